Context: an optimization exercise on an open-source flow, tuned for small area and a short achievable clock period. The choices shown serve that exercise and are no tape-out recipe.
At most, simulation tests tie the RTL to the original design; equivalence was not proved.
Runs are listed by start time; runs that overlapped did not see each other's results, and the first one shown may already differ from the original design.
Some runs may be left out. An edit can pass the tests and still lose a function that they never use.
For runs 5 to 10, 15, 18, 24 to 26, 34, 36, 38, 54 and 55, only the layout was checked, not whether the RTL still works.
Power and IR drop assume default switching activity.

==> flow/design.v <==
module alu(
	input 	wire[3:0]	op,
	input	wire[15:0]	A,
	input	wire[15:0]	B,
	output	reg[15:0]	out,
	output wire     		CF_out, 	 
  	output wire			ZF_out,		 
  	output wire			SF_out,		 
	output wire			OF_out		 
	);
	reg 	SF; 	 
	reg 	OF; 	 
	reg 	ZF; 	 
	reg 	CF; 	 
	assign SF_out = SF;
	assign OF_out = OF;
	assign ZF_out = ZF;
	assign CF_out = CF;
	always @(*) begin
		case(op)
			4'b0001: begin
				{CF, out} = {1'b0, A} + {1'b0, B};  
				OF = ($signed(A) > 0 && $signed(B) > 0 && $signed(out) < 0)||($signed(A) < 0 && $signed(B) < 0 && $signed(out) >= 0);
			end
			4'b0010: begin
				{CF, out} = {1'b1, A} - {1'b0, B};
				CF = ~ CF;  
				OF = ($signed(out) < 0 && $signed(A) > 0 && $signed(B) < 0)||($signed(out) > 0 && $signed(A) < 0 && $signed(B) > 0);
			end
			4'b0011: begin
				out = A & B;
				CF = 0;
				OF = 0;
			end
			4'b0100: begin
				out = A | B;
				CF = 0;
				OF = 0;
			end
			4'b0101: begin
				out = A ^ B;
				CF = 0;
				OF = 0;
			end
			4'b0110: begin
				out = ~ A;
				CF = 0;
				OF = 0;
			end
			4'b0111: begin
				out = A << B;
				CF = 0;
				OF = 0;
			end
			4'b1000: begin
				out = A >> B;
				CF = 0;
				OF = 0;
			end
			4'b1001: begin
				out = $signed(A) >>> B;
				CF = 0;
				OF = 0;
			end
			4'b1010: begin
				out = (A << B) | (A >> (16 - B));
				CF = 0;
				OF = 0;
			end
			default: begin
				out = 0;
				CF = 0;
				OF = 0;
			end
		endcase
		SF = out[15];
		ZF = ($signed(out) == 0);
	end
endmodule
module statem(
	input 	wire    	clk,
	input 	wire    	rst,
	input 	wire[15:0] 	sw,
	output 	wire[15:0] 	Fout
    );
	reg[3:0]	op0;
	reg[15:0]	A0;
	reg[15:0]	B0;
	integer 	i;
  	wire			SF;		 
	wire			OF;		 
  	wire			ZF;		 
	wire     		CF; 	 
	always @(posedge clk or negedge rst) begin
		if (rst == 0) begin
			i <= 0;
			op0 <= 0;
		end else if (i == 0) begin
			A0 <= sw[15:0];
			i <= i + 1;
		end else if (i == 1) begin
			B0 <= sw[15:0];
			i <= i + 1;
		end else if (i == 2) begin
			op0 <= sw[3:0];
			i <= i + 1;
		end else if (i == 3) begin
			op0 <= 4'b0001;
			i <= 0;
			A0 <= {SF, OF, ZF, CF};
			B0 <= 0;
		end
	end
	alu a(.op(op0), .A(A0), .B(B0), .out(Fout), .CF_out(CF), .OF_out(OF), .SF_out(SF), .ZF_out(ZF));
endmodule
==> flow/run.sh <==
#!/bin/bash
# synth_recipe.tcl (not shown) runs the flow's synth.tcl, then flattens the netlist and writes it again
# the make line also repeats each setting of config.mk as NAME=value (left out here)
make -C /OpenROAD-flow-scripts/flow DESIGN_CONFIG=/design/flow/config.mk WORK_HOME=/design/flow/orfs CLKGATE_MAP_FILE= SYNTH_SCRIPT=/design/flow/synth_recipe.tcl finish
==> flow/config.mk <==
export PLATFORM = sky130hd
export DESIGN_NAME = statem
export DESIGN_NICKNAME = statem
export VERILOG_FILES = /design/flow/design.v
export SDC_FILE = /design/flow/constraint.sdc
export NUM_CORES = 4
export LEC_CHECK = 0
export CAP_MARGIN = 20
export CORE_MARGIN = 2
export CORE_UTILIZATION = 40
export SLEW_MARGIN = 20
==> flow/constraint.sdc <==
create_clock -name core_clock -period 6.0 [get_ports {clk}]
set_input_delay 1.2000 -clock core_clock [delete_from_list [all_inputs] [get_ports {clk}]]
set_output_delay 1.2000 -clock core_clock [all_outputs]
set_load 0.01 [all_outputs]
==> results of run 1 <==
cell families (layout without fill, tap and decap cells):
kind of cell               count (synthesis)  after routing  share of synthesized area (%)
and+or+nand+nor                          367            367                           23.2
AOI/OAI and AO/OA                        277            277                           22.5
buffers and inverters                    172            151                           8.43
muxes                                     88             88                           14.5
DFF                                       68             68                           21.3
adders and majority gates                 55             55                           8.05
xor gates and xnor gates                  20             20                           2.01
final cells by class:
type / instances / area (um^2)
fill: 2165 / 12000
multi-input combinational: 807 / 6150
sequential: 68 / 1860
timing repair buffer: 78 / 663
tap: 280 / 350
clock buffer: 11 / 264
inverter: 57 / 214
clock inverter: 5 / 65.1
cell usage after synthesis, drive strengths merged, types with 7 or more instances:
| cell | instances | area (um^2) |
|---|---|---|
| ha | 53 | 663 |
| dfrtp | 36 | 901 |
| a22oi | 10 | 75.1 |
| nand3 | 27 | 148 |
| mux2 | 17 | 195 |
| a31oi | 16 | 100 |
| buf | 32 | 210 |
| nor3 | 39 | 211 |
| or3 | 8 | 50.1 |
| nand2b | 10 | 62.6 |
| a311oi | 8 | 70.1 |
| xnor2 | 13 | 114 |
| and3 | 37 | 231 |
| nand2 | 84 | 315 |
| nor4 | 24 | 186 |
| inv | 54 | 203 |
| xor2 | 7 | 61.3 |
| or4 | 11 | 91.3 |
| a21oi | 55 | 287 |
| clkbuf | 83 | 312 |
| mux4 | 29 | 653 |
| a211oi | 12 | 90.1 |
| o21ai | 50 | 250 |
| o211ai | 13 | 97.6 |
| nor2b | 12 | 75.1 |
| o22ai | 11 | 68.8 |
| edfxtp | 32 | 961 |
| nand4 | 16 | 100 |
| a221oi | 8 | 76.3 |
| nor2 | 61 | 229 |
| o21bai | 8 | 60.1 |
| mux2i | 42 | 420 |
routing by layer:
metal | GRT usage [%] | vias to the layer above | part of all wire (%)
met4 | 17.0 | 2 | 5.8
met2 | 43.4 | 614 | 42
met1 | 42.1 | 4206 | 41
li1 | - | 3902 | -
met5 | 0 | - | 0.043
met3 | 6.05 | 129 | 11
power breakdown:
| group | switching [mW] | internal [mW] |
|---|---|---|
| combinational | 0.201 | 0.143 |
| sequential | 0.0174 | 0.497 |
| clock | 0.207 | 0.362 |
| total | 0.425 | 1.00 |
final timing paths:
path                                startpoint                 to  slack, ns  cells past startpoint
hold / removal               i[28]$_DFFE_PN0P_  i[28]$_DFFE_PN0P_       0.38                      0
setup reg to reg           B0[1]$_SDFFCE_PN0P_    A0[1]$_DFFE_PP_       1.35                     12
hold reg to reg              i[28]$_DFFE_PN0P_  i[28]$_DFFE_PN0P_       0.38                      0
max in group asynchronous                  rst  i[23]$_DFFE_PN0P_       4.55                      1
min in group asynchronous                  rst   i[1]$_DFFE_PN0P_       0.95                      1
setup / recovery           B0[0]$_SDFFCE_PN0P_           Fout[14]       0.65                     12
flip-flops by register name, summed over array words and instances, names as in the netlist:
name / cells
B0: 16
i: 32
A0: 16
op0: 4
per-stage QoR:
stage | hold slack [ns] | setup WS, ns | cell area (um^2) | util (%)
2_1_floorplan | 0.429 | 1.35 | 8730 | -
3_3_place_gp | 0.366 | 1.10 | 9240 | 42.7
3_5_place_dp | 0.367 | 1.11 | 9240 | 42.7
4_1_cts | 0.381 | 0.746 | 9570 | 44.3
5_1_grt | 0.384 | 0.514 | 9570 | 44.3
6_report | 0.376 | 0.652 | 9570 | 44.3
placed cells by master (no fill, tap or decap), drive strengths merged, types with 7 or more instances in the layout:
master	instances
a311oi	8
edfxtp	32
nor3	39
a31oi	16
xnor2	13
nand2	84
mux4	29
mux2	17
and3	37
clkdlybuf4s50	32
a21oi	55
nand2b	10
a221oi	8
ha	53
dfrtp	36
nor2	61
buf	46
mux2i	42
nand4	16
nor2b	12
or4	11
o211ai	13
o21bai	8
inv	55
nand3	27
clkbuf	11
o21ai	50
nor4	24
xor2	7
a211oi	12
o22ai	11
a22oi	10
or3	8
==> results.json, run 1 <==
{
  "crit_required_ns": 4.80,
  "initial_core_util_pct": 40.4,
  "fmax_ghz": 0.187,
  "dp_hpwl_um": 26100,
  "async_flop_share_pct": 52.9,
  "crit_family": "compound AO/OA/AOI/OAI gates",
  "hold_viol_final": 0,
  "min_path_type": "reg -> reg",
  "die_w_um": 152,
  "rows": 54,
  "cts_setup_buffers": 0,
  "p_leak_nw": 3.88,
  "crit_path_max_incr_delay_ns": 0.62,
  "start_kind": "flop",
  "grt_setup_unrepaired": "false",
  "synth_area_mm2": 0.00873,
  "fin_tns_setup_ns": 0,
  "cts.reportedPaths.clkPinSlew_ns": 0.06,
  "drtPass1Iterations": 8,
  "track_usage_pct": 30.2,
  "syn_area_per_cell_um2": 8.34,
  "yosysWarnings": 2,
  "worstPathCellList": "buf_4 > ha_1 > fa_1 > nand3_1 > a21oi_1 > nor2_1 > o21ai_0 > a31oi_1 > nor2_1 > a211oi_1 > o21ai_0 > clkdlybuf4s50_1",
  "maxCapViolCount": 0,
  "drive_gt1_share_pct": 13.8,
  "finalSetupViolCount": 0,
  "cpMaxStageDelayCell": "clkdlybuf4s50_1",
  "port_buffers": 33,
  "slew_violations": 0,
  "layoutNonFillerInstCount": 1306,
  "viasPerCell": 6.78,
  "status": "timing/DRC/antenna clean",
  "htree_levels": 3,
  "clock_sinks": 68,
  "syn_to_final_growth_pct": 9.63,
  "max_slew_margin_pct": 39.5,
  "vias": 8853,
  "diodes": 0,
  "cp_max_fo": 21,
  "synthFlopType": "dfrtp_1",
  "gp_congestion": 1.04,
  "die_h_um": 152,
  "arrival_ns": 4.15,
  "grt_pass1_vias": 8277,
  "core_mm2": 0.0216,
  "period_share_pct": 89.1,
  "ys_seq_area_share_pct": 21.3,
  "antenna_left": 0,
  "cellPowerDensity_mw_per_mm2": 149,
  "wirelength_um": 34600,
  "grt_max_degree": 55,
  "cts_buffers": 9,
  "cts_resized": 0,
  "ioPinCount": 34,
  "drt_iter0_drc": 1216,
  "postCtsHoldBufs": 0,
  "critical_path_class": "reg -> out",
  "synth-edff-count": 32,
  "die_area_mm2": 0.0230,
  "insertion_delay_ns": 0.33,
  "grt_pass1_wl_um": 51800,
  "synthCells": 1047,
  "path_buf_inv": 2,
  "cts_root_buf": "clkbuf_16",
  "synth.net_count": 1120,
  "antenna_found_initial": 1,
  "layout_min_cycle_time_ns": 5.35,
  "place_inst": 1290,
  "cts.path.max_buffers": 2,
  "total_power_mw": 1.43,
  "fin_worst_skew_ns": 0.00833,
  "synth_seq_cells": 68,
  "finalNetCount": 1094,
  "tritoncts": "built",
  "grt.overflow.total": 0,
  "worstMarginPinSlew_ns": 0.908,
  "max-vdd-ir-drop_uv": 160,
  "drc": 0,
  "cp-end-kind": "primary output",
  "ys_types": 95,
  "post_drt_wl_per_cell_um": 26.5
}
==> run 2, diff against run 1 <==
==> flow/design.v (replaced) <==
module alu(
	input	wire		en,
	input	wire[3:0]	op,
	input	wire[15:0]	A,
	input	wire[15:0]	B,
	input	wire[15:0]	p,
	input	wire[15:0]	g,
	output	wire[15:0]	res
	);
	wire	o_and = en & (op == 4'b0011);
	wire	o_or  = en & (op == 4'b0100);
	wire	o_xor = en & (op == 4'b0101);
	wire	o_not = en & (op == 4'b0110);
	wire	o_sll = en & (op == 4'b0111);
	wire	o_srl = en & (op == 4'b1000);
	wire	o_sra = en & (op == 4'b1001);
	wire	o_rol = en & (op == 4'b1010);
	wire	right = (op[3:1] == 3'b100);
	wire	sg = o_and | o_or;
	wire	sp = o_or | o_xor;
	wire[15:0]	lo = ({16{sg}} & g) | ({16{sp}} & p) | ({16{o_not}} & ~A);
	wire[3:0]	b = B[3:0];
	wire[3:0]	amt;
	assign amt[0] = b[0];
	assign amt[1] = b[1] ^ (right & b[0]);
	assign amt[2] = b[2] ^ (right & (b[0] | b[1]));
	assign amt[3] = b[3] ^ (right & (b[0] | b[1] | b[2]));
	wire[15:0]	r0 = amt[0] ? {A[14:0], A[15]} : A;
	wire[15:0]	r1 = amt[1] ? {r0[13:0], r0[15:14]} : r0;
	wire[15:0]	r2 = amt[2] ? {r1[11:0], r1[15:12]} : r1;
	wire[15:0]	r3 = amt[3] ? {r2[7:0], r2[15:8]} : r2;
	wire		big = |B[15:4];
	wire		b16 = (B == 16'd16);
	wire[15:0]	tlv = 16'hffff << b;	 
	wire		rolm = o_rol & (~big | b16);
	wire		sllm = o_sll & ~big;
	wire		srm = (o_srl | o_sra) & ~big;
	genvar k;
	generate
		for (k = 0; k < 16; k = k + 1) begin : shm
			wire tr = tlv[15-k];
			wire m = (sllm & tlv[k]) | (srm & tr) | rolm;
			assign res[k] = (r3[k] & m) | (o_sra & A[15] & ~(tr & ~big)) | lo[k];
		end
	endgenerate
endmodule
module statem(
	input	wire		clk,
	input	wire		rst,
	input	wire[15:0]	sw,
	output	wire[15:0]	Fout
	);
	reg[1:0]	i;
	reg		show;		 
	reg[15:0]	A0;
	reg[15:0]	B0;
	reg		cin;
	wire[15:0]	p = A0 ^ B0;
	wire[15:0]	g = A0 & B0;
	wire[79:0]	gl;
	wire[79:0]	pl;
	assign gl[15:0] = {g[15:1], g[0] | (p[0] & cin)};
	assign pl[15:0] = p;
	genvar k, l;
	generate
		for (l = 0; l < 4; l = l + 1) begin : lvl
			for (k = 0; k < 16; k = k + 1) begin : bt
				if ((k >> l) & 1) begin : op
					localparam integer j = ((k >> l) << l) - 1;
					assign gl[16*l+16+k] = gl[16*l+k] | (pl[16*l+k] & gl[16*l+j]);
					assign pl[16*l+16+k] = pl[16*l+k] & pl[16*l+j];
				end else begin : pass
					assign gl[16*l+16+k] = gl[16*l+k];
					assign pl[16*l+16+k] = pl[16*l+k];
				end
			end
		end
	endgenerate
	wire[16:0]	c = {gl[79:64], cin};
	wire[15:0]	s = p ^ c[15:0];
	assign Fout = {16{show}} & s;
	wire	SF = s[15];
	wire	ZF = ~(|s);
	wire	CF = c[16] ^ cin;
	wire	OF = (c[15] ^ c[16]) & ~(cin & ~(|A0));
	wire	i0 = (i == 2'd0);
	wire	i1 = (i == 2'd1);
	wire	i2 = (i == 2'd2);
	wire	i3 = (i == 2'd3);
	wire	o_add = (sw[3:0] == 4'b0001);
	wire	o_sub = (sw[3:0] == 4'b0010);
	wire[15:0]	res;
	alu a(.en(i2), .op(sw[3:0]), .A(A0), .B(B0), .p(p), .g(g), .res(res));
	always @(posedge clk or negedge rst) begin
		if (rst == 0) begin
			i <= 2'd0;
			show <= 1'b0;
		end else begin
			i <= i + 2'd1;
			if (i2)
				show <= 1'b1;
		end
	end
	always @(posedge clk) begin
		cin <= i2 & o_sub;
		if (i0 | i3 | (i2 & ~o_add & ~o_sub))
			A0 <= ({16{i0}} & sw) | res | {12'b0, {4{i3}} & {SF, OF, ZF, CF}};
		if (i1 | i3 | (i2 & ~o_add))
			B0 <= ({16{i1}} & sw) | ({16{i2 & o_sub}} & ~B0);
	end
endmodule
==> results.json, run 2 <==
{
  "max_slew_margin_pct": 39.3,
  "yosys.area.top_type_share_pct": 22.3,
  "slew_violations": 0,
  "internal_power_mw": 0.448,
  "multi_input_cells": 411,
  "start_kind": "flop",
  "synth_top_family_by_area": "compound AO/OA/AOI/OAI gates",
  "finalSetupViolCount": 0,
  "ioPinCount": 34,
  "maxCapViolCount": 0,
  "insertion_delay_ns": 0.32,
  "nonClkBufAreaFrac_pct": 8.56,
  "antenna_left": 0,
  "p_leak_nw": 1.74,
  "top_regs": "A0: 16 flops, B0: 16 flops, i: 2 flops",
  "place_inst": 642,
  "core_mm2": 0.0104,
  "tritoncts": "built",
  "synth_seq_cells": 36,
  "vias": 4321,
  "r2r_slack_ns": 2.00,
  "finalNetCount": 556,
  "largest_cell_class": "multi-input combinational cells",
  "syn_area_per_cell_um2": 8.68,
  "ys_types": 66,
  "p_clk_share_pct": 29.8,
  "async_flop_share_pct": 8.33,
  "drt_iter0_drc": 431,
  "gp_congestion": 1.01,
  "drtPass1Iterations": 5,
  "regToRegStartpoint": "A0[0]$_DFFE_PP_",
  "grt.overflow.total": 0,
  "placed_cell_area_mm2": 0.00473,
  "antenna_found_initial": 0,
  "die_h_um": 108,
  "cts.reportedPaths.clkPinSlew_ns": 0.09,
  "cts_buffers": 5,
  "post_drt_wl_per_cell_um": 23.8,
  "combPwrFrac_pct": 26.2,
  "rows": 37,
  "critical_path_class": "reg -> out",
  "synth_area_mm2": 0.00431,
  "synth-simple-area-share_pct": 18.3,
  "synth-xor-area-share_pct": 3.02,
  "htree_levels": 2,
  "grt_pass1_wl_um": 24100,
  "nWellTaps": 136,
  "inv_count": 15,
  "arrival_ns": 3.75,
  "regToRegEndpoint": "A0[1]$_DFFE_PP_",
  "fin_tns_setup_ns": 0,
  "fillers": 1039,
  "drive_gt1_share_pct": 8.95,
  "layout_commonest_cell": "o21ai_0",
  "seq_area_share_pct": 21.9,
  "design_area_mm2": 0.00482,
  "area_share_clock_buf_inv_pct": 1.92,
  "layoutNonFillerInstCount": 650,
  "status": "timing/DRC/antenna clean",
  "fin_worst_skew_ns": 0.0232,
  "min_path_type": "reg -> reg",
  "synthCells": 497,
  "cts_resized": 0,
  "synth.mux.area_fraction_pct": 15.5,
  "hold_viol_final": 0,
  "worst_hold_path.endpoint": "i[0]$_DFF_PN0_",
  "synthAdderAreaFrac_pct": 8.12,
  "p_seq_share_pct": 44.0,
  "period_share_pct": 82.4,
  "postCtsHoldBufs": 0,
  "ys_seq_area_share_pct": 24.5,
  "switchingPower_mw": 0.220,
  "synth_compound_area_share_pct": 25.3,
  "yosys-top-cells-area": "edfxtp_1, o21ai_0, mux2i_1",
  "multi_input_area_mm2": 0.00304,
  "cts.path.max_buffers": 2,
  "r2r_cells": 15,
  "yosysMostFrequentCell": "o21ai_0",
  "port_buffers": 33,
  "synthFlopType": "edfxtp_1",
  "cellPowerDensity_mw_per_mm2": 139,
  "nClkBuffers": 5,
  "grt_setup_unrepaired": "false",
  "dp_hpwl_um": 11500,
  "clock_sinks": 36,
  "crit_required_ns": 4.80,
  "wirelength_um": 15500,
  "seq_cells": 36,
  "synth.net_count": 540,
  "die_w_um": 108,
  "yosysWarnings": 1,
  "initial_core_util_pct": 41.4,
  "sw_frac_of_total_pct": 33.0,
  "synth_common_cells": "o21ai_0, nor2_1, nand2_1, edfxtp_1, mux2i_1",
  "holdPathStages": 1,
  "cp-end-kind": "primary output",
  "cts_setup_buffers": 0,
  "netlist.top_cell.by_area": "edfxtp_1",
  "worstMarginPinSlew_ns": 0.911,
  "regArea_mm2": 0.00106,
  "grt_pass1_vias": 4083,
  "fmax_ghz": 0.202,
  "syn_to_final_growth_pct": 11.9,
  "cts_root_buf": "clkbuf_8",
  "synth-edff-count": 32,
  "buffers_excl_clock": 44,
  "die_area_mm2": 0.0116,
  "grt_max_degree": 32,
  "cp_max_fo": 9,
  "layout_common_cells": "o21ai_0, nand2_1, nor2_1",
  "layout_min_cycle_time_ns": 4.95,
  "multi_input_area_share_pct": 62.9,
  "drc": 0,
  "diodes": 0,
  "hp-start": "i[0]$_DFF_PN0_",
  "viasPerCell": 6.65,
  "max-vdd-ir-drop_uv": 90.2,
  "track_usage_pct": 27.6,
  "total_power_mw": 0.668
}
==> run 2: cells by family after synthesis <==
group / after synthesis
AOI/OAI and AO/OA: 167
and+or+nand+nor: 154
muxes: 51
buffers and inverters: 50
DFF: 36
adders and majority gates: 25
xor gates and xnor gates: 14
==> run 2: worst max path at each step <==
stage | from | end | slack (ns) | cells after the start
5_1_grt | A0[0]$_DFFE_PP_ | Fout[9] | 0.85 | 13
4_1_cts | A0[0]$_DFFE_PP_ | Fout[9] | 1.07 | 13
6_report | A0[0]$_DFFE_PP_ | Fout[9] | 1.05 | 13
2_1_floorplan | B0[1]$_DFFE_PP_ | Fout[8] | 1.92 | 13
3_3_place_gp | A0[0]$_DFFE_PP_ | Fout[9] | 1.44 | 13
3_5_place_dp | A0[0]$_DFFE_PP_ | Fout[9] | 1.42 | 13
==> run 2: routing by layer <==
metal | up-vias | part of all wire, % | global-route usage (%)
li1 | 1945 | - | -
met1 | 2081 | 43 | 40.5
met2 | 250 | 43 | 39.9
met3 | 45 | 10 | 4.18
met4 | 0 | 4.2 | 11.7
met5 | - | 0 | 0
==> run 2: power groups by stage <==
stage                     combinational, mW  clock [mW]  sequential, mW
after floorplan                       0.111           0           0.289
after global placement                0.171           0           0.299
after detailed placement              0.172           0           0.299
after CTS                             0.173       0.197           0.294
after global routing                  0.189       0.207           0.295
final                                 0.175       0.199           0.294
==> run 2: critical path, stage by stage, from the launching register on <==
cell and delay, ns:
edfxtp_1 0.54, fa_1 0.47, inv_1 0.08, fa_1 0.20, nor2b_1 0.08, o31ai_1 0.20, nand2_1 0.12, and2_1 0.21
o21ai_0 0.20, nand2b_1 0.10, fa_1 0.38, xor2_1 0.19, and2_1 0.14, clkdlybuf4s50_1 0.52
==> run 2: stage by stage <==
| stage | setup WS (ns) | hold slack (ns) | util, % |
|---|---|---|---|
| 6_report | 1.05 | 0.518 | 46.3 |
| 2_1_floorplan | 1.92 | 0.465 | - |
| 4_1_cts | 1.07 | 0.516 | 46.3 |
| 5_1_grt | 0.855 | 0.552 | 46.3 |
| 3_5_place_dp | 1.42 | 0.504 | 45.4 |
| 3_3_place_gp | 1.44 | 0.477 | 45.4 |
==> run 3, diff against run 2 <==
--- a/flow/config.mk
+++ b/flow/config.mk
@@ -9,3 +9,4 @@
 export CORE_MARGIN = 2
 export CORE_UTILIZATION = 40
+export SETUP_SLACK_MARGIN = 3.0
 export SLEW_MARGIN = 20
==> results.json, run 3 <==
{
  "initial_core_util_pct": 41.4,
  "slew_violations": 0,
  "regToRegStartpoint": "A0[0]$_DFFE_PP_",
  "wirelength_um": 17600,
  "regToRegEndpoint": "A0[1]$_DFFE_PP_",
  "placed_cell_area_mm2": 0.00482,
  "place_inst": 639,
  "yosys.area.top_type_share_pct": 22.3,
  "syn_to_final_growth_pct": 38.2,
  "p_comb_mw": 0.271,
  "arrival_ns": 2.97,
  "drive_gt1_share_pct": 35.9,
  "start_kind": "flop",
  "finalSetupViolCount": 0,
  "core_mm2": 0.0104,
  "synth_seq_cells": 36,
  "antenna_found_initial": 0,
  "tritoncts": "built",
  "fin_worst_skew_ns": 0.0164,
  "track_usage_pct": 29.6,
  "layout_min_cycle_time_ns": 4.17,
  "insertion_delay_ns": 0.31,
  "dp_hpwl_um": 11400,
  "min_path_type": "reg -> reg",
  "fmax_ghz": 0.240,
  "worstMarginPinSlew_ns": 0.778,
  "gp_congestion": 0.991,
  "r2r_cells": 17,
  "status": "timing/DRC/antenna clean",
  "cts_root_buf": "clkbuf_8",
  "grt_max_degree": 32,
  "worst_hold_path.endpoint": "i[0]$_DFF_PN0_",
  "max-vdd-ir-drop_uv": 106,
  "diodes": 0,
  "max_slew_margin_pct": 48.2,
  "holdPathStages": 1,
  "port_buffers": 33,
  "cts.reportedPaths.clkPinSlew_ns": 0.09,
  "switchingPower_mw": 0.250,
  "critical_path_class": "reg -> out",
  "ioPinCount": 34,
  "ys_types": 66,
  "hold_ws_ns": 0.519,
  "sw_frac_of_total_pct": 32.7,
  "synth.net_count": 540,
  "dp_slack_ns": 1.49,
  "yosys-top-cells-area": "edfxtp_1, o21ai_0, mux2i_1",
  "crit_required_ns": 4.80,
  "synthFlopType": "edfxtp_1",
  "p_clk_mw": 0.201,
  "synth_common_cells": "o21ai_0, nor2_1, nand2_1, edfxtp_1, mux2i_1",
  "netlist.top_cell.by_area": "edfxtp_1",
  "layoutNonFillerInstCount": 715,
  "die_area_mm2": 0.0116,
  "clock_sinks": 36,
  "drc": 0,
  "cts.path.max_buffers": 2,
  "viasPerCell": 6.65,
  "design_area_mm2": 0.00596,
  "period_share_pct": 69.6,
  "maxCapViolCount": 0,
  "fin_tns_setup_ns": 0,
  "grt_pass1_vias": 4512,
  "antenna_left": 0,
  "ys_seq_area_share_pct": 24.5,
  "top_regs": "A0: 16 flops, B0: 16 flops, i: 2 flops",
  "p_clk_share_pct": 26.3,
  "grt_setup_unrepaired": "true",
  "hold_viol_final": 0,
  "total_power_mw": 0.762,
  "cts_buffers": 5,
  "grt.overflow.total": 0,
  "drt_iter0_drc": 597,
  "yosysMostFrequentCell": "o21ai_0",
  "combPwrFrac_pct": 35.6,
  "synth-edff-count": 32,
  "hp-start": "i[0]$_DFF_PN0_",
  "finalNetCount": 621,
  "p_leak_nw": 2.22,
  "pg_seq_mw": 0.291,
  "htree_levels": 2,
  "async_flop_share_pct": 8.33,
  "finalWorstSetupSlack_ns": 1.83,
  "layout_commonest_cell": "buf_4",
  "grt_pass1_wl_um": 26000,
  "fillers": 911,
  "power_leader": "sequential cells",
  "finish.utilization_pct": 57.2,
  "cellPowerDensity_mw_per_mm2": 128,
  "die_w_um": 108,
  "drtPass1Iterations": 5,
  "p_seq_share_pct": 38.1,
  "cp_max_fo": 3,
  "synth_area_mm2": 0.00431,
  "r2r_slack_ns": 2.36,
  "rows": 37,
  "die_h_um": 108,
  "syn_area_per_cell_um2": 8.68,
  "vias": 4755,
  "post_drt_wl_per_cell_um": 24.7,
  "synthCells": 497,
  "yosysWarnings": 1,
  "layout_common_cells": "buf_4, o21ai_0, nand2_1",
  "internal_power_mw": 0.513,
  "cp-end-kind": "primary output"
}
## run 3: cell counts after synthesis
Identical to the previous run, type by type.
## run 3: logic make-up after synthesis
group	after synthesis	share of synthesized area, %
AO/OA/AOI/OAI	167	25.3
XOR/XNOR	14	3.02
adder cells (fa/ha/maj)	25	8.12
buffers and inverters	50	5.25
flip-flops	36	24.5
multiplexers	51	15.5
AND/OR/NAND/NOR	154	18.3
## run 3: worst max-delay path: stages, from the launching register on
cell      delay [ns]
edfxtp_1        0.47
fa_2            0.38
inv_2           0.06
fa_2            0.20
nor2b_2         0.06
o31ai_2         0.20
nand2_1         0.10
and2_4          0.17
o21ai_2         0.11
nand2b_1        0.10
fa_2            0.37
xor2_2          0.16
and2_4          0.16
buf_2           0.13
## run 3: per-layer routing
layer  routed length, um  vias to the layer above  global-route usage (%)
met5                   0                        -                       0
met4                 682                        0                    11.5
met3                1920                       62                    5.81
met2                7990                      316                    45.6
met1                7040                     2311                    40.9
li1                    -                     2066                       -
## run 3: area by class of cell
cell class | count | area [um^2] | area share (%)
Clock buffer | 7 | 86.3 | 1.45
Clock inverter | 1 | 7.51 | 0.126
Inverter | 15 | 58.8 | 0.986
Multi-Input combinational cell | 411 | 3590 | 60.2
Sequential cell | 36 | 1060 | 17.7
Tap cell | 136 | 170 | 2.85
Timing Repair Buffer | 109 | 992 | 16.6
## run 3: worst max path at each step
| stage | startpoint | end | slack [ns] | depth (start not counted) |
|---|---|---|---|---|
| CTS | A0[0]$_DFFE_PP_ | Fout[9] | 1.74 | 13 |
| finish | A0[0]$_DFFE_PP_ | Fout[9] | 1.83 | 13 |
| global placement | A0[0]$_DFFE_PP_ | Fout[9] | 1.61 | 13 |
| global route | B0[0]$_DFFE_PP_ | Fout[9] | 1.75 | 13 |
| detailed placement | A0[0]$_DFFE_PP_ | Fout[9] | 1.49 | 13 |
| floorplan | A0[0]$_DFFE_PP_ | Fout[8] | 2.34 | 11 |
## run 3: repair_timing
action,in CTS,in global routing
setup buffers,45,21
pin swaps,32,30
endpoints found under the setup margin,35,31
gates cloned,1,1
gates resized for setup,128,52
hold buffers,0,0
==> run 4, diff against run 3 <==
--- a/flow/config.mk
+++ b/flow/config.mk
@@ -9,4 +9,4 @@
 export CORE_MARGIN = 2
 export CORE_UTILIZATION = 40
-export SETUP_SLACK_MARGIN = 3.0
+export SETUP_SLACK_MARGIN = 2.0
 export SLEW_MARGIN = 20
==> results.json, run 4 <==
{
  "status": "timing/DRC/antenna clean",
  "yosysWarnings": 1,
  "fmax_ghz": 0.233,
  "start_kind": "flop",
  "cts.reportedPaths.clkPinSlew_ns": 0.09,
  "port_buffers": 33,
  "maxCapViolCount": 0,
  "grt_setup_unrepaired": "true",
  "gp_congestion": 0.931,
  "rows": 37,
  "synthFlopType": "edfxtp_1",
  "max-vdd-ir-drop_uv": 106,
  "crit_family": "adder cells",
  "regToRegStartpoint": "B0[0]$_DFFE_PP_",
  "top_regs": "A0: 16 flops, B0: 16 flops, i: 2 flops",
  "track_usage_pct": 28.6,
  "layout_common_cells": "o21ai_0, nor2_1, nand2_1",
  "max_slew_margin_pct": 37.6,
  "finalNetCount": 580,
  "yosys.area.top_type_share_pct": 22.3,
  "fin_worst_skew_ns": 0.00854,
  "cpMaxStageDelayCell": "edfxtp_1",
  "core_mm2": 0.0104,
  "drive_gt1_share_pct": 18.0,
  "wirelength_um": 16500,
  "critical_path_class": "reg -> out",
  "post_drt_wl_per_cell_um": 24.4,
  "grt.overflow.total": 0,
  "holdPathStages": 1,
  "syn_to_final_growth_pct": 18.1,
  "hold_viol_final": 0,
  "ioPinCount": 34,
  "finalSetupViolCount": 0,
  "cellPowerDensity_mw_per_mm2": 134,
  "antenna_found_initial": 0,
  "diodes": 0,
  "synth-edff-count": 32,
  "cts_buffers": 5,
  "hold_ws_ns": 0.504,
  "crit_required_ns": 4.80,
  "die_area_mm2": 0.0116,
  "placed_cell_area_mm2": 0.00474,
  "synth_seq_cells": 36,
  "netlist.top_cell.by_area": "edfxtp_1",
  "total_power_mw": 0.685,
  "drtPass1Iterations": 7,
  "initial_core_util_pct": 41.4,
  "ys_types": 66,
  "grt_pass1_vias": 4246,
  "hp-start": "i[0]$_DFF_PN0_",
  "synth.net_count": 540,
  "syn_area_per_cell_um2": 8.68,
  "regToRegEndpoint": "A0[1]$_DFFE_PP_",
  "worst_hold_path.endpoint": "i[0]$_DFF_PN0_",
  "die_h_um": 108,
  "dp_slack_ns": 1.34,
  "antenna_left": 0,
  "htree_levels": 2,
  "cp_max_fo": 3,
  "cts_root_buf": "clkbuf_8",
  "yosysMostFrequentCell": "o21ai_0",
  "synthCells": 497,
  "yosys-top-cells-area": "edfxtp_1, o21ai_0, mux2i_1",
  "synth_area_mm2": 0.00431,
  "cp-end-kind": "primary output",
  "layout_commonest_cell": "o21ai_0",
  "dp_hpwl_um": 11900,
  "clock_sinks": 36,
  "p_leak_nw": 1.92,
  "path_buf_inv": 2,
  "layoutNonFillerInstCount": 674,
  "min_path_type": "reg -> reg",
  "crit_path_frequent_cell": "fa_2",
  "insertion_delay_ns": 0.31,
  "cts.path.max_buffers": 2,
  "slew_violations": 0,
  "viasPerCell": 6.65,
  "layout_min_cycle_time_ns": 4.29,
  "place_inst": 644,
  "worstMarginPinSlew_ns": 0.936,
  "crit_path_max_incr_delay_ns": 0.48,
  "vias": 4482,
  "ys_seq_area_share_pct": 24.5,
  "finalWorstSetupSlack_ns": 1.71,
  "design_area_mm2": 0.00509,
  "period_share_pct": 71.4,
  "drt_iter0_drc": 488,
  "drc": 0,
  "r2r_cells": 16,
  "r2r_slack_ns": 2.21,
  "tritoncts": "built",
  "finish.utilization_pct": 48.9,
  "arrival_ns": 3.09,
  "fin_tns_setup_ns": 0,
  "grt_max_degree": 32,
  "die_w_um": 108,
  "worstPathCellList": "fa_2 > inv_2 > fa_2 > nor2b_2 > o31ai_2 > nand2_1 > and2_4 > o21ai_2 > nand2b_1 > fa_2 > xor2_2 > and2_1 > buf_2",
  "async_flop_share_pct": 8.33,
  "synth_common_cells": "o21ai_0, nor2_1, nand2_1, edfxtp_1, mux2i_1",
  "grt_pass1_wl_um": 24900
}
-- run 4: cell count changes in the layout (fill, tap and decap cells not counted), moves of 9 or more --
cell | before | now
buf_4 | 64 | 34
mux2i_1 | 14 | 28
mux2i_4 | 10 | 0
nor2_1 | 29 | 38
o21ai_0 | 49 | 58
o21ai_1 | 11 | 2
-- run 4: cell families after synthesis --
group	count (synthesis)	synth area share, %
xor+xnor	14	3.02
simple gates	154	18.3
fa+ha+maj	25	8.12
mux	51	15.5
buf+inv	50	5.25
flops	36	24.5
compound gates	167	25.3
-- run 4: how the worst max path moves through the flow --
stage	startpoint	cells past startpoint	endpoint	slack, ns
2_1_floorplan	B0[1]$_DFFE_PP_	13	Fout[8]	2.00
3_3_place_gp	sw[1]	8	A0[1]$_DFFE_PP_	1.43
3_5_place_dp	sw[1]	8	A0[1]$_DFFE_PP_	1.34
4_1_cts	B0[0]$_DFFE_PP_	13	Fout[9]	1.79
5_1_grt	A0[0]$_DFFE_PP_	13	Fout[9]	1.62
6_report	B0[0]$_DFFE_PP_	13	Fout[9]	1.71
-- run 4: timing repair --
| item | 4_1_cts | 5_1_grt |
|---|---|---|
| gates cloned | 0 | 0 |
| hold buffers | 0 | 0 |
| buffers inserted | 20 | 2 |
| endpoints found under the setup margin | 29 | 14 |
| gates resized for setup | 59 | 6 |
| pin swaps | 17 | 7 |
-- run 4: metal layers --
layer	track usage, %	wire length [um]
met4	10.4	624
met1	40.7	6820
met3	5.02	1730
met2	43.4	7300
met5	0	0
-- run 4: power breakdown --
group / total (mW) / leakage (nW) / internal, mW / switching [mW]
Combinational: 0.197 / 1.57 / 0.0976 / 0.0992
Clock: 0.195 / 0.0404 / 0.0825 / 0.112
Sequential: 0.293 / 0.309 / 0.277 / 0.0167
Total: 0.685 / 1.92 / 0.457 / 0.228
-- run 4: area by class of cell --
type                       instances  area, um^2
sequential                        36        1060
inverter                          15        56.3
timing repair buffer              68         571
multi-input combinational        411        3150
fill                            1022        5320
clock inverter                     3        23.8
tap                              136         170
clock buffer                       5        68.8
==> run 5, diff against run 4 <==
--- a/flow/design.v
+++ b/flow/design.v
@@ -45,20 +45,13 @@
 	endgenerate
 endmodule
-module statem(
-	input	wire		clk,
-	input	wire		rst,
-	input	wire[15:0]	sw,
-	output	wire[15:0]	Fout
+module cla16(
+	input	wire[15:0]	g,
+	input	wire[15:0]	p,
+	input	wire		ci,
+	output	wire[16:0]	c
 	);
-	reg[1:0]	i;
-	reg		show;		 
-	reg[15:0]	A0;
-	reg[15:0]	B0;
-	reg		cin;
-	wire[15:0]	p = A0 ^ B0;
-	wire[15:0]	g = A0 & B0;
 	wire[79:0]	gl;
 	wire[79:0]	pl;
-	assign gl[15:0] = {g[15:1], g[0] | (p[0] & cin)};
+	assign gl[15:0] = {g[15:1], g[0] | (p[0] & ci)};
 	assign pl[15:0] = p;
 	genvar k, l;
@@ -77,5 +70,45 @@
 		end
 	endgenerate
-	wire[16:0]	c = {gl[79:64], cin};
+	assign c = {gl[79:64], ci};
+endmodule
+module statem(
+	input	wire		clk,
+	input	wire		rst,
+	input	wire[15:0]	sw,
+	output	wire[15:0]	Fout
+	);
+	reg[1:0]	i;
+	reg		show;		 
+	reg[15:0]	A0;
+	reg[15:0]	B0;
+	reg		cin;
+	reg		c4, c8, c12;
+	wire	i0 = (i == 2'd0);
+	wire	i1 = (i == 2'd1);
+	wire	i2 = (i == 2'd2);
+	wire	i3 = (i == 2'd3);
+	wire	o_add = (sw[3:0] == 4'b0001);
+	wire	o_sub = (sw[3:0] == 4'b0010);
+	wire[15:0]	bn = ({16{i1}} & sw) | ({16{i2 & o_add}} & B0) | ({16{i2 & o_sub}} & ~B0);
+	wire		cn = i2 & o_sub;
+	wire[15:0]	pn = A0 ^ bn;
+	wire[15:0]	gn = A0 & bn;
+	wire[16:0]	cc;
+	cla16 nc(.g(gn), .p(pn), .ci(cn), .c(cc));
+	wire[15:0]	p = A0 ^ B0;
+	wire[15:0]	g = A0 & B0;
+	genvar k;
+	wire[16:0]	c;
+	assign c[0] = cin;
+	assign c[4] = c4;
+	assign c[8] = c8;
+	assign c[12] = c12;
+	generate
+		for (k = 0; k < 16; k = k + 1) begin : fc
+			if (k % 4 != 3)
+				assign c[k+1] = g[k] | (p[k] & c[k]);
+		end
+	endgenerate
+	assign c[16] = g[15] | (p[15] & c[15]);
 	wire[15:0]	s = p ^ c[15:0];
 	assign Fout = {16{show}} & s;
@@ -84,10 +117,4 @@
 	wire	CF = c[16] ^ cin;
 	wire	OF = (c[15] ^ c[16]) & ~(cin & ~(|A0));
-	wire	i0 = (i == 2'd0);
-	wire	i1 = (i == 2'd1);
-	wire	i2 = (i == 2'd2);
-	wire	i3 = (i == 2'd3);
-	wire	o_add = (sw[3:0] == 4'b0001);
-	wire	o_sub = (sw[3:0] == 4'b0010);
 	wire[15:0]	res;
 	alu a(.en(i2), .op(sw[3:0]), .A(A0), .B(B0), .p(p), .g(g), .res(res));
@@ -103,9 +130,11 @@
 	end
 	always @(posedge clk) begin
-		cin <= i2 & o_sub;
+		B0 <= bn;
+		cin <= cn;
+		c4 <= cc[4];
+		c8 <= cc[8];
+		c12 <= cc[12];
 		if (i0 | i3 | (i2 & ~o_add & ~o_sub))
 			A0 <= ({16{i0}} & sw) | res | {12'b0, {4{i3}} & {SF, OF, ZF, CF}};
-		if (i1 | i3 | (i2 & ~o_add))
-			B0 <= ({16{i1}} & sw) | ({16{i2 & o_sub}} & ~B0);
 	end
 endmodule
--- a/flow/config.mk
+++ b/flow/config.mk
@@ -9,4 +9,4 @@
 export CORE_MARGIN = 2
 export CORE_UTILIZATION = 40
-export SETUP_SLACK_MARGIN = 2.0
+export SETUP_SLACK_MARGIN = 2.5
 export SLEW_MARGIN = 20
==> results.json, run 5 <==
{
  "status": "timing/DRC/antenna clean",
  "async_flop_share_pct": 7.69,
  "finalSetupViolCount": 0,
  "p_clk_share_pct": 37.1,
  "ys_seq_area_share_pct": 21.7,
  "combPwrFrac_pct": 18.7,
  "p_leak_nw": 2.23,
  "yosysMostFrequentCell": "nor2_1",
  "synth-edff-count": 16,
  "slew_violations": 0,
  "yosys.area.top_type_share_pct": 10.9,
  "synth-xor-area-share_pct": 2.56,
  "synth-simple-area-share_pct": 16.3,
  "fillers": 1056,
  "ys_types": 63,
  "netlist.top_cell.by_area": "edfxtp_1",
  "drive_gt1_share_pct": 18.9,
  "synthFlopType": "dfxtp_1",
  "internal_power_mw": 0.473,
  "period_share_pct": 63.3,
  "rows": 38,
  "p_comb_mw": 0.125,
  "syn_to_final_growth_pct": 21.1,
  "top_layer": "met4",
  "pg_seq_mw": 0.293,
  "grt_util_met2_pct": 43.3,
  "hold_viol_final": 0,
  "switchingPower_mw": 0.191,
  "synth_seq_cells": 39,
  "cts_root_buf": "clkbuf_8",
  "synth.net_count": 573,
  "syn_area_per_cell_um2": 8.63,
  "gp_congestion": 0.984,
  "met1_usage_pct": 36.1,
  "dp_hpwl_um": 10800,
  "viasPerCell": 6.45,
  "cp_max_fo": 2,
  "fmax_ghz": 0.263,
  "htree_levels": 2,
  "drt_iter0_drc": 451,
  "drtPass1Iterations": 5,
  "grt.overflow.total": 0,
  "wl_met1_um": 6480,
  "arrival_ns": 2.60,
  "cellPowerDensity_mw_per_mm2": 125,
  "cts.reportedPaths.clkPinSlew_ns": 0.09,
  "p_seq_share_pct": 44.2,
  "maxCapViolCount": 0,
  "grt_setup_unrepaired": "true",
  "diodes": 0,
  "cts_buffers": 5,
  "port_buffers": 33,
  "postCtsHoldBufs": 0,
  "critical_path_class": "reg -> out",
  "synth.mux.area_fraction_pct": 11.3,
  "total_power_mw": 0.664,
  "vias": 4452,
  "tritoncts": "built",
  "synth_common_cells": "nor2_1, a21oi_1, ha_1, mux2i_1, inv_1",
  "layout_min_cycle_time_ns": 3.80,
  "route.met3.wl_um": 1320,
  "top_regs": "A0: 16 flops, B0: 16 flops, i: 2 flops",
  "drc": 0,
  "wirelength_um": 15900,
  "core_mm2": 0.0108,
  "crit_required_ns": 4.80,
  "start_kind": "flop",
  "yosysWarnings": 1,
  "met2_length_um": 7080,
  "synth_top_family_by_area": "compound AO/OA/AOI/OAI gates",
  "grt_max_degree": 27,
  "die_area_mm2": 0.0119,
  "sw_frac_of_total_pct": 28.8,
  "die_w_um": 109,
  "ioPinCount": 34,
  "synth_compound_area_share_pct": 27.3,
  "p_clk_mw": 0.246,
  "synthCells": 510,
  "finalNetCount": 612,
  "min_path_type": "reg -> reg",
  "yosys-top-cells-area": "edfxtp_1, dfxtp_1, ha_1",
  "fin_worst_skew_ns": 0.0109,
  "cts.path.max_buffers": 2,
  "busiest_layer": "met2",
  "cp-end-kind": "primary output",
  "synthAdderAreaFrac_pct": 15.0,
  "post_drt_wl_per_cell_um": 23.1,
  "die_h_um": 109,
  "antenna_found_initial": 0,
  "grt_pass1_vias": 4371,
  "use_met3_pct": 5.02,
  "track_usage_pct": 27.9,
  "power_leader": "sequential cells",
  "max-vdd-ir-drop_uv": 89.8,
  "fin_tns_setup_ns": 0,
  "layout_common_cells": "nor2_1, a21oi_1, ha_1",
  "initial_core_util_pct": 40.8,
  "layout_commonest_cell": "nor2_1",
  "insertion_delay_ns": 0.31,
  "max_slew_margin_pct": 39.3,
  "worstMarginPinSlew_ns": 0.911,
  "synth_area_mm2": 0.00440,
  "clock_sinks": 39,
  "grt_pass1_wl_um": 24700,
  "antenna_left": 0
}
==> run 5: worst paths after layout <==
path / startpoint / end / slack [ns] / depth (start not counted)
setup / recovery: A0[12]$_DFFE_PP_ / Fout[15] / 2.20 / 9
hold / removal: i[0]$_DFF_PN0_ / i[0]$_DFF_PN0_ / 0.52 / 1
setup reg to reg: A0[12]$_DFFE_PP_ / A0[3]$_DFFE_PP_ / 2.70 / 14
hold reg to reg: i[0]$_DFF_PN0_ / i[0]$_DFF_PN0_ / 0.52 / 1
max in group asynchronous: rst / show$_DFFE_PN0N_ / 4.79 / 1
min in group asynchronous: rst / i[0]$_DFF_PN0_ / 1.06 / 1
==> run 5: stage by stage <==
step                setup slack, ns  utilization (%)  hold WS, ns  std cells  instance area [um^2]
CTS                            2.22             49.2        0.523        688                  5310
detailed placement             1.51             44.6        0.514        655                  4810
global placement               1.63             44.6        0.490        655                  4810
global route                   2.16             49.4        0.549        690                  5330
finish                         2.20             49.4        0.518        690                  5330
floorplan                      2.55                -        0.465        510                  4410
==> run 5: repair_timing <==
action / 4_1_cts / 5_1_grt
pin swaps: 13 / 6
resized for setup: 71 / 15
gates cloned: 4 / 0
endpoints found under the setup margin: 31 / 19
setup buffers: 21 / 2
==> run 5: cell type report <==
class	instances	area [um^2]	share of cell area [%]
Timing Repair Buffer	66	666	12.5
Tap cell	140	175	3.29
Multi-Input combinational cell	408	3290	61.7
Inverter	29	109	2.04
Clock buffer	8	123	2.30
Sequential cell	39	970	18.2
==> run 5: cell families (layout without fill, tap and decap cells) <==
family | count (synthesis) | after routing
AO/OA/AOI/OAI | 171 | 171
XOR/XNOR | 9 | 9
adder cells (fa/ha/maj) | 45 | 45
buffers and inverters | 63 | 103
flip-flops | 39 | 39
multiplexers | 45 | 45
AND/OR/NAND/NOR | 138 | 138
==> run 5: worst max-delay path, stage by stage (launching register included) <==
cell and delay, ns:
edfxtp_1 0.49, fa_2 0.40, inv_2 0.06, fa_2 0.17, inv_1 0.05, fa_2 0.35
inv_2 0.07, fa_2 0.45, nor2b_1 0.12, buf_2 0.14
==> run 6, diff against run 5 <==
--- a/flow/config.mk
+++ b/flow/config.mk
@@ -9,4 +9,4 @@
 export CORE_MARGIN = 2
 export CORE_UTILIZATION = 40
-export SETUP_SLACK_MARGIN = 2.5
+export SETUP_SLACK_MARGIN = 3.0
 export SLEW_MARGIN = 20
==> results.json, run 6 <==
{
  "finalSetupViolCount": 0,
  "route.met3.wl_um": 1530,
  "arrival_ns": 2.59,
  "cts_buffers": 5,
  "cp_max_fo": 2,
  "cts.reportedPaths.clkPinSlew_ns": 0.08,
  "layout_commonest_cell": "buf_4",
  "finalNetCount": 637,
  "ioPinCount": 34,
  "multi_input_cells": 408,
  "top_layer": "met4",
  "placed_cell_area_mm2": 0.00490,
  "maxCapViolCount": 0,
  "yosys.area.top_type_share_pct": 10.9,
  "hp-start": "i[0]$_DFF_PN0_",
  "synth.net_count": 573,
  "grt_max_degree": 27,
  "grt_pass1_vias": 4339,
  "fillers": 999,
  "nonClkBufAreaFrac_pct": 15.4,
  "layout_min_cycle_time_ns": 3.79,
  "sw_frac_of_total_pct": 30.6,
  "hold_viol_final": 0,
  "cp-end-kind": "primary output",
  "drc": 0,
  "p_leak_nw": 2.43,
  "die_h_um": 109,
  "start_kind": "flop",
  "design_area_mm2": 0.00565,
  "synth-edff-count": 16,
  "grt_pass1_wl_um": 24900,
  "tritoncts": "built",
  "buffers_excl_clock": 91,
  "syn_to_final_growth_pct": 28.3,
  "wl_met1_um": 6630,
  "wirelength_um": 16400,
  "rows": 38,
  "hold_ws_ns": 0.521,
  "yosys-top-cells-area": "edfxtp_1, dfxtp_1, ha_1",
  "met2_length_um": 7260,
  "min_path_type": "reg -> reg",
  "track_usage_pct": 28.1,
  "clock_sinks": 39,
  "place_inst": 653,
  "internal_power_mw": 0.438,
  "antenna_left": 0,
  "p_clk_share_pct": 30.9,
  "seq_area_share_pct": 17.2,
  "area_share_clock_buf_inv_pct": 1.51,
  "worstMarginPinSlew_ns": 0.921,
  "dp_hpwl_um": 10900,
  "drtPass1Iterations": 6,
  "synthCells": 510,
  "gp_congestion": 0.972,
  "largest_cell_class": "multi-input combinational cells",
  "multi_input_area_mm2": 0.00344,
  "cts_root_buf": "clkbuf_8",
  "drt_iter0_drc": 579,
  "drive_gt1_share_pct": 29.2,
  "synthFlopType": "dfxtp_1",
  "nClkBuffers": 7,
  "grt_setup_unrepaired": "true",
  "inv_count": 29,
  "postCtsHoldBufs": 0,
  "top_regs": "A0: 16 flops, B0: 16 flops, i: 2 flops",
  "core_mm2": 0.0108,
  "viasPerCell": 6.42,
  "switchingPower_mw": 0.193,
  "slew_violations": 0,
  "port_buffers": 33,
  "vias": 4593,
  "combPwrFrac_pct": 22.5,
  "multi_input_area_share_pct": 60.9,
  "p_seq_share_pct": 46.6,
  "netlist.top_cell.by_area": "edfxtp_1",
  "r2r_slack_ns": 2.82,
  "seq_cells": 39,
  "diodes": 0,
  "layout_common_cells": "buf_4, nor2_1, mux2i_1",
  "critical_path_class": "reg -> out",
  "regToRegStartpoint": "A0[12]$_DFFE_PP_",
  "max_slew_margin_pct": 38.6,
  "fmax_ghz": 0.264,
  "yosysMostFrequentCell": "nor2_1",
  "synth_common_cells": "nor2_1, a21oi_1, ha_1, mux2i_1, inv_1",
  "grt.overflow.total": 0,
  "initial_core_util_pct": 40.8,
  "max-vdd-ir-drop_uv": 72.4,
  "synth_area_mm2": 0.00440,
  "regArea_um2": 971,
  "crit_required_ns": 4.80,
  "period_share_pct": 63.2,
  "die_w_um": 109,
  "layoutNonFillerInstCount": 715,
  "yosysWarnings": 1,
  "status": "timing/DRC/antenna clean",
  "ys_types": 63,
  "async_flop_share_pct": 7.69,
  "antenna_found_initial": 0,
  "nWellTaps": 140,
  "crit_start": "A0[12]$_DFFE_PP_",
  "ys_seq_area_share_pct": 21.7,
  "die_area_mm2": 0.0119,
  "fin_tns_setup_ns": 0,
  "fin_worst_skew_ns": 0.0104,
  "htree_levels": 2,
  "insertion_delay_ns": 0.31,
  "syn_area_per_cell_um2": 8.63,
  "cellPowerDensity_mw_per_mm2": 112,
  "cts.path.max_buffers": 2,
  "post_drt_wl_per_cell_um": 22.9,
  "synth_seq_cells": 39
}
==> run 6: per-layer routing <==
metal / global-route usage (%) / vias to the layer above
met5: 0 / -
met4: 15.2 / 0
met3: 6.04 / 64
met2: 42.3 / 255
met1: 37.6 / 2220
li1: - / 2054
==> run 6: cell families after synthesis <==
logic type               after synthesis  synth area share, %
AND/OR/NAND/NOR                      138                 16.3
AO/OA/AOI/OAI                        171                 27.3
multiplexers                          45                 11.3
flip-flops                            39                 21.7
buffers and inverters                 63                 5.88
adder cells (fa/ha/maj)               45                 15.0
XOR/XNOR                               9                 2.56
==> run 6: worst paths after layout <==
check	endpoint	cells after the start
max	Fout[15]	9
min reg2reg	i[0]$_DFF_PN0_	1
min	i[0]$_DFF_PN0_	1
max in group asynchronous	i[1]$_DFF_PN0_	1
max reg2reg	A0[3]$_DFFE_PP_	14
min in group asynchronous	i[0]$_DFF_PN0_	1
==> run 6: per-stage QoR <==
step	total power, mW	setup slack (ns)	util (%)
after floorplan	0.368	2.71	-
after global placement	0.417	1.67	45.4
after detailed placement	0.419	1.57	45.4
after CTS	0.619	2.15	50.6
after global routing	0.648	2.15	52.3
final	0.631	2.21	52.3
==> run 6: what timing repair did <==
| action | CTS | global route |
|---|---|---|
| pin swaps | 31 | 26 |
| buffers inserted | 40 | 11 |
| gates resized for setup | 118 | 24 |
| cloned | 2 | 1 |
| endpoints found under the setup margin | 51 | 33 |
==> run 6: critical path, cell delays in order, from the launching register on <==
cell,delay [ns]
edfxtp_1,0.50
fa_2,0.38
inv_2,0.06
fa_1,0.17
inv_2,0.04
fa_2,0.35
inv_2,0.07
fa_2,0.46
nor2b_2,0.12
buf_2,0.13
==> run 6: power groups by stage <==
stage          registers [mW]  logic, mW  clock network (mW)
6_report                0.294      0.142               0.195
5_1_grt                 0.294      0.152               0.203
4_1_cts                 0.294      0.132               0.193
3_5_place_dp            0.306      0.113                   0
3_3_place_gp            0.306      0.111                   0
2_1_floorplan           0.295     0.0721                   0
==> run 7, diff against run 6 <==
==> flow/flow/run.sh (new file) <==
#!/bin/bash
# Own flow: the standard layout, except that synthesis leaves adders to ABC
# (no full/half-adder cells) and maps with the ABC script in flow/abc.script.
set -euo pipefail
W=$(pwd)
# scripts folder = ORFS's scripts, with abc_area.script replaced by ours
mkdir -p "$W/scripts_own"
for f in "$FLOW_HOME"/scripts/*; do ln -sf "$f" "$W/scripts_own/"; done
rm -f "$W/scripts_own/abc_area.script"
cp "$W/flow/abc.script" "$W/scripts_own/abc_area.script"
make -C "$FLOW_HOME" DESIGN_CONFIG="$W/config.mk" WORK_HOME="$W/orfs" CLKGATE_MAP_FILE= \
	SYNTH_SCRIPT="$W/synth_recipe.tcl" SCRIPTS_DIR="$W/scripts_own" \
	ADDER_MAP_FILE= ABC_AREA=1 synth > "$W/synth.log" 2>&1
# the rest of the standard flow (synthesis is up to date, so make skips it)
bash "$W/standard.sh" > "$W/layout.log" 2>&1
==> flow/flow/abc.script (new file) <==
strash
dch -f
map -a
topo
==> flow/standard.sh (new file) <==
#!/bin/bash
# synth_recipe.tcl (not shown) runs the flow's synth.tcl, then flattens the netlist and writes it again
# the make line also repeats each setting of config.mk as NAME=value (left out here)
make -C /OpenROAD-flow-scripts/flow DESIGN_CONFIG=/design/flow/config.mk WORK_HOME=/design/flow/orfs CLKGATE_MAP_FILE= SYNTH_SCRIPT=/design/flow/synth_recipe.tcl "${@:-finish}"
--- a/flow/config.mk
+++ b/flow/config.mk
@@ -9,4 +9,4 @@
 export CORE_MARGIN = 2
 export CORE_UTILIZATION = 40
-export SETUP_SLACK_MARGIN = 3.0
+export SETUP_SLACK_MARGIN = 2.5
 export SLEW_MARGIN = 20
removed: flow/run.sh
==> results.json, run 7 <==
{
  "synth_area_mm2": 0.00379,
  "hold_viol_final": 0,
  "grt_setup_unrepaired": "true",
  "synth-edff-count": 16,
  "synth_seq_cells": 39,
  "crit_family": "buffers and inverters",
  "diodes": 0,
  "wirelength_um": 16200,
  "max-vdd-ir-drop_uv": 85.7,
  "finalSetupViolCount": 0,
  "cts_root_buf": "clkbuf_8",
  "maxCapViolCount": 0,
  "start_kind": "flop",
  "initial_core_util_pct": 41.1,
  "vias": 4815,
  "synth.net_count": 625,
  "htree_levels": 2,
  "async_flop_share_pct": 7.69,
  "rows": 35,
  "yosys-top-cells-area": "edfxtp_1, nor2_1, dfxtp_1",
  "crit_path_frequent_cell": "nor2_1",
  "cp_max_fo": 5,
  "die_h_um": 101,
  "crit_path_max_incr_delay_ns": 0.56,
  "synth_common_cells": "nor2_1, clkinv_1, nand2_1, o21ai_0, a21oi_1",
  "ys_seq_area_share_pct": 25.2,
  "worstMarginPinSlew_ns": 0.900,
  "dp_hpwl_um": 12000,
  "insertion_delay_ns": 0.31,
  "viasPerCell": 5.91,
  "grt_pass1_wl_um": 24700,
  "p_leak_nw": 1.79,
  "synthCells": 607,
  "antenna_found_initial": 0,
  "top_regs": "A0: 16 flops, B0: 16 flops, i: 2 flops",
  "period_share_pct": 58.0,
  "drive_gt1_share_pct": 13.6,
  "cp-end-kind": "primary output",
  "track_usage_pct": 31.6,
  "arrival_ns": 2.28,
  "gp_congestion": 0.984,
  "drc": 0,
  "status": "timing/DRC/antenna clean",
  "finalNetCount": 703,
  "cts_buffers": 5,
  "layout_common_cells": "nor2_1, clkinv_1, nand2_1",
  "yosysWarnings": 1,
  "grt_max_degree": 34,
  "syn_area_per_cell_um2": 6.25,
  "yosys.area.top_type_share_pct": 12.7,
  "die_w_um": 101,
  "drt_iter0_drc": 660,
  "netlist.top_cell.by_area": "edfxtp_1",
  "antenna_left": 0,
  "cpMaxStageDelayCell": "clkdlybuf4s50_1",
  "drtPass1Iterations": 7,
  "cts.reportedPaths.clkPinSlew_ns": 0.10,
  "cts.path.max_buffers": 2,
  "fmax_ghz": 0.287,
  "synthFlopType": "dfxtp_1",
  "port_buffers": 33,
  "yosysMostFrequentCell": "nor2_1",
  "fin_worst_skew_ns": 0.00992,
  "fin_tns_setup_ns": 0,
  "max_slew_margin_pct": 38.4,
  "layout_commonest_cell": "nor2_1",
  "ioPinCount": 34,
  "crit_required_ns": 4.80,
  "layout_min_cycle_time_ns": 3.48,
  "die_area_mm2": 0.0103,
  "total_power_mw": 0.660,
  "grt.overflow.total": 0,
  "syn_to_final_growth_pct": 28.9,
  "min_path_type": "reg -> reg",
  "path_buf_inv": 2,
  "grt_pass1_vias": 4560,
  "tritoncts": "built",
  "ys_types": 31,
  "post_drt_wl_per_cell_um": 19.8,
  "slew_violations": 0,
  "worstPathCellList": "clkinv_2 > nor2_1 > o21bai_1 > a21oi_2 > o21ai_1 > xnor2_1 > nor2_1 > clkdlybuf4s50_1",
  "clock_sinks": 39,
  "core_mm2": 0.00924,
  "critical_path_class": "reg -> out",
  "cellPowerDensity_mw_per_mm2": 135
}
[run 7: kinds of logic after synthesis]
family          synth area share [%]
xor+xnor                        5.08
simple gates                    26.1
fa+ha+maj                      0.264
flops                           25.2
buf+inv                         9.89
mux                             1.09
compound gates                  32.3
[run 7: routing by layer]
layer,wire length [um],vias up,GRT usage [%],share of wire [%]
met5,0,-,0,0
met4,730,0,14.8,4.5
met3,1660,60,6.14,10
met2,7310,298,52.1,45
met1,6460,2162,40.0,40
li1,-,2295,-,-
[run 7: per-stage QoR]
stage	hold slack [ns]	cells	instance area, um^2	utilization (%)	worst slack (ns)
global route	0.549	815	4890	53.0	2.34
floorplan	0.469	607	3860	-	2.45
finish	0.523	815	4890	53.0	2.52
detailed placement	0.490	775	4390	47.6	1.03
CTS	0.517	814	4850	52.4	2.49
global placement	0.485	775	4390	47.6	1.22
[run 7: power by group]
group          switching (mW)  internal [mW]
clock                   0.118          0.108
combinational          0.0853         0.0589
sequential            0.00954          0.281
total                   0.213          0.448
[run 7: what timing repair did]
action / CTS / global route
endpoints found under the setup margin: 27 / 20
setup buffers: 28 / 1
pin swaps: 9 / 4
gates cloned: 3 / 0
hold buffers: 0 / 0
resized for setup: 46 / 24
[run 7: worst paths after layout]
kind                                       from               end  slack, ns  depth (start not counted)
worst max register to register   B0[13]$_DFF_P_   A0[0]$_DFFE_PP_       2.79                         11
min in group asynchronous                   rst  show$_DFFE_PN0N_       1.06                          1
worst min register to register   i[0]$_DFF_PN0_    i[0]$_DFF_PN0_       0.52                          1
worst max-delay path            A0[8]$_DFFE_PP_          Fout[11]       2.52                          8
max in group asynchronous                   rst    i[1]$_DFF_PN0_       4.80                          1
worst min-delay path             i[0]$_DFF_PN0_    i[0]$_DFF_PN0_       0.52                          1
[run 7: layout make-up]
type                            count  area [um^2]
Sequential cell                    39          963
Inverter                          100          405
Clock buffer                        6         93.8
Tap cell                          129          161
Fill cell                         944         4350
Clock inverter                      2         12.5
Timing Repair Buffer               68          622
Multi-Input combinational cell    471         2640
==> run 8, diff against run 7 <==
==> flow/flow/abc.script (replaced) <==
strash
&get -n
&st
&dch -f
&nf -a
&put
topo
==> results.json, run 8 <==
{
  "insertion_delay_ns": 0.30,
  "crit_required_ns": 4.80,
  "synth_common_cells": "nor2_1, o21ai_0, mux2i_1, nand2_1, a21oi_1",
  "antenna_left": 0,
  "slew_violations": 0,
  "die_h_um": 101,
  "status": "timing/DRC/antenna clean",
  "layoutNonFillerInstCount": 664,
  "drc": 0,
  "fin_tns_setup_ns": 0,
  "layout_commonest_cell": "nor2_1",
  "synth.net_count": 483,
  "postCtsHoldBufs": 0,
  "track_usage_pct": 28.2,
  "max_slew_margin_pct": 24.7,
  "place_inst": 636,
  "fin_worst_skew_ns": 0.00627,
  "grt_pass1_wl_um": 22000,
  "initial_core_util_pct": 41.1,
  "finalWorstSetupSlack_ns": 2.46,
  "cp-end-kind": "primary output",
  "gp_congestion": 0.903,
  "maxCapViolCount": 0,
  "core_mm2": 0.00924,
  "cts_resized": 50,
  "cts.path.max_buffers": 2,
  "finalNetCount": 552,
  "syn_to_final_growth_pct": 25.8,
  "grt_setup_unrepaired": "true",
  "vias": 4207,
  "drtPass1Iterations": 5,
  "die_w_um": 101,
  "drive_gt1_share_pct": 12.7,
  "ys_types": 51,
  "cts.reportedPaths.clkPinSlew_ns": 0.08,
  "cts_root_buf": "clkbuf_8",
  "finalSetupViolCount": 0,
  "ys_seq_area_share_pct": 25.2,
  "synth_seq_cells": 39,
  "clock_sinks": 39,
  "max-vdd-ir-drop_uv": 84.0,
  "synth-edff-count": 16,
  "antenna_found_initial": 0,
  "post_drt_wl_per_cell_um": 21.5,
  "critical_path_class": "reg -> out",
  "yosysWarnings": 1,
  "arrival_ns": 2.34,
  "min_path_type": "reg -> reg",
  "design_area_mm2": 0.00478,
  "synth_area_mm2": 0.00380,
  "cts_setup_buffers": 11,
  "p_leak_nw": 1.79,
  "yosysMostFrequentCell": "nor2_1",
  "multi_input_area_mm2": 0.00297,
  "start_kind": "flop",
  "grt.overflow.total": 0,
  "placed_cell_area_mm2": 0.00438,
  "netlist.top_cell.by_area": "edfxtp_1",
  "diodes": 0,
  "cts_buffers": 5,
  "layout_common_cells": "nor2_1, mux2i_1, nand2_1",
  "dp_hpwl_um": 10200,
  "grt_pass1_vias": 3968,
  "total_power_mw": 0.641,
  "dp_slack_ns": 1.65,
  "finish.utilization_pct": 51.7,
  "fillers": 877,
  "period_share_pct": 59.0,
  "hold_viol_final": 0,
  "async_flop_share_pct": 7.69,
  "port_buffers": 33,
  "fmax_ghz": 0.283,
  "hold_ws_ns": 0.555,
  "layout_min_cycle_time_ns": 3.54,
  "cp_max_fo": 2,
  "synthFlopType": "dfxtp_1",
  "yosys-top-cells-area": "edfxtp_1, dfxtp_1, mux2i_1",
  "regArea_um2": 957,
  "top_regs": "A0: 16 flops, B0: 16 flops, i: 2 flops",
  "yosys.area.top_type_share_pct": 12.7,
  "synthCells": 465,
  "rows": 35,
  "wirelength_um": 14300,
  "syn_area_per_cell_um2": 8.17,
  "ioPinCount": 34,
  "cellPowerDensity_mw_per_mm2": 134,
  "htree_levels": 2,
  "tritoncts": "built",
  "drt_iter0_drc": 390,
  "worstMarginPinSlew_ns": 1.12,
  "viasPerCell": 6.34,
  "die_area_mm2": 0.0103,
  "grt_max_degree": 28
}
## run 8: cell types whose count changed after synthesis, sizes merged, moves of 13 or more
| cell | change |
|---|---|
| and2 | +18 |
| clkinv | -94 |
| maj3 | +13 |
| mux2i | +35 |
| nand2 | -47 |
| nor2 | -80 |
| o21ai | -32 |
| xnor2 | +16 |
## run 8: layout make-up
class | instances | share of cell area (%)
Tap cell | 129 | 3.38
Timing Repair Buffer | 61 | 11.2
Clock inverter | 1 | 0.131
Clock buffer | 7 | 2.49
Sequential cell | 39 | 20.0
Multi-Input combinational cell | 421 | 62.3
Inverter | 6 | 0.472
## run 8: worst max-delay path, cell delays in order (launching register included)
cell and delay [ns]:
edfxtp_1 0.44, maj3_2 0.36, maj3_2 0.34, maj3_2 0.33
xor2_2 0.16, and2_0 0.17, clkdlybuf4s15_1 0.23
## run 8: cells by family after synthesis
group	share of synthesized area, %
simple gates	23.5
buf+inv	0.593
flops	25.2
xor+xnor	8.99
fa+ha+maj	3.69
mux	12.1
compound gates	26.0
## run 8: where the power goes
group / total, mW / internal, mW / switching, mW
logic: 0.107 / 0.0517 / 0.0552
registers: 0.297 / 0.281 / 0.0159
clock network: 0.238 / 0.133 / 0.105
total: 0.641 / 0.465 / 0.176
## run 8: metal layers
layer  vias up  GRT usage (%)  share of wire, %  routed length [um]
met5         -              0                 0                   0
met4         0           10.2               2.9                 414
met1      1981           38.9                43                6150
met3        36           4.49               8.7                1250
li1       1976              -                 -                   -
met2       214           44.8                45                6470
## run 8: worst paths after layout
check / start / to / slack (ns) / cells past startpoint
min in group asynchronous: rst / i[0]$_DFF_PN0_ / 1.07 / 1
worst min-delay path: i[0]$_DFF_PN0_ / i[0]$_DFF_PN0_ / 0.55 / 1
worst max-delay path: A0[8]$_DFFE_PP_ / Fout[11] / 2.46 / 6
max in group asynchronous: rst / show$_DFFE_PN0N_ / 4.80 / 1
worst max register to register: A0[12]$_DFFE_PP_ / A0[3]$_DFFE_PP_ / 3.01 / 8
worst min register to register: i[0]$_DFF_PN0_ / i[0]$_DFF_PN0_ / 0.55 / 1
==> run 9, diff against run 8 <==
--- a/flow/config.mk
+++ b/flow/config.mk
@@ -9,4 +9,4 @@
 export CORE_MARGIN = 2
 export CORE_UTILIZATION = 40
-export SETUP_SLACK_MARGIN = 2.5
+export SETUP_SLACK_MARGIN = 3.0
 export SLEW_MARGIN = 20
==> results.json, run 9 <==
{
  "status": "timing/DRC/antenna clean",
  "top_regs": "A0: 16 flops, B0: 16 flops, i: 2 flops",
  "period_share_pct": 57.6,
  "ioPinCount": 34,
  "max-vdd-ir-drop_uv": 68.7,
  "maxCapViolCount": 0,
  "yosys-top-cells-area": "edfxtp_1, dfxtp_1, mux2i_1",
  "antenna_found_initial": 0,
  "vias": 4549,
  "yosys.area.top_type_share_pct": 12.7,
  "cp-end-kind": "primary output",
  "layout_commonest_cell": "buf_4",
  "arrival_ns": 2.26,
  "worstMarginPinSlew_ns": 1.24,
  "clock_sinks": 39,
  "grt_max_degree": 21,
  "synth.net_count": 483,
  "p_leak_nw": 2.03,
  "rows": 35,
  "initial_core_util_pct": 41.1,
  "hold_viol_final": 0,
  "worstPathCellList": "maj3_2 > maj3_2 > maj3_2 > xor2_2 > and2_4 > buf_6",
  "regToRegEndpoint": "A0[5]$_DFFE_PP_",
  "core_mm2": 0.00924,
  "cts_buffers": 5,
  "layout_common_cells": "buf_4, nor2_1, nand2_1",
  "regToRegStartpoint": "i[0]$_DFF_PN0_",
  "crit_family": "adder cells",
  "die_w_um": 101,
  "diodes": 0,
  "drtPass1Iterations": 5,
  "tritoncts": "built",
  "cts.path.max_buffers": 2,
  "syn_to_final_growth_pct": 44.0,
  "layout_min_cycle_time_ns": 3.46,
  "yosysMostFrequentCell": "nor2_1",
  "crit_path_max_incr_delay_ns": 0.48,
  "track_usage_pct": 29.9,
  "cpMaxStageDelayCell": "edfxtp_1",
  "hold_ws_ns": 0.567,
  "synth_area_mm2": 0.00380,
  "start_kind": "flop",
  "synthFlopType": "dfxtp_1",
  "yosysWarnings": 1,
  "htree_levels": 2,
  "synth-edff-count": 16,
  "fin_tns_setup_ns": 0,
  "r2r_slack_ns": 3.12,
  "worst_hold_path.endpoint": "i[0]$_DFF_PN0_",
  "die_area_mm2": 0.0103,
  "post_drt_wl_per_cell_um": 22.6,
  "cellPowerDensity_mw_per_mm2": 113,
  "gp_congestion": 0.966,
  "die_h_um": 101,
  "grt_pass1_wl_um": 23500,
  "wirelength_um": 15600,
  "min_path_type": "reg -> reg",
  "synth_common_cells": "nor2_1, o21ai_0, mux2i_1, nand2_1, a21oi_1",
  "placed_cell_area_mm2": 0.00448,
  "fin_worst_skew_ns": 0.0148,
  "antenna_left": 0,
  "holdPathStages": 1,
  "drive_gt1_share_pct": 28.5,
  "hp-start": "i[0]$_DFF_PN0_",
  "insertion_delay_ns": 0.31,
  "grt_pass1_vias": 4283,
  "cts_root_buf": "clkbuf_8",
  "finalNetCount": 581,
  "r2r_cells": 6,
  "dp_hpwl_um": 10400,
  "grt.overflow.total": 0,
  "critical_path_class": "reg -> out",
  "cts.reportedPaths.clkPinSlew_ns": 0.09,
  "grt_setup_unrepaired": "true",
  "max_slew_margin_pct": 16.7,
  "drc": 0,
  "port_buffers": 33,
  "syn_area_per_cell_um2": 8.17,
  "netlist.top_cell.by_area": "edfxtp_1",
  "design_area_mm2": 0.00547,
  "ys_types": 51,
  "crit_path_frequent_cell": "maj3_2",
  "synthCells": 465,
  "viasPerCell": 6.56,
  "crit_required_ns": 4.80,
  "drt_iter0_drc": 434,
  "ys_seq_area_share_pct": 25.2,
  "slew_violations": 0,
  "fmax_ghz": 0.289,
  "finalSetupViolCount": 0,
  "cp_max_fo": 2,
  "path_buf_inv": 1,
  "synth_seq_cells": 39,
  "fillers": 809,
  "async_flop_share_pct": 7.69
}
## run 9: where the power goes
group	internal, mW	total (mW)	leakage, nW	switching, mW
clock	0.0821	0.192	0.0422	0.110
sequential	0.279	0.293	0.357	0.0139
combinational	0.0682	0.135	1.63	0.0669
## run 9: timing repair
item | CTS | global route
resized for setup | 108 | 62
setup buffers | 31 | 20
endpoints found under the setup margin | 55 | 28
pin swaps | 26 | 29
hold buffers | 0 | 0
cloned | 2 | 0
## run 9: routing by layer
| metal | share of wire [%] | global-route usage [%] |
|---|---|---|
| met5 | 0 | 0 |
| met4 | 3.6 | 12.3 |
| met3 | 10 | 6.63 |
| met2 | 47 | 49.2 |
| met1 | 39 | 38.0 |
## run 9: worst max-delay path by stage
stage	from	end	slack, ns	cells past startpoint
floorplan	sw[1]	A0[9]$_DFFE_PP_	2.94	7
global placement	sw[3]	A0[0]$_DFFE_PP_	2.01	8
detailed placement	sw[2]	c12$_DFF_P_	1.94	8
CTS	A0[4]$_DFFE_PP_	Fout[7]	2.55	6
global route	A0[4]$_DFFE_PP_	Fout[7]	2.50	6
finish	A0[4]$_DFFE_PP_	Fout[7]	2.54	6
## run 9: final cells by class
cell class	instances	area (um^2)	area share, %
clock buffers	7	76.3	1.40
clock inverters	1	5.00	0.0915
inverters	6	22.5	0.412
multi-input cells	422	3410	62.4
flip-flops and latches	39	973	17.8
well taps	129	161	2.95
repair buffers	89	818	15.0
## run 9: through the flow
step           total power [mW]  worst slack, ns  instances  util, %
5_1_grt                   0.638             2.50        693     59.2
2_1_floorplan             0.356             2.94        465        -
4_1_cts                   0.600             2.55        673     54.9
3_3_place_gp              0.403             2.01        632     48.5
3_5_place_dp              0.405             1.94        632     48.5
6_report                  0.620             2.54        693     59.2
## run 9: cells by family after synthesis
| kind of cell | count (synthesis) | synth area share, % |
|---|---|---|
| multiplexers | 45 | 12.1 |
| XOR/XNOR | 39 | 8.99 |
| AND/OR/NAND/NOR | 178 | 23.5 |
| adder cells (fa/ha/maj) | 14 | 3.69 |
| AO/OA/AOI/OAI | 144 | 26.0 |
| flip-flops | 39 | 25.2 |
| buffers and inverters | 6 | 0.593 |
==> run 10, diff against run 9 <==
--- a/flow/config.mk
+++ b/flow/config.mk
@@ -9,4 +9,4 @@
 export CORE_MARGIN = 2
 export CORE_UTILIZATION = 40
-export SETUP_SLACK_MARGIN = 3.0
+export SETUP_SLACK_MARGIN = 3.4
 export SLEW_MARGIN = 20
==> results.json, run 10 <==
{
  "regToRegEndpoint": "A0[11]$_DFFE_PP_",
  "combPwrFrac_pct": 25.9,
  "core_mm2": 0.00924,
  "fillers": 743,
  "track_usage_pct": 33.5,
  "fmax_ghz": 0.286,
  "pg_seq_mw": 0.294,
  "async_flop_share_pct": 7.69,
  "slew_violations": 0,
  "power_leader": "sequential cells",
  "yosys.area.top_type_share_pct": 12.7,
  "clock_sinks": 39,
  "die_area_mm2": 0.0103,
  "tritoncts": "built",
  "syn_to_final_growth_pct": 65.2,
  "wl_met1_um": 6640,
  "rows": 35,
  "worst_hold_path.endpoint": "i[0]$_DFF_PN0_",
  "layoutNonFillerInstCount": 736,
  "diodes": 0,
  "grt_pass1_vias": 4615,
  "synth_seq_cells": 39,
  "design_area_mm2": 0.00627,
  "dp_hpwl_um": 10500,
  "finalNetCount": 624,
  "multi_input_area_mm2": 0.00382,
  "die_h_um": 101,
  "port_buffers": 33,
  "p_clk_share_pct": 28.8,
  "vias": 4945,
  "cpMaxStageDelayCell": "edfxtp_1",
  "r2r_slack_ns": 3.11,
  "grt_pass1_wl_um": 26000,
  "place_inst": 630,
  "yosys-top-cells-area": "edfxtp_1, dfxtp_1, mux2i_1",
  "cts.path.max_buffers": 2,
  "layout_common_cells": "buf_4, nor2_1, nand2_1",
  "synthCells": 465,
  "ioPinCount": 34,
  "crit_start": "A0[4]$_DFFE_PP_",
  "yosysMostFrequentCell": "nor2_1",
  "path_buf_inv": 1,
  "max-vdd-ir-drop_uv": 96.8,
  "wirelength_um": 17700,
  "finish.utilization_pct": 67.9,
  "gp_congestion": 0.959,
  "placed_cell_area_mm2": 0.00453,
  "viasPerCell": 6.72,
  "synthFlopType": "dfxtp_1",
  "p_seq_share_pct": 45.4,
  "total_power_mw": 0.649,
  "p_leak_nw": 2.26,
  "arrival_ns": 2.30,
  "worstMarginPinSlew_ns": 0.729,
  "holdPathStages": 1,
  "post_drt_wl_per_cell_um": 24.0,
  "finalSetupViolCount": 0,
  "insertion_delay_ns": 0.31,
  "initial_core_util_pct": 41.1,
  "synth_common_cells": "nor2_1, o21ai_0, mux2i_1, nand2_1, a21oi_1",
  "r2r_cells": 6,
  "regArea_um2": 971,
  "htree_levels": 2,
  "critical_path_class": "reg -> out",
  "antenna_left": 0,
  "drt_iter0_drc": 654,
  "synth-edff-count": 16,
  "met2_length_um": 8370,
  "dp_slack_ns": 1.94,
  "ys_types": 51,
  "yosysWarnings": 1,
  "drtPass1Iterations": 8,
  "finalWorstSetupSlack_ns": 2.50,
  "sw_frac_of_total_pct": 30.8,
  "hold_viol_final": 0,
  "max_slew_margin_pct": 51.3,
  "top_layer": "met4",
  "synth.net_count": 483,
  "start_kind": "flop",
  "grt_max_degree": 21,
  "period_share_pct": 58.3,
  "grt.overflow.total": 0,
  "maxCapViolCount": 0,
  "cts.reportedPaths.clkPinSlew_ns": 0.09,
  "drc": 0,
  "cts_buffers": 5,
  "crit_path_max_incr_delay_ns": 0.48,
  "netlist.top_cell.by_area": "edfxtp_1",
  "route.met3.wl_um": 1670,
  "cellPowerDensity_mw_per_mm2": 103,
  "fin_worst_skew_ns": 0.00954,
  "p_clk_mw": 0.187,
  "antenna_found_initial": 0,
  "regToRegStartpoint": "B0[13]$_DFF_P_",
  "cts_root_buf": "clkbuf_8",
  "grt_setup_unrepaired": "true",
  "p_comb_mw": 0.168,
  "crit_path_frequent_cell": "maj3_2",
  "status": "timing/DRC/antenna clean",
  "cp_max_fo": 2,
  "hold_ws_ns": 0.573,
  "ys_seq_area_share_pct": 25.2,
  "min_path_type": "reg -> reg",
  "crit_family": "adder cells",
  "top_regs": "A0: 16 flops, B0: 16 flops, i: 2 flops",
  "drive_gt1_share_pct": 42.0,
  "die_w_um": 101,
  "syn_area_per_cell_um2": 8.17,
  "switchingPower_mw": 0.200,
  "hp-start": "i[0]$_DFF_PN0_",
  "synth_area_mm2": 0.00380,
  "internal_power_mw": 0.449,
  "layout_commonest_cell": "buf_4",
  "fin_tns_setup_ns": 0,
  "worstPathCellList": "maj3_2 > maj3_2 > maj3_2 > xor2_2 > and2_4 > buf_6",
  "crit_required_ns": 4.80,
  "cp-end-kind": "primary output",
  "layout_min_cycle_time_ns": 3.50
}
-- run 10: changes by cell type in the layout (fill, tap and decap cells not counted), moves of 5 or more --
| cell | before | now |
|---|---|---|
| buf_6 | 13 | 33 |
| buf_4 | 42 | 61 |
| mux2i_1 | 35 | 21 |
| o21ai_0 | 31 | 17 |
| mux2i_2 | 3 | 11 |
| o21ai_1 | 4 | 12 |
| xnor2_4 | 8 | 16 |
| o21ai_2 | 1 | 8 |
| mux2_1 | 7 | 1 |
| mux2_4 | 0 | 6 |
| mux2i_4 | 0 | 6 |
| a21oi_1 | 20 | 15 |
-- run 10: how the worst max path moves through the flow --
stage / slack, ns / depth (start not counted) / end
after floorplan: 2.94 / 7 / A0[9]$_DFFE_PP_
final: 2.50 / 6 / Fout[7]
after detailed placement: 1.94 / 8 / c12$_DFF_P_
after CTS: 2.59 / 6 / Fout[7]
after global placement: 1.98 / 8 / c12$_DFF_P_
after global routing: 2.48 / 6 / Fout[7]
-- run 10: layer usage --
layer / track usage [%] / vias to the layer above
li1: - / 2117
met1: 41.7 / 2374
met2: 55.3 / 351
met3: 6.63 / 103
met4: 17.0 / 0
met5: 0 / -
-- run 10: layout make-up --
cell class | count | share of cell area, %
multi-input combinational | 426 | 60.9
clock inverter | 1 | 0.0798
inverter | 6 | 0.359
clock buffer | 7 | 1.22
timing repair buffer | 128 | 19.4
sequential | 39 | 15.5
tap | 129 | 2.57
-- run 10: cells by family (layout without fill, tap and decap cells) --
logic type | count (synthesis) | after routing | synth area share (%)
AOI/OAI and AO/OA | 144 | 144 | 26.0
xor gates and xnor gates | 39 | 44 | 8.99
adders and majority gates | 14 | 14 | 3.69
buffers and inverters | 6 | 142 | 0.593
DFF | 39 | 39 | 25.2
muxes | 45 | 45 | 12.1
and+or+nand+nor | 178 | 179 | 23.5
-- run 10: timing repair --
item,CTS,global route
resized for setup,206,68
hold buffers,0,0
buffers inserted,68,24
setup endpoints to repair,68,35
pin swaps,53,50
cloned,6,0
==> run 11, diff against run 10 <==
--- a/flow/design.v
+++ b/flow/design.v
@@ -82,6 +82,5 @@
 	reg[15:0]	A0;
 	reg[15:0]	B0;
-	reg		cin;
-	reg		c4, c8, c12;
+	reg[7:0]	cr;		 
 	wire	i0 = (i == 2'd0);
 	wire	i1 = (i == 2'd1);
@@ -91,21 +90,17 @@
 	wire	o_sub = (sw[3:0] == 4'b0010);
 	wire[15:0]	bn = ({16{i1}} & sw) | ({16{i2 & o_add}} & B0) | ({16{i2 & o_sub}} & ~B0);
-	wire		cn = i2 & o_sub;
-	wire[15:0]	pn = A0 ^ bn;
-	wire[15:0]	gn = A0 & bn;
-	wire[16:0]	cc;
-	cla16 nc(.g(gn), .p(pn), .ci(cn), .c(cc));
+	wire[15:0]	y = i1 ? sw : ~B0;
+	wire[16:0]	cy;
+	cla16 nc(.g(A0 & y), .p(A0 ^ y), .ci(~i1), .c(cy));
+	wire[7:0]	cyv = {cy[14], cy[12], cy[10], cy[8], cy[6], cy[4], cy[2], cy[0]};
+	wire[7:0]	crn = ({8{i1 | (i2 & o_sub)}} & cyv) | ({8{i2 & o_add}} & cr);
 	wire[15:0]	p = A0 ^ B0;
 	wire[15:0]	g = A0 & B0;
+	wire[16:0]	c;
 	genvar k;
-	wire[16:0]	c;
-	assign c[0] = cin;
-	assign c[4] = c4;
-	assign c[8] = c8;
-	assign c[12] = c12;
 	generate
-		for (k = 0; k < 16; k = k + 1) begin : fc
-			if (k % 4 != 3)
-				assign c[k+1] = g[k] | (p[k] & c[k]);
+		for (k = 0; k < 8; k = k + 1) begin : fc
+			assign c[2*k] = cr[k];
+			assign c[2*k+1] = g[2*k] | (p[2*k] & cr[k]);
 		end
 	endgenerate
@@ -115,6 +110,6 @@
 	wire	SF = s[15];
 	wire	ZF = ~(|s);
-	wire	CF = c[16] ^ cin;
-	wire	OF = (c[15] ^ c[16]) & ~(cin & ~(|A0));
+	wire	CF = c[16] ^ cr[0];
+	wire	OF = (c[15] ^ c[16]) & ~(cr[0] & ~(|A0));
 	wire[15:0]	res;
 	alu a(.en(i2), .op(sw[3:0]), .A(A0), .B(B0), .p(p), .g(g), .res(res));
@@ -131,8 +126,5 @@
 	always @(posedge clk) begin
 		B0 <= bn;
-		cin <= cn;
-		c4 <= cc[4];
-		c8 <= cc[8];
-		c12 <= cc[12];
+		cr <= crn;
 		if (i0 | i3 | (i2 & ~o_add & ~o_sub))
 			A0 <= ({16{i0}} & sw) | res | {12'b0, {4{i3}} & {SF, OF, ZF, CF}};
--- a/flow/config.mk
+++ b/flow/config.mk
@@ -9,4 +9,4 @@
 export CORE_MARGIN = 2
 export CORE_UTILIZATION = 40
-export SETUP_SLACK_MARGIN = 3.4
+export SETUP_SLACK_MARGIN = 3.1
 export SLEW_MARGIN = 20
==> results.json, run 11 <==
{
  "status": "timing/DRC/antenna clean",
  "largest_cell_class": "multi-input combinational cells",
  "cts.reportedPaths.clkPinSlew_ns": 0.10,
  "layoutNonFillerInstCount": 816,
  "grt.overflow.total": 0,
  "arrival_ns": 1.80,
  "worstPathCellList": "buf_6 > buf_6 > maj3_2 > xnor2_2 > and2_0 > buf_2",
  "drt_iter0_drc": 742,
  "die_h_um": 106,
  "fin_tns_setup_ns": 0,
  "seq_area_share_pct": 17.0,
  "top_regs": "A0: 16 flops, B0: 16 flops, cr: 8 flops",
  "diodes": 0,
  "seq_cells": 43,
  "multi_input_area_share_pct": 61.1,
  "port_buffers": 33,
  "crit_family": "flip-flops",
  "async_flop_share_pct": 6.98,
  "crit_required_ns": 4.80,
  "antenna_left": 0,
  "fmax_ghz": 0.333,
  "nonClkBufAreaFrac_pct": 17.2,
  "yosys-top-cells-area": "dfxtp_1, edfxtp_1, mux2i_1",
  "crit_path_max_incr_delay_ns": 0.44,
  "postCtsHoldBufs": 0,
  "die_w_um": 106,
  "p_leak_nw": 2.25,
  "layout_commonest_cell": "buf_4",
  "nClkBuffers": 6,
  "grt_setup_unrepaired": "true",
  "finalNetCount": 697,
  "drive_gt1_share_pct": 33.2,
  "post_drt_wl_per_cell_um": 22.8,
  "clock_sinks": 43,
  "htree_levels": 2,
  "rows": 37,
  "initial_core_util_pct": 40.7,
  "fin_worst_skew_ns": 0.00808,
  "grt_pass1_wl_um": 28100,
  "critical_path_class": "reg -> out",
  "total_power_mw": 0.705,
  "track_usage_pct": 32.7,
  "slew_violations": 0,
  "hold_viol_final": 0,
  "place_inst": 714,
  "netlist.top_cell.by_area": "dfxtp_1",
  "die_area_mm2": 0.0112,
  "cts.path.max_buffers": 2,
  "synth_area_mm2": 0.00415,
  "cpMaxStageDelayCell": "edfxtp_1",
  "cp_max_fo": 2,
  "start_kind": "flop",
  "vias": 5304,
  "cp-end-kind": "primary output",
  "drtPass1Iterations": 6,
  "max-vdd-ir-drop_uv": 79.8,
  "drc": 0,
  "nWellTaps": 136,
  "syn_area_per_cell_um2": 7.66,
  "synth-edff-count": 16,
  "maxCapViolCount": 0,
  "synth_common_cells": "nand2_1, nor2_1, o21ai_0, a21oi_1, mux2i_1",
  "max_slew_margin_pct": 25.4,
  "layout_min_cycle_time_ns": 3.00,
  "wirelength_um": 18600,
  "core_mm2": 0.0102,
  "antenna_found_initial": 0,
  "finalSetupViolCount": 0,
  "dp_hpwl_um": 11500,
  "min_path_type": "reg -> reg",
  "grt_pass1_vias": 4899,
  "yosysWarnings": 1,
  "cellPowerDensity_mw_per_mm2": 113,
  "area_share_clock_buf_inv_pct": 1.37,
  "synth.net_count": 559,
  "buffers_excl_clock": 127,
  "tritoncts": "built",
  "ys_types": 56,
  "cts_buffers": 5,
  "ys_seq_area_share_pct": 25.0,
  "period_share_pct": 50.1,
  "inv_count": 10,
  "insertion_delay_ns": 0.32,
  "layout_common_cells": "buf_4, nand2_1, nor2_1",
  "synthFlopType": "dfxtp_1",
  "crit_path_frequent_cell": "buf_6",
  "grt_max_degree": 26,
  "path_buf_inv": 3,
  "multi_input_area_mm2": 0.00380,
  "gp_congestion": 0.941,
  "regArea_mm2": 0.00106,
  "syn_to_final_growth_pct": 49.9,
  "yosysMostFrequentCell": "nand2_1",
  "fillers": 895,
  "synth_seq_cells": 43,
  "yosys.area.top_type_share_pct": 11.6,
  "worstMarginPinSlew_ns": 1.11,
  "viasPerCell": 6.50,
  "multi_input_cells": 492,
  "cts_root_buf": "clkbuf_8",
  "ioPinCount": 34,
  "synthCells": 541
}
[run 11: what timing repair did]
action / CTS / global route
hold endpoints to repair: 0 / 0
buffers inserted: 72 / 18
gates cloned: 4 / 0
endpoints found under the setup margin: 71 / 34
pin swaps: 29 / 28
resized for setup: 147 / 72
[run 11: power by group]
group / switching (mW) / internal (mW)
combinational: 0.0947 / 0.0925
clock: 0.122 / 0.0818
sequential: 0.00821 / 0.306
total: 0.225 / 0.480
[run 11: layer usage]
layer / up-vias / track usage [%] / wire length (um)
met5: - / 0 / 0
met4: 0 / 12.2 / 932
met3: 92 / 7.61 / 2110
met2: 394 / 51.3 / 8210
met1: 2483 / 43.7 / 7380
li1: 2335 / - / -
[run 11: final timing paths]
| path | start | end | slack (ns) | cells past startpoint |
|---|---|---|---|---|
| max | A0[12]$_DFFE_PP_ | Fout[13] | 3.00 | 6 |
| min | cr[4]$_DFF_P_ | cr[4]$_DFF_P_ | 0.52 | 2 |
| max reg2reg | A0[12]$_DFFE_PP_ | A0[2]$_DFFE_PP_ | 3.19 | 9 |
| min reg2reg | cr[4]$_DFF_P_ | cr[4]$_DFF_P_ | 0.52 | 2 |
| max in group asynchronous | rst | i[1]$_DFF_PN0_ | 4.80 | 1 |
| min in group asynchronous | rst | i[0]$_DFF_PN0_ | 1.05 | 1 |
[run 11: cell families after synthesis]
family                     after synthesis  share of synthesized area [%]
adders and majority gates               10                           2.41
muxes                                   39                           9.54
AOI/OAI and AO/OA                      174                           27.0
and+or+nand+nor                        224                           26.5
xor gates and xnor gates                41                           8.66
DFF                                     43                           25.0
buffers and inverters                   10                          0.906
[run 11: stage by stage]
stage / setup WS [ns] / instance area [um^2] / utilization (%) / hold slack [ns]
finish: 3.00 / 6210 / 61.0 / 0.521
floorplan: 2.98 / 4220 / - / 0.452
detailed placement: 1.86 / 4760 / 46.7 / 0.485
global route: 2.96 / 6210 / 61.0 / 0.543
global placement: 1.98 / 4760 / 46.7 / 0.481
CTS: 2.92 / 5860 / 57.5 / 0.500
==> run 12, diff against run 11 <==
--- a/flow/config.mk
+++ b/flow/config.mk
@@ -9,4 +9,4 @@
 export CORE_MARGIN = 2
 export CORE_UTILIZATION = 40
-export SETUP_SLACK_MARGIN = 3.1
+export SETUP_SLACK_MARGIN = 2.5
 export SLEW_MARGIN = 20
==> results.json, run 12 <==
{
  "status": "timing/DRC/antenna clean",
  "finalNetCount": 622,
  "vias": 4739,
  "arrival_ns": 3.50,
  "finalSetupViolCount": 0,
  "use_met3_pct": 4.14,
  "route.met3.wl_um": 1450,
  "period_share_pct": 57.9,
  "postCtsHoldBufs": 0,
  "layout_min_cycle_time_ns": 3.48,
  "synth_area_mm2": 0.00415,
  "grt_util_met2_pct": 43.7,
  "combPwrFrac_pct": 18.9,
  "drc": 0,
  "layout_commonest_cell": "nand2_1",
  "wirelength_um": 15900,
  "dp_slack_ns": 1.49,
  "grt_setup_unrepaired": "true",
  "yosysMostFrequentCell": "nand2_1",
  "cts.path.max_buffers": 2,
  "cpMaxStageDelayCell": "clkdlybuf4s50_1",
  "diodes": 0,
  "synth_top_family_by_area": "compound AO/OA/AOI/OAI gates",
  "tritoncts": "built",
  "post_drt_wl_per_cell_um": 21.5,
  "met2_length_um": 6980,
  "synth-simple-area-share_pct": 26.5,
  "layoutNonFillerInstCount": 741,
  "track_usage_pct": 27.9,
  "cp-end-kind": "flop",
  "top_regs": "A0: 16 flops, B0: 16 flops, cr: 8 flops",
  "min_path_type": "reg -> reg",
  "grt.overflow.total": 0,
  "core_mm2": 0.0102,
  "ioPinCount": 34,
  "hp-start": "cr[4]$_DFF_P_",
  "p_clk_share_pct": 31.2,
  "top_layer": "met4",
  "die_h_um": 106,
  "antenna_left": 0,
  "syn_to_final_growth_pct": 22.9,
  "synth-edff-count": 16,
  "synthFlopType": "dfxtp_1",
  "viasPerCell": 6.40,
  "regToRegStartpoint": "i[1]$_DFF_PN0_",
  "port_buffers": 33,
  "drtPass1Iterations": 5,
  "critical_path_class": "in -> reg",
  "layout_common_cells": "nand2_1, nor2_1, o21ai_0",
  "max_slew_margin_pct": 27.1,
  "synthCells": 541,
  "synthAdderAreaFrac_pct": 2.41,
  "place_inst": 717,
  "met1_usage_pct": 38.1,
  "grt_pass1_wl_um": 24200,
  "synth_seq_cells": 43,
  "grt_max_degree": 26,
  "path_buf_inv": 2,
  "yosys.area.top_type_share_pct": 11.6,
  "sw_frac_of_total_pct": 30.5,
  "fin_tns_setup_ns": 0,
  "synth_common_cells": "nand2_1, nor2_1, o21ai_0, a21oi_1, mux2i_1",
  "rows": 37,
  "crit_path_max_incr_delay_ns": 0.63,
  "clock_sinks": 43,
  "crit_required_ns": 6.02,
  "cts.reportedPaths.clkPinSlew_ns": 0.09,
  "grt_pass1_vias": 4247,
  "cellPowerDensity_mw_per_mm2": 126,
  "wl_met1_um": 6670,
  "gp_congestion": 0.993,
  "die_area_mm2": 0.0112,
  "yosysWarnings": 1,
  "antenna_found_initial": 0,
  "cts_buffers": 5,
  "async_flop_share_pct": 6.98,
  "synth.net_count": 559,
  "switchingPower_mw": 0.196,
  "crit_family": "compound AO/OA/AOI/OAI gates",
  "cp_max_fo": 16,
  "initial_core_util_pct": 40.7,
  "internal_power_mw": 0.447,
  "start_kind": "input pin",
  "drt_iter0_drc": 535,
  "fmax_ghz": 0.288,
  "max-vdd-ir-drop_uv": 68.3,
  "synth.mux.area_fraction_pct": 9.54,
  "crit_start": "sw[0]",
  "dp_hpwl_um": 11500,
  "hold_viol_final": 0,
  "drive_gt1_share_pct": 8.60,
  "htree_levels": 2,
  "p_seq_share_pct": 49.9,
  "synth-xor-area-share_pct": 8.66,
  "p_leak_nw": 1.75,
  "finalWorstSetupSlack_ns": 2.52,
  "ys_seq_area_share_pct": 25.0,
  "slew_violations": 0,
  "total_power_mw": 0.643,
  "syn_area_per_cell_um2": 7.66,
  "fin_worst_skew_ns": 0.00337,
  "insertion_delay_ns": 0.31,
  "yosys-top-cells-area": "dfxtp_1, edfxtp_1, mux2i_1",
  "synth_compound_area_share_pct": 27.0,
  "die_w_um": 106,
  "maxCapViolCount": 0,
  "worstPathCellList": "clkdlybuf4s50_1 > nand2_1 > nor3_1 > o21ai_1 > buf_4 > o221ai_1 > a2111oi_0 > o21ai_0",
  "cts_root_buf": "clkbuf_8",
  "busiest_layer": "met2",
  "ys_types": 56,
  "netlist.top_cell.by_area": "dfxtp_1",
  "worstMarginPinSlew_ns": 1.08
}
## run 12: cell count changes in the layout (fill, tap and decap cells not counted), sizes merged
cell and delta:
clkdlybuf4s50 +17, xnor2 -2, clkbuf -9, o21ai -1
buf -81, dlymetal6s2s +3, dlygate4sd2 -2
## run 12: stage by stage
step | cell area [um^2] | hold slack (ns) | util [%]
2_1_floorplan | 4160 | 0.452 | -
3_3_place_gp | 4720 | 0.486 | 46.3
4_1_cts | 4910 | 0.499 | 48.3
5_1_grt | 5090 | 0.539 | 50.0
3_5_place_dp | 4730 | 0.486 | 46.4
6_report | 5090 | 0.499 | 50.0
## run 12: timing repair
item                                   4_1_cts  5_1_grt
gates cloned                                 0        1
pin swaps                                    1        4
gates resized for setup                     14       18
endpoints found under the hold margin        0        0
setup endpoints to repair                   22       23
setup buffers                                4       11
## run 12: layout make-up
cell class | count | area (um^2)
clock inverters | 2 | 12.5
flip-flops and latches | 43 | 1050
repair buffers | 55 | 529
clock buffers | 6 | 72.6
multi-input cells | 489 | 3220
well taps | 136 | 170
inverters | 10 | 37.5
fillers | 996 | 5090
## run 12: cells by family (layout without fill, tap and decap cells)
family | after synthesis | after routing
compound gates | 174 | 174
xor+xnor | 41 | 42
fa+ha+maj | 10 | 10
buf+inv | 10 | 73
flops | 43 | 43
mux | 39 | 39
simple gates | 224 | 224
## run 12: power groups by stage
stage,Combinational [mW],Clock (mW),Sequential (mW)
finish,0.122,0.201,0.321
global route,0.133,0.213,0.321
CTS,0.111,0.203,0.323
detailed placement,0.108,0,0.331
global placement,0.106,0,0.330
floorplan,0.0651,0,0.324
## run 12: path summary, 6_finish.rpt
check	cells past startpoint	slack [ns]	to
min	2	0.50	cr[4]$_DFF_P_
min reg2reg	2	0.50	cr[4]$_DFF_P_
max in group asynchronous	1	4.81	i[1]$_DFF_PN0_
max reg2reg	6	2.86	cr[5]$_DFF_P_
min in group asynchronous	1	1.05	i[0]$_DFF_PN0_
max	8	2.52	A0[14]$_DFFE_PP_
## run 12: worst min-delay path, cell delays in order, from the launching register on
cell	delay [ns]
dfxtp_1	0.35
nand2_1	0.07
nand2_1	0.04
==> run 13, diff against run 12 <==
--- a/flow/config.mk
+++ b/flow/config.mk
@@ -9,4 +9,4 @@
 export CORE_MARGIN = 2
 export CORE_UTILIZATION = 40
-export SETUP_SLACK_MARGIN = 2.5
+export SETUP_SLACK_MARGIN = 2.8
 export SLEW_MARGIN = 20
==> results.json, run 13 <==
{
  "top_regs": "A0: 16 flops, B0: 16 flops, cr: 8 flops",
  "ioPinCount": 34,
  "port_buffers": 33,
  "yosys.area.top_type_share_pct": 11.6,
  "max-vdd-ir-drop_uv": 105,
  "r2r_slack_ns": 2.97,
  "internal_power_mw": 0.457,
  "cts.path.max_buffers": 2,
  "tritoncts": "built",
  "drtPass1Iterations": 6,
  "cp-end-kind": "primary output",
  "layout_common_cells": "nand2_1, nor2_1, o21ai_0",
  "sw_frac_of_total_pct": 31.3,
  "max_slew_margin_pct": 27.9,
  "clock_sinks": 43,
  "min_path_type": "reg -> reg",
  "synthFlopType": "dfxtp_1",
  "post_drt_wl_per_cell_um": 22.4,
  "netlist.top_cell.by_area": "dfxtp_1",
  "yosys-top-cells-area": "dfxtp_1, edfxtp_1, mux2i_1",
  "vias": 4855,
  "worstMarginPinSlew_ns": 1.08,
  "drt_iter0_drc": 570,
  "grt_max_degree": 26,
  "diodes": 0,
  "synth.net_count": 559,
  "cts_root_buf": "clkbuf_8",
  "crit_required_ns": 4.80,
  "combPwrFrac_pct": 21.8,
  "cpMaxStageDelayCell": "clkdlybuf4s50_1",
  "hold_ws_ns": 0.523,
  "start_kind": "flop",
  "postCtsHoldBufs": 0,
  "synth_area_mm2": 0.00415,
  "core_mm2": 0.0102,
  "grt.overflow.total": 0,
  "multi_input_area_mm2": 0.00339,
  "die_h_um": 106,
  "fin_tns_setup_ns": 0,
  "wirelength_um": 17200,
  "period_share_pct": 53.3,
  "die_w_um": 106,
  "cellPowerDensity_mw_per_mm2": 122,
  "drive_gt1_share_pct": 17.1,
  "yosysMostFrequentCell": "nand2_1",
  "htree_levels": 2,
  "die_area_mm2": 0.0112,
  "rows": 37,
  "maxCapViolCount": 0,
  "grt_setup_unrepaired": "true",
  "synthCells": 541,
  "synth_common_cells": "nand2_1, nor2_1, o21ai_0, a21oi_1, mux2i_1",
  "design_area_mm2": 0.00547,
  "insertion_delay_ns": 0.33,
  "initial_core_util_pct": 40.7,
  "cp_max_fo": 3,
  "yosysWarnings": 1,
  "crit_path_max_incr_delay_ns": 0.54,
  "worstPathCellList": "maj3_2 > xor2_2 > and2_0 > clkdlybuf4s50_1",
  "finalWorstSetupSlack_ns": 2.80,
  "synth_seq_cells": 43,
  "antenna_left": 0,
  "fin_worst_skew_ns": 0.00478,
  "drc": 0,
  "regArea_mm2": 0.00105,
  "p_leak_nw": 1.98,
  "arrival_ns": 2.00,
  "layout_min_cycle_time_ns": 3.20,
  "dp_slack_ns": 1.72,
  "fillers": 978,
  "finalSetupViolCount": 0,
  "cts.reportedPaths.clkPinSlew_ns": 0.09,
  "dp_hpwl_um": 11300,
  "p_clk_share_pct": 30.4,
  "grt_pass1_wl_um": 26000,
  "syn_to_final_growth_pct": 31.9,
  "critical_path_class": "reg -> out",
  "switchingPower_mw": 0.208,
  "ys_seq_area_share_pct": 25.0,
  "p_comb_mw": 0.145,
  "cts_buffers": 5,
  "synth-edff-count": 16,
  "placed_cell_area_mm2": 0.00476,
  "hold_viol_final": 0,
  "finalNetCount": 650,
  "gp_congestion": 0.928,
  "track_usage_pct": 30.7,
  "syn_area_per_cell_um2": 7.66,
  "fmax_ghz": 0.313,
  "ys_types": 56,
  "async_flop_share_pct": 6.98,
  "antenna_found_initial": 0,
  "power_leader": "sequential cells",
  "status": "timing/DRC/antenna clean",
  "p_clk_mw": 0.202,
  "p_seq_share_pct": 47.8,
  "layout_commonest_cell": "nand2_1",
  "total_power_mw": 0.665,
  "viasPerCell": 6.31,
  "pg_seq_mw": 0.318,
  "slew_violations": 0,
  "grt_pass1_vias": 4430
}
==> run 13: cell count changes in the layout (fill, tap and decap cells not counted), sizes merged <==
cell	change
buf	+27
bufbuf	+1
clkbuf	+2
clkdlybuf4s15	+1
clkdlybuf4s50	-13
dlygate4sd2	+10
==> run 13: final timing paths <==
check                                   end            start  cells past startpoint
min                           cr[4]$_DFF_P_    cr[4]$_DFF_P_                      2
max                                 Fout[9]  A0[8]$_DFFE_PP_                      4
min in group asynchronous    i[0]$_DFF_PN0_              rst                      1
max reg2reg                A0[13]$_DFFE_PP_   i[1]$_DFF_PN0_                      6
max in group asynchronous    i[1]$_DFF_PN0_              rst                      1
min reg2reg                   cr[4]$_DFF_P_    cr[4]$_DFF_P_                      2
==> run 13: what timing repair did <==
action | 4_1_cts | 5_1_grt
setup endpoints to repair | 34 | 25
buffers inserted | 33 | 7
pin swaps | 12 | 7
gates cloned | 2 | 0
resized for setup | 63 | 22
==> run 13: cells by family (layout without fill, tap and decap cells) <==
group | after synthesis | in the layout | synth area share, %
compound gates | 174 | 174 | 27.0
flops | 43 | 43 | 25.0
xor+xnor | 41 | 42 | 8.66
mux | 39 | 39 | 9.54
buf+inv | 10 | 101 | 0.906
fa+ha+maj | 10 | 10 | 2.41
simple gates | 224 | 224 | 26.5
==> run 13: worst max-delay path: cells and delay by family, from the launching register on <==
kind / cells / cell delay (ns)
xor+xnor: 1 / 0.14
fa+ha+maj: 1 / 0.36
buf+inv: 1 / 0.54
flops: 1 / 0.48
simple gates: 1 / 0.15
==> run 13: cell type report <==
class                      count  share of cell area, %
multi-input combinational    489                   62.0
sequential                    43                   19.2
timing repair buffer          83                   13.5
tap                          136                   3.11
clock buffer                   6                   1.33
inverter                      10                  0.686
clock inverter                 2                  0.229
==> run 13: metal layers <==
metal  wire, um  global-route usage (%)
met5          0                       0
met4        389                    10.6
met3       1870                    5.57
met2       7830                    48.3
met1       7130                    42.4
==> run 13: stage by stage <==
| step | std cells | util, % |
|---|---|---|
| floorplan | 541 | - |
| global placement | 719 | 46.7 |
| detailed placement | 719 | 46.7 |
| CTS | 762 | 52.6 |
| global route | 769 | 53.7 |
| finish | 769 | 53.7 |
==> run 14, diff against run 13 <==
--- a/flow/flow/run.sh
+++ b/flow/flow/run.sh
@@ -12,4 +12,6 @@
 	SYNTH_SCRIPT="$W/synth_recipe.tcl" SCRIPTS_DIR="$W/scripts_own" \
 	ADDER_MAP_FILE= ABC_AREA=1 synth > "$W/synth.log" 2>&1
-# the rest of the standard flow (synthesis is up to date, so make skips it)
+# the rest of the standard flow (synthesis is up to date, so make skips it),
+# with plain buffers on the ports
+export BUFFER_PORTS_ARGS="-buffer_cell sky130_fd_sc_hd__buf_2"
 bash "$W/standard.sh" > "$W/layout.log" 2>&1
--- a/flow/config.mk
+++ b/flow/config.mk
@@ -9,4 +9,4 @@
 export CORE_MARGIN = 2
 export CORE_UTILIZATION = 40
-export SETUP_SLACK_MARGIN = 2.8
+export SETUP_SLACK_MARGIN = 2.5
 export SLEW_MARGIN = 20
==> results.json, run 14 <==
{
  "status": "timing/DRC/antenna clean",
  "rows": 37,
  "die_w_um": 106,
  "dp_hpwl_um": 11400,
  "synth_seq_cells": 43,
  "finish.utilization_pct": 45.9,
  "yosysWarnings": 1,
  "p_leak_nw": 1.60,
  "core_mm2": 0.0102,
  "drt_iter0_drc": 448,
  "dp_slack_ns": 2.04,
  "top_regs": "A0: 16 flops, B0: 16 flops, cr: 8 flops",
  "design_area_mm2": 0.00468,
  "grt_pass1_vias": 4288,
  "synthFlopType": "dfxtp_1",
  "cts.path.max_buffers": 2,
  "place_inst": 716,
  "layout_commonest_cell": "nand2_1",
  "synth.net_count": 559,
  "drtPass1Iterations": 5,
  "syn_to_final_growth_pct": 12.9,
  "maxCapViolCount": 0,
  "synth_common_cells": "nand2_1, nor2_1, o21ai_0, a21oi_1, mux2i_1",
  "crit_required_ns": 6.05,
  "worstPathCellList": "buf_2 > nand2b_1 > nand2b_1 > o221ai_1 > a2111oi_0 > o21ai_0",
  "track_usage_pct": 28.0,
  "async_flop_share_pct": 6.98,
  "yosys-top-cells-area": "dfxtp_1, edfxtp_1, mux2i_1",
  "cts_setup_buffers": 0,
  "ys_types": 56,
  "layoutNonFillerInstCount": 724,
  "diodes": 0,
  "cts_root_buf": "clkbuf_8",
  "min_path_type": "reg -> reg",
  "cellPowerDensity_mw_per_mm2": 135,
  "worstMarginPinSlew_ns": 1.11,
  "fillers": 1049,
  "regToRegStartpoint": "i[1]$_DFF_PN0_",
  "tritoncts": "built",
  "grt.overflow.total": 0,
  "insertion_delay_ns": 0.34,
  "htree_levels": 2,
  "finalWorstSetupSlack_ns": 2.63,
  "finalNetCount": 605,
  "period_share_pct": 56.1,
  "hp-start": "cr[4]$_DFF_P_",
  "hold_viol_final": 0,
  "initial_core_util_pct": 40.7,
  "wirelength_um": 15600,
  "cpMaxStageDelayCell": "a2111oi_0",
  "antenna_left": 0,
  "grt_max_degree": 32,
  "max_slew_margin_pct": 25.5,
  "vias": 4628,
  "layout_common_cells": "nand2_1, nor2_1, o21ai_0",
  "viasPerCell": 6.39,
  "critical_path_class": "in -> reg",
  "fmax_ghz": 0.297,
  "start_kind": "input pin",
  "placed_cell_area_mm2": 0.00455,
  "cts_buffers": 5,
  "regArea_mm2": 0.00104,
  "port_buffers": 33,
  "netlist.top_cell.by_area": "dfxtp_1",
  "synth_area_mm2": 0.00415,
  "cts.reportedPaths.clkPinSlew_ns": 0.10,
  "arrival_ns": 3.42,
  "regToRegEndpoint": "A0[14]$_DFFE_PP_",
  "clock_sinks": 43,
  "max-vdd-ir-drop_uv": 81.2,
  "ioPinCount": 34,
  "syn_area_per_cell_um2": 7.66,
  "gp_congestion": 0.926,
  "ys_seq_area_share_pct": 25.0,
  "cp_max_fo": 16,
  "drc": 0,
  "r2r_cells": 6,
  "layout_min_cycle_time_ns": 3.37,
  "yosys.area.top_type_share_pct": 11.6,
  "cp-end-kind": "flop",
  "die_h_um": 106,
  "path_buf_inv": 1,
  "synth-edff-count": 16,
  "yosysMostFrequentCell": "nand2_1",
  "r2r_slack_ns": 2.65,
  "crit_family": "compound AO/OA/AOI/OAI gates",
  "post_drt_wl_per_cell_um": 21.6,
  "drive_gt1_share_pct": 9.01,
  "antenna_found_initial": 0,
  "fin_worst_skew_ns": 0.0138,
  "synthCells": 541,
  "multi_input_area_mm2": 0.00314,
  "worst_hold_path.endpoint": "cr[4]$_DFF_P_",
  "slew_violations": 0,
  "fin_tns_setup_ns": 0,
  "grt_pass1_wl_um": 24000,
  "crit_path_frequent_cell": "nand2b_1",
  "grt_setup_unrepaired": "false",
  "die_area_mm2": 0.0112,
  "finalSetupViolCount": 0,
  "total_power_mw": 0.630,
  "crit_path_max_incr_delay_ns": 0.72,
  "holdPathStages": 2,
  "hold_ws_ns": 0.496
}
==> run 14: cell counts after synthesis <==
No cell type changed its count.
==> run 14: per-layer routing <==
metal | vias up | track usage [%] | wire [um]
met4 | 0 | 8.83 | 361
li1 | 2159 | - | -
met1 | 2231 | 36.1 | 6620
met2 | 211 | 46.1 | 7260
met5 | - | 0 | 0
met3 | 27 | 6.62 | 1370
==> run 14: final cells by class <==
class	instances	area share, %
Clock inverter	3	0.321
Tap cell	136	3.64
Sequential cell	43	22.2
Timing Repair Buffer	39	4.49
Clock buffer	5	1.47
Inverter	10	0.802
Multi-Input combinational cell	488	67.1
==> run 14: repair_timing <==
| action | CTS | global route |
|---|---|---|
| endpoints found under the setup margin | 5 | 13 |
| gates cloned | 0 | 0 |
| endpoints found under the hold margin | 0 | 0 |
| hold buffers | 0 | 0 |
| resized for setup | 1 | 3 |
==> run 14: worst min-delay path: cells and delay by family, from the launching register on <==
family,cells,cell delay [ns]
flops,1,0.35
simple gates,2,0.10
==> run 14: where the power goes <==
group	total [mW]	internal [mW]	switching [mW]
clock	0.206	0.0795	0.127
combinational	0.0991	0.0419	0.0572
sequential	0.325	0.308	0.0172
total	0.630	0.429	0.201
==> run 14: worst max-delay path by stage <==
stage,cells after the start,from,endpoint
floorplan,6,sw[1],A0[9]$_DFFE_PP_
global placement,7,sw[1],A0[9]$_DFFE_PP_
detailed placement,7,sw[1],A0[9]$_DFFE_PP_
CTS,7,sw[1],A0[9]$_DFFE_PP_
global route,7,sw[1],A0[1]$_DFFE_PP_
finish,6,sw[3],A0[14]$_DFFE_PP_
==> run 14: logic make-up after synthesis <==
kind of cell    after synthesis  synth area share (%)
simple gates                224                  26.5
compound gates              174                  27.0
flops                        43                  25.0
xor+xnor                     41                  8.66
mux                          39                  9.54
buf+inv                      10                 0.906
fa+ha+maj                    10                  2.41
==> run 15, diff against run 14 <==
--- a/flow/design.v
+++ b/flow/design.v
@@ -82,5 +82,6 @@
 	reg[15:0]	A0;
 	reg[15:0]	B0;
-	reg[7:0]	cr;		 
+	reg		cin;
+	reg		c4, c8, c12;
 	wire	i0 = (i == 2'd0);
 	wire	i1 = (i == 2'd1);
@@ -90,17 +91,21 @@
 	wire	o_sub = (sw[3:0] == 4'b0010);
 	wire[15:0]	bn = ({16{i1}} & sw) | ({16{i2 & o_add}} & B0) | ({16{i2 & o_sub}} & ~B0);
-	wire[15:0]	y = i1 ? sw : ~B0;
-	wire[16:0]	cy;
-	cla16 nc(.g(A0 & y), .p(A0 ^ y), .ci(~i1), .c(cy));
-	wire[7:0]	cyv = {cy[14], cy[12], cy[10], cy[8], cy[6], cy[4], cy[2], cy[0]};
-	wire[7:0]	crn = ({8{i1 | (i2 & o_sub)}} & cyv) | ({8{i2 & o_add}} & cr);
+	wire		cn = i2 & o_sub;
+	wire[15:0]	pn = A0 ^ bn;
+	wire[15:0]	gn = A0 & bn;
+	wire[16:0]	cc;
+	cla16 nc(.g(gn), .p(pn), .ci(cn), .c(cc));
 	wire[15:0]	p = A0 ^ B0;
 	wire[15:0]	g = A0 & B0;
+	genvar k;
 	wire[16:0]	c;
-	genvar k;
+	assign c[0] = cin;
+	assign c[4] = c4;
+	assign c[8] = c8;
+	assign c[12] = c12;
 	generate
-		for (k = 0; k < 8; k = k + 1) begin : fc
-			assign c[2*k] = cr[k];
-			assign c[2*k+1] = g[2*k] | (p[2*k] & cr[k]);
+		for (k = 0; k < 16; k = k + 1) begin : fc
+			if (k % 4 != 3)
+				assign c[k+1] = g[k] | (p[k] & c[k]);
 		end
 	endgenerate
@@ -110,6 +115,6 @@
 	wire	SF = s[15];
 	wire	ZF = ~(|s);
-	wire	CF = c[16] ^ cr[0];
-	wire	OF = (c[15] ^ c[16]) & ~(cr[0] & ~(|A0));
+	wire	CF = c[16] ^ cin;
+	wire	OF = (c[15] ^ c[16]) & ~(cin & ~(|A0));
 	wire[15:0]	res;
 	alu a(.en(i2), .op(sw[3:0]), .A(A0), .B(B0), .p(p), .g(g), .res(res));
@@ -126,5 +131,8 @@
 	always @(posedge clk) begin
 		B0 <= bn;
-		cr <= crn;
+		cin <= cn;
+		c4 <= cc[4];
+		c8 <= cc[8];
+		c12 <= cc[12];
 		if (i0 | i3 | (i2 & ~o_add & ~o_sub))
 			A0 <= ({16{i0}} & sw) | res | {12'b0, {4{i3}} & {SF, OF, ZF, CF}};
==> results.json, run 15 <==
{
  "grt.overflow.total": 0,
  "viasPerCell": 6.41,
  "drt_iter0_drc": 436,
  "finalSetupViolCount": 0,
  "cellPowerDensity_mw_per_mm2": 138,
  "yosysWarnings": 1,
  "async_flop_share_pct": 7.69,
  "p_seq_share_pct": 48.3,
  "start_kind": "flop",
  "dp_hpwl_um": 10200,
  "crit_family": "adder cells",
  "ys_seq_area_share_pct": 25.2,
  "die_h_um": 101,
  "fillers": 917,
  "die_area_mm2": 0.0103,
  "synth-edff-count": 16,
  "crit_required_ns": 4.80,
  "insertion_delay_ns": 0.30,
  "cp-end-kind": "primary output",
  "die_w_um": 101,
  "crit_path_frequent_cell": "maj3_2",
  "synth.net_count": 483,
  "fin_tns_setup_ns": 0,
  "layout_common_cells": "nor2_1, mux2i_1, nand2_1",
  "track_usage_pct": 27.2,
  "grt_pass1_vias": 3940,
  "cts.path.max_buffers": 2,
  "hold_viol_final": 0,
  "syn_to_final_growth_pct": 17.8,
  "yosys-top-cells-area": "edfxtp_1, dfxtp_1, mux2i_1",
  "layout_min_cycle_time_ns": 3.45,
  "dp_slack_ns": 2.07,
  "p_clk_share_pct": 36.3,
  "wirelength_um": 14000,
  "rows": 35,
  "antenna_found_initial": 0,
  "finalWorstSetupSlack_ns": 2.55,
  "cts_root_buf": "clkbuf_8",
  "syn_area_per_cell_um2": 8.17,
  "synth_seq_cells": 39,
  "p_comb_mw": 0.0952,
  "internal_power_mw": 0.441,
  "switchingPower_mw": 0.174,
  "cp_max_fo": 2,
  "power_leader": "sequential cells",
  "diodes": 0,
  "hp-start": "i[0]$_DFF_PN0_",
  "htree_levels": 2,
  "path_buf_inv": 1,
  "synth_area_mm2": 0.00380,
  "min_path_type": "reg -> reg",
  "finalNetCount": 544,
  "worstMarginPinSlew_ns": 1.16,
  "port_buffers": 33,
  "post_drt_wl_per_cell_um": 21.3,
  "synthCells": 465,
  "cts_buffers": 5,
  "crit_path_max_incr_delay_ns": 0.44,
  "synthFlopType": "dfxtp_1",
  "critical_path_class": "reg -> out",
  "ioPinCount": 34,
  "top_regs": "A0: 16 flops, B0: 16 flops, i: 2 flops",
  "slew_violations": 0,
  "fin_worst_skew_ns": 0.00759,
  "status": "timing/DRC/antenna clean",
  "placed_cell_area_mm2": 0.00422,
  "combPwrFrac_pct": 15.5,
  "ys_types": 51,
  "pg_seq_mw": 0.297,
  "sw_frac_of_total_pct": 28.3,
  "grt_setup_unrepaired": "false",
  "cpMaxStageDelayCell": "edfxtp_1",
  "fmax_ghz": 0.290,
  "layout_commonest_cell": "nor2_1",
  "tritoncts": "built",
  "yosysMostFrequentCell": "nor2_1",
  "drtPass1Iterations": 6,
  "drc": 0,
  "drive_gt1_share_pct": 15.2,
  "vias": 4206,
  "regToRegStartpoint": "B0[1]$_DFF_P_",
  "maxCapViolCount": 0,
  "core_mm2": 0.00924,
  "max-vdd-ir-drop_uv": 70.5,
  "design_area_mm2": 0.00447,
  "period_share_pct": 57.5,
  "synth_common_cells": "nor2_1, o21ai_0, mux2i_1, nand2_1, a21oi_1",
  "netlist.top_cell.by_area": "edfxtp_1",
  "yosys.area.top_type_share_pct": 12.7,
  "arrival_ns": 2.25,
  "max_slew_margin_pct": 22.2,
  "gp_congestion": 0.904,
  "clock_sinks": 39,
  "grt_max_degree": 28,
  "worstPathCellList": "maj3_2 > maj3_2 > maj3_2 > xor2_2 > and2_0 > buf_2",
  "p_clk_mw": 0.223,
  "postCtsHoldBufs": 0,
  "p_leak_nw": 1.69,
  "antenna_left": 0,
  "cts.reportedPaths.clkPinSlew_ns": 0.09,
  "hold_ws_ns": 0.550,
  "initial_core_util_pct": 41.1,
  "grt_pass1_wl_um": 21500,
  "crit_start": "A0[8]$_DFFE_PP_"
}
==> run 15: cell types whose count changed in the layout (fill, tap and decap cells not counted), sizes merged, moves of 7 or more <==
cell	before	now
buf	39	54
nand2	62	38
a21oi	36	23
o211ai	10	3
nand3b	8	0
nor2	59	45
a32oi	0	9
o21ai	57	42
==> run 15: worst paths after layout <==
kind | end | slack (ns) | cells after the start
max | Fout[11] | 2.55 | 6
min | i[0]$_DFF_PN0_ | 0.55 | 1
max reg2reg | A0[9]$_DFFE_PP_ | 3.08 | 6
min reg2reg | i[0]$_DFF_PN0_ | 0.55 | 1
max in group asynchronous | show$_DFFE_PN0N_ | 5.21 | 1
min in group asynchronous | i[0]$_DFF_PN0_ | 0.69 | 1
==> run 15: stage by stage <==
step                      utilization (%)  power [mW]  std cells
final                                48.4       0.615        656
after global routing                 48.4       0.640        656
after CTS                            47.6       0.614        650
after detailed placement             45.6       0.390        636
after global placement               45.6       0.388        636
after floorplan                         -       0.353        465
==> run 15: logic make-up (layout without fill, tap and decap cells) <==
family                     count (synthesis)  after routing  share of synthesized area, %
muxes                                     45             45                          12.1
xor gates and xnor gates                  39             39                          8.99
buffers and inverters                      6             68                         0.593
DFF                                       39             39                          25.2
adders and majority gates                 14             14                          3.69
and+or+nand+nor                          178            178                          23.5
AOI/OAI and AO/OA                        144            144                          26.0
==> run 15: what timing repair did <==
item                                    4_1_cts  5_1_grt
cloned                                        0        0
endpoints found under the setup margin        6       14
resized for setup                            15        7
buffers inserted                              6        6
pin swaps                                     2        2
endpoints found under the hold margin         0        0
==> run 15: area by class of cell <==
class	count	area, um^2	area share, %
clock buffer	7	108	2.41
sequential	39	956	21.4
inverter	6	22.5	0.503
multi-input combinational	420	2890	64.7
clock inverter	1	5.00	0.112
timing repair buffer	54	327	7.30
tap	129	161	3.61
==> run 15: routing by layer <==
| layer | wire length (um) | track usage, % | part of all wire, % |
|---|---|---|---|
| met5 | 0 | 0 | 0 |
| met4 | 339 | 9.04 | 2.4 |
| met3 | 1220 | 4.97 | 8.7 |
| met2 | 6360 | 43.6 | 45 |
| met1 | 6070 | 37.0 | 43 |
==> run 16, diff against run 15 <==
--- a/flow/design.v
+++ b/flow/design.v
@@ -82,6 +82,5 @@
 	reg[15:0]	A0;
 	reg[15:0]	B0;
-	reg		cin;
-	reg		c4, c8, c12;
+	reg[7:0]	cr;		 
 	wire	i0 = (i == 2'd0);
 	wire	i1 = (i == 2'd1);
@@ -91,21 +90,17 @@
 	wire	o_sub = (sw[3:0] == 4'b0010);
 	wire[15:0]	bn = ({16{i1}} & sw) | ({16{i2 & o_add}} & B0) | ({16{i2 & o_sub}} & ~B0);
-	wire		cn = i2 & o_sub;
-	wire[15:0]	pn = A0 ^ bn;
-	wire[15:0]	gn = A0 & bn;
-	wire[16:0]	cc;
-	cla16 nc(.g(gn), .p(pn), .ci(cn), .c(cc));
+	wire[15:0]	y = i1 ? sw : ~B0;
+	wire[16:0]	cy;
+	cla16 nc(.g(A0 & y), .p(A0 ^ y), .ci(~i1), .c(cy));
+	wire[7:0]	cyv = {cy[14], cy[12], cy[10], cy[8], cy[6], cy[4], cy[2], cy[0]};
+	wire[7:0]	crn = ({8{i1 | (i2 & o_sub)}} & cyv) | ({8{i2 & o_add}} & cr);
 	wire[15:0]	p = A0 ^ B0;
 	wire[15:0]	g = A0 & B0;
+	wire[16:0]	c;
 	genvar k;
-	wire[16:0]	c;
-	assign c[0] = cin;
-	assign c[4] = c4;
-	assign c[8] = c8;
-	assign c[12] = c12;
 	generate
-		for (k = 0; k < 16; k = k + 1) begin : fc
-			if (k % 4 != 3)
-				assign c[k+1] = g[k] | (p[k] & c[k]);
+		for (k = 0; k < 8; k = k + 1) begin : fc
+			assign c[2*k] = cr[k];
+			assign c[2*k+1] = g[2*k] | (p[2*k] & cr[k]);
 		end
 	endgenerate
@@ -115,6 +110,6 @@
 	wire	SF = s[15];
 	wire	ZF = ~(|s);
-	wire	CF = c[16] ^ cin;
-	wire	OF = (c[15] ^ c[16]) & ~(cin & ~(|A0));
+	wire	CF = c[16] ^ cr[0];
+	wire	OF = (c[15] ^ c[16]) & ~(cr[0] & ~(|A0));
 	wire[15:0]	res;
 	alu a(.en(i2), .op(sw[3:0]), .A(A0), .B(B0), .p(p), .g(g), .res(res));
@@ -131,8 +126,5 @@
 	always @(posedge clk) begin
 		B0 <= bn;
-		cin <= cn;
-		c4 <= cc[4];
-		c8 <= cc[8];
-		c12 <= cc[12];
+		cr <= crn;
 		if (i0 | i3 | (i2 & ~o_add & ~o_sub))
 			A0 <= ({16{i0}} & sw) | res | {12'b0, {4{i3}} & {SF, OF, ZF, CF}};
--- a/flow/config.mk
+++ b/flow/config.mk
@@ -9,4 +9,4 @@
 export CORE_MARGIN = 2
 export CORE_UTILIZATION = 40
-export SETUP_SLACK_MARGIN = 2.5
+export SETUP_SLACK_MARGIN = 2.8
 export SLEW_MARGIN = 20
==> results.json, run 16 <==
{
  "cp-end-kind": "flop",
  "crit_required_ns": 6.16,
  "finalSetupViolCount": 0,
  "post_drt_wl_per_cell_um": 21.6,
  "synth_area_mm2": 0.00415,
  "critical_path_class": "in -> reg",
  "design_area_mm2": 0.00478,
  "cts.path.max_buffers": 2,
  "synth-simple-area-share_pct": 26.5,
  "antenna_left": 0,
  "synth_top_family_by_area": "compound AO/OA/AOI/OAI gates",
  "ys_types": 56,
  "finalNetCount": 610,
  "cellPowerDensity_mw_per_mm2": 136,
  "ioPinCount": 34,
  "yosysWarnings": 1,
  "crit_family": "simple AND/OR/NAND/NOR gates",
  "hold_viol_final": 0,
  "fin_tns_setup_ns": 0,
  "synth-edff-count": 16,
  "worstMarginPinSlew_ns": 1.11,
  "synthAdderAreaFrac_pct": 2.41,
  "synth-xor-area-share_pct": 8.66,
  "fin_worst_skew_ns": 0.00941,
  "drtPass1Iterations": 6,
  "multi_input_area_mm2": 0.00315,
  "finish.utilization_pct": 46.9,
  "cpMaxStageDelayCell": "nand3_1",
  "gp_congestion": 0.932,
  "ys_seq_area_share_pct": 25.0,
  "p_clk_share_pct": 34.5,
  "netlist.top_cell.by_area": "dfxtp_1",
  "cts_root_buf": "clkbuf_8",
  "die_h_um": 106,
  "syn_area_per_cell_um2": 7.66,
  "clock_sinks": 43,
  "dp_slack_ns": 2.31,
  "path_buf_inv": 1,
  "yosys.area.top_type_share_pct": 11.6,
  "min_path_type": "reg -> reg",
  "grt_max_degree": 32,
  "arrival_ns": 3.30,
  "crit_path_frequent_cell": "nor2_1",
  "p_seq_share_pct": 50.3,
  "p_leak_nw": 1.66,
  "internal_power_mw": 0.456,
  "max-vdd-ir-drop_uv": 83.8,
  "diodes": 0,
  "insertion_delay_ns": 0.32,
  "port_buffers": 33,
  "layout_commonest_cell": "nand2_1",
  "rows": 37,
  "syn_to_final_growth_pct": 15.3,
  "antenna_found_initial": 0,
  "fillers": 1074,
  "dp_hpwl_um": 11500,
  "layout_min_cycle_time_ns": 3.14,
  "grt_pass1_wl_um": 24500,
  "status": "timing/DRC/antenna clean",
  "viasPerCell": 6.42,
  "slew_violations": 0,
  "synth_common_cells": "nand2_1, nor2_1, o21ai_0, a21oi_1, mux2i_1",
  "drive_gt1_share_pct": 11.1,
  "max_slew_margin_pct": 25.6,
  "core_mm2": 0.0102,
  "synth.mux.area_fraction_pct": 9.54,
  "grt.overflow.total": 0,
  "fmax_ghz": 0.318,
  "drt_iter0_drc": 412,
  "cts.reportedPaths.clkPinSlew_ns": 0.10,
  "sw_frac_of_total_pct": 29.7,
  "postCtsHoldBufs": 0,
  "track_usage_pct": 28.5,
  "initial_core_util_pct": 40.7,
  "grt_setup_unrepaired": "true",
  "crit_path_max_incr_delay_ns": 0.48,
  "synthFlopType": "dfxtp_1",
  "start_kind": "input pin",
  "top_regs": "A0: 16 flops, B0: 16 flops, cr: 8 flops",
  "wirelength_um": 15800,
  "worstPathCellList": "buf_2 > or3b_1 > nor2_1 > nand3_1 > nor2_1 > a2111oi_1 > o21ai_0",
  "cp_max_fo": 12,
  "maxCapViolCount": 0,
  "period_share_pct": 52.4,
  "placed_cell_area_mm2": 0.00460,
  "die_w_um": 106,
  "drc": 0,
  "finalWorstSetupSlack_ns": 2.86,
  "htree_levels": 2,
  "yosys-top-cells-area": "dfxtp_1, edfxtp_1, mux2i_1",
  "synthCells": 541,
  "yosysMostFrequentCell": "nand2_1",
  "hold_ws_ns": 0.494,
  "synth_seq_cells": 43,
  "switchingPower_mw": 0.193,
  "layout_common_cells": "nand2_1, nor2_1, o21ai_0",
  "synth.net_count": 559,
  "cts_buffers": 5,
  "die_area_mm2": 0.0112,
  "combPwrFrac_pct": 15.2,
  "regArea_mm2": 0.00104,
  "grt_pass1_vias": 4324,
  "async_flop_share_pct": 6.98,
  "tritoncts": "built",
  "vias": 4683,
  "synth_compound_area_share_pct": 27.0
}
==> run 16: cell families (layout without fill, tap and decap cells) <==
logic type | after synthesis | after routing
and+or+nand+nor | 224 | 224
AOI/OAI and AO/OA | 174 | 174
DFF | 43 | 43
xor gates and xnor gates | 41 | 41
muxes | 39 | 39
adders and majority gates | 10 | 10
buffers and inverters | 10 | 62
==> run 16: path summary, 6_finish.rpt <==
check	from	to	slack, ns	depth (start not counted)
max	sw[1]	A0[14]$_DFFE_PP_	2.86	7
min	cr[4]$_DFF_P_	cr[4]$_DFF_P_	0.49	2
max reg2reg	B0[8]$_DFF_P_	A0[10]$_DFFE_PP_	2.96	6
min reg2reg	cr[4]$_DFF_P_	cr[4]$_DFF_P_	0.49	2
max in group asynchronous	rst	i[1]$_DFF_PN0_	5.22	1
min in group asynchronous	rst	i[0]$_DFF_PN0_	0.66	1
==> run 16: final cells by class <==
type	instances	share of cell area, %
Clock buffer	7	2.02
Clock inverter	1	0.131
Inverter	10	0.785
Multi-Input combinational cell	488	65.9
Sequential cell	43	21.8
Tap cell	136	3.56
Timing Repair Buffer	44	5.86
==> run 16: stage by stage <==
stage	cells	total power [mW]
after floorplan	541	0.389
after global placement	718	0.426
after detailed placement	718	0.428
after CTS	729	0.648
after global routing	729	0.676
final	729	0.648
==> run 16: repair_timing <==
action,in CTS,in global routing
cloned,0,0
setup endpoints to repair,10,14
resized for setup,4,7
setup buffers,3,0
==> run 16: metal layers <==
| metal | track usage [%] | share of wire, % |
|---|---|---|
| met5 | 0 | 0 |
| met4 | 11.7 | 3.3 |
| met3 | 4.95 | 8.1 |
| met2 | 45.9 | 45 |
| met1 | 37.6 | 44 |
==> run 16: power groups by stage <==
| stage | logic [mW] | registers (mW) | clock network [mW] |
|---|---|---|---|
| 6_report | 0.0987 | 0.326 | 0.224 |
| 5_1_grt | 0.110 | 0.327 | 0.239 |
| 4_1_cts | 0.0974 | 0.325 | 0.226 |
| 3_5_place_dp | 0.0965 | 0.332 | 0 |
| 3_3_place_gp | 0.0945 | 0.332 | 0 |
| 2_1_floorplan | 0.0652 | 0.324 | 0 |
==> run 17, diff against run 16 <==
--- a/flow/config.mk
+++ b/flow/config.mk
@@ -9,4 +9,4 @@
 export CORE_MARGIN = 2
 export CORE_UTILIZATION = 40
-export SETUP_SLACK_MARGIN = 2.8
+export SETUP_SLACK_MARGIN = 3.0
 export SLEW_MARGIN = 20
==> results.json, run 17 <==
{
  "yosysWarnings": 1,
  "fin_worst_skew_ns": 0.0137,
  "yosysMostFrequentCell": "nand2_1",
  "slew_violations": 0,
  "cts.reportedPaths.clkPinSlew_ns": 0.10,
  "synthCells": 541,
  "cp-end-kind": "primary output",
  "drc": 0,
  "synth-edff-count": 16,
  "post_drt_wl_per_cell_um": 21.4,
  "cts_root_buf": "clkbuf_8",
  "hp-start": "cr[4]$_DFF_P_",
  "synth.net_count": 559,
  "synth.mux.area_fraction_pct": 9.54,
  "synth_top_family_by_area": "compound AO/OA/AOI/OAI gates",
  "layoutNonFillerInstCount": 753,
  "placed_cell_area_mm2": 0.00460,
  "regToRegStartpoint": "i[1]$_DFF_PN0_",
  "syn_to_final_growth_pct": 25.1,
  "track_usage_pct": 28.7,
  "yosys.area.top_type_share_pct": 11.6,
  "synth_common_cells": "nand2_1, nor2_1, o21ai_0, a21oi_1, mux2i_1",
  "critical_path_class": "reg -> out",
  "layout_common_cells": "nand2_1, nor2_1, o21ai_0",
  "synth-xor-area-share_pct": 8.66,
  "gp_congestion": 0.970,
  "cellPowerDensity_mw_per_mm2": 128,
  "die_h_um": 106,
  "max_slew_margin_pct": 47.1,
  "grt_pass1_vias": 4453,
  "cts_buffers": 5,
  "synthAdderAreaFrac_pct": 2.41,
  "layout_min_cycle_time_ns": 2.96,
  "finalNetCount": 634,
  "crit_start": "B0[2]$_DFF_P_",
  "r2r_slack_ns": 3.11,
  "start_kind": "flop",
  "synth-simple-area-share_pct": 26.5,
  "cts.path.max_buffers": 2,
  "core_mm2": 0.0102,
  "grt_util_met2_pct": 45.6,
  "r2r_cells": 6,
  "grt_setup_unrepaired": "true",
  "drtPass1Iterations": 5,
  "worst_hold_path.endpoint": "cr[4]$_DFF_P_",
  "postCtsHoldBufs": 0,
  "grt_max_degree": 32,
  "p_leak_nw": 1.81,
  "busiest_layer": "met2",
  "synthFlopType": "dfxtp_1",
  "async_flop_share_pct": 6.98,
  "finalWorstSetupSlack_ns": 3.04,
  "die_area_mm2": 0.0112,
  "max-vdd-ir-drop_uv": 83.6,
  "ys_types": 56,
  "layout_commonest_cell": "nand2_1",
  "finalSetupViolCount": 0,
  "crit_required_ns": 4.80,
  "period_share_pct": 49.4,
  "port_buffers": 33,
  "grt.overflow.total": 0,
  "top_regs": "A0: 16 flops, B0: 16 flops, cr: 8 flops",
  "met1_usage_pct": 38.2,
  "drt_iter0_drc": 571,
  "cpMaxStageDelayCell": "dfxtp_4",
  "use_met3_pct": 6.00,
  "htree_levels": 2,
  "status": "timing/DRC/antenna clean",
  "netlist.top_cell.by_area": "dfxtp_1",
  "diodes": 0,
  "vias": 4743,
  "antenna_left": 0,
  "synth_compound_area_share_pct": 27.0,
  "crit_path_max_incr_delay_ns": 0.60,
  "design_area_mm2": 0.00519,
  "worstMarginPinSlew_ns": 0.793,
  "place_inst": 716,
  "antenna_found_initial": 0,
  "clock_sinks": 43,
  "synth_seq_cells": 43,
  "grt_pass1_wl_um": 24800,
  "dp_slack_ns": 2.39,
  "initial_core_util_pct": 40.7,
  "min_path_type": "reg -> reg",
  "syn_area_per_cell_um2": 7.66,
  "fillers": 988,
  "ys_seq_area_share_pct": 25.0,
  "dp_hpwl_um": 11200,
  "insertion_delay_ns": 0.32,
  "viasPerCell": 6.30,
  "wirelength_um": 16100,
  "fin_tns_setup_ns": 0,
  "yosys-top-cells-area": "dfxtp_1, edfxtp_1, mux2i_1",
  "fmax_ghz": 0.338,
  "rows": 37,
  "regToRegEndpoint": "A0[13]$_DFFE_PP_",
  "die_w_um": 106,
  "cp_max_fo": 23,
  "holdPathStages": 2,
  "maxCapViolCount": 0,
  "arrival_ns": 1.76,
  "hold_viol_final": 0,
  "synth_area_mm2": 0.00415,
  "tritoncts": "built",
  "ioPinCount": 34,
  "worstPathCellList": "xnor2_2 > o21ai_0 > xnor2_1 > and2_0 > buf_2",
  "drive_gt1_share_pct": 18.6
}
-- run 17: timing repair --
action | in CTS | in global routing
pin swaps | 2 | 8
buffers inserted | 13 | 14
gates cloned | 1 | 1
setup endpoints to repair | 24 | 23
resized for setup | 16 | 31
-- run 17: worst max-delay path by stage --
stage                            end  slack (ns)  cells after the start
finish                       Fout[3]        3.04                      5
global route         A0[0]$_DFFE_PP_        2.97                      8
CTS                          Fout[3]        2.90                      5
detailed placement  A0[15]$_DFFE_PP_        2.39                      7
global placement     A0[2]$_DFFE_PP_        2.48                      6
floorplan           A0[10]$_DFFE_PP_        2.98                      6
-- run 17: cell families after synthesis --
family	count (synthesis)
flip-flops	43
XOR/XNOR	41
AND/OR/NAND/NOR	224
buffers and inverters	10
AO/OA/AOI/OAI	174
multiplexers	39
adder cells (fa/ha/maj)	10
-- run 17: routing by layer --
layer / part of all wire (%) / vias up
met5: 0 / -
met4: 3.8 / 0
met3: 10 / 47
met2: 45 / 257
met1: 41 / 2219
li1: - / 2220
-- run 17: through the flow --
stage	hold WS, ns	util [%]	power [mW]
6_report	0.509	50.9	0.666
5_1_grt	0.529	50.9	0.689
4_1_cts	0.504	48.1	0.653
3_5_place_dp	0.488	45.2	0.428
3_3_place_gp	0.483	45.2	0.426
2_1_floorplan	0.452	-	0.390
-- run 17: layout make-up --
class / count / area (um^2) / area share, %
tap: 136 / 170 / 3.28
timing repair buffer: 66 / 463 / 8.93
sequential: 43 / 1050 / 20.2
inverter: 10 / 37.5 / 0.724
clock buffer: 8 / 101 / 1.95
multi-input combinational: 490 / 3370 / 64.9
-- run 17: power by group --
part	total, mW	switching [mW]	internal (mW)
registers	0.319	0.0124	0.307
clock network	0.225	0.117	0.108
logic	0.122	0.0675	0.0543
total	0.666	0.197	0.469
-- run 17: critical path, delay by kind of cell (launching register included) --
family | cells | cell delay, ns
simple gates | 1 | 0.17
compound gates | 1 | 0.23
xor+xnor | 2 | 0.32
buf+inv | 1 | 0.13
flops | 1 | 0.60
==> run 18, diff against run 17 <==
--- a/flow/design.v
+++ b/flow/design.v
@@ -82,5 +82,6 @@
 	reg[15:0]	A0;
 	reg[15:0]	B0;
-	reg[7:0]	cr;		 
+	reg		cin;
+	reg		c4, c8, c12;
 	wire	i0 = (i == 2'd0);
 	wire	i1 = (i == 2'd1);
@@ -90,17 +91,21 @@
 	wire	o_sub = (sw[3:0] == 4'b0010);
 	wire[15:0]	bn = ({16{i1}} & sw) | ({16{i2 & o_add}} & B0) | ({16{i2 & o_sub}} & ~B0);
-	wire[15:0]	y = i1 ? sw : ~B0;
-	wire[16:0]	cy;
-	cla16 nc(.g(A0 & y), .p(A0 ^ y), .ci(~i1), .c(cy));
-	wire[7:0]	cyv = {cy[14], cy[12], cy[10], cy[8], cy[6], cy[4], cy[2], cy[0]};
-	wire[7:0]	crn = ({8{i1 | (i2 & o_sub)}} & cyv) | ({8{i2 & o_add}} & cr);
+	wire		cn = i2 & o_sub;
+	wire[15:0]	pn = A0 ^ bn;
+	wire[15:0]	gn = A0 & bn;
+	wire[16:0]	cc;
+	cla16 nc(.g(gn), .p(pn), .ci(cn), .c(cc));
 	wire[15:0]	p = A0 ^ B0;
 	wire[15:0]	g = A0 & B0;
+	genvar k;
 	wire[16:0]	c;
-	genvar k;
+	assign c[0] = cin;
+	assign c[4] = c4;
+	assign c[8] = c8;
+	assign c[12] = c12;
 	generate
-		for (k = 0; k < 8; k = k + 1) begin : fc
-			assign c[2*k] = cr[k];
-			assign c[2*k+1] = g[2*k] | (p[2*k] & cr[k]);
+		for (k = 0; k < 16; k = k + 1) begin : fc
+			if (k % 4 != 3)
+				assign c[k+1] = g[k] | (p[k] & c[k]);
 		end
 	endgenerate
@@ -110,6 +115,6 @@
 	wire	SF = s[15];
 	wire	ZF = ~(|s);
-	wire	CF = c[16] ^ cr[0];
-	wire	OF = (c[15] ^ c[16]) & ~(cr[0] & ~(|A0));
+	wire	CF = c[16] ^ cin;
+	wire	OF = (c[15] ^ c[16]) & ~(cin & ~(|A0));
 	wire[15:0]	res;
 	alu a(.en(i2), .op(sw[3:0]), .A(A0), .B(B0), .p(p), .g(g), .res(res));
@@ -126,5 +131,8 @@
 	always @(posedge clk) begin
 		B0 <= bn;
-		cr <= crn;
+		cin <= cn;
+		c4 <= cc[4];
+		c8 <= cc[8];
+		c12 <= cc[12];
 		if (i0 | i3 | (i2 & ~o_add & ~o_sub))
 			A0 <= ({16{i0}} & sw) | res | {12'b0, {4{i3}} & {SF, OF, ZF, CF}};
--- a/flow/config.mk
+++ b/flow/config.mk
@@ -9,4 +9,4 @@
 export CORE_MARGIN = 2
 export CORE_UTILIZATION = 40
-export SETUP_SLACK_MARGIN = 3.0
+export SETUP_SLACK_MARGIN = 2.8
 export SLEW_MARGIN = 20
==> results.json, run 18 <==
{
  "netlist.top_cell.by_area": "edfxtp_1",
  "path_buf_inv": 1,
  "min_path_type": "reg -> reg",
  "ioPinCount": 34,
  "arrival_ns": 2.26,
  "die_area_mm2": 0.0103,
  "r2r_cells": 8,
  "top_layer": "met4",
  "fillers": 900,
  "layout_min_cycle_time_ns": 3.46,
  "max_slew_margin_pct": 47.1,
  "design_area_mm2": 0.00471,
  "syn_area_per_cell_um2": 8.17,
  "holdPathStages": 1,
  "ys_seq_area_share_pct": 25.2,
  "yosys.area.top_type_share_pct": 12.7,
  "cp-end-kind": "primary output",
  "dp_hpwl_um": 10200,
  "synth_common_cells": "nor2_1, o21ai_0, mux2i_1, nand2_1, a21oi_1",
  "syn_to_final_growth_pct": 24.1,
  "drive_gt1_share_pct": 21.5,
  "internal_power_mw": 0.408,
  "drc": 0,
  "switchingPower_mw": 0.183,
  "slew_violations": 0,
  "worstMarginPinSlew_ns": 0.793,
  "r2r_slack_ns": 2.96,
  "worst_hold_path.endpoint": "i[0]$_DFF_PN0_",
  "start_kind": "flop",
  "top_regs": "A0: 16 flops, B0: 16 flops, i: 2 flops",
  "placed_cell_area_mm2": 0.00426,
  "regArea_um2": 958,
  "p_seq_share_pct": 50.2,
  "insertion_delay_ns": 0.32,
  "cp_max_fo": 2,
  "viasPerCell": 6.54,
  "regToRegStartpoint": "A0[12]$_DFFE_PP_",
  "cts_root_buf": "clkbuf_8",
  "layout_commonest_cell": "nor2_1",
  "cts.reportedPaths.clkPinSlew_ns": 0.08,
  "cts.path.max_buffers": 2,
  "cts_buffers": 5,
  "p_clk_share_pct": 32.7,
  "gp_congestion": 0.940,
  "route.met3.wl_um": 1250,
  "cpMaxStageDelayCell": "edfxtp_1",
  "port_buffers": 33,
  "tritoncts": "built",
  "finish.utilization_pct": 51.0,
  "yosysMostFrequentCell": "nor2_1",
  "die_w_um": 101,
  "regToRegEndpoint": "A0[3]$_DFFE_PP_",
  "period_share_pct": 57.7,
  "finalSetupViolCount": 0,
  "synth_seq_cells": 39,
  "crit_path_max_incr_delay_ns": 0.49,
  "crit_family": "adder cells",
  "grt_setup_unrepaired": "true",
  "synthFlopType": "dfxtp_1",
  "cellPowerDensity_mw_per_mm2": 125,
  "layout_common_cells": "nor2_1, mux2i_1, nand2_1",
  "met2_length_um": 6520,
  "synth-edff-count": 16,
  "multi_input_area_mm2": 0.00304,
  "hp-start": "i[0]$_DFF_PN0_",
  "grt_pass1_wl_um": 22000,
  "clock_sinks": 39,
  "antenna_left": 0,
  "hold_ws_ns": 0.558,
  "worstPathCellList": "maj3_2 > maj3_2 > maj3_2 > xor2_2 > and2_1 > buf_2",
  "antenna_found_initial": 0,
  "fin_worst_skew_ns": 0.0179,
  "track_usage_pct": 27.7,
  "core_mm2": 0.00924,
  "die_h_um": 101,
  "grt_pass1_vias": 4037,
  "combPwrFrac_pct": 17.1,
  "yosys-top-cells-area": "edfxtp_1, dfxtp_1, mux2i_1",
  "maxCapViolCount": 0,
  "initial_core_util_pct": 41.1,
  "synth.net_count": 483,
  "yosysWarnings": 1,
  "crit_required_ns": 4.80,
  "htree_levels": 2,
  "fin_tns_setup_ns": 0,
  "async_flop_share_pct": 7.69,
  "synthCells": 465,
  "grt_max_degree": 27,
  "crit_path_frequent_cell": "maj3_2",
  "hold_viol_final": 0,
  "status": "timing/DRC/antenna clean",
  "grt.overflow.total": 0,
  "wl_met1_um": 5960,
  "max-vdd-ir-drop_uv": 86.4,
  "drt_iter0_drc": 487,
  "critical_path_class": "reg -> out",
  "vias": 4402,
  "sw_frac_of_total_pct": 31.0,
  "p_leak_nw": 1.79,
  "synth_area_mm2": 0.00380,
  "ys_types": 51,
  "fmax_ghz": 0.289,
  "wirelength_um": 14300,
  "diodes": 0,
  "rows": 35,
  "post_drt_wl_per_cell_um": 21.2,
  "drtPass1Iterations": 5,
  "finalNetCount": 561
}
## run 18: how the worst max path moves through the flow
stage | startpoint | endpoint | slack (ns) | cells after the start
after floorplan | sw[3] | c12$_DFF_P_ | 2.80 | 7
after global placement | sw[3] | c12$_DFF_P_ | 2.37 | 8
after detailed placement | sw[3] | c12$_DFF_P_ | 2.29 | 8
after CTS | A0[8]$_DFFE_PP_ | Fout[11] | 2.60 | 6
after global routing | A0[12]$_DFFE_PP_ | Fout[15] | 2.51 | 6
final | A0[4]$_DFFE_PP_ | Fout[7] | 2.54 | 6
## run 18: layout make-up
cell class | instances | area share (%)
Clock buffer | 6 | 1.54
Clock inverter | 2 | 0.239
Inverter | 6 | 0.478
Multi-Input combinational cell | 421 | 64.5
Sequential cell | 39 | 20.3
Tap cell | 129 | 3.43
Timing Repair Buffer | 70 | 9.51
## run 18: cell families after synthesis
| family | Yosys count | synth area share (%) |
|---|---|---|
| AND/OR/NAND/NOR | 178 | 23.5 |
| AO/OA/AOI/OAI | 144 | 26.0 |
| multiplexers | 45 | 12.1 |
| XOR/XNOR | 39 | 8.99 |
| flip-flops | 39 | 25.2 |
| adder cells (fa/ha/maj) | 14 | 3.69 |
| buffers and inverters | 6 | 0.593 |
## run 18: per-stage QoR
stage	setup WS [ns]	std cells	total power, mW
2_1_floorplan	2.80	465	0.353
3_3_place_gp	2.37	635	0.389
3_5_place_dp	2.29	637	0.390
4_1_cts	2.60	656	0.579
5_1_grt	2.51	673	0.606
6_report	2.54	673	0.591
## run 18: timing repair
item / 4_1_cts / 5_1_grt
cloned: 1 / 0
setup buffers: 10 / 17
hold buffers: 0 / 0
pin swaps: 10 / 10
setup endpoints to repair: 17 / 20
resized for setup: 21 / 19
hold endpoints to repair: 0 / 0
## run 18: power by group through the flow
stage	clock network [mW]	logic (mW)	registers, mW
floorplan	0	0.0562	0.297
global placement	0	0.0843	0.305
detailed placement	0	0.0849	0.305
CTS	0.189	0.0935	0.296
global route	0.198	0.110	0.298
finish	0.193	0.101	0.297
## run 18: routing by layer
metal,track usage [%],vias up
met5,0,-
met4,10.3,0
met3,4.42,52
met2,43.8,272
met1,38.0,2083
li1,-,1995
==> run 19, diff against run 18 <==
--- a/flow/design.v
+++ b/flow/design.v
@@ -82,6 +82,5 @@
 	reg[15:0]	A0;
 	reg[15:0]	B0;
-	reg		cin;
-	reg		c4, c8, c12;
+	reg[7:0]	cr;		 
 	wire	i0 = (i == 2'd0);
 	wire	i1 = (i == 2'd1);
@@ -92,20 +91,15 @@
 	wire[15:0]	bn = ({16{i1}} & sw) | ({16{i2 & o_add}} & B0) | ({16{i2 & o_sub}} & ~B0);
 	wire		cn = i2 & o_sub;
-	wire[15:0]	pn = A0 ^ bn;
-	wire[15:0]	gn = A0 & bn;
-	wire[16:0]	cc;
-	cla16 nc(.g(gn), .p(pn), .ci(cn), .c(cc));
+	wire[16:0]	cy;
+	cla16 nc(.g(A0 & bn), .p(A0 ^ bn), .ci(cn), .c(cy));
+	wire[7:0]	crn = {cy[14], cy[12], cy[10], cy[8], cy[6], cy[4], cy[2], cy[0]};
 	wire[15:0]	p = A0 ^ B0;
 	wire[15:0]	g = A0 & B0;
+	wire[16:0]	c;
 	genvar k;
-	wire[16:0]	c;
-	assign c[0] = cin;
-	assign c[4] = c4;
-	assign c[8] = c8;
-	assign c[12] = c12;
 	generate
-		for (k = 0; k < 16; k = k + 1) begin : fc
-			if (k % 4 != 3)
-				assign c[k+1] = g[k] | (p[k] & c[k]);
+		for (k = 0; k < 8; k = k + 1) begin : fc
+			assign c[2*k] = cr[k];
+			assign c[2*k+1] = g[2*k] | (p[2*k] & cr[k]);
 		end
 	endgenerate
@@ -115,6 +109,6 @@
 	wire	SF = s[15];
 	wire	ZF = ~(|s);
-	wire	CF = c[16] ^ cin;
-	wire	OF = (c[15] ^ c[16]) & ~(cin & ~(|A0));
+	wire	CF = c[16] ^ cr[0];
+	wire	OF = (c[15] ^ c[16]) & ~(cr[0] & ~(|A0));
 	wire[15:0]	res;
 	alu a(.en(i2), .op(sw[3:0]), .A(A0), .B(B0), .p(p), .g(g), .res(res));
@@ -131,8 +125,5 @@
 	always @(posedge clk) begin
 		B0 <= bn;
-		cin <= cn;
-		c4 <= cc[4];
-		c8 <= cc[8];
-		c12 <= cc[12];
+		cr <= crn;
 		if (i0 | i3 | (i2 & ~o_add & ~o_sub))
 			A0 <= ({16{i0}} & sw) | res | {12'b0, {4{i3}} & {SF, OF, ZF, CF}};
==> results.json, run 19 <==
{
  "status": "timing/DRC/antenna clean",
  "cellPowerDensity_mw_per_mm2": 133,
  "die_area_mm2": 0.0107,
  "netlist.top_cell.by_area": "dfxtp_1",
  "viasPerCell": 6.36,
  "syn_to_final_growth_pct": 17.8,
  "arrival_ns": 3.23,
  "worstPathCellList": "buf_2 > nand2b_1 > or3_1 > o221ai_1 > a2111oi_0 > o21ai_0",
  "cts_root_buf": "clkbuf_8",
  "cts_buffers": 5,
  "cp-end-kind": "flop",
  "core_mm2": 0.00968,
  "crit_family": "compound AO/OA/AOI/OAI gates",
  "yosysWarnings": 1,
  "die_h_um": 103,
  "finalNetCount": 558,
  "p_leak_nw": 1.70,
  "grt_pass1_wl_um": 21800,
  "grt.overflow.total": 0,
  "grt_max_degree": 31,
  "diodes": 0,
  "drc": 0,
  "layoutNonFillerInstCount": 674,
  "drtPass1Iterations": 5,
  "synth_area_mm2": 0.00395,
  "min_path_type": "reg -> reg",
  "antenna_found_initial": 0,
  "crit_path_max_incr_delay_ns": 0.63,
  "place_inst": 657,
  "rows": 36,
  "yosys.area.top_type_share_pct": 12.2,
  "hold_ws_ns": 0.517,
  "synthCells": 482,
  "finalSetupViolCount": 0,
  "track_usage_pct": 27.2,
  "port_buffers": 33,
  "synth_common_cells": "nor2_1, nand2_1, mux2i_1, xnor2_1, o21ai_0",
  "ioPinCount": 34,
  "worstMarginPinSlew_ns": 0.779,
  "ys_types": 54,
  "tritoncts": "built",
  "synthFlopType": "dfxtp_1",
  "grt_setup_unrepaired": "true",
  "grt_pass1_vias": 3909,
  "crit_required_ns": 6.02,
  "postCtsHoldBufs": 0,
  "dp_hpwl_um": 10500,
  "multi_input_area_mm2": 0.00303,
  "antenna_left": 0,
  "vias": 4288,
  "period_share_pct": 53.5,
  "htree_levels": 2,
  "clock_sinks": 43,
  "cts.path.max_buffers": 2,
  "maxCapViolCount": 0,
  "finish.utilization_pct": 48.1,
  "hold_viol_final": 0,
  "fin_tns_setup_ns": 0,
  "max_slew_margin_pct": 47.6,
  "critical_path_class": "in -> reg",
  "cpMaxStageDelayCell": "a2111oi_0",
  "dp_slack_ns": 2.11,
  "fmax_ghz": 0.312,
  "slew_violations": 0,
  "drt_iter0_drc": 381,
  "syn_area_per_cell_um2": 8.20,
  "layout_min_cycle_time_ns": 3.21,
  "die_w_um": 103,
  "path_buf_inv": 1,
  "cts.reportedPaths.clkPinSlew_ns": 0.09,
  "top_regs": "A0: 16 flops, B0: 16 flops, cr: 8 flops",
  "synth-edff-count": 16,
  "gp_congestion": 0.987,
  "ys_seq_area_share_pct": 26.2,
  "layout_common_cells": "nor2_1, nand2_1, mux2i_1",
  "initial_core_util_pct": 40.8,
  "layout_commonest_cell": "nor2_1",
  "finalWorstSetupSlack_ns": 2.79,
  "r2r_slack_ns": 2.97,
  "synth_seq_cells": 43,
  "max-vdd-ir-drop_uv": 98.1,
  "insertion_delay_ns": 0.31,
  "cp_max_fo": 16,
  "yosysMostFrequentCell": "nor2_1",
  "regArea_mm2": 0.00104,
  "async_flop_share_pct": 6.98,
  "fin_worst_skew_ns": 0.0129,
  "post_drt_wl_per_cell_um": 21.3,
  "start_kind": "input pin",
  "synth.net_count": 500,
  "drive_gt1_share_pct": 14.2,
  "yosys-top-cells-area": "dfxtp_1, edfxtp_1, mux2i_1",
  "wirelength_um": 14400,
  "fillers": 964
}
[run 19: cell types whose count changed after synthesis, moves of 5 or more]
cell / delta
xnor2_1: +14
nor2_1: +13
o21ai_0: -10
xor2_1: -10
a31oi_1: +8
a211oi_1: -6
a22oi_1: -6
a21oi_1: -5
[run 19: where the power goes]
group / switching (mW) / total [mW] / internal, mW / leakage (nW)
logic: 0.0549 / 0.101 / 0.0459 / 1.27
registers: 0.0195 / 0.327 / 0.308 / 0.387
clock network: 0.111 / 0.193 / 0.0817 / 0.0412
total: 0.186 / 0.621 / 0.435 / 1.70
[run 19: cell type report]
class / instances / area share, %
sequential: 43 / 22.2
timing repair buffer: 50 / 6.88
clock buffer: 6 / 1.56
multi-input combinational: 434 / 65.0
clock inverter: 2 / 0.269
tap: 133 / 3.57
inverter: 6 / 0.484
[run 19: timing repair]
item                                    4_1_cts  5_1_grt
pin swaps                                     3        3
setup buffers                                 4        4
endpoints found under the setup margin       19       11
resized for setup                             8        9
cloned                                        0        1
[run 19: worst paths after layout]
path                       depth (start not counted)      startpoint          endpoint
max in group asynchronous                          1             rst    i[1]$_DFF_PN0_
max reg2reg                                        5  i[0]$_DFF_PN0_   A0[3]$_DFFE_PP_
min                                                1  i[0]$_DFF_PN0_    i[0]$_DFF_PN0_
min in group asynchronous                          1             rst  show$_DFFE_PN0N_
min reg2reg                                        1  i[0]$_DFF_PN0_    i[0]$_DFF_PN0_
max                                                6           sw[3]   A0[3]$_DFFE_PP_
[run 19: metrics by stage]
step | cell area, um^2 | total power, mW
after detailed placement | 4410 | 0.428
after CTS | 4580 | 0.622
after global placement | 4410 | 0.426
after floorplan | 4000 | 0.389
final | 4660 | 0.621
after global routing | 4660 | 0.648
[run 19: logic make-up after synthesis]
family / synth area share [%]
simple gates: 24.8
compound gates: 23.7
mux: 11.4
xor+xnor: 9.53
flops: 26.2
fa+ha+maj: 3.80
buf+inv: 0.570
[run 19: routing by layer]
metal / global-route usage, % / part of all wire (%)
met1: 38.2 / 43
met2: 42.1 / 45
met3: 3.56 / 8.3
met4: 10.6 / 3.2
met5: 0 / 0
==> run 20, diff against run 19 <==
--- a/flow/config.mk
+++ b/flow/config.mk
@@ -9,4 +9,4 @@
 export CORE_MARGIN = 2
 export CORE_UTILIZATION = 40
-export SETUP_SLACK_MARGIN = 2.8
+export SETUP_SLACK_MARGIN = 3.0
 export SLEW_MARGIN = 20
==> results.json, run 20 <==
{
  "crit_required_ns": 6.23,
  "regToRegStartpoint": "B0[8]$_DFF_P_",
  "syn_to_final_growth_pct": 31.8,
  "r2r_slack_ns": 3.29,
  "die_area_mm2": 0.0107,
  "wl_met1_um": 6270,
  "synth-edff-count": 16,
  "min_path_type": "reg -> reg",
  "fin_worst_skew_ns": 0.00583,
  "cp-end-kind": "flop",
  "ioPinCount": 34,
  "grt.overflow.total": 0,
  "antenna_found_initial": 0,
  "finalSetupViolCount": 0,
  "antenna_left": 0,
  "htree_levels": 2,
  "regArea_mm2": 0.00104,
  "cellPowerDensity_mw_per_mm2": 132,
  "hold_ws_ns": 0.527,
  "r2r_cells": 7,
  "fmax_ghz": 0.329,
  "yosys.area.top_type_share_pct": 12.2,
  "cts_buffers": 5,
  "hp-start": "i[0]$_DFF_PN0_",
  "finalWorstSetupSlack_ns": 2.96,
  "layout_min_cycle_time_ns": 3.04,
  "layout_commonest_cell": "nor2_1",
  "viasPerCell": 6.51,
  "max_slew_margin_pct": 52.7,
  "p_leak_nw": 1.97,
  "post_drt_wl_per_cell_um": 22.0,
  "netlist.top_cell.by_area": "dfxtp_1",
  "regToRegEndpoint": "A0[13]$_DFFE_PP_",
  "yosysMostFrequentCell": "nor2_1",
  "drt_iter0_drc": 537,
  "drive_gt1_share_pct": 24.2,
  "synthCells": 482,
  "vias": 4605,
  "top_layer": "met4",
  "tritoncts": "built",
  "max-vdd-ir-drop_uv": 78.7,
  "wirelength_um": 15600,
  "worst_hold_path.endpoint": "i[0]$_DFF_PN0_",
  "multi_input_area_mm2": 0.00321,
  "yosys-top-cells-area": "dfxtp_1, edfxtp_1, mux2i_1",
  "initial_core_util_pct": 40.8,
  "synth_area_mm2": 0.00395,
  "grt_setup_unrepaired": "true",
  "cts.path.max_buffers": 2,
  "cts.reportedPaths.clkPinSlew_ns": 0.09,
  "fin_tns_setup_ns": 0,
  "ys_types": 54,
  "rows": 36,
  "maxCapViolCount": 0,
  "layout_common_cells": "nor2_1, buf_4, nand2_1",
  "postCtsHoldBufs": 0,
  "core_mm2": 0.00968,
  "cts_root_buf": "clkbuf_8",
  "holdPathStages": 1,
  "critical_path_class": "in -> reg",
  "finish.utilization_pct": 53.8,
  "cp_max_fo": 6,
  "top_regs": "A0: 16 flops, B0: 16 flops, cr: 8 flops",
  "worstMarginPinSlew_ns": 0.703,
  "met2_length_um": 6900,
  "dp_slack_ns": 2.21,
  "track_usage_pct": 28.4,
  "drc": 0,
  "yosysWarnings": 1,
  "grt_max_degree": 30,
  "ys_seq_area_share_pct": 26.2,
  "grt_pass1_vias": 4069,
  "syn_area_per_cell_um2": 8.20,
  "gp_congestion": 0.962,
  "insertion_delay_ns": 0.31,
  "start_kind": "input pin",
  "drtPass1Iterations": 5,
  "diodes": 0,
  "clock_sinks": 43,
  "status": "timing/DRC/antenna clean",
  "route.met3.wl_um": 1540,
  "dp_hpwl_um": 10400,
  "finalNetCount": 591,
  "synth_common_cells": "nor2_1, nand2_1, mux2i_1, xnor2_1, o21ai_0",
  "async_flop_share_pct": 6.98,
  "slew_violations": 0,
  "crit_start": "sw[3]",
  "arrival_ns": 3.28,
  "die_w_um": 103,
  "die_h_um": 103,
  "fillers": 910,
  "hold_viol_final": 0,
  "synth.net_count": 500,
  "synth_seq_cells": 43,
  "synthFlopType": "dfxtp_1",
  "port_buffers": 33,
  "grt_pass1_wl_um": 22700,
  "period_share_pct": 50.7
}
[run 20: cell counts after synthesis]
Identical to the previous run, type by type.
[run 20: logic make-up after synthesis]
kind of cell	after synthesis	synth area share (%)
flip-flops	43	26.2
XOR/XNOR	43	9.53
buffers and inverters	6	0.570
AO/OA/AOI/OAI	134	23.7
AND/OR/NAND/NOR	197	24.8
multiplexers	44	11.4
adder cells (fa/ha/maj)	15	3.80
[run 20: worst max-delay path by stage]
stage,slack (ns),end,cells after the start
after CTS,2.90,cr[6]$_DFF_P_,8
after global placement,2.31,cr[7]$_DFF_P_,9
after global routing,2.90,cr[6]$_DFF_P_,8
after floorplan,2.92,cr[7]$_DFF_P_,8
after detailed placement,2.21,cr[7]$_DFF_P_,9
final,2.96,cr[6]$_DFF_P_,8
[run 20: report_power, final]
part / internal, mW / total (mW) / switching, mW
Sequential: 0.308 / 0.322 / 0.0140
Combinational: 0.0626 / 0.131 / 0.0687
Clock: 0.118 / 0.237 / 0.119
[run 20: final cells by class]
cell class	count	area share (%)
clock inverter	1	0.0960
timing repair buffer	82	12.6
tap	133	3.19
multi-input combinational	435	61.7
clock buffer	7	2.06
sequential	43	20.0
inverter	6	0.456
[run 20: what timing repair did]
action	in CTS	in global routing
setup endpoints to repair	24	23
setup buffers	21	20
resized for setup	23	33
gates cloned	0	3
pin swaps	9	15
[run 20: worst max-delay path: stages]
cell and delay, ns:
buf_12 0.11, or4b_4 0.59, or3_4 0.36, and3b_1 0.18, nor4_2 0.26, nand3_1 0.12
o21a_2 0.27, o31ai_1 0.18
[run 20: routing by layer]
layer | vias to the layer above | global-route usage, %
li1 | 2062 | -
met1 | 2195 | 38.7
met2 | 283 | 44.2
met3 | 65 | 4.23
met4 | 0 | 13.1
met5 | - | 0
[run 20: through the flow]
stage	power [mW]	instance area, um^2	instances
global placement	0.429	4470	655
global route	0.708	5210	707
floorplan	0.391	4090	482
finish	0.690	5210	707
detailed placement	0.431	4470	655
CTS	0.671	4840	684
==> run 21, diff against run 20 <==
==> flow/flow/abc.script (replaced) <==
strash
&get -n
&st
&dch -f
&nf -R 20
&put
topo
--- a/flow/config.mk
+++ b/flow/config.mk
@@ -9,4 +9,4 @@
 export CORE_MARGIN = 2
 export CORE_UTILIZATION = 40
-export SETUP_SLACK_MARGIN = 3.0
+export SETUP_SLACK_MARGIN = 2.8
 export SLEW_MARGIN = 20
==> results.json, run 21 <==
{
  "status": "timing/DRC/antenna clean",
  "period_share_pct": 54.5,
  "synth.mux.area_fraction_pct": 11.8,
  "port_buffers": 33,
  "ioPinCount": 34,
  "min_path_type": "reg -> reg",
  "vias": 4281,
  "track_usage_pct": 27.6,
  "cts.reportedPaths.clkPinSlew_ns": 0.10,
  "yosys.area.top_type_share_pct": 12.3,
  "fin_worst_skew_ns": 0.00767,
  "top_layer": "met4",
  "layout_min_cycle_time_ns": 3.27,
  "cts_buffers": 5,
  "maxCapViolCount": 0,
  "grt.overflow.total": 0,
  "internal_power_mw": 0.489,
  "finish.utilization_pct": 49.5,
  "arrival_ns": 3.47,
  "cp_max_fo": 10,
  "viasPerCell": 6.33,
  "syn_area_per_cell_um2": 8.17,
  "diodes": 0,
  "drt_iter0_drc": 319,
  "p_leak_nw": 1.87,
  "core_mm2": 0.00964,
  "syn_to_final_growth_pct": 21.8,
  "grt_pass1_wl_um": 22100,
  "die_w_um": 103,
  "layout_commonest_cell": "nor2_1",
  "max-vdd-ir-drop_uv": 84.2,
  "p_clk_share_pct": 36.8,
  "combPwrFrac_pct": 15.4,
  "insertion_delay_ns": 0.31,
  "finalWorstSetupSlack_ns": 2.73,
  "synth_common_cells": "nor2_1, nand2_1, o21ai_0, xnor2_1, mux2i_1",
  "htree_levels": 2,
  "crit_path_max_incr_delay_ns": 0.57,
  "drc": 0,
  "yosys-top-cells-area": "dfxtp_1, edfxtp_1, xnor2_1",
  "route.met3.wl_um": 1010,
  "netlist.top_cell.by_area": "dfxtp_1",
  "cts.path.max_buffers": 2,
  "busiest_layer": "met2",
  "met1_usage_pct": 37.4,
  "crit_required_ns": 6.20,
  "met2_length_um": 6680,
  "drtPass1Iterations": 5,
  "synthFlopType": "dfxtp_1",
  "fmax_ghz": 0.306,
  "dp_slack_ns": 2.11,
  "synth.net_count": 498,
  "start_kind": "input pin",
  "top_regs": "A0: 16 flops, B0: 16 flops, cr: 8 flops",
  "synthCells": 480,
  "drive_gt1_share_pct": 16.9,
  "synth_top_family_by_area": "simple AND/OR/NAND/NOR gates",
  "antenna_found_initial": 0,
  "initial_core_util_pct": 40.7,
  "p_comb_mw": 0.104,
  "post_drt_wl_per_cell_um": 21.5,
  "hold_viol_final": 0,
  "synth-edff-count": 16,
  "postCtsHoldBufs": 0,
  "pg_seq_mw": 0.324,
  "slew_violations": 0,
  "synthAdderAreaFrac_pct": 3.06,
  "fin_tns_setup_ns": 0,
  "cellPowerDensity_mw_per_mm2": 142,
  "critical_path_class": "in -> reg",
  "max_slew_margin_pct": 45.7,
  "synth-xor-area-share_pct": 9.83,
  "wl_met1_um": 6300,
  "grt_setup_unrepaired": "true",
  "antenna_left": 0,
  "synth_compound_area_share_pct": 23.5,
  "p_seq_share_pct": 47.8,
  "yosysMostFrequentCell": "nor2_1",
  "cts_root_buf": "clkbuf_8",
  "power_leader": "sequential cells",
  "synth_area_mm2": 0.00392,
  "wirelength_um": 14500,
  "die_h_um": 103,
  "async_flop_share_pct": 6.98,
  "grt_max_degree": 31,
  "synth_seq_cells": 43,
  "worstMarginPinSlew_ns": 0.808,
  "crit_path_frequent_cell": "a31o_1",
  "layoutNonFillerInstCount": 676,
  "cp-end-kind": "flop",
  "use_met3_pct": 4.14,
  "yosysWarnings": 1,
  "ys_types": 53,
  "place_inst": 653,
  "switchingPower_mw": 0.188,
  "layout_common_cells": "nor2_1, nand2_1, o21ai_0, buf_2, xnor2_1",
  "die_area_mm2": 0.0106,
  "gp_congestion": 0.904,
  "synth-simple-area-share_pct": 25.0,
  "grt_pass1_vias": 3942,
  "ys_seq_area_share_pct": 26.4,
  "p_clk_mw": 0.249,
  "clock_sinks": 43,
  "tritoncts": "built",
  "rows": 36,
  "worstPathCellList": "buf_12 > or4b_4 > or2_4 > o21ai_4 > xor2_1 > a31o_1 > a31o_1 > a31oi_4 > clkinv_2 > a211o_1",
  "dp_hpwl_um": 10400,
  "finalNetCount": 560,
  "sw_frac_of_total_pct": 27.7,
  "cpMaxStageDelayCell": "or4b_4",
  "grt_util_met2_pct": 44.4,
  "finalSetupViolCount": 0
}
[run 21: cell families (layout without fill, tap and decap cells)]
kind of cell | count (synthesis) | in the layout
AOI/OAI and AO/OA | 134 | 134
xor gates and xnor gates | 44 | 44
adders and majority gates | 12 | 12
buffers and inverters | 4 | 66
DFF | 43 | 43
muxes | 44 | 44
and+or+nand+nor | 199 | 200
[run 21: final timing paths]
path,start,slack (ns),to,cells past startpoint
max in group asynchronous,rst,5.22,i[1]$_DFF_PN0_,1
worst min register to register,i[0]$_DFF_PN0_,0.56,i[0]$_DFF_PN0_,1
min in group asynchronous,rst,0.67,i[0]$_DFF_PN0_,1
worst max register to register,B0[13]$_DFF_P_,2.91,A0[13]$_DFFE_PP_,8
worst min-delay path,i[0]$_DFF_PN0_,0.56,i[0]$_DFF_PN0_,1
worst max-delay path,sw[0],2.73,cr[7]$_DFF_P_,10
[run 21: critical path: cells and delay by family]
kind | cells | cell delay [ns]
simple gates | 2 | 0.88
compound gates | 5 | 1.10
xor+xnor | 1 | 0.08
buf+inv | 2 | 0.21
[run 21: layout make-up]
cell class / count / area, um^2
well taps: 133 / 166
fillers: 950 / 4860
flip-flops and latches: 43 / 1040
inverters: 4 / 16.3
repair buffers: 54 / 373
clock buffers: 8 / 123
multi-input cells: 434 / 3060
[run 21: what timing repair did]
| action | 4_1_cts | 5_1_grt |
|---|---|---|
| endpoints found under the setup margin | 20 | 19 |
| pin swaps | 6 | 1 |
| setup buffers | 10 | 4 |
| gates cloned | 1 | 0 |
| resized for setup | 25 | 22 |
[run 21: per-stage QoR]
| stage | power (mW) | instance area (um^2) | hold slack, ns |
|---|---|---|---|
| 2_1_floorplan | 0.385 | 3970 | 0.498 |
| 3_3_place_gp | 0.420 | 4360 | 0.529 |
| 3_5_place_dp | 0.421 | 4370 | 0.536 |
| 4_1_cts | 0.670 | 4690 | 0.553 |
| 5_1_grt | 0.699 | 4770 | 0.593 |
| 6_report | 0.677 | 4770 | 0.561 |
==> run 22, diff against run 21 <==
==> flow/flow/abc.script (replaced) <==
strash
&get -n
&st
&dch -f
&nf -p -R 10
&put
topo
==> results.json, run 22 <==
{
  "worstMarginPinSlew_ns": 0.802,
  "path_buf_inv": 1,
  "yosys-top-cells-area": "dfxtp_1, edfxtp_1, mux2i_1",
  "wl_met1_um": 6090,
  "postCtsHoldBufs": 0,
  "p_leak_nw": 1.79,
  "yosys.area.top_type_share_pct": 12.2,
  "cts.reportedPaths.clkPinSlew_ns": 0.10,
  "grt_setup_unrepaired": "true",
  "busiest_layer": "met2",
  "wirelength_um": 14900,
  "port_buffers": 33,
  "clock_sinks": 43,
  "crit_required_ns": 6.17,
  "cp-end-kind": "flop",
  "period_share_pct": 53.5,
  "htree_levels": 2,
  "antenna_found_initial": 0,
  "layout_common_cells": "nor2_1, nand2_1, mux2i_1",
  "finish.utilization_pct": 49.7,
  "min_path_type": "reg -> reg",
  "grt_pass1_vias": 4090,
  "cpMaxStageDelayCell": "nor2_1",
  "synth-edff-count": 16,
  "r2r_slack_ns": 3.04,
  "max-vdd-ir-drop_uv": 76.9,
  "tritoncts": "built",
  "layout_min_cycle_time_ns": 3.21,
  "use_met3_pct": 4.57,
  "fin_tns_setup_ns": 0,
  "drt_iter0_drc": 403,
  "worstPathCellList": "buf_4 > or3b_1 > nor2_1 > nand3_2 > nor2_1 > a31oi_1 > and3_1 > o21ai_0",
  "cts_buffers": 5,
  "synth.net_count": 500,
  "hold_viol_final": 0,
  "fillers": 964,
  "drive_gt1_share_pct": 16.5,
  "status": "timing/DRC/antenna clean",
  "grt_util_met2_pct": 46.9,
  "syn_to_final_growth_pct": 21.9,
  "finalNetCount": 562,
  "async_flop_share_pct": 6.98,
  "dp_hpwl_um": 10800,
  "top_layer": "met4",
  "arrival_ns": 3.38,
  "grt_max_degree": 31,
  "crit_path_max_incr_delay_ns": 0.49,
  "drtPass1Iterations": 6,
  "top_regs": "A0: 16 flops, B0: 16 flops, cr: 8 flops",
  "place_inst": 657,
  "placed_cell_area_mm2": 0.00443,
  "synthFlopType": "dfxtp_1",
  "fin_worst_skew_ns": 0.0142,
  "ioPinCount": 34,
  "layoutNonFillerInstCount": 678,
  "synth_common_cells": "nor2_1, nand2_1, mux2i_1, o21ai_0, xnor2_1",
  "syn_area_per_cell_um2": 8.20,
  "vias": 4413,
  "slew_violations": 0,
  "post_drt_wl_per_cell_um": 21.9,
  "cts_root_buf": "clkbuf_8",
  "hold_ws_ns": 0.581,
  "cellPowerDensity_mw_per_mm2": 142,
  "route.met3.wl_um": 1350,
  "die_h_um": 103,
  "synth_seq_cells": 43,
  "gp_congestion": 0.901,
  "synth_area_mm2": 0.00395,
  "track_usage_pct": 28.1,
  "die_w_um": 103,
  "viasPerCell": 6.51,
  "core_mm2": 0.00968,
  "antenna_left": 0,
  "netlist.top_cell.by_area": "dfxtp_1",
  "critical_path_class": "in -> reg",
  "initial_core_util_pct": 40.8,
  "yosysMostFrequentCell": "nor2_1",
  "grt.overflow.total": 0,
  "drc": 0,
  "insertion_delay_ns": 0.31,
  "fmax_ghz": 0.312,
  "crit_family": "simple AND/OR/NAND/NOR gates",
  "ys_seq_area_share_pct": 26.2,
  "cp_max_fo": 10,
  "rows": 36,
  "max_slew_margin_pct": 46.5,
  "diodes": 0,
  "met1_usage_pct": 37.2,
  "met2_length_um": 6900,
  "design_area_mm2": 0.00481,
  "crit_path_frequent_cell": "nor2_1",
  "maxCapViolCount": 0,
  "start_kind": "input pin",
  "yosysWarnings": 1,
  "die_area_mm2": 0.0107,
  "finalSetupViolCount": 0,
  "synthCells": 482,
  "ys_types": 54,
  "layout_commonest_cell": "nor2_1",
  "grt_pass1_wl_um": 22600,
  "cts.path.max_buffers": 2
}
## run 22: changes by cell type after synthesis, moves of 7 or more
cell     change
nor3_1      +11
a21oi_1      +7
mux2_1      -12
nand2_1     -12
and2_0      -11
nor2b_1      +9
mux2i_1     +12
## run 22: layout make-up
class / instances / area (um^2) / area share [%]
Multi-Input combinational cell: 436 / 3130 / 65.1
Sequential cell: 43 / 1040 / 21.5
Timing Repair Buffer: 53 / 337 / 6.99
Tap cell: 133 / 166 / 3.46
Clock buffer: 8 / 123 / 2.55
Inverter: 5 / 20.0 / 0.416
## run 22: timing repair
item                       4_1_cts  5_1_grt
resized for setup               18       18
cloned                           1        1
hold endpoints to repair         0        0
setup endpoints to repair       13       17
setup buffers                    9        2
pin swaps                        6        9
## run 22: through the flow
step / setup slack (ns) / total power [mW]
4_1_cts: 2.75 / 0.676
5_1_grt: 2.76 / 0.705
3_5_place_dp: 2.28 / 0.427
3_3_place_gp: 2.34 / 0.425
6_report: 2.79 / 0.686
2_1_floorplan: 2.79 / 0.388
## run 22: path summary, 6_finish.rpt
kind | start | to | cells past startpoint
worst min-delay path | i[0]$_DFF_PN0_ | i[0]$_DFF_PN0_ | 1
worst min register to register | i[0]$_DFF_PN0_ | i[0]$_DFF_PN0_ | 1
worst max-delay path | sw[3] | A0[1]$_DFFE_PP_ | 8
worst max register to register | i[0]$_DFF_PN0_ | A0[2]$_DFFE_PP_ | 6
min in group asynchronous | rst | i[1]$_DFF_PN0_ | 1
max in group asynchronous | rst | i[0]$_DFF_PN0_ | 1
## run 22: where the power goes
part	switching (mW)	total (mW)	internal, mW
registers	0.0180	0.326	0.308
logic	0.0609	0.111	0.0502
clock network	0.116	0.249	0.133
total	0.195	0.686	0.491
## run 22: cells by family after synthesis
kind of cell / after synthesis / share of synthesized area [%]
adder cells (fa/ha/maj): 12 / 3.04
buffers and inverters: 5 / 0.475
flip-flops: 43 / 26.2
AO/OA/AOI/OAI: 145 / 25.1
AND/OR/NAND/NOR: 192 / 24.7
multiplexers: 44 / 11.4
XOR/XNOR: 41 / 9.09
==> run 23, diff against run 22 <==
==> flow/flow/abc.script (replaced) <==
strash
&get -n
&st
&dch -f
&nf -R 50
&put
topo
==> results.json, run 23 <==
{
  "status": "timing/DRC/antenna clean",
  "grt_setup_unrepaired": "true",
  "synth.net_count": 508,
  "drtPass1Iterations": 6,
  "cts.path.max_buffers": 2,
  "die_h_um": 101,
  "synth_area_mm2": 0.00378,
  "regToRegEndpoint": "cr[7]$_DFF_P_",
  "yosys.area.top_type_share_pct": 12.7,
  "period_share_pct": 52.7,
  "min_path_type": "reg -> reg",
  "layout_min_cycle_time_ns": 3.16,
  "worstPathCellList": "buf_4 > nor2_1 > nand2_1 > nor2_1 > xnor2_2 > buf_6 > mux2_1 > mux2i_1 > o21ai_0",
  "critical_path_class": "in -> reg",
  "cellPowerDensity_mw_per_mm2": 150,
  "hold_ws_ns": 0.556,
  "tritoncts": "built",
  "design_area_mm2": 0.00451,
  "antenna_left": 0,
  "max_slew_margin_pct": 48.6,
  "combPwrFrac_pct": 14.4,
  "crit_path_max_incr_delay_ns": 0.37,
  "die_w_um": 101,
  "yosysMostFrequentCell": "nor2_1",
  "p_seq_share_pct": 48.4,
  "die_area_mm2": 0.0102,
  "multi_input_area_mm2": 0.00290,
  "max-vdd-ir-drop_uv": 83.8,
  "worstMarginPinSlew_ns": 0.768,
  "cp_max_fo": 31,
  "arrival_ns": 3.20,
  "p_leak_nw": 1.61,
  "cts_root_buf": "clkbuf_8",
  "cts.reportedPaths.clkPinSlew_ns": 0.10,
  "total_power_mw": 0.675,
  "grt.overflow.total": 0,
  "grt_max_degree": 32,
  "drive_gt1_share_pct": 14.3,
  "synth-edff-count": 16,
  "fmax_ghz": 0.316,
  "crit_required_ns": 6.04,
  "finalNetCount": 562,
  "synth_seq_cells": 43,
  "cp-end-kind": "flop",
  "fin_worst_skew_ns": 0.0118,
  "yosys-top-cells-area": "dfxtp_1, edfxtp_1, nor2_1",
  "antenna_found_initial": 0,
  "core_mm2": 0.00920,
  "drc": 0,
  "post_drt_wl_per_cell_um": 21.2,
  "fillers": 922,
  "viasPerCell": 6.47,
  "grt_pass1_vias": 3849,
  "setup.worst_path.end": "A0[2]$_DFFE_PP_",
  "clock_sinks": 43,
  "netlist.top_cell.by_area": "dfxtp_1",
  "hold_viol_final": 0,
  "initial_core_util_pct": 41.1,
  "ys_types": 46,
  "ioPinCount": 34,
  "r2r_cells": 8,
  "finish.utilization_pct": 49.0,
  "fin_tns_setup_ns": 0,
  "gp_congestion": 0.918,
  "yosysWarnings": 1,
  "cpMaxStageDelayCell": "mux2_1",
  "htree_levels": 2,
  "ys_seq_area_share_pct": 27.4,
  "synth_common_cells": "nor2_1, nand2_1, o21ai_0, a21oi_1, xnor2_1",
  "vias": 4245,
  "layout_common_cells": "nor2_1, nand2_1, o21ai_0",
  "finalSetupViolCount": 0,
  "layoutNonFillerInstCount": 656,
  "sw_frac_of_total_pct": 28.3,
  "place_inst": 641,
  "r2r_slack_ns": 3.17,
  "dp_hpwl_um": 10100,
  "crit_start": "sw[1]",
  "hp-start": "B0[14]$_DFF_P_",
  "grt_pass1_wl_um": 21400,
  "dp_slack_ns": 2.02,
  "finalWorstSetupSlack_ns": 2.84,
  "cts_buffers": 5,
  "rows": 35,
  "crit_path_frequent_cell": "nor2_1",
  "drt_iter0_drc": 358,
  "diodes": 0,
  "start_kind": "input pin",
  "placed_cell_area_mm2": 0.00417,
  "path_buf_inv": 2,
  "synthCells": 490,
  "syn_area_per_cell_um2": 7.72,
  "insertion_delay_ns": 0.31,
  "synthFlopType": "dfxtp_1",
  "internal_power_mw": 0.484,
  "switchingPower_mw": 0.191,
  "slew_violations": 0,
  "track_usage_pct": 27.1,
  "regArea_mm2": 0.00104,
  "port_buffers": 33,
  "wirelength_um": 13900,
  "crit_family": "simple AND/OR/NAND/NOR gates",
  "regToRegStartpoint": "i[1]$_DFF_PN0_",
  "maxCapViolCount": 0,
  "p_clk_share_pct": 37.2,
  "syn_to_final_growth_pct": 19.2,
  "top_regs": "A0: 16 flops, B0: 16 flops, cr: 8 flops",
  "async_flop_share_pct": 6.98,
  "crit_cells": 9,
  "layout_commonest_cell": "nor2_1"
}
==> run 23: worst min-delay path by stage <==
stage                           to  slack (ns)  cells after the start
finish              B0[14]$_DFF_P_        0.56                      1
global route        B0[14]$_DFF_P_        0.61                      1
detailed placement  B0[14]$_DFF_P_        0.53                      1
global placement    B0[14]$_DFF_P_        0.53                      1
floorplan           i[0]$_DFF_PN0_        0.50                      1
CTS                 B0[14]$_DFF_P_        0.55                      1
==> run 23: cell type report <==
| class | count | share of cell area [%] |
|---|---|---|
| inverters | 5 | 0.417 |
| multi-input cells | 444 | 64.5 |
| flip-flops and latches | 43 | 23.0 |
| repair buffers | 45 | 6.28 |
| clock buffers | 8 | 2.72 |
| well taps | 111 | 3.08 |
==> run 23: repair_timing <==
| item | in CTS | in global routing |
|---|---|---|
| hold buffers | 0 | 0 |
| buffers inserted | 1 | 4 |
| setup endpoints to repair | 7 | 21 |
| hold endpoints to repair | 0 | 0 |
| gates resized for setup | 13 | 25 |
| pin swaps | 1 | 4 |
| cloned | 1 | 1 |
==> run 23: kinds of logic (layout without fill, tap and decap cells) <==
| kind of cell | after synthesis | count (layout) | share of synthesized area [%] |
|---|---|---|---|
| mux | 23 | 23 | 6.39 |
| buf+inv | 5 | 58 | 0.496 |
| compound gates | 165 | 165 | 28.4 |
| fa+ha+maj | 13 | 13 | 3.44 |
| simple gates | 199 | 200 | 24.2 |
| flops | 43 | 43 | 27.4 |
| xor+xnor | 42 | 43 | 9.73 |
==> run 23: metal layers <==
metal	GRT usage, %	wire length (um)
met1	38.1	5940
met2	43.0	6320
met3	3.59	1260
met4	9.04	386
met5	0	0
==> run 23: power by group through the flow <==
| stage | clock network [mW] | logic, mW | registers, mW |
|---|---|---|---|
| final | 0.251 | 0.0975 | 0.326 |
| after global routing | 0.262 | 0.107 | 0.327 |
| after CTS | 0.250 | 0.0917 | 0.326 |
| after detailed placement | 0 | 0.0892 | 0.332 |
| after global placement | 0 | 0.0865 | 0.332 |
| after floorplan | 0 | 0.0604 | 0.324 |
==> run 24, diff against run 23 <==
--- a/flow/design.v
+++ b/flow/design.v
@@ -4,6 +4,4 @@
 	input	wire[15:0]	A,
 	input	wire[15:0]	B,
-	input	wire[15:0]	p,
-	input	wire[15:0]	g,
 	output	wire[15:0]	res
 	);
@@ -16,14 +14,9 @@
 	wire	o_sra = en & (op == 4'b1001);
 	wire	o_rol = en & (op == 4'b1010);
-	wire	right = (op[3:1] == 3'b100);
-	wire	sg = o_and | o_or;
-	wire	sp = o_or | o_xor;
-	wire[15:0]	lo = ({16{sg}} & g) | ({16{sp}} & p) | ({16{o_not}} & ~A);
+	wire	left  = o_sll | o_rol;
+	wire	right = o_srl | o_sra;
 	wire[3:0]	b = B[3:0];
-	wire[3:0]	amt;
-	assign amt[0] = b[0];
-	assign amt[1] = b[1] ^ (right & b[0]);
-	assign amt[2] = b[2] ^ (right & (b[0] | b[1]));
-	assign amt[3] = b[3] ^ (right & (b[0] | b[1] | b[2]));
+	wire[3:0]	nb = 4'd0 - b;
+	wire[3:0]	amt = ({4{left}} & b) | ({4{right}} & nb);
 	wire[15:0]	r0 = amt[0] ? {A[14:0], A[15]} : A;
 	wire[15:0]	r1 = amt[1] ? {r0[13:0], r0[15:14]} : r0;
@@ -35,11 +28,13 @@
 	wire		rolm = o_rol & (~big | b16);
 	wire		sllm = o_sll & ~big;
-	wire		srm = (o_srl | o_sra) & ~big;
+	wire		srm = right & ~big;
+	wire		fil = (o_sra & A[15]) | o_or;
 	genvar k;
 	generate
 		for (k = 0; k < 16; k = k + 1) begin : shm
-			wire tr = tlv[15-k];
-			wire m = (sllm & tlv[k]) | (srm & tr) | rolm;
-			assign res[k] = (r3[k] & m) | (o_sra & A[15] & ~(tr & ~big)) | lo[k];
+			wire keep = (sllm & tlv[k]) | (srm & tlv[15-k]) | rolm |
+				    (o_and & B[k]) | ((o_or | o_xor) & ~B[k]);
+			wire fill = fil | ((o_xor | o_not) & ~A[k]);
+			assign res[k] = keep ? r3[k] : fill;
 		end
 	endgenerate
@@ -112,5 +107,5 @@
 	wire	OF = (c[15] ^ c[16]) & ~(cr[0] & ~(|A0));
 	wire[15:0]	res;
-	alu a(.en(i2), .op(sw[3:0]), .A(A0), .B(B0), .p(p), .g(g), .res(res));
+	alu a(.en(i2), .op(sw[3:0]), .A(A0), .B(B0), .res(res));
 	always @(posedge clk or negedge rst) begin
 		if (rst == 0) begin
==> results.json, run 24 <==
{
  "grt_pass1_vias": 3577,
  "synth.mux.area_fraction_pct": 18.8,
  "ys_types": 37,
  "grt_pass1_wl_um": 20100,
  "layout_common_cells": "nand2_1, mux2i_1, buf_4",
  "grt_util_met2_pct": 41.0,
  "grt.overflow.total": 0,
  "gp_congestion": 0.950,
  "post_drt_wl_per_cell_um": 21.7,
  "insertion_delay_ns": 0.30,
  "synth_compound_area_share_pct": 19.8,
  "die_h_um": 101,
  "cts_buffers": 5,
  "crit_start": "sw[0]",
  "yosys-top-cells-area": "mux2i_1, dfxtp_1, edfxtp_1",
  "vias": 4039,
  "cp-end-kind": "flop",
  "placed_cell_area_mm2": 0.00421,
  "setup.worst_path.end": "A0[15]$_DFFE_PP_",
  "r2r_cells": 11,
  "synth_common_cells": "mux2i_1, nand2_1, o21ai_0, xnor2_1, nor2_1",
  "arrival_ns": 3.35,
  "drc": 0,
  "slew_violations": 0,
  "top_layer": "met4",
  "internal_power_mw": 0.459,
  "htree_levels": 2,
  "initial_core_util_pct": 40.9,
  "synth_top_family_by_area": "simple AND/OR/NAND/NOR gates",
  "critical_path_class": "in -> reg",
  "drt_iter0_drc": 383,
  "grt_max_degree": 20,
  "synth_area_mm2": 0.00376,
  "design_area_mm2": 0.00499,
  "yosys.area.top_type_share_pct": 17.6,
  "synthCells": 443,
  "fin_worst_skew_ns": 0.00757,
  "p_clk_share_pct": 30.6,
  "switchingPower_mw": 0.184,
  "yosysMostFrequentCell": "mux2i_1",
  "layout_min_cycle_time_ns": 3.29,
  "syn_area_per_cell_um2": 8.49,
  "tritoncts": "built",
  "cts.path.max_buffers": 2,
  "port_buffers": 33,
  "max-vdd-ir-drop_uv": 87.2,
  "use_met3_pct": 2.64,
  "r2r_slack_ns": 2.90,
  "cts_root_buf": "clkbuf_8",
  "diodes": 0,
  "max_slew_margin_pct": 45.5,
  "ioPinCount": 34,
  "regToRegStartpoint": "i[0]$_DFF_PN0_",
  "cellPowerDensity_mw_per_mm2": 129,
  "synth-xor-area-share_pct": 9.08,
  "fmax_ghz": 0.304,
  "maxCapViolCount": 0,
  "synthAdderAreaFrac_pct": 3.73,
  "async_flop_share_pct": 6.98,
  "p_leak_nw": 1.84,
  "status": "timing/DRC/antenna clean",
  "netlist.top_cell.by_area": "mux2i_1",
  "met1_usage_pct": 37.5,
  "min_path_type": "reg -> reg",
  "rows": 35,
  "cp_max_fo": 8,
  "die_area_mm2": 0.0102,
  "combPwrFrac_pct": 18.0,
  "drtPass1Iterations": 5,
  "finalNetCount": 540,
  "clock_sinks": 43,
  "synth_seq_cells": 43,
  "regToRegEndpoint": "A0[15]$_DFFE_PP_",
  "syn_to_final_growth_pct": 32.6,
  "busiest_layer": "met2",
  "core_mm2": 0.00920,
  "wirelength_um": 13800,
  "antenna_found_initial": 1,
  "grt_setup_unrepaired": "true",
  "drive_gt1_share_pct": 25.4,
  "hold_viol_final": 0,
  "track_usage_pct": 25.7,
  "cts.reportedPaths.clkPinSlew_ns": 0.09,
  "worstMarginPinSlew_ns": 0.818,
  "met2_length_um": 6300,
  "hp-start": "i[0]$_DFF_PN0_",
  "antenna_left": 0,
  "start_kind": "input pin",
  "synth-edff-count": 16,
  "finalSetupViolCount": 0,
  "ys_seq_area_share_pct": 27.5,
  "yosysWarnings": 1,
  "route.met3.wl_um": 1120,
  "dp_hpwl_um": 9170,
  "top_regs": "A0: 16 flops, B0: 16 flops, cr: 8 flops",
  "wl_met1_um": 6010,
  "synthFlopType": "dfxtp_1",
  "period_share_pct": 54.8,
  "sw_frac_of_total_pct": 28.7,
  "p_seq_share_pct": 51.4,
  "synth-simple-area-share_pct": 20.6,
  "viasPerCell": 6.37,
  "crit_required_ns": 6.06,
  "fin_tns_setup_ns": 0,
  "synth.net_count": 461,
  "die_w_um": 101,
  "holdPathStages": 1,
  "worst_hold_path.endpoint": "i[0]$_DFF_PN0_"
}
run 24: cell types whose count changed in the layout (fill, tap and decap cells not counted), sizes merged, moves of 6 or more:
cell	previous run	this run
a21oi	31	14
a22oi	15	23
a31oi	11	3
buf	43	71
mux2i	14	66
nand2	55	44
nand2b	1	8
nand4	3	14
nor2	71	29
o21a	1	7
o21ai	49	41
o221ai	12	0
xor2	13	5
run 24: layout make-up:
type | instances | area (um^2)
clock buffers | 7 | 86.3
flip-flops and latches | 43 | 1040
well taps | 111 | 139
clock inverters | 1 | 5.00
inverters | 5 | 18.8
fillers | 855 | 4210
repair buffers | 72 | 563
multi-input cells | 395 | 3140
run 24: repair_timing:
| action | in CTS | in global routing |
|---|---|---|
| hold buffers | 0 | 0 |
| setup buffers | 12 | 22 |
| pin swaps | 7 | 14 |
| setup endpoints to repair | 20 | 21 |
| gates resized for setup | 33 | 51 |
| cloned | 1 | 0 |
run 24: power by group through the flow:
stage               logic (mW)  clock network [mW]  registers, mW
floorplan               0.0599                   0          0.323
global placement        0.0880                   0          0.331
detailed placement      0.0893                   0          0.331
CTS                     0.0975               0.198          0.326
global route             0.124               0.207          0.331
finish                   0.116               0.197          0.330
run 24: critical path, stage by stage:
cell and delay (ns):
buf_12 0.10, buf_4 0.13, nand4_1 0.18, nand2_4 0.10
o21ai_4 0.23, clkbuf_16 0.24, mux2i_4 0.27, mux2i_1 0.14
mux2i_1 0.21, mux2i_1 0.11, nor2b_2 0.18, a221o_1 0.26
run 24: kinds of logic (layout without fill, tap and decap cells):
logic type,after synthesis,count (layout)
AOI/OAI and AO/OA,115,115
xor gates and xnor gates,39,39
adders and majority gates,14,14
buffers and inverters,5,85
DFF,43,43
muxes,70,70
and+or+nand+nor,157,157
run 24: through the flow:
stage	utilization [%]	std cells	worst slack, ns	total power, mW	hold WS [ns]
global placement	45.8	591	2.23	0.419	0.516
detailed placement	45.8	591	2.09	0.420	0.530
global route	54.2	634	2.63	0.662	0.579
finish	54.2	634	2.71	0.643	0.547
CTS	49.6	612	2.74	0.622	0.551
floorplan	-	443	2.73	0.383	0.493
==> run 25, diff against run 24 <==
==> flow/flow/abc.script (replaced) <==
strash
&get -n
&st
&dch -f
&nf -R 100
&put
topo
==> results.json, run 25 <==
{
  "status": "timing/DRC/antenna clean",
  "total_power_mw": 0.634,
  "layoutNonFillerInstCount": 622,
  "async_flop_share_pct": 6.98,
  "syn_area_per_cell_um2": 8.46,
  "worstMarginPinSlew_ns": 1.06,
  "max_slew_margin_pct": 29.0,
  "wl_met1_um": 5590,
  "rows": 35,
  "vias": 3967,
  "grt_setup_unrepaired": "true",
  "maxCapViolCount": 0,
  "drtPass1Iterations": 5,
  "met2_length_um": 6020,
  "crit_path_max_incr_delay_ns": 0.38,
  "cellPowerDensity_mw_per_mm2": 135,
  "yosys.area.top_type_share_pct": 17.6,
  "postCtsHoldBufs": 0,
  "cp-end-kind": "flop",
  "top_layer": "met4",
  "crit_path_frequent_cell": "mux2i_1",
  "yosysMostFrequentCell": "mux2i_1",
  "grt_pass1_wl_um": 20200,
  "cts_root_buf": "clkbuf_8",
  "fillers": 852,
  "cp_max_fo": 8,
  "diodes": 0,
  "ys_types": 37,
  "place_inst": 593,
  "busiest_layer": "met2",
  "layout_min_cycle_time_ns": 3.28,
  "slew_violations": 0,
  "antenna_found_initial": 0,
  "cts.reportedPaths.clkPinSlew_ns": 0.09,
  "drive_gt1_share_pct": 21.3,
  "start_kind": "input pin",
  "yosysWarnings": 1,
  "layout_commonest_cell": "mux2i_1",
  "fmax_ghz": 0.305,
  "ioPinCount": 34,
  "finalWorstSetupSlack_ns": 2.72,
  "arrival_ns": 3.36,
  "post_drt_wl_per_cell_um": 21.5,
  "met1_usage_pct": 35.3,
  "route.met3.wl_um": 1280,
  "use_met3_pct": 5.83,
  "insertion_delay_ns": 0.31,
  "crit_required_ns": 6.07,
  "antenna_left": 0,
  "synth_area_mm2": 0.00375,
  "wirelength_um": 13300,
  "netlist.top_cell.by_area": "mux2i_1",
  "clock_sinks": 43,
  "grt.overflow.total": 0,
  "design_area_mm2": 0.00469,
  "cts_buffers": 5,
  "dp_hpwl_um": 9100,
  "finalNetCount": 528,
  "die_area_mm2": 0.0102,
  "gp_congestion": 1.00,
  "yosys-top-cells-area": "mux2i_1, dfxtp_1, edfxtp_1",
  "hold_viol_final": 0,
  "tritoncts": "built",
  "port_buffers": 33,
  "worstPathCellList": "buf_12 > nand2b_4 > or3_4 > nand2_4 > o21ai_4 > buf_12 > mux2i_2 > mux2i_1 > mux2i_1 > mux2i_1 > nor2b_1 > a221o_1",
  "synthFlopType": "dfxtp_1",
  "hold_ws_ns": 0.558,
  "viasPerCell": 6.38,
  "grt_max_degree": 19,
  "synth_seq_cells": 43,
  "period_share_pct": 54.7,
  "max-vdd-ir-drop_uv": 74.7,
  "syn_to_final_growth_pct": 25.2,
  "synth.net_count": 461,
  "critical_path_class": "in -> reg",
  "grt_pass1_vias": 3706,
  "regArea_mm2": 0.00104,
  "track_usage_pct": 26.0,
  "drc": 0,
  "synth_common_cells": "mux2i_1, nand2_1, o21ai_0, xnor2_1, nor2_1",
  "htree_levels": 2,
  "cpMaxStageDelayCell": "or3_4",
  "multi_input_area_mm2": 0.00295,
  "dp_slack_ns": 2.06,
  "layout_common_cells": "mux2i_1, nand2_1, xnor2_1",
  "finish.utilization_pct": 51.3,
  "min_path_type": "reg -> reg",
  "fin_worst_skew_ns": 0.00618,
  "placed_cell_area_mm2": 0.00420,
  "top_regs": "A0: 16 flops, B0: 16 flops, cr: 8 flops",
  "synthCells": 443,
  "cts.path.max_buffers": 2,
  "p_leak_nw": 1.79,
  "fin_tns_setup_ns": 0,
  "finalSetupViolCount": 0,
  "drt_iter0_drc": 338,
  "die_w_um": 101,
  "ys_seq_area_share_pct": 27.6,
  "synth-edff-count": 16,
  "core_mm2": 0.00915,
  "die_h_um": 101,
  "grt_util_met2_pct": 39.5,
  "initial_core_util_pct": 40.9
}
[run 25: cell types whose count changed in the layout (fill, tap and decap cells not counted), sizes merged, moves of 2 or more]
cell	change
nor2	-3
buf	-11
a31o	-2
nand3	+6
[run 25: final cells by class]
cell class	count	share of cell area [%]
multi-input cells	395	62.9
flip-flops and latches	43	22.1
repair buffers	60	9.71
well taps	111	2.96
clock buffers	7	1.84
inverters	5	0.400
clock inverters	1	0.0800
[run 25: cells by family (layout without fill, tap and decap cells)]
logic type | Yosys count | count (layout) | share of synthesized area, %
AOI/OAI and AO/OA | 113 | 113 | 19.4
buffers and inverters | 5 | 73 | 0.501
xor gates and xnor gates | 40 | 40 | 9.35
adders and majority gates | 13 | 13 | 3.47
muxes | 69 | 69 | 18.5
DFF | 43 | 43 | 27.6
and+or+nand+nor | 160 | 160 | 21.1
[run 25: final timing paths]
path / start / to / slack [ns] / cells past startpoint
max reg2reg: i[0]$_DFF_PN0_ / A0[15]$_DFFE_PP_ / 2.96 / 12
min reg2reg: i[0]$_DFF_PN0_ / i[0]$_DFF_PN0_ / 0.56 / 1
min in group asynchronous: rst / show$_DFFE_PN0N_ / 0.66 / 1
max: sw[0] / A0[15]$_DFFE_PP_ / 2.72 / 12
min: i[0]$_DFF_PN0_ / i[0]$_DFF_PN0_ / 0.56 / 1
max in group asynchronous: rst / i[1]$_DFF_PN0_ / 5.24 / 1
[run 25: critical path, delay by kind of cell]
kind                   cells  cell delay, ns
buffers and inverters      2            0.29
multiplexers               4            0.75
AND/OR/NAND/NOR            4            0.76
AO/OA/AOI/OAI              2            0.34
[run 25: repair_timing]
item	4_1_cts	5_1_grt
buffers inserted	15	5
pin swaps	5	7
gates resized for setup	25	30
setup endpoints to repair	20	19
gates cloned	1	0
[run 25: report_power, final]
| group | switching [mW] | internal [mW] |
|---|---|---|
| combinational | 0.0545 | 0.0514 |
| sequential | 0.0170 | 0.308 |
| clock | 0.111 | 0.0926 |
| total | 0.182 | 0.452 |
==> run 26, diff against run 25 <==
==> flow/flow/abc.script (replaced) <==
strash
&get -n
&st
&dch -f
&nf -R 200
&put
topo
==> results.json, run 26 <==
{
  "p_leak_nw": 1.79,
  "layout_min_cycle_time_ns": 3.28,
  "track_usage_pct": 26.0,
  "ioPinCount": 34,
  "fillers": 852,
  "met1_usage_pct": 35.3,
  "fmax_ghz": 0.305,
  "grt_pass1_wl_um": 20200,
  "fin_tns_setup_ns": 0,
  "cts.path.max_buffers": 2,
  "antenna_found_initial": 0,
  "crit_path_frequent_cell": "mux2i_1",
  "vias": 3967,
  "synth-edff-count": 16,
  "path_buf_inv": 2,
  "layout_commonest_cell": "mux2i_1",
  "layout_common_cells": "mux2i_1, nand2_1, xnor2_1",
  "insertion_delay_ns": 0.31,
  "grt_util_met2_pct": 39.5,
  "regArea_mm2": 0.00104,
  "cp-end-kind": "flop",
  "start_kind": "input pin",
  "crit_family": "simple AND/OR/NAND/NOR gates",
  "gp_congestion": 1.00,
  "synthCells": 443,
  "synth.mux.area_fraction_pct": 18.5,
  "syn_area_per_cell_um2": 8.46,
  "max_slew_margin_pct": 29.0,
  "die_h_um": 101,
  "yosys.area.top_type_share_pct": 17.6,
  "drt_iter0_drc": 338,
  "finalNetCount": 528,
  "synth-xor-area-share_pct": 9.35,
  "maxCapViolCount": 0,
  "crit_path_max_incr_delay_ns": 0.38,
  "slew_violations": 0,
  "synthFlopType": "dfxtp_1",
  "critical_path_class": "in -> reg",
  "crit_required_ns": 6.07,
  "initial_core_util_pct": 40.9,
  "netlist.top_cell.by_area": "mux2i_1",
  "arrival_ns": 3.36,
  "cts_buffers": 5,
  "wirelength_um": 13300,
  "yosys-top-cells-area": "mux2i_1, dfxtp_1, edfxtp_1",
  "min_path_type": "reg -> reg",
  "top_regs": "A0: 16 flops, B0: 16 flops, cr: 8 flops",
  "cp_max_fo": 8,
  "antenna_left": 0,
  "worstPathCellList": "buf_12 > nand2b_4 > or3_4 > nand2_4 > o21ai_4 > buf_12 > mux2i_2 > mux2i_1 > mux2i_1 > mux2i_1 > nor2b_1 > a221o_1",
  "tritoncts": "built",
  "total_power_mw": 0.634,
  "worstMarginPinSlew_ns": 1.06,
  "drive_gt1_share_pct": 21.3,
  "period_share_pct": 54.7,
  "cts_root_buf": "clkbuf_8",
  "yosysWarnings": 1,
  "dp_hpwl_um": 9100,
  "viasPerCell": 6.38,
  "synth.net_count": 461,
  "port_buffers": 33,
  "syn_to_final_growth_pct": 25.2,
  "drc": 0,
  "die_area_mm2": 0.0102,
  "synth_area_mm2": 0.00375,
  "post_drt_wl_per_cell_um": 21.5,
  "cts.reportedPaths.clkPinSlew_ns": 0.09,
  "dp_slack_ns": 2.06,
  "die_w_um": 101,
  "grt_max_degree": 19,
  "cpMaxStageDelayCell": "or3_4",
  "synth_seq_cells": 43,
  "fin_worst_skew_ns": 0.00618,
  "ys_seq_area_share_pct": 27.6,
  "rows": 35,
  "finalWorstSetupSlack_ns": 2.72,
  "htree_levels": 2,
  "core_mm2": 0.00915,
  "grt_setup_unrepaired": "true",
  "drtPass1Iterations": 5,
  "status": "timing/DRC/antenna clean",
  "diodes": 0,
  "synthAdderAreaFrac_pct": 3.47,
  "synth-simple-area-share_pct": 21.1,
  "async_flop_share_pct": 6.98,
  "max-vdd-ir-drop_uv": 74.7,
  "yosysMostFrequentCell": "mux2i_1",
  "grt.overflow.total": 0,
  "synth_compound_area_share_pct": 19.4,
  "multi_input_area_mm2": 0.00295,
  "busiest_layer": "met2",
  "hold_viol_final": 0,
  "grt_pass1_vias": 3706,
  "postCtsHoldBufs": 0,
  "finalSetupViolCount": 0,
  "use_met3_pct": 5.83,
  "clock_sinks": 43,
  "synth_top_family_by_area": "simple AND/OR/NAND/NOR gates",
  "ys_types": 37,
  "cellPowerDensity_mw_per_mm2": 135,
  "synth_common_cells": "mux2i_1, nand2_1, o21ai_0, xnor2_1, nor2_1"
}
[run 26: cell counts after synthesis]
No cell type changed its count.
[run 26: per-stage QoR]
| stage | cells | hold slack [ns] | cell area, um^2 | util, % |
|---|---|---|---|---|
| after global placement | 593 | 0.521 | 4200 | 45.9 |
| after detailed placement | 593 | 0.534 | 4200 | 45.9 |
| after global routing | 622 | 0.593 | 4690 | 51.3 |
| after floorplan | 443 | 0.498 | 3850 | - |
| final | 622 | 0.558 | 4690 | 51.3 |
| after CTS | 617 | 0.555 | 4550 | 49.7 |
[run 26: kinds of logic (layout without fill, tap and decap cells)]
kind of cell,after synthesis,in the layout
and+or+nand+nor,160,160
buffers and inverters,5,73
AOI/OAI and AO/OA,113,113
muxes,69,69
xor gates and xnor gates,40,40
DFF,43,43
adders and majority gates,13,13
[run 26: power by group]
| group | internal [mW] | switching (mW) |
|---|---|---|
| registers | 0.308 | 0.0170 |
| clock network | 0.0926 | 0.111 |
| logic | 0.0514 | 0.0545 |
[run 26: area by class of cell]
class	instances	area share, %
inverters	5	0.400
flip-flops and latches	43	22.1
multi-input cells	395	62.9
well taps	111	2.96
clock buffers	7	1.84
repair buffers	60	9.71
clock inverters	1	0.0800
[run 26: timing repair]
action	in CTS	in global routing
setup buffers	15	5
gates cloned	1	0
endpoints found under the setup margin	20	19
resized for setup	25	30
pin swaps	5	7
endpoints found under the hold margin	0	0
[run 26: path summary, 6_finish.rpt]
check,endpoint,cells after the start,slack [ns],startpoint
max in group asynchronous,i[1]$_DFF_PN0_,1,5.24,rst
max reg2reg,A0[15]$_DFFE_PP_,12,2.96,i[0]$_DFF_PN0_
min,i[0]$_DFF_PN0_,1,0.56,i[0]$_DFF_PN0_
min in group asynchronous,show$_DFFE_PN0N_,1,0.66,rst
max,A0[15]$_DFFE_PP_,12,2.72,sw[0]
min reg2reg,i[0]$_DFF_PN0_,1,0.56,i[0]$_DFF_PN0_
[run 26: metal layers]
layer	vias to the layer above	part of all wire [%]
li1	1832	-
met1	1891	42
met2	211	45
met3	33	9.6
met4	0	3.4
met5	-	0
==> run 27, diff against run 26 <==
--- a/flow/design.v
+++ b/flow/design.v
@@ -4,4 +4,6 @@
 	input	wire[15:0]	A,
 	input	wire[15:0]	B,
+	input	wire[15:0]	p,
+	input	wire[15:0]	g,
 	output	wire[15:0]	res
 	);
@@ -14,9 +16,14 @@
 	wire	o_sra = en & (op == 4'b1001);
 	wire	o_rol = en & (op == 4'b1010);
-	wire	left  = o_sll | o_rol;
-	wire	right = o_srl | o_sra;
+	wire	right = (op[3:1] == 3'b100);
+	wire	sg = o_and | o_or;
+	wire	sp = o_or | o_xor;
+	wire[15:0]	lo = ({16{sg}} & g) | ({16{sp}} & p) | ({16{o_not}} & ~A);
 	wire[3:0]	b = B[3:0];
-	wire[3:0]	nb = 4'd0 - b;
-	wire[3:0]	amt = ({4{left}} & b) | ({4{right}} & nb);
+	wire[3:0]	amt;
+	assign amt[0] = b[0];
+	assign amt[1] = b[1] ^ (right & b[0]);
+	assign amt[2] = b[2] ^ (right & (b[0] | b[1]));
+	assign amt[3] = b[3] ^ (right & (b[0] | b[1] | b[2]));
 	wire[15:0]	r0 = amt[0] ? {A[14:0], A[15]} : A;
 	wire[15:0]	r1 = amt[1] ? {r0[13:0], r0[15:14]} : r0;
@@ -28,13 +35,11 @@
 	wire		rolm = o_rol & (~big | b16);
 	wire		sllm = o_sll & ~big;
-	wire		srm = right & ~big;
-	wire		fil = (o_sra & A[15]) | o_or;
+	wire		srm = (o_srl | o_sra) & ~big;
 	genvar k;
 	generate
 		for (k = 0; k < 16; k = k + 1) begin : shm
-			wire keep = (sllm & tlv[k]) | (srm & tlv[15-k]) | rolm |
-				    (o_and & B[k]) | ((o_or | o_xor) & ~B[k]);
-			wire fill = fil | ((o_xor | o_not) & ~A[k]);
-			assign res[k] = keep ? r3[k] : fill;
+			wire tr = tlv[15-k];
+			wire m = (sllm & tlv[k]) | (srm & tr) | rolm;
+			assign res[k] = (r3[k] & m) | (o_sra & A[15] & ~(tr & ~big)) | lo[k];
 		end
 	endgenerate
@@ -107,5 +112,5 @@
 	wire	OF = (c[15] ^ c[16]) & ~(cr[0] & ~(|A0));
 	wire[15:0]	res;
-	alu a(.en(i2), .op(sw[3:0]), .A(A0), .B(B0), .res(res));
+	alu a(.en(i2), .op(sw[3:0]), .A(A0), .B(B0), .p(p), .g(g), .res(res));
 	always @(posedge clk or negedge rst) begin
 		if (rst == 0) begin
==> flow/flow/abc.script (replaced) <==
strash
&get -n
&st
&dch -f
&nf -R 35
&put
topo
==> results.json, run 27 <==
{
  "yosys.area.top_type_share_pct": 12.6,
  "status": "timing/DRC/antenna clean",
  "grt_pass1_vias": 3711,
  "tritoncts": "built",
  "core_mm2": 0.00924,
  "cpMaxStageDelayCell": "or4b_4",
  "die_area_mm2": 0.0103,
  "worst_hold_path.endpoint": "i[0]$_DFF_PN0_",
  "fin_tns_setup_ns": 0,
  "layout_common_cells": "nor2_1, nand2_1, o21ai_0",
  "die_h_um": 102,
  "grt_pass1_wl_um": 20500,
  "drive_gt1_share_pct": 16.0,
  "maxCapViolCount": 0,
  "drtPass1Iterations": 6,
  "synth_area_mm2": 0.00381,
  "cts.path.max_buffers": 2,
  "r2r_cells": 10,
  "synthAdderAreaFrac_pct": 3.94,
  "p_leak_nw": 1.67,
  "cts_root_buf": "clkbuf_8",
  "synth.mux.area_fraction_pct": 7.29,
  "gp_congestion": 0.935,
  "critical_path_class": "in -> reg",
  "grt_setup_unrepaired": "true",
  "layout_min_cycle_time_ns": 3.36,
  "finish.utilization_pct": 49.3,
  "synth-xor-area-share_pct": 9.66,
  "holdPathStages": 1,
  "crit_required_ns": 6.21,
  "regToRegEndpoint": "cr[7]$_DFF_P_",
  "regToRegStartpoint": "i[0]$_DFF_PN0_",
  "port_buffers": 33,
  "antenna_left": 0,
  "setup.worst_path.end": "cr[7]$_DFF_P_",
  "path_buf_inv": 2,
  "antenna_found_initial": 0,
  "initial_core_util_pct": 41.2,
  "post_drt_wl_per_cell_um": 20.3,
  "period_share_pct": 56.1,
  "layout_commonest_cell": "nor2_1",
  "cp-end-kind": "flop",
  "syn_area_per_cell_um2": 7.87,
  "worstMarginPinSlew_ns": 1.22,
  "synth-simple-area-share_pct": 24.6,
  "rows": 35,
  "max-vdd-ir-drop_uv": 75.3,
  "finalNetCount": 562,
  "synth_compound_area_share_pct": 27.0,
  "ys_seq_area_share_pct": 27.2,
  "die_w_um": 102,
  "track_usage_pct": 26.1,
  "wirelength_um": 13700,
  "hold_viol_final": 0,
  "cts_buffers": 5,
  "clock_sinks": 43,
  "drt_iter0_drc": 425,
  "cp_max_fo": 12,
  "finalSetupViolCount": 0,
  "crit_family": "compound AO/OA/AOI/OAI gates",
  "synth-edff-count": 16,
  "htree_levels": 2,
  "yosysMostFrequentCell": "nor2_1",
  "crit_start": "sw[1]",
  "synth.net_count": 502,
  "synth_top_family_by_area": "compound AO/OA/AOI/OAI gates",
  "yosysWarnings": 1,
  "synthCells": 484,
  "insertion_delay_ns": 0.31,
  "max_slew_margin_pct": 18.1,
  "synth_common_cells": "nor2_1, nand2_1, o21ai_0, xnor2_1, a21oi_1",
  "syn_to_final_growth_pct": 19.6,
  "drc": 0,
  "netlist.top_cell.by_area": "dfxtp_1",
  "fin_worst_skew_ns": 0.0146,
  "diodes": 0,
  "grt_max_degree": 32,
  "slew_violations": 0,
  "crit_path_max_incr_delay_ns": 0.55,
  "arrival_ns": 3.57,
  "cts.reportedPaths.clkPinSlew_ns": 0.10,
  "cellPowerDensity_mw_per_mm2": 136,
  "viasPerCell": 6.24,
  "grt.overflow.total": 0,
  "ys_types": 50,
  "min_path_type": "reg -> reg",
  "dp_hpwl_um": 9910,
  "crit_cells": 11,
  "top_regs": "A0: 16 flops, B0: 16 flops, cr: 8 flops",
  "crit_path_frequent_cell": "a31o_1",
  "start_kind": "input pin",
  "fillers": 897,
  "vias": 4209,
  "r2r_slack_ns": 2.78,
  "hp-start": "i[0]$_DFF_PN0_",
  "async_flop_share_pct": 6.98,
  "synthFlopType": "dfxtp_1",
  "worstPathCellList": "buf_6 > or4b_4 > nor2_4 > a221o_1 > and2_4 > nor2_1 > a31o_1 > a31o_1 > a21oi_2 > clkinv_2 > a211o_1",
  "yosys-top-cells-area": "dfxtp_1, edfxtp_1, xnor2_1",
  "ioPinCount": 34,
  "synth_seq_cells": 43,
  "fmax_ghz": 0.297
}
[run 27: cell types whose count changed after synthesis, sizes merged, moves of 5 or more]
cell / before / now
nand4: 13 / 3
nand2: 45 / 50
a221oi: 8 / 3
o221ai: 0 / 11
nand3: 21 / 10
nor2: 26 / 61
nor3: 7 / 13
o21ai: 41 / 49
a22oi: 23 / 15
o21a: 7 / 1
a21oi: 14 / 27
mux2i: 66 / 21
xor2: 6 / 11
a31oi: 3 / 12
[run 27: area by class of cell]
cell class | count | area, um^2 | area share, %
Clock inverter | 2 | 11.3 | 0.247
Tap cell | 129 | 161 | 3.54
Sequential cell | 43 | 1040 | 22.8
Clock buffer | 6 | 72.6 | 1.59
Inverter | 4 | 16.3 | 0.357
Multi-Input combinational cell | 438 | 2900 | 63.7
Timing Repair Buffer | 52 | 355 | 7.80
[run 27: power by group]
part	leakage [nW]	switching, mW	total, mW	internal [mW]
sequential	0.387	0.0180	0.326	0.308
clock	0.0455	0.109	0.191	0.0819
combinational	1.24	0.0526	0.102	0.0490
total	1.67	0.179	0.618	0.439
[run 27: timing repair]
action / 4_1_cts / 5_1_grt
resized for setup: 22 / 18
endpoints found under the setup margin: 12 / 24
hold buffers: 0 / 0
setup buffers: 10 / 2
pin swaps: 11 / 6
gates cloned: 1 / 0
[run 27: logic make-up after synthesis]
group / count (synthesis)
buffers and inverters: 4
multiplexers: 27
flip-flops: 43
adder cells (fa/ha/maj): 15
AND/OR/NAND/NOR: 195
XOR/XNOR: 42
AO/OA/AOI/OAI: 158
[run 27: through the flow]
step	hold slack (ns)	area, um^2	power, mW	std cells	worst slack [ns]
final	0.550	4560	0.618	674	2.64
after global routing	0.582	4560	0.637	674	2.57
after CTS	0.543	4460	0.610	672	2.70
after detailed placement	0.524	4230	0.421	653	1.99
after global placement	0.518	4230	0.419	653	2.07
after floorplan	0.492	3840	0.385	484	2.57
[run 27: layer usage]
metal	vias up	wire length [um]	GRT usage [%]	share of wire [%]
li1	1985	-	-	-
met4	0	478	9.98	3.5
met2	226	6210	40.2	45
met3	38	1270	4.55	9.3
met5	-	0	0	0
met1	1960	5700	36.3	42
==> run 28, diff against run 27 <==
==> flow/flow/abc.script (replaced) <==
strash
&get -n
&st
&dch -f
&nf -R 50
&put
topo
--- a/flow/config.mk
+++ b/flow/config.mk
@@ -9,4 +9,4 @@
 export CORE_MARGIN = 2
 export CORE_UTILIZATION = 40
-export SETUP_SLACK_MARGIN = 2.8
+export SETUP_SLACK_MARGIN = 3.0
 export SLEW_MARGIN = 20
==> results.json, run 28 <==
{
  "multi_input_area_share_pct": 61.8,
  "async_flop_share_pct": 6.98,
  "ys_seq_area_share_pct": 27.4,
  "seq_cells": 43,
  "start_kind": "input pin",
  "netlist.top_cell.by_area": "dfxtp_1",
  "post_drt_wl_per_cell_um": 21.4,
  "cp-end-kind": "flop",
  "maxCapViolCount": 0,
  "crit_path_max_incr_delay_ns": 0.32,
  "drc": 0,
  "track_usage_pct": 27.5,
  "max-vdd-ir-drop_uv": 74.1,
  "p_leak_nw": 1.82,
  "synthFlopType": "dfxtp_1",
  "sw_frac_of_total_pct": 28.7,
  "vias": 4434,
  "multi_input_cells": 446,
  "switchingPower_mw": 0.192,
  "min_path_type": "reg -> reg",
  "antenna_left": 0,
  "p_seq_share_pct": 48.4,
  "yosysMostFrequentCell": "nor2_1",
  "syn_area_per_cell_um2": 7.72,
  "internal_power_mw": 0.476,
  "syn_to_final_growth_pct": 31.0,
  "layout_min_cycle_time_ns": 3.08,
  "crit_path_frequent_cell": "a31o_1",
  "regArea_mm2": 0.00104,
  "initial_core_util_pct": 41.1,
  "inv_count": 5,
  "cts_buffers": 5,
  "layout_commonest_cell": "nor2_1",
  "fillers": 833,
  "worstPathCellList": "buf_12 > nor4b_4 > buf_4 > and2_4 > a221o_1 > o22ai_2 > o21ai_2 > a31o_1 > a31o_1 > a31o_1 > a211o_1",
  "diodes": 0,
  "fin_worst_skew_ns": 0.0113,
  "nClkBuffers": 8,
  "htree_levels": 2,
  "drt_iter0_drc": 508,
  "arrival_ns": 3.28,
  "largest_cell_class": "multi-input combinational cells",
  "worstMarginPinSlew_ns": 0.903,
  "cp_max_fo": 5,
  "hp-start": "B0[14]$_DFF_P_",
  "cts_setup_buffers": 16,
  "die_area_mm2": 0.0102,
  "crit_start": "sw[0]",
  "max_slew_margin_pct": 39.7,
  "cpMaxStageDelayCell": "a221o_1",
  "fmax_ghz": 0.325,
  "dp_hpwl_um": 9940,
  "die_w_um": 101,
  "yosys.area.top_type_share_pct": 12.7,
  "p_clk_share_pct": 33.1,
  "die_h_um": 101,
  "hold_viol_final": 0,
  "ys_types": 46,
  "synth_area_mm2": 0.00378,
  "grt_setup_unrepaired": "true",
  "synth-edff-count": 16,
  "grt_pass1_wl_um": 21800,
  "finalSetupViolCount": 0,
  "grt.overflow.total": 0,
  "gp_congestion": 0.935,
  "grt_max_degree": 32,
  "rows": 35,
  "finalNetCount": 594,
  "regToRegStartpoint": "i[1]$_DFF_PN0_",
  "cellPowerDensity_mw_per_mm2": 135,
  "critical_path_class": "in -> reg",
  "ioPinCount": 34,
  "synth.net_count": 508,
  "drive_gt1_share_pct": 22.7,
  "hold_ws_ns": 0.581,
  "placed_cell_area_mm2": 0.00422,
  "multi_input_area_mm2": 0.00306,
  "nonClkBufAreaFrac_pct": 12.0,
  "synthCells": 490,
  "postCtsHoldBufs": 0,
  "cts.reportedPaths.clkPinSlew_ns": 0.09,
  "grt_pass1_vias": 3848,
  "area_share_clock_buf_inv_pct": 2.05,
  "combPwrFrac_pct": 18.5,
  "viasPerCell": 6.44,
  "nWellTaps": 111,
  "crit_required_ns": 6.20,
  "wirelength_um": 14700,
  "buffers_excl_clock": 75,
  "layout_common_cells": "nor2_1, nand2_1, buf_4",
  "slew_violations": 0,
  "insertion_delay_ns": 0.31,
  "seq_area_share_pct": 21.0,
  "tritoncts": "built",
  "yosysWarnings": 1,
  "clock_sinks": 43,
  "cts.path.max_buffers": 2,
  "synth_common_cells": "nor2_1, nand2_1, o21ai_0, a21oi_1, xnor2_1",
  "fin_tns_setup_ns": 0,
  "cts_root_buf": "clkbuf_8",
  "design_area_mm2": 0.00495,
  "drtPass1Iterations": 5,
  "synth_seq_cells": 43,
  "core_mm2": 0.00920,
  "antenna_found_initial": 0,
  "top_regs": "A0: 16 flops, B0: 16 flops, cr: 8 flops",
  "yosys-top-cells-area": "dfxtp_1, edfxtp_1, nor2_1",
  "port_buffers": 33,
  "period_share_pct": 51.3,
  "status": "timing/DRC/antenna clean",
  "cts_resized": 26
}
==> run 28: cell types whose count changed after synthesis, sizes merged, moves of 3 or more <==
cell / change
a21oi: +4
mux2: +3
a21o: -3
nand2: +5
nor2: +10
o32ai: -3
nor3: -3
mux2i: -7
nand2b: -3
o211ai: +3
==> run 28: through the flow <==
step	cells	setup slack [ns]	utilization [%]	power, mW
floorplan	490	2.98	-	0.386
global placement	638	2.46	45.8	0.421
detailed placement	638	2.45	45.9	0.422
CTS	664	2.89	49.6	0.642
global route	688	2.87	53.9	0.684
finish	688	2.92	53.9	0.668
==> run 28: power groups by stage <==
stage                     clock network (mW)  logic (mW)  registers (mW)
after global placement                     0      0.0901           0.331
after detailed placement                   0      0.0915           0.330
final                                  0.221       0.124           0.323
after global routing                   0.226       0.134           0.324
after CTS                              0.217       0.101           0.324
after floorplan                            0      0.0619           0.324
==> run 28: logic make-up after synthesis <==
family | after synthesis | share of synthesized area (%)
xor+xnor | 42 | 9.73
mux | 23 | 6.39
fa+ha+maj | 13 | 3.44
compound gates | 165 | 28.4
simple gates | 199 | 24.2
buf+inv | 5 | 0.496
flops | 43 | 27.4
==> run 28: per-layer routing <==
layer  routed length [um]  global-route usage (%)  vias to the layer above
li1                     -                       -                     2050
met1                 6280                    39.3                     2082
met2                 6710                    44.1                      255
met3                 1280                    3.17                       47
met4                  471                    7.28                        0
met5                    0                       0                        -
==> run 28: worst paths after layout <==
path | end | slack, ns | cells past startpoint
worst min register to register | B0[14]$_DFF_P_ | 0.58 | 1
worst min-delay path | B0[14]$_DFF_P_ | 0.58 | 1
worst max register to register | cr[7]$_DFF_P_ | 2.99 | 8
max in group asynchronous | show$_DFFE_PN0N_ | 5.23 | 1
worst max-delay path | cr[7]$_DFF_P_ | 2.92 | 11
min in group asynchronous | i[1]$_DFF_PN0_ | 0.67 | 1
==> run 28: critical path: cells and delay by family <==
family	cells	cell delay, ns
AOI/OAI and AO/OA	7	1.55
and+or+nand+nor	2	0.29
buffers and inverters	2	0.24
==> run 29, diff against run 28 <==
--- a/flow/design.v
+++ b/flow/design.v
@@ -90,8 +90,9 @@
 	wire	o_sub = (sw[3:0] == 4'b0010);
 	wire[15:0]	bn = ({16{i1}} & sw) | ({16{i2 & o_add}} & B0) | ({16{i2 & o_sub}} & ~B0);
-	wire		cn = i2 & o_sub;
+	wire[15:0]	y = i1 ? sw : ~B0;
 	wire[16:0]	cy;
-	cla16 nc(.g(A0 & bn), .p(A0 ^ bn), .ci(cn), .c(cy));
-	wire[7:0]	crn = {cy[14], cy[12], cy[10], cy[8], cy[6], cy[4], cy[2], cy[0]};
+	cla16 nc(.g(A0 & y), .p(A0 ^ y), .ci(~i1), .c(cy));
+	wire[7:0]	cyv = {cy[14], cy[12], cy[10], cy[8], cy[6], cy[4], cy[2], cy[0]};
+	wire[7:0]	crn = ({8{i1 | (i2 & o_sub)}} & cyv) | ({8{i2 & o_add}} & cr);
 	wire[15:0]	p = A0 ^ B0;
 	wire[15:0]	g = A0 & B0;
==> flow/flow/abc.script (replaced) <==
strash
&get -n
&st
&dch -f
&nf -R 75
&put
topo
--- a/flow/config.mk
+++ b/flow/config.mk
@@ -9,4 +9,4 @@
 export CORE_MARGIN = 2
 export CORE_UTILIZATION = 40
-export SETUP_SLACK_MARGIN = 3.0
+export SETUP_SLACK_MARGIN = 2.8
 export SLEW_MARGIN = 20
==> results.json, run 29 <==
{
  "status": "timing/DRC/antenna clean",
  "port_buffers": 33,
  "hold_viol_final": 0,
  "core_mm2": 0.00968,
  "vias": 4613,
  "top_regs": "A0: 16 flops, B0: 16 flops, cr: 8 flops",
  "fillers": 1000,
  "finalNetCount": 599,
  "netlist.top_cell.by_area": "dfxtp_1",
  "max-vdd-ir-drop_uv": 68.8,
  "antenna_left": 0,
  "critical_path_class": "in -> reg",
  "finalWorstSetupSlack_ns": 2.81,
  "cellPowerDensity_mw_per_mm2": 133,
  "synth_common_cells": "nand2_1, o21ai_0, nor2_1, a21oi_1",
  "synth_area_mm2": 0.00395,
  "grt_max_degree": 32,
  "total_power_mw": 0.614,
  "start_kind": "input pin",
  "viasPerCell": 6.45,
  "regToRegEndpoint": "A0[5]$_DFFE_PP_",
  "async_flop_share_pct": 6.98,
  "finish.utilization_pct": 47.6,
  "arrival_ns": 3.23,
  "syn_to_final_growth_pct": 16.6,
  "post_drt_wl_per_cell_um": 21.3,
  "p_leak_nw": 1.72,
  "finalSetupViolCount": 0,
  "htree_levels": 2,
  "multi_input_area_mm2": 0.00307,
  "diodes": 0,
  "cp-end-kind": "flop",
  "drive_gt1_share_pct": 12.0,
  "grt_pass1_wl_um": 22800,
  "place_inst": 702,
  "die_area_mm2": 0.0107,
  "ys_seq_area_share_pct": 26.2,
  "fin_worst_skew_ns": 0.00423,
  "yosys.area.top_type_share_pct": 12.2,
  "cts.path.max_buffers": 2,
  "track_usage_pct": 28.4,
  "syn_area_per_cell_um2": 7.46,
  "grt_pass1_vias": 4004,
  "ys_types": 49,
  "rows": 36,
  "cts_root_buf": "clkbuf_8",
  "fmax_ghz": 0.313,
  "synthCells": 529,
  "drtPass1Iterations": 6,
  "slew_violations": 0,
  "tritoncts": "built",
  "initial_core_util_pct": 40.8,
  "yosysMostFrequentCell": "nand2_1",
  "yosysWarnings": 1,
  "setup.worst_path.end": "A0[12]$_DFFE_PP_",
  "r2r_slack_ns": 2.92,
  "synthFlopType": "dfxtp_1",
  "antenna_found_initial": 0,
  "layout_min_cycle_time_ns": 3.19,
  "dp_hpwl_um": 10900,
  "yosys-top-cells-area": "dfxtp_1, edfxtp_1, o21ai_0",
  "synth_seq_cells": 43,
  "maxCapViolCount": 0,
  "layoutNonFillerInstCount": 715,
  "cp_max_fo": 10,
  "max_slew_margin_pct": 35.4,
  "die_h_um": 103,
  "drc": 0,
  "cts.reportedPaths.clkPinSlew_ns": 0.09,
  "hold_ws_ns": 0.489,
  "crit_start": "sw[1]",
  "ioPinCount": 34,
  "cts_buffers": 5,
  "regArea_mm2": 0.00104,
  "period_share_pct": 53.2,
  "r2r_cells": 7,
  "synth-edff-count": 16,
  "grt_setup_unrepaired": "true",
  "layout_commonest_cell": "nand2_1",
  "layout_common_cells": "nand2_1, o21ai_0, nor2_1",
  "die_w_um": 103,
  "gp_congestion": 0.987,
  "drt_iter0_drc": 640,
  "synth.net_count": 547,
  "regToRegStartpoint": "B0[12]$_DFF_P_",
  "grt.overflow.total": 0,
  "crit_required_ns": 6.04,
  "clock_sinks": 43,
  "insertion_delay_ns": 0.31,
  "worstMarginPinSlew_ns": 0.964,
  "postCtsHoldBufs": 0,
  "placed_cell_area_mm2": 0.00439,
  "fin_tns_setup_ns": 0,
  "design_area_mm2": 0.00461,
  "min_path_type": "reg -> reg",
  "wirelength_um": 15200,
  "dp_slack_ns": 2.24
}
==> run 29: layer usage <==
metal	global-route usage, %	share of wire (%)	up-vias
li1	-	-	2121
met4	12.2	4.5	0
met5	0	0	-
met2	43.0	44	298
met1	39.5	41	2137
met3	5.38	10	57
==> run 29: what timing repair did <==
action,CTS,global route
pin swaps,1,3
buffers inserted,0,1
gates cloned,1,3
endpoints found under the setup margin,16,21
gates resized for setup,3,12
==> run 29: cell families (layout without fill, tap and decap cells) <==
kind of cell	count (synthesis)	after routing	share of synthesized area [%]
and+or+nand+nor	222	223	25.8
AOI/OAI and AO/OA	180	182	28.5
DFF	43	43	26.2
xor gates and xnor gates	42	43	9.32
muxes	29	29	7.64
adders and majority gates	8	8	2.03
buffers and inverters	5	54	0.475
==> run 29: cell type report <==
type	count	share of cell area, %
repair buffers	41	4.97
clock inverters	3	0.326
inverters	5	0.407
clock buffers	5	1.49
well taps	133	3.61
multi-input cells	485	66.6
flip-flops and latches	43	22.6
==> run 29: where the power goes <==
part	leakage, nW	switching (mW)	internal, mW
sequential	0.388	0.0170	0.307
clock	0.0392	0.112	0.0794
combinational	1.30	0.0576	0.0413
==> run 29: worst max-delay path, stage by stage <==
cell and delay (ns):
buf_2 0.17, nor2_4 0.12, nand2_2 0.14, a21oi_1 0.28
xor2_1 0.76, mux2i_1 0.25, o31ai_1 0.18, nand3_1 0.12
==> run 29: how the worst min path moves through the flow <==
stage                  startpoint             to  cells past startpoint
floorplan           cr[4]$_DFF_P_  cr[4]$_DFF_P_                      2
global placement    cr[4]$_DFF_P_  cr[4]$_DFF_P_                      2
detailed placement  cr[4]$_DFF_P_  cr[4]$_DFF_P_                      2
CTS                 cr[4]$_DFF_P_  cr[4]$_DFF_P_                      2
global route        cr[4]$_DFF_P_  cr[4]$_DFF_P_                      2
finish              cr[4]$_DFF_P_  cr[4]$_DFF_P_                      2
==> run 30, diff against run 29 <==
--- a/flow/design.v
+++ b/flow/design.v
@@ -90,9 +90,8 @@
 	wire	o_sub = (sw[3:0] == 4'b0010);
 	wire[15:0]	bn = ({16{i1}} & sw) | ({16{i2 & o_add}} & B0) | ({16{i2 & o_sub}} & ~B0);
-	wire[15:0]	y = i1 ? sw : ~B0;
+	wire		cn = i2 & o_sub;
 	wire[16:0]	cy;
-	cla16 nc(.g(A0 & y), .p(A0 ^ y), .ci(~i1), .c(cy));
-	wire[7:0]	cyv = {cy[14], cy[12], cy[10], cy[8], cy[6], cy[4], cy[2], cy[0]};
-	wire[7:0]	crn = ({8{i1 | (i2 & o_sub)}} & cyv) | ({8{i2 & o_add}} & cr);
+	cla16 nc(.g(A0 & bn), .p(A0 ^ bn), .ci(cn), .c(cy));
+	wire[7:0]	crn = {cy[14], cy[12], cy[10], cy[8], cy[6], cy[4], cy[2], cy[0]};
 	wire[15:0]	p = A0 ^ B0;
 	wire[15:0]	g = A0 & B0;
--- a/flow/config.mk
+++ b/flow/config.mk
@@ -8,5 +8,6 @@
 export CAP_MARGIN = 20
 export CORE_MARGIN = 2
-export CORE_UTILIZATION = 40
+export CORE_UTILIZATION = 60
+export PLACE_DENSITY = 0.75
 export SETUP_SLACK_MARGIN = 2.8
 export SLEW_MARGIN = 20
==> results.json, run 30 <==
{
  "status": "timing/DRC/antenna clean",
  "viasPerCell": 7.10,
  "fin_tns_setup_ns": 0,
  "p_seq_share_pct": 52.7,
  "switchingPower_mw": 0.185,
  "synthFlopType": "dfxtp_1",
  "grt_setup_unrepaired": "true",
  "fin_worst_skew_ns": 0.00431,
  "finalSetupViolCount": 0,
  "yosysWarnings": 1,
  "synth_seq_cells": 43,
  "path_buf_inv": 2,
  "synth_area_mm2": 0.00378,
  "maxCapViolCount": 0,
  "grt_util_met2_pct": 56.1,
  "inv_count": 4,
  "area_share_clock_buf_inv_pct": 1.89,
  "ioPinCount": 34,
  "placed_cell_area_mm2": 0.00413,
  "seq_area_share_pct": 23.4,
  "layout_common_cells": "nor2_1, nand2_1, o21ai_0",
  "synth-edff-count": 16,
  "drt_iter0_drc": 804,
  "layoutNonFillerInstCount": 630,
  "nonClkBufAreaFrac_pct": 7.77,
  "nWellTaps": 75,
  "fmax_ghz": 0.313,
  "top_regs": "A0: 16 flops, B0: 16 flops, cr: 8 flops",
  "cpMaxStageDelayCell": "or4b_1",
  "initial_core_util_pct": 63.1,
  "cts.path.max_buffers": 2,
  "track_usage_pct": 37.8,
  "critical_path_class": "in -> reg",
  "arrival_ns": 3.25,
  "finalNetCount": 572,
  "cellPowerDensity_mw_per_mm2": 139,
  "worstPathCellList": "buf_4 > nor2_4 > nand2_2 > nor2_4 > buf_4 > xnor2_4 > mux2i_1 > nor2_1 > a21oi_1 > o21ai_1 > or4b_1",
  "start_kind": "input pin",
  "wirelength_um": 13400,
  "regArea_mm2": 0.00104,
  "use_met3_pct": 8.15,
  "vias": 4471,
  "yosysMostFrequentCell": "nor2_1",
  "dp_hpwl_um": 9380,
  "antenna_left": 0,
  "layout_min_cycle_time_ns": 3.20,
  "synthCells": 490,
  "multi_input_area_mm2": 0.00287,
  "min_path_type": "reg -> reg",
  "die_area_mm2": 0.00695,
  "drive_gt1_share_pct": 14.8,
  "yosys-top-cells-area": "dfxtp_1, edfxtp_1, o21ai_0",
  "p_leak_nw": 1.61,
  "worstMarginPinSlew_ns": 0.836,
  "nClkBuffers": 5,
  "cts_buffers": 5,
  "buffers_excl_clock": 55,
  "crit_required_ns": 6.06,
  "syn_to_final_growth_pct": 17.5,
  "post_drt_wl_per_cell_um": 21.2,
  "sw_frac_of_total_pct": 30.1,
  "p_clk_share_pct": 31.8,
  "place_inst": 604,
  "multi_input_area_share_pct": 64.5,
  "clock_sinks": 43,
  "die_w_um": 83.4,
  "antenna_found_initial": 0,
  "gp_congestion": 1.06,
  "tritoncts": "built",
  "port_buffers": 33,
  "holdPathStages": 1,
  "crit_cells": 11,
  "cp-end-kind": "flop",
  "async_flop_share_pct": 6.98,
  "combPwrFrac_pct": 15.6,
  "netlist.top_cell.by_area": "dfxtp_1",
  "met1_usage_pct": 52.2,
  "crit_path_max_incr_delay_ns": 0.48,
  "die_h_um": 83.4,
  "fillers": 513,
  "insertion_delay_ns": 0.32,
  "cts_root_buf": "clkbuf_8",
  "hold_viol_final": 0,
  "layout_commonest_cell": "nor2_1",
  "syn_area_per_cell_um2": 7.71,
  "postCtsHoldBufs": 0,
  "synth.net_count": 508,
  "max_slew_margin_pct": 44.2,
  "cts.reportedPaths.clkPinSlew_ns": 0.09,
  "multi_input_cells": 445,
  "grt_pass1_wl_um": 20900,
  "largest_cell_class": "multi-input combinational cells",
  "yosys.area.top_type_share_pct": 12.7,
  "htree_levels": 2,
  "grt_max_degree": 28,
  "seq_cells": 43,
  "r2r_cells": 5,
  "design_area_mm2": 0.00444,
  "crit_family": "simple AND/OR/NAND/NOR gates",
  "cp_max_fo": 11,
  "max-vdd-ir-drop_uv": 112,
  "drc": 0,
  "drtPass1Iterations": 6,
  "core_mm2": 0.00599,
  "rows": 28,
  "diodes": 0,
  "grt_pass1_vias": 3938,
  "internal_power_mw": 0.431,
  "ys_seq_area_share_pct": 27.4,
  "synth_common_cells": "nor2_1, o21ai_0, nand2_1, a21oi_1, xnor2_1",
  "slew_violations": 0,
  "busiest_layer": "met2",
  "period_share_pct": 53.3,
  "grt.overflow.total": 0,
  "ys_types": 45
}
-- run 30: changes by cell type in the layout (fill, tap and decap cells not counted), sizes merged, moves of 10 or more --
cell	change
nand2	-30
buf	+14
xor2	-13
nor2	+12
xnor2	+12
o211ai	-10
-- run 30: path summary, 6_finish.rpt --
check                               startpoint          endpoint  slack, ns
worst max-delay path                     sw[1]   A0[1]$_DFFE_PP_       2.80
worst min-delay path            i[0]$_DFF_PN0_    i[0]$_DFF_PN0_       0.55
worst max register to register   B0[4]$_DFF_P_  A0[10]$_DFFE_PP_       3.16
worst min register to register  i[0]$_DFF_PN0_    i[0]$_DFF_PN0_       0.55
max in group asynchronous                  rst    i[0]$_DFF_PN0_       5.24
min in group asynchronous                  rst  show$_DFFE_PN0N_       0.66
-- run 30: repair_timing --
item | CTS | global route
pin swaps | 7 | 5
buffers inserted | 6 | 10
gates cloned | 2 | 0
setup endpoints to repair | 20 | 13
resized for setup | 9 | 12
-- run 30: kinds of logic (layout without fill, tap and decap cells) --
family	Yosys count	in the layout	share of synthesized area, %
xor+xnor	41	42	9.50
mux	26	26	7.15
compound gates	163	164	27.4
buf+inv	4	67	0.397
fa+ha+maj	14	14	3.71
simple gates	199	199	24.5
flops	43	43	27.4
-- run 30: metrics by stage --
step / hold WS [ns] / utilization (%) / setup WS (ns) / power [mW]
floorplan: 0.498 / - / 2.57 / 0.385
global placement: 0.521 / 69.0 / 2.13 / 0.416
detailed placement: 0.529 / 69.0 / 1.96 / 0.419
CTS: 0.548 / 72.1 / 2.79 / 0.605
global route: 0.593 / 74.1 / 2.78 / 0.635
finish: 0.552 / 74.1 / 2.80 / 0.616
-- run 30: per-layer routing --
metal | share of wire (%) | routed length [um] | vias to the layer above
li1 | - | - | 2005
met1 | 40 | 5300 | 2051
met2 | 44 | 5870 | 347
met3 | 11 | 1530 | 68
met4 | 5.0 | 672 | 0
met5 | 0 | 0 | -
-- run 30: power by group through the flow --
stage	registers [mW]	clock network, mW	logic, mW
finish	0.325	0.196	0.0959
global route	0.326	0.205	0.105
CTS	0.324	0.191	0.0905
detailed placement	0.331	0	0.0884
global placement	0.330	0	0.0859
floorplan	0.324	0	0.0610
==> run 31, diff against run 30 <==
--- a/flow/config.mk
+++ b/flow/config.mk
@@ -8,6 +8,5 @@
 export CAP_MARGIN = 20
 export CORE_MARGIN = 2
-export CORE_UTILIZATION = 60
-export PLACE_DENSITY = 0.75
+export CORE_UTILIZATION = 40
 export SETUP_SLACK_MARGIN = 2.8
 export SLEW_MARGIN = 20
==> results.json, run 31 <==
{
  "cts_root_buf": "clkbuf_8",
  "cts.reportedPaths.clkPinSlew_ns": 0.09,
  "sw_frac_of_total_pct": 27.5,
  "crit_start": "B0[0]$_DFF_P_",
  "synthFlopType": "dfxtp_1",
  "track_usage_pct": 27.5,
  "ys_types": 45,
  "vias": 4265,
  "drc": 0,
  "start_kind": "flop",
  "period_share_pct": 52.0,
  "yosysWarnings": 1,
  "layout_common_cells": "nor2_1, nand2_1, o21ai_0",
  "yosys.area.top_type_share_pct": 12.7,
  "top_layer": "met4",
  "netlist.top_cell.by_area": "dfxtp_1",
  "drive_gt1_share_pct": 13.9,
  "grt.overflow.total": 0,
  "syn_to_final_growth_pct": 20.0,
  "synth-xor-area-share_pct": 9.50,
  "worstMarginPinSlew_ns": 0.868,
  "synth.net_count": 508,
  "tritoncts": "built",
  "hold_viol_final": 0,
  "die_h_um": 101,
  "grt_util_met2_pct": 42.4,
  "route.met3.wl_um": 1230,
  "layout_commonest_cell": "nor2_1",
  "rows": 35,
  "critical_path_class": "reg -> out",
  "cts_resized": 11,
  "p_clk_share_pct": 37.0,
  "fin_tns_setup_ns": 0,
  "use_met3_pct": 4.42,
  "postCtsHoldBufs": 0,
  "cp-end-kind": "primary output",
  "top_regs": "A0: 16 flops, B0: 16 flops, cr: 8 flops",
  "synthCells": 490,
  "gp_congestion": 0.999,
  "dp_hpwl_um": 10200,
  "antenna_left": 0,
  "drtPass1Iterations": 5,
  "synth_seq_cells": 43,
  "async_flop_share_pct": 6.98,
  "yosysMostFrequentCell": "nor2_1",
  "cts.path.max_buffers": 2,
  "initial_core_util_pct": 41.1,
  "synth_top_family_by_area": "compound AO/OA/AOI/OAI gates",
  "grt_max_degree": 30,
  "grt_setup_unrepaired": "true",
  "maxCapViolCount": 0,
  "fin_worst_skew_ns": 0.0125,
  "diodes": 0,
  "core_mm2": 0.00920,
  "met2_length_um": 6280,
  "max_slew_margin_pct": 42.0,
  "yosys-top-cells-area": "dfxtp_1, edfxtp_1, o21ai_0",
  "synth_common_cells": "nor2_1, o21ai_0, nand2_1, a21oi_1, xnor2_1",
  "regToRegStartpoint": "B0[1]$_DFF_P_",
  "regToRegEndpoint": "A0[1]$_DFFE_PP_",
  "synth_area_mm2": 0.00378,
  "p_seq_share_pct": 48.5,
  "synth.mux.area_fraction_pct": 7.15,
  "p_leak_nw": 1.63,
  "drt_iter0_drc": 549,
  "ys_seq_area_share_pct": 27.4,
  "viasPerCell": 6.43,
  "r2r_slack_ns": 3.17,
  "internal_power_mw": 0.487,
  "syn_area_per_cell_um2": 7.71,
  "r2r_cells": 8,
  "arrival_ns": 1.92,
  "cts_setup_buffers": 7,
  "synthAdderAreaFrac_pct": 3.71,
  "hold_ws_ns": 0.559,
  "setup.worst_path.end": "Fout[1]",
  "die_w_um": 101,
  "fillers": 910,
  "cts_buffers": 5,
  "layout_min_cycle_time_ns": 3.12,
  "busiest_layer": "met2",
  "synth_compound_area_share_pct": 27.4,
  "fmax_ghz": 0.320,
  "htree_levels": 2,
  "grt_pass1_vias": 3726,
  "status": "timing/DRC/antenna clean",
  "synth-edff-count": 16,
  "finalSetupViolCount": 0,
  "antenna_found_initial": 0,
  "met1_usage_pct": 40.1,
  "crit_required_ns": 4.80,
  "wl_met1_um": 6210,
  "combPwrFrac_pct": 14.5,
  "wirelength_um": 14100,
  "synth-simple-area-share_pct": 24.5,
  "die_area_mm2": 0.0102,
  "grt_pass1_wl_um": 21400,
  "switchingPower_mw": 0.185,
  "slew_violations": 0,
  "max-vdd-ir-drop_uv": 93.9,
  "finish.utilization_pct": 49.3,
  "min_path_type": "reg -> reg",
  "port_buffers": 33,
  "cp_max_fo": 27,
  "ioPinCount": 34,
  "post_drt_wl_per_cell_um": 21.2,
  "clock_sinks": 43,
  "finalNetCount": 569,
  "insertion_delay_ns": 0.32,
  "cellPowerDensity_mw_per_mm2": 148
}
[run 31: cells by family after synthesis]
group           after synthesis
compound gates              163
xor+xnor                     41
fa+ha+maj                    14
buf+inv                       4
flops                        43
mux                          26
simple gates                199
[run 31: critical path, cell delays in order, from the launching register on]
cell and delay [ns]:
dfxtp_1 0.32, buf_4 0.35, xor2_1 0.29, nand2_1 0.09, nand2_1 0.09, xnor2_1 0.18, and2_0 0.16, buf_2 0.12
[run 31: through the flow]
stage,total power [mW],cell area [um^2],setup WS [ns],std cells
finish,0.671,4530,2.88,663
detailed placement,0.420,4180,2.05,640
global route,0.695,4530,2.77,663
global placement,0.419,4180,2.10,640
CTS,0.664,4420,2.77,656
floorplan,0.385,3830,2.57,490
[run 31: how the worst min path moves through the flow]
| stage | cells after the start | slack [ns] | start | endpoint |
|---|---|---|---|---|
| after floorplan | 1 | 0.50 | i[0]$_DFF_PN0_ | i[0]$_DFF_PN0_ |
| after global placement | 1 | 0.53 | B0[15]$_DFF_P_ | B0[15]$_DFF_P_ |
| after detailed placement | 1 | 0.54 | i[0]$_DFF_PN0_ | i[0]$_DFF_PN0_ |
| after CTS | 1 | 0.56 | i[0]$_DFF_PN0_ | i[0]$_DFF_PN0_ |
| after global routing | 1 | 0.58 | i[0]$_DFF_PN0_ | i[0]$_DFF_PN0_ |
| final | 1 | 0.56 | i[0]$_DFF_PN0_ | i[0]$_DFF_PN0_ |
[run 31: cell type report]
type / instances / area, um^2 / share of cell area (%)
flip-flops and latches: 43 / 1040 / 22.9
repair buffers: 52 / 372 / 8.20
clock buffers: 8 / 123 / 2.70
well taps: 111 / 139 / 3.06
inverters: 4 / 15.0 / 0.331
multi-input cells: 445 / 2850 / 62.8
[run 31: power groups by stage]
stage / logic [mW] / clock network [mW] / registers (mW)
4_1_cts: 0.0917 / 0.248 / 0.324
2_1_floorplan: 0.0610 / 0 / 0.324
5_1_grt: 0.107 / 0.262 / 0.326
3_5_place_dp: 0.0893 / 0 / 0.331
3_3_place_gp: 0.0881 / 0 / 0.331
6_report: 0.0974 / 0.249 / 0.325
==> run 32, diff against run 31 <==
--- a/flow/config.mk
+++ b/flow/config.mk
@@ -9,4 +9,5 @@
 export CORE_MARGIN = 2
 export CORE_UTILIZATION = 40
+export CTS_BUF_LIST = sky130_fd_sc_hd__clkbuf_4 sky130_fd_sc_hd__clkbuf_8
 export SETUP_SLACK_MARGIN = 2.8
 export SLEW_MARGIN = 20
==> results.json, run 32 <==
{
  "status": "timing/DRC/antenna clean",
  "die_h_um": 101,
  "wirelength_um": 14200,
  "drt_iter0_drc": 571,
  "synth_compound_area_share_pct": 27.4,
  "die_area_mm2": 0.0102,
  "busiest_layer": "met2",
  "synth_seq_cells": 43,
  "synth.mux.area_fraction_pct": 7.15,
  "route.met3.wl_um": 1360,
  "slew_violations": 0,
  "max-vdd-ir-drop_uv": 122,
  "synth.net_count": 508,
  "cellPowerDensity_mw_per_mm2": 155,
  "synth_area_mm2": 0.00378,
  "crit_required_ns": 4.80,
  "fin_tns_setup_ns": 0,
  "port_buffers": 33,
  "drive_gt1_share_pct": 14.1,
  "max_slew_margin_pct": 40.3,
  "clock_sinks": 43,
  "ys_seq_area_share_pct": 27.4,
  "dp_hpwl_um": 10200,
  "worstMarginPinSlew_ns": 0.889,
  "finalNetCount": 569,
  "met1_usage_pct": 40.1,
  "gp_congestion": 0.999,
  "track_usage_pct": 27.5,
  "netlist.top_cell.by_area": "dfxtp_1",
  "initial_core_util_pct": 41.1,
  "cts_root_buf": "clkbuf_8",
  "critical_path_class": "reg -> out",
  "top_layer": "met4",
  "hold_viol_final": 0,
  "die_w_um": 101,
  "use_met3_pct": 4.42,
  "cp-end-kind": "primary output",
  "grt_util_met2_pct": 42.4,
  "rows": 35,
  "synth-simple-area-share_pct": 24.5,
  "layout_commonest_cell": "nor2_1",
  "synthCells": 490,
  "arrival_ns": 1.94,
  "tritoncts": "built",
  "design_area_mm2": 0.00455,
  "syn_to_final_growth_pct": 20.3,
  "synth-edff-count": 16,
  "synthFlopType": "dfxtp_1",
  "core_mm2": 0.00920,
  "diodes": 0,
  "grt_max_degree": 30,
  "grt_pass1_wl_um": 21400,
  "total_power_mw": 0.707,
  "async_flop_share_pct": 6.98,
  "antenna_left": 0,
  "layoutNonFillerInstCount": 663,
  "grt_setup_unrepaired": "true",
  "p_leak_nw": 1.64,
  "fin_worst_skew_ns": 0.0128,
  "yosysWarnings": 1,
  "cts_buffers": 5,
  "maxCapViolCount": 0,
  "layout_min_cycle_time_ns": 3.14,
  "post_drt_wl_per_cell_um": 21.3,
  "yosys.area.top_type_share_pct": 12.7,
  "cts.path.max_buffers": 2,
  "synth-xor-area-share_pct": 9.50,
  "yosysMostFrequentCell": "nor2_1",
  "vias": 4282,
  "met2_length_um": 6270,
  "synth_common_cells": "nor2_1, o21ai_0, nand2_1, a21oi_1, xnor2_1",
  "placed_cell_area_mm2": 0.00418,
  "min_path_type": "reg -> reg",
  "place_inst": 640,
  "layout_common_cells": "nor2_1, nand2_1, o21ai_0",
  "grt.overflow.total": 0,
  "cts.reportedPaths.clkPinSlew_ns": 0.09,
  "top_regs": "A0: 16 flops, B0: 16 flops, cr: 8 flops",
  "drtPass1Iterations": 5,
  "wl_met1_um": 6170,
  "yosys-top-cells-area": "dfxtp_1, edfxtp_1, o21ai_0",
  "syn_area_per_cell_um2": 7.71,
  "ioPinCount": 34,
  "ys_types": 45,
  "cp_max_fo": 27,
  "period_share_pct": 52.3,
  "htree_levels": 2,
  "drc": 0,
  "synth_top_family_by_area": "compound AO/OA/AOI/OAI gates",
  "grt_pass1_vias": 3729,
  "synthAdderAreaFrac_pct": 3.71,
  "insertion_delay_ns": 0.31,
  "antenna_found_initial": 0,
  "start_kind": "flop",
  "finalSetupViolCount": 0,
  "viasPerCell": 6.46,
  "fmax_ghz": 0.319
}
run 32: cell types whose count changed in the layout (fill, tap and decap cells not counted):
cell,change
bufinv_16,+2
clkbuf_16,-2
clkbuf_1,-1
clkbuf_4,+1
run 32: final timing paths:
check,startpoint,endpoint,slack [ns],cells past startpoint
min in group asynchronous,rst,i[0]$_DFF_PN0_,0.67,1
worst max register to register,B0[4]$_DFF_P_,A0[7]$_DFFE_PP_,3.13,7
worst max-delay path,B0[0]$_DFF_P_,Fout[1],2.86,7
max in group asynchronous,rst,i[1]$_DFF_PN0_,5.23,1
worst min-delay path,i[0]$_DFF_PN0_,i[0]$_DFF_PN0_,0.56,1
worst min register to register,i[0]$_DFF_PN0_,i[0]$_DFF_PN0_,0.56,1
run 32: what timing repair did:
item,CTS,global route
buffers inserted,7,6
gates cloned,1,1
hold buffers,0,0
pin swaps,5,13
setup endpoints to repair,21,10
resized for setup,11,17
run 32: per-stage QoR:
step	hold slack (ns)	worst slack, ns	utilization, %
global placement	0.526	2.10	45.4
detailed placement	0.537	2.05	45.4
global route	0.579	2.77	49.5
finish	0.559	2.86	49.5
floorplan	0.498	2.57	-
CTS	0.557	2.77	48.2
run 32: worst max-delay path: stages, from the launching register on:
cell and delay, ns:
dfxtp_1 0.32, buf_4 0.35, xor2_1 0.29, nand2_1 0.10, nand2_1 0.09, xnor2_1 0.18
and2_0 0.17, buf_2 0.12
run 32: logic make-up after synthesis:
kind of cell | count (synthesis)
AO/OA/AOI/OAI | 163
AND/OR/NAND/NOR | 199
XOR/XNOR | 41
multiplexers | 26
flip-flops | 43
buffers and inverters | 4
adder cells (fa/ha/maj) | 14
run 32: cell type report:
type	count	area, um^2
clock buffers	6	76.3
clock inverters	2	60.1
fillers	909	4650
inverters	4	15.0
multi-input cells	445	2850
flip-flops and latches	43	1040
well taps	111	139
repair buffers	52	372
run 32: power breakdown:
part,switching [mW],internal (mW)
Clock,0.113,0.171
Sequential,0.0176,0.308
Combinational,0.0520,0.0456
==> run 33, diff against run 32 <==
==> flow/flow/abc.script (replaced) <==
strash
&get -n
&st
&dch -f
&nf -R 100
&put
topo
--- a/flow/config.mk
+++ b/flow/config.mk
@@ -9,5 +9,4 @@
 export CORE_MARGIN = 2
 export CORE_UTILIZATION = 40
-export CTS_BUF_LIST = sky130_fd_sc_hd__clkbuf_4 sky130_fd_sc_hd__clkbuf_8
-export SETUP_SLACK_MARGIN = 2.8
+export SETUP_SLACK_MARGIN = 2.9
 export SLEW_MARGIN = 20
==> results.json, run 33 <==
{
  "regToRegEndpoint": "A0[7]$_DFFE_PP_",
  "antenna_left": 0,
  "cpMaxStageDelayCell": "maj3_2",
  "hold_ws_ns": 0.546,
  "critical_path_class": "in -> reg",
  "drive_gt1_share_pct": 16.2,
  "r2r_slack_ns": 3.03,
  "synth_seq_cells": 43,
  "met1_usage_pct": 38.5,
  "use_met3_pct": 5.34,
  "worstPathCellList": "buf_8 > nor2_4 > nand3b_1 > nor2_4 > a22oi_1 > o21ai_1 > maj3_2 > maj3_2 > a31o_1 > nand3_1 > nand3_1 > nand3_1 > nand3_2 > a21o_1",
  "yosysMostFrequentCell": "nor2_1",
  "grt_pass1_wl_um": 21700,
  "regArea_mm2": 0.00104,
  "cts.path.max_buffers": 2,
  "max-vdd-ir-drop_uv": 85.1,
  "synthFlopType": "dfxtp_1",
  "period_share_pct": 51.1,
  "wirelength_um": 14200,
  "synth.net_count": 504,
  "top_regs": "A0: 16 flops, B0: 16 flops, cr: 8 flops",
  "setup.worst_path.end": "cr[5]$_DFF_P_",
  "status": "timing/DRC/antenna clean",
  "layout_commonest_cell": "nor2_1",
  "holdPathStages": 1,
  "yosys.area.top_type_share_pct": 12.8,
  "track_usage_pct": 27.8,
  "fin_tns_setup_ns": 0,
  "r2r_cells": 7,
  "fin_worst_skew_ns": 0.0129,
  "die_h_um": 101,
  "cp_max_fo": 6,
  "slew_violations": 0,
  "drc": 0,
  "syn_to_final_growth_pct": 21.7,
  "grt.overflow.total": 0,
  "viasPerCell": 6.48,
  "diodes": 0,
  "grt_max_degree": 28,
  "cts_root_buf": "clkbuf_8",
  "ioPinCount": 34,
  "die_area_mm2": 0.0102,
  "arrival_ns": 3.28,
  "layout_common_cells": "nor2_1, nand2_1, o21ai_0",
  "antenna_found_initial": 0,
  "synth_area_mm2": 0.00375,
  "crit_family": "compound AO/OA/AOI/OAI gates",
  "layout_min_cycle_time_ns": 3.07,
  "initial_core_util_pct": 41.0,
  "maxCapViolCount": 0,
  "max_slew_margin_pct": 42.7,
  "crit_required_ns": 6.21,
  "worstMarginPinSlew_ns": 0.853,
  "fmax_ghz": 0.326,
  "grt_setup_unrepaired": "true",
  "grt_util_met2_pct": 42.9,
  "crit_cells": 14,
  "crit_path_max_incr_delay_ns": 0.32,
  "clock_sinks": 43,
  "layoutNonFillerInstCount": 667,
  "hold_viol_final": 0,
  "post_drt_wl_per_cell_um": 21.3,
  "cts_buffers": 5,
  "synthCells": 486,
  "core_mm2": 0.00915,
  "crit_start": "sw[2]",
  "drt_iter0_drc": 483,
  "path_buf_inv": 1,
  "synth_common_cells": "nor2_1, nand2_1, o21ai_0, xnor2_1, a21oi_1",
  "crit_path_frequent_cell": "nand3_1",
  "tritoncts": "built",
  "vias": 4319,
  "synth-edff-count": 16,
  "yosys-top-cells-area": "dfxtp_1, edfxtp_1, o21ai_0",
  "cellPowerDensity_mw_per_mm2": 147,
  "postCtsHoldBufs": 0,
  "netlist.top_cell.by_area": "dfxtp_1",
  "finalSetupViolCount": 0,
  "place_inst": 635,
  "drtPass1Iterations": 5,
  "cts.reportedPaths.clkPinSlew_ns": 0.09,
  "cp-end-kind": "flop",
  "insertion_delay_ns": 0.31,
  "ys_types": 46,
  "regToRegStartpoint": "B0[4]$_DFF_P_",
  "fillers": 890,
  "port_buffers": 33,
  "multi_input_area_mm2": 0.00285,
  "p_leak_nw": 1.69,
  "rows": 35,
  "yosysWarnings": 1,
  "worst_hold_path.endpoint": "i[0]$_DFF_PN0_",
  "finalNetCount": 573,
  "gp_congestion": 0.942,
  "async_flop_share_pct": 6.98,
  "ys_seq_area_share_pct": 27.6,
  "htree_levels": 2,
  "busiest_layer": "met2",
  "syn_area_per_cell_um2": 7.73,
  "hp-start": "i[0]$_DFF_PN0_",
  "dp_hpwl_um": 10200,
  "min_path_type": "reg -> reg",
  "die_w_um": 101,
  "start_kind": "input pin",
  "grt_pass1_vias": 3817
}
## run 33: changes by cell type in the layout (fill, tap and decap cells not counted), sizes merged, moves of 3 or more
cell	previous run	this run
a21oi	31	25
nor2	68	61
mux2i	18	21
buf	52	60
nand2	52	56
nand3	14	21
## run 33: kinds of logic after synthesis
| kind of cell | Yosys count | share of synthesized area, % |
|---|---|---|
| simple gates | 198 | 24.3 |
| compound gates | 158 | 26.8 |
| xor+xnor | 43 | 10.0 |
| flops | 43 | 27.6 |
| mux | 28 | 7.70 |
| fa+ha+maj | 12 | 3.20 |
| buf+inv | 4 | 0.400 |
## run 33: where the power goes
group	switching (mW)	internal, mW
clock network	0.109	0.133
logic	0.0571	0.0481
registers	0.0159	0.308
total	0.182	0.489
## run 33: worst register-to-register path: stages, from the launching register on
cell,delay (ns)
dfxtp_1,0.42
or4_1,0.59
or2_0,0.44
nor3_1,0.78
a211oi_1,0.18
a21oi_1,0.15
o21ai_0,0.16
nand2_1,0.13
## run 33: repair_timing
item                       in CTS  in global routing
setup endpoints to repair      21                 26
gates resized for setup         9                 22
pin swaps                       2                  6
gates cloned                    1                  1
setup buffers                   7                 15
## run 33: per-stage QoR
stage	utilization (%)	cell area [um^2]	worst slack [ns]	total power, mW
3_3_place_gp	45.4	4160	2.24	0.420
3_5_place_dp	45.4	4160	2.21	0.421
5_1_grt	49.9	4570	2.86	0.696
2_1_floorplan	-	3820	2.88	0.385
6_report	49.9	4570	2.93	0.671
4_1_cts	47.9	4380	2.90	0.659
## run 33: per-layer routing
metal	wire (um)	vias to the layer above
met2	6380	230
met5	0	-
met4	482	0
met1	6230	2050
met3	1110	39
li1	-	2000
## run 33: area by class of cell
class | count | share of cell area [%]
timing repair buffer | 60 | 8.85
multi-input combinational | 441 | 62.4
inverter | 4 | 0.329
tap | 111 | 3.04
clock buffer | 8 | 2.68
sequential | 43 | 22.7
==> run 34, diff against run 33 <==
--- a/flow/design.v
+++ b/flow/design.v
@@ -82,5 +82,6 @@
 	reg[15:0]	A0;
 	reg[15:0]	B0;
-	reg[7:0]	cr;		 
+	reg		cin;
+	reg		c4, c8, c12;
 	wire	i0 = (i == 2'd0);
 	wire	i1 = (i == 2'd1);
@@ -91,15 +92,20 @@
 	wire[15:0]	bn = ({16{i1}} & sw) | ({16{i2 & o_add}} & B0) | ({16{i2 & o_sub}} & ~B0);
 	wire		cn = i2 & o_sub;
-	wire[16:0]	cy;
-	cla16 nc(.g(A0 & bn), .p(A0 ^ bn), .ci(cn), .c(cy));
-	wire[7:0]	crn = {cy[14], cy[12], cy[10], cy[8], cy[6], cy[4], cy[2], cy[0]};
+	wire[15:0]	pn = A0 ^ bn;
+	wire[15:0]	gn = A0 & bn;
+	wire[16:0]	cc;
+	cla16 nc(.g(gn), .p(pn), .ci(cn), .c(cc));
 	wire[15:0]	p = A0 ^ B0;
 	wire[15:0]	g = A0 & B0;
+	genvar k;
 	wire[16:0]	c;
-	genvar k;
+	assign c[0] = cin;
+	assign c[4] = c4;
+	assign c[8] = c8;
+	assign c[12] = c12;
 	generate
-		for (k = 0; k < 8; k = k + 1) begin : fc
-			assign c[2*k] = cr[k];
-			assign c[2*k+1] = g[2*k] | (p[2*k] & cr[k]);
+		for (k = 0; k < 16; k = k + 1) begin : fc
+			if (k % 4 != 3)
+				assign c[k+1] = g[k] | (p[k] & c[k]);
 		end
 	endgenerate
@@ -109,6 +115,6 @@
 	wire	SF = s[15];
 	wire	ZF = ~(|s);
-	wire	CF = c[16] ^ cr[0];
-	wire	OF = (c[15] ^ c[16]) & ~(cr[0] & ~(|A0));
+	wire	CF = c[16] ^ cin;
+	wire	OF = (c[15] ^ c[16]) & ~(cin & ~(|A0));
 	wire[15:0]	res;
 	alu a(.en(i2), .op(sw[3:0]), .A(A0), .B(B0), .p(p), .g(g), .res(res));
@@ -125,5 +131,8 @@
 	always @(posedge clk) begin
 		B0 <= bn;
-		cr <= crn;
+		cin <= cn;
+		c4 <= cc[4];
+		c8 <= cc[8];
+		c12 <= cc[12];
 		if (i0 | i3 | (i2 & ~o_add & ~o_sub))
 			A0 <= ({16{i0}} & sw) | res | {12'b0, {4{i3}} & {SF, OF, ZF, CF}};
==> flow/flow/abc.script (replaced) <==
strash
&get -n
&st
&dch -f
&nf -R 75
&put
topo
--- a/flow/config.mk
+++ b/flow/config.mk
@@ -9,4 +9,4 @@
 export CORE_MARGIN = 2
 export CORE_UTILIZATION = 40
-export SETUP_SLACK_MARGIN = 2.9
+export SETUP_SLACK_MARGIN = 2.8
 export SLEW_MARGIN = 20
==> results.json, run 34 <==
{
  "design_area_mm2": 0.00457,
  "synth.net_count": 502,
  "hold_ws_ns": 0.529,
  "internal_power_mw": 0.459,
  "cp_max_fo": 2,
  "gp_congestion": 0.964,
  "die_w_um": 99.5,
  "arrival_ns": 2.13,
  "max_slew_margin_pct": 41.1,
  "switchingPower_mw": 0.175,
  "drc": 0,
  "top_layer": "met4",
  "initial_core_util_pct": 41.5,
  "sw_frac_of_total_pct": 27.6,
  "p_leak_nw": 1.70,
  "diodes": 0,
  "dp_hpwl_um": 9750,
  "insertion_delay_ns": 0.31,
  "p_clk_share_pct": 38.2,
  "die_area_mm2": 0.00991,
  "die_h_um": 99.5,
  "viasPerCell": 6.42,
  "max-vdd-ir-drop_uv": 130,
  "netlist.top_cell.by_area": "edfxtp_1",
  "layout_common_cells": "nor2_1, nand2_1, o21ai_0",
  "track_usage_pct": 27.5,
  "antenna_found_initial": 0,
  "cts_buffers": 5,
  "place_inst": 633,
  "yosysMostFrequentCell": "nor2_1",
  "min_path_type": "reg -> reg",
  "finish.utilization_pct": 51.9,
  "ys_types": 41,
  "maxCapViolCount": 0,
  "core_mm2": 0.00881,
  "dp_slack_ns": 2.08,
  "cts.reportedPaths.clkPinSlew_ns": 0.08,
  "syn_area_per_cell_um2": 7.54,
  "fmax_ghz": 0.300,
  "cts_setup_buffers": 14,
  "grt.overflow.total": 0,
  "wl_met1_um": 5880,
  "synth_area_mm2": 0.00365,
  "finalWorstSetupSlack_ns": 2.67,
  "grt_pass1_wl_um": 21300,
  "period_share_pct": 55.5,
  "async_flop_share_pct": 7.69,
  "layoutNonFillerInstCount": 664,
  "cts_root_buf": "clkbuf_8",
  "clock_sinks": 39,
  "finalNetCount": 573,
  "postCtsHoldBufs": 0,
  "wirelength_um": 13800,
  "cp-end-kind": "primary output",
  "finalSetupViolCount": 0,
  "status": "timing/DRC/antenna clean",
  "ioPinCount": 34,
  "met2_length_um": 6200,
  "syn_to_final_growth_pct": 25.2,
  "grt_pass1_vias": 3930,
  "crit_required_ns": 4.80,
  "port_buffers": 33,
  "cts_resized": 26,
  "post_drt_wl_per_cell_um": 20.8,
  "critical_path_class": "reg -> out",
  "worstMarginPinSlew_ns": 0.881,
  "synth-edff-count": 16,
  "drtPass1Iterations": 6,
  "synthFlopType": "dfxtp_1",
  "fin_tns_setup_ns": 0,
  "tritoncts": "built",
  "yosysWarnings": 1,
  "yosys-top-cells-area": "edfxtp_1, dfxtp_1, o21ai_0",
  "grt_max_degree": 33,
  "layout_commonest_cell": "nor2_1",
  "drt_iter0_drc": 520,
  "grt_setup_unrepaired": "true",
  "start_kind": "flop",
  "layout_min_cycle_time_ns": 3.33,
  "yosys.area.top_type_share_pct": 13.2,
  "route.met3.wl_um": 1320,
  "drive_gt1_share_pct": 20.1,
  "top_regs": "A0: 16 flops, B0: 16 flops, i: 2 flops",
  "synthCells": 484,
  "slew_violations": 0,
  "rows": 34,
  "combPwrFrac_pct": 15.6,
  "htree_levels": 2,
  "r2r_slack_ns": 2.91,
  "cellPowerDensity_mw_per_mm2": 139,
  "fin_worst_skew_ns": 0.0173,
  "ys_seq_area_share_pct": 26.2,
  "synth_seq_cells": 39,
  "total_power_mw": 0.634,
  "p_seq_share_pct": 46.3,
  "vias": 4264,
  "synth_common_cells": "nor2_1, o21ai_0, nand2_1, a21oi_1, xnor2_1",
  "hold_viol_final": 0,
  "antenna_left": 0,
  "cts.path.max_buffers": 2,
  "placed_cell_area_mm2": 0.00403
}
-- run 34: changes by cell type in the layout (fill, tap and decap cells not counted), sizes merged, moves of 5 or more --
| cell | change |
|---|---|
| a21oi | +13 |
| nand3 | -7 |
| xnor2 | -7 |
| a211oi | -5 |
| mux2i | -5 |
| o21ai | +5 |
| xor2 | +5 |
-- run 34: cells by family (layout without fill, tap and decap cells) --
logic type               Yosys count  in the layout  share of synthesized area, %
AND/OR/NAND/NOR                  196            196                          24.8
AO/OA/AOI/OAI                    170            171                          29.3
XOR/XNOR                          40             41                          9.60
flip-flops                        39             39                          26.2
multiplexers                      25             25                          7.16
adder cells (fa/ha/maj)            9              9                          2.47
buffers and inverters              5             75                         0.514
-- run 34: path summary, 6_finish.rpt --
path,startpoint,cells after the start,to
min reg2reg,i[0]$_DFF_PN0_,1,i[0]$_DFF_PN0_
min in group asynchronous,rst,1,i[0]$_DFF_PN0_
max in group asynchronous,rst,1,i[1]$_DFF_PN0_
max reg2reg,A0[12]$_DFFE_PP_,10,A0[2]$_DFFE_PP_
min,i[0]$_DFF_PN0_,1,i[0]$_DFF_PN0_
max,A0[12]$_DFFE_PP_,6,Fout[15]
-- run 34: layer usage --
layer  vias to the layer above  track usage [%]
li1                       2003                -
met1                      1972             39.3
met2                       254             42.7
met3                        35             4.64
met4                         0             7.80
met5                         -                0
-- run 34: worst max-delay path, cell delays in order, from the launching register on --
cell and delay, ns:
edfxtp_1 0.42, maj3_2 0.34, maj3_2 0.34, maj3_2 0.35, xnor2_2 0.16, nor2_1 0.09, buf_2 0.13
-- run 34: cell type report --
| class | count | area (um^2) |
|---|---|---|
| inverter | 5 | 18.8 |
| timing repair buffer | 62 | 439 |
| sequential | 39 | 965 |
| fill | 868 | 4240 |
| clock inverter | 2 | 35.0 |
| tap | 108 | 135 |
| clock buffer | 6 | 82.6 |
| multi-input combinational | 442 | 2900 |
-- run 34: power groups by stage --
stage,clock network (mW),registers [mW],logic [mW]
detailed placement,0,0.303,0.0816
CTS,0.242,0.293,0.0928
global route,0.256,0.294,0.109
global placement,0,0.303,0.0803
finish,0.242,0.293,0.0988
floorplan,0,0.296,0.0553
==> run 35, diff against run 34 <==
--- a/flow/design.v
+++ b/flow/design.v
@@ -82,6 +82,5 @@
 	reg[15:0]	A0;
 	reg[15:0]	B0;
-	reg		cin;
-	reg		c4, c8, c12;
+	reg[7:0]	cr;		 
 	wire	i0 = (i == 2'd0);
 	wire	i1 = (i == 2'd1);
@@ -92,20 +91,15 @@
 	wire[15:0]	bn = ({16{i1}} & sw) | ({16{i2 & o_add}} & B0) | ({16{i2 & o_sub}} & ~B0);
 	wire		cn = i2 & o_sub;
-	wire[15:0]	pn = A0 ^ bn;
-	wire[15:0]	gn = A0 & bn;
-	wire[16:0]	cc;
-	cla16 nc(.g(gn), .p(pn), .ci(cn), .c(cc));
+	wire[16:0]	cy;
+	cla16 nc(.g(A0 & bn), .p(A0 ^ bn), .ci(cn), .c(cy));
+	wire[7:0]	crn = {cy[14], cy[12], cy[10], cy[8], cy[6], cy[4], cy[2], cy[0]};
 	wire[15:0]	p = A0 ^ B0;
 	wire[15:0]	g = A0 & B0;
+	wire[16:0]	c;
 	genvar k;
-	wire[16:0]	c;
-	assign c[0] = cin;
-	assign c[4] = c4;
-	assign c[8] = c8;
-	assign c[12] = c12;
 	generate
-		for (k = 0; k < 16; k = k + 1) begin : fc
-			if (k % 4 != 3)
-				assign c[k+1] = g[k] | (p[k] & c[k]);
+		for (k = 0; k < 8; k = k + 1) begin : fc
+			assign c[2*k] = cr[k];
+			assign c[2*k+1] = g[2*k] | (p[2*k] & cr[k]);
 		end
 	endgenerate
@@ -115,6 +109,6 @@
 	wire	SF = s[15];
 	wire	ZF = ~(|s);
-	wire	CF = c[16] ^ cin;
-	wire	OF = (c[15] ^ c[16]) & ~(cin & ~(|A0));
+	wire	CF = c[16] ^ cr[0];
+	wire	OF = (c[15] ^ c[16]) & ~(cr[0] & ~(|A0));
 	wire[15:0]	res;
 	alu a(.en(i2), .op(sw[3:0]), .A(A0), .B(B0), .p(p), .g(g), .res(res));
@@ -131,8 +125,5 @@
 	always @(posedge clk) begin
 		B0 <= bn;
-		cin <= cn;
-		c4 <= cc[4];
-		c8 <= cc[8];
-		c12 <= cc[12];
+		cr <= crn;
 		if (i0 | i3 | (i2 & ~o_add & ~o_sub))
 			A0 <= ({16{i0}} & sw) | res | {12'b0, {4{i3}} & {SF, OF, ZF, CF}};
==> flow/flow/abc.script (replaced) <==
strash
&get -n
&st
&dch -f
&nf -R 100
&put
topo
--- a/flow/config.mk
+++ b/flow/config.mk
@@ -9,4 +9,4 @@
 export CORE_MARGIN = 2
 export CORE_UTILIZATION = 40
-export SETUP_SLACK_MARGIN = 2.8
+export SETUP_SLACK_MARGIN = 3.0
 export SLEW_MARGIN = 20
==> results.json, run 35 <==
{
  "fillers": 891,
  "clock_sinks": 43,
  "r2r_cells": 8,
  "track_usage_pct": 28.5,
  "synth_common_cells": "nor2_1, nand2_1, o21ai_0, xnor2_1, a21oi_1",
  "vias": 4311,
  "synth.net_count": 504,
  "crit_family": "adder cells",
  "min_path_type": "reg -> reg",
  "fin_tns_setup_ns": 0,
  "ys_seq_area_share_pct": 27.6,
  "syn_area_per_cell_um2": 7.73,
  "finalNetCount": 587,
  "cp_max_fo": 6,
  "r2r_slack_ns": 3.11,
  "regToRegEndpoint": "A0[7]$_DFFE_PP_",
  "multi_input_area_mm2": 0.00287,
  "regArea_mm2": 0.00104,
  "arrival_ns": 3.22,
  "layout_min_cycle_time_ns": 3.00,
  "regToRegStartpoint": "B0[13]$_DFF_P_",
  "port_buffers": 33,
  "die_w_um": 101,
  "start_kind": "input pin",
  "crit_required_ns": 6.21,
  "period_share_pct": 50.1,
  "synthCells": 486,
  "worstPathCellList": "buf_12 > nor2_4 > nand3b_1 > nor2_4 > a22oi_2 > o21ai_1 > maj3_2 > maj3_2 > a31o_1 > nand3_1 > nand3_1 > nand3_1 > nand3_2 > a21o_1",
  "layout_common_cells": "nor2_1, nand2_1, o21ai_0",
  "async_flop_share_pct": 6.98,
  "cts.path.max_buffers": 2,
  "ys_types": 46,
  "worstMarginPinSlew_ns": 0.850,
  "insertion_delay_ns": 0.31,
  "cpMaxStageDelayCell": "maj3_2",
  "core_mm2": 0.00915,
  "status": "timing/DRC/antenna clean",
  "netlist.top_cell.by_area": "dfxtp_1",
  "worst_hold_path.endpoint": "i[0]$_DFF_PN0_",
  "grt.overflow.total": 0,
  "grt_pass1_vias": 3941,
  "syn_to_final_growth_pct": 26.0,
  "synth_seq_cells": 43,
  "yosysMostFrequentCell": "nor2_1",
  "maxCapViolCount": 0,
  "max_slew_margin_pct": 42.9,
  "yosysWarnings": 1,
  "finish.utilization_pct": 51.7,
  "crit_path_max_incr_delay_ns": 0.32,
  "design_area_mm2": 0.00473,
  "hold_viol_final": 0,
  "wirelength_um": 14600,
  "initial_core_util_pct": 41.0,
  "synthFlopType": "dfxtp_1",
  "rows": 35,
  "grt_max_degree": 28,
  "drt_iter0_drc": 369,
  "viasPerCell": 6.33,
  "holdPathStages": 1,
  "p_leak_nw": 1.78,
  "cellPowerDensity_mw_per_mm2": 145,
  "htree_levels": 2,
  "fin_worst_skew_ns": 0.0138,
  "path_buf_inv": 1,
  "yosys.area.top_type_share_pct": 12.8,
  "cts.reportedPaths.clkPinSlew_ns": 0.10,
  "drive_gt1_share_pct": 19.5,
  "post_drt_wl_per_cell_um": 21.4,
  "crit_path_frequent_cell": "nand3_1",
  "fmax_ghz": 0.333,
  "postCtsHoldBufs": 0,
  "drc": 0,
  "cp-end-kind": "flop",
  "synth-edff-count": 16,
  "cts_root_buf": "clkbuf_8",
  "grt_pass1_wl_um": 22200,
  "die_h_um": 101,
  "synth_area_mm2": 0.00375,
  "hp-start": "i[0]$_DFF_PN0_",
  "critical_path_class": "in -> reg",
  "antenna_found_initial": 0,
  "grt_setup_unrepaired": "true",
  "die_area_mm2": 0.0102,
  "tritoncts": "built",
  "placed_cell_area_mm2": 0.00417,
  "total_power_mw": 0.687,
  "max-vdd-ir-drop_uv": 122,
  "cts_buffers": 5,
  "gp_congestion": 0.995,
  "diodes": 0,
  "yosys-top-cells-area": "dfxtp_1, edfxtp_1, o21ai_0",
  "top_regs": "A0: 16 flops, B0: 16 flops, cr: 8 flops",
  "dp_hpwl_um": 10400,
  "drtPass1Iterations": 5,
  "finalSetupViolCount": 0,
  "slew_violations": 0,
  "antenna_left": 0,
  "ioPinCount": 34
}
[run 35: cell families after synthesis]
kind of cell	share of synthesized area (%)
XOR/XNOR	10.0
multiplexers	7.70
AO/OA/AOI/OAI	26.8
flip-flops	27.6
AND/OR/NAND/NOR	24.3
buffers and inverters	0.400
adder cells (fa/ha/maj)	3.20
[run 35: metrics by stage]
step,instances,setup WS [ns],hold WS (ns)
finish,681,3.00,0.549
global route,681,2.94,0.587
CTS,663,3.00,0.549
detailed placement,636,2.22,0.526
global placement,636,2.26,0.518
floorplan,486,2.88,0.498
[run 35: worst reg2reg max path, stage by stage, from the launching register on]
cell	delay (ns)
dfxtp_1	0.39
nor4_1	0.39
nand2_1	0.24
or2_0	0.44
nor3_1	0.77
a211oi_1	0.17
a21oi_1	0.14
o21ai_0	0.12
nand2_1	0.10
[run 35: repair_timing]
| item | CTS | global route |
|---|---|---|
| pin swaps | 11 | 3 |
| buffers inserted | 18 | 17 |
| endpoints found under the setup margin | 26 | 23 |
| cloned | 1 | 1 |
| resized for setup | 23 | 17 |
[run 35: area by class of cell]
class                      instances  share of cell area [%]
multi-input combinational        441                    60.7
sequential                        43                    22.0
timing repair buffer              74                    11.5
tap                              111                    2.94
clock buffer                       8                    2.59
inverter                           4                   0.317
[run 35: where the power goes]
part	internal [mW]	total, mW	switching (mW)
Sequential	0.308	0.322	0.0144
Clock	0.133	0.250	0.117
Combinational	0.0550	0.115	0.0599
[run 35: routing by layer]
metal  track usage (%)  vias up  part of all wire, %
li1                  -     2028                    -
met1              38.6     2041                   44
met2              48.1      218                   47
met3              3.61       24                  6.7
met4              6.74        0                  2.0
met5                 0        -                    0
[run 35: worst max-delay path by stage]
| stage | startpoint | to | cells past startpoint |
|---|---|---|---|
| global placement | sw[1] | A0[0]$_DFFE_PP_ | 12 |
| floorplan | sw[1] | A0[15]$_DFFE_PP_ | 9 |
| global route | B0[13]$_DFF_P_ | A0[7]$_DFFE_PP_ | 8 |
| detailed placement | sw[1] | A0[0]$_DFFE_PP_ | 12 |
| finish | sw[2] | cr[5]$_DFF_P_ | 14 |
| CTS | A0[4]$_DFFE_PP_ | Fout[5] | 4 |
==> run 36, diff against run 35 <==
--- a/flow/design.v
+++ b/flow/design.v
@@ -126,6 +126,6 @@
 		B0 <= bn;
 		cr <= crn;
-		if (i0 | i3 | (i2 & ~o_add & ~o_sub))
-			A0 <= ({16{i0}} & sw) | res | {12'b0, {4{i3}} & {SF, OF, ZF, CF}};
+		A0 <= ({16{i0}} & sw) | res | {12'b0, {4{i3}} & {SF, OF, ZF, CF}} |
+		      ({16{i1 | (i2 & (o_add | o_sub))}} & A0);
 	end
 endmodule
--- a/flow/config.mk
+++ b/flow/config.mk
@@ -9,4 +9,4 @@
 export CORE_MARGIN = 2
 export CORE_UTILIZATION = 40
-export SETUP_SLACK_MARGIN = 3.0
+export SETUP_SLACK_MARGIN = 2.9
 export SLEW_MARGIN = 20
==> results.json, run 36 <==
{
  "status": "timing/DRC/antenna clean",
  "grt_pass1_vias": 3944,
  "top_layer": "met4",
  "die_w_um": 99.9,
  "regArea_um2": 880,
  "yosys-top-cells-area": "dfxtp_1, mux2i_1, o21ai_0",
  "yosysMostFrequentCell": "nand2_1",
  "regToRegEndpoint": "cr[7]$_DFF_P_",
  "wirelength_um": 13500,
  "clock_sinks": 43,
  "viasPerCell": 6.44,
  "syn_to_final_growth_pct": 22.0,
  "synth_common_cells": "nand2_1, o21ai_0, dfxtp_1, nor2_1, a21oi_1",
  "fillers": 890,
  "syn_area_per_cell_um2": 7.69,
  "top_regs": "A0: 16 flops, B0: 16 flops, cr: 8 flops",
  "dp_hpwl_um": 9520,
  "grt.overflow.total": 0,
  "worstMarginPinSlew_ns": 0.987,
  "insertion_delay_ns": 0.30,
  "drtPass1Iterations": 6,
  "core_mm2": 0.00906,
  "placed_cell_area_mm2": 0.00411,
  "r2r_cells": 14,
  "drc": 0,
  "ys_seq_area_share_pct": 23.8,
  "netlist.top_cell.by_area": "dfxtp_1",
  "hold_ws_ns": 0.591,
  "holdPathStages": 1,
  "p_leak_nw": 1.78,
  "critical_path_class": "in -> reg",
  "grt_setup_unrepaired": "true",
  "worst_hold_path.endpoint": "B0[15]$_DFF_P_",
  "fin_tns_setup_ns": 0,
  "ioPinCount": 34,
  "synthCells": 479,
  "rows": 35,
  "place_inst": 629,
  "route.met3.wl_um": 1060,
  "antenna_left": 0,
  "synth.net_count": 497,
  "max-vdd-ir-drop_uv": 92.6,
  "antenna_found_initial": 0,
  "initial_core_util_pct": 40.6,
  "track_usage_pct": 27.0,
  "yosys.area.top_type_share_pct": 21.7,
  "gp_congestion": 0.956,
  "min_path_type": "reg -> reg",
  "layout_commonest_cell": "nand2_1",
  "cp_max_fo": 8,
  "cellPowerDensity_mw_per_mm2": 155,
  "cts_buffers": 5,
  "finish.utilization_pct": 49.6,
  "die_h_um": 99.9,
  "async_flop_share_pct": 6.98,
  "die_area_mm2": 0.00999,
  "cts.path.max_buffers": 2,
  "finalSetupViolCount": 0,
  "postCtsHoldBufs": 0,
  "met2_length_um": 6250,
  "multi_input_area_mm2": 0.00292,
  "diodes": 0,
  "drive_gt1_share_pct": 16.9,
  "finalNetCount": 562,
  "fmax_ghz": 0.299,
  "drt_iter0_drc": 481,
  "grt_max_degree": 30,
  "synth_seq_cells": 43,
  "fin_worst_skew_ns": 0.0103,
  "cp-end-kind": "flop",
  "synth-edff-count": 0,
  "cts_root_buf": "clkbuf_8",
  "r2r_slack_ns": 2.83,
  "synthFlopType": "dfxtp_1",
  "cts.reportedPaths.clkPinSlew_ns": 0.09,
  "period_share_pct": 55.7,
  "layout_min_cycle_time_ns": 3.34,
  "design_area_mm2": 0.00449,
  "dp_slack_ns": 1.97,
  "post_drt_wl_per_cell_um": 20.5,
  "yosysWarnings": 1,
  "synth_area_mm2": 0.00368,
  "maxCapViolCount": 0,
  "crit_required_ns": 6.25,
  "slew_violations": 0,
  "ys_types": 45,
  "vias": 4223,
  "port_buffers": 33,
  "hp-start": "B0[15]$_DFF_P_",
  "layout_common_cells": "nand2_1, o21ai_0, dfxtp_1",
  "start_kind": "input pin",
  "setup.worst_path.end": "cr[7]$_DFF_P_",
  "grt_pass1_wl_um": 21400,
  "max_slew_margin_pct": 33.9,
  "arrival_ns": 3.59,
  "tritoncts": "built",
  "layoutNonFillerInstCount": 656,
  "finalWorstSetupSlack_ns": 2.66,
  "crit_start": "sw[0]",
  "regToRegStartpoint": "i[0]$_DFF_PN0_",
  "total_power_mw": 0.696,
  "htree_levels": 2,
  "hold_viol_final": 0,
  "wl_met1_um": 5730
}
run 36: changes by cell type in the layout (fill, tap and decap cells not counted), moves of 7 or more:
cell      change
buf_4        -18
mux2i_1       +8
dfxtp_1      +16
xor2_1        +9
nor2_1       -18
a22oi_1       +8
o21ai_0       -7
and2_0        -7
edfxtp_1     -16
run 36: logic make-up (layout without fill, tap and decap cells):
group                    after synthesis  count (layout)  share of synthesized area, %
multiplexers                          42              42                          12.5
adder cells (fa/ha/maj)               10              10                          2.72
AO/OA/AOI/OAI                        163             165                          27.9
buffers and inverters                  6              70                         0.612
XOR/XNOR                              42              42                          9.99
AND/OR/NAND/NOR                      173             173                          22.5
flip-flops                            43              43                          23.8
run 36: worst max-delay path, stage by stage:
cell and delay (ns):
buf_12 0.10, or3b_4 0.37, or3_4 0.40, o21ai_2 0.15, maj3_2 0.19, maj3_2 0.17, a31o_1 0.16, nand4bb_1 0.11
o211ai_1 0.16, nand4bb_1 0.13, o211ai_1 0.20, nand4_1 0.15, nand4_1 0.09
run 36: what timing repair did:
item,CTS,global route
gates cloned,1,2
buffers inserted,12,4
pin swaps,10,6
endpoints found under the setup margin,22,21
resized for setup,15,18
run 36: metal layers:
| metal | GRT usage [%] | vias to the layer above |
|---|---|---|
| met4 | 8.85 | 0 |
| met3 | 3.76 | 33 |
| li1 | - | 1983 |
| met2 | 43.7 | 224 |
| met1 | 37.2 | 1983 |
| met5 | 0 | - |
run 36: report_power, final:
part           internal [mW]  switching, mW
logic                 0.0491         0.0564
clock network          0.167          0.111
registers              0.292         0.0195
run 36: final cells by class:
cell class              count  area share (%)
well taps                 111            3.09
repair buffers             56            8.86
multi-input cells         432            65.0
flip-flops and latches     43            19.6
inverters                   6           0.501
clock buffers               6            1.62
clock inverters             2            1.34
==> run 37, diff against run 36 <==
--- a/flow/design.v
+++ b/flow/design.v
@@ -126,6 +126,6 @@
 		B0 <= bn;
 		cr <= crn;
-		A0 <= ({16{i0}} & sw) | res | {12'b0, {4{i3}} & {SF, OF, ZF, CF}} |
-		      ({16{i1 | (i2 & (o_add | o_sub))}} & A0);
+		if (i0 | i3 | (i2 & ~o_add & ~o_sub))
+			A0 <= ({16{i0}} & sw) | res | {12'b0, {4{i3}} & {SF, OF, ZF, CF}};
 	end
 endmodule
==> flow/flow/abc.script (replaced) <==
strash
&get -n
&st
&dch -f
&dc2
&dch -f
&nf -R 100
&put
topo
==> results.json, run 37 <==
{
  "tritoncts": "built",
  "p_seq_share_pct": 50.1,
  "max_slew_margin_pct": 48.8,
  "yosysWarnings": 1,
  "drive_gt1_share_pct": 22.4,
  "switchingPower_mw": 0.182,
  "ys_seq_area_share_pct": 28.0,
  "cts_buffers": 5,
  "gp_congestion": 0.947,
  "core_mm2": 0.00911,
  "insertion_delay_ns": 0.31,
  "crit_path_max_incr_delay_ns": 0.55,
  "fin_tns_setup_ns": 0,
  "layout_common_cells": "nor2_1, nand2_1, o21ai_0",
  "crit_required_ns": 6.24,
  "layout_min_cycle_time_ns": 3.09,
  "worstPathCellList": "buf_6 > nor2b_4 > nand3_4 > buf_12 > nor2_1 > a221o_1 > a22o_1 > nor2_1 > o21ai_1 > or4_4 > o22ai_4 > o2bb2ai_1",
  "internal_power_mw": 0.466,
  "initial_core_util_pct": 40.6,
  "maxCapViolCount": 0,
  "yosys-top-cells-area": "dfxtp_1, edfxtp_1, nor2_1",
  "hold_viol_final": 0,
  "vias": 4435,
  "cp_max_fo": 8,
  "ioPinCount": 34,
  "synthCells": 483,
  "min_path_type": "reg -> reg",
  "finalWorstSetupSlack_ns": 2.91,
  "yosys.area.top_type_share_pct": 13.0,
  "regToRegStartpoint": "i[0]$_DFF_PN0_",
  "fmax_ghz": 0.323,
  "layoutNonFillerInstCount": 670,
  "wirelength_um": 14500,
  "grt_pass1_vias": 3826,
  "netlist.top_cell.by_area": "dfxtp_1",
  "critical_path_class": "in -> reg",
  "die_h_um": 100,
  "fin_worst_skew_ns": 0.0105,
  "period_share_pct": 51.5,
  "start_kind": "input pin",
  "slew_violations": 0,
  "cp-end-kind": "flop",
  "holdPathStages": 2,
  "drt_iter0_drc": 560,
  "hold_ws_ns": 0.632,
  "htree_levels": 2,
  "synth_seq_cells": 43,
  "post_drt_wl_per_cell_um": 21.7,
  "combPwrFrac_pct": 16.4,
  "finalNetCount": 576,
  "layout_commonest_cell": "nor2_1",
  "syn_area_per_cell_um2": 7.66,
  "track_usage_pct": 26.9,
  "die_area_mm2": 0.0100,
  "finish.utilization_pct": 52.9,
  "dp_slack_ns": 2.33,
  "grt_max_degree": 33,
  "dp_hpwl_um": 10100,
  "ys_types": 44,
  "arrival_ns": 3.33,
  "synth.net_count": 501,
  "cts.path.max_buffers": 2,
  "grt_setup_unrepaired": "true",
  "cellPowerDensity_mw_per_mm2": 134,
  "synth-edff-count": 16,
  "diodes": 0,
  "crit_path_frequent_cell": "nor2_1",
  "p_leak_nw": 1.86,
  "syn_to_final_growth_pct": 30.3,
  "status": "timing/DRC/antenna clean",
  "viasPerCell": 6.62,
  "r2r_cells": 11,
  "rows": 35,
  "place_inst": 632,
  "antenna_found_initial": 0,
  "grt_pass1_wl_um": 21100,
  "cts_root_buf": "clkbuf_8",
  "synth_common_cells": "nor2_1, nand2_1, o21ai_0, a21oi_1, dfxtp_1",
  "p_clk_share_pct": 33.4,
  "grt.overflow.total": 0,
  "antenna_left": 0,
  "async_flop_share_pct": 6.98,
  "clock_sinks": 43,
  "sw_frac_of_total_pct": 28.1,
  "cts.reportedPaths.clkPinSlew_ns": 0.09,
  "yosysMostFrequentCell": "nor2_1",
  "top_regs": "A0: 16 flops, B0: 16 flops, cr: 8 flops",
  "max-vdd-ir-drop_uv": 81.9,
  "worstMarginPinSlew_ns": 0.765,
  "synth_area_mm2": 0.00370,
  "die_w_um": 100,
  "drtPass1Iterations": 5,
  "finalSetupViolCount": 0,
  "cpMaxStageDelayCell": "or4_4",
  "crit_start": "sw[1]",
  "synthFlopType": "dfxtp_1",
  "drc": 0,
  "port_buffers": 33,
  "hp-start": "B0[14]$_DFF_P_"
}
[run 37: final cells by class]
cell class	instances	area [um^2]
inverter	4	15.0
clock buffer	8	101
fill	855	4290
tap	111	139
sequential	43	1040
multi-input combinational	440	3000
timing repair buffer	64	523
[run 37: path summary, 6_finish.rpt]
| check | slack (ns) | end |
|---|---|---|
| setup / recovery | 2.91 | cr[7]$_DFF_P_ |
| min in group asynchronous | 0.68 | i[1]$_DFF_PN0_ |
| hold / removal | 0.63 | B0[14]$_DFF_P_ |
| hold reg to reg | 0.63 | B0[14]$_DFF_P_ |
| setup reg to reg | 3.03 | cr[7]$_DFF_P_ |
| max in group asynchronous | 5.20 | i[0]$_DFF_PN0_ |
[run 37: kinds of logic (layout without fill, tap and decap cells)]
logic type,Yosys count,after routing,share of synthesized area [%]
AND/OR/NAND/NOR,203,203,25.2
AO/OA/AOI/OAI,161,164,27.9
flip-flops,43,43,28.0
XOR/XNOR,37,38,8.76
multiplexers,26,26,7.34
adder cells (fa/ha/maj),9,9,2.43
buffers and inverters,4,76,0.406
[run 37: power groups by stage]
stage	logic, mW	clock network (mW)	registers, mW
3_3_place_gp	0.0816	0	0.330
3_5_place_dp	0.0827	0	0.330
2_1_floorplan	0.0555	0	0.324
5_1_grt	0.115	0.226	0.326
4_1_cts	0.0849	0.214	0.324
6_report	0.106	0.216	0.325
[run 37: per-stage QoR]
step	power (mW)	cell area (um^2)
floorplan	0.379	3780
global placement	0.412	4120
detailed placement	0.413	4130
CTS	0.623	4290
global route	0.667	4820
finish	0.648	4820
[run 37: worst max-delay path, delay by kind of cell]
family | cells | cell delay, ns
buffers and inverters | 2 | 0.25
AO/OA/AOI/OAI | 5 | 0.93
AND/OR/NAND/NOR | 5 | 0.95
[run 37: timing repair]
item,in CTS,in global routing
pin swaps,2,27
cloned,0,5
resized for setup,6,85
setup endpoints to repair,13,22
setup buffers,4,21
hold buffers,0,0
[run 37: layer usage]
metal	wire length, um	vias up	track usage (%)
li1	-	2012	-
met1	6060	2119	38.4
met2	6860	273	42.7
met3	1240	31	4.11
met4	350	0	6.74
met5	0	-	0
==> run 38, diff against run 37 <==
--- a/flow/design.v
+++ b/flow/design.v
@@ -126,6 +126,6 @@
 		B0 <= bn;
 		cr <= crn;
-		if (i0 | i3 | (i2 & ~o_add & ~o_sub))
-			A0 <= ({16{i0}} & sw) | res | {12'b0, {4{i3}} & {SF, OF, ZF, CF}};
+		A0 <= ({16{i0}} & sw) | res | {12'b0, {4{i3}} & {SF, OF, ZF, CF}} |
+		      ({16{i1 | (i2 & (o_add | o_sub))}} & A0);
 	end
 endmodule
==> flow/flow/abc.script (replaced) <==
strash
&get -n
&st
&dch -f
&nf -R 50
&put
topo
==> results.json, run 38 <==
{
  "status": "timing/DRC/antenna clean",
  "ys_seq_area_share_pct": 23.7,
  "fin_tns_setup_ns": 0,
  "grt_setup_unrepaired": "true",
  "synth-xor-area-share_pct": 9.72,
  "met2_length_um": 6400,
  "cts_resized": 19,
  "synthCells": 471,
  "finalSetupViolCount": 0,
  "initial_core_util_pct": 40.6,
  "port_buffers": 33,
  "gp_congestion": 0.908,
  "slew_violations": 0,
  "r2r_slack_ns": 2.90,
  "cpMaxStageDelayCell": "maj3_2",
  "synth.net_count": 489,
  "max_slew_margin_pct": 44.0,
  "hold_viol_final": 0,
  "setup.worst_path.end": "cr[7]$_DFF_P_",
  "synth.mux.area_fraction_pct": 12.1,
  "crit_start": "sw[1]",
  "crit_path_frequent_cell": "a31o_1",
  "finalWorstSetupSlack_ns": 2.77,
  "p_seq_share_pct": 49.3,
  "max-vdd-ir-drop_uv": 69.8,
  "yosys-top-cells-area": "dfxtp_1, o21ai_0, mux2i_1",
  "p_clk_share_pct": 34.2,
  "layoutNonFillerInstCount": 648,
  "cts.path.max_buffers": 2,
  "use_met3_pct": 4.74,
  "critical_path_class": "in -> reg",
  "route.met3.wl_um": 1110,
  "cts_setup_buffers": 11,
  "maxCapViolCount": 0,
  "tritoncts": "built",
  "ys_types": 44,
  "core_mm2": 0.00911,
  "grt_max_degree": 31,
  "regToRegEndpoint": "cr[7]$_DFF_P_",
  "p_leak_nw": 1.76,
  "internal_power_mw": 0.445,
  "worstPathCellList": "buf_12 > nand2b_4 > nor4_4 > buf_12 > a22oi_2 > o21ai_2 > maj3_2 > maj3_2 > a31o_1 > a31o_1 > a31o_1 > a211o_1",
  "crit_cells": 12,
  "syn_to_final_growth_pct": 23.0,
  "track_usage_pct": 27.4,
  "wl_met1_um": 6010,
  "dp_hpwl_um": 9730,
  "r2r_cells": 11,
  "post_drt_wl_per_cell_um": 21.7,
  "netlist.top_cell.by_area": "dfxtp_1",
  "postCtsHoldBufs": 0,
  "synth-simple-area-share_pct": 20.6,
  "regToRegStartpoint": "i[0]$_DFF_PN0_",
  "switchingPower_mw": 0.187,
  "grt_pass1_vias": 3956,
  "htree_levels": 2,
  "yosys.area.top_type_share_pct": 21.7,
  "min_path_type": "reg -> reg",
  "vias": 4281,
  "ioPinCount": 34,
  "path_buf_inv": 2,
  "cp-end-kind": "flop",
  "finalNetCount": 554,
  "synth-edff-count": 0,
  "crit_path_max_incr_delay_ns": 0.33,
  "diodes": 0,
  "yosysMostFrequentCell": "o21ai_0",
  "top_regs": "A0: 16 flops, B0: 16 flops, cr: 8 flops",
  "worstMarginPinSlew_ns": 0.839,
  "combPwrFrac_pct": 16.5,
  "layout_commonest_cell": "o21ai_0",
  "grt_pass1_wl_um": 21600,
  "drc": 0,
  "grt.overflow.total": 0,
  "arrival_ns": 3.44,
  "dp_slack_ns": 2.05,
  "insertion_delay_ns": 0.31,
  "yosysWarnings": 1,
  "cts.reportedPaths.clkPinSlew_ns": 0.09,
  "die_w_um": 100,
  "fin_worst_skew_ns": 0.00888,
  "synthFlopType": "dfxtp_1",
  "cts_root_buf": "clkbuf_8",
  "antenna_found_initial": 0,
  "wirelength_um": 14100,
  "antenna_left": 0,
  "synth_area_mm2": 0.00370,
  "place_inst": 622,
  "synthAdderAreaFrac_pct": 4.06,
  "clock_sinks": 43,
  "cp_max_fo": 5,
  "drtPass1Iterations": 6,
  "crit_family": "compound AO/OA/AOI/OAI gates",
  "fmax_ghz": 0.309,
  "met1_usage_pct": 36.2,
  "cellPowerDensity_mw_per_mm2": 139,
  "synth_top_family_by_area": "compound AO/OA/AOI/OAI gates",
  "layout_min_cycle_time_ns": 3.23,
  "fillers": 914,
  "die_h_um": 100,
  "viasPerCell": 6.61,
  "drive_gt1_share_pct": 17.1,
  "rows": 35,
  "crit_required_ns": 6.21,
  "cts_buffers": 5,
  "die_area_mm2": 0.0100,
  "start_kind": "input pin",
  "sw_frac_of_total_pct": 29.6,
  "grt_util_met2_pct": 44.9,
  "busiest_layer": "met2",
  "layout_common_cells": "o21ai_0, nand2_1, dfxtp_1",
  "synth_seq_cells": 43,
  "async_flop_share_pct": 6.98,
  "top_layer": "met4",
  "synth_compound_area_share_pct": 29.4,
  "syn_area_per_cell_um2": 7.85,
  "synth_common_cells": "o21ai_0, nand2_1, dfxtp_1, nor2_1, a21oi_1",
  "period_share_pct": 53.9,
  "drt_iter0_drc": 391
}
run 38: changes by cell type after synthesis, sizes merged, moves of 7 or more:
cell,previous run,this run
nor2,74,35
dfxtp,24,40
edfxtp,16,0
a221o,14,2
a22oi,13,24
a211oi,1,10
mux2,9,17
nand2,54,47
run 38: stage by stage:
| stage | total power, mW | area (um^2) | util [%] | hold WS (ns) |
|---|---|---|---|---|
| 5_1_grt | 0.658 | 4540 | 49.9 | 0.638 |
| 3_3_place_gp | 0.410 | 4140 | 45.4 | 0.557 |
| 3_5_place_dp | 0.413 | 4140 | 45.4 | 0.561 |
| 4_1_cts | 0.631 | 4420 | 48.5 | 0.596 |
| 6_report | 0.633 | 4540 | 49.9 | 0.594 |
| 2_1_floorplan | 0.375 | 3780 | - | 0.494 |
run 38: power by group through the flow:
stage               Sequential [mW]  Combinational, mW  Clock (mW)
floorplan                     0.310             0.0652           0
global placement              0.317             0.0928           0
detailed placement            0.318             0.0955           0
CTS                           0.311              0.101       0.220
global route                  0.313              0.115       0.230
finish                        0.312              0.104       0.216
run 38: worst min path at each step:
stage | startpoint | end | slack [ns] | cells after the start
floorplan | i[0]$_DFF_PN0_ | i[0]$_DFF_PN0_ | 0.49 | 1
global placement | B0[15]$_DFF_P_ | B0[15]$_DFF_P_ | 0.56 | 1
detailed placement | B0[15]$_DFF_P_ | B0[15]$_DFF_P_ | 0.56 | 1
CTS | B0[14]$_DFF_P_ | B0[14]$_DFF_P_ | 0.60 | 1
global route | i[0]$_DFF_PN0_ | i[0]$_DFF_PN0_ | 0.64 | 1
finish | B0[14]$_DFF_P_ | B0[14]$_DFF_P_ | 0.59 | 1
run 38: layout make-up:
cell class / count / area (um^2) / share of cell area [%]
Multi-Input combinational cell: 426 / 3020 / 66.5
Sequential cell: 43 / 880 / 19.4
Timing Repair Buffer: 55 / 382 / 8.40
Tap cell: 111 / 139 / 3.06
Clock buffer: 7 / 96.3 / 2.12
Inverter: 5 / 18.8 / 0.413
Clock inverter: 1 / 7.51 / 0.165
==> run 39, diff against run 38 <==
--- a/flow/design.v
+++ b/flow/design.v
@@ -90,8 +90,9 @@
 	wire	o_sub = (sw[3:0] == 4'b0010);
 	wire[15:0]	bn = ({16{i1}} & sw) | ({16{i2 & o_add}} & B0) | ({16{i2 & o_sub}} & ~B0);
-	wire		cn = i2 & o_sub;
+	wire[15:0]	y = i1 ? sw : ~B0;
 	wire[16:0]	cy;
-	cla16 nc(.g(A0 & bn), .p(A0 ^ bn), .ci(cn), .c(cy));
-	wire[7:0]	crn = {cy[14], cy[12], cy[10], cy[8], cy[6], cy[4], cy[2], cy[0]};
+	cla16 nc(.g(A0 & y), .p(A0 ^ y), .ci(~i1), .c(cy));
+	wire[7:0]	cyv = {cy[14], cy[12], cy[10], cy[8], cy[6], cy[4], cy[2], cy[0]};
+	wire[7:0]	crn = ({8{i1 | (i2 & o_sub)}} & cyv) | ({8{i2 & o_add}} & cr);
 	wire[15:0]	p = A0 ^ B0;
 	wire[15:0]	g = A0 & B0;
==> flow/flow/abc.script (replaced) <==
strash
&get -n
&st
&dch -f
&nf -R 100
&put
topo
==> results.json, run 39 <==
{
  "status": "timing/DRC/antenna clean",
  "fin_worst_skew_ns": 0.00886,
  "yosysWarnings": 1,
  "arrival_ns": 3.27,
  "tritoncts": "built",
  "top_regs": "A0: 16 flops, B0: 16 flops, cr: 8 flops",
  "grt.overflow.total": 0,
  "drtPass1Iterations": 5,
  "hold_viol_final": 0,
  "drive_gt1_share_pct": 11.6,
  "finish.utilization_pct": 48.7,
  "rows": 35,
  "hp-start": "cr[4]$_DFF_P_",
  "regToRegStartpoint": "B0[5]$_DFF_P_",
  "core_mm2": 0.00924,
  "fmax_ghz": 0.332,
  "initial_core_util_pct": 41.2,
  "die_area_mm2": 0.0103,
  "finalSetupViolCount": 0,
  "yosysMostFrequentCell": "nand2_1",
  "post_drt_wl_per_cell_um": 19.7,
  "cts.path.max_buffers": 2,
  "grt_setup_unrepaired": "true",
  "place_inst": 687,
  "clock_sinks": 43,
  "gp_congestion": 1.03,
  "multi_input_area_share_pct": 67.4,
  "cts_buffers": 5,
  "layoutNonFillerInstCount": 705,
  "wirelength_um": 13900,
  "worstMarginPinSlew_ns": 0.954,
  "layout_common_cells": "nand2_1, o21ai_0, a21oi_1",
  "async_flop_share_pct": 6.98,
  "seq_cells": 43,
  "cts_root_buf": "clkbuf_8",
  "r2r_slack_ns": 3.06,
  "crit_required_ns": 6.25,
  "maxCapViolCount": 0,
  "drc": 0,
  "vias": 4479,
  "diodes": 0,
  "postCtsHoldBufs": 0,
  "cpMaxStageDelayCell": "o31a_1",
  "hold_ws_ns": 0.495,
  "cp_max_fo": 11,
  "dp_slack_ns": 2.45,
  "yosys.area.top_type_share_pct": 21.0,
  "viasPerCell": 6.35,
  "ioPinCount": 34,
  "die_h_um": 102,
  "synthFlopType": "dfxtp_1",
  "ys_types": 47,
  "yosys-top-cells-area": "dfxtp_1, o21ai_0, nand2_1",
  "r2r_cells": 8,
  "track_usage_pct": 26.9,
  "cp-end-kind": "flop",
  "fillers": 945,
  "design_area_mm2": 0.00450,
  "buffers_excl_clock": 48,
  "synth-edff-count": 0,
  "critical_path_class": "in -> reg",
  "fin_tns_setup_ns": 0,
  "area_share_clock_buf_inv_pct": 2.23,
  "multi_input_cells": 472,
  "worst_hold_path.endpoint": "cr[4]$_DFF_P_",
  "largest_cell_class": "multi-input combinational cells",
  "insertion_delay_ns": 0.30,
  "period_share_pct": 50.2,
  "synth.net_count": 536,
  "crit_family": "compound AO/OA/AOI/OAI gates",
  "worstPathCellList": "buf_2 > nand2_1 > o21ai_0 > maj3_1 > nand3_1 > and3_1 > o31a_1 > o31ai_4 > nand3b_1 > o211ai_1 > a22o_1",
  "finalNetCount": 593,
  "total_power_mw": 0.638,
  "seq_area_share_pct": 19.6,
  "dp_hpwl_um": 10200,
  "inv_count": 5,
  "grt_pass1_vias": 3881,
  "cellPowerDensity_mw_per_mm2": 142,
  "finalWorstSetupSlack_ns": 2.99,
  "start_kind": "input pin",
  "placed_cell_area_mm2": 0.00423,
  "crit_path_max_incr_delay_ns": 0.33,
  "p_leak_nw": 1.70,
  "antenna_found_initial": 0,
  "syn_to_final_growth_pct": 18.1,
  "synth_common_cells": "nand2_1, o21ai_0, a21oi_1, nor2_1, dfxtp_1",
  "port_buffers": 33,
  "max-vdd-ir-drop_uv": 87.6,
  "synthCells": 518,
  "regToRegEndpoint": "A0[10]$_DFF_P_",
  "die_w_um": 102,
  "max_slew_margin_pct": 36.2,
  "holdPathStages": 2,
  "drt_iter0_drc": 426,
  "grt_max_degree": 30,
  "slew_violations": 0,
  "ys_seq_area_share_pct": 23.0,
  "layout_min_cycle_time_ns": 3.01,
  "nonClkBufAreaFrac_pct": 6.82,
  "nWellTaps": 129,
  "multi_input_area_mm2": 0.00303,
  "netlist.top_cell.by_area": "dfxtp_1",
  "syn_area_per_cell_um2": 7.35,
  "synth_seq_cells": 43,
  "min_path_type": "reg -> reg",
  "grt_pass1_wl_um": 21500,
  "htree_levels": 2,
  "antenna_left": 0,
  "layout_commonest_cell": "nand2_1",
  "synth_area_mm2": 0.00381,
  "cts.reportedPaths.clkPinSlew_ns": 0.09,
  "regArea_um2": 880,
  "path_buf_inv": 1,
  "nClkBuffers": 8
}
run 39: cell count changes after synthesis, sizes merged, moves of 7 or more:
cell	before	now
nand2	47	69
a22oi	24	15
o211ai	7	17
nor2	35	45
mux2	17	10
a21oi	30	45
xor2	24	16
run 39: worst min-delay path, cell delays in order, from the launching register on:
cell and delay [ns]:
dfxtp_1 0.35, nand2_1 0.06, nand2_1 0.04
run 39: kinds of logic (layout without fill, tap and decap cells):
family	count (synthesis)	in the layout	synth area share [%]
DFF	43	43	23.0
adders and majority gates	9	9	2.37
xor gates and xnor gates	39	41	8.97
muxes	34	34	9.27
and+or+nand+nor	192	192	23.5
AOI/OAI and AO/OA	196	196	32.4
buffers and inverters	5	61	0.493
run 39: where the power goes:
| part | internal (mW) | total, mW | switching [mW] | leakage (nW) |
|---|---|---|---|---|
| clock | 0.105 | 0.212 | 0.106 | 0.0515 |
| sequential | 0.293 | 0.312 | 0.0194 | 0.374 |
| combinational | 0.0495 | 0.114 | 0.0646 | 1.28 |
| total | 0.447 | 0.638 | 0.190 | 1.70 |
run 39: worst max path at each step:
stage | startpoint | end | slack, ns | cells after the start
2_1_floorplan | sw[2] | A0[10]$_DFF_P_ | 2.97 | 8
6_report | sw[1] | cr[7]$_DFF_P_ | 2.99 | 11
4_1_cts | sw[2] | A0[4]$_DFF_P_ | 2.85 | 8
3_3_place_gp | sw[1] | cr[7]$_DFF_P_ | 2.50 | 11
3_5_place_dp | sw[2] | A0[4]$_DFF_P_ | 2.45 | 11
5_1_grt | B0[8]$_DFF_P_ | A0[10]$_DFF_P_ | 2.84 | 9
run 39: what timing repair did:
action / in CTS / in global routing
pin swaps: 1 / 4
gates cloned: 2 / 0
buffers inserted: 0 / 8
endpoints found under the setup margin: 9 / 20
gates resized for setup: 3 / 7
run 39: per-layer routing:
layer | routed length [um] | part of all wire (%) | vias up | GRT usage, %
li1 | - | - | 2107 | -
met1 | 6150 | 44 | 2112 | 38.7
met2 | 6120 | 44 | 225 | 40.4
met3 | 1200 | 8.6 | 35 | 4.00
met4 | 444 | 3.2 | 0 | 10.4
met5 | 0 | 0 | - | 0
==> run 40, diff against run 39 <==
==> flow/flow/abc.script (replaced) <==
strash
&get -n
&st
&dch -f
&nf -R 75
&put
topo
--- a/flow/config.mk
+++ b/flow/config.mk
@@ -9,4 +9,4 @@
 export CORE_MARGIN = 2
 export CORE_UTILIZATION = 40
-export SETUP_SLACK_MARGIN = 2.9
+export SETUP_SLACK_MARGIN = 3.1
 export SLEW_MARGIN = 20
==> results.json, run 40 <==
{
  "port_buffers": 33,
  "cts_root_buf": "clkbuf_8",
  "synth-edff-count": 0,
  "htree_levels": 2,
  "core_mm2": 0.00924,
  "synth_top_family_by_area": "compound AO/OA/AOI/OAI gates",
  "min_path_type": "reg -> reg",
  "grt_setup_unrepaired": "true",
  "maxCapViolCount": 0,
  "synth-simple-area-share_pct": 23.5,
  "total_power_mw": 0.619,
  "cts_buffers": 5,
  "crit_required_ns": 6.24,
  "post_drt_wl_per_cell_um": 20.5,
  "r2r_slack_ns": 3.24,
  "p_seq_share_pct": 50.3,
  "start_kind": "input pin",
  "regToRegStartpoint": "i[0]$_DFF_PN0_",
  "p_clk_mw": 0.181,
  "synth.net_count": 536,
  "synth_compound_area_share_pct": 32.4,
  "grt.overflow.total": 0,
  "top_regs": "A0: 16 flops, B0: 16 flops, cr: 8 flops",
  "die_w_um": 102,
  "fmax_ghz": 0.347,
  "layout_min_cycle_time_ns": 2.89,
  "power_leader": "sequential cells",
  "ys_seq_area_share_pct": 23.0,
  "status": "timing/DRC/antenna clean",
  "p_clk_share_pct": 29.3,
  "sw_frac_of_total_pct": 30.6,
  "antenna_found_initial": 0,
  "yosys-top-cells-area": "dfxtp_1, o21ai_0, nand2_1",
  "synthAdderAreaFrac_pct": 2.37,
  "postCtsHoldBufs": 0,
  "p_comb_mw": 0.126,
  "finalSetupViolCount": 0,
  "place_inst": 689,
  "fin_tns_setup_ns": 0,
  "drc": 0,
  "internal_power_mw": 0.429,
  "finish.utilization_pct": 50.9,
  "layout_common_cells": "nand2_1, o21ai_0, nor2_1, a21oi_1, buf_2",
  "regToRegEndpoint": "cr[7]$_DFF_P_",
  "tritoncts": "built",
  "die_h_um": 102,
  "wirelength_um": 14700,
  "insertion_delay_ns": 0.30,
  "dp_hpwl_um": 10300,
  "combPwrFrac_pct": 20.4,
  "yosysMostFrequentCell": "nand2_1",
  "worstMarginPinSlew_ns": 0.724,
  "synth_seq_cells": 43,
  "yosys.area.top_type_share_pct": 21.0,
  "viasPerCell": 6.40,
  "grt_max_degree": 30,
  "layout_commonest_cell": "nand2_1",
  "cts.reportedPaths.clkPinSlew_ns": 0.08,
  "hold_viol_final": 0,
  "holdPathStages": 2,
  "p_leak_nw": 1.79,
  "clock_sinks": 43,
  "initial_core_util_pct": 41.2,
  "netlist.top_cell.by_area": "dfxtp_1",
  "gp_congestion": 0.939,
  "grt_pass1_vias": 4020,
  "antenna_left": 0,
  "max-vdd-ir-drop_uv": 86.0,
  "synth-xor-area-share_pct": 8.97,
  "critical_path_class": "in -> reg",
  "grt_pass1_wl_um": 22300,
  "fin_worst_skew_ns": 0.0112,
  "rows": 35,
  "async_flop_share_pct": 6.98,
  "finalNetCount": 603,
  "ys_types": 47,
  "layoutNonFillerInstCount": 714,
  "syn_area_per_cell_um2": 7.35,
  "syn_to_final_growth_pct": 23.6,
  "switchingPower_mw": 0.190,
  "drtPass1Iterations": 5,
  "die_area_mm2": 0.0103,
  "drt_iter0_drc": 412,
  "max_slew_margin_pct": 51.4,
  "drive_gt1_share_pct": 17.3,
  "pg_seq_mw": 0.311,
  "cts.path.max_buffers": 2,
  "diodes": 0,
  "synth_area_mm2": 0.00381,
  "slew_violations": 0,
  "period_share_pct": 48.1,
  "synthCells": 518,
  "cellPowerDensity_mw_per_mm2": 132,
  "hp-start": "cr[4]$_DFF_P_",
  "worst_hold_path.endpoint": "cr[4]$_DFF_P_",
  "r2r_cells": 13,
  "synth.mux.area_fraction_pct": 9.27,
  "track_usage_pct": 28.0,
  "cp-end-kind": "flop",
  "cp_max_fo": 5,
  "arrival_ns": 3.13,
  "synthFlopType": "dfxtp_1",
  "synth_common_cells": "nand2_1, o21ai_0, a21oi_1, nor2_1, dfxtp_1",
  "vias": 4572,
  "ioPinCount": 34,
  "yosysWarnings": 1
}
==> run 40: cell counts after synthesis <==
No cell type changed its count.
==> run 40: how the worst max path moves through the flow <==
stage | from | to | cells past startpoint
5_1_grt | sw[1] | cr[7]$_DFF_P_ | 11
2_1_floorplan | sw[2] | A0[10]$_DFF_P_ | 8
6_report | sw[3] | cr[7]$_DFF_P_ | 11
3_3_place_gp | sw[2] | A0[11]$_DFF_P_ | 8
3_5_place_dp | sw[2] | A0[11]$_DFF_P_ | 8
4_1_cts | B0[2]$_DFF_P_ | Fout[3] | 5
==> run 40: cell families after synthesis <==
kind of cell,count (synthesis)
compound gates,196
xor+xnor,39
fa+ha+maj,9
buf+inv,5
flops,43
mux,34
simple gates,192
==> run 40: area by class of cell <==
class | count | area (um^2)
clock buffer | 7 | 76.3
inverter | 5 | 18.8
tap | 129 | 161
sequential | 43 | 897
fill | 907 | 4530
multi-input combinational | 475 | 3160
timing repair buffer | 55 | 395
==> run 40: worst max-delay path, cell delays in order <==
cell	delay (ns)
buf_2	0.14
nand2_1	0.08
o21ai_0	0.15
xor2_1	0.26
nand3_1	0.12
and3_1	0.23
o31a_1	0.32
o31ai_4	0.24
nand3b_1	0.14
o211ai_1	0.11
a22o_1	0.14
==> run 40: per-stage QoR <==
| stage | instance area, um^2 | setup WS (ns) | hold slack [ns] |
|---|---|---|---|
| final | 4710 | 3.11 | 0.507 |
| after detailed placement | 4260 | 2.61 | 0.493 |
| after floorplan | 3870 | 3.08 | 0.452 |
| after CTS | 4540 | 3.08 | 0.504 |
| after global routing | 4710 | 3.05 | 0.522 |
| after global placement | 4260 | 2.64 | 0.489 |
==> run 40: metal layers <==
| metal | vias to the layer above | part of all wire (%) | GRT usage (%) |
|---|---|---|---|
| met2 | 302 | 45 | 43.9 |
| met5 | - | 0 | 0 |
| met4 | 0 | 3.4 | 10.3 |
| li1 | 2128 | - | - |
| met3 | 44 | 9.2 | 3.73 |
| met1 | 2098 | 43 | 39.3 |
==> run 40: timing repair <==
item | CTS | global route
buffers inserted | 9 | 4
pin swaps | 5 | 3
setup endpoints to repair | 22 | 28
cloned | 5 | 0
resized for setup | 12 | 33
==> run 41, diff against run 40 <==
==> flow/flow/abc.script (replaced) <==
strash
&get -n
&st
&dch -f
&nf -R 50
&put
topo
--- a/flow/config.mk
+++ b/flow/config.mk
@@ -9,4 +9,4 @@
 export CORE_MARGIN = 2
 export CORE_UTILIZATION = 40
-export SETUP_SLACK_MARGIN = 3.1
+export SETUP_SLACK_MARGIN = 3.0
 export SLEW_MARGIN = 20
==> results.json, run 41 <==
{
  "die_area_mm2": 0.0103,
  "route.met3.wl_um": 1130,
  "grt_setup_unrepaired": "true",
  "grt_max_degree": 33,
  "synth_seq_cells": 43,
  "min_path_type": "reg -> reg",
  "die_h_um": 101,
  "max_slew_margin_pct": 51.4,
  "holdPathStages": 2,
  "yosys.area.top_type_share_pct": 21.1,
  "rows": 35,
  "crit_required_ns": 6.19,
  "tritoncts": "built",
  "placed_cell_area_mm2": 0.00424,
  "drt_iter0_drc": 538,
  "dp_slack_ns": 2.44,
  "yosysWarnings": 1,
  "period_share_pct": 49.1,
  "synth_area_mm2": 0.00380,
  "status": "timing/DRC/antenna clean",
  "top_layer": "met4",
  "r2r_cells": 11,
  "grt.overflow.total": 0,
  "cellPowerDensity_mw_per_mm2": 143,
  "finish.utilization_pct": 49.4,
  "vias": 4508,
  "p_leak_nw": 1.75,
  "antenna_found_initial": 0,
  "hold_viol_final": 0,
  "drtPass1Iterations": 6,
  "busiest_layer": "met2",
  "max-vdd-ir-drop_uv": 78.2,
  "synth.net_count": 532,
  "slew_violations": 0,
  "syn_area_per_cell_um2": 7.39,
  "finalSetupViolCount": 0,
  "wirelength_um": 14500,
  "cpMaxStageDelayCell": "xnor2_4",
  "place_inst": 685,
  "viasPerCell": 6.42,
  "top_regs": "A0: 16 flops, B0: 16 flops, cr: 8 flops",
  "arrival_ns": 3.14,
  "cp-end-kind": "flop",
  "port_buffers": 33,
  "worstMarginPinSlew_ns": 0.727,
  "cts_root_buf": "clkbuf_8",
  "crit_cells": 8,
  "finalWorstSetupSlack_ns": 3.05,
  "met1_usage_pct": 40.2,
  "netlist.top_cell.by_area": "dfxtp_1",
  "layoutNonFillerInstCount": 702,
  "initial_core_util_pct": 41.1,
  "insertion_delay_ns": 0.31,
  "design_area_mm2": 0.00457,
  "layout_commonest_cell": "nand2_1",
  "layout_common_cells": "nand2_1, o21ai_0, nor2_1, a21oi_1, dfxtp_1",
  "diodes": 0,
  "fillers": 926,
  "antenna_left": 0,
  "ys_types": 48,
  "path_buf_inv": 1,
  "ioPinCount": 34,
  "crit_family": "simple AND/OR/NAND/NOR gates",
  "die_w_um": 101,
  "synth_common_cells": "nand2_1, o21ai_0, nor2_1, a21oi_1, dfxtp_1",
  "synthCells": 514,
  "clock_sinks": 43,
  "cts.reportedPaths.clkPinSlew_ns": 0.09,
  "hold_ws_ns": 0.488,
  "core_mm2": 0.00924,
  "layout_min_cycle_time_ns": 2.95,
  "fin_tns_setup_ns": 0,
  "yosysMostFrequentCell": "nand2_1",
  "cp_max_fo": 10,
  "synthFlopType": "dfxtp_1",
  "use_met3_pct": 2.48,
  "post_drt_wl_per_cell_um": 20.7,
  "yosys-top-cells-area": "dfxtp_1, o21ai_0, mux2i_1",
  "fmax_ghz": 0.339,
  "gp_congestion": 0.915,
  "ys_seq_area_share_pct": 23.0,
  "synth-edff-count": 0,
  "met2_length_um": 6600,
  "crit_path_max_incr_delay_ns": 0.47,
  "cts.path.max_buffers": 2,
  "track_usage_pct": 28.7,
  "fin_worst_skew_ns": 0.00727,
  "cts_buffers": 5,
  "finalNetCount": 591,
  "drc": 0,
  "critical_path_class": "in -> reg",
  "wl_met1_um": 6350,
  "total_power_mw": 0.654,
  "maxCapViolCount": 0,
  "worstPathCellList": "buf_2 > nand2b_1 > nor2_2 > o21ai_1 > xnor2_4 > mux2_1 > nand2_1 > nand3_1",
  "drive_gt1_share_pct": 12.7,
  "grt_util_met2_pct": 46.2,
  "dp_hpwl_um": 10100,
  "htree_levels": 2,
  "grt_pass1_wl_um": 22800,
  "grt_pass1_vias": 4066,
  "r2r_slack_ns": 3.23,
  "start_kind": "input pin",
  "async_flop_share_pct": 6.98,
  "syn_to_final_growth_pct": 20.2
}
run 41: cell count changes in the layout (fill, tap and decap cells not counted), sizes merged, moves of 2 or more:
cell    previous run  this run
and3               4         2
o21ai             60        62
a21oi             45        43
a22oi             15        17
xnor2             25        27
clkbuf             8         6
nand2             69        66
buf               54        49
run 41: path summary, 6_finish.rpt:
kind                             endpoint      startpoint
setup / recovery            A0[4]$_DFF_P_           sw[2]
hold / removal              cr[4]$_DFF_P_   cr[4]$_DFF_P_
setup reg to reg            cr[7]$_DFF_P_  i[0]$_DFF_PN0_
hold reg to reg             cr[4]$_DFF_P_   cr[4]$_DFF_P_
max in group asynchronous  i[1]$_DFF_PN0_             rst
min in group asynchronous  i[0]$_DFF_PN0_             rst
run 41: cell families (layout without fill, tap and decap cells):
kind of cell    after synthesis  in the layout  share of synthesized area (%)
compound gates              196            196                           32.3
xor+xnor                     40             43                           9.22
fa+ha+maj                    10             10                           2.63
buf+inv                       5             61                          0.494
flops                        43             43                           23.0
mux                          35             35                           9.55
simple gates                185            185                           22.8
run 41: power breakdown:
group | leakage (nW) | switching (mW) | internal, mW | total, mW
sequential | 0.374 | 0.0205 | 0.292 | 0.312
clock | 0.0513 | 0.112 | 0.122 | 0.235
combinational | 1.33 | 0.0598 | 0.0464 | 0.106
total | 1.75 | 0.193 | 0.461 | 0.654
run 41: tightest hold or removal path: cells and delay by family (launching register included):
kind / cells / cell delay, ns
and+or+nand+nor: 2 / 0.10
DFF: 1 / 0.35
run 41: what timing repair did:
action	4_1_cts	5_1_grt
endpoints found under the setup margin	18	21
hold buffers	0	0
pin swaps	2	3
buffers inserted	6	1
cloned	2	1
gates resized for setup	9	12
run 41: final cells by class:
cell class | instances | area [um^2] | area share (%)
tap | 129 | 161 | 3.54
multi-input combinational | 469 | 3100 | 67.9
inverter | 5 | 18.8 | 0.411
clock buffer | 6 | 72.6 | 1.59
timing repair buffer | 49 | 302 | 6.60
sequential | 43 | 880 | 19.3
clock inverter | 1 | 30.0 | 0.658
==> run 42, diff against run 41 <==
==> flow/flow/abc.script (replaced) <==
strash
&get -n
&st
&dch -f
&nf -R 75
&put
topo
--- a/flow/config.mk
+++ b/flow/config.mk
@@ -9,4 +9,4 @@
 export CORE_MARGIN = 2
 export CORE_UTILIZATION = 40
-export SETUP_SLACK_MARGIN = 3.0
+export SETUP_SLACK_MARGIN = 2.9
 export SLEW_MARGIN = 20
==> results.json, run 42 <==
{
  "syn_area_per_cell_um2": 7.35,
  "cts_buffers": 5,
  "setup.worst_path.end": "cr[7]$_DFF_P_",
  "grt_setup_unrepaired": "true",
  "ys_seq_area_share_pct": 23.0,
  "holdPathStages": 2,
  "yosysWarnings": 1,
  "fmax_ghz": 0.332,
  "fin_tns_setup_ns": 0,
  "drt_iter0_drc": 426,
  "die_w_um": 102,
  "grt_max_degree": 30,
  "max_slew_margin_pct": 36.2,
  "crit_required_ns": 6.25,
  "grt_pass1_vias": 3881,
  "regToRegEndpoint": "A0[10]$_DFF_P_",
  "finalNetCount": 593,
  "htree_levels": 2,
  "synth.net_count": 536,
  "layout_min_cycle_time_ns": 3.01,
  "port_buffers": 33,
  "clock_sinks": 43,
  "vias": 4479,
  "min_path_type": "reg -> reg",
  "synthCells": 518,
  "hold_viol_final": 0,
  "cts.reportedPaths.clkPinSlew_ns": 0.09,
  "layoutNonFillerInstCount": 705,
  "r2r_cells": 8,
  "slew_violations": 0,
  "cts.path.max_buffers": 2,
  "cp-end-kind": "flop",
  "synthFlopType": "dfxtp_1",
  "yosysMostFrequentCell": "nand2_1",
  "dp_hpwl_um": 10200,
  "yosys.area.top_type_share_pct": 21.0,
  "start_kind": "input pin",
  "syn_to_final_growth_pct": 18.1,
  "hold_ws_ns": 0.495,
  "ys_types": 47,
  "gp_congestion": 1.03,
  "place_inst": 687,
  "regToRegStartpoint": "B0[5]$_DFF_P_",
  "cts_root_buf": "clkbuf_8",
  "drtPass1Iterations": 5,
  "synth_seq_cells": 43,
  "synth-edff-count": 0,
  "fillers": 945,
  "fin_worst_skew_ns": 0.00886,
  "post_drt_wl_per_cell_um": 19.7,
  "worst_hold_path.endpoint": "cr[4]$_DFF_P_",
  "async_flop_share_pct": 6.98,
  "synth_area_mm2": 0.00381,
  "netlist.top_cell.by_area": "dfxtp_1",
  "layout_common_cells": "nand2_1, o21ai_0, a21oi_1",
  "max-vdd-ir-drop_uv": 87.6,
  "rows": 35,
  "diodes": 0,
  "cp_max_fo": 11,
  "cellPowerDensity_mw_per_mm2": 142,
  "status": "timing/DRC/antenna clean",
  "arrival_ns": 3.27,
  "layout_commonest_cell": "nand2_1",
  "finish.utilization_pct": 48.7,
  "tritoncts": "built",
  "finalSetupViolCount": 0,
  "p_leak_nw": 1.70,
  "die_area_mm2": 0.0103,
  "synth_common_cells": "nand2_1, o21ai_0, a21oi_1, nor2_1, dfxtp_1",
  "maxCapViolCount": 0,
  "drc": 0,
  "drive_gt1_share_pct": 11.6,
  "track_usage_pct": 26.9,
  "hp-start": "cr[4]$_DFF_P_",
  "top_regs": "A0: 16 flops, B0: 16 flops, cr: 8 flops",
  "critical_path_class": "in -> reg",
  "antenna_left": 0,
  "grt_pass1_wl_um": 21500,
  "grt.overflow.total": 0,
  "crit_start": "sw[1]",
  "viasPerCell": 6.35,
  "die_h_um": 102,
  "period_share_pct": 50.2,
  "core_mm2": 0.00924,
  "postCtsHoldBufs": 0,
  "insertion_delay_ns": 0.30,
  "yosys-top-cells-area": "dfxtp_1, o21ai_0, nand2_1",
  "r2r_slack_ns": 3.06,
  "wirelength_um": 13900,
  "ioPinCount": 34,
  "antenna_found_initial": 0,
  "worstMarginPinSlew_ns": 0.954,
  "initial_core_util_pct": 41.2
}
run 42: worst max-delay path, stage by stage:
cell	delay, ns
buf_2	0.21
nand2_1	0.10
o21ai_0	0.14
maj3_1	0.31
nand3_1	0.08
and3_1	0.19
o31a_1	0.33
o31ai_4	0.28
nand3b_1	0.16
o211ai_1	0.13
a22o_1	0.14
run 42: power breakdown:
part	leakage, nW	total, mW	internal, mW	switching (mW)
Sequential	0.374	0.312	0.293	0.0194
Combinational	1.28	0.114	0.0495	0.0646
Clock	0.0515	0.212	0.105	0.106
run 42: layout make-up:
cell class / instances / area, um^2 / area share (%)
Multi-Input combinational cell: 472 / 3030 / 67.4
Sequential cell: 43 / 880 / 19.6
Timing Repair Buffer: 48 / 307 / 6.82
Tap cell: 129 / 161 / 3.59
Clock buffer: 8 / 100 / 2.23
Inverter: 5 / 18.8 / 0.417
run 42: per-layer routing:
layer,up-vias,track usage (%),routed length (um)
met3,35,4.00,1200
met2,225,40.4,6120
met1,2112,38.7,6150
li1,2107,-,-
met5,-,0,0
met4,0,10.4,444
run 42: logic make-up (layout without fill, tap and decap cells):
| group | Yosys count | after routing | share of synthesized area (%) |
|---|---|---|---|
| compound gates | 196 | 196 | 32.4 |
| xor+xnor | 39 | 41 | 8.97 |
| fa+ha+maj | 9 | 9 | 2.37 |
| buf+inv | 5 | 61 | 0.493 |
| flops | 43 | 43 | 23.0 |
| mux | 34 | 34 | 9.27 |
| simple gates | 192 | 192 | 23.5 |
run 42: stage by stage:
stage	area, um^2	total power [mW]	worst slack (ns)
detailed placement	4230	0.427	2.45
global placement	4230	0.425	2.50
floorplan	3850	0.386	2.97
CTS	4380	0.638	2.85
global route	4500	0.670	2.84
finish	4500	0.638	2.99
run 42: what timing repair did:
action,CTS,global route
setup endpoints to repair,9,20
buffers inserted,0,8
gates resized for setup,3,7
cloned,2,0
pin swaps,1,4
==> run 43, diff against run 42 <==
==> flow/flow/abc.script (replaced) <==
strash
&get -n
&st
&dch -f
&nf -R 50
&put
topo
==> results.json, run 43 <==
{
  "status": "timing/DRC/antenna clean",
  "synth_area_mm2": 0.00380,
  "layout_commonest_cell": "nand2_1",
  "regArea_um2": 878,
  "placed_cell_area_mm2": 0.00420,
  "layoutNonFillerInstCount": 700,
  "drc": 0,
  "total_power_mw": 0.652,
  "p_seq_share_pct": 47.9,
  "cts.reportedPaths.clkPinSlew_ns": 0.09,
  "diodes": 0,
  "insertion_delay_ns": 0.31,
  "initial_core_util_pct": 41.1,
  "cts_root_buf": "clkbuf_8",
  "synth.net_count": 532,
  "core_mm2": 0.00924,
  "critical_path_class": "reg -> out",
  "ioPinCount": 34,
  "max_slew_margin_pct": 51.3,
  "antenna_found_initial": 0,
  "yosys-top-cells-area": "dfxtp_1, o21ai_0, mux2i_1",
  "start_kind": "flop",
  "drtPass1Iterations": 6,
  "sw_frac_of_total_pct": 29.3,
  "ys_types": 48,
  "yosysMostFrequentCell": "nand2_1",
  "vias": 4474,
  "multi_input_area_mm2": 0.00307,
  "htree_levels": 2,
  "layout_common_cells": "nand2_1, o21ai_0, nor2_1, a21oi_1, dfxtp_1",
  "async_flop_share_pct": 6.98,
  "cp-end-kind": "primary output",
  "post_drt_wl_per_cell_um": 20.3,
  "hold_viol_final": 0,
  "p_clk_share_pct": 36.1,
  "period_share_pct": 50.9,
  "cts_buffers": 5,
  "tritoncts": "built",
  "finalSetupViolCount": 0,
  "synth_common_cells": "nand2_1, o21ai_0, nor2_1, a21oi_1, dfxtp_1",
  "dp_slack_ns": 2.26,
  "slew_violations": 0,
  "track_usage_pct": 27.5,
  "ys_seq_area_share_pct": 23.0,
  "synth-edff-count": 0,
  "antenna_left": 0,
  "yosys.area.top_type_share_pct": 21.1,
  "layout_min_cycle_time_ns": 3.05,
  "rows": 35,
  "die_h_um": 101,
  "clock_sinks": 43,
  "grt.overflow.total": 0,
  "min_path_type": "reg -> reg",
  "hold_ws_ns": 0.482,
  "finalWorstSetupSlack_ns": 2.95,
  "crit_required_ns": 4.80,
  "grt_setup_unrepaired": "true",
  "combPwrFrac_pct": 16.1,
  "drt_iter0_drc": 561,
  "syn_to_final_growth_pct": 18.9,
  "fin_tns_setup_ns": 0,
  "place_inst": 682,
  "die_area_mm2": 0.0103,
  "internal_power_mw": 0.461,
  "p_leak_nw": 1.72,
  "dp_hpwl_um": 10100,
  "arrival_ns": 1.85,
  "fmax_ghz": 0.327,
  "cts.path.max_buffers": 2,
  "r2r_slack_ns": 3.26,
  "port_buffers": 33,
  "grt_max_degree": 33,
  "wirelength_um": 14200,
  "drive_gt1_share_pct": 12.4,
  "synthCells": 514,
  "finalNetCount": 589,
  "worstMarginPinSlew_ns": 0.727,
  "max-vdd-ir-drop_uv": 90.1,
  "viasPerCell": 6.39,
  "maxCapViolCount": 0,
  "fin_worst_skew_ns": 0.0112,
  "synth_seq_cells": 43,
  "die_w_um": 101,
  "syn_area_per_cell_um2": 7.39,
  "postCtsHoldBufs": 0,
  "cp_max_fo": 30,
  "gp_congestion": 0.992,
  "netlist.top_cell.by_area": "dfxtp_1",
  "design_area_mm2": 0.00452,
  "top_regs": "A0: 16 flops, B0: 16 flops, cr: 8 flops",
  "grt_pass1_wl_um": 22000,
  "synthFlopType": "dfxtp_1",
  "fillers": 937,
  "finish.utilization_pct": 48.9,
  "grt_pass1_vias": 3979,
  "cellPowerDensity_mw_per_mm2": 144,
  "switchingPower_mw": 0.191,
  "yosysWarnings": 1
}
run 43: area by class of cell:
type | count | share of cell area (%)
clock inverters | 1 | 0.665
clock buffers | 6 | 1.61
flip-flops and latches | 43 | 19.4
multi-input cells | 468 | 67.9
repair buffers | 48 | 6.42
well taps | 129 | 3.57
inverters | 5 | 0.415
run 43: final timing paths:
kind                       cells after the start          endpoint           start
hold reg to reg                                2     cr[4]$_DFF_P_   cr[4]$_DFF_P_
min in group asynchronous                      1    i[1]$_DFF_PN0_             rst
max in group asynchronous                      1  show$_DFFE_PN0P_             rst
setup / recovery                               5           Fout[1]   B0[0]$_DFF_P_
hold / removal                                 2     cr[4]$_DFF_P_   cr[4]$_DFF_P_
setup reg to reg                              11     cr[6]$_DFF_P_  i[0]$_DFF_PN0_
run 43: power groups by stage:
stage	combinational, mW	sequential [mW]	clock [mW]
after floorplan	0.0672	0.310	0
after global placement	0.0965	0.318	0
after detailed placement	0.0984	0.318	0
after CTS	0.0996	0.311	0.236
after global routing	0.116	0.313	0.243
final	0.105	0.312	0.235
run 43: what timing repair did:
action                                  in CTS  in global routing
gates resized for setup                      7                 10
pin swaps                                    0                  3
cloned                                       1                  1
buffers inserted                             0                  9
endpoints found under the hold margin        0                  0
endpoints found under the setup margin      18                 18
run 43: cell families (layout without fill, tap and decap cells):
| family | Yosys count | count (layout) | synth area share [%] |
|---|---|---|---|
| DFF | 43 | 43 | 23.0 |
| buffers and inverters | 5 | 60 | 0.494 |
| muxes | 35 | 35 | 9.55 |
| xor gates and xnor gates | 40 | 42 | 9.22 |
| AOI/OAI and AO/OA | 196 | 196 | 32.3 |
| adders and majority gates | 10 | 10 | 2.63 |
| and+or+nand+nor | 185 | 185 | 22.8 |
run 43: critical path, stage by stage (launching register included):
cell     delay (ns)
dfxtp_1        0.30
buf_4          0.25
maj3_1         0.43
xnor2_2        0.25
and2_0         0.18
buf_2          0.13
run 43: layer usage:
metal | up-vias | routed length (um) | GRT usage (%)
met4 | 0 | 503 | 11.2
li1 | 2099 | - | -
met2 | 219 | 6530 | 44.4
met5 | - | 0 | 0
met1 | 2116 | 6300 | 37.6
met3 | 40 | 850 | 2.90
==> run 44, diff against run 43 <==
--- a/flow/config.mk
+++ b/flow/config.mk
@@ -9,4 +9,5 @@
 export CORE_MARGIN = 2
 export CORE_UTILIZATION = 40
-export SETUP_SLACK_MARGIN = 2.9
+export PLACE_DENSITY = 0.75
+export SETUP_SLACK_MARGIN = 3.0
 export SLEW_MARGIN = 20
==> results.json, run 44 <==
{
  "start_kind": "flop",
  "synth_common_cells": "nand2_1, o21ai_0, nor2_1, a21oi_1, dfxtp_1",
  "yosys-top-cells-area": "dfxtp_1, o21ai_0, mux2i_1",
  "drive_gt1_share_pct": 13.1,
  "slew_violations": 0,
  "antenna_left": 0,
  "top_regs": "A0: 16 flops, B0: 16 flops, cr: 8 flops",
  "finalSetupViolCount": 0,
  "syn_area_per_cell_um2": 7.39,
  "total_power_mw": 0.647,
  "fmax_ghz": 0.329,
  "cts.path.max_buffers": 2,
  "die_h_um": 101,
  "clock_sinks": 43,
  "ioPinCount": 34,
  "track_usage_pct": 26.5,
  "power_leader": "sequential cells",
  "cellPowerDensity_mw_per_mm2": 143,
  "layout_min_cycle_time_ns": 3.04,
  "antenna_found_initial": 0,
  "port_buffers": 33,
  "critical_path_class": "reg -> reg",
  "route.met3.wl_um": 1420,
  "combPwrFrac_pct": 16.7,
  "sw_frac_of_total_pct": 30.9,
  "dp_slack_ns": 2.47,
  "yosysMostFrequentCell": "nand2_1",
  "die_w_um": 101,
  "grt_pass1_vias": 4114,
  "drtPass1Iterations": 5,
  "drt_iter0_drc": 632,
  "period_share_pct": 50.6,
  "vias": 4614,
  "synth-edff-count": 0,
  "wl_met1_um": 5730,
  "grt_pass1_wl_um": 21700,
  "arrival_ns": 3.30,
  "p_comb_mw": 0.108,
  "switchingPower_mw": 0.200,
  "grt_util_met2_pct": 41.0,
  "die_area_mm2": 0.0103,
  "cp-end-kind": "flop",
  "layout_commonest_cell": "nand2_1",
  "cts.reportedPaths.clkPinSlew_ns": 0.10,
  "diodes": 0,
  "worstMarginPinSlew_ns": 1.07,
  "post_drt_wl_per_cell_um": 19.9,
  "synth.net_count": 532,
  "syn_to_final_growth_pct": 19.4,
  "drc": 0,
  "synthFlopType": "dfxtp_1",
  "fillers": 883,
  "top_layer": "met4",
  "met1_usage_pct": 36.4,
  "grt_setup_unrepaired": "true",
  "cts_buffers": 5,
  "initial_core_util_pct": 41.1,
  "max_slew_margin_pct": 28.6,
  "viasPerCell": 6.59,
  "gp_congestion": 0.969,
  "dp_hpwl_um": 9730,
  "htree_levels": 2,
  "cp_max_fo": 15,
  "p_clk_mw": 0.227,
  "hold_viol_final": 0,
  "internal_power_mw": 0.447,
  "finalWorstSetupSlack_ns": 2.96,
  "max-vdd-ir-drop_uv": 82.7,
  "insertion_delay_ns": 0.31,
  "synthCells": 514,
  "maxCapViolCount": 0,
  "core_mm2": 0.00924,
  "ys_types": 48,
  "busiest_layer": "met2",
  "wirelength_um": 14000,
  "finalNetCount": 588,
  "tritoncts": "built",
  "pg_seq_mw": 0.312,
  "ys_seq_area_share_pct": 23.0,
  "async_flop_share_pct": 6.98,
  "crit_required_ns": 6.27,
  "synth_area_mm2": 0.00380,
  "layout_common_cells": "nand2_1, o21ai_0, a21oi_1",
  "grt.overflow.total": 0,
  "yosys.area.top_type_share_pct": 21.1,
  "fin_tns_setup_ns": 0,
  "synth_seq_cells": 43,
  "status": "timing/DRC/antenna clean",
  "use_met3_pct": 3.86,
  "min_path_type": "reg -> reg",
  "fin_worst_skew_ns": 0.0139,
  "p_clk_share_pct": 35.1,
  "grt_max_degree": 31,
  "rows": 35,
  "yosysWarnings": 1,
  "p_leak_nw": 1.74,
  "met2_length_um": 6190,
  "p_seq_share_pct": 48.2,
  "netlist.top_cell.by_area": "dfxtp_1",
  "cts_root_buf": "clkbuf_8"
}
-- run 44: what timing repair did --
action	4_1_cts	5_1_grt
resized for setup	7	16
hold buffers	0	0
pin swaps	2	5
cloned	2	1
endpoints found under the setup margin	18	23
setup buffers	1	5
-- run 44: cell families (layout without fill, tap and decap cells) --
kind of cell	Yosys count	count (layout)	synth area share (%)
flip-flops	43	43	23.0
adder cells (fa/ha/maj)	10	10	2.63
AO/OA/AOI/OAI	196	196	32.3
buffers and inverters	5	59	0.494
XOR/XNOR	40	43	9.22
multiplexers	35	35	9.55
AND/OR/NAND/NOR	185	185	22.8
-- run 44: stage by stage --
step	cells	util [%]	instance area, um^2	hold slack, ns
detailed placement	683	45.7	4230	0.482
global placement	683	45.7	4230	0.465
finish	700	49.1	4540	0.491
floorplan	514	-	3840	0.452
global route	700	49.1	4540	0.512
CTS	694	47.8	4410	0.495
-- run 44: final cells by class --
type | count | area, um^2 | share of cell area [%]
Clock buffer | 6 | 93.8 | 2.07
Timing Repair Buffer | 46 | 283 | 6.23
Tap cell | 129 | 161 | 3.56
Inverter | 5 | 18.8 | 0.414
Multi-Input combinational cell | 469 | 3090 | 68.1
Clock inverter | 2 | 13.8 | 0.303
Sequential cell | 43 | 878 | 19.4
-- run 44: worst max-delay path: stages (launching register included) --
cell and delay (ns):
dfxtp_1 0.40, or4_1 0.53, nor2_1 0.83, nand4_1 0.40
a21oi_1 0.34, a221o_1 0.20, o21ai_0 0.07, a21oi_1 0.11
or3_1 0.11
-- run 44: worst paths after layout --
| kind | start | to | slack [ns] | cells after the start |
|---|---|---|---|---|
| setup / recovery | B0[4]$_DFF_P_ | A0[10]$_DFF_P_ | 2.96 | 8 |
| setup reg to reg | B0[4]$_DFF_P_ | A0[10]$_DFF_P_ | 2.96 | 8 |
| hold / removal | cr[4]$_DFF_P_ | cr[4]$_DFF_P_ | 0.49 | 2 |
| max in group asynchronous | rst | i[1]$_DFF_PN0_ | 5.22 | 1 |
| hold reg to reg | cr[4]$_DFF_P_ | cr[4]$_DFF_P_ | 0.49 | 2 |
| min in group asynchronous | rst | i[0]$_DFF_PN0_ | 0.67 | 1 |
==> run 45, diff against run 44 <==
--- a/flow/config.mk
+++ b/flow/config.mk
@@ -9,5 +9,5 @@
 export CORE_MARGIN = 2
 export CORE_UTILIZATION = 40
-export PLACE_DENSITY = 0.75
+export GPL_ROUTABILITY_DRIVEN = 0
 export SETUP_SLACK_MARGIN = 3.0
 export SLEW_MARGIN = 20
==> results.json, run 45 <==
{
  "drive_gt1_share_pct": 12.7,
  "crit_path_max_incr_delay_ns": 0.47,
  "synthCells": 514,
  "slew_violations": 0,
  "layout_commonest_cell": "nand2_1",
  "max-vdd-ir-drop_uv": 78.2,
  "p_leak_nw": 1.75,
  "p_clk_share_pct": 35.9,
  "period_share_pct": 49.1,
  "grt_pass1_vias": 4066,
  "finalSetupViolCount": 0,
  "synth_area_mm2": 0.00380,
  "cpMaxStageDelayCell": "xnor2_4",
  "syn_to_final_growth_pct": 20.2,
  "p_seq_share_pct": 47.8,
  "vias": 4508,
  "arrival_ns": 3.14,
  "hp-start": "cr[4]$_DFF_P_",
  "worstMarginPinSlew_ns": 0.727,
  "status": "timing/DRC/antenna clean",
  "ioPinCount": 34,
  "wirelength_um": 14500,
  "fmax_ghz": 0.339,
  "total_power_mw": 0.654,
  "grt_setup_unrepaired": "true",
  "worst_hold_path.endpoint": "cr[4]$_DFF_P_",
  "hold_viol_final": 0,
  "core_mm2": 0.00924,
  "dp_slack_ns": 2.44,
  "yosys-top-cells-area": "dfxtp_1, o21ai_0, mux2i_1",
  "place_inst": 685,
  "finalWorstSetupSlack_ns": 3.05,
  "diodes": 0,
  "die_h_um": 101,
  "drtPass1Iterations": 6,
  "antenna_found_initial": 0,
  "cts_buffers": 5,
  "yosys.area.top_type_share_pct": 21.1,
  "die_w_um": 101,
  "clock_sinks": 43,
  "drt_iter0_drc": 538,
  "layout_min_cycle_time_ns": 2.95,
  "sw_frac_of_total_pct": 29.5,
  "dp_hpwl_um": 10100,
  "htree_levels": 2,
  "switchingPower_mw": 0.193,
  "cts_root_buf": "clkbuf_8",
  "synth_common_cells": "nand2_1, o21ai_0, nor2_1, a21oi_1, dfxtp_1",
  "post_drt_wl_per_cell_um": 20.7,
  "fin_worst_skew_ns": 0.00727,
  "min_path_type": "reg -> reg",
  "port_buffers": 33,
  "grt_pass1_wl_um": 22800,
  "insertion_delay_ns": 0.31,
  "top_regs": "A0: 16 flops, B0: 16 flops, cr: 8 flops",
  "synth.net_count": 532,
  "track_usage_pct": 28.7,
  "synth_seq_cells": 43,
  "initial_core_util_pct": 41.1,
  "internal_power_mw": 0.461,
  "grt_max_degree": 33,
  "synthFlopType": "dfxtp_1",
  "tritoncts": "built",
  "fin_tns_setup_ns": 0,
  "drc": 0,
  "layout_common_cells": "nand2_1, o21ai_0, nor2_1, a21oi_1, dfxtp_1",
  "cp-end-kind": "flop",
  "r2r_cells": 11,
  "antenna_left": 0,
  "layoutNonFillerInstCount": 702,
  "cts.reportedPaths.clkPinSlew_ns": 0.09,
  "die_area_mm2": 0.0103,
  "finalNetCount": 591,
  "holdPathStages": 2,
  "maxCapViolCount": 0,
  "combPwrFrac_pct": 16.2,
  "ys_seq_area_share_pct": 23.0,
  "syn_area_per_cell_um2": 7.39,
  "crit_required_ns": 6.19,
  "cts.path.max_buffers": 2,
  "yosysWarnings": 1,
  "netlist.top_cell.by_area": "dfxtp_1",
  "regToRegEndpoint": "cr[7]$_DFF_P_",
  "async_flop_share_pct": 6.98,
  "start_kind": "input pin",
  "synth-edff-count": 0,
  "rows": 35,
  "critical_path_class": "in -> reg",
  "max_slew_margin_pct": 51.4,
  "hold_ws_ns": 0.488,
  "yosysMostFrequentCell": "nand2_1",
  "worstPathCellList": "buf_2 > nand2b_1 > nor2_2 > o21ai_1 > xnor2_4 > mux2_1 > nand2_1 > nand3_1",
  "r2r_slack_ns": 3.23,
  "ys_types": 48,
  "viasPerCell": 6.42,
  "regToRegStartpoint": "i[0]$_DFF_PN0_",
  "grt.overflow.total": 0,
  "cp_max_fo": 10,
  "cellPowerDensity_mw_per_mm2": 143
}
## run 45: per-layer routing
layer / wire, um / track usage, % / share of wire [%]
met1: 6350 / 40.2 / 44
met2: 6600 / 46.2 / 45
met3: 1130 / 2.48 / 7.7
met4: 469 / 9.98 / 3.2
met5: 0 / 0 / 0
## run 45: timing repair
item	CTS	global route
setup buffers	6	1
cloned	2	1
gates resized for setup	9	12
pin swaps	2	3
hold buffers	0	0
endpoints found under the setup margin	18	21
## run 45: stage by stage
| stage | cell area, um^2 | util (%) |
|---|---|---|
| floorplan | 3840 | - |
| global placement | 4240 | 45.9 |
| detailed placement | 4240 | 45.9 |
| CTS | 4480 | 48.5 |
| global route | 4570 | 49.4 |
| finish | 4570 | 49.4 |
## run 45: worst max path at each step
stage                       start              to  slack (ns)  cells past startpoint
floorplan                   sw[3]  A0[10]$_DFF_P_        2.97                      8
global placement            sw[1]  A0[10]$_DFF_P_        2.47                     10
detailed placement          sw[1]   A0[3]$_DFF_P_        2.44                      7
CTS                 B0[0]$_DFF_P_         Fout[1]        3.00                      5
global route                sw[2]   A0[9]$_DFF_P_        2.93                     12
finish                      sw[2]   A0[4]$_DFF_P_        3.05                      8
## run 45: cell families after synthesis
kind of cell    count (synthesis)  share of synthesized area [%]
mux                            35                           9.55
simple gates                  185                           22.8
xor+xnor                       40                           9.22
flops                          43                           23.0
fa+ha+maj                      10                           2.63
compound gates                196                           32.3
buf+inv                         5                          0.494
## run 45: critical path: cells and delay by family
family	cells	cell delay, ns
AND/OR/NAND/NOR	4	0.61
XOR/XNOR	1	0.47
AO/OA/AOI/OAI	1	0.29
buffers and inverters	1	0.15
multiplexers	1	0.41
## run 45: power by group through the flow
stage                     logic, mW  registers (mW)  clock network [mW]
after detailed placement     0.0989           0.319                   0
after global routing          0.117           0.314               0.245
final                         0.106           0.312               0.235
after CTS                     0.101           0.312               0.234
after floorplan              0.0672           0.310                   0
after global placement       0.0973           0.318                   0
## run 45: area by class of cell
class	count	area (um^2)
clock buffers	6	72.6
clock inverters	1	30.0
fillers	926	4670
inverters	5	18.8
multi-input cells	469	3100
flip-flops and latches	43	880
well taps	129	161
repair buffers	49	302
==> run 46, diff against run 45 <==
--- a/flow/flow/run.sh
+++ b/flow/flow/run.sh
@@ -14,4 +14,4 @@
 # the rest of the standard flow (synthesis is up to date, so make skips it),
 # with plain buffers on the ports
-export BUFFER_PORTS_ARGS="-buffer_cell sky130_fd_sc_hd__buf_2"
+export BUFFER_PORTS_ARGS="-buffer_cell sky130_fd_sc_hd__buf_1"
 bash "$W/standard.sh" > "$W/layout.log" 2>&1
--- a/flow/config.mk
+++ b/flow/config.mk
@@ -9,5 +9,4 @@
 export CORE_MARGIN = 2
 export CORE_UTILIZATION = 40
-export GPL_ROUTABILITY_DRIVEN = 0
-export SETUP_SLACK_MARGIN = 3.0
+export SETUP_SLACK_MARGIN = 3.1
 export SLEW_MARGIN = 20
==> results.json, run 46 <==
{
  "hold_viol_final": 0,
  "regToRegEndpoint": "cr[7]$_DFF_P_",
  "layout_commonest_cell": "nand2_1",
  "worstPathCellList": "buf_12 > maj3_2 > xnor2_4 > and2_0 > buf_2",
  "cts.reportedPaths.clkPinSlew_ns": 0.08,
  "cellPowerDensity_mw_per_mm2": 140,
  "hp-start": "cr[4]$_DFF_P_",
  "p_leak_nw": 1.70,
  "die_h_um": 101,
  "yosys.area.top_type_share_pct": 21.1,
  "multi_input_area_mm2": 0.00323,
  "synthFlopType": "dfxtp_1",
  "grt_pass1_wl_um": 22400,
  "diodes": 0,
  "synth-simple-area-share_pct": 22.8,
  "htree_levels": 2,
  "ys_types": 48,
  "status": "timing/DRC/antenna clean",
  "grt_util_met2_pct": 44.6,
  "antenna_left": 0,
  "synth.net_count": 532,
  "postCtsHoldBufs": 0,
  "cts.path.max_buffers": 2,
  "clock_sinks": 43,
  "finish.utilization_pct": 51.0,
  "ys_seq_area_share_pct": 23.0,
  "drive_gt1_share_pct": 14.3,
  "drt_iter0_drc": 509,
  "regArea_um2": 895,
  "p_clk_share_pct": 35.7,
  "p_seq_share_pct": 47.6,
  "crit_path_max_incr_delay_ns": 0.36,
  "layout_common_cells": "nand2_1, o21ai_0, nor2_1",
  "crit_required_ns": 4.80,
  "gp_congestion": 0.903,
  "tritoncts": "built",
  "cp-end-kind": "primary output",
  "max_slew_margin_pct": 51.5,
  "yosys-top-cells-area": "dfxtp_1, o21ai_0, mux2i_1",
  "synth_seq_cells": 43,
  "holdPathStages": 2,
  "post_drt_wl_per_cell_um": 20.5,
  "worstMarginPinSlew_ns": 0.723,
  "placed_cell_area_mm2": 0.00421,
  "core_mm2": 0.00924,
  "place_inst": 681,
  "grt.overflow.total": 0,
  "fin_worst_skew_ns": 0.00755,
  "fin_tns_setup_ns": 0,
  "async_flop_share_pct": 6.98,
  "synth-xor-area-share_pct": 9.22,
  "grt_max_degree": 33,
  "maxCapViolCount": 0,
  "top_regs": "A0: 16 flops, B0: 16 flops, cr: 8 flops",
  "track_usage_pct": 27.9,
  "cts_root_buf": "clkbuf_8",
  "start_kind": "flop",
  "syn_to_final_growth_pct": 24.0,
  "switchingPower_mw": 0.193,
  "yosysMostFrequentCell": "nand2_1",
  "regToRegStartpoint": "i[0]$_DFF_PN0_",
  "met1_usage_pct": 37.9,
  "cpMaxStageDelayCell": "maj3_2",
  "port_buffers": 33,
  "arrival_ns": 1.65,
  "finalWorstSetupSlack_ns": 3.15,
  "layoutNonFillerInstCount": 701,
  "dp_slack_ns": 2.34,
  "period_share_pct": 47.5,
  "finalSetupViolCount": 0,
  "fillers": 915,
  "grt_pass1_vias": 4156,
  "viasPerCell": 6.49,
  "synth-edff-count": 0,
  "total_power_mw": 0.658,
  "netlist.top_cell.by_area": "dfxtp_1",
  "initial_core_util_pct": 41.1,
  "grt_setup_unrepaired": "true",
  "synth_common_cells": "nand2_1, o21ai_0, nor2_1, a21oi_1, dfxtp_1",
  "synth_top_family_by_area": "compound AO/OA/AOI/OAI gates",
  "drc": 0,
  "synthAdderAreaFrac_pct": 2.63,
  "insertion_delay_ns": 0.30,
  "crit_family": "adder cells",
  "die_w_um": 101,
  "synth.mux.area_fraction_pct": 9.55,
  "cts_buffers": 5,
  "path_buf_inv": 2,
  "internal_power_mw": 0.466,
  "fmax_ghz": 0.351,
  "design_area_mm2": 0.00471,
  "drtPass1Iterations": 6,
  "vias": 4547,
  "finalNetCount": 589,
  "min_path_type": "reg -> reg",
  "synthCells": 514,
  "worst_hold_path.endpoint": "cr[4]$_DFF_P_",
  "max-vdd-ir-drop_uv": 97.3,
  "sw_frac_of_total_pct": 29.3,
  "rows": 35,
  "r2r_slack_ns": 3.28,
  "wirelength_um": 14300,
  "syn_area_per_cell_um2": 7.39,
  "synth_compound_area_share_pct": 32.3,
  "combPwrFrac_pct": 16.7,
  "use_met3_pct": 3.86,
  "layout_min_cycle_time_ns": 2.85,
  "dp_hpwl_um": 10200,
  "synth_area_mm2": 0.00380,
  "antenna_found_initial": 0,
  "r2r_cells": 11,
  "ioPinCount": 34,
  "hold_ws_ns": 0.486,
  "cp_max_fo": 30,
  "critical_path_class": "reg -> out",
  "yosysWarnings": 1,
  "busiest_layer": "met2",
  "slew_violations": 0,
  "die_area_mm2": 0.0103
}
==> run 46: how the worst max path moves through the flow <==
stage | startpoint | depth (start not counted) | slack [ns] | end
final | B0[0]$_DFF_P_ | 5 | 3.15 | Fout[1]
after CTS | sw[2] | 8 | 3.09 | A0[10]$_DFF_P_
after global placement | sw[2] | 7 | 2.41 | A0[10]$_DFF_P_
after floorplan | sw[2] | 8 | 3.06 | A0[10]$_DFF_P_
after detailed placement | sw[2] | 7 | 2.34 | A0[10]$_DFF_P_
after global routing | sw[1] | 12 | 3.04 | A0[1]$_DFF_P_
==> run 46: cell type report <==
type                       count  area share, %
sequential                    43           19.0
clock buffer                   7           1.62
multi-input combinational    469           68.5
inverter                       5          0.398
tap                          129           3.43
timing repair buffer          47           6.45
clock inverter                 1          0.637
==> run 46: per-layer routing <==
layer  wire, um  part of all wire [%]  vias to the layer above
li1           -                     -                     2099
met1       5860                    41                     2134
met2       6610                    46                      265
met3       1290                   9.0                       49
met4        583                   4.1                        0
met5          0                     0                        -
==> run 46: cells by family after synthesis <==
logic type      count (synthesis)
xor+xnor                       40
mux                            35
buf+inv                         5
flops                          43
compound gates                196
fa+ha+maj                      10
simple gates                  185
==> run 46: power by group through the flow <==
stage	Sequential (mW)	Combinational, mW	Clock (mW)
after detailed placement	0.318	0.0965	0
after global placement	0.318	0.0947	0
after global routing	0.314	0.121	0.247
after CTS	0.311	0.100	0.235
final	0.314	0.110	0.235
after floorplan	0.310	0.0678	0
==> run 46: repair_timing <==
item                                    CTS  global route
endpoints found under the setup margin   22            30
pin swaps                                 8             6
buffers inserted                          8             1
cloned                                    3             0
resized for setup                        25            52
==> run 46: worst reg2reg max path: cells and delay by family (launching register included) <==
family,cells,cell delay [ns]
compound gates,6,1.18
flops,1,0.50
simple gates,3,0.46
xor+xnor,1,0.30
buf+inv,1,0.24
==> run 47, diff against run 46 <==
==> flow/flow/abc.script (replaced) <==
strash
&get -n
&st
&dch -f
&nf -R 75
&put
topo
--- a/flow/config.mk
+++ b/flow/config.mk
@@ -9,4 +9,4 @@
 export CORE_MARGIN = 2
 export CORE_UTILIZATION = 40
-export SETUP_SLACK_MARGIN = 3.1
+export SETUP_SLACK_MARGIN = 3.0
 export SLEW_MARGIN = 20
==> results.json, run 47 <==
{
  "core_mm2": 0.00924,
  "top_regs": "A0: 16 flops, B0: 16 flops, cr: 8 flops",
  "seq_area_share_pct": 19.1,
  "hold_viol_final": 0,
  "regArea_um2": 885,
  "cts.path.max_buffers": 2,
  "yosysMostFrequentCell": "nand2_1",
  "ioPinCount": 34,
  "inv_count": 5,
  "synthCells": 518,
  "largest_cell_class": "multi-input combinational cells",
  "yosys.area.top_type_share_pct": 21.0,
  "grt_pass1_wl_um": 22700,
  "met2_length_um": 6680,
  "max-vdd-ir-drop_uv": 67.3,
  "cpMaxStageDelayCell": "dfxtp_1",
  "finalNetCount": 602,
  "dp_hpwl_um": 10400,
  "die_h_um": 102,
  "port_buffers": 33,
  "initial_core_util_pct": 41.2,
  "seq_cells": 43,
  "critical_path_class": "reg -> out",
  "regToRegEndpoint": "cr[6]$_DFF_P_",
  "min_path_type": "reg -> reg",
  "crit_path_max_incr_delay_ns": 0.49,
  "fin_tns_setup_ns": 0,
  "period_share_pct": 49.3,
  "area_share_clock_buf_inv_pct": 2.14,
  "arrival_ns": 1.76,
  "antenna_left": 0,
  "drc": 0,
  "status": "timing/DRC/antenna clean",
  "hold_ws_ns": 0.494,
  "wl_met1_um": 6410,
  "grt_setup_unrepaired": "true",
  "grt_pass1_vias": 4058,
  "syn_area_per_cell_um2": 7.35,
  "regToRegStartpoint": "i[0]$_DFF_PN0_",
  "layoutNonFillerInstCount": 714,
  "yosys-top-cells-area": "dfxtp_1, o21ai_0, nand2_1",
  "nonClkBufAreaFrac_pct": 6.60,
  "async_flop_share_pct": 6.98,
  "multi_input_cells": 475,
  "grt_util_met2_pct": 44.8,
  "nClkBuffers": 6,
  "die_area_mm2": 0.0103,
  "start_kind": "flop",
  "synth.net_count": 536,
  "use_met3_pct": 2.69,
  "multi_input_area_share_pct": 68.2,
  "wirelength_um": 14700,
  "finalSetupViolCount": 0,
  "layout_min_cycle_time_ns": 2.96,
  "maxCapViolCount": 0,
  "netlist.top_cell.by_area": "dfxtp_1",
  "worst_hold_path.endpoint": "cr[4]$_DFF_P_",
  "gp_congestion": 0.908,
  "cts_root_buf": "clkbuf_8",
  "crit_family": "flip-flops",
  "met1_usage_pct": 40.2,
  "crit_required_ns": 4.80,
  "vias": 4576,
  "htree_levels": 2,
  "post_drt_wl_per_cell_um": 20.6,
  "multi_input_area_mm2": 0.00316,
  "buffers_excl_clock": 54,
  "fillers": 967,
  "max_slew_margin_pct": 48.5,
  "worstMarginPinSlew_ns": 0.771,
  "postCtsHoldBufs": 0,
  "layout_common_cells": "nand2_1, o21ai_0, a21oi_1",
  "grt.overflow.total": 0,
  "nWellTaps": 129,
  "yosysWarnings": 1,
  "rows": 35,
  "cts.reportedPaths.clkPinSlew_ns": 0.09,
  "worstPathCellList": "maj3_1 > xnor2_1 > and2_0 > buf_1",
  "synth-edff-count": 0,
  "tritoncts": "built",
  "layout_commonest_cell": "nand2_1",
  "drt_iter0_drc": 455,
  "fin_worst_skew_ns": 0.0108,
  "slew_violations": 0,
  "cp_max_fo": 10,
  "r2r_cells": 12,
  "r2r_slack_ns": 3.28,
  "insertion_delay_ns": 0.32,
  "synth_common_cells": "nand2_1, o21ai_0, a21oi_1, nor2_1, dfxtp_1",
  "busiest_layer": "met2",
  "antenna_found_initial": 0,
  "cp-end-kind": "primary output",
  "holdPathStages": 2,
  "finish.utilization_pct": 50.0,
  "synth_area_mm2": 0.00381,
  "place_inst": 688,
  "syn_to_final_growth_pct": 21.5,
  "ys_seq_area_share_pct": 23.0,
  "diodes": 0,
  "hp-start": "cr[4]$_DFF_P_",
  "drtPass1Iterations": 5,
  "p_leak_nw": 1.69,
  "synthFlopType": "dfxtp_1",
  "synth_seq_cells": 43,
  "fmax_ghz": 0.338,
  "path_buf_inv": 1,
  "top_layer": "met4",
  "die_w_um": 102,
  "clock_sinks": 43,
  "cellPowerDensity_mw_per_mm2": 139,
  "track_usage_pct": 28.4,
  "viasPerCell": 6.41,
  "route.met3.wl_um": 1110,
  "grt_max_degree": 30,
  "ys_types": 47,
  "cts_buffers": 5,
  "drive_gt1_share_pct": 10.8
}
run 47: changes by cell type in the layout (fill, tap and decap cells not counted), moves of 4 or more:
cell,before,now
a21oi_2,8,0
dfxtp_1,27,33
o21ai_0,54,50
buf_4,7,18
a21oi_1,35,45
dfxtp_2,12,7
mux2i_2,4,0
run 47: timing repair:
item,CTS,global route
gates cloned,3,2
endpoints found under the setup margin,22,29
buffers inserted,4,9
gates resized for setup,13,28
pin swaps,4,5
run 47: how the worst max path moves through the flow:
stage / from / endpoint / slack, ns / cells past startpoint
3_3_place_gp: sw[1] / A0[8]$_DFF_P_ / 2.35 / 8
5_1_grt: sw[2] / A0[4]$_DFF_P_ / 2.94 / 12
3_5_place_dp: sw[1] / A0[8]$_DFF_P_ / 2.28 / 8
2_1_floorplan: sw[2] / A0[4]$_DFF_P_ / 2.99 / 10
6_report: A0[4]$_DFF_P_ / Fout[5] / 3.04 / 4
4_1_cts: sw[2] / A0[4]$_DFF_P_ / 2.97 / 11
run 47: worst register-to-register path, cell delays in order, from the launching register on:
cell and delay [ns]:
dfrtp_1 0.47, clkinv_1 0.18, nor2_4 0.28, nand2_1 0.16, o21ai_2 0.11, xor2_1 0.22, nand3_1 0.09, and3_1 0.20
o31a_1 0.32, o31ai_4 0.23, nand3b_1 0.13, a21oi_1 0.16, a21o_1 0.11
run 47: metrics by stage:
stage          area [um^2]  power, mW  worst slack, ns
6_report              4620      0.644             3.04
5_1_grt               4620      0.669             2.94
4_1_cts               4450      0.632             2.97
3_5_place_dp          4200      0.424             2.28
3_3_place_gp          4200      0.423             2.35
2_1_floorplan         3850      0.386             2.99
run 47: kinds of logic after synthesis:
family          after synthesis  share of synthesized area [%]
fa+ha+maj                     9                           2.37
mux                          34                           9.27
simple gates                192                           23.5
flops                        43                           23.0
xor+xnor                     39                           8.97
compound gates              196                           32.4
buf+inv                       5                          0.493
run 47: power breakdown:
part | leakage (nW) | internal [mW] | switching [mW] | total (mW)
clock network | 0.0474 | 0.0943 | 0.119 | 0.214
logic | 1.27 | 0.0502 | 0.0670 | 0.117
registers | 0.374 | 0.293 | 0.0206 | 0.314
==> run 48, diff against run 47 <==
==> flow/flow/abc.script (replaced) <==
strash
&get -n
&st
&dch -f
&nf -R 50
&put
topo
--- a/flow/config.mk
+++ b/flow/config.mk
@@ -9,4 +9,4 @@
 export CORE_MARGIN = 2
 export CORE_UTILIZATION = 40
-export SETUP_SLACK_MARGIN = 3.0
+export SETUP_SLACK_MARGIN = 2.9
 export SLEW_MARGIN = 20
==> results.json, run 48 <==
{
  "finalSetupViolCount": 0,
  "async_flop_share_pct": 6.98,
  "tritoncts": "built",
  "drtPass1Iterations": 6,
  "yosysWarnings": 1,
  "track_usage_pct": 27.8,
  "switchingPower_mw": 0.195,
  "synth.net_count": 532,
  "cp_max_fo": 8,
  "worstPathCellList": "maj3_1 > xnor2_2 > and2_0 > buf_1",
  "antenna_found_initial": 0,
  "r2r_slack_ns": 3.15,
  "critical_path_class": "reg -> out",
  "period_share_pct": 50.4,
  "p_clk_share_pct": 35.0,
  "hold_viol_final": 0,
  "grt_setup_unrepaired": "false",
  "hold_ws_ns": 0.485,
  "gp_congestion": 0.920,
  "die_w_um": 101,
  "layout_commonest_cell": "nand2_1",
  "cts_buffers": 5,
  "placed_cell_area_mm2": 0.00416,
  "post_drt_wl_per_cell_um": 20.1,
  "core_mm2": 0.00924,
  "netlist.top_cell.by_area": "dfxtp_1",
  "cts_setup_buffers": 0,
  "worstMarginPinSlew_ns": 0.729,
  "synth_common_cells": "nand2_1, o21ai_0, nor2_1, a21oi_1, dfxtp_1",
  "cts.path.max_buffers": 2,
  "viasPerCell": 6.32,
  "fin_worst_skew_ns": 0.0116,
  "synthFlopType": "dfxtp_1",
  "dp_slack_ns": 2.25,
  "syn_area_per_cell_um2": 7.39,
  "htree_levels": 2,
  "yosysMostFrequentCell": "nand2_1",
  "status": "timing/DRC/antenna clean",
  "grt_pass1_vias": 4072,
  "fmax_ghz": 0.331,
  "top_regs": "A0: 16 flops, B0: 16 flops, cr: 8 flops",
  "ioPinCount": 34,
  "ys_types": 48,
  "slew_violations": 0,
  "grt.overflow.total": 0,
  "crit_path_max_incr_delay_ns": 0.49,
  "layout_common_cells": "nand2_1, o21ai_0, a21oi_1",
  "sw_frac_of_total_pct": 30.7,
  "internal_power_mw": 0.439,
  "max-vdd-ir-drop_uv": 82.5,
  "yosys-top-cells-area": "dfxtp_1, o21ai_0, mux2i_1",
  "grt_pass1_wl_um": 22100,
  "combPwrFrac_pct": 15.8,
  "synthCells": 514,
  "diodes": 0,
  "ys_seq_area_share_pct": 23.0,
  "synth_seq_cells": 43,
  "syn_to_final_growth_pct": 19.2,
  "yosys.area.top_type_share_pct": 21.1,
  "design_area_mm2": 0.00453,
  "cp-end-kind": "primary output",
  "layout_min_cycle_time_ns": 3.02,
  "p_leak_nw": 1.66,
  "port_buffers": 33,
  "vias": 4442,
  "clock_sinks": 43,
  "postCtsHoldBufs": 0,
  "cellPowerDensity_mw_per_mm2": 140,
  "rows": 35,
  "drc": 0,
  "dp_hpwl_um": 9980,
  "synth-edff-count": 0,
  "die_h_um": 101,
  "cts_root_buf": "clkbuf_8",
  "insertion_delay_ns": 0.31,
  "drt_iter0_drc": 569,
  "fin_tns_setup_ns": 0,
  "path_buf_inv": 1,
  "cts.reportedPaths.clkPinSlew_ns": 0.10,
  "antenna_left": 0,
  "arrival_ns": 1.82,
  "maxCapViolCount": 0,
  "grt_max_degree": 33,
  "max_slew_margin_pct": 51.3,
  "total_power_mw": 0.634,
  "finalNetCount": 591,
  "drive_gt1_share_pct": 8.01,
  "synth_area_mm2": 0.00380,
  "initial_core_util_pct": 41.1,
  "cpMaxStageDelayCell": "maj3_1",
  "cts_resized": 10,
  "crit_family": "adder cells",
  "start_kind": "flop",
  "finalWorstSetupSlack_ns": 2.98,
  "p_seq_share_pct": 49.2,
  "min_path_type": "reg -> reg",
  "crit_required_ns": 4.80,
  "die_area_mm2": 0.0103,
  "wirelength_um": 14100
}
-- run 48: changes by cell type in the layout (fill, tap and decap cells not counted), moves of 3 or more --
cell     previous run  this run
xnor2_1            18        21
o21ai_2             3         0
buf_4              18        13
dfxtp_2             7         0
dfxtp_1            33        38
a21oi_1            45        42
o21ai_0            50        60
o21ai_1             5         2
-- run 48: cell families after synthesis --
family,after synthesis,synth area share [%]
compound gates,196,32.3
xor+xnor,40,9.22
fa+ha+maj,10,2.63
buf+inv,5,0.494
flops,43,23.0
mux,35,9.55
simple gates,185,22.8
-- run 48: path summary, 6_finish.rpt --
kind                                start               end  cells after the start
max                        A0[14]$_DFF_P_          Fout[15]                      4
min                         cr[4]$_DFF_P_     cr[4]$_DFF_P_                      2
max reg2reg                i[0]$_DFF_PN0_     cr[7]$_DFF_P_                     10
min reg2reg                 cr[4]$_DFF_P_     cr[4]$_DFF_P_                      2
max in group asynchronous             rst    i[1]$_DFF_PN0_                      1
min in group asynchronous             rst  show$_DFFE_PN0P_                      1
-- run 48: area by class of cell --
| cell class | count | area (um^2) |
|---|---|---|
| Sequential cell | 43 | 883 |
| Clock inverter | 1 | 7.51 |
| Tap cell | 129 | 161 |
| Clock buffer | 7 | 96.3 |
| Inverter | 5 | 18.8 |
| Timing Repair Buffer | 49 | 275 |
| Fill cell | 925 | 4710 |
| Multi-Input combinational cell | 469 | 3090 |
-- run 48: power by group through the flow --
stage	Clock (mW)	Sequential (mW)	Combinational, mW
final	0.222	0.312	0.100
after global placement	0	0.319	0.0940
after global routing	0.231	0.313	0.112
after detailed placement	0	0.318	0.0950
after CTS	0.222	0.312	0.0973
after floorplan	0	0.310	0.0672
-- run 48: through the flow --
stage / util, % / std cells
2_1_floorplan: - / 514
5_1_grt: 49.0 / 703
3_5_place_dp: 45.0 / 682
4_1_cts: 47.0 / 692
3_3_place_gp: 45.0 / 682
6_report: 49.0 / 703
-- run 48: layer usage --
metal	vias to the layer above	GRT usage, %	routed length, um
met5	-	0	0
met4	0	11.7	578
met3	42	3.59	1020
met2	223	44.1	6320
met1	2060	38.1	6190
li1	2117	-	-
==> run 49, diff against run 48 <==
--- a/flow/config.mk
+++ b/flow/config.mk
@@ -9,4 +9,4 @@
 export CORE_MARGIN = 2
 export CORE_UTILIZATION = 40
-export SETUP_SLACK_MARGIN = 2.9
+export SETUP_SLACK_MARGIN = 3.0
 export SLEW_MARGIN = 20
==> results.json, run 49 <==
{
  "status": "timing/DRC/antenna clean",
  "async_flop_share_pct": 6.98,
  "tritoncts": "built",
  "placed_cell_area_mm2": 0.00419,
  "crit_path_max_incr_delay_ns": 0.47,
  "clock_sinks": 43,
  "internal_power_mw": 0.459,
  "switchingPower_mw": 0.190,
  "p_seq_share_pct": 48.2,
  "grt_pass1_vias": 4130,
  "synthCells": 514,
  "gp_congestion": 0.956,
  "finalNetCount": 592,
  "syn_to_final_growth_pct": 19.3,
  "finalWorstSetupSlack_ns": 3.07,
  "die_h_um": 101,
  "total_power_mw": 0.649,
  "top_layer": "met4",
  "layout_common_cells": "nand2_1, o21ai_0, nor2_1",
  "p_leak_nw": 1.67,
  "min_path_type": "reg -> reg",
  "synth_common_cells": "nand2_1, o21ai_0, nor2_1, a21oi_1, dfxtp_1",
  "top_regs": "A0: 16 flops, B0: 16 flops, cr: 8 flops",
  "yosysWarnings": 1,
  "antenna_left": 0,
  "finish.utilization_pct": 49.0,
  "postCtsHoldBufs": 0,
  "start_kind": "flop",
  "initial_core_util_pct": 41.1,
  "p_clk_share_pct": 36.0,
  "cts_buffers": 5,
  "finalSetupViolCount": 0,
  "worstPathCellList": "maj3_1 > xnor2_2 > and2_0 > buf_1",
  "arrival_ns": 1.73,
  "netlist.top_cell.by_area": "dfxtp_1",
  "syn_area_per_cell_um2": 7.39,
  "critical_path_class": "reg -> out",
  "sw_frac_of_total_pct": 29.2,
  "insertion_delay_ns": 0.31,
  "slew_violations": 0,
  "fin_worst_skew_ns": 0.00505,
  "yosys.area.top_type_share_pct": 21.1,
  "wirelength_um": 14400,
  "htree_levels": 2,
  "core_mm2": 0.00924,
  "hold_ws_ns": 0.493,
  "vias": 4539,
  "rows": 35,
  "post_drt_wl_per_cell_um": 20.5,
  "maxCapViolCount": 0,
  "port_buffers": 33,
  "die_w_um": 101,
  "synth_area_mm2": 0.00380,
  "layoutNonFillerInstCount": 703,
  "wl_met1_um": 6180,
  "hold_viol_final": 0,
  "use_met3_pct": 5.18,
  "layout_commonest_cell": "nand2_1",
  "met2_length_um": 6640,
  "synth.net_count": 532,
  "worstMarginPinSlew_ns": 0.835,
  "busiest_layer": "met2",
  "cts.path.max_buffers": 2,
  "ys_seq_area_share_pct": 23.0,
  "synth_seq_cells": 43,
  "dp_hpwl_um": 10200,
  "crit_required_ns": 4.80,
  "fmax_ghz": 0.341,
  "grt_util_met2_pct": 45.6,
  "fin_tns_setup_ns": 0,
  "r2r_slack_ns": 3.21,
  "grt.overflow.total": 0,
  "yosys-top-cells-area": "dfxtp_1, o21ai_0, mux2i_1",
  "cts_root_buf": "clkbuf_8",
  "grt_max_degree": 31,
  "drc": 0,
  "drt_iter0_drc": 576,
  "layout_min_cycle_time_ns": 2.93,
  "grt_setup_unrepaired": "true",
  "track_usage_pct": 28.4,
  "period_share_pct": 48.9,
  "ys_types": 48,
  "die_area_mm2": 0.0103,
  "cp-end-kind": "primary output",
  "met1_usage_pct": 37.7,
  "diodes": 0,
  "cts.reportedPaths.clkPinSlew_ns": 0.09,
  "design_area_mm2": 0.00453,
  "ioPinCount": 34,
  "max_slew_margin_pct": 44.2,
  "antenna_found_initial": 0,
  "combPwrFrac_pct": 15.8,
  "viasPerCell": 6.46,
  "synth-edff-count": 0,
  "place_inst": 684,
  "cellPowerDensity_mw_per_mm2": 143,
  "yosysMostFrequentCell": "nand2_1",
  "max-vdd-ir-drop_uv": 77.2,
  "cpMaxStageDelayCell": "maj3_1",
  "drive_gt1_share_pct": 8.54,
  "synthFlopType": "dfxtp_1",
  "route.met3.wl_um": 1180,
  "dp_slack_ns": 2.24,
  "drtPass1Iterations": 5,
  "grt_pass1_wl_um": 22600,
  "cp_max_fo": 8
}
-- run 49: cells by family after synthesis --
| logic type | count (synthesis) | synth area share [%] |
|---|---|---|
| flip-flops | 43 | 23.0 |
| buffers and inverters | 5 | 0.494 |
| adder cells (fa/ha/maj) | 10 | 2.63 |
| multiplexers | 35 | 9.55 |
| AO/OA/AOI/OAI | 196 | 32.3 |
| AND/OR/NAND/NOR | 185 | 22.8 |
| XOR/XNOR | 40 | 9.22 |
-- run 49: worst max-delay path, delay by kind of cell (launching register included) --
kind	cells	cell delay, ns
buffers and inverters	1	0.15
flip-flops	1	0.44
XOR/XNOR	1	0.23
adder cells (fa/ha/maj)	1	0.47
AND/OR/NAND/NOR	1	0.15
-- run 49: power groups by stage --
stage / sequential (mW) / clock, mW / combinational (mW)
6_report: 0.312 / 0.234 / 0.103
5_1_grt: 0.313 / 0.244 / 0.114
4_1_cts: 0.311 / 0.235 / 0.0989
3_5_place_dp: 0.318 / 0 / 0.0962
3_3_place_gp: 0.318 / 0 / 0.0951
2_1_floorplan: 0.310 / 0 / 0.0672
-- run 49: final cells by class --
class                           count  area (um^2)
Sequential cell                    43          881
Multi-Input combinational cell    469         3090
Timing Repair Buffer               50          277
Tap cell                          129          161
Inverter                            5         18.8
Fill cell                         917         4710
Clock inverter                      1         30.0
Clock buffer                        6         72.6
-- run 49: what timing repair did --
item | CTS | global route
endpoints found under the setup margin | 21 | 23
pin swaps | 3 | 4
cloned | 2 | 1
buffers inserted | 6 | 3
resized for setup | 17 | 11
-- run 49: final timing paths --
check / startpoint / to / cells past startpoint
min reg2reg: cr[4]$_DFF_P_ / cr[4]$_DFF_P_ / 2
max in group asynchronous: rst / i[1]$_DFF_PN0_ / 1
min: cr[4]$_DFF_P_ / cr[4]$_DFF_P_ / 2
max reg2reg: i[0]$_DFF_PN0_ / cr[6]$_DFF_P_ / 9
max: A0[14]$_DFF_P_ / Fout[15] / 4
min in group asynchronous: rst / show$_DFFE_PN0P_ / 1
==> run 50, diff against run 49 <==
==> flow/flow/abc.script (replaced) <==
strash
&get -n
&st
&dch -f
&nf -R 40
&put
topo
==> results.json, run 50 <==
{
  "status": "timing/DRC/antenna clean",
  "crit_required_ns": 4.80,
  "yosys-top-cells-area": "dfxtp_1, nand2_1, xnor2_1",
  "worstMarginPinSlew_ns": 0.858,
  "diodes": 0,
  "initial_core_util_pct": 41.6,
  "port_buffers": 33,
  "crit_path_max_incr_delay_ns": 0.37,
  "insertion_delay_ns": 0.32,
  "synth_common_cells": "nand2_1, nor2_1, o21ai_0, a21oi_1, dfxtp_1",
  "async_flop_share_pct": 6.98,
  "grt.overflow.total": 0,
  "grt_max_degree": 29,
  "syn_to_final_growth_pct": 20.5,
  "synthFlopType": "dfxtp_1",
  "buffers_excl_clock": 48,
  "layout_min_cycle_time_ns": 2.95,
  "path_buf_inv": 2,
  "netlist.top_cell.by_area": "dfxtp_1",
  "rows": 35,
  "htree_levels": 2,
  "finalSetupViolCount": 0,
  "slew_violations": 0,
  "layoutNonFillerInstCount": 720,
  "vias": 4646,
  "drc": 0,
  "nonClkBufAreaFrac_pct": 6.05,
  "gp_congestion": 0.966,
  "synth-edff-count": 0,
  "place_inst": 704,
  "nWellTaps": 129,
  "wirelength_um": 14900,
  "area_share_clock_buf_inv_pct": 1.74,
  "largest_cell_class": "multi-input combinational cells",
  "synth.net_count": 550,
  "arrival_ns": 1.75,
  "grt_pass1_vias": 4055,
  "die_w_um": 102,
  "seq_cells": 43,
  "hold_viol_final": 0,
  "synth-simple-area-share_pct": 26.2,
  "min_path_type": "reg -> reg",
  "drive_gt1_share_pct": 11.2,
  "ys_types": 49,
  "fin_worst_skew_ns": 0.00842,
  "yosys.area.top_type_share_pct": 20.6,
  "synth_compound_area_share_pct": 31.8,
  "post_drt_wl_per_cell_um": 20.7,
  "finalNetCount": 608,
  "die_area_mm2": 0.0105,
  "dp_slack_ns": 2.25,
  "layout_common_cells": "nand2_1, nor2_1, o21ai_0",
  "cpMaxStageDelayCell": "dfxtp_2",
  "grt_pass1_wl_um": 22700,
  "p_leak_nw": 1.58,
  "period_share_pct": 49.1,
  "antenna_found_initial": 0,
  "dp_hpwl_um": 10300,
  "tritoncts": "built",
  "cts.reportedPaths.clkPinSlew_ns": 0.09,
  "viasPerCell": 6.45,
  "top_regs": "A0: 16 flops, B0: 16 flops, cr: 8 flops",
  "max-vdd-ir-drop_uv": 73.6,
  "start_kind": "flop",
  "synthCells": 532,
  "core_mm2": 0.00933,
  "cts.path.max_buffers": 2,
  "synth-xor-area-share_pct": 9.03,
  "track_usage_pct": 28.2,
  "yosysWarnings": 1,
  "drt_iter0_drc": 519,
  "crit_path_frequent_cell": "nand2_1",
  "fillers": 956,
  "cellPowerDensity_mw_per_mm2": 130,
  "seq_area_share_pct": 19.3,
  "antenna_left": 0,
  "syn_area_per_cell_um2": 7.29,
  "synth.mux.area_fraction_pct": 8.94,
  "fin_tns_setup_ns": 0,
  "cts_root_buf": "clkbuf_8",
  "cts_buffers": 5,
  "drtPass1Iterations": 9,
  "ioPinCount": 34,
  "yosysMostFrequentCell": "nand2_1",
  "critical_path_class": "reg -> out",
  "synth_area_mm2": 0.00388,
  "fmax_ghz": 0.339,
  "die_h_um": 102,
  "clock_sinks": 43,
  "multi_input_area_mm2": 0.00322,
  "multi_input_area_share_pct": 68.9,
  "cp_max_fo": 14,
  "r2r_cells": 8,
  "grt_setup_unrepaired": "true",
  "inv_count": 7,
  "layout_commonest_cell": "nand2_1",
  "cp-end-kind": "primary output",
  "regArea_um2": 901,
  "worstPathCellList": "buf_12 > xor2_4 > nand2_1 > nand2_1 > xnor2_1 > and2_0 > buf_1",
  "multi_input_cells": 485,
  "finalWorstSetupSlack_ns": 3.05,
  "max_slew_margin_pct": 42.3,
  "crit_cells": 7,
  "ys_seq_area_share_pct": 22.6,
  "synth_top_family_by_area": "compound AO/OA/AOI/OAI gates",
  "synth_seq_cells": 43,
  "maxCapViolCount": 0,
  "synthAdderAreaFrac_pct": 0.774,
  "holdPathStages": 2,
  "crit_family": "XOR/XNOR gates",
  "nClkBuffers": 7
}
run 50: cell count changes after synthesis, moves of 6 or more:
cell,change
a31oi_1,-11
maj3_1,-7
nand2_1,+13
nand3_1,-10
nor2_1,+12
o21ai_0,-8
o221ai_1,+6
xnor2_1,+7
xor2_1,-7
run 50: through the flow:
step                area [um^2]  hold WS [ns]  total power [mW]  util [%]
floorplan                  3930         0.433             0.378         -
global placement           4290         0.447             0.414      46.0
detailed placement         4290         0.455             0.415      46.0
CTS                        4490         0.476             0.604      48.2
global route               4670         0.531             0.631      50.1
finish                     4670         0.481             0.608      50.1
run 50: power by group:
part           leakage, nW  total [mW]  internal [mW]  switching (mW)
clock               0.0422       0.192         0.0820           0.110
sequential           0.376       0.312          0.293          0.0192
combinational         1.17       0.104         0.0456          0.0582
total                 1.58       0.608          0.420           0.188
run 50: metal layers:
metal	part of all wire (%)	GRT usage [%]
met5	0	0
met4	4.1	8.92
met3	8.0	3.21
met2	44	44.4
met1	43	40.1
run 50: timing repair:
action | 4_1_cts | 5_1_grt
resized for setup | 21 | 31
hold buffers | 0 | 0
cloned | 1 | 3
setup endpoints to repair | 25 | 25
buffers inserted | 2 | 2
pin swaps | 2 | 5
run 50: cells by family (layout without fill, tap and decap cells):
| family | count (synthesis) | in the layout |
|---|---|---|
| AOI/OAI and AO/OA | 191 | 191 |
| xor gates and xnor gates | 40 | 43 |
| adders and majority gates | 3 | 3 |
| and+or+nand+nor | 215 | 215 |
| DFF | 43 | 43 |
| muxes | 33 | 33 |
| buffers and inverters | 7 | 63 |
run 50: final timing paths:
check                                    start                to  slack, ns
worst min register to register   cr[3]$_DFF_P_     cr[3]$_DFF_P_       0.48
worst min-delay path             cr[3]$_DFF_P_     cr[3]$_DFF_P_       0.48
min in group asynchronous                  rst  show$_DFFE_PN0P_       0.68
max in group asynchronous                  rst    i[0]$_DFF_PN0_       5.14
worst max register to register  B0[15]$_DFF_P_     A0[0]$_DFF_P_       3.20
worst max-delay path             B0[0]$_DFF_P_           Fout[1]       3.05
==> run 51, diff against run 50 <==
==> flow/flow/abc.script (replaced) <==
strash
&get -n
&st
&dch -f
&nf -R 60
&put
topo
==> results.json, run 51 <==
{
  "worstMarginPinSlew_ns": 0.941,
  "fin_worst_skew_ns": 0.0135,
  "ys_seq_area_share_pct": 23.0,
  "core_mm2": 0.00924,
  "layout_min_cycle_time_ns": 2.93,
  "critical_path_class": "reg -> out",
  "maxCapViolCount": 0,
  "post_drt_wl_per_cell_um": 20.1,
  "dp_slack_ns": 2.30,
  "max_slew_margin_pct": 36.8,
  "p_seq_share_pct": 51.4,
  "max-vdd-ir-drop_uv": 65.7,
  "cts.path.max_buffers": 2,
  "layout_commonest_cell": "nand2_1",
  "cts.reportedPaths.clkPinSlew_ns": 0.10,
  "drt_iter0_drc": 377,
  "switchingPower_mw": 0.187,
  "regArea_um2": 883,
  "clock_sinks": 43,
  "htree_levels": 2,
  "grt_max_degree": 31,
  "yosys.area.top_type_share_pct": 21.0,
  "yosysMostFrequentCell": "nand2_1",
  "antenna_found_initial": 0,
  "layout_common_cells": "nand2_1, o21ai_0, nor2_1",
  "multi_input_area_mm2": 0.00312,
  "hold_viol_final": 0,
  "total_power_mw": 0.606,
  "insertion_delay_ns": 0.31,
  "synth_seq_cells": 43,
  "layoutNonFillerInstCount": 705,
  "fillers": 932,
  "path_buf_inv": 2,
  "drtPass1Iterations": 6,
  "grt_pass1_wl_um": 21900,
  "synth_area_mm2": 0.00381,
  "initial_core_util_pct": 41.2,
  "async_flop_share_pct": 6.98,
  "track_usage_pct": 27.2,
  "drive_gt1_share_pct": 7.99,
  "period_share_pct": 48.9,
  "rows": 35,
  "p_leak_nw": 1.63,
  "gp_congestion": 1.02,
  "synthCells": 520,
  "sw_frac_of_total_pct": 30.9,
  "vias": 4483,
  "yosysWarnings": 1,
  "drc": 0,
  "finalNetCount": 593,
  "cp_max_fo": 24,
  "die_h_um": 102,
  "start_kind": "flop",
  "tritoncts": "built",
  "grt_pass1_vias": 4053,
  "wirelength_um": 14200,
  "finalSetupViolCount": 0,
  "finalWorstSetupSlack_ns": 3.07,
  "top_regs": "A0: 16 flops, B0: 16 flops, cr: 8 flops",
  "synth_common_cells": "nand2_1, o21ai_0, nor2_1, a21oi_1, dfxtp_1",
  "arrival_ns": 1.73,
  "crit_family": "adder cells",
  "cellPowerDensity_mw_per_mm2": 134,
  "syn_to_final_growth_pct": 18.4,
  "ioPinCount": 34,
  "min_path_type": "reg -> reg",
  "crit_path_max_incr_delay_ns": 0.42,
  "dp_hpwl_um": 10200,
  "placed_cell_area_mm2": 0.00420,
  "p_comb_mw": 0.104,
  "yosys-top-cells-area": "dfxtp_1, o21ai_0, nand2_1",
  "grt.overflow.total": 0,
  "syn_area_per_cell_um2": 7.32,
  "grt_setup_unrepaired": "false",
  "worstPathCellList": "buf_6 > maj3_1 > xnor2_2 > and2_0 > buf_1",
  "synth.net_count": 538,
  "viasPerCell": 6.36,
  "diodes": 0,
  "status": "timing/DRC/antenna clean",
  "pg_seq_mw": 0.311,
  "postCtsHoldBufs": 0,
  "slew_violations": 0,
  "ys_types": 48,
  "internal_power_mw": 0.419,
  "synth-edff-count": 0,
  "power_leader": "sequential cells",
  "p_clk_mw": 0.191,
  "synthFlopType": "dfxtp_1",
  "cpMaxStageDelayCell": "maj3_1",
  "antenna_left": 0,
  "die_area_mm2": 0.0103,
  "crit_required_ns": 4.80,
  "port_buffers": 33,
  "cp-end-kind": "primary output",
  "fin_tns_setup_ns": 0,
  "p_clk_share_pct": 31.5,
  "fmax_ghz": 0.341,
  "die_w_um": 102,
  "netlist.top_cell.by_area": "dfxtp_1",
  "design_area_mm2": 0.00451,
  "cts_buffers": 5,
  "cts_root_buf": "clkbuf_8",
  "place_inst": 689,
  "combPwrFrac_pct": 17.1
}
==> run 51: cell count changes after synthesis, moves of 5 or more <==
cell and change:
nand3_1 +12, o211ai_1 +5, xnor2_1 -8, a31oi_1 +9
nand2_1 -10, maj3_1 +6, a211oi_1 -6, o221ai_1 -6
xor2_1 +9
==> run 51: logic make-up (layout without fill, tap and decap cells) <==
logic type / Yosys count / in the layout / share of synthesized area [%]
simple gates: 201 / 201 / 24.3
xor+xnor: 41 / 44 / 9.43
buf+inv: 4 / 57 / 0.394
mux: 34 / 34 / 9.26
fa+ha+maj: 9 / 9 / 2.37
compound gates: 188 / 188 / 31.2
flops: 43 / 43 / 23.0
==> run 51: per-layer routing <==
metal  wire, um  global-route usage (%)  up-vias
li1           -                       -     2097
met1       6280                    39.1     2140
met2       6530                    42.8      214
met3       1020                    3.11       32
met4        341                    8.21        0
met5          0                       0        -
==> run 51: cell type report <==
class,count,area share [%]
Sequential cell,43,19.6
Clock buffer,7,1.69
Timing Repair Buffer,45,5.60
Tap cell,129,3.58
Inverter,4,0.333
Multi-Input combinational cell,476,69.1
Clock inverter,1,0.111
==> run 51: path summary, 6_finish.rpt <==
kind | start | endpoint | slack, ns | depth (start not counted)
worst min-delay path | cr[4]$_DFF_P_ | cr[4]$_DFF_P_ | 0.50 | 2
max in group asynchronous | rst | i[0]$_DFF_PN0_ | 5.15 | 1
min in group asynchronous | rst | show$_DFFE_PN0P_ | 0.69 | 1
worst max register to register | i[0]$_DFF_PN0_ | cr[7]$_DFF_P_ | 3.24 | 11
worst max-delay path | B0[2]$_DFF_P_ | Fout[3] | 3.07 | 5
worst min register to register | cr[4]$_DFF_P_ | cr[4]$_DFF_P_ | 0.50 | 2
==> run 51: stage by stage <==
stage               hold WS, ns  utilization, %
finish                    0.503            48.8
detailed placement        0.492            45.5
CTS                       0.504            47.8
floorplan                 0.452               -
global placement          0.490            45.5
global route              0.524            48.8
==> run 51: repair_timing <==
item                                    in CTS  in global routing
gates cloned                                 2                  1
endpoints found under the hold margin        0                  0
resized for setup                            8                 23
pin swaps                                    2                  1
buffers inserted                             4                  1
endpoints found under the setup margin      20                 26
==> run 52, diff against run 51 <==
--- a/flow/design.v
+++ b/flow/design.v
@@ -36,12 +36,8 @@
 	wire		sllm = o_sll & ~big;
 	wire		srm = (o_srl | o_sra) & ~big;
-	genvar k;
-	generate
-		for (k = 0; k < 16; k = k + 1) begin : shm
-			wire tr = tlv[15-k];
-			wire m = (sllm & tlv[k]) | (srm & tr) | rolm;
-			assign res[k] = (r3[k] & m) | (o_sra & A[15] & ~(tr & ~big)) | lo[k];
-		end
-	endgenerate
+	wire[15:0]	trv = {tlv[0], tlv[1], tlv[2], tlv[3], tlv[4], tlv[5], tlv[6], tlv[7],
+			       tlv[8], tlv[9], tlv[10], tlv[11], tlv[12], tlv[13], tlv[14], tlv[15]};
+	wire[15:0]	m = ({16{sllm}} & tlv) | ({16{srm}} & trv) | {16{rolm}};
+	assign res = (r3 & m) | ({16{o_sra & A[15]}} & ~(trv & {16{~big}})) | lo;
 endmodule
 module cla16(
@@ -51,24 +47,18 @@
 	output	wire[16:0]	c
 	);
-	wire[79:0]	gl;
-	wire[79:0]	pl;
-	assign gl[15:0] = {g[15:1], g[0] | (p[0] & ci)};
-	assign pl[15:0] = p;
-	genvar k, l;
-	generate
-		for (l = 0; l < 4; l = l + 1) begin : lvl
-			for (k = 0; k < 16; k = k + 1) begin : bt
-				if ((k >> l) & 1) begin : op
-					localparam integer j = ((k >> l) << l) - 1;
-					assign gl[16*l+16+k] = gl[16*l+k] | (pl[16*l+k] & gl[16*l+j]);
-					assign pl[16*l+16+k] = pl[16*l+k] & pl[16*l+j];
-				end else begin : pass
-					assign gl[16*l+16+k] = gl[16*l+k];
-					assign pl[16*l+16+k] = pl[16*l+k];
-				end
-			end
-		end
-	endgenerate
-	assign c = {gl[79:64], ci};
+	wire[15:0]	G0 = {g[15:1], g[0] | (p[0] & ci)};
+	wire[15:0]	P0 = p;
+	wire[15:0]	G1 = G0 | (P0 & {G0[14], 1'b0, G0[12], 1'b0, G0[10], 1'b0, G0[8], 1'b0,
+					 G0[6], 1'b0, G0[4], 1'b0, G0[2], 1'b0, G0[0], 1'b0});
+	wire[15:0]	P1 = P0 & {P0[14], 1'b1, P0[12], 1'b1, P0[10], 1'b1, P0[8], 1'b1,
+				   P0[6], 1'b1, P0[4], 1'b1, P0[2], 1'b1, P0[0], 1'b1};
+	wire[15:0]	G2 = G1 | (P1 & {{2{G1[13]}}, 2'b0, {2{G1[9]}}, 2'b0,
+					 {2{G1[5]}}, 2'b0, {2{G1[1]}}, 2'b0});
+	wire[15:0]	P2 = P1 & {{2{P1[13]}}, 2'b11, {2{P1[9]}}, 2'b11,
+				   {2{P1[5]}}, 2'b11, {2{P1[1]}}, 2'b11};
+	wire[15:0]	G3 = G2 | (P2 & {{4{G2[11]}}, 4'b0, {4{G2[3]}}, 4'b0});
+	wire[15:0]	P3 = P2 & {{4{P2[11]}}, 4'hf, {4{P2[3]}}, 4'hf};
+	wire[15:0]	Gt = G3 | (P3 & {{8{G3[7]}}, 8'b0});
+	assign c = {Gt, ci};
 endmodule
 module statem(
@@ -97,13 +87,10 @@
 	wire[15:0]	p = A0 ^ B0;
 	wire[15:0]	g = A0 & B0;
-	wire[16:0]	c;
-	genvar k;
-	generate
-		for (k = 0; k < 8; k = k + 1) begin : fc
-			assign c[2*k] = cr[k];
-			assign c[2*k+1] = g[2*k] | (p[2*k] & cr[k]);
-		end
-	endgenerate
-	assign c[16] = g[15] | (p[15] & c[15]);
+	wire[7:0]	ge = {g[14], g[12], g[10], g[8], g[6], g[4], g[2], g[0]};
+	wire[7:0]	pe = {p[14], p[12], p[10], p[8], p[6], p[4], p[2], p[0]};
+	wire[7:0]	co = ge | (pe & cr);	 
+	wire[16:0]	c = {g[15] | (p[15] & co[7]),
+			     co[7], cr[7], co[6], cr[6], co[5], cr[5], co[4], cr[4],
+			     co[3], cr[3], co[2], cr[2], co[1], cr[1], co[0], cr[0]};
 	wire[15:0]	s = p ^ c[15:0];
 	assign Fout = {16{show}} & s;
==> flow/flow/abc.script (replaced) <==
strash
&get -n
&st
&dch -f
&nf -R 50
&put
topo
==> results.json, run 52 <==
{
  "synth_area_mm2": 0.00380,
  "cellPowerDensity_mw_per_mm2": 143,
  "fmax_ghz": 0.341,
  "hold_ws_ns": 0.493,
  "track_usage_pct": 28.4,
  "p_leak_nw": 1.67,
  "drc": 0,
  "cp_max_fo": 8,
  "cp-end-kind": "primary output",
  "regToRegStartpoint": "i[0]$_DFF_PN0_",
  "combPwrFrac_pct": 15.8,
  "top_regs": "A0: 16 flops, B0: 16 flops, cr: 8 flops",
  "switchingPower_mw": 0.190,
  "holdPathStages": 2,
  "r2r_slack_ns": 3.21,
  "clock_sinks": 43,
  "gp_congestion": 0.956,
  "ioPinCount": 34,
  "yosysWarnings": 1,
  "dp_hpwl_um": 10200,
  "r2r_cells": 9,
  "slew_violations": 0,
  "synthCells": 514,
  "tritoncts": "built",
  "synth.net_count": 532,
  "max-vdd-ir-drop_uv": 77.2,
  "async_flop_share_pct": 6.98,
  "finalSetupViolCount": 0,
  "p_clk_share_pct": 36.0,
  "core_mm2": 0.00924,
  "synth-edff-count": 0,
  "synth_common_cells": "nand2_1, o21ai_0, nor2_1, a21oi_1, dfxtp_1",
  "cts_resized": 17,
  "fin_tns_setup_ns": 0,
  "fin_worst_skew_ns": 0.00505,
  "netlist.top_cell.by_area": "dfxtp_1",
  "ys_types": 48,
  "cts.path.max_buffers": 2,
  "postCtsHoldBufs": 0,
  "die_h_um": 101,
  "drive_gt1_share_pct": 8.54,
  "drt_iter0_drc": 576,
  "min_path_type": "reg -> reg",
  "maxCapViolCount": 0,
  "grt.overflow.total": 0,
  "insertion_delay_ns": 0.31,
  "period_share_pct": 48.9,
  "diodes": 0,
  "crit_start": "A0[14]$_DFF_P_",
  "grt_pass1_wl_um": 22600,
  "hold_viol_final": 0,
  "layoutNonFillerInstCount": 703,
  "htree_levels": 2,
  "syn_to_final_growth_pct": 19.3,
  "place_inst": 684,
  "worstMarginPinSlew_ns": 0.835,
  "layout_min_cycle_time_ns": 2.93,
  "layout_common_cells": "nand2_1, o21ai_0, nor2_1",
  "start_kind": "flop",
  "sw_frac_of_total_pct": 29.2,
  "port_buffers": 33,
  "finish.utilization_pct": 49.0,
  "syn_area_per_cell_um2": 7.39,
  "cts_setup_buffers": 6,
  "cts.reportedPaths.clkPinSlew_ns": 0.09,
  "arrival_ns": 1.73,
  "drtPass1Iterations": 5,
  "status": "timing/DRC/antenna clean",
  "yosys-top-cells-area": "dfxtp_1, o21ai_0, mux2i_1",
  "antenna_found_initial": 0,
  "total_power_mw": 0.649,
  "p_seq_share_pct": 48.2,
  "hp-start": "cr[4]$_DFF_P_",
  "synthFlopType": "dfxtp_1",
  "internal_power_mw": 0.459,
  "critical_path_class": "reg -> out",
  "finalNetCount": 592,
  "max_slew_margin_pct": 44.2,
  "post_drt_wl_per_cell_um": 20.5,
  "yosysMostFrequentCell": "nand2_1",
  "die_w_um": 101,
  "viasPerCell": 6.46,
  "grt_pass1_vias": 4130,
  "cts_buffers": 5,
  "cts_root_buf": "clkbuf_8",
  "initial_core_util_pct": 41.1,
  "synth_seq_cells": 43,
  "vias": 4539,
  "die_area_mm2": 0.0103,
  "wirelength_um": 14400,
  "rows": 35,
  "grt_setup_unrepaired": "true",
  "crit_required_ns": 4.80,
  "antenna_left": 0,
  "yosys.area.top_type_share_pct": 21.1,
  "layout_commonest_cell": "nand2_1",
  "ys_seq_area_share_pct": 23.0,
  "grt_max_degree": 31
}
-- run 52: area by class of cell --
| type | count | area [um^2] |
|---|---|---|
| Multi-Input combinational cell | 469 | 3090 |
| Clock inverter | 1 | 30.0 |
| Tap cell | 129 | 161 |
| Timing Repair Buffer | 50 | 277 |
| Sequential cell | 43 | 881 |
| Fill cell | 917 | 4710 |
| Inverter | 5 | 18.8 |
| Clock buffer | 6 | 72.6 |
-- run 52: final timing paths --
check | endpoint
setup / recovery | Fout[15]
hold / removal | cr[4]$_DFF_P_
setup reg to reg | cr[6]$_DFF_P_
hold reg to reg | cr[4]$_DFF_P_
max in group asynchronous | i[1]$_DFF_PN0_
min in group asynchronous | show$_DFFE_PN0P_
-- run 52: cell families after synthesis --
logic type / after synthesis / share of synthesized area (%)
AO/OA/AOI/OAI: 196 / 32.3
AND/OR/NAND/NOR: 185 / 22.8
flip-flops: 43 / 23.0
XOR/XNOR: 40 / 9.22
multiplexers: 35 / 9.55
adder cells (fa/ha/maj): 10 / 2.63
buffers and inverters: 5 / 0.494
-- run 52: critical path, stage by stage, from the launching register on --
cell,delay [ns]
dfxtp_1,0.44
maj3_1,0.47
xnor2_2,0.23
and2_0,0.15
buf_1,0.15
-- run 52: power groups by stage --
stage          clock network [mW]  registers, mW  logic [mW]
2_1_floorplan                   0          0.310      0.0672
3_3_place_gp                    0          0.318      0.0951
3_5_place_dp                    0          0.318      0.0962
4_1_cts                     0.235          0.311      0.0989
5_1_grt                     0.244          0.313       0.114
6_report                    0.234          0.312       0.103
-- run 52: per-layer routing --
layer  vias to the layer above  share of wire (%)  GRT usage, %
li1                       2117                  -             -
met1                      2152                 43          37.7
met2                       228                 46          45.6
met3                        42                8.2          5.18
met4                         0                2.9          11.4
met5                         -                  0             0
-- run 52: per-stage QoR --
stage,setup WS [ns],instance area [um^2]
floorplan,2.97,3840
global placement,2.33,4190
detailed placement,2.24,4190
CTS,2.92,4470
global route,2.97,4530
finish,3.07,4530
==> run 53, diff against run 52 <==
==> flow/flow/abc.script (replaced) <==
strash
&get -n
&st
&dch -f
&nf -R 60
&put
topo
==> results.json, run 53 <==
{
  "die_area_mm2": 0.0103,
  "hold_viol_final": 0,
  "fmax_ghz": 0.341,
  "syn_to_final_growth_pct": 18.4,
  "cts_buffers": 5,
  "ys_seq_area_share_pct": 23.0,
  "p_clk_share_pct": 31.5,
  "finalSetupViolCount": 0,
  "internal_power_mw": 0.419,
  "synth_area_mm2": 0.00381,
  "yosysMostFrequentCell": "nand2_1",
  "ioPinCount": 34,
  "die_h_um": 102,
  "layout_commonest_cell": "nand2_1",
  "grt_setup_unrepaired": "false",
  "max-vdd-ir-drop_uv": 65.7,
  "synth.net_count": 538,
  "port_buffers": 33,
  "power_leader": "sequential cells",
  "antenna_left": 0,
  "ys_types": 48,
  "htree_levels": 2,
  "p_seq_share_pct": 51.4,
  "wirelength_um": 14200,
  "drt_iter0_drc": 377,
  "finalNetCount": 593,
  "dp_slack_ns": 2.30,
  "synth-edff-count": 0,
  "drtPass1Iterations": 6,
  "worstMarginPinSlew_ns": 0.941,
  "die_w_um": 102,
  "yosysWarnings": 1,
  "finish.utilization_pct": 48.8,
  "fin_worst_skew_ns": 0.0135,
  "yosys.area.top_type_share_pct": 21.0,
  "cp-end-kind": "primary output",
  "status": "timing/DRC/antenna clean",
  "crit_start": "B0[2]$_DFF_P_",
  "regToRegStartpoint": "i[0]$_DFF_PN0_",
  "diodes": 0,
  "synthFlopType": "dfxtp_1",
  "p_leak_nw": 1.63,
  "p_clk_mw": 0.191,
  "holdPathStages": 2,
  "hp-start": "cr[4]$_DFF_P_",
  "hold_ws_ns": 0.503,
  "cts_root_buf": "clkbuf_8",
  "layout_common_cells": "nand2_1, o21ai_0, nor2_1",
  "netlist.top_cell.by_area": "dfxtp_1",
  "crit_required_ns": 4.80,
  "pg_seq_mw": 0.311,
  "layout_min_cycle_time_ns": 2.93,
  "antenna_found_initial": 0,
  "arrival_ns": 1.73,
  "syn_area_per_cell_um2": 7.32,
  "max_slew_margin_pct": 36.8,
  "track_usage_pct": 27.2,
  "synth_common_cells": "nand2_1, o21ai_0, nor2_1, a21oi_1, dfxtp_1",
  "grt_max_degree": 31,
  "clock_sinks": 43,
  "grt.overflow.total": 0,
  "initial_core_util_pct": 41.2,
  "sw_frac_of_total_pct": 30.9,
  "r2r_cells": 11,
  "grt_pass1_wl_um": 21900,
  "post_drt_wl_per_cell_um": 20.1,
  "dp_hpwl_um": 10200,
  "p_comb_mw": 0.104,
  "min_path_type": "reg -> reg",
  "fin_tns_setup_ns": 0,
  "cts.reportedPaths.clkPinSlew_ns": 0.10,
  "switchingPower_mw": 0.187,
  "yosys-top-cells-area": "dfxtp_1, o21ai_0, nand2_1",
  "combPwrFrac_pct": 17.1,
  "viasPerCell": 6.36,
  "drive_gt1_share_pct": 7.99,
  "start_kind": "flop",
  "async_flop_share_pct": 6.98,
  "r2r_slack_ns": 3.24,
  "total_power_mw": 0.606,
  "maxCapViolCount": 0,
  "critical_path_class": "reg -> out",
  "synth_seq_cells": 43,
  "period_share_pct": 48.9,
  "gp_congestion": 1.02,
  "top_regs": "A0: 16 flops, B0: 16 flops, cr: 8 flops",
  "cellPowerDensity_mw_per_mm2": 134,
  "finalWorstSetupSlack_ns": 3.07,
  "slew_violations": 0,
  "drc": 0,
  "cp_max_fo": 24,
  "vias": 4483,
  "cts.path.max_buffers": 2,
  "tritoncts": "built",
  "synthCells": 520,
  "rows": 35,
  "worst_hold_path.endpoint": "cr[4]$_DFF_P_",
  "insertion_delay_ns": 0.31,
  "grt_pass1_vias": 4053,
  "core_mm2": 0.00924,
  "regToRegEndpoint": "cr[7]$_DFF_P_"
}
run 53: cell types whose count changed in the layout (fill, tap and decap cells not counted), moves of 3 or more:
cell,before,now
o21ai_0,61,53
nor2_1,43,52
mux2i_1,25,22
buf_4,14,8
run 53: cell type report:
type	count	area, um^2
Fill cell	932	4730
Multi-Input combinational cell	476	3120
Sequential cell	43	883
Timing Repair Buffer	45	253
Tap cell	129	161
Clock buffer	7	76.3
Inverter	4	15.0
Clock inverter	1	5.00
run 53: worst max-delay path, stage by stage (launching register included):
cell and delay (ns):
dfxtp_1 0.32, buf_6 0.18, maj3_1 0.42, xnor2_2 0.20
and2_0 0.15, buf_1 0.15
run 53: stage by stage:
stage	instance area, um^2	std cells
3_5_place_dp	4200	689
3_3_place_gp	4200	689
4_1_cts	4410	703
5_1_grt	4510	705
6_report	4510	705
2_1_floorplan	3860	520
run 53: repair_timing:
action | 4_1_cts | 5_1_grt
hold buffers | 0 | 0
cloned | 2 | 1
pin swaps | 2 | 1
buffers inserted | 4 | 1
resized for setup | 8 | 23
endpoints found under the setup margin | 20 | 26
run 53: cells by family (layout without fill, tap and decap cells):
logic type / after synthesis / in the layout / synth area share [%]
and+or+nand+nor: 201 / 201 / 24.3
buffers and inverters: 4 / 57 / 0.394
AOI/OAI and AO/OA: 188 / 188 / 31.2
muxes: 34 / 34 / 9.26
xor gates and xnor gates: 41 / 44 / 9.43
DFF: 43 / 43 / 23.0
adders and majority gates: 9 / 9 / 2.37
run 53: worst max path at each step:
| stage | to | depth (start not counted) |
|---|---|---|
| finish | Fout[3] | 5 |
| global route | Fout[3] | 5 |
| CTS | A0[15]$_DFF_P_ | 10 |
| detailed placement | A0[11]$_DFF_P_ | 8 |
| global placement | A0[11]$_DFF_P_ | 8 |
| floorplan | A0[10]$_DFF_P_ | 9 |
run 53: per-layer routing:
metal  up-vias  wire [um]  global-route usage [%]
met5         -          0                       0
li1       2097          -                       -
met1      2140       6280                    39.1
met2       214       6530                    42.8
met3        32       1020                    3.11
met4         0        341                    8.21
==> run 54, diff against run 53 <==
--- a/flow/design.v
+++ b/flow/design.v
@@ -16,18 +16,16 @@
 	wire	o_sra = en & (op == 4'b1001);
 	wire	o_rol = en & (op == 4'b1010);
-	wire	right = (op[3:1] == 3'b100);
 	wire	sg = o_and | o_or;
 	wire	sp = o_or | o_xor;
 	wire[15:0]	lo = ({16{sg}} & g) | ({16{sp}} & p) | ({16{o_not}} & ~A);
 	wire[3:0]	b = B[3:0];
-	wire[3:0]	amt;
-	assign amt[0] = b[0];
-	assign amt[1] = b[1] ^ (right & b[0]);
-	assign amt[2] = b[2] ^ (right & (b[0] | b[1]));
-	assign amt[3] = b[3] ^ (right & (b[0] | b[1] | b[2]));
-	wire[15:0]	r0 = amt[0] ? {A[14:0], A[15]} : A;
-	wire[15:0]	r1 = amt[1] ? {r0[13:0], r0[15:14]} : r0;
-	wire[15:0]	r2 = amt[2] ? {r1[11:0], r1[15:12]} : r1;
-	wire[15:0]	r3 = amt[3] ? {r2[7:0], r2[15:8]} : r2;
+	wire[3:0]	nb = 4'd0 - b;
+	wire[15:0]	r0 = b[0] ? {A[14:0], A[15]} : A;
+	wire[15:0]	l1 = b[1] ? {r0[13:0], r0[15:14]} : r0;
+	wire[15:0]	l2 = b[2] ? {l1[11:0], l1[15:12]} : l1;
+	wire[15:0]	rl = b[3] ? {l2[7:0], l2[15:8]} : l2;
+	wire[15:0]	q1 = nb[1] ? {r0[13:0], r0[15:14]} : r0;
+	wire[15:0]	q2 = nb[2] ? {q1[11:0], q1[15:12]} : q1;
+	wire[15:0]	rr = nb[3] ? {q2[7:0], q2[15:8]} : q2;
 	wire		big = |B[15:4];
 	wire		b16 = (B == 16'd16);
@@ -38,6 +36,6 @@
 	wire[15:0]	trv = {tlv[0], tlv[1], tlv[2], tlv[3], tlv[4], tlv[5], tlv[6], tlv[7],
 			       tlv[8], tlv[9], tlv[10], tlv[11], tlv[12], tlv[13], tlv[14], tlv[15]};
-	wire[15:0]	m = ({16{sllm}} & tlv) | ({16{srm}} & trv) | {16{rolm}};
-	assign res = (r3 & m) | ({16{o_sra & A[15]}} & ~(trv & {16{~big}})) | lo;
+	assign res = (rl & (({16{sllm}} & tlv) | {16{rolm}})) | (rr & {16{srm}} & trv) |
+		     ({16{o_sra & A[15]}} & ~(trv & {16{~big}})) | lo;
 endmodule
 module cla16(
--- a/flow/config.mk
+++ b/flow/config.mk
@@ -9,4 +9,4 @@
 export CORE_MARGIN = 2
 export CORE_UTILIZATION = 40
-export SETUP_SLACK_MARGIN = 3.0
+export SETUP_SLACK_MARGIN = 3.1
 export SLEW_MARGIN = 20
==> results.json, run 54 <==
{
  "async_flop_share_pct": 6.98,
  "netlist.top_cell.by_area": "dfxtp_1",
  "cellPowerDensity_mw_per_mm2": 127,
  "hold_ws_ns": 0.497,
  "worstPathCellList": "buf_12 > maj3_2 > xnor2_2 > and2_1 > clkbuf_2",
  "min_path_type": "reg -> reg",
  "busiest_layer": "met2",
  "drc": 0,
  "synth_common_cells": "nand2_1, nor2_1, o21ai_0, a21oi_1, dfxtp_1",
  "crit_required_ns": 4.80,
  "crit_family": "adder cells",
  "htree_levels": 2,
  "ys_types": 45,
  "arrival_ns": 1.67,
  "fillers": 1059,
  "insertion_delay_ns": 0.31,
  "grt_setup_unrepaired": "true",
  "design_area_mm2": 0.00506,
  "gp_congestion": 0.933,
  "post_drt_wl_per_cell_um": 21.5,
  "die_w_um": 107,
  "hold_viol_final": 0,
  "drt_iter0_drc": 581,
  "synth_area_mm2": 0.00424,
  "drtPass1Iterations": 6,
  "layout_common_cells": "nand2_1, nor2_1, o21ai_0",
  "status": "timing/DRC/antenna clean",
  "cp-end-kind": "primary output",
  "grt_util_met2_pct": 49.5,
  "diodes": 0,
  "cts.reportedPaths.clkPinSlew_ns": 0.09,
  "path_buf_inv": 2,
  "total_power_mw": 0.644,
  "syn_area_per_cell_um2": 6.86,
  "layoutNonFillerInstCount": 816,
  "dp_slack_ns": 2.24,
  "dp_hpwl_um": 12500,
  "postCtsHoldBufs": 0,
  "period_share_pct": 47.8,
  "regToRegEndpoint": "A0[9]$_DFF_P_",
  "clock_sinks": 43,
  "yosys-top-cells-area": "dfxtp_1, nand2_1, o21ai_0",
  "port_buffers": 33,
  "regToRegStartpoint": "B0[2]$_DFF_P_",
  "worstMarginPinSlew_ns": 0.744,
  "finalSetupViolCount": 0,
  "setup.worst_path.end": "Fout[3]",
  "max-vdd-ir-drop_uv": 74.4,
  "r2r_cells": 8,
  "fin_tns_setup_ns": 0,
  "max_slew_margin_pct": 50.3,
  "synthFlopType": "dfxtp_1",
  "cts.path.max_buffers": 2,
  "drive_gt1_share_pct": 11.6,
  "finalWorstSetupSlack_ns": 3.13,
  "use_met3_pct": 3.95,
  "wirelength_um": 17600,
  "viasPerCell": 6.54,
  "crit_path_max_incr_delay_ns": 0.35,
  "grt.overflow.total": 0,
  "yosys.area.top_type_share_pct": 18.9,
  "finish.utilization_pct": 49.0,
  "synth_seq_cells": 43,
  "track_usage_pct": 30.7,
  "ioPinCount": 34,
  "synth-edff-count": 0,
  "placed_cell_area_mm2": 0.00462,
  "initial_core_util_pct": 41.1,
  "synth.net_count": 637,
  "die_h_um": 107,
  "core_mm2": 0.0103,
  "fmax_ghz": 0.349,
  "yosysMostFrequentCell": "nand2_1",
  "antenna_found_initial": 0,
  "cts_buffers": 5,
  "grt_max_degree": 52,
  "r2r_slack_ns": 3.21,
  "ys_seq_area_share_pct": 20.6,
  "place_inst": 795,
  "synthCells": 619,
  "tritoncts": "built",
  "fin_worst_skew_ns": 0.00856,
  "die_area_mm2": 0.0115,
  "cts_root_buf": "clkbuf_8",
  "crit_cells": 5,
  "vias": 5337,
  "grt_pass1_wl_um": 27200,
  "antenna_left": 0,
  "layout_min_cycle_time_ns": 2.87,
  "met1_usage_pct": 41.0,
  "crit_start": "B0[2]$_DFF_P_",
  "maxCapViolCount": 0,
  "critical_path_class": "reg -> out",
  "yosysWarnings": 1,
  "start_kind": "flop",
  "cp_max_fo": 36,
  "slew_violations": 0,
  "p_leak_nw": 1.75,
  "top_regs": "A0: 16 flops, B0: 16 flops, cr: 8 flops",
  "cpMaxStageDelayCell": "maj3_2",
  "syn_to_final_growth_pct": 19.3,
  "layout_commonest_cell": "nand2_1",
  "finalNetCount": 697,
  "rows": 37,
  "grt_pass1_vias": 4797
}
run 54: power by group:
part	internal, mW	leakage [nW]	switching (mW)
clock network	0.0933	0.0482	0.114
logic	0.0506	1.32	0.0716
registers	0.293	0.377	0.0224
total	0.437	1.75	0.208
run 54: logic make-up after synthesis:
group                      synth area share (%)
buffers and inverters                     0.442
xor gates and xnor gates                   7.43
AOI/OAI and AO/OA                          34.2
adders and majority gates                  2.36
DFF                                        20.6
muxes                                      8.73
and+or+nand+nor                            26.2
run 54: worst min path at each step:
| stage | from | to | slack, ns | cells after the start |
|---|---|---|---|---|
| 4_1_cts | cr[4]$_DFF_P_ | cr[4]$_DFF_P_ | 0.49 | 2 |
| 6_report | cr[4]$_DFF_P_ | cr[4]$_DFF_P_ | 0.50 | 2 |
| 3_5_place_dp | cr[4]$_DFF_P_ | cr[4]$_DFF_P_ | 0.48 | 2 |
| 2_1_floorplan | cr[4]$_DFF_P_ | cr[4]$_DFF_P_ | 0.45 | 2 |
| 3_3_place_gp | cr[4]$_DFF_P_ | cr[4]$_DFF_P_ | 0.47 | 2 |
| 5_1_grt | cr[4]$_DFF_P_ | cr[4]$_DFF_P_ | 0.52 | 2 |
run 54: area by class of cell:
| type | instances | area, um^2 | area share [%] |
|---|---|---|---|
| clock buffers | 7 | 86.3 | 1.70 |
| clock inverters | 1 | 5.00 | 0.0988 |
| inverters | 5 | 20.0 | 0.395 |
| multi-input cells | 571 | 3550 | 70.2 |
| flip-flops and latches | 43 | 903 | 17.8 |
| well taps | 136 | 170 | 3.36 |
| repair buffers | 53 | 324 | 6.40 |
run 54: what timing repair did:
action,in CTS,in global routing
pin swaps,2,6
gates cloned,0,0
buffers inserted,5,8
gates resized for setup,35,33
setup endpoints to repair,28,29
run 54: metal layers:
| metal | share of wire, % | routed length, um |
|---|---|---|
| met3 | 8.1 | 1420 |
| met4 | 4.4 | 769 |
| met2 | 45 | 7820 |
| met5 | 0 | 0 |
| met1 | 43 | 7550 |
==> run 55, diff against run 54 <==
--- a/flow/config.mk
+++ b/flow/config.mk
@@ -9,4 +9,4 @@
 export CORE_MARGIN = 2
 export CORE_UTILIZATION = 40
-export SETUP_SLACK_MARGIN = 3.1
+export SETUP_SLACK_MARGIN = 3.3
 export SLEW_MARGIN = 20
==> results.json, run 55 <==
{
  "viasPerCell": 6.56,
  "dp_slack_ns": 2.33,
  "finalNetCount": 739,
  "layout_commonest_cell": "nand2_1",
  "dp_hpwl_um": 12900,
  "htree_levels": 2,
  "cellPowerDensity_mw_per_mm2": 115,
  "slew_violations": 0,
  "clock_sinks": 43,
  "busiest_layer": "met2",
  "core_mm2": 0.0103,
  "yosysWarnings": 1,
  "fin_tns_setup_ns": 0,
  "layout_common_cells": "nand2_1, nor2_1, o21ai_0",
  "grt_pass1_wl_um": 28400,
  "hp-start": "cr[4]$_DFF_P_",
  "antenna_left": 0,
  "fin_worst_skew_ns": 0.00757,
  "finalWorstSetupSlack_ns": 3.25,
  "p_leak_nw": 2.10,
  "initial_core_util_pct": 41.1,
  "async_flop_share_pct": 6.98,
  "max_slew_margin_pct": 47.0,
  "worst_hold_path.endpoint": "cr[4]$_DFF_P_",
  "regToRegEndpoint": "A0[8]$_DFF_P_",
  "start_kind": "flop",
  "cts.reportedPaths.clkPinSlew_ns": 0.09,
  "syn_area_per_cell_um2": 6.86,
  "die_w_um": 107,
  "grt.overflow.total": 0,
  "synthFlopType": "dfxtp_1",
  "layout_min_cycle_time_ns": 2.75,
  "yosys-top-cells-area": "dfxtp_1, nand2_1, o21ai_0",
  "path_buf_inv": 2,
  "maxCapViolCount": 0,
  "max-vdd-ir-drop_uv": 82.8,
  "cts_root_buf": "clkbuf_8",
  "synth_common_cells": "nand2_1, nor2_1, o21ai_0, a21oi_1, dfxtp_1",
  "drc": 0,
  "synth.net_count": 637,
  "use_met3_pct": 7.11,
  "insertion_delay_ns": 0.31,
  "arrival_ns": 1.55,
  "met1_usage_pct": 42.1,
  "regToRegStartpoint": "B0[2]$_DFF_P_",
  "die_area_mm2": 0.0115,
  "yosysMostFrequentCell": "nand2_1",
  "cts.path.max_buffers": 2,
  "synth-edff-count": 0,
  "ys_types": 45,
  "crit_required_ns": 4.80,
  "r2r_slack_ns": 3.37,
  "holdPathStages": 2,
  "ys_seq_area_share_pct": 20.6,
  "port_buffers": 33,
  "synth_area_mm2": 0.00424,
  "gp_congestion": 1.01,
  "crit_path_max_incr_delay_ns": 0.36,
  "yosys.area.top_type_share_pct": 18.9,
  "r2r_cells": 9,
  "cp-end-kind": "primary output",
  "fmax_ghz": 0.364,
  "netlist.top_cell.by_area": "dfxtp_1",
  "diodes": 0,
  "synth_seq_cells": 43,
  "grt_pass1_vias": 4936,
  "drtPass1Iterations": 6,
  "crit_family": "flip-flops",
  "post_drt_wl_per_cell_um": 22.9,
  "cp_max_fo": 4,
  "worstPathCellList": "buf_12 > maj3_2 > xnor2_2 > and2_0 > buf_2",
  "drt_iter0_drc": 648,
  "design_area_mm2": 0.00568,
  "total_power_mw": 0.656,
  "die_h_um": 107,
  "hold_viol_final": 0,
  "crit_start": "B0[2]$_DFF_P_",
  "rows": 37,
  "ioPinCount": 34,
  "syn_to_final_growth_pct": 33.8,
  "worstMarginPinSlew_ns": 0.793,
  "cts_buffers": 5,
  "finalSetupViolCount": 0,
  "place_inst": 794,
  "vias": 5626,
  "grt_util_met2_pct": 50.6,
  "wirelength_um": 19600,
  "postCtsHoldBufs": 0,
  "cpMaxStageDelayCell": "dfxtp_4",
  "status": "timing/DRC/antenna clean",
  "top_regs": "A0: 16 flops, B0: 16 flops, cr: 8 flops",
  "drive_gt1_share_pct": 24.2,
  "synthCells": 619,
  "tritoncts": "built",
  "grt_max_degree": 52,
  "min_path_type": "reg -> reg",
  "critical_path_class": "reg -> out",
  "fillers": 1009,
  "period_share_pct": 45.8,
  "antenna_found_initial": 0,
  "layoutNonFillerInstCount": 858,
  "track_usage_pct": 32.7,
  "grt_setup_unrepaired": "true",
  "placed_cell_area_mm2": 0.00464
}
run 55: cell count changes in the layout (fill, tap and decap cells not counted), moves of 5 or more:
cell,delta
buf_1,-8
buf_2,+9
buf_4,+41
dfxtp_1,-12
dfxtp_4,+15
maj3_1,-9
maj3_2,+9
nor2_1,-6
nor2_2,+6
xnor2_1,-6
xnor2_2,+5
run 55: metal layers:
layer / wire, um / vias up
li1: - / 2563
met1: 7990 / 2598
met2: 8640 / 376
met3: 1910 / 89
met4: 1090 / 0
met5: 0 / -
run 55: final cells by class:
class	count	area (um^2)	share of cell area, %
Timing Repair Buffer	93	692	12.2
Sequential cell	43	956	16.8
Inverter	5	22.5	0.396
Tap cell	136	170	3.00
Multi-Input combinational cell	573	3760	66.2
Clock inverter	1	5.00	0.0881
Clock buffer	7	76.3	1.34
run 55: cells by family after synthesis:
group	share of synthesized area, %
simple gates	26.2
compound gates	34.2
flops	20.6
xor+xnor	7.43
mux	8.73
fa+ha+maj	2.36
buf+inv	0.442
run 55: tightest hold or removal path, stage by stage, from the launching register on:
cell	delay (ns)
dfxtp_1	0.35
nand2_1	0.06
nand2_1	0.04
run 55: metrics by stage:
stage	utilization (%)	hold WS, ns
final	55.0	0.491
after global routing	55.0	0.519
after CTS	51.4	0.486
after detailed placement	44.9	0.472
after global placement	44.9	0.467
after floorplan	-	0.451
run 55: timing repair:
item / in CTS / in global routing
cloned: 2 / 2
buffers inserted: 32 / 20
endpoints found under the setup margin: 37 / 30
pin swaps: 13 / 12
gates resized for setup: 99 / 56
run 55: how the worst max path moves through the flow:
| stage | cells past startpoint | to |
|---|---|---|
| 2_1_floorplan | 7 | A0[6]$_DFF_P_ |
| 3_5_place_dp | 8 | A0[4]$_DFF_P_ |
| 6_report | 5 | Fout[3] |
| 4_1_cts | 5 | Fout[3] |
| 3_3_place_gp | 8 | A0[4]$_DFF_P_ |
| 5_1_grt | 5 | Fout[3] |
run 55: power by group:
group / internal, mW / switching [mW] / total [mW]
clock: 0.0821 / 0.112 / 0.195
combinational: 0.0692 / 0.0868 / 0.156
sequential: 0.288 / 0.0174 / 0.305
==> run 56, diff against run 55 <==
--- a/flow/design.v
+++ b/flow/design.v
@@ -16,16 +16,18 @@
 	wire	o_sra = en & (op == 4'b1001);
 	wire	o_rol = en & (op == 4'b1010);
+	wire	right = (op[3:1] == 3'b100);
 	wire	sg = o_and | o_or;
 	wire	sp = o_or | o_xor;
 	wire[15:0]	lo = ({16{sg}} & g) | ({16{sp}} & p) | ({16{o_not}} & ~A);
 	wire[3:0]	b = B[3:0];
-	wire[3:0]	nb = 4'd0 - b;
-	wire[15:0]	r0 = b[0] ? {A[14:0], A[15]} : A;
-	wire[15:0]	l1 = b[1] ? {r0[13:0], r0[15:14]} : r0;
-	wire[15:0]	l2 = b[2] ? {l1[11:0], l1[15:12]} : l1;
-	wire[15:0]	rl = b[3] ? {l2[7:0], l2[15:8]} : l2;
-	wire[15:0]	q1 = nb[1] ? {r0[13:0], r0[15:14]} : r0;
-	wire[15:0]	q2 = nb[2] ? {q1[11:0], q1[15:12]} : q1;
-	wire[15:0]	rr = nb[3] ? {q2[7:0], q2[15:8]} : q2;
+	wire[3:0]	amt;
+	assign amt[0] = b[0];
+	assign amt[1] = b[1] ^ (right & b[0]);
+	assign amt[2] = b[2] ^ (right & (b[0] | b[1]));
+	assign amt[3] = b[3] ^ (right & (b[0] | b[1] | b[2]));
+	wire[15:0]	r0 = amt[0] ? {A[14:0], A[15]} : A;
+	wire[15:0]	r1 = amt[1] ? {r0[13:0], r0[15:14]} : r0;
+	wire[15:0]	r2 = amt[2] ? {r1[11:0], r1[15:12]} : r1;
+	wire[15:0]	r3 = amt[3] ? {r2[7:0], r2[15:8]} : r2;
 	wire		big = |B[15:4];
 	wire		b16 = (B == 16'd16);
@@ -36,6 +38,6 @@
 	wire[15:0]	trv = {tlv[0], tlv[1], tlv[2], tlv[3], tlv[4], tlv[5], tlv[6], tlv[7],
 			       tlv[8], tlv[9], tlv[10], tlv[11], tlv[12], tlv[13], tlv[14], tlv[15]};
-	assign res = (rl & (({16{sllm}} & tlv) | {16{rolm}})) | (rr & {16{srm}} & trv) |
-		     ({16{o_sra & A[15]}} & ~(trv & {16{~big}})) | lo;
+	wire[15:0]	m = ({16{sllm}} & tlv) | ({16{srm}} & trv) | {16{rolm}};
+	assign res = (r3 & m) | ({16{o_sra & A[15]}} & ~(trv & {16{~big}})) | lo;
 endmodule
 module cla16(
--- a/flow/config.mk
+++ b/flow/config.mk
@@ -9,4 +9,5 @@
 export CORE_MARGIN = 2
 export CORE_UTILIZATION = 40
-export SETUP_SLACK_MARGIN = 3.3
+export SETUP_SLACK_MARGIN = 3.0
 export SLEW_MARGIN = 20
+export TNS_END_PERCENT = 30
==> results.json, run 56 <==
{
  "htree_levels": 2,
  "die_h_um": 102,
  "drive_gt1_share_pct": 7.12,
  "cts_root_buf": "clkbuf_8",
  "cts.reportedPaths.clkPinSlew_ns": 0.10,
  "arrival_ns": 1.82,
  "tritoncts": "built",
  "worstMarginPinSlew_ns": 0.940,
  "status": "timing/DRC/antenna clean",
  "grt_pass1_wl_um": 21900,
  "drtPass1Iterations": 6,
  "yosysWarnings": 1,
  "fin_worst_skew_ns": 0.0156,
  "synthFlopType": "dfxtp_1",
  "grt_setup_unrepaired": "true",
  "cp_max_fo": 8,
  "dp_hpwl_um": 10200,
  "ioPinCount": 34,
  "track_usage_pct": 27.1,
  "total_power_mw": 0.607,
  "fin_tns_setup_ns": 0,
  "synth_seq_cells": 43,
  "cellPowerDensity_mw_per_mm2": 135,
  "port_buffers": 33,
  "hold_ws_ns": 0.504,
  "yosys.area.top_type_share_pct": 21.0,
  "async_flop_share_pct": 6.98,
  "die_w_um": 102,
  "wl_met1_um": 6280,
  "ys_seq_area_share_pct": 23.0,
  "top_regs": "A0: 16 flops, B0: 16 flops, cr: 8 flops",
  "die_area_mm2": 0.0103,
  "clock_sinks": 43,
  "finalSetupViolCount": 0,
  "cts_buffers": 5,
  "route.met3.wl_um": 1080,
  "insertion_delay_ns": 0.31,
  "cp-end-kind": "primary output",
  "synth-edff-count": 0,
  "max-vdd-ir-drop_uv": 67.3,
  "synth_common_cells": "nand2_1, o21ai_0, nor2_1, a21oi_1, dfxtp_1",
  "worstPathCellList": "maj3_1 > xnor2_1 > and2_0 > buf_1",
  "path_buf_inv": 1,
  "fmax_ghz": 0.331,
  "yosysMostFrequentCell": "nand2_1",
  "vias": 4483,
  "drt_iter0_drc": 410,
  "synth.mux.area_fraction_pct": 9.26,
  "crit_family": "adder cells",
  "cts.path.max_buffers": 2,
  "finalWorstSetupSlack_ns": 2.98,
  "antenna_left": 0,
  "hold_viol_final": 0,
  "synthCells": 520,
  "synth_compound_area_share_pct": 31.2,
  "wirelength_um": 14100,
  "syn_to_final_growth_pct": 17.7,
  "slew_violations": 0,
  "crit_required_ns": 4.80,
  "netlist.top_cell.by_area": "dfxtp_1",
  "p_leak_nw": 1.61,
  "start_kind": "flop",
  "top_layer": "met4",
  "grt_max_degree": 31,
  "cpMaxStageDelayCell": "maj3_1",
  "core_mm2": 0.00924,
  "layout_common_cells": "nand2_1, o21ai_0, nor2_1",
  "grt.overflow.total": 0,
  "drc": 0,
  "max_slew_margin_pct": 36.9,
  "antenna_found_initial": 0,
  "crit_path_max_incr_delay_ns": 0.42,
  "synth_area_mm2": 0.00381,
  "post_drt_wl_per_cell_um": 20.1,
  "maxCapViolCount": 0,
  "finalNetCount": 593,
  "r2r_slack_ns": 3.23,
  "layout_commonest_cell": "nand2_1",
  "synth_top_family_by_area": "compound AO/OA/AOI/OAI gates",
  "grt_pass1_vias": 4036,
  "synth.net_count": 538,
  "synthAdderAreaFrac_pct": 2.37,
  "yosys-top-cells-area": "dfxtp_1, o21ai_0, nand2_1",
  "diodes": 0,
  "layout_min_cycle_time_ns": 3.02,
  "min_path_type": "reg -> reg",
  "dp_slack_ns": 2.30,
  "initial_core_util_pct": 41.2,
  "syn_area_per_cell_um2": 7.32,
  "critical_path_class": "reg -> out",
  "ys_types": 48,
  "viasPerCell": 6.36,
  "period_share_pct": 50.3,
  "synth-simple-area-share_pct": 24.3,
  "rows": 35,
  "synth-xor-area-share_pct": 9.43,
  "met2_length_um": 6510,
  "gp_congestion": 1.02
}
## run 56: changes by cell type in the layout (fill, tap and decap cells not counted), sizes merged, moves of 10 or more
cell,change
buf,-51
nand2,-28
nor2,-27
a21oi,-21
o21ai,-15
a31oi,-10
o211ai,-10
## run 56: where the power goes
group / total [mW] / switching (mW) / internal [mW]
registers: 0.311 / 0.0191 / 0.292
logic: 0.103 / 0.0590 / 0.0440
clock network: 0.193 / 0.111 / 0.0821
total: 0.607 / 0.189 / 0.418
## run 56: path summary, 6_finish.rpt
kind                                start                to  depth (start not counted)
max                        A0[14]$_DFF_P_          Fout[15]                          4
min                         cr[4]$_DFF_P_     cr[4]$_DFF_P_                          2
max reg2reg                i[0]$_DFF_PN0_     cr[7]$_DFF_P_                         11
min reg2reg                 cr[4]$_DFF_P_     cr[4]$_DFF_P_                          2
max in group asynchronous             rst    i[0]$_DFF_PN0_                          1
min in group asynchronous             rst  show$_DFFE_PN0P_                          1
## run 56: layout make-up
class,count,area [um^2]
tap,129,161
inverter,4,15.0
multi-input combinational,476,3090
fill,934,4760
clock inverter,1,5.00
timing repair buffer,45,249
sequential,43,881
clock buffer,7,76.3
## run 56: tightest hold or removal path, stage by stage, from the launching register on
cell and delay, ns:
dfxtp_1 0.36, nand2_1 0.07, nand2_1 0.04
## run 56: cells by family after synthesis
kind of cell    Yosys count
simple gates            201
compound gates          188
flops                    43
xor+xnor                 41
mux                      34
fa+ha+maj                 9
buf+inv                   4
## run 56: what timing repair did
item                                    4_1_cts  5_1_grt
cloned                                        2        1
hold buffers                                  0        0
resized for setup                             4       19
setup buffers                                 4        1
pin swaps                                     2        1
endpoints found under the setup margin       20       28
## run 56: layer usage
layer | up-vias | track usage, %
li1 | 2089 | -
met1 | 2147 | 39.2
met2 | 223 | 42.7
met3 | 24 | 3.04
met4 | 0 | 7.69
met5 | - | 0
## run 56: through the flow
stage	util, %	cells	cell area [um^2]
floorplan	-	520	3860
global placement	45.5	689	4200
detailed placement	45.5	689	4200
finish	48.5	705	4480
global route	48.5	705	4480
CTS	47.5	703	4390
==> run 57, diff against run 56 <==
--- a/flow/config.mk
+++ b/flow/config.mk
@@ -11,3 +11,3 @@
 export SETUP_SLACK_MARGIN = 3.0
 export SLEW_MARGIN = 20
-export TNS_END_PERCENT = 30
+export TNS_END_PERCENT = 0
==> results.json, run 57 <==
{
  "synthFlopType": "dfxtp_1",
  "synth_seq_cells": 43,
  "drt_iter0_drc": 356,
  "slew_violations": 0,
  "insertion_delay_ns": 0.30,
  "synth.net_count": 538,
  "grt_pass1_wl_um": 21600,
  "fmax_ghz": 0.339,
  "cp-end-kind": "primary output",
  "gp_congestion": 0.951,
  "dp_hpwl_um": 10200,
  "layoutNonFillerInstCount": 708,
  "hold_viol_final": 0,
  "min_path_type": "reg -> reg",
  "wirelength_um": 14000,
  "cp_max_fo": 24,
  "clock_sinks": 43,
  "multi_input_area_mm2": 0.00311,
  "drc": 0,
  "initial_core_util_pct": 41.2,
  "yosysWarnings": 1,
  "crit_family": "adder cells",
  "track_usage_pct": 26.7,
  "yosysMostFrequentCell": "nand2_1",
  "ioPinCount": 34,
  "netlist.top_cell.by_area": "dfxtp_1",
  "cts.reportedPaths.clkPinSlew_ns": 0.09,
  "yosys.area.top_type_share_pct": 21.0,
  "design_area_mm2": 0.00454,
  "cts_buffers": 5,
  "arrival_ns": 1.75,
  "cpMaxStageDelayCell": "maj3_1",
  "synthCells": 520,
  "port_buffers": 33,
  "synth_common_cells": "nand2_1, o21ai_0, nor2_1, a21oi_1, dfxtp_1",
  "worstPathCellList": "buf_4 > maj3_1 > xnor2_2 > and2_0 > buf_1",
  "ys_types": 48,
  "cts_root_buf": "clkbuf_8",
  "drive_gt1_share_pct": 7.94,
  "grt.overflow.total": 0,
  "post_drt_wl_per_cell_um": 19.8,
  "finalNetCount": 596,
  "tritoncts": "built",
  "start_kind": "flop",
  "dp_slack_ns": 2.28,
  "worstMarginPinSlew_ns": 0.955,
  "r2r_slack_ns": 3.17,
  "finalSetupViolCount": 0,
  "busiest_layer": "met2",
  "cts.path.max_buffers": 2,
  "die_w_um": 102,
  "viasPerCell": 6.29,
  "grt_util_met2_pct": 43.4,
  "finish.utilization_pct": 49.2,
  "crit_path_max_incr_delay_ns": 0.42,
  "syn_to_final_growth_pct": 19.3,
  "fin_tns_setup_ns": 0,
  "total_power_mw": 0.628,
  "max_slew_margin_pct": 35.8,
  "htree_levels": 2,
  "layout_common_cells": "nand2_1, o21ai_0, nor2_1",
  "p_leak_nw": 1.66,
  "fin_worst_skew_ns": 0.0111,
  "yosys-top-cells-area": "dfxtp_1, o21ai_0, nand2_1",
  "regArea_um2": 882,
  "use_met3_pct": 3.24,
  "layout_commonest_cell": "nand2_1",
  "top_regs": "A0: 16 flops, B0: 16 flops, cr: 8 flops",
  "finalWorstSetupSlack_ns": 3.05,
  "crit_required_ns": 4.80,
  "max-vdd-ir-drop_uv": 82.2,
  "async_flop_share_pct": 6.98,
  "syn_area_per_cell_um2": 7.32,
  "status": "timing/DRC/antenna clean",
  "path_buf_inv": 2,
  "critical_path_class": "reg -> out",
  "die_area_mm2": 0.0103,
  "postCtsHoldBufs": 0,
  "drtPass1Iterations": 5,
  "grt_pass1_vias": 3951,
  "cellPowerDensity_mw_per_mm2": 138,
  "synth_area_mm2": 0.00381,
  "maxCapViolCount": 0,
  "ys_seq_area_share_pct": 23.0,
  "core_mm2": 0.00924,
  "placed_cell_area_mm2": 0.00419,
  "hold_ws_ns": 0.513,
  "grt_max_degree": 31,
  "rows": 35,
  "period_share_pct": 49.1,
  "vias": 4456,
  "met1_usage_pct": 38.1,
  "place_inst": 688,
  "synth-edff-count": 0,
  "layout_min_cycle_time_ns": 2.95,
  "fillers": 913,
  "grt_setup_unrepaired": "true",
  "die_h_um": 102,
  "diodes": 0,
  "antenna_left": 0,
  "antenna_found_initial": 0
}
-- run 57: what timing repair did --
item | CTS | global route
pin swaps | 1 | 3
gates resized for setup | 4 | 24
buffers inserted | 0 | 9
endpoints found under the setup margin | 22 | 26
cloned | 1 | 2
-- run 57: worst min-delay path: stages (launching register included) --
cell	delay [ns]
dfxtp_1	0.34
nand2_1	0.06
o21ai_0	0.07
-- run 57: per-layer routing --
layer  share of wire (%)  vias to the layer above
met4                 1.8                        0
met1                  45                     2107
met5                   0                        -
met2                  46                      221
met3                 7.1                       21
li1                    -                     2107
-- run 57: final timing paths --
path | cells past startpoint | to | start
max | 5 | Fout[3] | B0[2]$_DFF_P_
min | 2 | cr[3]$_DFF_P_ | cr[3]$_DFF_P_
max reg2reg | 11 | cr[7]$_DFF_P_ | i[0]$_DFF_PN0_
min reg2reg | 2 | cr[3]$_DFF_P_ | cr[3]$_DFF_P_
max in group asynchronous | 1 | i[1]$_DFF_PN0_ | rst
min in group asynchronous | 1 | show$_DFFE_PN0P_ | rst
-- run 57: layout make-up --
| class | count | share of cell area [%] |
|---|---|---|
| sequential | 43 | 19.4 |
| timing repair buffer | 48 | 5.95 |
| inverter | 4 | 0.331 |
| multi-input combinational | 476 | 68.5 |
| clock buffer | 8 | 2.20 |
| tap | 129 | 3.55 |
-- run 57: kinds of logic after synthesis --
family | synth area share, %
and+or+nand+nor | 24.3
AOI/OAI and AO/OA | 31.2
DFF | 23.0
xor gates and xnor gates | 9.43
muxes | 9.26
adders and majority gates | 2.37
buffers and inverters | 0.394
-- run 57: power by group --
group / leakage, nW / total, mW / internal, mW / switching [mW]
clock network: 0.0515 / 0.214 / 0.105 / 0.109
registers: 0.374 / 0.311 / 0.292 / 0.0186
logic: 1.23 / 0.102 / 0.0439 / 0.0585
total: 1.66 / 0.628 / 0.441 / 0.186
==> run 58, diff against run 57 <==
--- a/flow/config.mk
+++ b/flow/config.mk
@@ -9,5 +9,7 @@
 export CORE_MARGIN = 2
 export CORE_UTILIZATION = 40
+export CTS_BUF_LIST = sky130_fd_sc_hd__clkbuf_16
+export CTS_CLUSTER_DIAMETER = 200
+export CTS_CLUSTER_SIZE = 50
 export SETUP_SLACK_MARGIN = 3.0
 export SLEW_MARGIN = 20
-export TNS_END_PERCENT = 0
==> results.json, run 58 <==
{
  "status": "timing/DRC/antenna clean",
  "max-vdd-ir-drop_uv": 101,
  "met2_length_um": 6470,
  "maxCapViolCount": 0,
  "start_kind": "flop",
  "grt_max_degree": 31,
  "total_power_mw": 0.684,
  "period_share_pct": 49.2,
  "htree_levels": 2,
  "viasPerCell": 6.36,
  "die_area_mm2": 0.0103,
  "syn_to_final_growth_pct": 19.6,
  "hp-start": "cr[4]$_DFF_P_",
  "cts.path.max_buffers": 2,
  "wirelength_um": 14200,
  "antenna_found_initial": 0,
  "layoutNonFillerInstCount": 704,
  "dp_hpwl_um": 10200,
  "drc": 0,
  "tritoncts": "built",
  "min_path_type": "reg -> reg",
  "cts.reportedPaths.clkPinSlew_ns": 0.07,
  "drtPass1Iterations": 5,
  "synthFlopType": "dfxtp_1",
  "grt_pass1_wl_um": 21900,
  "syn_area_per_cell_um2": 7.32,
  "worstMarginPinSlew_ns": 0.929,
  "cellPowerDensity_mw_per_mm2": 150,
  "grt_setup_unrepaired": "true",
  "layout_min_cycle_time_ns": 2.95,
  "max_slew_margin_pct": 37.6,
  "drt_iter0_drc": 344,
  "finalWorstSetupSlack_ns": 3.05,
  "dp_slack_ns": 2.30,
  "crit_required_ns": 4.80,
  "setup.worst_path.end": "Fout[3]",
  "gp_congestion": 1.02,
  "r2r_slack_ns": 3.23,
  "crit_start": "B0[2]$_DFF_P_",
  "grt_pass1_vias": 4032,
  "ys_seq_area_share_pct": 23.0,
  "arrival_ns": 1.75,
  "fmax_ghz": 0.339,
  "insertion_delay_ns": 0.29,
  "finish.utilization_pct": 49.3,
  "layout_common_cells": "nand2_1, o21ai_0, nor2_1",
  "p_leak_nw": 1.65,
  "cts_root_buf": "clkbuf_16",
  "top_regs": "A0: 16 flops, B0: 16 flops, cr: 8 flops",
  "regToRegEndpoint": "cr[7]$_DFF_P_",
  "port_buffers": 33,
  "hold_ws_ns": 0.498,
  "ioPinCount": 34,
  "grt.overflow.total": 0,
  "layout_commonest_cell": "nand2_1",
  "cp_max_fo": 24,
  "synth.net_count": 538,
  "design_area_mm2": 0.00456,
  "finalSetupViolCount": 0,
  "synth_seq_cells": 43,
  "synth_area_mm2": 0.00381,
  "fin_worst_skew_ns": 0.00662,
  "rows": 35,
  "regToRegStartpoint": "i[0]$_DFF_PN0_",
  "yosys-top-cells-area": "dfxtp_1, o21ai_0, nand2_1",
  "synth_common_cells": "nand2_1, o21ai_0, nor2_1, a21oi_1, dfxtp_1",
  "yosys.area.top_type_share_pct": 21.0,
  "r2r_cells": 11,
  "clock_sinks": 43,
  "core_mm2": 0.00924,
  "initial_core_util_pct": 41.2,
  "cts_buffers": 5,
  "placed_cell_area_mm2": 0.00420,
  "fin_tns_setup_ns": 0,
  "track_usage_pct": 27.2,
  "die_w_um": 102,
  "finalNetCount": 592,
  "synth-edff-count": 0,
  "yosysMostFrequentCell": "nand2_1",
  "yosysWarnings": 1,
  "antenna_left": 0,
  "async_flop_share_pct": 6.98,
  "die_h_um": 102,
  "post_drt_wl_per_cell_um": 20.2,
  "drive_gt1_share_pct": 7.65,
  "route.met3.wl_um": 1180,
  "hold_viol_final": 0,
  "cp-end-kind": "primary output",
  "synthCells": 520,
  "vias": 4474,
  "diodes": 0,
  "wl_met1_um": 6270,
  "netlist.top_cell.by_area": "dfxtp_1",
  "place_inst": 689,
  "ys_types": 48,
  "top_layer": "met4",
  "critical_path_class": "reg -> out",
  "slew_violations": 0
}
run 58: logic make-up (layout without fill, tap and decap cells):
logic type	after synthesis	count (layout)	synth area share (%)
and+or+nand+nor	201	201	24.3
AOI/OAI and AO/OA	188	188	31.2
DFF	43	43	23.0
xor gates and xnor gates	41	44	9.43
muxes	34	34	9.26
adders and majority gates	9	9	2.37
buffers and inverters	4	56	0.394
run 58: timing repair:
item / in CTS / in global routing
setup buffers: 3 / 1
setup endpoints to repair: 20 / 26
gates cloned: 2 / 1
hold buffers: 0 / 0
gates resized for setup: 9 / 20
pin swaps: 4 / 1
hold endpoints to repair: 0 / 0
run 58: critical path, stage by stage (launching register included):
cell	delay, ns
dfxtp_1	0.30
buf_4	0.23
maj3_1	0.43
xnor2_2	0.19
and2_0	0.15
buf_1	0.15
run 58: worst min path at each step:
stage | end | slack [ns] | depth (start not counted)
6_report | cr[4]$_DFF_P_ | 0.50 | 2
5_1_grt | cr[4]$_DFF_P_ | 0.52 | 2
3_5_place_dp | cr[4]$_DFF_P_ | 0.49 | 2
2_1_floorplan | cr[4]$_DFF_P_ | 0.45 | 2
3_3_place_gp | cr[4]$_DFF_P_ | 0.49 | 2
4_1_cts | cr[4]$_DFF_P_ | 0.50 | 2
run 58: cell type report:
type                            count  area [um^2]
Fill cell                         934         4680
Multi-Input combinational cell    476         3120
Sequential cell                    43          882
Timing Repair Buffer               44          240
Tap cell                          129          161
Clock buffer                        5          125
Inverter                            4         15.0
Clock inverter                      3         12.5
run 58: layer usage:
metal | GRT usage, % | vias to the layer above
met1 | 38.9 | 2127
met4 | 8.00 | 0
li1 | - | 2097
met2 | 43.2 | 223
met3 | 2.83 | 27
met5 | 0 | -
run 58: power breakdown:
group,switching (mW),total [mW],internal (mW),leakage [nW]
clock network,0.118,0.269,0.151,0.0762
registers,0.0191,0.312,0.292,0.374
logic,0.0593,0.104,0.0445,1.20
total,0.196,0.684,0.488,1.65
==> run 59, diff against run 58 <==
--- a/flow/config.mk
+++ b/flow/config.mk
@@ -9,5 +9,4 @@
 export CORE_MARGIN = 2
 export CORE_UTILIZATION = 40
-export CTS_BUF_LIST = sky130_fd_sc_hd__clkbuf_16
 export CTS_CLUSTER_DIAMETER = 200
 export CTS_CLUSTER_SIZE = 50
==> results.json, run 59 <==
{
  "internal_power_mw": 0.419,
  "clock_sinks": 43,
  "synth.net_count": 538,
  "drc": 0,
  "synth_area_mm2": 0.00381,
  "syn_area_per_cell_um2": 7.32,
  "met2_length_um": 6530,
  "syn_to_final_growth_pct": 18.4,
  "cp_max_fo": 24,
  "viasPerCell": 6.36,
  "finalSetupViolCount": 0,
  "ys_types": 48,
  "switchingPower_mw": 0.187,
  "slew_violations": 0,
  "grt_pass1_vias": 4053,
  "fillers": 932,
  "htree_levels": 2,
  "post_drt_wl_per_cell_um": 20.1,
  "start_kind": "flop",
  "rows": 35,
  "design_area_mm2": 0.00451,
  "drive_gt1_share_pct": 7.99,
  "finalWorstSetupSlack_ns": 3.07,
  "max-vdd-ir-drop_uv": 65.7,
  "fin_tns_setup_ns": 0,
  "worstMarginPinSlew_ns": 0.941,
  "finalNetCount": 593,
  "tritoncts": "built",
  "p_seq_share_pct": 51.4,
  "drt_iter0_drc": 377,
  "ys_seq_area_share_pct": 23.0,
  "wirelength_um": 14200,
  "yosysWarnings": 1,
  "total_power_mw": 0.606,
  "yosysMostFrequentCell": "nand2_1",
  "sw_frac_of_total_pct": 30.9,
  "antenna_left": 0,
  "arrival_ns": 1.73,
  "insertion_delay_ns": 0.31,
  "drtPass1Iterations": 6,
  "busiest_layer": "met2",
  "cts.path.max_buffers": 2,
  "route.met3.wl_um": 1020,
  "top_layer": "met4",
  "p_leak_nw": 1.63,
  "core_mm2": 0.00924,
  "gp_congestion": 1.02,
  "initial_core_util_pct": 41.2,
  "min_path_type": "reg -> reg",
  "port_buffers": 33,
  "dp_hpwl_um": 10200,
  "synth-edff-count": 0,
  "use_met3_pct": 3.11,
  "grt_util_met2_pct": 42.8,
  "antenna_found_initial": 0,
  "synth_seq_cells": 43,
  "grt.overflow.total": 0,
  "yosys.area.top_type_share_pct": 21.0,
  "layoutNonFillerInstCount": 705,
  "ioPinCount": 34,
  "die_h_um": 102,
  "grt_pass1_wl_um": 21900,
  "die_w_um": 102,
  "p_clk_share_pct": 31.5,
  "cts_buffers": 5,
  "combPwrFrac_pct": 17.1,
  "cellPowerDensity_mw_per_mm2": 134,
  "max_slew_margin_pct": 36.8,
  "synthFlopType": "dfxtp_1",
  "placed_cell_area_mm2": 0.00420,
  "grt_setup_unrepaired": "false",
  "top_regs": "A0: 16 flops, B0: 16 flops, cr: 8 flops",
  "cts.reportedPaths.clkPinSlew_ns": 0.10,
  "critical_path_class": "reg -> out",
  "maxCapViolCount": 0,
  "wl_met1_um": 6280,
  "period_share_pct": 48.9,
  "diodes": 0,
  "grt_max_degree": 31,
  "layout_min_cycle_time_ns": 2.93,
  "fin_worst_skew_ns": 0.0135,
  "async_flop_share_pct": 6.98,
  "crit_required_ns": 4.80,
  "finish.utilization_pct": 48.8,
  "hold_ws_ns": 0.503,
  "netlist.top_cell.by_area": "dfxtp_1",
  "layout_common_cells": "nand2_1, o21ai_0, nor2_1",
  "cp-end-kind": "primary output",
  "met1_usage_pct": 39.1,
  "die_area_mm2": 0.0103,
  "hold_viol_final": 0,
  "track_usage_pct": 27.2,
  "layout_commonest_cell": "nand2_1",
  "fmax_ghz": 0.341,
  "cts_root_buf": "clkbuf_8",
  "yosys-top-cells-area": "dfxtp_1, o21ai_0, nand2_1",
  "vias": 4483,
  "status": "timing/DRC/antenna clean",
  "synth_common_cells": "nand2_1, o21ai_0, nor2_1, a21oi_1, dfxtp_1",
  "synthCells": 520,
  "place_inst": 689,
  "dp_slack_ns": 2.30
}
-- run 59: area by class of cell --
cell class / instances / area [um^2] / area share [%]
clock inverters: 1 / 5.00 / 0.111
clock buffers: 7 / 76.3 / 1.69
well taps: 129 / 161 / 3.58
inverters: 4 / 15.0 / 0.333
repair buffers: 45 / 253 / 5.60
multi-input cells: 476 / 3120 / 69.1
flip-flops and latches: 43 / 883 / 19.6
-- run 59: worst max-delay path, cell delays in order (launching register included) --
cell and delay, ns:
dfxtp_1 0.32, buf_6 0.18, maj3_1 0.42, xnor2_2 0.20, and2_0 0.15, buf_1 0.15
-- run 59: timing repair --
item,4_1_cts,5_1_grt
pin swaps,2,1
hold buffers,0,0
gates cloned,2,1
setup endpoints to repair,20,26
buffers inserted,4,1
resized for setup,8,23
-- run 59: power groups by stage --
stage	clock (mW)	sequential [mW]	combinational [mW]
after floorplan	0	0.310	0.0677
after global placement	0	0.317	0.0947
after detailed placement	0	0.317	0.0961
after CTS	0.190	0.311	0.0986
after global routing	0.200	0.313	0.115
final	0.191	0.311	0.104
-- run 59: path summary, 6_finish.rpt --
path | start | to | slack, ns | depth (start not counted)
worst min register to register | cr[4]$_DFF_P_ | cr[4]$_DFF_P_ | 0.50 | 2
min in group asynchronous | rst | show$_DFFE_PN0P_ | 0.69 | 1
worst max register to register | i[0]$_DFF_PN0_ | cr[7]$_DFF_P_ | 3.24 | 11
worst min-delay path | cr[4]$_DFF_P_ | cr[4]$_DFF_P_ | 0.50 | 2
worst max-delay path | B0[2]$_DFF_P_ | Fout[3] | 3.07 | 5
max in group asynchronous | rst | i[0]$_DFF_PN0_ | 5.15 | 1
-- run 59: cell families after synthesis --
logic type | after synthesis | synth area share, %
AND/OR/NAND/NOR | 201 | 24.3
flip-flops | 43 | 23.0
XOR/XNOR | 41 | 9.43
AO/OA/AOI/OAI | 188 | 31.2
buffers and inverters | 4 | 0.394
multiplexers | 34 | 9.26
adder cells (fa/ha/maj) | 9 | 2.37

[afterwards: timing with drivers on the ports]
How much do the figures lean on ideal ports? The routed layouts below were timed once more, with nothing changed but the port constraints.
Step 1: set_driving_cell puts a clkbuf_16 on clk and a buf_2 on each other input, an assumption about the parent block.
Step 2 times the ports against the registers' clock, not the clock port: input delays grow and output delays shrink by t, the midpoint of the rising clock arrivals with the driver on.
Three values: ideal ports, drivers, drivers and shift; two values: the first two.
run	shift t [ns]	setup WS [ns]	hold slack, ns	clock arrival spread, ns	pins driven straight from the clock port
run 1	0.367	0.652 / 0.611 / 0.978	0.376 / 0.376 / 0.376	0.008 / 0.008	1
run 2	0.342	1.055 / 1.023 / 1.365	0.518 / 0.518 / 0.518	0.023 / 0.023	1
run 3	0.336	1.827 / 1.793 / 2.128	0.519 / 0.519 / 0.519	0.016 / 0.017	1
run 4	0.337	1.714 / 1.680 / 2.016	0.504 / 0.504 / 0.504	0.009 / 0.009	1
run 5	0.331	2.199 / 2.168 / 2.291	0.518 / 0.518 / 0.518	0.011 / 0.011	1
run 6	0.343	2.210 / 2.176 / 2.518	0.521 / 0.521 / 0.521	0.010 / 0.011	1
run 7	0.341	2.522 / 2.488 / 2.230	0.523 / 0.523 / 0.523	0.010 / 0.010	1
run 8	0.328	2.463 / 2.430 / 2.263	0.555 / 0.555 / 0.555	0.006 / 0.007	1
run 9	0.340	2.545 / 2.511 / 2.598	0.567 / 0.567 / 0.567	0.015 / 0.014	1
run 10	0.334	2.504 / 2.472 / 2.583	0.573 / 0.573 / 0.573	0.010 / 0.010	1
run 11	0.353	2.996 / 2.961 / 2.762	0.521 / 0.521 / 0.521	0.008 / 0.008	1
run 12	0.344	2.523 / 2.513 / 2.190	0.499 / 0.499 / 0.499	0.004 / 0.004	1
run 13	0.365	2.805 / 2.770 / 2.560	0.523 / 0.523 / 0.523	0.005 / 0.005	1
run 14	0.366	2.635 / 2.647 / 2.282	0.496 / 0.496 / 0.496	0.014 / 0.013	1
run 15	0.325	2.550 / 2.517 / 2.327	0.550 / 0.550 / 0.550	0.008 / 0.007	1
run 16	0.347	2.857 / 2.834 / 2.527	0.494 / 0.494 / 0.494	0.011 / 0.011	1
run 17	0.351	3.039 / 3.003 / 2.720	0.509 / 0.509 / 0.509	0.014 / 0.014	1
run 18	0.341	2.536 / 2.502 / 2.501	0.558 / 0.558 / 0.558	0.018 / 0.018	1
run 19	0.334	2.791 / 2.804 / 2.470	0.517 / 0.517 / 0.517	0.013 / 0.013	1
run 20	0.346	2.959 / 2.920 / 2.573	0.527 / 0.527 / 0.527	0.006 / 0.005	1
run 21	0.340	2.731 / 2.721 / 2.381	0.561 / 0.561 / 0.561	0.008 / 0.009	1
run 22	0.342	2.790 / 2.803 / 2.462	0.581 / 0.581 / 0.581	0.014 / 0.015	1
run 23	0.336	2.837 / 2.846 / 2.510	0.556 / 0.556 / 0.556	0.012 / 0.012	1
run 24	0.326	2.710 / 2.687 / 2.361	0.547 / 0.547 / 0.547	0.008 / 0.007	1
run 25	0.343	2.718 / 2.701 / 2.358	0.558 / 0.558 / 0.558	0.006 / 0.006	1
run 26	0.343	2.718 / 2.701 / 2.358	0.558 / 0.558 / 0.558	0.006 / 0.006	1
run 27	0.334	2.636 / 2.624 / 2.290	0.550 / 0.550 / 0.550	0.015 / 0.015	1
run 28	0.338	2.921 / 2.909 / 2.572	0.581 / 0.581 / 0.581	0.011 / 0.011	1
run 29	0.340	2.809 / 2.825 / 2.485	0.489 / 0.489 / 0.489	0.006 / 0.006	1
run 30	0.346	2.805 / 2.813 / 2.467	0.552 / 0.552 / 0.552	0.004 / 0.005	1
run 31	0.342	2.879 / 2.847 / 2.515	0.559 / 0.559 / 0.559	0.013 / 0.012	1
run 32	0.337	2.864 / 2.832 / 2.511	0.559 / 0.559 / 0.559	0.013 / 0.012	1
run 33	0.330	2.933 / 2.913 / 2.584	0.546 / 0.546 / 0.546	0.013 / 0.013	1
run 34	0.330	2.670 / 2.639 / 2.577	0.529 / 0.529 / 0.529	0.018 / 0.018	1
run 35	0.337	2.997 / 2.967 / 2.630	0.549 / 0.549 / 0.549	0.014 / 0.014	1
run 36	0.334	2.657 / 2.646 / 2.312	0.591 / 0.591 / 0.591	0.010 / 0.010	1
run 37	0.334	2.907 / 2.895 / 2.561	0.632 / 0.632 / 0.632	0.010 / 0.010	1
run 38	0.336	2.765 / 2.733 / 2.397	0.594 / 0.594 / 0.594	0.009 / 0.009	1
run 39	0.329	2.986 / 2.997 / 2.669	0.495 / 0.495 / 0.495	0.009 / 0.009	1
run 40	0.330	3.115 / 3.124 / 2.794	0.507 / 0.507 / 0.507	0.012 / 0.011	1
run 41	0.339	3.052 / 3.018 / 2.728	0.488 / 0.488 / 0.488	0.007 / 0.008	1
run 42	0.329	2.986 / 2.997 / 2.669	0.495 / 0.495 / 0.495	0.009 / 0.009	1
run 43	0.333	2.945 / 2.916 / 2.665	0.482 / 0.482 / 0.482	0.011 / 0.011	1
run 44	0.339	2.964 / 2.964 / 2.704	0.491 / 0.491 / 0.491	0.014 / 0.014	1
run 45	0.339	3.052 / 3.018 / 2.728	0.488 / 0.488 / 0.488	0.007 / 0.008	1
run 46	0.333	3.147 / 3.113 / 2.864	0.486 / 0.486 / 0.486	0.007 / 0.007	1
run 47	0.343	3.045 / 3.013 / 2.785	0.494 / 0.494 / 0.494	0.011 / 0.011	1
run 48	0.336	2.976 / 2.944 / 2.665	0.485 / 0.485 / 0.485	0.011 / 0.012	1
run 49	0.336	3.066 / 3.034 / 2.776	0.493 / 0.493 / 0.493	0.005 / 0.005	1
run 50	0.343	3.052 / 3.020 / 2.745	0.481 / 0.481 / 0.481	0.008 / 0.008	1
run 51	0.333	3.065 / 3.034 / 2.781	0.503 / 0.503 / 0.503	0.013 / 0.014	1
run 52	0.336	3.066 / 3.034 / 2.776	0.493 / 0.493 / 0.493	0.005 / 0.005	1
run 53	0.333	3.065 / 3.034 / 2.781	0.503 / 0.503 / 0.503	0.013 / 0.014	1
run 54	0.344	3.132 / 3.098 / 2.822	0.497 / 0.497 / 0.497	0.009 / 0.008	1
run 55	0.340	3.254 / 3.220 / 2.957	0.491 / 0.491 / 0.491	0.007 / 0.008	1
run 56	0.334	2.983 / 2.953 / 2.782	0.504 / 0.504 / 0.504	0.016 / 0.016	1
run 57	0.332	3.051 / 3.018 / 2.771	0.513 / 0.513 / 0.513	0.011 / 0.012	1
run 58	0.324	3.049 / 3.013 / 2.800	0.498 / 0.498 / 0.498	0.007 / 0.006	1
run 59	0.333	3.065 / 3.034 / 2.781	0.503 / 0.503 / 0.503	0.013 / 0.014	1
After both steps setup and hold are still met in every run listed. The setup slack of run 20, which loses most, moves by -0.039 ns with the drivers and by -0.386 ns with both steps.
